Context: an optimization exercise on an open-source flow, tuned for small area. The choices shown serve that exercise and are no tape-out recipe. Only simulation tests tie the RTL to the original design; equivalence was not proved. The runs stand in the order in which they began. Some may have run side by side, so a run need not build on the results above it, and the first need not be the original design. Some runs may be left out. An edit can pass the tests and still lose a function that they never use. Power is estimated from default activity; no workload was simulated.

==> flow/config.mk <==
export PLATFORM = sky130hd
export DESIGN_NAME = ef934x_video
export DESIGN_NICKNAME = ef934x_video
export VERILOG_FILES = /design/flow/design.v
export SDC_FILE = /design/flow/constraint.sdc
export NUM_CORES = 4
export LEC_CHECK = 0
export CAP_MARGIN = 20
export CORE_MARGIN = 2
export CORE_UTILIZATION = 40
export SLEW_MARGIN = 20
export SYNTH_MEMORY_MAX_BITS = 32768
==> flow/constraint.sdc <==
create_clock -name core_clock -period 10.0 [get_ports {clk}]
set_input_delay 2.0000 -clock core_clock [delete_from_list [all_inputs] [get_ports {clk}]]
set_output_delay 2.0000 -clock core_clock [all_outputs]
set_load 0.01 [all_outputs]
==> flow/design.v <==
`timescale 1ns / 1ps
`default_nettype none
module VIN_9340(
    input wire  [7:0]busA,
    input wire  [7:0]busB,   
    output reg  [9:0]adr,
    output reg  r_w,
    output reg  sm_n,       
    output reg  sg_n,       
    output reg  st_n,       
    output wire r,g,b,       
    output wire tt,          
    output wire tl,          
    output reg  i,         
    input wire  syt,         
    input wire  clk,         
    input wire  ve_n,         
    input wire  c_t,         
    input wire  res_n,        
    input wire  rst           
    );
assign tl=(TL_Disabled)||                    
          (R[5])?(TF<12 || TF>51)?1:0: 
          (TF<4)?0:1;                        
assign tt=(LineCounter>1);
wire BusEnable=(R[0])?
    (R[6] && LineCounter>38 && LineCounter<290)?1:
    (~R[6] && LineCounter>30 && LineCounter<242)?1:0:0;
wire VisibleLine=(TF>11) && (TF<52) && BusEnable;
wire [9:0]Transcode=(Y[4] & Y[3])?
        {2'b11,X[5:3],2'b11,X[2:0]}:
        (X[5])?{2'b11,Y[2:0],Y[4:3],X[2:0]}:
        {Y[4:0],X[4:0]};        
wire [9:0]Transcode_C=(YC[4] & YC[3])?
        {2'b11,XC[5:3],2'b11,XC[2:0]}:
        (XC[5])?{2'b11,YC[2:0],YC[4:3],XC[2:0]}:
        {YC[4:0],XC[4:0]};
reg [7:0] R;       
reg [7:0] M;           
reg [5:0] XC;          
reg [4:0] YC;          
reg [5:0] Y0;          
reg [5:0] X;           
reg [4:0] Y;           
reg [3:0] S;           
reg [5:0]BlinkCounter;  
reg [1:0]WindowDivider;        
reg [5:0]TF;                   
reg [8:0]LineCounter;          
reg [6:0] AttrL;       
reg [3:0] TypeL;
reg [7:0] SliceVal;    
reg [2:0] C0;          
reg [2:0] C1;          
reg BOXED;             
reg CONCEALED;         
reg UNDERLINE;         
reg ZOOM;              
reg CURSOR_POS_MATCH;
reg command_pending;   
reg ve_n_copy;          
reg mailbox_full;      
reg HParity;           
reg WParity;           
reg DHeight;           
reg DWidth;            
reg syt_copy;          
reg syt_valid;         
reg TL_Disabled;       
reg prescaler;    
reg doublescan;
reg [2:0]BGR_HIGH;
assign r=BGR_HIGH[0];
assign g=BGR_HIGH[1];
assign b=BGR_HIGH[2];
always @(posedge clk)begin
    if (rst) begin
        adr<=0;
        r_w<=1;
        sm_n<=1;
        sg_n<=1;
        st_n<=1;
        i<=0;
        R<=8'h41;
        M<=0;
        XC<=0;
        YC<=0;
        Y0<=0;
        X<=0;
        Y<=0;
        S<=0;
        BlinkCounter<=0;
        WindowDivider<=0;
        TF<=0;
        LineCounter<=0;
        AttrL<=0;
        TypeL<=0;
        SliceVal<=0;
        C0<=0;
        C1<=0;
        BOXED<=0;
        CONCEALED<=0;
        UNDERLINE<=0;
        ZOOM<=0;
        CURSOR_POS_MATCH<=0;
        command_pending<=0;
        ve_n_copy<=0;
        mailbox_full<=0;
        HParity<=0;
        WParity<=0;
        DHeight<=0;
        DWidth<=0;
        syt_copy<=0;
        syt_valid<=0;
        TL_Disabled<=0;
        prescaler<=0;
        doublescan<=0;
        BGR_HIGH<=0;
    end
    else begin
prescaler<=~prescaler;
if (~prescaler) begin         
    WindowDivider<=WindowDivider+1;
    if (~res_n)TL_Disabled<=1;  
    ve_n_copy<=ve_n;
    if (ve_n_copy & ~ve_n)command_pending<=c_t;  
    if (VisibleLine) begin            
        case (WindowDivider)         
            {2'b00}:begin            
                adr<=Transcode;
                r_w<=1;
                sm_n<=0;              
                if (Y==11)begin
                    syt_copy<=syt;
                    if (~syt & syt_copy) syt_valid<=1; 
                end
                CURSOR_POS_MATCH<=(X==XC & Y==YC & R[4]==1);
                INC_X;
                end
            {2'b01}:begin            
                sm_n<=1;              
                AttrL<=busA[6:0];
                TypeL<={busB[7:5],busA[7]};
                end             
            {2'b10}:begin            
                if ((~TypeL[0]) && AttrL[4]) begin   
                    if (HParity)adr[3:0]<=((S>>1)+4'h5) & 4'hF;
                    else adr[3:0]<=(S>>1)& 4'hF;
                end
                else adr[3:0]<=S;         
                adr[4]<=TypeL[3] & (TypeL[2] | TypeL[1]);  
                sg_n<=0;
                end
            {2'b11}:begin            
                sg_n<=1;             
                DECODE_WINDOW_CODE;
                end
        endcase
    end      
end  
if (~doublescan) begin      
    if (~BusEnable)begin                          
        case (WindowDivider)             
            {2'b00}:begin
                if (~ve_n) begin          
                    mailbox_full<=1;     
                    if (command_pending) begin   
                        st_n<=0;
                        r_w<=0;
                    end
                    else ACCESS_MODE;
                end
                end
            {2'b01}:begin                
                end             
            {2'b10}:begin
                if (mailbox_full) begin
                    if (command_pending) begin
                        DECODE_COMMAND;
                    end
                    else begin
                        if (M[7:5]==3'b000 ||
                            M[7:5]==3'b001)INC_C;
                    end
                end
                end
            {2'b11}:begin                
                    mailbox_full<=0;
                    if (ve_n)command_pending<=0;
                    st_n<=1;
                    sm_n<=1;
                    sg_n<=1;
                end
        endcase
    end      
end      
if (~prescaler) begin         
    if (&WindowDivider)begin 
        if (TF==55)begin
            TF<=0;
            DWidth<=0;
            X<=0;
            BOXED<=0;
            CONCEALED<=0;
            UNDERLINE<=0;
            C0<=0;          
            doublescan<=~doublescan;
            if (doublescan) begin  
            if ((~R[6] && LineCounter==261)   
                ||LineCounter==311
                ||syt_valid) begin
                LineCounter<=0;
                BlinkCounter<=BlinkCounter+1;
                syt_valid<=0;
                end
            else begin 
                LineCounter<=LineCounter+1;      
                if ((R[6] && LineCounter==38) || (~R[6] && LineCounter==30)) begin
                    Y<=31;             
                    S<=0;
                end
                else begin                     
                    if (~ZOOM || LineCounter[0] || Y==31) INC_S;    
                end
            end
            end  
        end
        else begin
            TF<=TF+1;
        end 
    end  
end         
    if ({WindowDivider,prescaler}!=3'b110) SliceVal<={SliceVal[6:0],1'b00};
    if (VisibleLine && (R[3] || Y!=31)&&
       ~(R[2] & CONCEALED) && ~(R[1] & ~BOXED))begin  
        BGR_HIGH<=SliceVal[7]?C1:C0;             
    end
    else begin
        BGR_HIGH<=0;
    end
    if (R[1] & ~BOXED) i<=0;             
    else i<=1;
    end  
end   
task INC_X;              
begin
    if (X==39) X<=0;
    else X<=X+1;
    if (DWidth) WParity<=~WParity;
    else WParity<=0;
    DWidth<=0;
end
endtask
task INC_S;              
begin
    if (S==9)begin       
        S<=0;
        INC_Y;
    end
    else S<=S+1;
end
endtask
task INC_Y;              
begin
    if (DHeight)HParity<=~HParity;
    else HParity<=0;
    DHeight<=0; 
    if (Y==31) begin
        Y<=Y0[4:0];
        ZOOM<=Y0[5];      
    end
    else if (Y==23) Y<=0;
    else Y<=Y+1;
end
endtask
task INC_C;              
begin
    if (XC==39 || XC==47 || XC==55 || XC==63) begin
        XC<=0;
        if (YC==23) YC<=0;
        else YC<=YC+1;
    end
    else XC<=XC+1;
end
endtask
task DECODE_COMMAND;       
begin
    case (busB[7:5])
    3'b000:  begin X<=0;Y<=busA[4:0];end
    3'b001:     begin Y<=busA[4:0];end
    3'b010:     begin X<=busA[5:0];end
    3'b011:      begin INC_C;end
    3'b100:     begin M<=busA;end
    3'b101:     begin R<=busA;TL_Disabled<=0;end  
    3'b110:    begin Y0<=busA[5:0];end
    endcase
end
endtask
task ACCESS_MODE;          
begin
    case (M[7:5])
    3'b000:     begin           
                            adr<=Transcode_C;r_w<=0;sm_n<=0;st_n<=0;end 
    3'b001:      begin           
                            adr<=Transcode_C;r_w<=1;sm_n<=0;st_n<=0;end 
    3'b010:  begin           
                            adr<=Transcode_C;r_w<=0;sm_n<=0;st_n<=0;end 
    3'b011:   begin           
                            adr<=Transcode_C;r_w<=1;sm_n<=0;st_n<=0;end 
    3'b100:  begin           
                            adr[3:0]<=M[3:0];r_w<=0;sg_n<=0;st_n<=0;INC_NT;end 
    3'b101:   begin           
                            adr[3:0]<=M[3:0];r_w<=1;sg_n<=0;st_n<=0;INC_NT;end 
    default:             begin           
                            r_w<=1;st_n<=0;end
    endcase
end
endtask
task INC_NT;
begin
    if (M[3:0]==9) M[3:0]<=0;
    else M[3:0]<=M[3:0]+1;
end
endtask
task DECODE_WINDOW_CODE;
begin
    if (TypeL==4'b1000) begin              
        C1<=AttrL[2:0];               
        C0<=AttrL[6:4];
        BOXED<=busA[1];
        CONCEALED<=busA[0];
        UNDERLINE<=busA[2];
        SliceVal<=8'hFF & ~(CURSOR_POS_MATCH & (R[7] & BlinkCounter[5]));  
        end     
    else if (~TypeL[0]) begin      
        C1<=AttrL[2:0];
        if (AttrL[5])DWidth<=1;
        if (AttrL[4])DHeight<=1;
        SliceVal<=(((((AttrL[5])?                 
            (~WParity)?{{2{busA[7]}},{2{busA[6]}},{2{busA[5]}},{2{busA[4]}}}:
            {{2{busA[3]}},{2{busA[2]}},{2{busA[1]}},{2{busA[0]}}}:
            busA[7:0]) |
            ({8{(S==9 & UNDERLINE)}})) &                    
            ~(CURSOR_POS_MATCH & (R[7] & (BlinkCounter[5] ^AttrL[6]))))   
            ^({8{AttrL[6]}}));                   
        end
    else if (TypeL==4'b1001) begin
        SliceVal<=8'hFF;
        end
    else begin           
        C1<=AttrL[2:0];C0<=AttrL[6:4];
        SliceVal<=busA[7:0] &
        ~(CURSOR_POS_MATCH & (R[7] & BlinkCounter[5]) & AttrL[3]);   
        end
end
endtask
endmodule
`timescale 1ns / 1ps
`default_nettype none
module GEN_9341(
    input wire      clk,
    input wire      rst,         
    input wire    [7:0]d,
    input wire         e,
    input wire      cs_n,
    input wire       r_w,
    input wire       b_a,
    input wire       c_t,
    output wire      ve_n,
    input wire  [7:0]busA_i,     
    output wire [7:0]busA_o,     
    output wire      busA_oe,    
    input wire  [7:0]busB_i,     
    output wire [7:0]busB_o,     
    output wire      busB_oe,    
    input wire       r_wi,
    input wire       sm_n,
    input wire       st_n,
    input wire       sg_n,
    input wire   [3:0]adr);
wire busA_gen=(r_wi & ~prev_sg & (Gen_Selected || Del_Selected));  
wire busA_mbx=(~r_wi & ~st_n);                                     
assign busA_oe=busA_gen | busA_mbx;
assign busA_o=busA_gen?OutA:
              busA_mbx?TA:
              8'h00;  
assign busB_oe=(~r_wi & ~st_n);                                     
assign busB_o=busB_oe?TB:8'h00;
assign ve_n=~Busy;
reg [7:0] TA;      
reg [7:0] TB;
reg     Busy;      
reg [7:0] OutA;
reg Gen_Selected;
reg Del_Selected;
reg s;
reg i;
reg m;
reg prev_e;        
reg prev_sm;       
reg prev_sg;      
reg pprev_sm;      
reg pprev_sg;      
reg prev_st;
reg pprev_st;
reg [11:0]CC;
reg [7:0]ROM[0:2559];   
initial $readmemh ("charset_ef9341.hex",ROM);
always @(posedge clk)begin
  if (rst) begin
    TA<=0;TB<=0;Busy<=0;OutA<=0;
    Gen_Selected<=0;Del_Selected<=0;s<=0;i<=0;m<=0;
    prev_e<=1;prev_sm<=0;prev_sg<=0;pprev_sm<=0;pprev_sg<=0;prev_st<=0;pprev_st<=0;
    CC<=0;
  end
  else begin
    prev_e<=e;
    prev_sm<=sm_n;pprev_sm<=prev_sm;
    prev_sg<=sg_n;pprev_sg<=prev_sg;
    prev_st<=st_n;pprev_st<=prev_st;
    if (pprev_st & ~prev_st & ~st_n) Busy<=0;
    if (~prev_e & e & ~cs_n) begin          
        case ({c_t,b_a,r_w})                
            3'b000:begin TA<=d;end          
            3'b010:begin TB<=d;Busy<=1;end
            3'b011:begin Busy<=1;end 
            3'b100:begin TA<=d;end
            3'b110:begin TB<=d;Busy<=1;end
            default:;
        endcase
    end
    if (pprev_sm & ~prev_sm & ~sm_n)begin    
        if (r_wi) begin
            if (st_n)begin                    
                Gen_Selected<=(~busB_i[7]);
                CC<={busA_i[7],busB_i[6:0]}*10;
                if ({busB_i[7:5],busA_i[7]}==4'b1000) begin  
                    s<=busB_i[2];
                    i<=busB_i[1];
                    m<=busB_i[0];
                    Del_Selected<=1;
                end
                else Del_Selected<=0;
            end
            else begin                       
                TA<=busA_i;
                TB<=busB_i;
            end
        end
    end
    else if (prev_sg & ~sg_n)begin    
        if (r_wi) begin
            if (st_n)begin                    
                if (Gen_Selected) OutA<=ROM[CC+adr];
                else if (Del_Selected) OutA<={5'h00,s,i,m};
            end
            else begin                       
                TA<=busA_i;
                TB<=busB_i;
            end
        end
    end
  end
end   
endmodule
`timescale 1ns / 1ps
`default_nettype none
module ef934x_video(
    input  wire       clk,       
    input  wire       rst,       
    input  wire  [7:0]d,
    input  wire       e,
    input  wire       cs_n,
    input  wire       cpu_r_w,
    input  wire       b_a,
    input  wire       c_t,
    output wire  [9:0]adr,
    output wire       r_w,
    output wire       sm_n,
    output wire       sg_n,
    output wire       st_n,
    input  wire  [7:0]busA_i,    
    input  wire  [7:0]busB_i,    
    output wire  [7:0]busA_o,    
    output wire       busA_oe,
    output wire  [7:0]busB_o,    
    output wire       busB_oe,
    output wire       r,
    output wire       g,
    output wire       b,
    output wire       tt,
    output wire       tl,
    output wire       i,
    input  wire       syt,
    input  wire       res_n);
wire ve_n;
wire [7:0]busA=busA_oe?busA_o:busA_i;
wire [7:0]busB=busB_oe?busB_o:busB_i;
VIN_9340 vin(
    .busA(busA),.busB(busB),
    .adr(adr),.r_w(r_w),.sm_n(sm_n),.sg_n(sg_n),.st_n(st_n),
    .r(r),.g(g),.b(b),.tt(tt),.tl(tl),.i(i),.syt(syt),
    .clk(clk),.ve_n(ve_n),.c_t(c_t),.res_n(res_n),.rst(rst));
GEN_9341 gen(
    .clk(clk),.rst(rst),
    .d(d),.e(e),.cs_n(cs_n),.r_w(cpu_r_w),.b_a(b_a),.c_t(c_t),
    .ve_n(ve_n),
    .busA_i(busA),.busA_o(busA_o),.busA_oe(busA_oe),
    .busB_i(busB),.busB_o(busB_o),.busB_oe(busB_oe),
    .r_wi(r_w),.sm_n(sm_n),.st_n(st_n),.sg_n(sg_n),.adr(adr[3:0]));
endmodule
==> flow/charset_ef9341.hex <==
00 38 44 40 20 10 00 10 00 00 00 10 28 00 38 44
7C 44 00 00 00 08 10 3C 20 30 20 3C 00 00 00 08
14 10 38 10 24 3C 00 00 00 10 38 50 38 14 54 38
10 00 00 38 44 40 40 40 44 38 10 20 00 28 28 7C
28 7C 28 28 00 00 00 20 18 00 38 44 7C 44 00 00
00 20 18 00 44 44 44 38 00 00 00 10 08 3C 20 30
20 3C 00 00 00 3C 50 50 58 50 50 3C 00 00 00 08
14 3C 20 30 20 3C 00 00 00 00 10 20 7F 20 10 00
00 00 00 10 38 54 10 10 10 10 10 10 00 00 08 04
FE 04 08 00 00 00 10 10 10 10 10 10 54 38 10 00
00 18 24 18 00 00 00 00 00 00 00 10 10 7C 10 10
00 7C 00 00 00 08 10 38 44 7C 40 38 00 00 00 28
00 38 44 7C 40 38 00 00 00 28 00 30 10 10 10 38
00 00 00 00 00 38 40 40 40 38 10 20 00 10 28 00
44 44 4C 34 00 00 00 20 10 34 4C 44 4C 34 00 00
00 00 10 00 7C 00 10 00 00 00 00 20 10 38 44 7C
40 38 00 00 00 00 00 3C 52 5E 50 3E 00 00 00 10
28 38 44 7C 40 38 00 00 00 40 C0 40 44 4C 14 3E
04 00 00 40 C0 40 4C 52 04 08 1E 00 00 E0 20 40
24 CC 14 3E 04 00 00 10 28 00 38 44 44 38 00 00
00 00 00 00 00 00 00 00 00 00 00 10 10 10 10 10
00 10 00 00 00 28 28 28 00 00 00 00 00 00 00 28
00 3C 20 30 20 3C 00 00 00 10 28 34 4C 44 4C 34
00 00 00 60 64 08 10 20 4C 0C 00 00 00 20 50 50
20 54 48 34 00 00 00 10 10 20 00 00 00 00 00 00
00 08 10 20 20 20 10 08 00 00 00 20 10 08 08 08
10 20 00 00 00 10 54 38 10 38 54 10 00 00 00 00
10 10 7C 10 10 00 00 00 00 00 00 00 00 00 20 20
40 00 00 00 00 00 00 3C 00 00 00 00 00 00 00 00
00 00 00 20 00 00 01 02 02 04 08 10 20 20 40 80
00 10 28 44 44 44 28 10 00 00 00 10 30 10 10 10
10 10 00 00 00 38 44 04 18 20 40 7C 00 00 00 7C
04 08 18 04 44 38 00 00 00 08 18 28 48 7C 08 08
00 00 00 7C 40 78 04 04 44 38 00 00 00 18 20 40
78 44 44 38 00 00 00 7C 04 08 10 20 20 20 00 00
00 38 44 44 38 44 44 38 00 00 00 38 44 44 3C 04
04 38 00 00 00 00 00 20 00 00 00 20 00 00 00 00
00 20 00 00 20 20 40 00 00 04 08 10 20 10 08 04
00 00 00 00 00 7C 00 7C 00 00 00 00 00 40 20 10
08 10 20 40 00 00 00 38 44 04 08 10 00 10 00 00
00 38 44 5C 54 5C 40 38 00 00 00 38 44 44 44 7C
44 44 00 00 00 78 44 44 78 44 44 78 00 00 00 38
44 40 40 40 44 38 00 00 00 78 44 44 44 44 44 78
00 00 00 7C 40 40 70 40 40 7C 00 00 00 7C 40 40
70 40 40 40 00 00 00 38 44 40 40 4C 44 3C 00 00
00 44 44 44 7C 44 44 44 00 00 00 38 10 10 10 10
10 38 00 00 00 1C 08 08 08 08 48 30 00 00 00 44
48 50 60 50 48 44 00 00 00 40 40 40 40 40 40 7C
00 00 00 44 6C 54 44 44 44 44 00 00 00 44 44 64
54 4C 44 44 00 00 00 38 44 44 44 44 44 38 00 00
00 78 44 44 78 40 40 40 00 00 00 38 44 44 44 54
48 34 00 00 00 78 44 44 78 50 48 44 00 00 00 38
44 40 38 04 44 38 00 00 00 7C 10 10 10 10 10 10
00 00 00 44 44 44 44 44 44 38 00 00 00 44 44 44
28 28 10 10 00 00 00 44 44 44 54 54 54 28 00 00
00 44 44 28 10 28 44 44 00 00 00 44 44 28 10 10
10 10 00 00 00 7C 04 08 10 20 40 7C 00 00 00 1C
10 10 10 10 10 1C 00 00 80 40 40 20 10 08 04 04
02 01 00 38 08 08 08 08 08 38 00 00 00 10 28 00
30 10 10 38 00 00 00 00 00 00 00 00 00 00 00 FF
00 00 00 00 FF 00 00 00 00 00 00 00 00 34 4C 44
4C 34 00 00 00 40 40 78 44 44 44 78 00 00 00 00
00 38 40 40 40 38 00 00 00 04 04 3C 44 44 44 3C
00 00 00 00 00 38 44 7C 40 38 00 00 00 18 24 20
70 20 20 20 00 00 00 00 00 3C 44 44 3C 04 24 18
00 40 40 58 64 44 44 44 00 00 00 10 00 30 10 10
10 38 00 00 00 08 00 18 08 08 08 08 48 30 00 20
20 24 28 30 28 24 00 00 00 30 10 10 10 10 10 38
00 00 00 00 00 68 54 54 54 54 00 00 00 00 00 58
64 44 44 44 00 00 00 00 00 38 44 44 44 38 00 00
00 00 00 78 44 44 44 78 40 40 00 00 00 3C 44 44
44 3C 04 04 00 00 00 58 64 40 40 40 00 00 00 00
00 38 40 38 04 78 00 00 00 20 20 38 20 20 20 18
00 00 00 00 00 44 44 44 4C 34 00 00 00 00 00 44
44 28 28 10 00 00 00 00 00 44 44 54 54 28 00 00
00 00 00 44 28 10 28 44 00 00 00 00 00 44 44 4C
34 04 44 38 00 00 00 7C 08 10 20 7C 00 00 80 80
80 80 80 80 80 80 80 80 10 10 10 10 10 10 10 10
10 10 01 01 01 01 01 01 01 01 01 01 FF 00 00 00
00 00 00 00 00 00 FF FF FF FF FF FF FF FF FF FF
00 00 00 00 00 00 00 00 00 00 70 70 00 00 00 00
00 00 00 00 07 07 00 00 00 00 00 00 00 00 77 77
00 00 00 00 00 00 00 00 00 00 00 70 70 70 00 00
00 00 70 70 00 70 70 70 00 00 00 00 07 07 00 70
70 70 00 00 00 00 77 77 00 70 70 70 00 00 00 00
00 00 00 07 07 07 00 00 00 00 70 70 00 07 07 07
00 00 00 00 07 07 00 07 07 07 00 00 00 00 77 77
00 07 07 07 00 00 00 00 00 00 00 77 77 77 00 00
00 00 70 70 00 77 77 77 00 00 00 00 07 07 00 77
77 77 00 00 00 00 77 77 00 77 77 77 00 00 00 00
00 00 00 00 00 00 00 70 70 00 70 70 00 00 00 00
00 70 70 00 07 07 00 00 00 00 00 70 70 00 77 77
00 00 00 00 00 70 70 00 00 00 00 70 70 70 00 70
70 00 70 70 00 70 70 70 00 70 70 00 07 07 00 70
70 70 00 70 70 00 77 77 00 70 70 70 00 70 70 00
00 00 00 07 07 07 00 70 70 00 70 70 00 07 07 07
00 70 70 00 07 07 00 07 07 07 00 70 70 00 77 77
00 07 07 07 00 70 70 00 00 00 00 77 77 77 00 70
70 00 70 70 00 77 77 77 00 70 70 00 07 07 00 77
77 77 00 70 70 00 77 77 00 77 77 77 00 70 70 00
00 00 00 00 00 00 00 07 07 00 70 70 00 00 00 00
00 07 07 00 07 07 00 00 00 00 00 07 07 00 77 77
00 00 00 00 00 07 07 00 00 00 00 70 70 70 00 07
07 00 70 70 00 70 70 70 00 07 07 00 07 07 00 70
70 70 00 07 07 00 77 77 00 70 70 70 00 07 07 00
00 00 00 07 07 07 00 07 07 00 70 70 00 07 07 07
00 07 07 00 07 07 00 07 07 07 00 07 07 00 77 77
00 07 07 07 00 07 07 00 00 00 00 77 77 77 00 07
07 00 70 70 00 77 77 77 00 07 07 00 07 07 00 77
77 77 00 07 07 00 77 77 00 77 77 77 00 07 07 00
00 00 00 00 00 00 00 77 77 00 70 70 00 00 00 00
00 77 77 00 07 07 00 00 00 00 00 77 77 00 77 77
00 00 00 00 00 77 77 00 00 00 00 70 70 70 00 77
77 00 70 70 00 70 70 70 00 77 77 00 07 07 00 70
70 70 00 77 77 00 77 77 00 70 70 70 00 77 77 00
00 00 00 07 07 07 00 77 77 00 70 70 00 07 07 07
00 77 77 00 07 07 00 07 07 07 00 77 77 00 77 77
00 07 07 07 00 77 77 00 00 00 00 77 77 77 00 77
77 00 70 70 00 77 77 77 00 77 77 00 07 07 00 77
77 77 00 77 77 00 77 77 00 77 77 77 00 77 77 00
00 00 00 00 00 00 00 00 00 00 F0 F0 F0 00 00 00
00 00 00 00 0F 0F 0F 00 00 00 00 00 00 00 FF FF
FF 00 00 00 00 00 00 00 00 00 00 F0 F0 F0 F0 00
00 00 F0 F0 F0 F0 F0 F0 F0 00 00 00 0F 0F 0F F0
F0 F0 F0 00 00 00 FF FF FF F0 F0 F0 F0 00 00 00
00 00 00 0F 0F 0F 0F 00 00 00 F0 F0 F0 0F 0F 0F
0F 00 00 00 0F 0F 0F 0F 0F 0F 0F 00 00 00 FF FF
FF 0F 0F 0F 0F 00 00 00 00 00 00 FF FF FF FF 00
00 00 F0 F0 F0 FF FF FF FF 00 00 00 0F 0F 0F FF
FF FF FF 00 00 00 FF FF FF FF FF FF FF 00 00 00
00 00 00 00 00 00 00 F0 F0 F0 F0 F0 F0 00 00 00
00 F0 F0 F0 0F 0F 0F 00 00 00 00 F0 F0 F0 FF FF
FF 00 00 00 00 F0 F0 F0 00 00 00 F0 F0 F0 F0 F0
F0 F0 F0 F0 F0 F0 F0 F0 F0 F0 F0 F0 0F 0F 0F F0
F0 F0 F0 F0 F0 F0 FF FF FF F0 F0 F0 F0 F0 F0 F0
00 00 00 0F 0F 0F 0F F0 F0 F0 F0 F0 F0 0F 0F 0F
0F F0 F0 F0 0F 0F 0F 0F 0F 0F 0F F0 F0 F0 FF FF
FF 0F 0F 0F 0F F0 F0 F0 00 00 00 FF FF FF FF F0
F0 F0 F0 F0 F0 FF FF FF FF F0 F0 F0 0F 0F 0F FF
FF FF FF F0 F0 F0 FF FF FF FF FF FF FF F0 F0 F0
00 00 00 00 00 00 00 0F 0F 0F F0 F0 F0 00 00 00
00 0F 0F 0F 0F 0F 0F 00 00 00 00 0F 0F 0F FF FF
FF 00 00 00 00 0F 0F 0F 00 00 00 F0 F0 F0 F0 0F
0F 0F F0 F0 F0 F0 F0 F0 F0 0F 0F 0F 0F 0F 0F F0
F0 F0 F0 0F 0F 0F FF FF FF F0 F0 F0 F0 0F 0F 0F
00 00 00 0F 0F 0F 0F 0F 0F 0F F0 F0 F0 0F 0F 0F
0F 0F 0F 0F 0F 0F 0F 0F 0F 0F 0F 0F 0F 0F FF FF
FF 0F 0F 0F 0F 0F 0F 0F 00 00 00 FF FF FF FF 0F
0F 0F F0 F0 F0 FF FF FF FF 0F 0F 0F 0F 0F 0F FF
FF FF FF 0F 0F 0F FF FF FF FF FF FF FF 0F 0F 0F
00 00 00 00 00 00 00 FF FF FF F0 F0 F0 00 00 00
00 FF FF FF 0F 0F 0F 00 00 00 00 FF FF FF FF FF
FF 00 00 00 00 FF FF FF 00 00 00 F0 F0 F0 F0 FF
FF FF F0 F0 F0 F0 F0 F0 F0 FF FF FF 0F 0F 0F F0
F0 F0 F0 FF FF FF FF FF FF F0 F0 F0 F0 FF FF FF
00 00 00 0F 0F 0F 0F FF FF FF F0 F0 F0 0F 0F 0F
0F FF FF FF 0F 0F 0F 0F 0F 0F 0F FF FF FF FF FF
FF 0F 0F 0F 0F FF FF FF 00 00 00 FF FF FF FF FF
FF FF F0 F0 F0 FF FF FF FF FF FF FF 0F 0F 0F FF
FF FF FF FF FF FF FF FF FF FF FF FF FF FF FF FF
==> flow/run.sh <==
#!/bin/bash
# synth_recipe.tcl (not shown) runs the flow's synth.tcl, then flattens the netlist and writes it again
# the make line also repeats each setting of config.mk as NAME=value (left out here)
make -C /OpenROAD-flow-scripts/flow DESIGN_CONFIG=/design/flow/config.mk WORK_HOME=/design/flow/orfs CLKGATE_MAP_FILE= SYNTH_SCRIPT=/design/flow/synth_recipe.tcl finish
==> results of run 1 <==
==> worst reg2reg max path: cells and delay by family, from the launching register on <==
kind	cells	cell delay [ns]
flops	1	0.34
fa+ha+maj	2	0.83
xor+xnor	1	0.78
buf+inv	1	0.62
simple gates	4	1.41
compound gates	4	1.56
==> power groups by stage <==
| stage | Sequential (mW) | Clock, mW | Combinational [mW] |
|---|---|---|---|
| 6_report | 0.742 | 0.729 | 0.582 |
| 5_1_grt | 0.744 | 0.760 | 0.591 |
| 4_1_cts | 0.741 | 0.739 | 0.540 |
| 3_5_place_dp | 0.757 | 0 | 0.538 |
| 3_3_place_gp | 0.757 | 0 | 0.544 |
| 2_1_floorplan | 0.748 | 0 | 0.326 |
==> layer usage <==
layer  wire (um)  track usage [%]  share of wire [%]  vias to the layer above
li1            -                -                  -                     9634
met1       42200             57.0                 39                    10800
met2       42400             61.2                 39                     1947
met3       15600             19.1                 14                      513
met4        8600             29.3                7.9                        0
met5           0                0                  0                        -
==> worst max-delay path by stage <==
stage                     from  depth (start not counted)  slack (ns)          end
CTS                 vin.adr[1]                         12        4.82  gen.OutA[4]
global route        vin.adr[1]                         12        4.56  gen.OutA[2]
floorplan            busB_i[1]                         11        5.80   gen.CC[10]
finish              vin.adr[1]                         12        4.40  gen.OutA[4]
detailed placement  vin.adr[1]                         12        4.86  gen.OutA[4]
global placement    vin.adr[1]                         12        4.74  gen.OutA[4]
==> area by class of cell <==
type	instances	area [sq um]	share of cell area, %
Multi-Input combinational cell	2119	13500	67.4
Sequential cell	177	3540	17.7
Timing Repair Buffer	159	1390	6.96
Tap cell	600	751	3.75
Clock buffer	17	425	2.13
Inverter	55	206	1.03
Clock inverter	15	203	1.01
Antenna cell	5	12.5	0.0625
==> synthesized netlist by cell type (8+ instances only) <==
cell type	instances
a2111oi_0	10
a211o_1	8
a211oi_1	78
a21o_1	38
a21oi_1	204
a221oi_1	38
a22oi_1	28
a311oi_1	22
a31oi_1	54
a32oi_1	12
a41oi_1	10
and2_1	33
and3_1	28
buf_1	10
buf_2	73
buf_4	23
buf_6	14
clkbuf_1	133
dfxtp_1	177
ha_1	51
inv_1	51
mux2_2	8
mux2i_1	69
nand2_1	258
nand2b_1	17
nand3_1	104
nand3b_1	13
nand4_1	32
nor2_1	302
nor2b_1	33
nor3_1	78
nor3b_1	11
nor4_1	22
o2111ai_1	14
o211ai_1	43
o21ai_0	173
o21ai_1	15
o221ai_1	12
o22ai_1	21
o311ai_0	17
o31ai_1	23
o32ai_1	14
or3_1	18
xnor2_1	33
xor2_1	23
==> state kept, by name, summed over array words and instances (netlist names), 7 cells and up <==
register and count:
vin.R 8, gen.OutA 8, gen.TA 8, vin.LineCounter 9, vin.AttrL 7, vin.adr 10
vin.M 7, vin.SliceVal 8, gen.TB 8, gen.CC 11
==> placed cells by master (no fill, tap or decap), types with 11 or more instances in the layout <==
| master | n |
|---|---|
| a311oi_1 | 22 |
| o21ai_0 | 169 |
| mux2i_1 | 69 |
| o32ai_1 | 14 |
| o311ai_0 | 16 |
| a21oi_1 | 203 |
| nand4_1 | 32 |
| dfxtp_1 | 177 |
| o2111ai_1 | 14 |
| a22oi_1 | 28 |
| nor2b_1 | 32 |
| nand3_1 | 104 |
| nand2_1 | 257 |
| nor3b_1 | 11 |
| a221oi_1 | 37 |
| buf_4 | 86 |
| nand3b_1 | 13 |
| o31ai_1 | 23 |
| o21ai_1 | 18 |
| nor4_1 | 20 |
| o211ai_1 | 43 |
| clkdlybuf4s50_1 | 69 |
| clkbuf_16 | 17 |
| inv_1 | 51 |
| nand2b_1 | 17 |
| and3_1 | 28 |
| ha_1 | 51 |
| a21o_1 | 38 |
| xor2_1 | 20 |
| and2_1 | 34 |
| o22ai_1 | 21 |
| xnor2_1 | 32 |
| a32oi_1 | 12 |
| a31oi_1 | 54 |
| o221ai_1 | 12 |
| a211oi_1 | 78 |
| or3_1 | 17 |
| nor3_1 | 78 |
| nor2_1 | 298 |
==> kinds of logic after synthesis <==
family          Yosys count  share of synthesized area [%]
flops                   177                           19.3
mux                      83                           5.00
fa+ha+maj                54                           3.76
simple gates            989                           25.7
buf+inv                 309                           7.93
xor+xnor                 59                           2.94
compound gates          934                           35.4
==> stage by stage <==
| step | hold slack (ns) | power (mW) | worst slack [ns] | instances |
|---|---|---|---|---|
| global placement | 0.442 | 1.30 | 4.74 | 3108 |
| global route | 0.482 | 2.10 | 4.56 | 3143 |
| CTS | 0.462 | 2.02 | 4.82 | 3140 |
| finish | 0.460 | 2.05 | 4.40 | 3147 |
| floorplan | 0.427 | 1.07 | 5.80 | 2605 |
| detailed placement | 0.452 | 1.30 | 4.86 | 3108 |
==> run notes, run 1 <==
status -> no timing/DRC/antenna violations
worst reg-to-reg setup slack -> 4.40 ns
CP max stage cell -> xor2_4
Sum Neg Setup Slack -> 0 ns
syn_area_per_cell -> 7.04 sq um
first drt pass iteration count -> 7
Port Buf Inserts -> 70
die height -> 218 um
antenna violations before repair -> 4
max cap viols -> 0
ys flop type -> dfxtp_1
Sw Share -> 38.8%
clk_skew -> 0.0245 ns
Worst Path Arrival -> 6.01 ns
Hold Startpoint -> vin.Y0[5]
Worst Hold End -> vin.ZOOM
crit-path leading delay family -> compound AO/OA/AOI/OAI gates
R2R Path Start -> vin.adr[1]
Area contributors post-synth -> dfxtp_1 19%, nor2_1 6.2%, a21oi_1 5.6%
Nets -> 2615
I/O Pins -> 71
Synth top area share -> 19.3%
Critical Path Start Type -> flop
unrepaired setup endpoints after global routing -> no
core area -> 45300 sq um
# resized after CTS -> 0
PD cells -> 103 nW/um^2
f_max -> 179 MHz
Max clock buf depth -> 2
drt total wl -> 109000 um
DRT iter0 DRCs -> 3923
die area -> 47500 sq um
CTS Buf Count -> 17
worst skew pair latency -> 0.50 ns
hold depth -> 2
Max stage delay on crit path -> 0.78 ns
CTS Hold Bufs -> 0
kind of end point of the critical path -> flop
initial core utilization -> 40.5%
crit-path most repeated cell -> nand2_1
vias in the first global route -> 21100
Final setup violation count -> 0
register share of total power -> 36.1%
Cells after Synth -> 2605
final core utilization -> 44.2%
Worst Setup Path Type -> reg2reg
RePlAce Congestion -> 1.11
worst-margin pin slew -> 1.27 ns
Leakage -> 6.77 nW
combinational group share of total power -> 28.3%
grt ovf -> 0
buffers and inverters on the worst path -> 1
Syn Std Cell Area -> 18300 sq um
Synth area leader -> dfxtp_1
post-place instance area -> 19300 sq um
R2R cell count -> 12
FP Rows -> 78
Slew headroom -> 15.2%
total track usage -> 44.9%
fin crit share -> 56.0%
ANT nets after route -> 0
dpl hpwl -> 75900 um
count of final hold-check violations -> 0
layout cells sized above 1 -> 8.34%
TritonCTS Sinks -> 177
CTS root buffer -> clkbuf_16
Reg2Reg Capture Point -> gen.OutA[4]
Clk pin slew, worst setup/hold paths -> 0.08 ns
Synth cell types -> 106
Internal -> 1.26 mW
Worst Path Required -> 10.41 ns
width of the die -> 218 um
Post-CTS Setup Inserts -> 0
H-tree depth -> 4
VDD IR max -> 0.000123 V
Async SR Flop Fraction -> 0%
EDFF count, synth -> 0
final instance area -> 20000 sq um
Ys Warns -> 2
largest net degree at the start of global routing -> 132
fill count -> 4763
Area Growth Syn to Fin -> 9.23%
fin crit period -> 5.60 ns
Clk pwr share -> 35.5%
Slew Viols, Final -> 0
DRC errors left -> 0
sequential fraction of the synthesis area -> 19.3%
CP cell instances -> ha_1 -> fa_2 -> xor2_4 -> buf_4 -> nand2_1 -> nand2_1 -> nor3_1 -> o21ai_0 -> nand4_1 -> a221oi_1 -> o22ai_1 -> a221oi_2
routed length per instance -> 34.6 um
Hold Path Class -> reg2reg
flops & latches, synth -> 177
CTS tree -> done
total number of vias -> 22900
vias per cell -> 7.29
critical path fanouts, max -> 37
P_sw -> 0.796 mW
first-pass GRT wire length -> 154000 um
==> inputs of run 2 (changes only) <==
--- a/flow/design.v
+++ b/flow/design.v
@@ -393,30 +393,37 @@
 reg [7:0] OutA;
 reg Gen_Selected;
 reg Del_Selected;
-reg s;
-reg i;
-reg m;
 reg prev_e;        
 reg prev_sm;       
 reg prev_sg;      
 reg pprev_sm;      
-reg pprev_sg;      
 reg prev_st;
 reg pprev_st;
-reg [11:0]CC;
-reg [7:0]ROM[0:2559];   
-initial $readmemh ("charset_ef9341.hex",ROM);
+reg [7:0]CC;
+wire [7:0]rom_al;
+GEN_alrom alrom(
+    .c6(CC[6]),.c5(CC[5]),.c4(CC[4]),.c3(CC[3]),.c2(CC[2]),.c1(CC[1]),.c0(CC[0]),
+    .s3(adr[3]),.s2(adr[2]),.s1(adr[1]),.s0(adr[0]),
+    .q7(rom_al[7]),.q6(rom_al[6]),.q5(rom_al[5]),.q4(rom_al[4]),
+    .q3(rom_al[3]),.q2(rom_al[2]),.q1(rom_al[1]),.q0(rom_al[0]));
+wire band0=CC[6]?(adr<=4'd2):(adr<=4'd1);
+wire band1=CC[6]?(adr>=4'd3 && adr<=4'd6):(adr>=4'd3 && adr<=4'd5);
+wire band2=CC[6]?(adr>=4'd7):(adr>=4'd7 && adr<=4'd8);
+wire blk_h=(band0&CC[0])|(band1&CC[2])|(band2&CC[4]);
+wire blk_l=(band0&CC[1])|(band1&CC[3])|(band2&CC[5]);
+wire [7:0]rom_sg={blk_h&CC[6],blk_h,blk_h,blk_h,blk_l&CC[6],blk_l,blk_l,blk_l};
+wire [7:0]rom_q=CC[7]?rom_sg:rom_al;
 always @(posedge clk)begin
   if (rst) begin
     TA<=0;TB<=0;Busy<=0;OutA<=0;
-    Gen_Selected<=0;Del_Selected<=0;s<=0;i<=0;m<=0;
-    prev_e<=1;prev_sm<=0;prev_sg<=0;pprev_sm<=0;pprev_sg<=0;prev_st<=0;pprev_st<=0;
+    Gen_Selected<=0;Del_Selected<=0;
+    prev_e<=1;prev_sm<=0;prev_sg<=0;pprev_sm<=0;prev_st<=0;pprev_st<=0;
     CC<=0;
   end
   else begin
     prev_e<=e;
     prev_sm<=sm_n;pprev_sm<=prev_sm;
-    prev_sg<=sg_n;pprev_sg<=prev_sg;
+    prev_sg<=sg_n;
     prev_st<=st_n;pprev_st<=prev_st;
     if (pprev_st & ~prev_st & ~st_n) Busy<=0;
     if (~prev_e & e & ~cs_n) begin          
@@ -433,14 +440,8 @@
         if (r_wi) begin
             if (st_n)begin                    
                 Gen_Selected<=(~busB_i[7]);
-                CC<={busA_i[7],busB_i[6:0]}*10;
-                if ({busB_i[7:5],busA_i[7]}==4'b1000) begin  
-                    s<=busB_i[2];
-                    i<=busB_i[1];
-                    m<=busB_i[0];
-                    Del_Selected<=1;
-                end
-                else Del_Selected<=0;
+                CC<={busA_i[7],busB_i[6:0]};
+                Del_Selected<=({busB_i[7:5],busA_i[7]}==4'b1000);  
             end
             else begin                       
                 TA<=busA_i;
@@ -451,8 +452,8 @@
     else if (prev_sg & ~sg_n)begin    
         if (r_wi) begin
             if (st_n)begin                    
-                if (Gen_Selected) OutA<=ROM[CC+adr];
-                else if (Del_Selected) OutA<={5'h00,s,i,m};
+                if (Gen_Selected) OutA<=rom_q;
+                else if (Del_Selected) OutA<={5'h00,CC[2:0]};
             end
             else begin                       
                 TA<=busA_i;
@@ -463,6 +464,1440 @@
   end
 end   
 endmodule
+module GEN_alrom ( 
+    c6, c5, c4, c3, c2, c1, c0, s3, s2, s1, s0,
+    q7, q6, q5, q4, q3, q2, q1, q0  );
+  input  c6, c5, c4, c3, c2, c1, c0, s3, s2, s1, s0;
+  output q7, q6, q5, q4, q3, q2, q1, q0;
+  wire new_n20, new_n21, new_n22, new_n23, new_n24, new_n25, new_n26,
+    new_n27, new_n28, new_n29, new_n30, new_n31, new_n32, new_n33, new_n34,
+    new_n35, new_n36, new_n37, new_n38, new_n39, new_n40, new_n41, new_n42,
+    new_n43, new_n44, new_n45, new_n46, new_n47, new_n48, new_n49, new_n50,
+    new_n51, new_n52, new_n53, new_n54, new_n55, new_n56, new_n57, new_n58,
+    new_n59, new_n60, new_n61, new_n62, new_n63, new_n64, new_n65, new_n66,
+    new_n67, new_n68, new_n69, new_n70, new_n71, new_n72, new_n73, new_n74,
+    new_n75, new_n76, new_n77, new_n78, new_n79, new_n80, new_n82, new_n83,
+    new_n84, new_n85, new_n86, new_n87, new_n88, new_n89, new_n90, new_n91,
+    new_n92, new_n93, new_n94, new_n95, new_n96, new_n97, new_n98, new_n99,
+    new_n100, new_n101, new_n102, new_n103, new_n104, new_n105, new_n106,
+    new_n107, new_n108, new_n109, new_n110, new_n111, new_n112, new_n113,
+    new_n114, new_n115, new_n116, new_n117, new_n118, new_n119, new_n120,
+    new_n121, new_n122, new_n123, new_n124, new_n125, new_n126, new_n127,
+    new_n128, new_n129, new_n130, new_n131, new_n132, new_n133, new_n134,
+    new_n135, new_n136, new_n137, new_n138, new_n139, new_n140, new_n141,
+    new_n142, new_n143, new_n144, new_n145, new_n146, new_n147, new_n148,
+    new_n149, new_n150, new_n151, new_n152, new_n153, new_n154, new_n155,
+    new_n156, new_n157, new_n158, new_n159, new_n160, new_n161, new_n162,
+    new_n163, new_n164, new_n165, new_n166, new_n167, new_n168, new_n169,
+    new_n170, new_n171, new_n172, new_n173, new_n174, new_n175, new_n176,
+    new_n177, new_n178, new_n179, new_n180, new_n181, new_n182, new_n183,
+    new_n184, new_n185, new_n186, new_n187, new_n188, new_n189, new_n190,
+    new_n191, new_n192, new_n193, new_n194, new_n195, new_n196, new_n197,
+    new_n198, new_n199, new_n200, new_n201, new_n202, new_n203, new_n204,
+    new_n205, new_n206, new_n207, new_n208, new_n209, new_n210, new_n211,
+    new_n212, new_n213, new_n214, new_n215, new_n216, new_n217, new_n218,
+    new_n219, new_n220, new_n221, new_n222, new_n223, new_n224, new_n225,
+    new_n226, new_n227, new_n228, new_n229, new_n230, new_n231, new_n232,
+    new_n233, new_n234, new_n235, new_n236, new_n237, new_n238, new_n239,
+    new_n240, new_n241, new_n242, new_n243, new_n244, new_n245, new_n246,
+    new_n247, new_n248, new_n249, new_n250, new_n251, new_n252, new_n253,
+    new_n254, new_n255, new_n256, new_n257, new_n258, new_n259, new_n260,
+    new_n261, new_n262, new_n263, new_n264, new_n265, new_n266, new_n267,
+    new_n268, new_n269, new_n270, new_n271, new_n272, new_n273, new_n274,
+    new_n275, new_n276, new_n277, new_n278, new_n279, new_n280, new_n281,
+    new_n282, new_n283, new_n284, new_n285, new_n286, new_n287, new_n288,
+    new_n289, new_n290, new_n291, new_n292, new_n293, new_n294, new_n295,
+    new_n296, new_n297, new_n298, new_n299, new_n300, new_n301, new_n302,
+    new_n303, new_n304, new_n305, new_n306, new_n307, new_n308, new_n309,
+    new_n310, new_n311, new_n312, new_n313, new_n314, new_n315, new_n316,
+    new_n317, new_n318, new_n319, new_n320, new_n321, new_n322, new_n323,
+    new_n324, new_n325, new_n326, new_n327, new_n328, new_n329, new_n330,
+    new_n331, new_n332, new_n333, new_n334, new_n335, new_n336, new_n337,
+    new_n338, new_n339, new_n340, new_n341, new_n342, new_n343, new_n344,
+    new_n345, new_n346, new_n347, new_n348, new_n349, new_n350, new_n351,
+    new_n352, new_n353, new_n354, new_n355, new_n356, new_n357, new_n358,
+    new_n359, new_n360, new_n361, new_n362, new_n363, new_n364, new_n365,
+    new_n366, new_n367, new_n368, new_n369, new_n370, new_n371, new_n372,
+    new_n373, new_n374, new_n375, new_n376, new_n377, new_n378, new_n379,
+    new_n380, new_n381, new_n382, new_n383, new_n384, new_n385, new_n386,
+    new_n387, new_n388, new_n389, new_n390, new_n391, new_n393, new_n394,
+    new_n395, new_n396, new_n397, new_n398, new_n399, new_n400, new_n401,
+    new_n402, new_n403, new_n404, new_n405, new_n406, new_n407, new_n408,
+    new_n409, new_n410, new_n411, new_n412, new_n413, new_n414, new_n415,
+    new_n416, new_n417, new_n418, new_n419, new_n420, new_n421, new_n422,
+    new_n423, new_n424, new_n425, new_n426, new_n427, new_n428, new_n429,
+    new_n430, new_n431, new_n432, new_n433, new_n434, new_n435, new_n436,
+    new_n437, new_n438, new_n439, new_n440, new_n441, new_n442, new_n443,
+    new_n444, new_n445, new_n446, new_n447, new_n448, new_n449, new_n450,
+    new_n451, new_n452, new_n453, new_n454, new_n455, new_n456, new_n457,
+    new_n458, new_n459, new_n460, new_n461, new_n462, new_n463, new_n464,
+    new_n465, new_n466, new_n467, new_n468, new_n469, new_n470, new_n471,
+    new_n472, new_n473, new_n474, new_n475, new_n476, new_n477, new_n478,
+    new_n479, new_n480, new_n481, new_n482, new_n483, new_n484, new_n485,
+    new_n486, new_n487, new_n488, new_n489, new_n490, new_n491, new_n492,
+    new_n493, new_n494, new_n495, new_n496, new_n497, new_n498, new_n499,
+    new_n500, new_n501, new_n502, new_n503, new_n504, new_n505, new_n506,
+    new_n507, new_n508, new_n509, new_n510, new_n511, new_n512, new_n513,
+    new_n514, new_n515, new_n516, new_n517, new_n518, new_n519, new_n520,
+    new_n521, new_n522, new_n523, new_n524, new_n525, new_n526, new_n527,
+    new_n528, new_n529, new_n530, new_n531, new_n532, new_n533, new_n534,
+    new_n535, new_n536, new_n537, new_n538, new_n539, new_n540, new_n541,
+    new_n542, new_n543, new_n544, new_n545, new_n546, new_n547, new_n548,
+    new_n549, new_n550, new_n551, new_n552, new_n553, new_n554, new_n555,
+    new_n556, new_n557, new_n558, new_n559, new_n560, new_n561, new_n562,
+    new_n563, new_n564, new_n565, new_n566, new_n567, new_n568, new_n569,
+    new_n570, new_n571, new_n572, new_n573, new_n574, new_n575, new_n576,
+    new_n577, new_n578, new_n579, new_n580, new_n581, new_n582, new_n583,
+    new_n584, new_n585, new_n586, new_n587, new_n588, new_n589, new_n590,
+    new_n591, new_n592, new_n593, new_n594, new_n595, new_n596, new_n597,
+    new_n598, new_n599, new_n600, new_n601, new_n602, new_n603, new_n604,
+    new_n605, new_n606, new_n607, new_n608, new_n609, new_n610, new_n611,
+    new_n612, new_n613, new_n614, new_n615, new_n616, new_n617, new_n618,
+    new_n619, new_n620, new_n621, new_n622, new_n623, new_n624, new_n625,
+    new_n626, new_n627, new_n628, new_n629, new_n630, new_n631, new_n632,
+    new_n633, new_n634, new_n635, new_n636, new_n637, new_n638, new_n639,
+    new_n640, new_n641, new_n642, new_n643, new_n644, new_n645, new_n646,
+    new_n647, new_n648, new_n649, new_n650, new_n651, new_n652, new_n653,
+    new_n654, new_n655, new_n657, new_n658, new_n659, new_n660, new_n661,
+    new_n662, new_n663, new_n664, new_n665, new_n666, new_n667, new_n668,
+    new_n669, new_n670, new_n671, new_n672, new_n673, new_n674, new_n675,
+    new_n676, new_n677, new_n678, new_n679, new_n680, new_n681, new_n682,
+    new_n683, new_n684, new_n685, new_n686, new_n687, new_n688, new_n689,
+    new_n690, new_n691, new_n692, new_n693, new_n694, new_n695, new_n696,
+    new_n697, new_n698, new_n699, new_n700, new_n701, new_n702, new_n703,
+    new_n704, new_n705, new_n706, new_n707, new_n708, new_n709, new_n710,
+    new_n711, new_n712, new_n713, new_n714, new_n715, new_n716, new_n717,
+    new_n718, new_n719, new_n720, new_n721, new_n722, new_n723, new_n724,
+    new_n725, new_n726, new_n727, new_n728, new_n729, new_n730, new_n731,
+    new_n732, new_n733, new_n734, new_n735, new_n736, new_n737, new_n738,
+    new_n739, new_n740, new_n741, new_n742, new_n743, new_n744, new_n745,
+    new_n746, new_n747, new_n748, new_n749, new_n750, new_n751, new_n752,
+    new_n753, new_n754, new_n755, new_n756, new_n757, new_n758, new_n759,
+    new_n760, new_n761, new_n762, new_n763, new_n764, new_n765, new_n766,
+    new_n767, new_n768, new_n769, new_n770, new_n771, new_n772, new_n773,
+    new_n774, new_n775, new_n776, new_n777, new_n778, new_n779, new_n780,
+    new_n781, new_n782, new_n783, new_n784, new_n785, new_n786, new_n787,
+    new_n788, new_n789, new_n790, new_n791, new_n792, new_n793, new_n794,
+    new_n795, new_n796, new_n797, new_n798, new_n799, new_n800, new_n801,
+    new_n802, new_n803, new_n804, new_n805, new_n806, new_n807, new_n808,
+    new_n809, new_n810, new_n811, new_n812, new_n813, new_n814, new_n815,
+    new_n816, new_n817, new_n818, new_n819, new_n820, new_n821, new_n822,
+    new_n823, new_n824, new_n825, new_n826, new_n827, new_n828, new_n829,
+    new_n830, new_n831, new_n832, new_n833, new_n834, new_n835, new_n836,
+    new_n837, new_n838, new_n839, new_n840, new_n841, new_n842, new_n843,
+    new_n844, new_n845, new_n846, new_n847, new_n848, new_n849, new_n850,
+    new_n851, new_n852, new_n853, new_n854, new_n855, new_n856, new_n857,
+    new_n858, new_n859, new_n860, new_n861, new_n862, new_n863, new_n864,
+    new_n865, new_n866, new_n867, new_n868, new_n869, new_n870, new_n871,
+    new_n872, new_n873, new_n874, new_n875, new_n876, new_n877, new_n878,
+    new_n879, new_n880, new_n881, new_n882, new_n883, new_n885, new_n886,
+    new_n887, new_n888, new_n889, new_n890, new_n891, new_n892, new_n893,
+    new_n894, new_n895, new_n896, new_n897, new_n898, new_n899, new_n900,
+    new_n901, new_n902, new_n903, new_n904, new_n905, new_n906, new_n907,
+    new_n908, new_n909, new_n910, new_n911, new_n912, new_n913, new_n914,
+    new_n915, new_n916, new_n917, new_n918, new_n919, new_n920, new_n921,
+    new_n922, new_n923, new_n924, new_n925, new_n926, new_n927, new_n928,
+    new_n929, new_n930, new_n931, new_n932, new_n933, new_n934, new_n935,
+    new_n936, new_n937, new_n938, new_n939, new_n940, new_n941, new_n942,
+    new_n943, new_n944, new_n945, new_n946, new_n947, new_n948, new_n949,
+    new_n950, new_n951, new_n952, new_n953, new_n954, new_n955, new_n956,
+    new_n957, new_n958, new_n959, new_n960, new_n961, new_n962, new_n963,
+    new_n964, new_n965, new_n966, new_n967, new_n968, new_n969, new_n970,
+    new_n971, new_n972, new_n973, new_n974, new_n975, new_n976, new_n977,
+    new_n978, new_n979, new_n980, new_n981, new_n982, new_n983, new_n984,
+    new_n985, new_n986, new_n987, new_n988, new_n989, new_n990, new_n991,
+    new_n992, new_n993, new_n994, new_n995, new_n996, new_n997, new_n998,
+    new_n999, new_n1000, new_n1001, new_n1002, new_n1003, new_n1004,
+    new_n1005, new_n1006, new_n1007, new_n1008, new_n1009, new_n1010,
+    new_n1011, new_n1012, new_n1013, new_n1014, new_n1015, new_n1016,
+    new_n1017, new_n1018, new_n1019, new_n1020, new_n1021, new_n1022,
+    new_n1023, new_n1024, new_n1025, new_n1026, new_n1027, new_n1028,
+    new_n1029, new_n1030, new_n1031, new_n1032, new_n1033, new_n1034,
+    new_n1035, new_n1036, new_n1037, new_n1038, new_n1039, new_n1040,
+    new_n1041, new_n1042, new_n1043, new_n1044, new_n1045, new_n1046,
+    new_n1047, new_n1048, new_n1049, new_n1050, new_n1051, new_n1052,
+    new_n1053, new_n1054, new_n1055, new_n1056, new_n1057, new_n1059,
+    new_n1060, new_n1061, new_n1062, new_n1063, new_n1064, new_n1065,
+    new_n1066, new_n1067, new_n1068, new_n1069, new_n1070, new_n1071,
+    new_n1072, new_n1073, new_n1074, new_n1075, new_n1076, new_n1077,
+    new_n1078, new_n1079, new_n1080, new_n1081, new_n1082, new_n1083,
+    new_n1084, new_n1085, new_n1086, new_n1087, new_n1088, new_n1089,
+    new_n1090, new_n1091, new_n1092, new_n1093, new_n1094, new_n1095,
+    new_n1096, new_n1097, new_n1098, new_n1099, new_n1100, new_n1101,
+    new_n1102, new_n1103, new_n1104, new_n1105, new_n1106, new_n1107,
+    new_n1108, new_n1109, new_n1110, new_n1111, new_n1112, new_n1113,
+    new_n1114, new_n1115, new_n1116, new_n1117, new_n1118, new_n1119,
+    new_n1120, new_n1121, new_n1122, new_n1123, new_n1124, new_n1125,
+    new_n1126, new_n1127, new_n1128, new_n1129, new_n1130, new_n1131,
+    new_n1132, new_n1133, new_n1134, new_n1135, new_n1136, new_n1137,
+    new_n1138, new_n1139, new_n1140, new_n1141, new_n1142, new_n1143,
+    new_n1144, new_n1145, new_n1146, new_n1147, new_n1148, new_n1149,
+    new_n1150, new_n1151, new_n1152, new_n1153, new_n1154, new_n1155,
+    new_n1156, new_n1157, new_n1158, new_n1159, new_n1160, new_n1161,
+    new_n1162, new_n1163, new_n1164, new_n1165, new_n1166, new_n1167,
+    new_n1168, new_n1169, new_n1170, new_n1171, new_n1172, new_n1173,
+    new_n1174, new_n1175, new_n1176, new_n1177, new_n1178, new_n1179,
+    new_n1180, new_n1181, new_n1182, new_n1183, new_n1184, new_n1185,
+    new_n1186, new_n1187, new_n1188, new_n1189, new_n1190, new_n1191,
+    new_n1192, new_n1193, new_n1194, new_n1195, new_n1196, new_n1197,
+    new_n1198, new_n1199, new_n1200, new_n1201, new_n1202, new_n1203,
+    new_n1204, new_n1205, new_n1206, new_n1207, new_n1208, new_n1209,
+    new_n1210, new_n1211, new_n1212, new_n1213, new_n1214, new_n1215,
+    new_n1216, new_n1217, new_n1218, new_n1219, new_n1220, new_n1221,
+    new_n1222, new_n1223, new_n1224, new_n1225, new_n1226, new_n1227,
+    new_n1228, new_n1229, new_n1230, new_n1231, new_n1232, new_n1233,
+    new_n1234, new_n1235, new_n1236, new_n1237, new_n1238, new_n1239,
+    new_n1240, new_n1241, new_n1243, new_n1244, new_n1245, new_n1246,
+    new_n1247, new_n1248, new_n1249, new_n1250, new_n1251, new_n1252,
+    new_n1253, new_n1254, new_n1255, new_n1257, new_n1258, new_n1259,
+    new_n1260, new_n1261, new_n1262, new_n1263, new_n1264;
+  assign new_n20 = ~c6 & c2;
+  assign new_n21 = c1 & ~c0;
+  assign new_n22 = new_n20 & new_n21;
+  assign new_n23 = ~c5 & ~c4;
+  assign new_n24 = c3 & new_n23;
+  assign new_n25 = ~s3 & s2;
+  assign new_n26 = ~s1 & new_n25;
+  assign new_n27 = ~s0 & new_n26;
+  assign new_n28 = new_n24 & new_n27;
+  assign new_n29 = new_n22 & new_n28;
+  assign new_n30 = c4 & c3;
+  assign new_n31 = ~s2 & ~s1;
+  assign new_n32 = s3 & new_n31;
+  assign new_n33 = s0 & new_n32;
+  assign new_n34 = new_n30 & new_n33;
+  assign new_n35 = c6 & c2;
+  assign new_n36 = c1 & c0;
+  assign new_n37 = new_n35 & new_n36;
+  assign new_n38 = new_n34 & new_n37;
+  assign new_n39 = c1 & new_n35;
+  assign new_n40 = c5 & new_n30;
+  assign new_n41 = ~s1 & ~s0;
+  assign new_n42 = ~s3 & ~s2;
+  assign new_n43 = new_n41 & new_n42;
+  assign new_n44 = new_n40 & new_n43;
+  assign new_n45 = new_n39 & new_n44;
+  assign new_n46 = c6 & ~c2;
+  assign new_n47 = ~c1 & ~c0;
+  assign new_n48 = new_n46 & new_n47;
+  assign new_n49 = new_n27 & new_n48;
+  assign new_n50 = c5 & ~c3;
+  assign new_n51 = ~c4 & new_n50;
+  assign new_n52 = new_n49 & new_n51;
+  assign new_n53 = ~new_n38 & ~new_n45;
+  assign new_n54 = ~new_n52 & new_n53;
+  assign new_n55 = ~c5 & new_n30;
+  assign new_n56 = new_n35 & new_n47;
+  assign new_n57 = new_n43 & new_n56;
+  assign new_n58 = ~s1 & s0;
+  assign new_n59 = ~s3 & new_n58;
+  assign new_n60 = new_n22 & new_n59;
+  assign new_n61 = ~new_n57 & ~new_n60;
+  assign new_n62 = new_n55 & ~new_n61;
+  assign new_n63 = c5 & c3;
+  assign new_n64 = ~c4 & new_n63;
+  assign new_n65 = new_n20 & new_n36;
+  assign new_n66 = new_n64 & new_n65;
+  assign new_n67 = new_n33 & new_n66;
+  assign new_n68 = c6 & new_n36;
+  assign new_n69 = s3 & ~new_n31;
+  assign new_n70 = new_n40 & ~new_n69;
+  assign new_n71 = new_n68 & new_n70;
+  assign new_n72 = ~c1 & new_n20;
+  assign new_n73 = s1 & ~s0;
+  assign new_n74 = new_n42 & new_n73;
+  assign new_n75 = new_n55 & new_n74;
+  assign new_n76 = new_n72 & new_n75;
+  assign new_n77 = ~new_n67 & ~new_n71;
+  assign new_n78 = ~new_n76 & new_n77;
+  assign new_n79 = ~new_n29 & ~new_n62;
+  assign new_n80 = new_n78 & new_n79;
+  assign q7 = ~new_n54 | ~new_n80;
+  assign new_n82 = c4 & ~c3;
+  assign new_n83 = s1 & s0;
+  assign new_n84 = new_n42 & new_n83;
+  assign new_n85 = new_n82 & new_n84;
+  assign new_n86 = c6 & new_n21;
+  assign new_n87 = new_n85 & new_n86;
+  assign new_n88 = ~c1 & c0;
+  assign new_n89 = ~c2 & new_n88;
+  assign new_n90 = ~c5 & ~c3;
+  assign new_n91 = c4 & new_n90;
+  assign new_n92 = new_n84 & new_n91;
+  assign new_n93 = new_n89 & new_n92;
+  assign new_n94 = c5 & c4;
+  assign new_n95 = new_n46 & new_n88;
+  assign new_n96 = new_n94 & new_n95;
+  assign new_n97 = c3 & new_n96;
+  assign new_n98 = new_n21 & new_n46;
+  assign new_n99 = new_n64 & new_n98;
+  assign new_n100 = ~new_n97 & ~new_n99;
+  assign new_n101 = ~c6 & c0;
+  assign new_n102 = ~c2 & c1;
+  assign new_n103 = new_n101 & new_n102;
+  assign new_n104 = new_n40 & new_n103;
+  assign new_n105 = c2 & ~c1;
+  assign new_n106 = ~c6 & ~c0;
+  assign new_n107 = new_n105 & new_n106;
+  assign new_n108 = ~new_n65 & ~new_n107;
+  assign new_n109 = new_n64 & ~new_n108;
+  assign new_n110 = ~new_n104 & ~new_n109;
+  assign new_n111 = new_n100 & new_n110;
+  assign new_n112 = ~s0 & new_n32;
+  assign new_n113 = ~new_n111 & new_n112;
+  assign new_n114 = new_n25 & new_n73;
+  assign new_n115 = c2 & new_n88;
+  assign new_n116 = ~c3 & new_n115;
+  assign new_n117 = ~c2 & new_n21;
+  assign new_n118 = ~c5 & c4;
+  assign new_n119 = new_n117 & new_n118;
+  assign new_n120 = ~c0 & new_n46;
+  assign new_n121 = ~new_n65 & ~new_n120;
+  assign new_n122 = ~c5 & ~new_n121;
+  assign new_n123 = c6 & new_n23;
+  assign new_n124 = ~new_n88 & new_n123;
+  assign new_n125 = ~new_n116 & ~new_n119;
+  assign new_n126 = ~new_n124 & new_n125;
+  assign new_n127 = ~new_n122 & new_n126;
+  assign new_n128 = new_n114 & ~new_n127;
+  assign new_n129 = ~c4 & ~c3;
+  assign new_n130 = new_n105 & new_n114;
+  assign new_n131 = ~s3 & ~new_n41;
+  assign new_n132 = ~c2 & new_n131;
+  assign new_n133 = new_n86 & new_n132;
+  assign new_n134 = ~new_n130 & ~new_n133;
+  assign new_n135 = new_n129 & ~new_n134;
+  assign new_n136 = new_n42 & new_n58;
+  assign new_n137 = c6 & new_n47;
+  assign new_n138 = new_n118 & new_n137;
+  assign new_n139 = new_n22 & new_n30;
+  assign new_n140 = new_n98 & new_n118;
+  assign new_n141 = ~new_n138 & ~new_n139;
+  assign new_n142 = ~new_n140 & new_n141;
+  assign new_n143 = new_n136 & ~new_n142;
+  assign new_n144 = new_n25 & ~new_n83;
+  assign new_n145 = ~c3 & new_n144;
+  assign new_n146 = ~s3 & new_n83;
+  assign new_n147 = c5 & new_n146;
+  assign new_n148 = new_n25 & new_n83;
+  assign new_n149 = ~new_n145 & ~new_n148;
+  assign new_n150 = ~new_n147 & new_n149;
+  assign new_n151 = c4 & new_n120;
+  assign new_n152 = ~new_n150 & new_n151;
+  assign new_n153 = ~c4 & c3;
+  assign new_n154 = new_n39 & new_n144;
+  assign new_n155 = ~new_n21 & ~new_n88;
+  assign new_n156 = new_n35 & ~new_n155;
+  assign new_n157 = ~new_n48 & ~new_n156;
+  assign new_n158 = ~new_n132 & ~new_n146;
+  assign new_n159 = ~new_n157 & ~new_n158;
+  assign new_n160 = ~new_n154 & ~new_n159;
+  assign new_n161 = new_n153 & ~new_n160;
+  assign new_n162 = c4 & new_n50;
+  assign new_n163 = new_n102 & new_n148;
+  assign new_n164 = c6 & new_n163;
+  assign new_n165 = s1 & new_n25;
+  assign new_n166 = new_n117 & new_n165;
+  assign new_n167 = new_n32 & new_n48;
+  assign new_n168 = ~new_n166 & ~new_n167;
+  assign new_n169 = ~new_n164 & new_n168;
+  assign new_n170 = new_n162 & ~new_n169;
+  assign new_n171 = ~s0 & new_n25;
+  assign new_n172 = ~c6 & ~c2;
+  assign new_n173 = c0 & new_n172;
+  assign new_n174 = new_n171 & new_n173;
+  assign new_n175 = s1 & new_n42;
+  assign new_n176 = new_n72 & new_n175;
+  assign new_n177 = ~c1 & new_n46;
+  assign new_n178 = new_n136 & new_n177;
+  assign new_n179 = ~new_n174 & ~new_n176;
+  assign new_n180 = ~new_n178 & new_n179;
+  assign new_n181 = new_n55 & ~new_n180;
+  assign new_n182 = ~c6 & ~c1;
+  assign new_n183 = ~c2 & ~c0;
+  assign new_n184 = new_n182 & new_n183;
+  assign new_n185 = new_n94 & new_n184;
+  assign new_n186 = ~c6 & new_n55;
+  assign new_n187 = c2 & new_n90;
+  assign new_n188 = ~new_n186 & ~new_n187;
+  assign new_n189 = c0 & ~new_n188;
+  assign new_n190 = ~new_n185 & ~new_n189;
+  assign new_n191 = s0 & new_n25;
+  assign new_n192 = ~s1 & new_n191;
+  assign new_n193 = ~new_n190 & new_n192;
+  assign new_n194 = new_n20 & new_n88;
+  assign new_n195 = new_n84 & new_n94;
+  assign new_n196 = new_n194 & new_n195;
+  assign new_n197 = ~new_n34 & ~new_n70;
+  assign new_n198 = new_n37 & ~new_n197;
+  assign new_n199 = ~new_n45 & ~new_n198;
+  assign new_n200 = ~new_n196 & new_n199;
+  assign new_n201 = ~c3 & new_n23;
+  assign new_n202 = ~c2 & new_n47;
+  assign new_n203 = ~new_n115 & ~new_n202;
+  assign new_n204 = new_n175 & ~new_n203;
+  assign new_n205 = ~new_n114 & ~new_n192;
+  assign new_n206 = new_n88 & ~new_n205;
+  assign new_n207 = new_n65 & new_n165;
+  assign new_n208 = c2 & ~c0;
+  assign new_n209 = new_n84 & new_n208;
+  assign new_n210 = ~new_n207 & ~new_n209;
+  assign new_n211 = ~new_n204 & new_n210;
+  assign new_n212 = ~new_n206 & new_n211;
+  assign new_n213 = new_n201 & ~new_n212;
+  assign new_n214 = c6 & new_n129;
+  assign new_n215 = c6 & c0;
+  assign new_n216 = new_n50 & new_n215;
+  assign new_n217 = ~new_n214 & ~new_n216;
+  assign new_n218 = new_n27 & ~new_n217;
+  assign new_n219 = new_n21 & new_n172;
+  assign new_n220 = ~s3 & s1;
+  assign new_n221 = new_n23 & new_n220;
+  assign new_n222 = ~s2 & new_n221;
+  assign new_n223 = c3 & new_n222;
+  assign new_n224 = ~c5 & c3;
+  assign new_n225 = new_n26 & new_n224;
+  assign new_n226 = c4 & ~new_n50;
+  assign new_n227 = ~s3 & new_n73;
+  assign new_n228 = ~new_n129 & ~new_n226;
+  assign new_n229 = new_n227 & new_n228;
+  assign new_n230 = ~new_n223 & ~new_n225;
+  assign new_n231 = ~new_n229 & new_n230;
+  assign new_n232 = new_n219 & ~new_n231;
+  assign new_n233 = new_n192 & new_n194;
+  assign new_n234 = c3 & new_n233;
+  assign new_n235 = c4 & new_n234;
+  assign new_n236 = ~new_n37 & ~new_n202;
+  assign new_n237 = new_n195 & ~new_n236;
+  assign new_n238 = new_n51 & new_n175;
+  assign new_n239 = new_n40 & new_n148;
+  assign new_n240 = ~new_n238 & ~new_n239;
+  assign new_n241 = new_n22 & ~new_n240;
+  assign new_n242 = new_n184 & new_n227;
+  assign new_n243 = ~c2 & ~c1;
+  assign new_n244 = new_n84 & new_n243;
+  assign new_n245 = ~new_n242 & ~new_n244;
+  assign new_n246 = new_n40 & ~new_n245;
+  assign new_n247 = new_n27 & new_n63;
+  assign new_n248 = ~c4 & new_n103;
+  assign new_n249 = new_n247 & new_n248;
+  assign new_n250 = ~c6 & new_n36;
+  assign new_n251 = new_n162 & new_n250;
+  assign new_n252 = new_n35 & new_n91;
+  assign new_n253 = ~new_n251 & ~new_n252;
+  assign new_n254 = new_n136 & ~new_n253;
+  assign new_n255 = ~c6 & new_n91;
+  assign new_n256 = c1 & new_n26;
+  assign new_n257 = new_n255 & new_n256;
+  assign new_n258 = ~new_n249 & ~new_n257;
+  assign new_n259 = ~new_n254 & new_n258;
+  assign new_n260 = new_n22 & new_n192;
+  assign new_n261 = ~c3 & new_n260;
+  assign new_n262 = c2 & c0;
+  assign new_n263 = ~c6 & c1;
+  assign new_n264 = new_n82 & new_n114;
+  assign new_n265 = ~new_n262 & new_n263;
+  assign new_n266 = new_n264 & new_n265;
+  assign new_n267 = new_n50 & new_n194;
+  assign new_n268 = ~new_n136 & ~new_n227;
+  assign new_n269 = new_n267 & ~new_n268;
+  assign new_n270 = new_n22 & new_n50;
+  assign new_n271 = ~new_n84 & ~new_n114;
+  assign new_n272 = new_n270 & ~new_n271;
+  assign new_n273 = new_n90 & new_n175;
+  assign new_n274 = c2 & new_n47;
+  assign new_n275 = c6 & ~new_n274;
+  assign new_n276 = new_n273 & new_n275;
+  assign new_n277 = new_n27 & new_n224;
+  assign new_n278 = new_n118 & new_n263;
+  assign new_n279 = new_n106 & ~new_n278;
+  assign new_n280 = new_n277 & new_n279;
+  assign new_n281 = ~c4 & new_n49;
+  assign new_n282 = ~c1 & new_n172;
+  assign new_n283 = new_n40 & new_n282;
+  assign new_n284 = new_n175 & new_n283;
+  assign new_n285 = new_n215 & new_n227;
+  assign new_n286 = new_n26 & new_n115;
+  assign new_n287 = ~new_n285 & ~new_n286;
+  assign new_n288 = new_n90 & ~new_n287;
+  assign new_n289 = s0 & new_n42;
+  assign new_n290 = ~new_n36 & new_n289;
+  assign new_n291 = ~new_n192 & ~new_n290;
+  assign new_n292 = new_n20 & new_n55;
+  assign new_n293 = ~new_n291 & new_n292;
+  assign new_n294 = new_n118 & new_n177;
+  assign new_n295 = c2 & new_n36;
+  assign new_n296 = new_n40 & new_n295;
+  assign new_n297 = ~new_n294 & ~new_n296;
+  assign new_n298 = new_n74 & ~new_n297;
+  assign new_n299 = c6 & new_n88;
+  assign new_n300 = new_n25 & new_n201;
+  assign new_n301 = ~new_n145 & ~new_n300;
+  assign new_n302 = new_n299 & ~new_n301;
+  assign new_n303 = new_n153 & ~new_n157;
+  assign new_n304 = ~new_n214 & ~new_n303;
+  assign new_n305 = ~c2 & c0;
+  assign new_n306 = ~new_n263 & ~new_n305;
+  assign new_n307 = ~new_n299 & new_n306;
+  assign new_n308 = ~new_n304 & ~new_n307;
+  assign new_n309 = new_n37 & new_n94;
+  assign new_n310 = ~new_n308 & ~new_n309;
+  assign new_n311 = new_n171 & ~new_n310;
+  assign new_n312 = ~new_n26 & ~new_n175;
+  assign new_n313 = new_n68 & ~new_n312;
+  assign new_n314 = ~s3 & s0;
+  assign new_n315 = ~new_n36 & new_n314;
+  assign new_n316 = ~new_n175 & ~new_n315;
+  assign new_n317 = new_n35 & ~new_n316;
+  assign new_n318 = new_n36 & new_n46;
+  assign new_n319 = new_n314 & new_n318;
+  assign new_n320 = new_n26 & new_n202;
+  assign new_n321 = new_n114 & new_n183;
+  assign new_n322 = ~new_n319 & ~new_n320;
+  assign new_n323 = ~new_n321 & new_n322;
+  assign new_n324 = c3 & ~new_n323;
+  assign new_n325 = ~new_n313 & ~new_n317;
+  assign new_n326 = ~new_n324 & new_n325;
+  assign new_n327 = new_n23 & ~new_n326;
+  assign new_n328 = new_n47 & new_n123;
+  assign new_n329 = new_n51 & new_n274;
+  assign new_n330 = ~new_n96 & ~new_n329;
+  assign new_n331 = c0 & new_n214;
+  assign new_n332 = ~c6 & new_n47;
+  assign new_n333 = new_n162 & new_n332;
+  assign new_n334 = c0 & new_n35;
+  assign new_n335 = ~new_n30 & new_n334;
+  assign new_n336 = new_n118 & new_n194;
+  assign new_n337 = ~new_n328 & ~new_n331;
+  assign new_n338 = ~new_n333 & ~new_n335;
+  assign new_n339 = ~new_n336 & new_n338;
+  assign new_n340 = new_n330 & new_n337;
+  assign new_n341 = new_n339 & new_n340;
+  assign new_n342 = new_n26 & ~new_n341;
+  assign new_n343 = new_n74 & new_n224;
+  assign new_n344 = new_n137 & new_n343;
+  assign new_n345 = new_n90 & new_n148;
+  assign new_n346 = new_n88 & new_n172;
+  assign new_n347 = new_n345 & new_n346;
+  assign new_n348 = new_n27 & new_n162;
+  assign new_n349 = new_n21 & new_n348;
+  assign new_n350 = new_n84 & new_n88;
+  assign new_n351 = c5 & ~c4;
+  assign new_n352 = ~new_n226 & ~new_n351;
+  assign new_n353 = new_n350 & new_n352;
+  assign new_n354 = ~new_n349 & ~new_n353;
+  assign new_n355 = c2 & ~new_n354;
+  assign new_n356 = ~new_n87 & ~new_n93;
+  assign new_n357 = ~new_n218 & ~new_n237;
+  assign new_n358 = ~new_n266 & ~new_n269;
+  assign new_n359 = ~new_n272 & ~new_n276;
+  assign new_n360 = ~new_n284 & ~new_n344;
+  assign new_n361 = ~new_n347 & new_n360;
+  assign new_n362 = new_n358 & new_n359;
+  assign new_n363 = new_n356 & new_n357;
+  assign new_n364 = ~new_n241 & ~new_n246;
+  assign new_n365 = ~new_n261 & ~new_n280;
+  assign new_n366 = ~new_n281 & ~new_n288;
+  assign new_n367 = ~new_n293 & ~new_n298;
+  assign new_n368 = ~new_n302 & new_n367;
+  assign new_n369 = new_n365 & new_n366;
+  assign new_n370 = new_n363 & new_n364;
+  assign new_n371 = new_n361 & new_n362;
+  assign new_n372 = ~new_n135 & ~new_n143;
+  assign new_n373 = ~new_n152 & ~new_n170;
+  assign new_n374 = ~new_n181 & ~new_n235;
+  assign new_n375 = new_n373 & new_n374;
+  assign new_n376 = new_n371 & new_n372;
+  assign new_n377 = new_n369 & new_n370;
+  assign new_n378 = ~new_n113 & new_n368;
+  assign new_n379 = ~new_n128 & ~new_n161;
+  assign new_n380 = ~new_n193 & ~new_n213;
+  assign new_n381 = ~new_n232 & new_n259;
+  assign new_n382 = ~new_n342 & ~new_n355;
+  assign new_n383 = new_n381 & new_n382;
+  assign new_n384 = new_n379 & new_n380;
+  assign new_n385 = new_n377 & new_n378;
+  assign new_n386 = new_n375 & new_n376;
+  assign new_n387 = new_n200 & ~new_n327;
+  assign new_n388 = new_n386 & new_n387;
+  assign new_n389 = new_n384 & new_n385;
+  assign new_n390 = ~new_n311 & new_n383;
+  assign new_n391 = new_n389 & new_n390;
+  assign q6 = ~new_n388 | ~new_n391;
+  assign new_n393 = ~new_n31 & new_n314;
+  assign new_n394 = new_n173 & new_n224;
+  assign new_n395 = new_n393 & new_n394;
+  assign new_n396 = new_n94 & new_n146;
+  assign new_n397 = ~c3 & new_n396;
+  assign new_n398 = new_n177 & new_n397;
+  assign new_n399 = new_n23 & new_n136;
+  assign new_n400 = new_n184 & new_n399;
+  assign new_n401 = ~c6 & new_n21;
+  assign new_n402 = new_n136 & new_n401;
+  assign new_n403 = c0 & new_n112;
+  assign new_n404 = ~c0 & new_n220;
+  assign new_n405 = ~new_n114 & ~new_n404;
+  assign new_n406 = ~new_n403 & new_n405;
+  assign new_n407 = new_n39 & ~new_n406;
+  assign new_n408 = ~new_n402 & ~new_n407;
+  assign new_n409 = new_n51 & ~new_n408;
+  assign new_n410 = new_n55 & new_n136;
+  assign new_n411 = new_n27 & new_n201;
+  assign new_n412 = ~new_n410 & ~new_n411;
+  assign new_n413 = new_n35 & new_n88;
+  assign new_n414 = ~new_n412 & new_n413;
+  assign new_n415 = new_n33 & ~new_n100;
+  assign new_n416 = new_n46 & new_n50;
+  assign new_n417 = ~new_n255 & ~new_n416;
+  assign new_n418 = c0 & ~new_n417;
+  assign new_n419 = new_n146 & new_n418;
+  assign new_n420 = ~new_n136 & ~new_n148;
+  assign new_n421 = new_n117 & new_n146;
+  assign new_n422 = ~new_n37 & ~new_n421;
+  assign new_n423 = new_n23 & ~new_n420;
+  assign new_n424 = ~new_n422 & new_n423;
+  assign new_n425 = ~new_n414 & ~new_n424;
+  assign new_n426 = ~new_n415 & ~new_n419;
+  assign new_n427 = new_n425 & new_n426;
+  assign new_n428 = ~new_n41 & new_n65;
+  assign new_n429 = new_n162 & new_n428;
+  assign new_n430 = s1 & ~new_n110;
+  assign new_n431 = s0 & new_n118;
+  assign new_n432 = ~new_n51 & ~new_n431;
+  assign new_n433 = new_n103 & ~new_n432;
+  assign new_n434 = ~new_n429 & ~new_n433;
+  assign new_n435 = ~new_n430 & new_n434;
+  assign new_n436 = new_n25 & ~new_n435;
+  assign new_n437 = c1 & new_n172;
+  assign new_n438 = new_n226 & new_n437;
+  assign new_n439 = new_n36 & new_n51;
+  assign new_n440 = new_n24 & new_n86;
+  assign new_n441 = c2 & new_n440;
+  assign new_n442 = ~new_n439 & ~new_n441;
+  assign new_n443 = ~s2 & ~new_n442;
+  assign new_n444 = new_n51 & new_n86;
+  assign new_n445 = ~new_n438 & ~new_n444;
+  assign new_n446 = ~new_n443 & new_n445;
+  assign new_n447 = new_n146 & ~new_n446;
+  assign new_n448 = new_n65 & new_n94;
+  assign new_n449 = new_n46 & new_n90;
+  assign new_n450 = ~new_n448 & ~new_n449;
+  assign new_n451 = new_n90 & new_n137;
+  assign new_n452 = ~c5 & new_n95;
+  assign new_n453 = ~c4 & new_n452;
+  assign new_n454 = new_n450 & ~new_n451;
+  assign new_n455 = ~new_n453 & new_n454;
+  assign new_n456 = new_n136 & ~new_n455;
+  assign new_n457 = new_n219 & new_n238;
+  assign new_n458 = ~new_n68 & ~new_n115;
+  assign new_n459 = new_n345 & ~new_n458;
+  assign new_n460 = new_n74 & new_n129;
+  assign new_n461 = new_n107 & new_n460;
+  assign new_n462 = new_n148 & new_n224;
+  assign new_n463 = ~new_n75 & ~new_n462;
+  assign new_n464 = new_n250 & ~new_n463;
+  assign new_n465 = ~c4 & new_n56;
+  assign new_n466 = new_n21 & new_n55;
+  assign new_n467 = ~c5 & new_n437;
+  assign new_n468 = ~new_n465 & ~new_n466;
+  assign new_n469 = ~new_n467 & new_n468;
+  assign new_n470 = new_n148 & ~new_n469;
+  assign new_n471 = new_n25 & new_n162;
+  assign new_n472 = new_n319 & new_n471;
+  assign new_n473 = new_n30 & new_n184;
+  assign new_n474 = new_n46 & ~new_n88;
+  assign new_n475 = new_n91 & new_n474;
+  assign new_n476 = ~c0 & new_n20;
+  assign new_n477 = new_n23 & new_n476;
+  assign new_n478 = ~new_n473 & ~new_n475;
+  assign new_n479 = ~new_n477 & new_n478;
+  assign new_n480 = new_n27 & ~new_n479;
+  assign new_n481 = new_n63 & new_n233;
+  assign new_n482 = ~new_n457 & ~new_n459;
+  assign new_n483 = ~new_n461 & ~new_n472;
+  assign new_n484 = new_n482 & new_n483;
+  assign new_n485 = ~new_n464 & ~new_n481;
+  assign new_n486 = new_n484 & new_n485;
+  assign new_n487 = ~new_n470 & ~new_n480;
+  assign new_n488 = new_n486 & new_n487;
+  assign new_n489 = ~new_n456 & new_n488;
+  assign new_n490 = new_n200 & new_n489;
+  assign new_n491 = new_n137 & new_n148;
+  assign new_n492 = new_n59 & new_n95;
+  assign new_n493 = ~new_n491 & ~new_n492;
+  assign new_n494 = new_n201 & ~new_n493;
+  assign new_n495 = new_n84 & new_n215;
+  assign new_n496 = new_n148 & new_n476;
+  assign new_n497 = ~new_n495 & ~new_n496;
+  assign new_n498 = new_n351 & ~new_n497;
+  assign new_n499 = new_n56 & ~new_n312;
+  assign new_n500 = ~new_n242 & ~new_n499;
+  assign new_n501 = new_n162 & ~new_n500;
+  assign new_n502 = new_n51 & new_n74;
+  assign new_n503 = ~new_n85 & ~new_n502;
+  assign new_n504 = new_n72 & ~new_n503;
+  assign new_n505 = new_n90 & new_n194;
+  assign new_n506 = new_n33 & new_n505;
+  assign new_n507 = new_n118 & new_n148;
+  assign new_n508 = ~new_n345 & ~new_n507;
+  assign new_n509 = new_n476 & ~new_n508;
+  assign new_n510 = new_n23 & new_n346;
+  assign new_n511 = ~new_n139 & ~new_n510;
+  assign new_n512 = ~new_n224 & new_n227;
+  assign new_n513 = ~new_n511 & new_n512;
+  assign new_n514 = ~new_n36 & new_n46;
+  assign new_n515 = new_n114 & new_n514;
+  assign new_n516 = ~new_n421 & ~new_n515;
+  assign new_n517 = new_n40 & ~new_n516;
+  assign new_n518 = c2 & ~new_n47;
+  assign new_n519 = new_n136 & new_n201;
+  assign new_n520 = new_n518 & new_n519;
+  assign new_n521 = ~new_n89 & ~new_n137;
+  assign new_n522 = new_n55 & new_n84;
+  assign new_n523 = ~new_n521 & new_n522;
+  assign new_n524 = new_n74 & new_n162;
+  assign new_n525 = new_n282 & new_n524;
+  assign new_n526 = ~new_n25 & ~new_n146;
+  assign new_n527 = new_n201 & new_n401;
+  assign new_n528 = ~new_n526 & new_n527;
+  assign new_n529 = ~c0 & new_n35;
+  assign new_n530 = new_n114 & new_n162;
+  assign new_n531 = new_n529 & new_n530;
+  assign new_n532 = ~new_n27 & ~new_n136;
+  assign new_n533 = new_n283 & ~new_n532;
+  assign new_n534 = c3 & ~new_n23;
+  assign new_n535 = new_n346 & new_n534;
+  assign new_n536 = ~new_n194 & ~new_n437;
+  assign new_n537 = new_n50 & ~new_n536;
+  assign new_n538 = new_n91 & new_n274;
+  assign new_n539 = ~new_n64 & ~new_n82;
+  assign new_n540 = new_n56 & ~new_n539;
+  assign new_n541 = ~new_n140 & ~new_n535;
+  assign new_n542 = ~new_n538 & new_n541;
+  assign new_n543 = ~new_n537 & ~new_n540;
+  assign new_n544 = new_n542 & new_n543;
+  assign new_n545 = new_n136 & ~new_n544;
+  assign new_n546 = new_n22 & new_n410;
+  assign new_n547 = ~c3 & new_n263;
+  assign new_n548 = ~new_n173 & ~new_n547;
+  assign new_n549 = new_n23 & new_n171;
+  assign new_n550 = ~new_n548 & new_n549;
+  assign new_n551 = new_n40 & new_n332;
+  assign new_n552 = ~c2 & new_n36;
+  assign new_n553 = new_n153 & new_n552;
+  assign new_n554 = new_n86 & new_n90;
+  assign new_n555 = new_n82 & new_n98;
+  assign new_n556 = c1 & new_n292;
+  assign new_n557 = new_n21 & new_n35;
+  assign new_n558 = ~new_n23 & ~new_n94;
+  assign new_n559 = new_n557 & new_n558;
+  assign new_n560 = ~new_n270 & ~new_n551;
+  assign new_n561 = ~new_n553 & ~new_n554;
+  assign new_n562 = ~new_n555 & ~new_n559;
+  assign new_n563 = new_n561 & new_n562;
+  assign new_n564 = ~new_n556 & new_n560;
+  assign new_n565 = new_n563 & new_n564;
+  assign new_n566 = new_n27 & ~new_n565;
+  assign new_n567 = ~c0 & new_n172;
+  assign new_n568 = new_n136 & new_n567;
+  assign new_n569 = new_n74 & new_n115;
+  assign new_n570 = ~new_n26 & ~new_n84;
+  assign new_n571 = new_n107 & ~new_n570;
+  assign new_n572 = ~new_n568 & ~new_n569;
+  assign new_n573 = ~new_n571 & new_n572;
+  assign new_n574 = new_n24 & ~new_n573;
+  assign new_n575 = new_n55 & new_n120;
+  assign new_n576 = new_n162 & new_n274;
+  assign new_n577 = new_n51 & new_n115;
+  assign new_n578 = ~c3 & ~new_n23;
+  assign new_n579 = new_n557 & new_n578;
+  assign new_n580 = ~new_n575 & ~new_n576;
+  assign new_n581 = ~new_n577 & ~new_n579;
+  assign new_n582 = new_n580 & new_n581;
+  assign new_n583 = new_n192 & ~new_n582;
+  assign new_n584 = new_n84 & new_n274;
+  assign new_n585 = new_n148 & new_n299;
+  assign new_n586 = ~new_n584 & ~new_n585;
+  assign new_n587 = new_n50 & ~new_n586;
+  assign new_n588 = new_n82 & new_n148;
+  assign new_n589 = ~new_n262 & ~new_n263;
+  assign new_n590 = new_n588 & ~new_n589;
+  assign new_n591 = s0 & ~new_n312;
+  assign new_n592 = new_n567 & new_n591;
+  assign new_n593 = new_n68 & ~new_n158;
+  assign new_n594 = ~new_n592 & ~new_n593;
+  assign new_n595 = new_n64 & ~new_n594;
+  assign new_n596 = new_n82 & new_n184;
+  assign new_n597 = ~c4 & ~new_n90;
+  assign new_n598 = new_n22 & ~new_n597;
+  assign new_n599 = ~new_n596 & ~new_n598;
+  assign new_n600 = new_n74 & ~new_n599;
+  assign new_n601 = new_n413 & new_n507;
+  assign new_n602 = new_n48 & new_n597;
+  assign new_n603 = new_n106 & new_n201;
+  assign new_n604 = new_n63 & new_n202;
+  assign new_n605 = ~new_n602 & ~new_n603;
+  assign new_n606 = ~new_n604 & new_n605;
+  assign new_n607 = new_n27 & ~new_n606;
+  assign new_n608 = c0 & new_n91;
+  assign new_n609 = new_n89 & new_n153;
+  assign new_n610 = ~new_n24 & ~new_n40;
+  assign new_n611 = new_n172 & ~new_n610;
+  assign new_n612 = ~new_n608 & ~new_n609;
+  assign new_n613 = ~new_n611 & new_n612;
+  assign new_n614 = new_n148 & ~new_n613;
+  assign new_n615 = c2 & new_n21;
+  assign new_n616 = new_n75 & new_n615;
+  assign new_n617 = new_n136 & new_n250;
+  assign new_n618 = new_n191 & new_n219;
+  assign new_n619 = ~new_n617 & ~new_n618;
+  assign new_n620 = new_n82 & ~new_n619;
+  assign new_n621 = ~new_n395 & ~new_n400;
+  assign new_n622 = ~new_n506 & ~new_n520;
+  assign new_n623 = ~new_n523 & ~new_n525;
+  assign new_n624 = ~new_n528 & ~new_n531;
+  assign new_n625 = ~new_n546 & ~new_n550;
+  assign new_n626 = ~new_n590 & ~new_n601;
+  assign new_n627 = ~new_n616 & new_n626;
+  assign new_n628 = new_n624 & new_n625;
+  assign new_n629 = new_n622 & new_n623;
+  assign new_n630 = ~new_n398 & new_n621;
+  assign new_n631 = ~new_n494 & ~new_n498;
+  assign new_n632 = ~new_n504 & ~new_n509;
+  assign new_n633 = ~new_n513 & ~new_n517;
+  assign new_n634 = ~new_n533 & ~new_n587;
+  assign new_n635 = ~new_n600 & ~new_n620;
+  assign new_n636 = new_n634 & new_n635;
+  assign new_n637 = new_n632 & new_n633;
+  assign new_n638 = new_n630 & new_n631;
+  assign new_n639 = new_n628 & new_n629;
+  assign new_n640 = ~new_n501 & new_n627;
+  assign new_n641 = ~new_n574 & ~new_n583;
+  assign new_n642 = ~new_n607 & ~new_n614;
+  assign new_n643 = new_n641 & new_n642;
+  assign new_n644 = new_n639 & new_n640;
+  assign new_n645 = new_n637 & new_n638;
+  assign new_n646 = ~new_n545 & new_n636;
+  assign new_n647 = ~new_n566 & ~new_n595;
+  assign new_n648 = new_n646 & new_n647;
+  assign new_n649 = new_n644 & new_n645;
+  assign new_n650 = ~new_n409 & new_n643;
+  assign new_n651 = new_n427 & ~new_n436;
+  assign new_n652 = ~new_n447 & new_n651;
+  assign new_n653 = new_n649 & new_n650;
+  assign new_n654 = new_n648 & new_n653;
+  assign new_n655 = new_n490 & new_n652;
+  assign q5 = ~new_n654 | ~new_n655;
+  assign new_n657 = ~c6 & new_n88;
+  assign new_n658 = new_n399 & new_n657;
+  assign new_n659 = new_n92 & new_n182;
+  assign new_n660 = new_n82 & new_n192;
+  assign new_n661 = new_n197 & ~new_n660;
+  assign new_n662 = new_n37 & ~new_n661;
+  assign new_n663 = ~new_n22 & ~new_n305;
+  assign new_n664 = new_n50 & ~new_n663;
+  assign new_n665 = c1 & new_n46;
+  assign new_n666 = ~new_n274 & ~new_n665;
+  assign new_n667 = new_n129 & ~new_n666;
+  assign new_n668 = ~new_n465 & ~new_n664;
+  assign new_n669 = ~new_n667 & new_n668;
+  assign new_n670 = new_n148 & ~new_n669;
+  assign new_n671 = new_n165 & new_n557;
+  assign new_n672 = new_n307 & ~new_n476;
+  assign new_n673 = new_n148 & ~new_n672;
+  assign new_n674 = new_n175 & new_n346;
+  assign new_n675 = ~new_n671 & ~new_n674;
+  assign new_n676 = ~new_n673 & new_n675;
+  assign new_n677 = new_n118 & ~new_n676;
+  assign new_n678 = s0 & ~new_n153;
+  assign new_n679 = ~c5 & new_n32;
+  assign new_n680 = ~new_n678 & new_n679;
+  assign new_n681 = ~new_n195 & ~new_n680;
+  assign new_n682 = new_n194 & ~new_n681;
+  assign new_n683 = ~new_n137 & ~new_n243;
+  assign new_n684 = new_n90 & ~new_n683;
+  assign new_n685 = new_n22 & new_n82;
+  assign new_n686 = ~c5 & new_n98;
+  assign new_n687 = ~new_n685 & ~new_n686;
+  assign new_n688 = ~new_n684 & new_n687;
+  assign new_n689 = new_n136 & ~new_n688;
+  assign new_n690 = c5 & new_n84;
+  assign new_n691 = new_n98 & new_n690;
+  assign new_n692 = new_n33 & new_n51;
+  assign new_n693 = new_n63 & new_n146;
+  assign new_n694 = ~new_n692 & ~new_n693;
+  assign new_n695 = new_n37 & ~new_n694;
+  assign new_n696 = new_n48 & new_n314;
+  assign new_n697 = new_n171 & new_n346;
+  assign new_n698 = ~new_n696 & ~new_n697;
+  assign new_n699 = new_n201 & ~new_n698;
+  assign new_n700 = ~new_n691 & ~new_n699;
+  assign new_n701 = ~new_n695 & new_n700;
+  assign new_n702 = new_n31 & new_n56;
+  assign new_n703 = new_n191 & new_n295;
+  assign new_n704 = ~new_n702 & ~new_n703;
+  assign new_n705 = new_n40 & ~new_n704;
+  assign new_n706 = ~new_n49 & ~new_n260;
+  assign new_n707 = new_n129 & ~new_n706;
+  assign new_n708 = ~new_n86 & ~new_n250;
+  assign new_n709 = ~new_n412 & ~new_n708;
+  assign new_n710 = new_n84 & new_n552;
+  assign new_n711 = new_n25 & new_n219;
+  assign new_n712 = ~new_n710 & ~new_n711;
+  assign new_n713 = new_n224 & ~new_n712;
+  assign new_n714 = ~new_n108 & new_n171;
+  assign new_n715 = ~c3 & new_n72;
+  assign new_n716 = new_n112 & new_n715;
+  assign new_n717 = ~new_n714 & ~new_n716;
+  assign new_n718 = new_n23 & ~new_n717;
+  assign new_n719 = new_n20 & new_n28;
+  assign new_n720 = ~new_n155 & ~new_n665;
+  assign new_n721 = new_n588 & new_n720;
+  assign new_n722 = new_n105 & new_n345;
+  assign new_n723 = ~c0 & new_n64;
+  assign new_n724 = new_n84 & new_n723;
+  assign new_n725 = ~new_n519 & ~new_n724;
+  assign new_n726 = c6 & ~new_n725;
+  assign new_n727 = ~new_n50 & ~new_n94;
+  assign new_n728 = new_n136 & ~new_n727;
+  assign new_n729 = new_n74 & new_n90;
+  assign new_n730 = ~new_n728 & ~new_n729;
+  assign new_n731 = new_n65 & ~new_n730;
+  assign new_n732 = c1 & new_n20;
+  assign new_n733 = new_n74 & new_n732;
+  assign new_n734 = ~new_n495 & ~new_n733;
+  assign new_n735 = new_n51 & ~new_n734;
+  assign new_n736 = new_n220 & new_n318;
+  assign new_n737 = new_n25 & new_n557;
+  assign new_n738 = ~new_n736 & ~new_n737;
+  assign new_n739 = new_n55 & ~new_n738;
+  assign new_n740 = new_n37 & new_n578;
+  assign new_n741 = new_n55 & new_n106;
+  assign new_n742 = ~new_n740 & ~new_n741;
+  assign new_n743 = new_n114 & ~new_n742;
+  assign new_n744 = new_n50 & ~new_n312;
+  assign new_n745 = ~new_n471 & ~new_n744;
+  assign new_n746 = new_n346 & ~new_n745;
+  assign new_n747 = new_n118 & new_n665;
+  assign new_n748 = new_n129 & new_n557;
+  assign new_n749 = ~new_n747 & ~new_n748;
+  assign new_n750 = ~c3 & new_n346;
+  assign new_n751 = new_n749 & ~new_n750;
+  assign new_n752 = ~new_n532 & ~new_n751;
+  assign new_n753 = ~s0 & new_n221;
+  assign new_n754 = new_n129 & new_n289;
+  assign new_n755 = ~new_n524 & ~new_n753;
+  assign new_n756 = ~new_n754 & new_n755;
+  assign new_n757 = new_n107 & ~new_n756;
+  assign new_n758 = new_n91 & new_n220;
+  assign new_n759 = ~new_n25 & ~new_n131;
+  assign new_n760 = new_n63 & ~new_n759;
+  assign new_n761 = ~new_n147 & ~new_n758;
+  assign new_n762 = ~new_n760 & new_n761;
+  assign new_n763 = new_n56 & ~new_n762;
+  assign new_n764 = new_n91 & new_n117;
+  assign new_n765 = ~new_n20 & ~new_n120;
+  assign new_n766 = new_n40 & ~new_n765;
+  assign new_n767 = ~new_n35 & new_n153;
+  assign new_n768 = c6 & new_n162;
+  assign new_n769 = ~new_n767 & ~new_n768;
+  assign new_n770 = new_n36 & ~new_n769;
+  assign new_n771 = new_n94 & new_n107;
+  assign new_n772 = new_n224 & new_n305;
+  assign new_n773 = ~new_n452 & ~new_n772;
+  assign new_n774 = ~new_n603 & ~new_n764;
+  assign new_n775 = ~new_n771 & new_n774;
+  assign new_n776 = ~new_n766 & new_n773;
+  assign new_n777 = new_n775 & new_n776;
+  assign new_n778 = ~new_n770 & new_n777;
+  assign new_n779 = new_n192 & ~new_n778;
+  assign new_n780 = new_n219 & new_n273;
+  assign new_n781 = new_n184 & new_n343;
+  assign new_n782 = new_n23 & new_n148;
+  assign new_n783 = new_n567 & new_n782;
+  assign new_n784 = new_n94 & new_n282;
+  assign new_n785 = ~new_n420 & new_n784;
+  assign new_n786 = ~new_n114 & ~new_n221;
+  assign new_n787 = c3 & new_n95;
+  assign new_n788 = ~new_n786 & new_n787;
+  assign new_n789 = ~new_n40 & ~new_n129;
+  assign new_n790 = new_n84 & new_n476;
+  assign new_n791 = ~new_n789 & new_n790;
+  assign new_n792 = ~new_n65 & ~new_n177;
+  assign new_n793 = new_n277 & ~new_n792;
+  assign new_n794 = new_n137 & new_n397;
+  assign new_n795 = new_n89 & new_n118;
+  assign new_n796 = new_n351 & new_n413;
+  assign new_n797 = ~new_n795 & ~new_n796;
+  assign new_n798 = new_n191 & ~new_n797;
+  assign new_n799 = new_n26 & new_n64;
+  assign new_n800 = ~new_n222 & ~new_n799;
+  assign new_n801 = new_n437 & ~new_n800;
+  assign new_n802 = new_n136 & new_n162;
+  assign new_n803 = ~c6 & ~new_n47;
+  assign new_n804 = new_n802 & new_n803;
+  assign new_n805 = new_n25 & new_n538;
+  assign new_n806 = new_n44 & new_n529;
+  assign new_n807 = new_n25 & new_n299;
+  assign new_n808 = new_n172 & new_n227;
+  assign new_n809 = ~new_n807 & ~new_n808;
+  assign new_n810 = new_n64 & ~new_n809;
+  assign new_n811 = new_n248 & new_n591;
+  assign new_n812 = new_n263 & new_n348;
+  assign new_n813 = new_n393 & new_n467;
+  assign new_n814 = ~new_n95 & ~new_n219;
+  assign new_n815 = new_n153 & new_n314;
+  assign new_n816 = ~new_n814 & new_n815;
+  assign new_n817 = new_n30 & new_n148;
+  assign new_n818 = new_n98 & new_n817;
+  assign new_n819 = new_n68 & new_n91;
+  assign new_n820 = new_n129 & new_n194;
+  assign new_n821 = ~new_n346 & ~new_n820;
+  assign new_n822 = ~new_n727 & ~new_n821;
+  assign new_n823 = new_n23 & new_n557;
+  assign new_n824 = ~new_n138 & ~new_n473;
+  assign new_n825 = ~new_n819 & ~new_n823;
+  assign new_n826 = new_n824 & new_n825;
+  assign new_n827 = ~new_n822 & new_n826;
+  assign new_n828 = new_n27 & ~new_n827;
+  assign new_n829 = ~new_n112 & ~new_n220;
+  assign new_n830 = c2 & ~new_n829;
+  assign new_n831 = ~new_n191 & ~new_n830;
+  assign new_n832 = new_n101 & ~new_n831;
+  assign new_n833 = ~s3 & new_n65;
+  assign new_n834 = ~new_n350 & ~new_n833;
+  assign new_n835 = ~new_n832 & new_n834;
+  assign new_n836 = new_n24 & ~new_n835;
+  assign new_n837 = ~new_n658 & ~new_n659;
+  assign new_n838 = ~new_n721 & ~new_n722;
+  assign new_n839 = ~new_n780 & ~new_n781;
+  assign new_n840 = ~new_n783 & ~new_n785;
+  assign new_n841 = ~new_n788 & ~new_n791;
+  assign new_n842 = ~new_n804 & ~new_n805;
+  assign new_n843 = ~new_n806 & ~new_n813;
+  assign new_n844 = ~new_n816 & ~new_n818;
+  assign new_n845 = new_n843 & new_n844;
+  assign new_n846 = new_n841 & new_n842;
+  assign new_n847 = new_n839 & new_n840;
+  assign new_n848 = new_n837 & new_n838;
+  assign new_n849 = ~new_n234 & ~new_n705;
+  assign new_n850 = ~new_n713 & ~new_n719;
+  assign new_n851 = ~new_n731 & ~new_n735;
+  assign new_n852 = ~new_n739 & ~new_n743;
+  assign new_n853 = ~new_n793 & ~new_n794;
+  assign new_n854 = ~new_n798 & ~new_n801;
+  assign new_n855 = ~new_n810 & ~new_n811;
+  assign new_n856 = ~new_n812 & new_n855;
+  assign new_n857 = new_n853 & new_n854;
+  assign new_n858 = new_n851 & new_n852;
+  assign new_n859 = new_n849 & new_n850;
+  assign new_n860 = new_n847 & new_n848;
+  assign new_n861 = new_n845 & new_n846;
+  assign new_n862 = ~new_n682 & ~new_n689;
+  assign new_n863 = ~new_n707 & ~new_n709;
+  assign new_n864 = ~new_n718 & ~new_n726;
+  assign new_n865 = ~new_n746 & ~new_n752;
+  assign new_n866 = ~new_n757 & ~new_n763;
+  assign new_n867 = new_n865 & new_n866;
+  assign new_n868 = new_n863 & new_n864;
+  assign new_n869 = new_n861 & new_n862;
+  assign new_n870 = new_n859 & new_n860;
+  assign new_n871 = new_n857 & new_n858;
+  assign new_n872 = ~new_n662 & new_n856;
+  assign new_n873 = ~new_n670 & ~new_n677;
+  assign new_n874 = new_n701 & ~new_n828;
+  assign new_n875 = new_n873 & new_n874;
+  assign new_n876 = new_n871 & new_n872;
+  assign new_n877 = new_n869 & new_n870;
+  assign new_n878 = new_n867 & new_n868;
+  assign new_n879 = new_n427 & ~new_n779;
+  assign new_n880 = new_n878 & new_n879;
+  assign new_n881 = new_n876 & new_n877;
+  assign new_n882 = ~new_n836 & new_n875;
+  assign new_n883 = new_n881 & new_n882;
+  assign q4 = ~new_n880 | ~new_n883;
+  assign new_n885 = new_n115 & new_n519;
+  assign new_n886 = ~c4 & new_n95;
+  assign new_n887 = ~new_n107 & ~new_n886;
+  assign new_n888 = new_n50 & ~new_n887;
+  assign new_n889 = new_n40 & new_n48;
+  assign new_n890 = new_n82 & new_n686;
+  assign new_n891 = ~new_n889 & ~new_n890;
+  assign new_n892 = ~new_n888 & new_n891;
+  assign new_n893 = new_n171 & ~new_n892;
+  assign new_n894 = ~new_n56 & ~new_n194;
+  assign new_n895 = ~new_n552 & new_n894;
+  assign new_n896 = new_n50 & ~new_n895;
+  assign new_n897 = new_n91 & new_n657;
+  assign new_n898 = ~new_n394 & ~new_n897;
+  assign new_n899 = ~new_n896 & new_n898;
+  assign new_n900 = new_n146 & ~new_n899;
+  assign new_n901 = new_n314 & new_n413;
+  assign new_n902 = new_n191 & ~new_n262;
+  assign new_n903 = new_n803 & new_n902;
+  assign new_n904 = ~new_n901 & ~new_n903;
+  assign new_n905 = new_n55 & ~new_n904;
+  assign new_n906 = new_n59 & new_n177;
+  assign new_n907 = ~new_n163 & ~new_n906;
+  assign new_n908 = new_n201 & ~new_n907;
+  assign new_n909 = ~new_n117 & ~new_n657;
+  assign new_n910 = new_n64 & ~new_n909;
+  assign new_n911 = ~new_n440 & ~new_n910;
+  assign new_n912 = new_n192 & ~new_n911;
+  assign new_n913 = new_n182 & ~new_n208;
+  assign new_n914 = new_n24 & new_n913;
+  assign new_n915 = ~new_n510 & ~new_n914;
+  assign new_n916 = new_n74 & ~new_n915;
+  assign new_n917 = new_n153 & new_n289;
+  assign new_n918 = ~new_n82 & new_n147;
+  assign new_n919 = ~new_n917 & ~new_n918;
+  assign new_n920 = new_n98 & ~new_n919;
+  assign new_n921 = new_n118 & new_n393;
+  assign new_n922 = ~new_n399 & ~new_n921;
+  assign new_n923 = ~new_n348 & new_n922;
+  assign new_n924 = c1 & ~new_n923;
+  assign new_n925 = ~new_n92 & ~new_n924;
+  assign new_n926 = new_n172 & ~new_n925;
+  assign new_n927 = new_n397 & new_n418;
+  assign new_n928 = new_n20 & new_n802;
+  assign new_n929 = new_n51 & new_n114;
+  assign new_n930 = ~new_n300 & ~new_n929;
+  assign new_n931 = new_n22 & ~new_n930;
+  assign new_n932 = ~new_n120 & ~new_n401;
+  assign new_n933 = new_n28 & ~new_n932;
+  assign new_n934 = new_n55 & new_n192;
+  assign new_n935 = ~new_n397 & ~new_n934;
+  assign new_n936 = new_n47 & ~new_n172;
+  assign new_n937 = ~new_n935 & new_n936;
+  assign new_n938 = ~new_n201 & ~new_n396;
+  assign new_n939 = new_n37 & new_n191;
+  assign new_n940 = ~new_n938 & new_n939;
+  assign new_n941 = ~c4 & new_n686;
+  assign new_n942 = ~new_n65 & ~new_n554;
+  assign new_n943 = new_n118 & ~new_n942;
+  assign new_n944 = new_n55 & new_n115;
+  assign new_n945 = new_n22 & new_n94;
+  assign new_n946 = new_n51 & new_n177;
+  assign new_n947 = ~new_n944 & ~new_n945;
+  assign new_n948 = ~new_n946 & new_n947;
+  assign new_n949 = ~new_n941 & new_n948;
+  assign new_n950 = ~new_n943 & new_n949;
+  assign new_n951 = new_n27 & ~new_n950;
+  assign new_n952 = ~new_n75 & ~new_n660;
+  assign new_n953 = new_n557 & ~new_n952;
+  assign new_n954 = new_n114 & new_n665;
+  assign new_n955 = ~new_n95 & ~new_n184;
+  assign new_n956 = new_n148 & ~new_n955;
+  assign new_n957 = new_n84 & new_n346;
+  assign new_n958 = ~new_n954 & ~new_n957;
+  assign new_n959 = ~new_n956 & new_n958;
+  assign new_n960 = new_n153 & ~new_n959;
+  assign new_n961 = c3 & new_n665;
+  assign new_n962 = ~new_n22 & ~new_n961;
+  assign new_n963 = ~c5 & ~new_n30;
+  assign new_n964 = ~new_n962 & new_n963;
+  assign new_n965 = ~new_n333 & ~new_n771;
+  assign new_n966 = ~new_n964 & new_n965;
+  assign new_n967 = new_n227 & ~new_n966;
+  assign new_n968 = ~c5 & new_n183;
+  assign new_n969 = ~new_n437 & ~new_n968;
+  assign new_n970 = ~c3 & ~new_n969;
+  assign new_n971 = ~new_n283 & new_n749;
+  assign new_n972 = ~new_n970 & new_n971;
+  assign new_n973 = new_n136 & ~new_n972;
+  assign new_n974 = new_n346 & new_n817;
+  assign new_n975 = ~new_n33 & ~new_n192;
+  assign new_n976 = new_n97 & ~new_n975;
+  assign new_n977 = ~s0 & new_n799;
+  assign new_n978 = ~new_n507 & ~new_n977;
+  assign new_n979 = new_n552 & ~new_n978;
+  assign new_n980 = ~new_n120 & ~new_n299;
+  assign new_n981 = new_n522 & ~new_n980;
+  assign new_n982 = new_n250 & new_n289;
+  assign new_n983 = new_n148 & new_n401;
+  assign new_n984 = ~new_n982 & ~new_n983;
+  assign new_n985 = new_n162 & ~new_n984;
+  assign new_n986 = new_n95 & new_n114;
+  assign new_n987 = new_n47 & new_n136;
+  assign new_n988 = ~new_n986 & ~new_n987;
+  assign new_n989 = new_n91 & ~new_n988;
+  assign new_n990 = new_n72 & ~new_n508;
+  assign new_n991 = new_n88 & new_n292;
+  assign new_n992 = ~new_n99 & ~new_n991;
+  assign new_n993 = new_n112 & ~new_n992;
+  assign new_n994 = new_n250 & new_n411;
+  assign new_n995 = ~new_n37 & ~new_n72;
+  assign new_n996 = new_n929 & ~new_n995;
+  assign new_n997 = ~new_n117 & ~new_n334;
+  assign new_n998 = new_n84 & new_n351;
+  assign new_n999 = ~new_n997 & new_n998;
+  assign new_n1000 = new_n156 & new_n530;
+  assign new_n1001 = new_n289 & new_n527;
+  assign new_n1002 = new_n51 & new_n314;
+  assign new_n1003 = ~new_n55 & ~new_n1002;
+  assign new_n1004 = new_n25 & ~new_n1003;
+  assign new_n1005 = ~new_n343 & ~new_n1004;
+  assign new_n1006 = new_n413 & ~new_n1005;
+  assign new_n1007 = new_n63 & new_n184;
+  assign new_n1008 = new_n23 & new_n37;
+  assign new_n1009 = ~new_n1007 & ~new_n1008;
+  assign new_n1010 = ~new_n420 & ~new_n1009;
+  assign new_n1011 = ~new_n114 & ~new_n753;
+  assign new_n1012 = new_n90 & new_n732;
+  assign new_n1013 = ~new_n1011 & new_n1012;
+  assign new_n1014 = ~new_n65 & ~new_n98;
+  assign new_n1015 = ~new_n346 & new_n1014;
+  assign new_n1016 = new_n247 & ~new_n1015;
+  assign new_n1017 = new_n275 & new_n724;
+  assign new_n1018 = new_n107 & new_n471;
+  assign new_n1019 = ~new_n885 & ~new_n928;
+  assign new_n1020 = ~new_n974 & ~new_n981;
+  assign new_n1021 = ~new_n996 & ~new_n999;
+  assign new_n1022 = ~new_n1000 & ~new_n1001;
+  assign new_n1023 = ~new_n1018 & new_n1022;
+  assign new_n1024 = new_n1020 & new_n1021;
+  assign new_n1025 = ~new_n908 & new_n1019;
+  assign new_n1026 = ~new_n916 & ~new_n931;
+  assign new_n1027 = ~new_n933 & ~new_n940;
+  assign new_n1028 = ~new_n976 & ~new_n985;
+  assign new_n1029 = ~new_n989 & ~new_n990;
+  assign new_n1030 = ~new_n994 & ~new_n1010;
+  assign new_n1031 = ~new_n1013 & ~new_n1016;
+  assign new_n1032 = ~new_n1017 & new_n1031;
+  assign new_n1033 = new_n1029 & new_n1030;
+  assign new_n1034 = new_n1027 & new_n1028;
+  assign new_n1035 = new_n1025 & new_n1026;
+  assign new_n1036 = new_n1023 & new_n1024;
+  assign new_n1037 = ~new_n905 & ~new_n912;
+  assign new_n1038 = ~new_n920 & ~new_n927;
+  assign new_n1039 = ~new_n937 & ~new_n953;
+  assign new_n1040 = ~new_n960 & ~new_n979;
+  assign new_n1041 = ~new_n993 & new_n1040;
+  assign new_n1042 = new_n1038 & new_n1039;
+  assign new_n1043 = new_n1036 & new_n1037;
+  assign new_n1044 = new_n1034 & new_n1035;
+  assign new_n1045 = new_n1032 & new_n1033;
+  assign new_n1046 = new_n701 & ~new_n893;
+  assign new_n1047 = ~new_n900 & ~new_n967;
+  assign new_n1048 = ~new_n973 & ~new_n1006;
+  assign new_n1049 = new_n1047 & new_n1048;
+  assign new_n1050 = new_n1045 & new_n1046;
+  assign new_n1051 = new_n1043 & new_n1044;
+  assign new_n1052 = new_n1041 & new_n1042;
+  assign new_n1053 = ~new_n926 & ~new_n951;
+  assign new_n1054 = new_n1052 & new_n1053;
+  assign new_n1055 = new_n1050 & new_n1051;
+  assign new_n1056 = new_n1049 & new_n1055;
+  assign new_n1057 = new_n490 & new_n1054;
+  assign q3 = ~new_n1056 | ~new_n1057;
+  assign new_n1059 = ~new_n63 & new_n260;
+  assign new_n1060 = new_n185 & new_n591;
+  assign new_n1061 = ~new_n137 & ~new_n318;
+  assign new_n1062 = new_n224 & ~new_n1061;
+  assign new_n1063 = ~new_n140 & ~new_n1062;
+  assign new_n1064 = new_n148 & ~new_n1063;
+  assign new_n1065 = ~new_n277 & ~new_n1004;
+  assign new_n1066 = new_n476 & ~new_n1065;
+  assign new_n1067 = new_n201 & new_n305;
+  assign new_n1068 = ~new_n267 & ~new_n1067;
+  assign new_n1069 = new_n114 & ~new_n1068;
+  assign new_n1070 = c5 & new_n37;
+  assign new_n1071 = ~c3 & new_n1070;
+  assign new_n1072 = ~new_n610 & new_n657;
+  assign new_n1073 = new_n63 & new_n65;
+  assign new_n1074 = ~new_n527 & ~new_n1073;
+  assign new_n1075 = ~new_n1071 & new_n1074;
+  assign new_n1076 = ~new_n1072 & new_n1075;
+  assign new_n1077 = new_n84 & ~new_n1076;
+  assign new_n1078 = new_n129 & new_n1070;
+  assign new_n1079 = ~new_n96 & ~new_n1078;
+  assign new_n1080 = new_n112 & ~new_n1079;
+  assign new_n1081 = new_n23 & new_n84;
+  assign new_n1082 = ~new_n264 & ~new_n1081;
+  assign new_n1083 = new_n22 & ~new_n1082;
+  assign new_n1084 = ~new_n36 & new_n112;
+  assign new_n1085 = ~new_n114 & ~new_n1084;
+  assign new_n1086 = new_n292 & ~new_n1085;
+  assign new_n1087 = new_n27 & new_n86;
+  assign new_n1088 = new_n32 & new_n95;
+  assign new_n1089 = new_n171 & new_n177;
+  assign new_n1090 = ~new_n1088 & ~new_n1089;
+  assign new_n1091 = ~new_n1087 & new_n1090;
+  assign new_n1092 = new_n162 & ~new_n1091;
+  assign new_n1093 = new_n68 & new_n90;
+  assign new_n1094 = ~new_n283 & ~new_n820;
+  assign new_n1095 = ~new_n1093 & new_n1094;
+  assign new_n1096 = new_n227 & ~new_n1095;
+  assign new_n1097 = new_n118 & new_n514;
+  assign new_n1098 = c6 & ~new_n47;
+  assign new_n1099 = new_n91 & new_n1098;
+  assign new_n1100 = ~new_n1097 & ~new_n1099;
+  assign new_n1101 = new_n450 & new_n1100;
+  assign new_n1102 = new_n74 & ~new_n1101;
+  assign new_n1103 = new_n50 & new_n95;
+  assign new_n1104 = new_n351 & new_n715;
+  assign new_n1105 = ~new_n214 & ~new_n1012;
+  assign new_n1106 = new_n295 & ~new_n1105;
+  assign new_n1107 = new_n55 & new_n137;
+  assign new_n1108 = ~new_n1104 & ~new_n1107;
+  assign new_n1109 = ~new_n1106 & new_n1108;
+  assign new_n1110 = s1 & ~new_n1109;
+  assign new_n1111 = new_n22 & new_n118;
+  assign new_n1112 = ~new_n1103 & ~new_n1111;
+  assign new_n1113 = ~new_n303 & new_n1112;
+  assign new_n1114 = ~new_n1110 & new_n1113;
+  assign new_n1115 = new_n25 & ~new_n1114;
+  assign new_n1116 = new_n89 & new_n191;
+  assign new_n1117 = new_n137 & new_n175;
+  assign new_n1118 = ~new_n1116 & ~new_n1117;
+  assign new_n1119 = new_n201 & ~new_n1118;
+  assign new_n1120 = new_n51 & new_n103;
+  assign new_n1121 = new_n64 & new_n318;
+  assign new_n1122 = new_n89 & new_n91;
+  assign new_n1123 = ~new_n1120 & ~new_n1121;
+  assign new_n1124 = ~new_n1122 & new_n1123;
+  assign new_n1125 = new_n146 & ~new_n1124;
+  assign new_n1126 = new_n82 & new_n171;
+  assign new_n1127 = new_n26 & new_n597;
+  assign new_n1128 = ~new_n1126 & ~new_n1127;
+  assign new_n1129 = new_n35 & ~new_n1128;
+  assign new_n1130 = ~new_n928 & ~new_n1129;
+  assign new_n1131 = c0 & ~new_n1130;
+  assign new_n1132 = ~c2 & new_n410;
+  assign new_n1133 = new_n82 & ~new_n570;
+  assign new_n1134 = ~new_n471 & ~new_n1133;
+  assign new_n1135 = new_n88 & ~new_n1134;
+  assign new_n1136 = new_n223 & new_n518;
+  assign new_n1137 = ~new_n1132 & ~new_n1136;
+  assign new_n1138 = ~new_n1135 & new_n1137;
+  assign new_n1139 = c6 & ~new_n1138;
+  assign new_n1140 = new_n56 & new_n1002;
+  assign new_n1141 = new_n146 & new_n173;
+  assign new_n1142 = new_n117 & new_n136;
+  assign new_n1143 = ~new_n1141 & ~new_n1142;
+  assign new_n1144 = new_n24 & ~new_n1143;
+  assign new_n1145 = new_n144 & new_n1070;
+  assign new_n1146 = new_n120 & new_n146;
+  assign new_n1147 = new_n107 & new_n136;
+  assign new_n1148 = ~new_n1146 & ~new_n1147;
+  assign new_n1149 = new_n40 & ~new_n1148;
+  assign new_n1150 = new_n162 & ~new_n203;
+  assign new_n1151 = new_n30 & new_n182;
+  assign new_n1152 = ~new_n278 & ~new_n1151;
+  assign new_n1153 = new_n305 & ~new_n1152;
+  assign new_n1154 = ~new_n1150 & ~new_n1153;
+  assign new_n1155 = new_n26 & ~new_n1154;
+  assign new_n1156 = ~new_n26 & ~new_n146;
+  assign new_n1157 = ~c3 & new_n95;
+  assign new_n1158 = ~new_n1156 & new_n1157;
+  assign new_n1159 = new_n530 & new_n552;
+  assign new_n1160 = new_n136 & new_n224;
+  assign new_n1161 = new_n474 & new_n1160;
+  assign new_n1162 = ~c0 & new_n399;
+  assign new_n1163 = ~new_n85 & ~new_n1162;
+  assign new_n1164 = new_n39 & ~new_n1163;
+  assign new_n1165 = ~new_n91 & ~new_n187;
+  assign new_n1166 = new_n36 & ~new_n1165;
+  assign new_n1167 = ~new_n278 & ~new_n333;
+  assign new_n1168 = ~new_n1166 & new_n1167;
+  assign new_n1169 = new_n192 & ~new_n1168;
+  assign new_n1170 = ~new_n330 & ~new_n526;
+  assign new_n1171 = new_n107 & new_n817;
+  assign new_n1172 = new_n103 & new_n660;
+  assign new_n1173 = ~new_n205 & new_n307;
+  assign new_n1174 = new_n667 & new_n1173;
+  assign new_n1175 = new_n48 & ~new_n312;
+  assign new_n1176 = new_n114 & new_n295;
+  assign new_n1177 = new_n74 & new_n103;
+  assign new_n1178 = new_n413 & ~new_n420;
+  assign new_n1179 = ~new_n1176 & ~new_n1177;
+  assign new_n1180 = ~new_n1175 & new_n1179;
+  assign new_n1181 = ~new_n1178 & new_n1180;
+  assign new_n1182 = new_n23 & ~new_n1181;
+  assign new_n1183 = new_n24 & new_n144;
+  assign new_n1184 = ~new_n729 & ~new_n1183;
+  assign new_n1185 = new_n202 & ~new_n1184;
+  assign new_n1186 = ~new_n524 & ~new_n782;
+  assign new_n1187 = new_n437 & ~new_n1186;
+  assign new_n1188 = new_n92 & new_n295;
+  assign new_n1189 = new_n47 & new_n214;
+  assign new_n1190 = new_n50 & new_n120;
+  assign new_n1191 = ~c1 & new_n186;
+  assign new_n1192 = ~new_n1189 & ~new_n1190;
+  assign new_n1193 = ~new_n1191 & new_n1192;
+  assign new_n1194 = new_n27 & ~new_n1193;
+  assign new_n1195 = new_n502 & new_n529;
+  assign new_n1196 = new_n64 & new_n227;
+  assign new_n1197 = new_n55 & new_n146;
+  assign new_n1198 = ~new_n1196 & ~new_n1197;
+  assign new_n1199 = ~new_n397 & new_n1198;
+  assign new_n1200 = new_n219 & ~new_n1199;
+  assign new_n1201 = new_n120 & new_n273;
+  assign new_n1202 = ~new_n1140 & ~new_n1145;
+  assign new_n1203 = ~new_n1158 & ~new_n1159;
+  assign new_n1204 = ~new_n1161 & ~new_n1171;
+  assign new_n1205 = ~new_n1188 & ~new_n1195;
+  assign new_n1206 = ~new_n1201 & new_n1205;
+  assign new_n1207 = new_n1203 & new_n1204;
+  assign new_n1208 = ~new_n481 & new_n1202;
+  assign new_n1209 = ~new_n1059 & ~new_n1060;
+  assign new_n1210 = ~new_n1069 & ~new_n1083;
+  assign new_n1211 = ~new_n1119 & ~new_n1144;
+  assign new_n1212 = ~new_n1149 & ~new_n1170;
+  assign new_n1213 = ~new_n1172 & ~new_n1185;
+  assign new_n1214 = ~new_n1187 & new_n1213;
+  assign new_n1215 = new_n1211 & new_n1212;
+  assign new_n1216 = new_n1209 & new_n1210;
+  assign new_n1217 = new_n1207 & new_n1208;
+  assign new_n1218 = ~new_n1064 & new_n1206;
+  assign new_n1219 = ~new_n1080 & ~new_n1086;
+  assign new_n1220 = ~new_n1092 & ~new_n1096;
+  assign new_n1221 = ~new_n1102 & ~new_n1125;
+  assign new_n1222 = ~new_n1155 & ~new_n1164;
+  assign new_n1223 = ~new_n1169 & ~new_n1174;
+  assign new_n1224 = ~new_n1194 & ~new_n1200;
+  assign new_n1225 = new_n1223 & new_n1224;
+  assign new_n1226 = new_n1221 & new_n1222;
+  assign new_n1227 = new_n1219 & new_n1220;
+  assign new_n1228 = new_n1217 & new_n1218;
+  assign new_n1229 = new_n1215 & new_n1216;
+  assign new_n1230 = new_n199 & new_n1214;
+  assign new_n1231 = new_n259 & ~new_n1066;
+  assign new_n1232 = ~new_n1077 & ~new_n1131;
+  assign new_n1233 = ~new_n1182 & new_n1232;
+  assign new_n1234 = new_n1230 & new_n1231;
+  assign new_n1235 = new_n1228 & new_n1229;
+  assign new_n1236 = new_n1226 & new_n1227;
+  assign new_n1237 = ~new_n1139 & new_n1225;
+  assign new_n1238 = new_n1236 & new_n1237;
+  assign new_n1239 = new_n1234 & new_n1235;
+  assign new_n1240 = ~new_n1115 & new_n1233;
+  assign new_n1241 = new_n1239 & new_n1240;
+  assign q2 = ~new_n1238 | ~new_n1241;
+  assign new_n1243 = new_n28 & new_n476;
+  assign new_n1244 = new_n112 & ~new_n894;
+  assign new_n1245 = ~s1 & new_n711;
+  assign new_n1246 = ~new_n496 & ~new_n983;
+  assign new_n1247 = ~new_n233 & new_n1246;
+  assign new_n1248 = ~new_n1244 & ~new_n1245;
+  assign new_n1249 = new_n1247 & new_n1248;
+  assign new_n1250 = new_n55 & ~new_n1249;
+  assign new_n1251 = ~new_n74 & ~new_n136;
+  assign new_n1252 = new_n66 & ~new_n1251;
+  assign new_n1253 = ~new_n52 & ~new_n1252;
+  assign new_n1254 = ~new_n1243 & new_n1253;
+  assign new_n1255 = new_n199 & new_n1254;
+  assign q1 = new_n1250 | ~new_n1255;
+  assign new_n1257 = new_n70 & new_n334;
+  assign new_n1258 = new_n28 & new_n107;
+  assign new_n1259 = new_n43 & new_n66;
+  assign new_n1260 = ~c5 & new_n56;
+  assign new_n1261 = new_n34 & new_n1260;
+  assign new_n1262 = ~new_n1257 & ~new_n1259;
+  assign new_n1263 = ~new_n1258 & new_n1262;
+  assign new_n1264 = ~new_n1261 & new_n1263;
+  assign q0 = ~new_n54 | ~new_n1264;
+endmodule
 `timescale 1ns / 1ps
 `default_nettype none
 module ef934x_video(
==> flow/flow/run.sh (new file) <==
#!/bin/bash
# Layout flow: the standard flow, with the synthesis's final ABC mapping
# replaced by an area-oriented one (flow/abc_area.script). Everything else
# (registers, flattening, renaming, floorplan, place, CTS, route) as standard.
set -euo pipefail
W=$PWD
sed 's#source $::env(SCRIPTS_DIR)/synth.tcl#source '"$W"'/my_synth_core.tcl#' synth_recipe.tcl > my_synth.tcl
sed 's#log_cmd abc {\*}$abc_args#log_cmd abc -script '"$W"'/flow/abc_area.script {*}[lrange $abc_args 2 end]#' \
    "$FLOW_HOME/scripts/synth.tcl" > my_synth_core.tcl
grep -q my_synth_core my_synth.tcl
grep -q "flow/abc_area.script" my_synth_core.tcl
sed "s#SYNTH_SCRIPT=[^ ]*#SYNTH_SCRIPT=$W/my_synth.tcl#" standard.sh > my_standard.sh
grep -q "SYNTH_SCRIPT=$W/my_synth.tcl" my_standard.sh
bash my_standard.sh finish > flow.log 2>&1
==> flow/flow/abc_area.script (new file) <==
strash
dch
map -a
topo
stime -c
==> flow/standard.sh (new file) <==
#!/bin/bash
# synth_recipe.tcl (not shown) runs the flow's synth.tcl, then flattens the netlist and writes it again
# the make line also repeats each setting of config.mk as NAME=value (left out here)
make -C /OpenROAD-flow-scripts/flow DESIGN_CONFIG=/design/flow/config.mk WORK_HOME=/design/flow/orfs CLKGATE_MAP_FILE= SYNTH_SCRIPT=/design/flow/synth_recipe.tcl "${@:-finish}"
removed: flow/charset_ef9341.hex
removed: flow/run.sh
==> run 2 against run 1 <==
Effect of this change:
- clock-buffer cell count increased by 1
- synthesized cell count fell by 24%
- maximum frequency is 6.8% lower
- cell count down 19%
- via count shrank 20%
- first-iteration DRC count is 27% lower
- die area fell by 31%
- global-route usage rose by 7.5 points
- clock skew fell by 0.014 ns
- clock power grew 1%
- utilization rose by 4.0 points
- combinational power fell by 62%
- critical endpoint unchanged
- largest cell class unchanged
==> run notes, run 2 <==
# resized after CTS -> 0
unrepaired setup endpoints after global routing -> no
grt ovf -> 0
R2R cell count -> 14
Slew headroom -> 2.39%
largest net degree at the start of global routing -> 72
initial core utilization -> 40.7%
f_max -> 166 MHz
total number of vias -> 18400
first-pass GRT wire length -> 123000 um
sequential fraction of the synthesis area -> 27.4%
core area -> 30700 sq um
CTS root buffer -> clkbuf_16
max cap viols -> 0
count of final hold-check violations -> 0
Regs by FF count -> vin.adr: 10 flops, vin.LineCounter: 9 flops
RePlAce Congestion -> 1.24
syn_area_per_cell -> 6.29 sq um
most common cell in the netlist -> nor2_1
kind of end point of the critical path -> flop
Post-CTS Setup Inserts -> 0
Nets -> 2184
die area -> 32700 sq um
DRT iter0 DRCs -> 2879
CTS tree -> done
Reg2Reg Capture Point -> gen.OutA[4]
vias in the first global route -> 17300
dpl hpwl -> 61700 um
FP Rows -> 64
crit-path most repeated cell -> clkinv_1
worst-margin pin slew -> 1.45 ns
Final setup violation count -> 0
PD cells -> 113 nW/um^2
Max stage delay on crit path -> 0.92 ns
first drt pass iteration count -> 12
flops & latches, synth -> 171
critical path fanouts, max -> 9
fin crit period -> 6.01 ns
Ys Warns -> 2
Synth cell types -> 43
Area contributors post-synth -> dfxtp_1 27%, nor2_1 10%, a21oi_1 10%
VDD IR max -> 0.000217 V
total track usage -> 52.4%
Cells after Synth -> 1985
ys flop type -> dfxtp_1
drt total wl -> 87200 um
fin crit share -> 60.1%
CP cell instances -> clkinv_1 -> nor2_1 -> clkinv_1 -> nor2_1 -> buf_4 -> clkinv_1 -> nor2_1 -> buf_4 -> clkinv_1 -> o22ai_1 -> a22oi_1 -> a311oi_1 -> o41ai_1 -> a21oi_1
status -> no timing/DRC/antenna violations
CP max stage cell -> a311oi_1
CTS Buf Count -> 17
Slew Viols, Final -> 0
die height -> 181 um
most frequent cells in the layout -> 341 x nor2_1, 285 x clkinv_1, 255 x a21oi_1
Port Buf Inserts -> 70
Synth top area share -> 27.4%
Synth area leader -> dfxtp_1
R2R Path Start -> vin.adr[1]
I/O Pins -> 71
Hold Path Class -> reg2reg
ANT nets after route -> 0
Syn Std Cell Area -> 12500 sq um
Worst Setup Path Type -> reg2reg
antenna violations before repair -> 15
Worst Hold End -> gen.pprev_st
Largest Register -> vin.adr
Clk pin slew, worst setup/hold paths -> 0.07 ns
width of the die -> 181 um
clk_skew -> 0.0108 ns
Sum Neg Setup Slack -> 0 ns
TritonCTS Sinks -> 171
worst skew pair latency -> 0.45 ns
hold depth -> 2
EDFF count, synth -> 0
max reg flops -> 10
Worst Path Arrival -> 6.38 ns
worst reg-to-reg setup slack -> 3.99 ns
Worst Path Required -> 10.37 ns
Hold Startpoint -> gen.prev_st
H-tree depth -> 4
Critical Path Start Type -> flop
Async SR Flop Fraction -> 0%
Max clock buf depth -> 2
most common cell after layout, fill and taps aside -> nor2_1
Leakage -> 4.99 nW
routed length per instance -> 34.2 um
Design Power -> 1.68 mW
DRC errors left -> 0
CTS Hold Bufs -> 0
vias per cell -> 7.24
layout cells sized above 1 -> 5.00%
top cells by count, synth -> 346 x nor2_1, 286 x clkinv_1, 255 x a21oi_1
Area Growth Syn to Fin -> 18.3%
[run 2: report_power, final]
group | internal [mW] | switching [mW] | total [mW]
Clock | 0.426 | 0.310 | 0.736
Combinational | 0.0595 | 0.162 | 0.222
Sequential | 0.699 | 0.0183 | 0.717
Total | 1.18 | 0.491 | 1.68
[run 2: cell families (layout without fill, tap and decap cells)]
family          after synthesis  count (layout)  synth area share (%)
xor+xnor                     15              15                  1.05
flops                       171             171                  27.4
buf+inv                     290             445                  8.84
simple gates                731             731                  24.3
fa+ha+maj                    24              24                  2.40
mux                          10              10                 0.801
other cells                   0              11                     0
compound gates              744             744                  35.2
[run 2: worst max path at each step]
stage / startpoint / to / slack (ns) / depth (start not counted)
CTS: vin.LineCounter[1] / vin.adr[8] / 4.80 / 18
global placement: vin.adr[1] / gen.OutA[4] / 4.61 / 14
finish: vin.adr[1] / gen.OutA[4] / 3.99 / 14
floorplan: busB_i[7] / vin.YC[4] / 5.89 / 10
global route: vin.LineCounter[1] / vin.X[2] / 4.11 / 19
detailed placement: busB_i[7] / vin.YC[0] / 4.63 / 12
[run 2: area by class of cell]
class                      count  area [sq um]
fill                        3076         15900
sequential                   171          3420
antenna                       11          27.5
clock inverter                14           209
clock buffer                  18           429
inverter                     286          1070
tap                          396           495
timing repair buffer         127          1120
multi-input combinational   1524          7990
[run 2: metal layers]
metal | up-vias | global-route usage, % | part of all wire (%)
met5 | - | 3.26 | 0.26
met4 | 16 | 46.4 | 12
met3 | 713 | 28.1 | 15
met2 | 1874 | 77.0 | 41
met1 | 8386 | 53.6 | 32
li1 | 7453 | - | -
[run 2: worst max-delay path, delay by kind of cell, from the launching register on]
kind,cells,cell delay [ns]
flip-flops,1,0.67
AO/OA/AOI/OAI,5,2.23
AND/OR/NAND/NOR,3,0.73
buffers and inverters,6,2.27
[run 2: metrics by stage]
step	setup slack (ns)	util [%]	area (sq um)	hold WS, ns	instances
5_1_grt	4.11	48.1	14800	0.450	2538
3_5_place_dp	4.63	46.0	14100	0.415	2504
6_report	3.99	48.2	14800	0.421	2547
4_1_cts	4.80	48.0	14700	0.424	2536
2_1_floorplan	5.89	-	12500	0.398	1985
3_3_place_gp	4.61	45.9	14100	0.403	2504
==> inputs of run 3 (changes only) <==
==> flow/design.v (replaced) <==
`timescale 1ns / 1ps
`default_nettype none
module VIN_9340(
    input wire  [7:0]busA,
    input wire  [7:0]busB,   
    output reg  [9:0]adr,
    output reg  r_w,
    output reg  sm_n,       
    output reg  sg_n,       
    output reg  st_n,       
    output wire r,g,b,       
    output wire tt,          
    output wire tl,          
    output reg  i,         
    input wire  syt,         
    input wire  clk,         
    input wire  ve_n,         
    input wire  c_t,         
    input wire  res_n,        
    input wire  rst           
    );
assign tl=(TL_Disabled)||                    
          (R[5])?(TF<12 || TF>51)?1:0: 
          (TF<4)?0:1;                        
assign tt=(LineCounter>1);
wire BusEnable=(R[0])?
    (R[6] && LineCounter>38 && LineCounter<290)?1:
    (~R[6] && LineCounter>30 && LineCounter<242)?1:0:0;
wire VisibleLine=(TF>11) && (TF<52) && BusEnable;
wire [9:0]Transcode=(Y[4] & Y[3])?
        {2'b11,X[5:3],2'b11,X[2:0]}:
        (X[5])?{2'b11,Y[2:0],Y[4:3],X[2:0]}:
        {Y[4:0],X[4:0]};        
wire [9:0]Transcode_C=(YC[4] & YC[3])?
        {2'b11,XC[5:3],2'b11,XC[2:0]}:
        (XC[5])?{2'b11,YC[2:0],YC[4:3],XC[2:0]}:
        {YC[4:0],XC[4:0]};
reg [7:0] R;       
reg [7:0] M;           
reg [5:0] XC;          
reg [4:0] YC;          
reg [5:0] Y0;          
reg [5:0] X;           
reg [4:0] Y;           
reg [3:0] S;           
reg [5:0]BlinkCounter;  
reg [1:0]WindowDivider;        
reg [5:0]TF;                   
reg [8:0]LineCounter;          
reg [6:0] AttrL;       
reg [3:0] TypeL;
reg [7:0] SliceVal;    
reg [2:0] C0;          
reg [2:0] C1;          
reg BOXED;             
reg CONCEALED;         
reg UNDERLINE;         
reg ZOOM;              
reg CURSOR_POS_MATCH;
reg command_pending;   
reg ve_n_copy;          
reg mailbox_full;      
reg HParity;           
reg WParity;           
reg DHeight;           
reg DWidth;            
reg syt_copy;          
reg syt_valid;         
reg TL_Disabled;       
reg prescaler;    
reg doublescan;
reg [2:0]BGR_HIGH;
assign r=BGR_HIGH[0];
assign g=BGR_HIGH[1];
assign b=BGR_HIGH[2];
always @(posedge clk)begin
    if (rst) begin
        adr<=0;
        r_w<=1;
        sm_n<=1;
        sg_n<=1;
        st_n<=1;
        i<=0;
        R<=8'h41;
        M<=0;
        XC<=0;
        YC<=0;
        Y0<=0;
        X<=0;
        Y<=0;
        S<=0;
        BlinkCounter<=0;
        WindowDivider<=0;
        TF<=0;
        LineCounter<=0;
        AttrL<=0;
        TypeL<=0;
        SliceVal<=0;
        C0<=0;
        C1<=0;
        BOXED<=0;
        CONCEALED<=0;
        UNDERLINE<=0;
        ZOOM<=0;
        CURSOR_POS_MATCH<=0;
        command_pending<=0;
        ve_n_copy<=0;
        mailbox_full<=0;
        HParity<=0;
        WParity<=0;
        DHeight<=0;
        DWidth<=0;
        syt_copy<=0;
        syt_valid<=0;
        TL_Disabled<=0;
        prescaler<=0;
        doublescan<=0;
        BGR_HIGH<=0;
    end
    else begin
prescaler<=~prescaler;
if (~prescaler) begin         
    WindowDivider<=WindowDivider+1;
    if (~res_n)TL_Disabled<=1;  
    ve_n_copy<=ve_n;
    if (ve_n_copy & ~ve_n)command_pending<=c_t;  
    if (VisibleLine) begin            
        case (WindowDivider)         
            {2'b00}:begin            
                adr<=Transcode;
                r_w<=1;
                sm_n<=0;              
                if (Y==11)begin
                    syt_copy<=syt;
                    if (~syt & syt_copy) syt_valid<=1; 
                end
                CURSOR_POS_MATCH<=(X==XC & Y==YC & R[4]==1);
                INC_X;
                end
            {2'b01}:begin            
                sm_n<=1;              
                AttrL<=busA[6:0];
                TypeL<={busB[7:5],busA[7]};
                end             
            {2'b10}:begin            
                if ((~TypeL[0]) && AttrL[4]) begin   
                    if (HParity)adr[3:0]<=((S>>1)+4'h5) & 4'hF;
                    else adr[3:0]<=(S>>1)& 4'hF;
                end
                else adr[3:0]<=S;         
                adr[4]<=TypeL[3] & (TypeL[2] | TypeL[1]);  
                sg_n<=0;
                end
            {2'b11}:begin            
                sg_n<=1;             
                DECODE_WINDOW_CODE;
                end
        endcase
    end      
end  
if (~doublescan) begin      
    if (~BusEnable)begin                          
        case (WindowDivider)             
            {2'b00}:begin
                if (~ve_n) begin          
                    mailbox_full<=1;     
                    if (command_pending) begin   
                        st_n<=0;
                        r_w<=0;
                    end
                    else ACCESS_MODE;
                end
                end
            {2'b01}:begin                
                end             
            {2'b10}:begin
                if (mailbox_full) begin
                    if (command_pending) begin
                        DECODE_COMMAND;
                    end
                    else begin
                        if (M[7:5]==3'b000 ||
                            M[7:5]==3'b001)INC_C;
                    end
                end
                end
            {2'b11}:begin                
                    mailbox_full<=0;
                    if (ve_n)command_pending<=0;
                    st_n<=1;
                    sm_n<=1;
                    sg_n<=1;
                end
        endcase
    end      
end      
if (~prescaler) begin         
    if (&WindowDivider)begin 
        if (TF==55)begin
            TF<=0;
            DWidth<=0;
            X<=0;
            BOXED<=0;
            CONCEALED<=0;
            UNDERLINE<=0;
            C0<=0;          
            doublescan<=~doublescan;
            if (doublescan) begin  
            if ((~R[6] && LineCounter==261)   
                ||LineCounter==311
                ||syt_valid) begin
                LineCounter<=0;
                BlinkCounter<=BlinkCounter+1;
                syt_valid<=0;
                end
            else begin 
                LineCounter<=LineCounter+1;      
                if ((R[6] && LineCounter==38) || (~R[6] && LineCounter==30)) begin
                    Y<=31;             
                    S<=0;
                end
                else begin                     
                    if (~ZOOM || LineCounter[0] || Y==31) INC_S;    
                end
            end
            end  
        end
        else begin
            TF<=TF+1;
        end 
    end  
end         
    if ({WindowDivider,prescaler}!=3'b110) SliceVal<={SliceVal[6:0],1'b00};
    if (VisibleLine && (R[3] || Y!=31)&&
       ~(R[2] & CONCEALED) && ~(R[1] & ~BOXED))begin  
        BGR_HIGH<=SliceVal[7]?C1:C0;             
    end
    else begin
        BGR_HIGH<=0;
    end
    if (R[1] & ~BOXED) i<=0;             
    else i<=1;
    end  
end   
task INC_X;              
begin
    if (X==39) X<=0;
    else X<=X+1;
    if (DWidth) WParity<=~WParity;
    else WParity<=0;
    DWidth<=0;
end
endtask
task INC_S;              
begin
    if (S==9)begin       
        S<=0;
        INC_Y;
    end
    else S<=S+1;
end
endtask
task INC_Y;              
begin
    if (DHeight)HParity<=~HParity;
    else HParity<=0;
    DHeight<=0; 
    if (Y==31) begin
        Y<=Y0[4:0];
        ZOOM<=Y0[5];      
    end
    else if (Y==23) Y<=0;
    else Y<=Y+1;
end
endtask
task INC_C;              
begin
    if (XC==39 || XC==47 || XC==55 || XC==63) begin
        XC<=0;
        if (YC==23) YC<=0;
        else YC<=YC+1;
    end
    else XC<=XC+1;
end
endtask
task DECODE_COMMAND;       
begin
    case (busB[7:5])
    3'b000:  begin X<=0;Y<=busA[4:0];end
    3'b001:     begin Y<=busA[4:0];end
    3'b010:     begin X<=busA[5:0];end
    3'b011:      begin INC_C;end
    3'b100:     begin M<=busA;end
    3'b101:     begin R<=busA;TL_Disabled<=0;end  
    3'b110:    begin Y0<=busA[5:0];end
    endcase
end
endtask
task ACCESS_MODE;          
begin
    case (M[7:5])
    3'b000:     begin           
                            adr<=Transcode_C;r_w<=0;sm_n<=0;st_n<=0;end 
    3'b001:      begin           
                            adr<=Transcode_C;r_w<=1;sm_n<=0;st_n<=0;end 
    3'b010:  begin           
                            adr<=Transcode_C;r_w<=0;sm_n<=0;st_n<=0;end 
    3'b011:   begin           
                            adr<=Transcode_C;r_w<=1;sm_n<=0;st_n<=0;end 
    3'b100:  begin           
                            adr[3:0]<=M[3:0];r_w<=0;sg_n<=0;st_n<=0;INC_NT;end 
    3'b101:   begin           
                            adr[3:0]<=M[3:0];r_w<=1;sg_n<=0;st_n<=0;INC_NT;end 
    default:             begin           
                            r_w<=1;st_n<=0;end
    endcase
end
endtask
task INC_NT;
begin
    if (M[3:0]==9) M[3:0]<=0;
    else M[3:0]<=M[3:0]+1;
end
endtask
task DECODE_WINDOW_CODE;
begin
    if (TypeL==4'b1000) begin              
        C1<=AttrL[2:0];               
        C0<=AttrL[6:4];
        BOXED<=busA[1];
        CONCEALED<=busA[0];
        UNDERLINE<=busA[2];
        SliceVal<=8'hFF & ~(CURSOR_POS_MATCH & (R[7] & BlinkCounter[5]));  
        end     
    else if (~TypeL[0]) begin      
        C1<=AttrL[2:0];
        if (AttrL[5])DWidth<=1;
        if (AttrL[4])DHeight<=1;
        SliceVal<=(((((AttrL[5])?                 
            (~WParity)?{{2{busA[7]}},{2{busA[6]}},{2{busA[5]}},{2{busA[4]}}}:
            {{2{busA[3]}},{2{busA[2]}},{2{busA[1]}},{2{busA[0]}}}:
            busA[7:0]) |
            ({8{(S==9 & UNDERLINE)}})) &                    
            ~(CURSOR_POS_MATCH & (R[7] & (BlinkCounter[5] ^AttrL[6]))))   
            ^({8{AttrL[6]}}));                   
        end
    else if (TypeL==4'b1001) begin
        SliceVal<=8'hFF;
        end
    else begin           
        C1<=AttrL[2:0];C0<=AttrL[6:4];
        SliceVal<=busA[7:0] &
        ~(CURSOR_POS_MATCH & (R[7] & BlinkCounter[5]) & AttrL[3]);   
        end
end
endtask
endmodule
`timescale 1ns / 1ps
`default_nettype none
module GEN_9341(
    input wire      clk,
    input wire      rst,         
    input wire    [7:0]d,
    input wire         e,
    input wire      cs_n,
    input wire       r_w,
    input wire       b_a,
    input wire       c_t,
    output wire      ve_n,
    input wire  [7:0]busA_i,     
    output wire [7:0]busA_o,     
    output wire      busA_oe,    
    input wire  [7:0]busB_i,     
    output wire [7:0]busB_o,     
    output wire      busB_oe,    
    input wire       r_wi,
    input wire       sm_n,
    input wire       st_n,
    input wire       sg_n,
    input wire   [3:0]adr);
wire busA_gen=(r_wi & ~prev_sg & (Gen_Selected || Del_Selected));  
wire busA_mbx=(~r_wi & ~st_n);                                     
assign busA_oe=busA_gen | busA_mbx;
assign busA_o=busA_gen?OutA:
              busA_mbx?TA:
              8'h00;  
assign busB_oe=(~r_wi & ~st_n);                                     
assign busB_o=busB_oe?TB:8'h00;
assign ve_n=~Busy;
reg [7:0] TA;      
reg [7:0] TB;
reg     Busy;      
reg [7:0] OutA;
reg Gen_Selected;
reg Del_Selected;
reg prev_e;        
reg prev_sm;       
reg prev_sg;      
reg pprev_sm;      
reg prev_st;
reg pprev_st;
reg [7:0]CC;
wire [7:0]rom_al;
GEN_alrom alrom(
    .c6(CC[6]),.c5(CC[5]),.c4(CC[4]),.c3(CC[3]),.c2(CC[2]),.c1(CC[1]),.c0(CC[0]),
    .s3(adr[3]),.s2(adr[2]),.s1(adr[1]),.s0(adr[0]),
    .q7(rom_al[7]),.q6(rom_al[6]),.q5(rom_al[5]),.q4(rom_al[4]),
    .q3(rom_al[3]),.q2(rom_al[2]),.q1(rom_al[1]),.q0(rom_al[0]));
wire band0=CC[6]?(adr<=4'd2):(adr<=4'd1);
wire band1=CC[6]?(adr>=4'd3 && adr<=4'd6):(adr>=4'd3 && adr<=4'd5);
wire band2=CC[6]?(adr>=4'd7):(adr>=4'd7 && adr<=4'd8);
wire blk_h=(band0&CC[0])|(band1&CC[2])|(band2&CC[4]);
wire blk_l=(band0&CC[1])|(band1&CC[3])|(band2&CC[5]);
wire [7:0]rom_sg={blk_h&CC[6],blk_h,blk_h,blk_h,blk_l&CC[6],blk_l,blk_l,blk_l};
wire [7:0]rom_q=CC[7]?rom_sg:rom_al;
always @(posedge clk)begin
  if (rst) begin
    TA<=0;TB<=0;Busy<=0;OutA<=0;
    Gen_Selected<=0;Del_Selected<=0;
    prev_e<=1;prev_sm<=0;prev_sg<=0;pprev_sm<=0;prev_st<=0;pprev_st<=0;
    CC<=0;
  end
  else begin
    prev_e<=e;
    prev_sm<=sm_n;pprev_sm<=prev_sm;
    prev_sg<=sg_n;
    prev_st<=st_n;pprev_st<=prev_st;
    if (pprev_st & ~prev_st & ~st_n) Busy<=0;
    if (~prev_e & e & ~cs_n) begin          
        case ({c_t,b_a,r_w})                
            3'b000:begin TA<=d;end          
            3'b010:begin TB<=d;Busy<=1;end
            3'b011:begin Busy<=1;end 
            3'b100:begin TA<=d;end
            3'b110:begin TB<=d;Busy<=1;end
            default:;
        endcase
    end
    if (pprev_sm & ~prev_sm & ~sm_n)begin    
        if (r_wi) begin
            if (st_n)begin                    
                Gen_Selected<=(~busB_i[7]);
                CC<={busA_i[7],busB_i[6:0]};
                Del_Selected<=({busB_i[7:5],busA_i[7]}==4'b1000);  
            end
            else begin                       
                TA<=busA_i;
                TB<=busB_i;
            end
        end
    end
    else if (prev_sg & ~sg_n)begin    
        if (r_wi) begin
            if (st_n)begin                    
                if (Gen_Selected) OutA<=rom_q;
                else if (Del_Selected) OutA<={5'h00,CC[2:0]};
            end
            else begin                       
                TA<=busA_i;
                TB<=busB_i;
            end
        end
    end
  end
end   
endmodule
module GEN_alrom ( 
    s1, s2, c2, c3, c1, c4, c0, s3, c5, c6, s0,
    q7, q6, q5, q4, q3, q2, q1, q0  );
  input  s1, s2, c2, c3, c1, c4, c0, s3, c5, c6, s0;
  output q7, q6, q5, q4, q3, q2, q1, q0;
  wire new_n20, new_n21, new_n22, new_n23, new_n24, new_n25, new_n26,
    new_n27, new_n28, new_n29, new_n30, new_n31, new_n32, new_n33, new_n34,
    new_n35, new_n36, new_n37, new_n38, new_n39, new_n40, new_n41, new_n42,
    new_n43, new_n44, new_n45, new_n46, new_n47, new_n48, new_n49, new_n50,
    new_n51, new_n52, new_n53, new_n54, new_n55, new_n56, new_n57, new_n58,
    new_n59, new_n60, new_n61, new_n62, new_n63, new_n64, new_n65, new_n66,
    new_n67, new_n68, new_n69, new_n70, new_n71, new_n72, new_n73, new_n74,
    new_n75, new_n76, new_n77, new_n78, new_n79, new_n80, new_n81, new_n82,
    new_n83, new_n84, new_n86, new_n87, new_n88, new_n89, new_n90, new_n91,
    new_n92, new_n93, new_n94, new_n95, new_n96, new_n97, new_n98, new_n99,
    new_n100, new_n101, new_n102, new_n103, new_n104, new_n105, new_n106,
    new_n107, new_n108, new_n109, new_n110, new_n111, new_n112, new_n113,
    new_n114, new_n115, new_n116, new_n117, new_n118, new_n119, new_n120,
    new_n121, new_n122, new_n123, new_n124, new_n125, new_n126, new_n127,
    new_n128, new_n129, new_n130, new_n131, new_n132, new_n133, new_n134,
    new_n135, new_n136, new_n137, new_n138, new_n139, new_n140, new_n141,
    new_n142, new_n143, new_n144, new_n145, new_n146, new_n147, new_n148,
    new_n149, new_n150, new_n151, new_n152, new_n153, new_n154, new_n155,
    new_n156, new_n157, new_n158, new_n159, new_n160, new_n161, new_n162,
    new_n163, new_n164, new_n165, new_n166, new_n167, new_n168, new_n169,
    new_n170, new_n171, new_n172, new_n173, new_n174, new_n175, new_n176,
    new_n177, new_n178, new_n179, new_n180, new_n181, new_n182, new_n183,
    new_n184, new_n185, new_n186, new_n187, new_n188, new_n189, new_n190,
    new_n191, new_n192, new_n193, new_n194, new_n195, new_n196, new_n197,
    new_n198, new_n199, new_n200, new_n201, new_n202, new_n203, new_n204,
    new_n205, new_n206, new_n207, new_n208, new_n209, new_n210, new_n211,
    new_n212, new_n213, new_n214, new_n215, new_n216, new_n217, new_n218,
    new_n219, new_n220, new_n221, new_n222, new_n223, new_n224, new_n225,
    new_n226, new_n227, new_n228, new_n229, new_n230, new_n231, new_n232,
    new_n233, new_n234, new_n235, new_n236, new_n237, new_n238, new_n239,
    new_n240, new_n241, new_n242, new_n243, new_n244, new_n245, new_n246,
    new_n247, new_n248, new_n249, new_n250, new_n251, new_n252, new_n253,
    new_n254, new_n255, new_n256, new_n257, new_n258, new_n259, new_n260,
    new_n261, new_n262, new_n263, new_n264, new_n265, new_n266, new_n267,
    new_n268, new_n269, new_n270, new_n271, new_n272, new_n273, new_n274,
    new_n275, new_n276, new_n277, new_n278, new_n279, new_n280, new_n281,
    new_n282, new_n283, new_n284, new_n285, new_n286, new_n287, new_n288,
    new_n289, new_n290, new_n291, new_n292, new_n293, new_n294, new_n295,
    new_n296, new_n297, new_n298, new_n299, new_n300, new_n301, new_n302,
    new_n303, new_n304, new_n305, new_n306, new_n307, new_n308, new_n309,
    new_n310, new_n311, new_n312, new_n313, new_n314, new_n315, new_n316,
    new_n317, new_n318, new_n319, new_n320, new_n321, new_n322, new_n323,
    new_n324, new_n325, new_n326, new_n327, new_n328, new_n329, new_n330,
    new_n331, new_n332, new_n333, new_n334, new_n335, new_n336, new_n337,
    new_n338, new_n339, new_n340, new_n341, new_n342, new_n343, new_n344,
    new_n345, new_n346, new_n347, new_n348, new_n349, new_n350, new_n351,
    new_n352, new_n353, new_n354, new_n356, new_n357, new_n358, new_n359,
    new_n360, new_n361, new_n362, new_n363, new_n364, new_n365, new_n366,
    new_n367, new_n368, new_n369, new_n370, new_n371, new_n372, new_n373,
    new_n374, new_n375, new_n376, new_n377, new_n378, new_n379, new_n380,
    new_n381, new_n382, new_n383, new_n384, new_n385, new_n386, new_n387,
    new_n388, new_n389, new_n390, new_n391, new_n392, new_n393, new_n394,
    new_n395, new_n396, new_n397, new_n398, new_n399, new_n400, new_n401,
    new_n402, new_n403, new_n404, new_n405, new_n406, new_n407, new_n408,
    new_n409, new_n410, new_n411, new_n412, new_n413, new_n414, new_n415,
    new_n416, new_n417, new_n418, new_n419, new_n420, new_n421, new_n422,
    new_n423, new_n424, new_n425, new_n426, new_n427, new_n428, new_n429,
    new_n430, new_n431, new_n432, new_n433, new_n434, new_n435, new_n436,
    new_n437, new_n438, new_n439, new_n440, new_n441, new_n442, new_n443,
    new_n444, new_n445, new_n446, new_n447, new_n448, new_n449, new_n450,
    new_n451, new_n452, new_n453, new_n454, new_n455, new_n456, new_n457,
    new_n458, new_n459, new_n460, new_n461, new_n462, new_n463, new_n464,
    new_n465, new_n466, new_n467, new_n468, new_n469, new_n470, new_n471,
    new_n472, new_n473, new_n474, new_n475, new_n476, new_n477, new_n478,
    new_n479, new_n480, new_n481, new_n482, new_n483, new_n484, new_n485,
    new_n486, new_n487, new_n488, new_n489, new_n490, new_n491, new_n492,
    new_n493, new_n494, new_n495, new_n496, new_n497, new_n498, new_n499,
    new_n500, new_n501, new_n502, new_n503, new_n504, new_n505, new_n506,
    new_n507, new_n508, new_n509, new_n510, new_n511, new_n512, new_n513,
    new_n514, new_n515, new_n516, new_n517, new_n518, new_n519, new_n520,
    new_n521, new_n522, new_n523, new_n524, new_n525, new_n526, new_n527,
    new_n528, new_n529, new_n530, new_n531, new_n532, new_n533, new_n534,
    new_n535, new_n536, new_n537, new_n538, new_n539, new_n540, new_n541,
    new_n542, new_n543, new_n544, new_n545, new_n546, new_n547, new_n548,
    new_n549, new_n550, new_n551, new_n552, new_n553, new_n554, new_n555,
    new_n556, new_n557, new_n558, new_n559, new_n560, new_n561, new_n562,
    new_n563, new_n564, new_n565, new_n566, new_n567, new_n568, new_n569,
    new_n570, new_n571, new_n572, new_n573, new_n574, new_n575, new_n576,
    new_n577, new_n578, new_n579, new_n580, new_n581, new_n582, new_n583,
    new_n584, new_n585, new_n586, new_n587, new_n588, new_n589, new_n590,
    new_n591, new_n592, new_n593, new_n594, new_n595, new_n596, new_n597,
    new_n598, new_n599, new_n600, new_n601, new_n602, new_n603, new_n604,
    new_n605, new_n607, new_n608, new_n609, new_n610, new_n611, new_n612,
    new_n613, new_n614, new_n615, new_n616, new_n617, new_n618, new_n619,
    new_n620, new_n621, new_n622, new_n623, new_n624, new_n625, new_n626,
    new_n627, new_n628, new_n629, new_n630, new_n631, new_n632, new_n633,
    new_n634, new_n635, new_n636, new_n637, new_n638, new_n639, new_n640,
    new_n641, new_n642, new_n643, new_n644, new_n645, new_n646, new_n647,
    new_n648, new_n649, new_n650, new_n651, new_n652, new_n653, new_n654,
    new_n655, new_n656, new_n657, new_n658, new_n659, new_n660, new_n661,
    new_n662, new_n663, new_n664, new_n665, new_n666, new_n667, new_n668,
    new_n669, new_n670, new_n671, new_n672, new_n673, new_n674, new_n675,
    new_n676, new_n677, new_n678, new_n679, new_n680, new_n681, new_n682,
    new_n683, new_n684, new_n685, new_n686, new_n687, new_n688, new_n689,
    new_n690, new_n691, new_n692, new_n693, new_n694, new_n695, new_n696,
    new_n697, new_n698, new_n699, new_n700, new_n701, new_n702, new_n703,
    new_n704, new_n705, new_n706, new_n707, new_n708, new_n709, new_n710,
    new_n711, new_n712, new_n713, new_n714, new_n715, new_n716, new_n717,
    new_n718, new_n719, new_n720, new_n721, new_n722, new_n723, new_n724,
    new_n725, new_n726, new_n727, new_n728, new_n729, new_n730, new_n731,
    new_n732, new_n733, new_n734, new_n735, new_n736, new_n737, new_n738,
    new_n739, new_n740, new_n741, new_n742, new_n743, new_n744, new_n745,
    new_n746, new_n747, new_n748, new_n749, new_n750, new_n751, new_n752,
    new_n753, new_n754, new_n755, new_n756, new_n757, new_n758, new_n759,
    new_n760, new_n761, new_n762, new_n763, new_n764, new_n765, new_n766,
    new_n767, new_n768, new_n769, new_n770, new_n771, new_n772, new_n773,
    new_n774, new_n775, new_n776, new_n777, new_n778, new_n779, new_n780,
    new_n781, new_n782, new_n783, new_n784, new_n785, new_n786, new_n787,
    new_n788, new_n789, new_n790, new_n791, new_n792, new_n793, new_n794,
    new_n795, new_n796, new_n797, new_n798, new_n799, new_n800, new_n801,
    new_n803, new_n804, new_n805, new_n806, new_n807, new_n808, new_n809,
    new_n810, new_n811, new_n812, new_n813, new_n814, new_n815, new_n816,
    new_n817, new_n818, new_n819, new_n820, new_n821, new_n822, new_n823,
    new_n824, new_n825, new_n826, new_n827, new_n828, new_n829, new_n830,
    new_n831, new_n832, new_n833, new_n834, new_n835, new_n836, new_n837,
    new_n838, new_n839, new_n840, new_n841, new_n842, new_n843, new_n844,
    new_n845, new_n846, new_n847, new_n848, new_n849, new_n850, new_n851,
    new_n852, new_n853, new_n854, new_n855, new_n856, new_n857, new_n858,
    new_n859, new_n860, new_n861, new_n862, new_n863, new_n864, new_n865,
    new_n866, new_n867, new_n868, new_n869, new_n870, new_n871, new_n872,
    new_n873, new_n874, new_n875, new_n876, new_n877, new_n878, new_n879,
    new_n880, new_n881, new_n882, new_n883, new_n884, new_n885, new_n886,
    new_n887, new_n888, new_n889, new_n890, new_n891, new_n892, new_n893,
    new_n894, new_n895, new_n896, new_n897, new_n898, new_n899, new_n900,
    new_n901, new_n902, new_n903, new_n904, new_n905, new_n906, new_n907,
    new_n908, new_n909, new_n910, new_n911, new_n912, new_n913, new_n914,
    new_n915, new_n916, new_n917, new_n918, new_n919, new_n920, new_n921,
    new_n922, new_n923, new_n924, new_n925, new_n926, new_n927, new_n928,
    new_n929, new_n930, new_n931, new_n932, new_n933, new_n934, new_n935,
    new_n936, new_n937, new_n938, new_n939, new_n940, new_n941, new_n942,
    new_n943, new_n944, new_n945, new_n946, new_n947, new_n948, new_n949,
    new_n950, new_n951, new_n952, new_n953, new_n954, new_n955, new_n956,
    new_n957, new_n958, new_n959, new_n960, new_n961, new_n962, new_n963,
    new_n964, new_n965, new_n966, new_n967, new_n968, new_n970, new_n971,
    new_n972, new_n973, new_n974, new_n975, new_n976, new_n977, new_n978,
    new_n979, new_n980, new_n981, new_n982, new_n983, new_n984, new_n985,
    new_n986, new_n987, new_n988, new_n989, new_n990, new_n991, new_n992,
    new_n993, new_n994, new_n995, new_n996, new_n997, new_n998, new_n999,
    new_n1000, new_n1001, new_n1002, new_n1003, new_n1004, new_n1005,
    new_n1006, new_n1007, new_n1008, new_n1009, new_n1010, new_n1011,
    new_n1012, new_n1013, new_n1014, new_n1015, new_n1016, new_n1017,
    new_n1018, new_n1019, new_n1020, new_n1021, new_n1022, new_n1023,
    new_n1024, new_n1025, new_n1026, new_n1027, new_n1028, new_n1029,
    new_n1030, new_n1031, new_n1032, new_n1033, new_n1034, new_n1035,
    new_n1036, new_n1037, new_n1038, new_n1039, new_n1040, new_n1041,
    new_n1042, new_n1043, new_n1044, new_n1045, new_n1046, new_n1047,
    new_n1048, new_n1049, new_n1050, new_n1051, new_n1052, new_n1053,
    new_n1054, new_n1055, new_n1056, new_n1057, new_n1058, new_n1059,
    new_n1060, new_n1061, new_n1062, new_n1063, new_n1064, new_n1065,
    new_n1066, new_n1067, new_n1068, new_n1069, new_n1070, new_n1071,
    new_n1072, new_n1073, new_n1074, new_n1075, new_n1076, new_n1077,
    new_n1078, new_n1079, new_n1080, new_n1081, new_n1082, new_n1083,
    new_n1084, new_n1085, new_n1086, new_n1087, new_n1088, new_n1089,
    new_n1090, new_n1091, new_n1092, new_n1093, new_n1094, new_n1095,
    new_n1096, new_n1097, new_n1098, new_n1099, new_n1100, new_n1101,
    new_n1102, new_n1103, new_n1104, new_n1105, new_n1106, new_n1107,
    new_n1108, new_n1109, new_n1110, new_n1111, new_n1112, new_n1113,
    new_n1114, new_n1115, new_n1116, new_n1117, new_n1118, new_n1119,
    new_n1120, new_n1121, new_n1122, new_n1124, new_n1125, new_n1126,
    new_n1127, new_n1128, new_n1129, new_n1130, new_n1131, new_n1132,
    new_n1133, new_n1134, new_n1135, new_n1136, new_n1137, new_n1138,
    new_n1139, new_n1140, new_n1141, new_n1142, new_n1143, new_n1144,
    new_n1146, new_n1147, new_n1148, new_n1149, new_n1150, new_n1151,
    new_n1152, new_n1153, new_n1154, new_n1155, new_n1156, new_n1157;
  assign new_n20 = ~s1 & ~s2;
  assign new_n21 = s3 & ~new_n20;
  assign new_n22 = c5 & ~new_n21;
  assign new_n23 = c1 & new_n22;
  assign new_n24 = c4 & c0;
  assign new_n25 = c6 & new_n24;
  assign new_n26 = new_n23 & new_n25;
  assign new_n27 = ~c2 & ~new_n26;
  assign new_n28 = s1 & ~s3;
  assign new_n29 = s0 & new_n28;
  assign new_n30 = ~c0 & ~new_n29;
  assign new_n31 = ~s3 & s0;
  assign new_n32 = ~c5 & new_n31;
  assign new_n33 = new_n30 & new_n32;
  assign new_n34 = c1 & new_n33;
  assign new_n35 = ~s2 & new_n28;
  assign new_n36 = ~c5 & new_n35;
  assign new_n37 = ~s0 & new_n36;
  assign new_n38 = ~c1 & new_n37;
  assign new_n39 = ~new_n34 & ~new_n38;
  assign new_n40 = c4 & ~new_n39;
  assign new_n41 = s2 & ~s3;
  assign new_n42 = ~s0 & new_n41;
  assign new_n43 = ~s1 & new_n42;
  assign new_n44 = ~c0 & ~new_n43;
  assign new_n45 = ~c5 & ~new_n43;
  assign new_n46 = s0 & new_n41;
  assign new_n47 = ~s1 & new_n46;
  assign new_n48 = c5 & ~new_n47;
  assign new_n49 = ~new_n45 & ~new_n48;
  assign new_n50 = ~c0 & ~new_n49;
  assign new_n51 = ~new_n44 & ~new_n50;
  assign new_n52 = s3 & new_n20;
  assign new_n53 = s0 & new_n52;
  assign new_n54 = c5 & new_n53;
  assign new_n55 = c0 & ~new_n54;
  assign new_n56 = c1 & ~c4;
  assign new_n57 = ~new_n55 & new_n56;
  assign new_n58 = new_n51 & new_n57;
  assign new_n59 = ~new_n40 & ~new_n58;
  assign new_n60 = ~c6 & ~new_n59;
  assign new_n61 = ~new_n28 & ~new_n41;
  assign new_n62 = ~s0 & new_n61;
  assign new_n63 = ~s3 & new_n62;
  assign new_n64 = c5 & new_n63;
  assign new_n65 = ~c0 & ~new_n64;
  assign new_n66 = new_n63 & new_n65;
  assign new_n67 = ~c1 & ~new_n66;
  assign new_n68 = c0 & ~new_n22;
  assign new_n69 = ~new_n53 & new_n68;
  assign new_n70 = ~new_n65 & ~new_n69;
  assign new_n71 = c1 & ~new_n70;
  assign new_n72 = c4 & ~new_n71;
  assign new_n73 = c6 & new_n72;
  assign new_n74 = ~new_n67 & new_n73;
  assign new_n75 = c2 & ~new_n60;
  assign new_n76 = ~new_n74 & new_n75;
  assign new_n77 = ~new_n27 & ~new_n76;
  assign new_n78 = c3 & ~new_n77;
  assign new_n79 = ~c4 & c6;
  assign new_n80 = ~c2 & ~c1;
  assign new_n81 = new_n79 & new_n80;
  assign new_n82 = new_n43 & new_n81;
  assign new_n83 = ~new_n51 & new_n82;
  assign new_n84 = ~c3 & ~new_n83;
  assign q7 = ~new_n78 & ~new_n84;
  assign new_n86 = ~s0 & new_n52;
  assign new_n87 = c5 & ~new_n86;
  assign new_n88 = ~s0 & new_n28;
  assign new_n89 = s2 & new_n88;
  assign new_n90 = ~c5 & ~new_n89;
  assign new_n91 = ~new_n87 & ~new_n90;
  assign new_n92 = c0 & ~new_n91;
  assign new_n93 = c1 & ~new_n92;
  assign new_n94 = new_n51 & new_n93;
  assign new_n95 = ~new_n45 & ~new_n87;
  assign new_n96 = ~c0 & ~new_n95;
  assign new_n97 = s1 & new_n32;
  assign new_n98 = ~s2 & new_n97;
  assign new_n99 = c0 & ~new_n98;
  assign new_n100 = ~c1 & ~new_n99;
  assign new_n101 = ~new_n96 & new_n100;
  assign new_n102 = ~c4 & ~new_n101;
  assign new_n103 = ~new_n94 & new_n102;
  assign new_n104 = ~c5 & ~new_n31;
  assign new_n105 = ~s1 & ~s3;
  assign new_n106 = s2 & new_n105;
  assign new_n107 = ~new_n35 & ~new_n106;
  assign new_n108 = new_n104 & new_n107;
  assign new_n109 = s2 & new_n28;
  assign new_n110 = c5 & ~new_n109;
  assign new_n111 = ~new_n88 & new_n110;
  assign new_n112 = ~c0 & new_n111;
  assign new_n113 = s0 & ~new_n107;
  assign new_n114 = c5 & ~new_n113;
  assign new_n115 = ~c1 & ~new_n114;
  assign new_n116 = s2 & new_n29;
  assign new_n117 = ~new_n108 & ~new_n116;
  assign new_n118 = ~new_n112 & new_n117;
  assign new_n119 = new_n115 & new_n118;
  assign new_n120 = new_n31 & ~new_n35;
  assign new_n121 = ~new_n106 & new_n120;
  assign new_n122 = c5 & ~new_n121;
  assign new_n123 = ~c5 & new_n109;
  assign new_n124 = ~c5 & new_n106;
  assign new_n125 = s0 & new_n124;
  assign new_n126 = ~new_n123 & ~new_n125;
  assign new_n127 = ~new_n104 & ~new_n122;
  assign new_n128 = new_n126 & new_n127;
  assign new_n129 = ~c0 & ~new_n125;
  assign new_n130 = ~new_n128 & new_n129;
  assign new_n131 = ~s2 & new_n88;
  assign new_n132 = c5 & ~new_n131;
  assign new_n133 = ~new_n47 & new_n90;
  assign new_n134 = ~new_n132 & ~new_n133;
  assign new_n135 = c0 & ~new_n134;
  assign new_n136 = c1 & ~new_n135;
  assign new_n137 = ~new_n130 & new_n136;
  assign new_n138 = c4 & ~new_n119;
  assign new_n139 = ~new_n137 & new_n138;
  assign new_n140 = ~c6 & ~new_n103;
  assign new_n141 = ~new_n139 & new_n140;
  assign new_n142 = ~c1 & c0;
  assign new_n143 = s0 & new_n105;
  assign new_n144 = ~s2 & new_n143;
  assign new_n145 = ~c5 & new_n144;
  assign new_n146 = ~c1 & ~new_n37;
  assign new_n147 = ~new_n145 & new_n146;
  assign new_n148 = ~new_n142 & ~new_n147;
  assign new_n149 = ~new_n71 & new_n148;
  assign new_n150 = c4 & ~new_n149;
  assign new_n151 = s3 & s0;
  assign new_n152 = ~new_n62 & ~new_n151;
  assign new_n153 = ~c5 & ~new_n152;
  assign new_n154 = c5 & ~new_n29;
  assign new_n155 = ~new_n41 & new_n154;
  assign new_n156 = ~new_n153 & ~new_n155;
  assign new_n157 = ~c5 & new_n152;
  assign new_n158 = ~c0 & ~new_n157;
  assign new_n159 = ~c1 & new_n156;
  assign new_n160 = ~new_n158 & new_n159;
  assign new_n161 = ~c0 & ~new_n156;
  assign new_n162 = ~new_n42 & ~new_n47;
  assign new_n163 = ~new_n36 & new_n162;
  assign new_n164 = c0 & new_n163;
  assign new_n165 = c1 & ~new_n164;
  assign new_n166 = ~new_n161 & new_n165;
  assign new_n167 = ~c4 & ~new_n160;
  assign new_n168 = ~new_n166 & new_n167;
  assign new_n169 = c6 & ~new_n150;
  assign new_n170 = ~new_n168 & new_n169;
  assign new_n171 = c3 & ~new_n141;
  assign new_n172 = ~new_n170 & new_n171;
  assign new_n173 = c5 & ~new_n42;
  assign new_n174 = ~new_n113 & new_n173;
  assign new_n175 = ~c0 & new_n174;
  assign new_n176 = c5 & ~new_n144;
  assign new_n177 = c0 & new_n176;
  assign new_n178 = ~c5 & ~new_n42;
  assign new_n179 = ~new_n47 & new_n178;
  assign new_n180 = ~new_n177 & ~new_n179;
  assign new_n181 = c1 & ~new_n175;
  assign new_n182 = new_n180 & new_n181;
  assign new_n183 = new_n31 & ~new_n41;
  assign new_n184 = c5 & ~new_n183;
  assign new_n185 = ~new_n88 & new_n184;
  assign new_n186 = ~new_n179 & ~new_n185;
  assign new_n187 = c0 & ~new_n186;
  assign new_n188 = c5 & new_n106;
  assign new_n189 = ~c0 & ~new_n188;
  assign new_n190 = ~c1 & ~new_n189;
  assign new_n191 = ~new_n187 & new_n190;
  assign new_n192 = c4 & ~new_n191;
  assign new_n193 = ~new_n182 & new_n192;
  assign new_n194 = c0 & new_n126;
  assign new_n195 = c5 & new_n88;
  assign new_n196 = ~c0 & ~new_n195;
  assign new_n197 = ~new_n113 & new_n196;
  assign new_n198 = c1 & ~new_n197;
  assign new_n199 = ~new_n194 & new_n198;
  assign new_n200 = ~c0 & ~new_n98;
  assign new_n201 = ~new_n47 & new_n173;
  assign new_n202 = ~new_n90 & ~new_n201;
  assign new_n203 = new_n200 & ~new_n202;
  assign new_n204 = ~new_n35 & new_n179;
  assign new_n205 = c5 & ~new_n88;
  assign new_n206 = ~new_n144 & new_n205;
  assign new_n207 = ~new_n204 & ~new_n206;
  assign new_n208 = c0 & ~new_n207;
  assign new_n209 = ~c1 & ~new_n203;
  assign new_n210 = ~new_n208 & new_n209;
  assign new_n211 = ~c4 & ~new_n199;
  assign new_n212 = ~new_n210 & new_n211;
  assign new_n213 = ~c6 & ~new_n193;
  assign new_n214 = ~new_n212 & new_n213;
  assign new_n215 = ~c0 & ~new_n145;
  assign new_n216 = ~c1 & new_n215;
  assign new_n217 = s0 & new_n123;
  assign new_n218 = ~new_n153 & ~new_n217;
  assign new_n219 = ~s0 & new_n188;
  assign new_n220 = ~c0 & ~new_n219;
  assign new_n221 = ~new_n121 & new_n220;
  assign new_n222 = ~new_n35 & new_n221;
  assign new_n223 = ~new_n174 & new_n218;
  assign new_n224 = ~new_n222 & new_n223;
  assign new_n225 = ~new_n216 & new_n224;
  assign new_n226 = c4 & ~new_n225;
  assign new_n227 = c5 & ~new_n106;
  assign new_n228 = ~new_n204 & ~new_n227;
  assign new_n229 = c0 & ~new_n228;
  assign new_n230 = ~new_n157 & new_n220;
  assign new_n231 = c1 & ~new_n230;
  assign new_n232 = ~new_n229 & new_n231;
  assign new_n233 = c5 & ~new_n41;
  assign new_n234 = ~new_n153 & ~new_n233;
  assign new_n235 = ~c1 & new_n234;
  assign new_n236 = c5 & new_n121;
  assign new_n237 = new_n235 & ~new_n236;
  assign new_n238 = ~c4 & ~new_n232;
  assign new_n239 = ~new_n237 & new_n238;
  assign new_n240 = c6 & ~new_n226;
  assign new_n241 = ~new_n239 & new_n240;
  assign new_n242 = ~c3 & ~new_n214;
  assign new_n243 = ~new_n241 & new_n242;
  assign new_n244 = ~new_n172 & ~new_n243;
  assign new_n245 = c2 & ~new_n244;
  assign new_n246 = ~c0 & ~new_n36;
  assign new_n247 = ~c1 & ~new_n194;
  assign new_n248 = ~new_n246 & new_n247;
  assign new_n249 = ~c4 & ~new_n248;
  assign new_n250 = c5 & new_n113;
  assign new_n251 = new_n189 & ~new_n250;
  assign new_n252 = c0 & ~new_n97;
  assign new_n253 = ~c1 & ~new_n252;
  assign new_n254 = ~new_n251 & new_n253;
  assign new_n255 = c4 & ~new_n254;
  assign new_n256 = ~new_n89 & ~new_n180;
  assign new_n257 = c1 & ~new_n112;
  assign new_n258 = ~new_n256 & new_n257;
  assign new_n259 = new_n255 & ~new_n258;
  assign new_n260 = ~new_n249 & ~new_n259;
  assign new_n261 = ~c6 & ~new_n260;
  assign new_n262 = c5 & ~new_n89;
  assign new_n263 = ~c5 & ~new_n116;
  assign new_n264 = ~new_n262 & ~new_n263;
  assign new_n265 = c5 & ~new_n43;
  assign new_n266 = ~new_n35 & new_n263;
  assign new_n267 = ~new_n265 & ~new_n266;
  assign new_n268 = ~new_n109 & ~new_n267;
  assign new_n269 = ~new_n264 & ~new_n268;
  assign new_n270 = c0 & ~new_n269;
  assign new_n271 = c1 & ~new_n161;
  assign new_n272 = ~new_n270 & new_n271;
  assign new_n273 = ~s2 & new_n29;
  assign new_n274 = ~new_n106 & ~new_n273;
  assign new_n275 = new_n87 & new_n274;
  assign new_n276 = ~new_n41 & new_n275;
  assign new_n277 = ~new_n53 & new_n276;
  assign new_n278 = ~new_n153 & ~new_n277;
  assign new_n279 = ~c0 & ~new_n278;
  assign new_n280 = ~c1 & ~new_n164;
  assign new_n281 = ~new_n279 & new_n280;
  assign new_n282 = ~new_n272 & ~new_n281;
  assign new_n283 = c4 & ~new_n282;
  assign new_n284 = ~c0 & new_n152;
  assign new_n285 = c1 & new_n163;
  assign new_n286 = ~new_n284 & new_n285;
  assign new_n287 = ~c0 & ~new_n265;
  assign new_n288 = ~new_n107 & new_n287;
  assign new_n289 = ~c5 & ~new_n162;
  assign new_n290 = ~c0 & new_n289;
  assign new_n291 = ~c1 & ~new_n290;
  assign new_n292 = ~c5 & new_n61;
  assign new_n293 = c0 & ~new_n292;
  assign new_n294 = ~new_n201 & new_n293;
  assign new_n295 = ~new_n288 & ~new_n294;
  assign new_n296 = new_n291 & new_n295;
  assign new_n297 = ~c4 & ~new_n286;
  assign new_n298 = ~new_n296 & new_n297;
  assign new_n299 = c6 & ~new_n298;
  assign new_n300 = ~new_n283 & new_n299;
  assign new_n301 = ~new_n261 & ~new_n300;
  assign new_n302 = ~c3 & ~new_n301;
  assign new_n303 = ~c0 & ~new_n205;
  assign new_n304 = ~new_n204 & new_n303;
  assign new_n305 = c0 & new_n219;
  assign new_n306 = c1 & ~new_n305;
  assign new_n307 = ~new_n304 & new_n306;
  assign new_n308 = ~new_n291 & ~new_n307;
  assign new_n309 = ~c4 & ~new_n308;
  assign new_n310 = c0 & new_n95;
  assign new_n311 = ~new_n289 & ~new_n310;
  assign new_n312 = c1 & ~new_n311;
  assign new_n313 = c5 & ~new_n273;
  assign new_n314 = ~new_n45 & ~new_n313;
  assign new_n315 = new_n135 & ~new_n314;
  assign new_n316 = ~new_n113 & new_n205;
  assign new_n317 = ~new_n45 & ~new_n316;
  assign new_n318 = ~c0 & ~new_n317;
  assign new_n319 = ~c1 & ~new_n318;
  assign new_n320 = ~new_n315 & new_n319;
  assign new_n321 = c4 & ~new_n312;
  assign new_n322 = ~new_n320 & new_n321;
  assign new_n323 = ~c6 & ~new_n309;
  assign new_n324 = ~new_n322 & new_n323;
  assign new_n325 = ~c0 & ~new_n91;
  assign new_n326 = c0 & ~new_n157;
  assign new_n327 = c1 & ~new_n326;
  assign new_n328 = ~new_n325 & new_n327;
  assign new_n329 = ~c1 & new_n284;
  assign new_n330 = ~c4 & ~new_n329;
  assign new_n331 = ~new_n328 & new_n330;
  assign new_n332 = c1 & c0;
  assign new_n333 = ~new_n131 & ~new_n144;
  assign new_n334 = ~c5 & new_n333;
  assign new_n335 = ~new_n275 & ~new_n334;
  assign new_n336 = c0 & ~new_n335;
  assign new_n337 = ~c5 & ~new_n121;
  assign new_n338 = ~new_n154 & ~new_n337;
  assign new_n339 = ~c0 & ~new_n338;
  assign new_n340 = ~c5 & new_n88;
  assign new_n341 = new_n339 & ~new_n340;
  assign new_n342 = ~new_n336 & ~new_n341;
  assign new_n343 = ~c1 & ~new_n342;
  assign new_n344 = c1 & ~new_n338;
  assign new_n345 = ~new_n123 & new_n344;
  assign new_n346 = ~new_n332 & ~new_n345;
  assign new_n347 = ~new_n343 & new_n346;
  assign new_n348 = c4 & ~new_n347;
  assign new_n349 = c6 & ~new_n331;
  assign new_n350 = ~new_n348 & new_n349;
  assign new_n351 = c3 & ~new_n324;
  assign new_n352 = ~new_n350 & new_n351;
  assign new_n353 = ~new_n302 & ~new_n352;
  assign new_n354 = ~c2 & ~new_n353;
  assign q6 = ~new_n245 & ~new_n354;
  assign new_n356 = ~new_n263 & ~new_n265;
  assign new_n357 = ~c0 & ~new_n356;
  assign new_n358 = c0 & ~new_n250;
  assign new_n359 = ~c1 & ~new_n357;
  assign new_n360 = ~new_n358 & new_n359;
  assign new_n361 = ~s0 & ~new_n107;
  assign new_n362 = new_n263 & ~new_n361;
  assign new_n363 = ~new_n176 & ~new_n362;
  assign new_n364 = c0 & ~new_n363;
  assign new_n365 = ~new_n116 & ~new_n361;
  assign new_n366 = ~c5 & ~new_n365;
  assign new_n367 = ~new_n205 & ~new_n337;
  assign new_n368 = ~c0 & ~new_n367;
  assign new_n369 = ~new_n366 & new_n368;
  assign new_n370 = c1 & ~new_n364;
  assign new_n371 = ~new_n369 & new_n370;
  assign new_n372 = c4 & ~new_n360;
  assign new_n373 = ~new_n371 & new_n372;
  assign new_n374 = ~c5 & ~new_n106;
  assign new_n375 = ~new_n110 & ~new_n374;
  assign new_n376 = new_n200 & ~new_n375;
  assign new_n377 = ~c5 & ~new_n131;
  assign new_n378 = ~new_n48 & ~new_n377;
  assign new_n379 = c0 & ~new_n378;
  assign new_n380 = ~c1 & ~new_n379;
  assign new_n381 = ~new_n376 & new_n380;
  assign new_n382 = c0 & ~new_n116;
  assign new_n383 = ~new_n264 & new_n382;
  assign new_n384 = c5 & ~new_n116;
  assign new_n385 = ~new_n45 & ~new_n384;
  assign new_n386 = ~c0 & ~new_n385;
  assign new_n387 = c1 & ~new_n383;
  assign new_n388 = ~new_n386 & new_n387;
  assign new_n389 = ~c4 & ~new_n381;
  assign new_n390 = ~new_n388 & new_n389;
  assign new_n391 = ~c6 & ~new_n373;
  assign new_n392 = ~new_n390 & new_n391;
  assign new_n393 = c0 & ~new_n338;
  assign new_n394 = c0 & ~new_n32;
  assign new_n395 = ~new_n393 & ~new_n394;
  assign new_n396 = ~new_n200 & new_n395;
  assign new_n397 = ~c1 & ~new_n396;
  assign new_n398 = ~c0 & new_n366;
  assign new_n399 = new_n71 & ~new_n398;
  assign new_n400 = ~new_n397 & ~new_n399;
  assign new_n401 = c4 & ~new_n400;
  assign new_n402 = c1 & ~new_n393;
  assign new_n403 = new_n200 & ~new_n219;
  assign new_n404 = new_n402 & ~new_n403;
  assign new_n405 = ~new_n313 & ~new_n377;
  assign new_n406 = c0 & ~new_n405;
  assign new_n407 = ~c1 & ~new_n406;
  assign new_n408 = ~c0 & ~new_n116;
  assign new_n409 = ~new_n236 & new_n408;
  assign new_n410 = new_n407 & ~new_n409;
  assign new_n411 = ~c4 & ~new_n410;
  assign new_n412 = ~new_n404 & new_n411;
  assign new_n413 = c6 & ~new_n412;
  assign new_n414 = ~new_n401 & new_n413;
  assign new_n415 = c2 & ~new_n392;
  assign new_n416 = ~new_n414 & new_n415;
  assign new_n417 = ~new_n29 & new_n110;
  assign new_n418 = c1 & ~new_n417;
  assign new_n419 = ~new_n20 & new_n31;
  assign new_n420 = ~c5 & ~new_n419;
  assign new_n421 = ~new_n35 & new_n420;
  assign new_n422 = ~new_n30 & ~new_n421;
  assign new_n423 = new_n418 & new_n422;
  assign new_n424 = ~new_n121 & new_n265;
  assign new_n425 = ~new_n104 & ~new_n424;
  assign new_n426 = c0 & ~new_n425;
  assign new_n427 = new_n44 & ~new_n236;
  assign new_n428 = ~c1 & ~new_n427;
  assign new_n429 = ~new_n426 & new_n428;
  assign new_n430 = c4 & ~new_n423;
  assign new_n431 = ~new_n429 & new_n430;
  assign new_n432 = ~c5 & ~new_n29;
  assign new_n433 = ~new_n41 & new_n432;
  assign new_n434 = ~new_n265 & new_n332;
  assign new_n435 = ~new_n433 & new_n434;
  assign new_n436 = ~c0 & ~new_n337;
  assign new_n437 = ~new_n114 & new_n436;
  assign new_n438 = ~new_n122 & ~new_n433;
  assign new_n439 = c0 & ~new_n438;
  assign new_n440 = new_n190 & ~new_n439;
  assign new_n441 = ~c4 & ~new_n435;
  assign new_n442 = ~new_n437 & new_n441;
  assign new_n443 = ~new_n440 & new_n442;
  assign new_n444 = ~c6 & ~new_n431;
  assign new_n445 = ~new_n443 & new_n444;
  assign new_n446 = ~c1 & ~new_n393;
  assign new_n447 = ~new_n44 & new_n446;
  assign new_n448 = ~c0 & ~new_n217;
  assign new_n449 = ~new_n54 & new_n448;
  assign new_n450 = c5 & ~new_n152;
  assign new_n451 = ~new_n45 & ~new_n450;
  assign new_n452 = c0 & ~new_n451;
  assign new_n453 = c1 & ~new_n449;
  assign new_n454 = ~new_n452 & new_n453;
  assign new_n455 = ~c4 & ~new_n454;
  assign new_n456 = ~new_n447 & new_n455;
  assign new_n457 = ~c5 & ~new_n120;
  assign new_n458 = ~c0 & ~new_n457;
  assign new_n459 = new_n418 & new_n458;
  assign new_n460 = ~c5 & ~new_n273;
  assign new_n461 = ~new_n53 & new_n262;
  assign new_n462 = ~new_n460 & ~new_n461;
  assign new_n463 = c0 & ~new_n462;
  assign new_n464 = ~c5 & ~new_n113;
  assign new_n465 = ~new_n173 & ~new_n464;
  assign new_n466 = ~c0 & ~new_n465;
  assign new_n467 = ~c1 & ~new_n466;
  assign new_n468 = ~new_n463 & new_n467;
  assign new_n469 = c4 & ~new_n459;
  assign new_n470 = ~new_n468 & new_n469;
  assign new_n471 = c6 & ~new_n456;
  assign new_n472 = ~new_n470 & new_n471;
  assign new_n473 = ~c2 & ~new_n445;
  assign new_n474 = ~new_n472 & new_n473;
  assign new_n475 = ~new_n416 & ~new_n474;
  assign new_n476 = c3 & ~new_n475;
  assign new_n477 = c5 & ~new_n120;
  assign new_n478 = ~new_n420 & ~new_n477;
  assign new_n479 = ~c0 & ~new_n478;
  assign new_n480 = c0 & ~new_n236;
  assign new_n481 = ~new_n32 & new_n480;
  assign new_n482 = ~new_n479 & ~new_n481;
  assign new_n483 = c1 & ~new_n482;
  assign new_n484 = c5 & new_n131;
  assign new_n485 = new_n252 & ~new_n484;
  assign new_n486 = ~c0 & ~new_n37;
  assign new_n487 = ~new_n195 & new_n486;
  assign new_n488 = ~new_n485 & ~new_n487;
  assign new_n489 = ~c1 & ~new_n488;
  assign new_n490 = c4 & ~new_n489;
  assign new_n491 = ~new_n483 & new_n490;
  assign new_n492 = ~c0 & new_n51;
  assign new_n493 = ~new_n61 & new_n104;
  assign new_n494 = c0 & ~new_n493;
  assign new_n495 = ~new_n215 & ~new_n494;
  assign new_n496 = ~c1 & ~new_n495;
  assign new_n497 = ~new_n492 & new_n496;
  assign new_n498 = ~new_n131 & new_n184;
  assign new_n499 = ~c0 & ~new_n498;
  assign new_n500 = ~new_n433 & new_n499;
  assign new_n501 = ~new_n109 & new_n178;
  assign new_n502 = ~new_n31 & new_n233;
  assign new_n503 = ~new_n501 & ~new_n502;
  assign new_n504 = c0 & new_n503;
  assign new_n505 = c1 & ~new_n500;
  assign new_n506 = ~new_n504 & new_n505;
  assign new_n507 = ~c4 & ~new_n506;
  assign new_n508 = ~new_n497 & new_n507;
  assign new_n509 = ~c6 & ~new_n491;
  assign new_n510 = ~new_n508 & new_n509;
  assign new_n511 = ~c5 & ~new_n143;
  assign new_n512 = ~new_n154 & ~new_n511;
  assign new_n513 = c0 & ~new_n512;
  assign new_n514 = ~new_n32 & new_n44;
  assign new_n515 = ~new_n513 & ~new_n514;
  assign new_n516 = ~c1 & ~new_n515;
  assign new_n517 = new_n344 & ~new_n492;
  assign new_n518 = ~new_n516 & ~new_n517;
  assign new_n519 = ~c1 & new_n221;
  assign new_n520 = ~c4 & ~new_n519;
  assign new_n521 = new_n518 & new_n520;
  assign new_n522 = c5 & ~new_n419;
  assign new_n523 = new_n45 & ~new_n121;
  assign new_n524 = ~new_n522 & ~new_n523;
  assign new_n525 = c0 & ~new_n524;
  assign new_n526 = c1 & ~new_n525;
  assign new_n527 = ~new_n43 & new_n215;
  assign new_n528 = new_n526 & ~new_n527;
  assign new_n529 = ~new_n124 & new_n512;
  assign new_n530 = ~new_n51 & ~new_n529;
  assign new_n531 = new_n446 & ~new_n530;
  assign new_n532 = ~new_n528 & ~new_n531;
  assign new_n533 = c4 & ~new_n532;
  assign new_n534 = c6 & ~new_n521;
  assign new_n535 = ~new_n533 & new_n534;
  assign new_n536 = ~c2 & ~new_n510;
  assign new_n537 = ~new_n535 & new_n536;
  assign new_n538 = ~c0 & new_n362;
  assign new_n539 = new_n48 & new_n333;
  assign new_n540 = ~new_n53 & new_n337;
  assign new_n541 = ~new_n539 & ~new_n540;
  assign new_n542 = c0 & ~new_n541;
  assign new_n543 = new_n215 & ~new_n484;
  assign new_n544 = new_n154 & new_n543;
  assign new_n545 = ~c1 & ~new_n538;
  assign new_n546 = ~new_n544 & new_n545;
  assign new_n547 = ~new_n542 & new_n546;
  assign new_n548 = ~new_n121 & new_n230;
  assign new_n549 = ~new_n144 & new_n178;
  assign new_n550 = ~new_n313 & ~new_n549;
  assign new_n551 = c0 & ~new_n550;
  assign new_n552 = c1 & ~new_n551;
  assign new_n553 = ~new_n548 & new_n552;
  assign new_n554 = ~new_n547 & ~new_n553;
  assign new_n555 = ~c4 & ~new_n554;
  assign new_n556 = new_n361 & ~new_n377;
  assign new_n557 = new_n408 & ~new_n556;
  assign new_n558 = ~new_n183 & new_n432;
  assign new_n559 = ~new_n109 & new_n477;
  assign new_n560 = ~new_n558 & ~new_n559;
  assign new_n561 = c0 & ~new_n560;
  assign new_n562 = c1 & ~new_n557;
  assign new_n563 = ~new_n561 & new_n562;
  assign new_n564 = ~c5 & new_n53;
  assign new_n565 = ~new_n29 & new_n480;
  assign new_n566 = ~new_n564 & new_n565;
  assign new_n567 = ~new_n114 & ~new_n558;
  assign new_n568 = ~c0 & ~new_n567;
  assign new_n569 = ~c1 & ~new_n568;
  assign new_n570 = ~new_n566 & new_n569;
  assign new_n571 = ~new_n563 & ~new_n570;
  assign new_n572 = c4 & ~new_n571;
  assign new_n573 = ~c6 & ~new_n555;
  assign new_n574 = ~new_n572 & new_n573;
  assign new_n575 = ~new_n339 & ~new_n525;
  assign new_n576 = ~c1 & ~new_n575;
  assign new_n577 = ~c0 & c5;
  assign new_n578 = ~new_n43 & ~new_n144;
  assign new_n579 = ~c0 & ~new_n578;
  assign new_n580 = ~new_n577 & ~new_n579;
  assign new_n581 = ~new_n28 & new_n233;
  assign new_n582 = ~new_n580 & ~new_n581;
  assign new_n583 = ~new_n233 & ~new_n367;
  assign new_n584 = c0 & ~new_n276;
  assign new_n585 = ~new_n583 & new_n584;
  assign new_n586 = c1 & ~new_n582;
  assign new_n587 = ~new_n585 & new_n586;
  assign new_n588 = ~c4 & ~new_n576;
  assign new_n589 = ~new_n587 & new_n588;
  assign new_n590 = new_n152 & new_n384;
  assign new_n591 = new_n215 & ~new_n590;
  assign new_n592 = ~new_n382 & ~new_n591;
  assign new_n593 = ~c1 & ~new_n592;
  assign new_n594 = ~new_n162 & ~new_n269;
  assign new_n595 = ~c0 & ~new_n594;
  assign new_n596 = ~new_n382 & ~new_n595;
  assign new_n597 = c1 & ~new_n596;
  assign new_n598 = c4 & ~new_n597;
  assign new_n599 = ~new_n593 & new_n598;
  assign new_n600 = c6 & ~new_n589;
  assign new_n601 = ~new_n599 & new_n600;
  assign new_n602 = c2 & ~new_n574;
  assign new_n603 = ~new_n601 & new_n602;
  assign new_n604 = ~c3 & ~new_n537;
  assign new_n605 = ~new_n603 & new_n604;
  assign q5 = ~new_n476 & ~new_n605;
  assign new_n607 = ~new_n97 & ~new_n289;
  assign new_n608 = ~c0 & new_n607;
  assign new_n609 = c1 & ~new_n394;
  assign new_n610 = ~new_n608 & new_n609;
  assign new_n611 = ~new_n421 & ~new_n424;
  assign new_n612 = c0 & ~new_n611;
  assign new_n613 = ~c5 & ~new_n88;
  assign new_n614 = ~new_n424 & ~new_n613;
  assign new_n615 = new_n44 & ~new_n614;
  assign new_n616 = ~c1 & ~new_n612;
  assign new_n617 = ~new_n615 & new_n616;
  assign new_n618 = c4 & ~new_n610;
  assign new_n619 = ~new_n617 & new_n618;
  assign new_n620 = ~new_n37 & new_n448;
  assign new_n621 = ~new_n394 & ~new_n620;
  assign new_n622 = ~new_n195 & ~new_n621;
  assign new_n623 = ~c1 & ~new_n622;
  assign new_n624 = c5 & ~new_n162;
  assign new_n625 = ~c5 & new_n419;
  assign new_n626 = ~new_n35 & ~new_n625;
  assign new_n627 = ~new_n624 & new_n626;
  assign new_n628 = c0 & ~new_n627;
  assign new_n629 = ~new_n284 & ~new_n628;
  assign new_n630 = c1 & ~new_n629;
  assign new_n631 = ~c4 & ~new_n623;
  assign new_n632 = ~new_n630 & new_n631;
  assign new_n633 = ~new_n619 & ~new_n632;
  assign new_n634 = ~c6 & ~new_n633;
  assign new_n635 = ~c5 & ~new_n41;
  assign new_n636 = ~new_n461 & ~new_n635;
  assign new_n637 = c0 & ~new_n636;
  assign new_n638 = ~c1 & ~new_n50;
  assign new_n639 = ~new_n637 & new_n638;
  assign new_n640 = ~c0 & ~new_n524;
  assign new_n641 = new_n327 & ~new_n640;
  assign new_n642 = c4 & ~new_n639;
  assign new_n643 = ~new_n641 & new_n642;
  assign new_n644 = new_n326 & ~new_n503;
  assign new_n645 = ~c0 & ~new_n314;
  assign new_n646 = ~c1 & ~new_n645;
  assign new_n647 = ~new_n644 & new_n646;
  assign new_n648 = ~new_n48 & ~new_n464;
  assign new_n649 = c0 & new_n648;
  assign new_n650 = ~new_n53 & new_n313;
  assign new_n651 = new_n436 & ~new_n650;
  assign new_n652 = ~new_n649 & ~new_n651;
  assign new_n653 = c1 & ~new_n652;
  assign new_n654 = ~c4 & ~new_n647;
  assign new_n655 = ~new_n653 & new_n654;
  assign new_n656 = ~new_n643 & ~new_n655;
  assign new_n657 = c6 & ~new_n656;
  assign new_n658 = c3 & ~new_n657;
  assign new_n659 = ~new_n634 & new_n658;
  assign new_n660 = ~c0 & ~new_n128;
  assign new_n661 = ~new_n108 & ~new_n450;
  assign new_n662 = c0 & ~new_n661;
  assign new_n663 = c4 & ~new_n662;
  assign new_n664 = ~new_n660 & new_n663;
  assign new_n665 = c5 & ~new_n31;
  assign new_n666 = new_n107 & new_n665;
  assign new_n667 = ~new_n549 & ~new_n666;
  assign new_n668 = c0 & ~new_n667;
  assign new_n669 = ~new_n33 & new_n448;
  assign new_n670 = ~c4 & ~new_n668;
  assign new_n671 = ~new_n669 & new_n670;
  assign new_n672 = ~c1 & ~new_n671;
  assign new_n673 = ~new_n664 & new_n672;
  assign new_n674 = new_n107 & new_n432;
  assign new_n675 = ~new_n522 & ~new_n674;
  assign new_n676 = c0 & ~new_n675;
  assign new_n677 = ~new_n35 & ~new_n419;
  assign new_n678 = ~c5 & ~new_n677;
  assign new_n679 = ~c0 & ~new_n678;
  assign new_n680 = ~c4 & ~new_n679;
  assign new_n681 = ~new_n676 & new_n680;
  assign new_n682 = ~new_n420 & ~new_n424;
  assign new_n683 = c0 & ~new_n682;
  assign new_n684 = c4 & new_n611;
  assign new_n685 = ~new_n683 & new_n684;
  assign new_n686 = c1 & ~new_n681;
  assign new_n687 = ~new_n685 & new_n686;
  assign new_n688 = ~new_n673 & ~new_n687;
  assign new_n689 = ~c6 & ~new_n688;
  assign new_n690 = ~c4 & new_n518;
  assign new_n691 = ~new_n33 & new_n645;
  assign new_n692 = new_n526 & ~new_n691;
  assign new_n693 = ~new_n116 & new_n513;
  assign new_n694 = ~c1 & ~new_n693;
  assign new_n695 = ~new_n530 & new_n694;
  assign new_n696 = ~new_n692 & ~new_n695;
  assign new_n697 = c4 & ~new_n696;
  assign new_n698 = c6 & ~new_n690;
  assign new_n699 = ~new_n697 & new_n698;
  assign new_n700 = ~c3 & ~new_n689;
  assign new_n701 = ~new_n699 & new_n700;
  assign new_n702 = ~new_n659 & ~new_n701;
  assign new_n703 = ~c2 & ~new_n702;
  assign new_n704 = ~c5 & new_n86;
  assign new_n705 = new_n565 & ~new_n704;
  assign new_n706 = ~new_n433 & ~new_n581;
  assign new_n707 = ~new_n539 & new_n706;
  assign new_n708 = ~c0 & ~new_n707;
  assign new_n709 = ~c1 & ~new_n708;
  assign new_n710 = ~new_n705 & new_n709;
  assign new_n711 = ~new_n144 & new_n265;
  assign new_n712 = ~new_n266 & ~new_n711;
  assign new_n713 = c0 & ~new_n712;
  assign new_n714 = c1 & ~new_n221;
  assign new_n715 = ~new_n713 & new_n714;
  assign new_n716 = c4 & ~new_n715;
  assign new_n717 = ~new_n710 & new_n716;
  assign new_n718 = new_n158 & ~new_n512;
  assign new_n719 = ~new_n41 & ~new_n86;
  assign new_n720 = ~c5 & new_n719;
  assign new_n721 = ~new_n122 & ~new_n720;
  assign new_n722 = new_n718 & ~new_n721;
  assign new_n723 = ~new_n219 & ~new_n704;
  assign new_n724 = ~new_n395 & new_n723;
  assign new_n725 = ~c1 & ~new_n722;
  assign new_n726 = ~new_n724 & new_n725;
  assign new_n727 = ~new_n464 & ~new_n677;
  assign new_n728 = ~c0 & ~new_n727;
  assign new_n729 = c5 & ~new_n333;
  assign new_n730 = c0 & ~new_n729;
  assign new_n731 = ~new_n493 & new_n730;
  assign new_n732 = c1 & ~new_n728;
  assign new_n733 = ~new_n731 & new_n732;
  assign new_n734 = ~c4 & ~new_n733;
  assign new_n735 = ~new_n726 & new_n734;
  assign new_n736 = ~c6 & ~new_n717;
  assign new_n737 = ~new_n735 & new_n736;
  assign new_n738 = c0 & ~new_n337;
  assign new_n739 = new_n262 & new_n650;
  assign new_n740 = new_n738 & ~new_n739;
  assign new_n741 = c1 & ~new_n579;
  assign new_n742 = ~new_n740 & new_n741;
  assign new_n743 = ~new_n576 & ~new_n742;
  assign new_n744 = ~c4 & ~new_n743;
  assign new_n745 = ~c1 & ~new_n382;
  assign new_n746 = ~new_n718 & new_n745;
  assign new_n747 = new_n41 & ~new_n219;
  assign new_n748 = new_n597 & new_n747;
  assign new_n749 = c4 & ~new_n746;
  assign new_n750 = ~new_n748 & new_n749;
  assign new_n751 = c6 & ~new_n744;
  assign new_n752 = ~new_n750 & new_n751;
  assign new_n753 = ~c3 & ~new_n737;
  assign new_n754 = ~new_n752 & new_n753;
  assign new_n755 = new_n402 & ~new_n645;
  assign new_n756 = new_n408 & ~new_n590;
  assign new_n757 = ~new_n233 & ~new_n460;
  assign new_n758 = c0 & ~new_n757;
  assign new_n759 = ~c1 & ~new_n756;
  assign new_n760 = ~new_n758 & new_n759;
  assign new_n761 = ~c4 & ~new_n760;
  assign new_n762 = ~new_n755 & new_n761;
  assign new_n763 = ~new_n22 & ~new_n51;
  assign new_n764 = ~new_n394 & new_n446;
  assign new_n765 = ~new_n763 & new_n764;
  assign new_n766 = c5 & ~new_n63;
  assign new_n767 = ~new_n635 & ~new_n766;
  assign new_n768 = new_n669 & ~new_n767;
  assign new_n769 = c1 & ~new_n69;
  assign new_n770 = ~new_n768 & new_n769;
  assign new_n771 = c4 & ~new_n770;
  assign new_n772 = ~new_n765 & new_n771;
  assign new_n773 = c6 & ~new_n762;
  assign new_n774 = ~new_n772 & new_n773;
  assign new_n775 = ~new_n477 & ~new_n523;
  assign new_n776 = new_n332 & ~new_n775;
  assign new_n777 = ~c0 & ~new_n123;
  assign new_n778 = ~new_n125 & new_n142;
  assign new_n779 = ~new_n704 & new_n778;
  assign new_n780 = ~new_n777 & ~new_n779;
  assign new_n781 = ~new_n250 & ~new_n780;
  assign new_n782 = ~new_n776 & ~new_n781;
  assign new_n783 = c4 & ~new_n782;
  assign new_n784 = c1 & ~new_n151;
  assign new_n785 = ~new_n48 & new_n784;
  assign new_n786 = ~new_n21 & new_n785;
  assign new_n787 = new_n51 & new_n786;
  assign new_n788 = ~c0 & ~new_n493;
  assign new_n789 = ~new_n52 & new_n153;
  assign new_n790 = ~new_n48 & ~new_n789;
  assign new_n791 = c0 & ~new_n790;
  assign new_n792 = ~c1 & ~new_n788;
  assign new_n793 = ~new_n791 & new_n792;
  assign new_n794 = ~c4 & ~new_n787;
  assign new_n795 = ~new_n793 & new_n794;
  assign new_n796 = ~c6 & ~new_n783;
  assign new_n797 = ~new_n795 & new_n796;
  assign new_n798 = c3 & ~new_n774;
  assign new_n799 = ~new_n797 & new_n798;
  assign new_n800 = c2 & ~new_n799;
  assign new_n801 = ~new_n754 & new_n800;
  assign q4 = new_n703 | new_n801;
  assign new_n803 = ~c1 & ~new_n129;
  assign new_n804 = ~new_n326 & new_n803;
  assign new_n805 = ~new_n64 & new_n620;
  assign new_n806 = new_n769 & ~new_n805;
  assign new_n807 = c6 & ~new_n804;
  assign new_n808 = ~new_n806 & new_n807;
  assign new_n809 = ~c5 & ~new_n46;
  assign new_n810 = new_n287 & ~new_n809;
  assign new_n811 = c0 & ~new_n362;
  assign new_n812 = ~new_n711 & new_n811;
  assign new_n813 = ~new_n810 & ~new_n812;
  assign new_n814 = c1 & ~new_n813;
  assign new_n815 = ~new_n47 & new_n613;
  assign new_n816 = ~new_n719 & new_n815;
  assign new_n817 = ~new_n250 & ~new_n816;
  assign new_n818 = c0 & ~new_n817;
  assign new_n819 = new_n303 & ~new_n809;
  assign new_n820 = ~new_n818 & ~new_n819;
  assign new_n821 = ~c1 & ~new_n820;
  assign new_n822 = ~c6 & ~new_n814;
  assign new_n823 = ~new_n821 & new_n822;
  assign new_n824 = ~new_n808 & ~new_n823;
  assign new_n825 = c4 & ~new_n824;
  assign new_n826 = c5 & new_n273;
  assign new_n827 = new_n129 & ~new_n826;
  assign new_n828 = new_n402 & ~new_n827;
  assign new_n829 = new_n407 & ~new_n408;
  assign new_n830 = new_n79 & ~new_n829;
  assign new_n831 = ~new_n828 & new_n830;
  assign new_n832 = c0 & ~new_n356;
  assign new_n833 = c1 & ~new_n788;
  assign new_n834 = ~new_n832 & new_n833;
  assign new_n835 = new_n51 & new_n380;
  assign new_n836 = ~c4 & ~c6;
  assign new_n837 = ~new_n834 & new_n836;
  assign new_n838 = ~new_n835 & new_n837;
  assign new_n839 = c2 & ~new_n838;
  assign new_n840 = ~new_n831 & new_n839;
  assign new_n841 = ~new_n825 & new_n840;
  assign new_n842 = ~new_n37 & new_n409;
  assign new_n843 = ~new_n97 & ~new_n188;
  assign new_n844 = new_n406 & new_n843;
  assign new_n845 = ~new_n842 & ~new_n844;
  assign new_n846 = ~c1 & ~new_n845;
  assign new_n847 = ~c0 & ~new_n114;
  assign new_n848 = ~new_n523 & new_n847;
  assign new_n849 = ~new_n265 & ~new_n558;
  assign new_n850 = c0 & new_n849;
  assign new_n851 = c1 & ~new_n850;
  assign new_n852 = ~new_n848 & new_n851;
  assign new_n853 = ~new_n846 & ~new_n852;
  assign new_n854 = ~c4 & ~new_n853;
  assign new_n855 = ~c0 & ~new_n625;
  assign new_n856 = c1 & ~new_n855;
  assign new_n857 = new_n678 & new_n856;
  assign new_n858 = new_n428 & ~new_n683;
  assign new_n859 = c4 & ~new_n857;
  assign new_n860 = ~new_n858 & new_n859;
  assign new_n861 = ~new_n854 & ~new_n860;
  assign new_n862 = ~c6 & ~new_n861;
  assign new_n863 = ~new_n48 & ~new_n460;
  assign new_n864 = c0 & ~new_n863;
  assign new_n865 = ~new_n54 & new_n864;
  assign new_n866 = new_n467 & ~new_n865;
  assign new_n867 = ~new_n29 & ~new_n849;
  assign new_n868 = ~new_n394 & new_n402;
  assign new_n869 = ~new_n867 & new_n868;
  assign new_n870 = c4 & ~new_n866;
  assign new_n871 = ~new_n869 & new_n870;
  assign new_n872 = ~new_n173 & ~new_n613;
  assign new_n873 = c0 & new_n872;
  assign new_n874 = ~new_n86 & new_n502;
  assign new_n875 = ~c0 & ~new_n874;
  assign new_n876 = new_n218 & new_n875;
  assign new_n877 = ~new_n873 & ~new_n876;
  assign new_n878 = c1 & ~new_n877;
  assign new_n879 = new_n382 & ~new_n395;
  assign new_n880 = new_n646 & ~new_n879;
  assign new_n881 = ~c4 & ~new_n878;
  assign new_n882 = ~new_n880 & new_n881;
  assign new_n883 = ~new_n871 & ~new_n882;
  assign new_n884 = c6 & ~new_n883;
  assign new_n885 = ~c2 & ~new_n862;
  assign new_n886 = ~new_n884 & new_n885;
  assign new_n887 = ~new_n841 & ~new_n886;
  assign new_n888 = c3 & ~new_n887;
  assign new_n889 = c0 & new_n29;
  assign new_n890 = ~new_n425 & ~new_n889;
  assign new_n891 = c1 & ~new_n890;
  assign new_n892 = new_n32 & ~new_n41;
  assign new_n893 = new_n196 & ~new_n892;
  assign new_n894 = new_n253 & ~new_n893;
  assign new_n895 = ~new_n891 & ~new_n894;
  assign new_n896 = c4 & ~new_n895;
  assign new_n897 = c0 & ~new_n184;
  assign new_n898 = ~new_n889 & ~new_n897;
  assign new_n899 = ~new_n523 & ~new_n898;
  assign new_n900 = new_n499 & ~new_n558;
  assign new_n901 = c1 & ~new_n899;
  assign new_n902 = ~new_n900 & new_n901;
  assign new_n903 = ~c4 & ~new_n496;
  assign new_n904 = ~new_n902 & new_n903;
  assign new_n905 = ~new_n896 & ~new_n904;
  assign new_n906 = ~c2 & ~new_n905;
  assign new_n907 = ~new_n337 & ~new_n450;
  assign new_n908 = ~c0 & ~new_n907;
  assign new_n909 = ~new_n565 & ~new_n908;
  assign new_n910 = ~c1 & ~new_n909;
  assign new_n911 = ~new_n178 & new_n897;
  assign new_n912 = ~c0 & new_n614;
  assign new_n913 = c1 & ~new_n911;
  assign new_n914 = ~new_n912 & new_n913;
  assign new_n915 = ~new_n910 & ~new_n914;
  assign new_n916 = c4 & ~new_n915;
  assign new_n917 = c1 & ~new_n262;
  assign new_n918 = ~new_n494 & new_n917;
  assign new_n919 = ~new_n153 & new_n918;
  assign new_n920 = ~c0 & ~new_n361;
  assign new_n921 = ~new_n393 & ~new_n920;
  assign new_n922 = ~new_n264 & ~new_n921;
  assign new_n923 = ~c1 & ~new_n922;
  assign new_n924 = ~c4 & ~new_n919;
  assign new_n925 = ~new_n923 & new_n924;
  assign new_n926 = c2 & ~new_n916;
  assign new_n927 = ~new_n925 & new_n926;
  assign new_n928 = ~new_n906 & ~new_n927;
  assign new_n929 = ~c6 & ~new_n928;
  assign new_n930 = ~c0 & ~new_n550;
  assign new_n931 = new_n526 & ~new_n930;
  assign new_n932 = ~new_n90 & ~new_n313;
  assign new_n933 = c0 & ~new_n932;
  assign new_n934 = ~new_n529 & new_n933;
  assign new_n935 = ~c1 & ~new_n934;
  assign new_n936 = ~new_n530 & new_n935;
  assign new_n937 = ~new_n931 & ~new_n936;
  assign new_n938 = c4 & ~new_n937;
  assign new_n939 = ~new_n32 & new_n220;
  assign new_n940 = ~new_n173 & ~new_n511;
  assign new_n941 = c0 & ~new_n940;
  assign new_n942 = ~new_n939 & ~new_n941;
  assign new_n943 = ~c1 & ~new_n942;
  assign new_n944 = ~c4 & ~new_n943;
  assign new_n945 = ~new_n517 & new_n944;
  assign new_n946 = ~c2 & ~new_n945;
  assign new_n947 = ~new_n938 & new_n946;
  assign new_n948 = ~c0 & new_n529;
  assign new_n949 = c0 & new_n264;
  assign new_n950 = ~c1 & ~new_n948;
  assign new_n951 = ~new_n949 & new_n950;
  assign new_n952 = new_n598 & ~new_n951;
  assign new_n953 = ~c0 & new_n144;
  assign new_n954 = c0 & ~new_n457;
  assign new_n955 = ~new_n739 & new_n954;
  assign new_n956 = c1 & ~new_n953;
  assign new_n957 = ~new_n955 & new_n956;
  assign new_n958 = ~new_n337 & ~new_n522;
  assign new_n959 = ~new_n339 & new_n958;
  assign new_n960 = ~c1 & ~new_n959;
  assign new_n961 = ~c4 & ~new_n957;
  assign new_n962 = ~new_n960 & new_n961;
  assign new_n963 = c2 & ~new_n962;
  assign new_n964 = ~new_n952 & new_n963;
  assign new_n965 = c6 & ~new_n947;
  assign new_n966 = ~new_n964 & new_n965;
  assign new_n967 = ~new_n929 & ~new_n966;
  assign new_n968 = ~c3 & ~new_n967;
  assign q3 = new_n888 | new_n968;
  assign new_n970 = ~new_n155 & ~new_n215;
  assign new_n971 = new_n218 & new_n970;
  assign new_n972 = ~c1 & ~new_n971;
  assign new_n973 = c1 & ~new_n224;
  assign new_n974 = c4 & ~new_n972;
  assign new_n975 = ~new_n973 & new_n974;
  assign new_n976 = ~new_n88 & new_n809;
  assign new_n977 = ~new_n276 & ~new_n976;
  assign new_n978 = c0 & ~new_n977;
  assign new_n979 = ~new_n543 & ~new_n978;
  assign new_n980 = c1 & ~new_n979;
  assign new_n981 = ~new_n227 & new_n738;
  assign new_n982 = ~new_n204 & new_n284;
  assign new_n983 = ~c1 & ~new_n982;
  assign new_n984 = ~new_n981 & new_n983;
  assign new_n985 = ~c4 & ~new_n984;
  assign new_n986 = ~new_n980 & new_n985;
  assign new_n987 = c6 & ~new_n975;
  assign new_n988 = ~new_n986 & new_n987;
  assign new_n989 = new_n126 & new_n595;
  assign new_n990 = new_n607 & new_n730;
  assign new_n991 = c1 & ~new_n990;
  assign new_n992 = ~new_n989 & new_n991;
  assign new_n993 = new_n154 & ~new_n502;
  assign new_n994 = new_n638 & new_n993;
  assign new_n995 = ~new_n992 & ~new_n994;
  assign new_n996 = c4 & ~new_n995;
  assign new_n997 = ~new_n133 & ~new_n155;
  assign new_n998 = ~c0 & ~new_n997;
  assign new_n999 = ~new_n111 & ~new_n613;
  assign new_n1000 = c0 & ~new_n999;
  assign new_n1001 = ~c1 & ~new_n1000;
  assign new_n1002 = ~new_n998 & new_n1001;
  assign new_n1003 = c5 & ~new_n46;
  assign new_n1004 = ~new_n464 & ~new_n1003;
  assign new_n1005 = ~c0 & ~new_n1004;
  assign new_n1006 = c1 & ~new_n194;
  assign new_n1007 = ~new_n1005 & new_n1006;
  assign new_n1008 = ~new_n1002 & ~new_n1007;
  assign new_n1009 = ~c4 & ~new_n1008;
  assign new_n1010 = ~c6 & ~new_n1009;
  assign new_n1011 = ~new_n996 & new_n1010;
  assign new_n1012 = ~new_n988 & ~new_n1011;
  assign new_n1013 = c2 & ~new_n1012;
  assign new_n1014 = ~c0 & ~new_n97;
  assign new_n1015 = ~new_n340 & new_n382;
  assign new_n1016 = ~new_n932 & new_n1015;
  assign new_n1017 = c1 & ~new_n1014;
  assign new_n1018 = ~new_n1016 & new_n1017;
  assign new_n1019 = new_n247 & ~new_n486;
  assign new_n1020 = ~c4 & ~new_n1018;
  assign new_n1021 = ~new_n1019 & new_n1020;
  assign new_n1022 = ~new_n577 & ~new_n729;
  assign new_n1023 = ~new_n594 & new_n1022;
  assign new_n1024 = c1 & ~new_n544;
  assign new_n1025 = ~new_n1023 & new_n1024;
  assign new_n1026 = ~c0 & new_n38;
  assign new_n1027 = new_n255 & ~new_n1026;
  assign new_n1028 = ~new_n1025 & new_n1027;
  assign new_n1029 = ~c6 & ~new_n1021;
  assign new_n1030 = ~new_n1028 & new_n1029;
  assign new_n1031 = ~new_n262 & ~new_n815;
  assign new_n1032 = c0 & ~new_n1031;
  assign new_n1033 = ~c0 & ~new_n267;
  assign new_n1034 = c1 & ~new_n1032;
  assign new_n1035 = ~new_n1033 & new_n1034;
  assign new_n1036 = new_n246 & ~new_n624;
  assign new_n1037 = ~new_n277 & ~new_n674;
  assign new_n1038 = c0 & ~new_n1037;
  assign new_n1039 = ~c1 & ~new_n1036;
  assign new_n1040 = ~new_n1038 & new_n1039;
  assign new_n1041 = c4 & ~new_n1035;
  assign new_n1042 = ~new_n1040 & new_n1041;
  assign new_n1043 = ~new_n155 & new_n293;
  assign new_n1044 = ~new_n288 & ~new_n1043;
  assign new_n1045 = ~c1 & ~new_n1044;
  assign new_n1046 = ~new_n648 & ~new_n872;
  assign new_n1047 = c0 & ~new_n340;
  assign new_n1048 = c1 & ~new_n1047;
  assign new_n1049 = ~new_n1046 & new_n1048;
  assign new_n1050 = ~c4 & ~new_n1045;
  assign new_n1051 = ~new_n1049 & new_n1050;
  assign new_n1052 = c6 & ~new_n1051;
  assign new_n1053 = ~new_n1042 & new_n1052;
  assign new_n1054 = ~c2 & ~new_n1053;
  assign new_n1055 = ~new_n1030 & new_n1054;
  assign new_n1056 = ~new_n1013 & ~new_n1055;
  assign new_n1057 = ~c3 & ~new_n1056;
  assign new_n1058 = c0 & ~new_n267;
  assign new_n1059 = ~new_n368 & ~new_n1058;
  assign new_n1060 = c1 & ~new_n1059;
  assign new_n1061 = c0 & new_n97;
  assign new_n1062 = new_n291 & ~new_n1061;
  assign new_n1063 = ~new_n1060 & ~new_n1062;
  assign new_n1064 = ~c4 & ~new_n1063;
  assign new_n1065 = c0 & ~new_n124;
  assign new_n1066 = new_n856 & ~new_n1065;
  assign new_n1067 = ~new_n35 & new_n162;
  assign new_n1068 = ~new_n374 & ~new_n1067;
  assign new_n1069 = new_n319 & new_n1068;
  assign new_n1070 = c4 & ~new_n1066;
  assign new_n1071 = ~new_n1069 & new_n1070;
  assign new_n1072 = ~new_n1064 & ~new_n1071;
  assign new_n1073 = ~c6 & ~new_n1072;
  assign new_n1074 = ~new_n37 & new_n339;
  assign new_n1075 = new_n868 & ~new_n1074;
  assign new_n1076 = ~new_n276 & ~new_n334;
  assign new_n1077 = c0 & ~new_n1076;
  assign new_n1078 = ~c1 & ~new_n341;
  assign new_n1079 = ~new_n1077 & new_n1078;
  assign new_n1080 = ~new_n1075 & ~new_n1079;
  assign new_n1081 = c4 & ~new_n1080;
  assign new_n1082 = ~new_n215 & new_n402;
  assign new_n1083 = ~c0 & new_n235;
  assign new_n1084 = ~new_n1082 & ~new_n1083;
  assign new_n1085 = ~c4 & ~new_n1084;
  assign new_n1086 = c6 & ~new_n1085;
  assign new_n1087 = ~new_n1081 & new_n1086;
  assign new_n1088 = ~new_n1073 & ~new_n1087;
  assign new_n1089 = ~c2 & ~new_n1088;
  assign new_n1090 = ~c0 & ~new_n23;
  assign new_n1091 = new_n721 & new_n1090;
  assign new_n1092 = ~new_n134 & ~new_n932;
  assign new_n1093 = c1 & ~new_n1092;
  assign new_n1094 = ~new_n86 & new_n178;
  assign new_n1095 = new_n115 & ~new_n1094;
  assign new_n1096 = ~new_n1093 & ~new_n1095;
  assign new_n1097 = c0 & ~new_n1096;
  assign new_n1098 = c4 & ~new_n1091;
  assign new_n1099 = ~new_n1097 & new_n1098;
  assign new_n1100 = ~c1 & ~new_n864;
  assign new_n1101 = new_n51 & new_n1100;
  assign new_n1102 = c1 & ~new_n313;
  assign new_n1103 = ~new_n376 & new_n1102;
  assign new_n1104 = ~new_n933 & new_n1103;
  assign new_n1105 = ~c4 & ~new_n1101;
  assign new_n1106 = ~new_n1104 & new_n1105;
  assign new_n1107 = ~c6 & ~new_n1106;
  assign new_n1108 = ~new_n1099 & new_n1107;
  assign new_n1109 = ~c1 & ~new_n123;
  assign new_n1110 = ~new_n142 & ~new_n1109;
  assign new_n1111 = ~new_n71 & new_n1110;
  assign new_n1112 = c4 & ~new_n1111;
  assign new_n1113 = ~c1 & ~new_n448;
  assign new_n1114 = ~new_n165 & ~new_n1113;
  assign new_n1115 = new_n234 & ~new_n1114;
  assign new_n1116 = ~c4 & ~new_n1115;
  assign new_n1117 = c6 & ~new_n1112;
  assign new_n1118 = ~new_n1116 & new_n1117;
  assign new_n1119 = c2 & ~new_n1108;
  assign new_n1120 = ~new_n1118 & new_n1119;
  assign new_n1121 = ~new_n1089 & ~new_n1120;
  assign new_n1122 = c3 & ~new_n1121;
  assign q2 = ~new_n1057 & ~new_n1122;
  assign new_n1124 = c4 & ~new_n332;
  assign new_n1125 = ~new_n448 & new_n1124;
  assign new_n1126 = ~new_n779 & new_n1125;
  assign new_n1127 = new_n51 & ~new_n142;
  assign new_n1128 = ~c4 & ~new_n730;
  assign new_n1129 = new_n1127 & new_n1128;
  assign new_n1130 = ~new_n1126 & ~new_n1129;
  assign new_n1131 = ~c6 & ~new_n1130;
  assign new_n1132 = ~c0 & new_n704;
  assign new_n1133 = ~c1 & ~new_n1132;
  assign new_n1134 = new_n73 & ~new_n1133;
  assign new_n1135 = ~new_n1131 & ~new_n1134;
  assign new_n1136 = c2 & ~new_n1135;
  assign new_n1137 = ~c2 & c1;
  assign new_n1138 = c4 & ~c0;
  assign new_n1139 = ~c6 & new_n1138;
  assign new_n1140 = new_n41 & new_n1137;
  assign new_n1141 = new_n1139 & new_n1140;
  assign new_n1142 = new_n613 & new_n1141;
  assign new_n1143 = c3 & ~new_n1142;
  assign new_n1144 = ~new_n1136 & new_n1143;
  assign q1 = ~new_n84 & ~new_n1144;
  assign new_n1146 = ~c0 & ~new_n564;
  assign new_n1147 = ~new_n68 & ~new_n1146;
  assign new_n1148 = ~c1 & ~new_n1147;
  assign new_n1149 = new_n72 & ~new_n1148;
  assign new_n1150 = c6 & ~new_n1149;
  assign new_n1151 = ~c4 & ~new_n785;
  assign new_n1152 = new_n767 & new_n1151;
  assign new_n1153 = new_n1127 & new_n1152;
  assign new_n1154 = ~c6 & ~new_n1153;
  assign new_n1155 = c2 & ~new_n1154;
  assign new_n1156 = ~new_n1150 & new_n1155;
  assign new_n1157 = c3 & ~new_n1156;
  assign q0 = ~new_n84 & ~new_n1157;
endmodule
`timescale 1ns / 1ps
`default_nettype none
module ef934x_video(
    input  wire       clk,       
    input  wire       rst,       
    input  wire  [7:0]d,
    input  wire       e,
    input  wire       cs_n,
    input  wire       cpu_r_w,
    input  wire       b_a,
    input  wire       c_t,
    output wire  [9:0]adr,
    output wire       r_w,
    output wire       sm_n,
    output wire       sg_n,
    output wire       st_n,
    input  wire  [7:0]busA_i,    
    input  wire  [7:0]busB_i,    
    output wire  [7:0]busA_o,    
    output wire       busA_oe,
    output wire  [7:0]busB_o,    
    output wire       busB_oe,
    output wire       r,
    output wire       g,
    output wire       b,
    output wire       tt,
    output wire       tl,
    output wire       i,
    input  wire       syt,
    input  wire       res_n);
wire ve_n;
wire [7:0]busA=busA_oe?busA_o:busA_i;
wire [7:0]busB=busB_oe?busB_o:busB_i;
VIN_9340 vin(
    .busA(busA),.busB(busB),
    .adr(adr),.r_w(r_w),.sm_n(sm_n),.sg_n(sg_n),.st_n(st_n),
    .r(r),.g(g),.b(b),.tt(tt),.tl(tl),.i(i),.syt(syt),
    .clk(clk),.ve_n(ve_n),.c_t(c_t),.res_n(res_n),.rst(rst));
GEN_9341 gen(
    .clk(clk),.rst(rst),
    .d(d),.e(e),.cs_n(cs_n),.r_w(cpu_r_w),.b_a(b_a),.c_t(c_t),
    .ve_n(ve_n),
    .busA_i(busA),.busA_o(busA_o),.busA_oe(busA_oe),
    .busB_i(busB),.busB_o(busB_o),.busB_oe(busB_oe),
    .r_wi(r_w),.sm_n(sm_n),.st_n(st_n),.sg_n(sg_n),.adr(adr[3:0]));
endmodule
==> flow/flow/run.sh (replaced) <==
#!/bin/bash
# Layout flow: the standard flow (standard.sh's make command), with
#  - the synthesis's final ABC mapping replaced by an area-oriented one
#    (flow/abc_area.script); registers, flattening and renaming as standard;
#  - port buffers of the smallest buffer cell (every port still buffered);
#  - CTS with the buffers of CTS_BUF_LIST and without dummy loads.
# Each tool's output is in orfs/logs/...; make's output in flow.log.
set -euo pipefail
W=$PWD
sed 's#source $::env(SCRIPTS_DIR)/synth.tcl#source '"$W"'/my_synth_core.tcl#' synth_recipe.tcl > my_synth.tcl
sed 's#log_cmd abc {\*}$abc_args#log_cmd abc -script '"$W"'/flow/abc_area.script {*}[lrange $abc_args 2 end]#' \
    "$FLOW_HOME/scripts/synth.tcl" > my_synth_core.tcl
grep -q my_synth_core my_synth.tcl
grep -q "flow/abc_area.script" my_synth_core.tcl
BUFS=$(sed -n 's/^export CTS_BUF_LIST *= *//p' config.mk)
BUFS=${BUFS:-sky130_fd_sc_hd__clkbuf_4}
ROOT=$(cat flow/cts_root_buf.txt 2>/dev/null || true)
CTS="-sink_clustering_enable -repair_clock_nets -dont_use_dummy_load -buf_list {$BUFS}"
[ -n "$ROOT" ] && CTS="$CTS -root_buf $ROOT"
CSIZE=$(sed -n 's/^export CTS_CLUSTER_SIZE *= *//p' config.mk)
CDIAM=$(sed -n 's/^export CTS_CLUSTER_DIAMETER *= *//p' config.mk)
[ -n "$CSIZE" ] && CTS="$CTS -sink_clustering_size $CSIZE"
[ -n "$CDIAM" ] && CTS="$CTS -sink_clustering_max_diameter $CDIAM"
EXTRA="BUFFER_PORTS_ARGS=\"-buffer_cell sky130_fd_sc_hd__buf_1\" CTS_ARGS=\"$CTS\""
sed "s#SYNTH_SCRIPT=[^ ]*#SYNTH_SCRIPT=$W/my_synth.tcl $EXTRA#" standard.sh > my_standard.sh
grep -q "SYNTH_SCRIPT=$W/my_synth.tcl" my_standard.sh
bash my_standard.sh "${FLOW_TARGET:-finish}" > flow.log 2>&1
==> flow/flow/abc_area.script (replaced) <==
strash
dc2
dch
map -a
strash
dc2
dch
map -a
strash
dch
map -a
topo
stime -c
--- a/flow/config.mk
+++ b/flow/config.mk
@@ -5,8 +5,10 @@
 export SDC_FILE = /design/flow/constraint.sdc
 export NUM_CORES = 4
 export LEC_CHECK = 0
-export CAP_MARGIN = 20
+export CAP_MARGIN = 10
 export CORE_MARGIN = 2
 export CORE_UTILIZATION = 40
-export SLEW_MARGIN = 20
+export CTS_BUF_LIST = sky130_fd_sc_hd__clkbuf_8
+export GPL_TIMING_DRIVEN = 0
+export SLEW_MARGIN = 10
 export SYNTH_MEMORY_MAX_BITS = 32768
==> run 3 against run 2 <==
Effect of this change:
- now fails the layout checks on capacitance limit, slew limit
- utilization decreased by 3.3 points
- maximum frequency decreased by 16%
- first-iteration DRC count decreased by 25%
- critical endpoint is now gen.OutA[2]
==> run notes, run 3 <==
dpl hpwl -> 46400 um
Syn Std Cell Area -> 11800 sq um
EDFF count, synth -> 0
antenna violations before repair -> 0
first drt pass iteration count -> 6
dpl cells -> 2346
largest net degree at the start of global routing -> 66
Post-CTS Setup Inserts -> 0
Worst Slack Setup Final -> 2.85 ns
top cells by count, synth -> 342 x nor2_1, 284 x clkinv_1, 229 x a21oi_1
total track usage -> 39.2%
max cap viols -> 1
sequential fraction of the synthesis area -> 28.9%
worst skew pair latency -> 0.49 ns
I/O Pins -> 71
n_diodes -> 0
critical path fanouts, max -> 10
grt ovf -> 0
Post-Synth XOR/XNOR Area -> 0.814%
drt total wl -> 61500 um
CTS Buf Count -> 17
Critical Path Start Type -> flop
FP Rows -> 62
unrepaired setup endpoints after global routing -> no
fin crit share -> 71.5%
VDD IR max -> 0.0000829 V
vias per cell -> 6.49
pre-CTS setup slack -> 3.30 ns
Sum Neg Setup Slack -> 0 ns
Max clock buf depth -> 2
most common cell in the netlist -> nor2_1
CTS Hold Bufs -> 0
Slew Viols, Final -> 1
Compound-Gate Fraction of Synth Area -> 33.4%
main combinational cell family by area after synthesis -> compound AO/OA/AOI/OAI gates
total number of vias -> 15300
width of the die -> 176 um
H-tree depth -> 4
die height -> 176 um
most frequent cells in the layout -> 342 x nor2_1, 280 x clkinv_1, 229 x a21oi_1
fin crit period -> 7.15 ns
Nets -> 2030
Regs by FF count -> vin.adr: 10 flops, vin.LineCounter: 9 flops
syn_area_per_cell -> 6.28 sq um
mux share of post-synthesis cell area -> 0.169%
TritonCTS Sinks -> 171
SO Faults -> capacitance limit, slew limit
max reg flops -> 10
Clk pin slew, worst setup/hold paths -> 0.10 ns
Worst Setup Path Type -> reg2reg
DRT iter0 DRCs -> 2163
Slew headroom -> -0.0675%
Hold WS -> 0.427 ns
Worst Path Required -> 10.39 ns
Leakage -> 4.23 nW
worst reg-to-reg setup slack -> 2.85 ns
Largest Register -> vin.adr
die area -> 31000 sq um
# resized after CTS -> 0
worst-margin pin slew -> 1.49 ns
Hold Path Class -> reg2reg
CTS root buffer -> clkbuf_8
initial core utilization -> 40.9%
layout cells sized above 1 -> 2.27%
core area -> 28900 sq um
Cells after Synth -> 1885
Worst Path Arrival -> 7.54 ns
first-pass GRT wire length -> 90400 um
status -> complete, but fails checks
RePlAce Congestion -> 1.10
Final setup violation count -> 0
fill count -> 3119
ys flop type -> dfxtp_1
Final Instance Count excl. Fillers -> 2363
Area Growth Syn to Fin -> 9.70%
PD cells -> 102 nW/um^2
Synth cell types -> 40
vias in the first global route -> 14400
ANT nets after route -> 0
Design Power -> 1.33 mW
clk_skew -> 0.0491 ns
CTS tree -> done
Synth top area share -> 28.9%
Port Buf Inserts -> 70
DRC errors left -> 0
Post-Synth Adder-Cell Area -> 1.69%
count of final hold-check violations -> 0
routed length per instance -> 26.0 um
Area contributors post-synth -> dfxtp_1 29%, nor2_1 11%, a21oi_1 9.7%
Ys Warns -> 2
Synth area leader -> dfxtp_1
kind of end point of the critical path -> flop
Async SR Flop Fraction -> 0%
flops & latches, synth -> 171
f_max -> 140 MHz
simple-gate share of the synthesized area -> 25.8%
most common cell after layout, fill and taps aside -> nor2_1
==> run 3: cell types whose count changed in the layout (fill, tap and decap cells not counted), sizes merged, moves of 10 or more <==
cell	previous run	this run
clkdlybuf4s50	69	0
o22ai	66	19
nor3	60	99
a21oi	255	229
o21ai	227	203
buf	58	81
nand4	25	4
a211oi	17	36
nand2	211	193
o221ai	7	19
a31oi	23	34
diode	11	0
a22oi	40	30
==> run 3: cell families after synthesis <==
| family | after synthesis |
|---|---|
| XOR/XNOR | 11 |
| buffers and inverters | 288 |
| adder cells (fa/ha/maj) | 16 |
| flip-flops | 171 |
| multiplexers | 2 |
| AND/OR/NAND/NOR | 733 |
| AO/OA/AOI/OAI | 664 |
==> run 3: area by class of cell <==
cell class / instances / area, sq um / area share [%]
buffer: 4 / 30.0 / 0.231
clock buffer: 17 / 234 / 1.80
inverter: 284 / 1070 / 8.25
multi-input combinational: 1426 / 7330 / 56.4
sequential: 171 / 3430 / 26.4
tap: 384 / 480 / 3.70
timing repair buffer: 77 / 414 / 3.19
==> run 3: stage by stage <==
stage / cell area, sq um / util (%)
5_1_grt: 13000 / 44.9
3_5_place_dp: 12800 / 44.1
4_1_cts: 13000 / 44.9
6_report: 13000 / 44.9
2_1_floorplan: 11800 / -
3_3_place_gp: 12600 / 43.5
==> run 3: worst paths after layout <==
kind / start / cells past startpoint / end
worst max-delay path: vin.adr[2] / 24 / gen.OutA[2]
worst max register to register: vin.adr[2] / 24 / gen.OutA[2]
worst min-delay path: gen.prev_st / 2 / gen.pprev_st
worst min register to register: gen.prev_st / 2 / gen.pprev_st
==> run 3: critical path: stages (launching register included) <==
cell	delay [ns]
dfxtp_1	0.61
clkinv_1	0.35
nor2_1	0.69
clkinv_1	0.68
nor2_1	0.31
clkinv_1	0.19
nand2_1	0.23
clkinv_1	0.09
nor2_1	0.37
clkinv_1	0.32
nand2_1	0.18
clkinv_1	0.29
nor2_1	0.38
nor2_1	0.22
nor2_1	0.25
clkinv_1	0.26
nor2_1	0.33
o21ai_0	0.15
o21ai_0	0.12
nand2_1	0.07
o2111ai_1	0.11
nand3_1	0.26
a21oi_1	0.26
o221ai_1	0.16
a21oi_1	0.17
==> run 3: where the power goes <==
part,switching [mW],internal (mW)
logic,0.166,0.0582
registers,0.0234,0.697
clock network,0.231,0.150
total,0.421,0.906
==> run 3: metal layers <==
layer  global-route usage (%)  vias up  part of all wire [%]
li1                         -     6864                     -
met1                     48.8     7189                    39
met2                     63.0     1023                    45
met3                     5.84      266                   8.8
met4                     26.4        0                   7.7
met5                        0        -                     0
==> inputs of run 4 (changes only) <==
--- a/flow/design.v
+++ b/flow/design.v
@@ -20,19 +20,21 @@
     input wire  rst           
     );
 assign tl=(TL_Disabled)||                    
-          (R[5])?(TF<12 || TF>51)?1:0: 
+          (R[5])?(TF<12 || TF_ge52)?1:0: 
           (TF<4)?0:1;                        
 assign tt=(LineCounter>1);
 wire BusEnable=(R[0])?
     (R[6] && LineCounter>38 && LineCounter<290)?1:
     (~R[6] && LineCounter>30 && LineCounter<242)?1:0:0;
-wire VisibleLine=(TF>11) && (TF<52) && BusEnable;
+wire TF_ge52=TF[5] & TF[4] & TF[2];
+wire TF_55=TF[5] & TF[4] & TF[2] & TF[1] & TF[0];
+wire S_9=S[3] & S[0];
+wire VisibleLine=(TF>11) && ~TF_ge52 && BusEnable;
 wire [9:0]Transcode=(Y[4] & Y[3])?
         {2'b11,X[5:3],2'b11,X[2:0]}:
         (X[5])?{2'b11,Y[2:0],Y[4:3],X[2:0]}:
         {Y[4:0],X[4:0]};        
-wire [9:0]Transcode_C=(YC[4] & YC[3])?
-        {2'b11,XC[5:3],2'b11,XC[2:0]}:
+wire [9:0]Transcode_C=
         (XC[5])?{2'b11,YC[2:0],YC[4:3],XC[2:0]}:
         {YC[4:0],XC[4:0]};
 reg [7:0] R;       
@@ -48,7 +50,9 @@
 reg [5:0]TF;                   
 reg [8:0]LineCounter;          
 reg [6:0] AttrL;       
-reg [3:0] TypeL;
+reg TypeL0;             
+reg TypeL3;             
+reg TypeL21;            
 reg [7:0] SliceVal;    
 reg [2:0] C0;          
 reg [2:0] C1;          
@@ -73,6 +77,19 @@
 assign r=BGR_HIGH[0];
 assign g=BGR_HIGH[1];
 assign b=BGR_HIGH[2];
+wire CursorBlink=CURSOR_POS_MATCH & R[7];
+wire [7:0]SliceWide=(AttrL[5])?                 
+            (~WParity)?{{2{busA[7]}},{2{busA[6]}},{2{busA[5]}},{2{busA[4]}}}:
+            {{2{busA[3]}},{2{busA[2]}},{2{busA[1]}},{2{busA[0]}}}:
+            busA[7:0];
+wire [7:0]SliceUnder=SliceWide | {8{S_9 & UNDERLINE}};             
+wire [7:0]SliceAlpha={SliceUnder[7:1],
+            SliceUnder[0] & ~(CursorBlink & (BlinkCounter[5] ^ AttrL[6]))}  
+            ^ {8{AttrL[6]}};                                    
+wire [7:0]SliceSemi={busA[7:1], busA[0] & ~(CursorBlink & BlinkCounter[5] & AttrL[3])};
+wire [7:0]SliceDelIll={7'h7F, ~(CursorBlink & BlinkCounter[5]) | TypeL0};  
+wire [7:0]NewSlice=(TypeL3 & ~TypeL21)? SliceDelIll:
+            (~TypeL0) ? SliceAlpha : SliceSemi;
 always @(posedge clk)begin
     if (rst) begin
         adr<=0;
@@ -94,7 +111,9 @@
         TF<=0;
         LineCounter<=0;
         AttrL<=0;
-        TypeL<=0;
+        TypeL0<=0;
+        TypeL3<=0;
+        TypeL21<=0;
         SliceVal<=0;
         C0<=0;
         C1<=0;
@@ -140,15 +159,17 @@
             {2'b01}:begin            
                 sm_n<=1;              
                 AttrL<=busA[6:0];
-                TypeL<={busB[7:5],busA[7]};
+                TypeL0<=busA[7];
+                TypeL3<=busB[7];
+                TypeL21<=busB[6] | busB[5];
                 end             
             {2'b10}:begin            
-                if ((~TypeL[0]) && AttrL[4]) begin   
+                if ((~TypeL0) && AttrL[4]) begin   
                     if (HParity)adr[3:0]<=((S>>1)+4'h5) & 4'hF;
                     else adr[3:0]<=(S>>1)& 4'hF;
                 end
                 else adr[3:0]<=S;         
-                adr[4]<=TypeL[3] & (TypeL[2] | TypeL[1]);  
+                adr[4]<=TypeL3 & TypeL21;  
                 sg_n<=0;
                 end
             {2'b11}:begin            
@@ -196,7 +217,7 @@
 end      
 if (~prescaler) begin         
     if (&WindowDivider)begin 
-        if (TF==55)begin
+        if (TF_55)begin
             TF<=0;
             DWidth<=0;
             X<=0;
@@ -206,8 +227,8 @@
             C0<=0;          
             doublescan<=~doublescan;
             if (doublescan) begin  
-            if ((~R[6] && LineCounter==261)   
-                ||LineCounter==311
+            if ((~R[6] && LineCounter[8] && LineCounter[5:0]==6'd5)   
+                ||(LineCounter[8] && LineCounter[5:0]==6'd55)         
                 ||syt_valid) begin
                 LineCounter<=0;
                 BlinkCounter<=BlinkCounter+1;
@@ -230,7 +251,7 @@
         end 
     end  
 end         
-    if ({WindowDivider,prescaler}!=3'b110) SliceVal<={SliceVal[6:0],1'b00};
+    if (~({WindowDivider,prescaler}==3'b110 && VisibleLine)) SliceVal<={SliceVal[6:0],1'b0};
     if (VisibleLine && (R[3] || Y!=31)&&
        ~(R[2] & CONCEALED) && ~(R[1] & ~BOXED))begin  
         BGR_HIGH<=SliceVal[7]?C1:C0;             
@@ -253,7 +274,7 @@
 endtask
 task INC_S;              
 begin
-    if (S==9)begin       
+    if (S_9)begin       
         S<=0;
         INC_Y;
     end
@@ -275,9 +296,9 @@
 endtask
 task INC_C;              
 begin
-    if (XC==39 || XC==47 || XC==55 || XC==63) begin
+    if (XC[5] & (&XC[2:0])) begin      
         XC<=0;
-        if (YC==23) YC<=0;
+        if (YC[4] & (&YC[2:0])) YC<=0;    
         else YC<=YC+1;
     end
     else XC<=XC+1;
@@ -324,33 +345,23 @@
 endtask
 task DECODE_WINDOW_CODE;
 begin
-    if (TypeL==4'b1000) begin              
+    SliceVal<=NewSlice;
+    if (TypeL3 & ~TypeL21 & ~TypeL0) begin              
         C1<=AttrL[2:0];               
         C0<=AttrL[6:4];
         BOXED<=busA[1];
         CONCEALED<=busA[0];
         UNDERLINE<=busA[2];
-        SliceVal<=8'hFF & ~(CURSOR_POS_MATCH & (R[7] & BlinkCounter[5]));  
         end     
-    else if (~TypeL[0]) begin      
+    else if (~TypeL0) begin      
         C1<=AttrL[2:0];
         if (AttrL[5])DWidth<=1;
         if (AttrL[4])DHeight<=1;
-        SliceVal<=(((((AttrL[5])?                 
-            (~WParity)?{{2{busA[7]}},{2{busA[6]}},{2{busA[5]}},{2{busA[4]}}}:
-            {{2{busA[3]}},{2{busA[2]}},{2{busA[1]}},{2{busA[0]}}}:
-            busA[7:0]) |
-            ({8{(S==9 & UNDERLINE)}})) &                    
-            ~(CURSOR_POS_MATCH & (R[7] & (BlinkCounter[5] ^AttrL[6]))))   
-            ^({8{AttrL[6]}}));                   
         end
-    else if (TypeL==4'b1001) begin
-        SliceVal<=8'hFF;
+    else if (TypeL3 & ~TypeL21 & TypeL0) begin
         end
     else begin           
         C1<=AttrL[2:0];C0<=AttrL[6:4];
-        SliceVal<=busA[7:0] &
-        ~(CURSOR_POS_MATCH & (R[7] & BlinkCounter[5]) & AttrL[3]);   
         end
 end
 endtask
--- a/flow/config.mk
+++ b/flow/config.mk
@@ -5,10 +5,10 @@
 export SDC_FILE = /design/flow/constraint.sdc
 export NUM_CORES = 4
 export LEC_CHECK = 0
-export CAP_MARGIN = 10
+export CAP_MARGIN = 20
 export CORE_MARGIN = 2
 export CORE_UTILIZATION = 40
 export CTS_BUF_LIST = sky130_fd_sc_hd__clkbuf_8
 export GPL_TIMING_DRIVEN = 0
-export SLEW_MARGIN = 10
+export SLEW_MARGIN = 20
 export SYNTH_MEMORY_MAX_BITS = 32768
==> run 4 against run 3 <==
Effect of this change:
- sequential share of layout area is 0.20 points lower
- critical endpoint is now gen.OutA[5]
- worst hold slack worse by 0.017 ns
- clock-buffer cell count stayed put
- critical path type unchanged
- wire length is 2.9% lower
- the run now finishes clean
- combinational power hardly changed
- global-route usage is 0.76 points lower
- first-iteration DRC count is 13% lower
- non-clock buffer count is 8 higher
- clock skew is 0.013 ns lower
- sequential power is 0.8% lower
- power is 0.95% lower
- maximum frequency is 13% higher
==> run notes, run 4 <==
status -> no timing/DRC/antenna violations
grt ovf -> 0
CTS root buffer -> clkbuf_8
TritonCTS Sinks -> 170
largest net degree at the start of global routing -> 60
Worst Path Required -> 10.41 ns
CTS Hold Bufs -> 0
dpl cells -> 2341
vias in the first global route -> 13600
total number of vias -> 14900
total track usage -> 38.5%
Sum Neg Setup Slack -> 0 ns
most frequent cells in the layout -> 343 x nor2_1, 271 x clkinv_1, 249 x a21oi_1
last element of the critical path -> gen.OutA[5]
top cells by count, synth -> 346 x nor2_1, 275 x clkinv_1, 253 x a21oi_1
Leakage -> 4.36 nW
post-place instance area -> 12800 sq um
I/O Pins -> 71
register area -> 3410 sq um
flops & latches, synth -> 170
H-tree depth -> 4
FP Rows -> 62
Hold Path Class -> reg2reg
Synth area leader -> dfxtp_1
count of final hold-check violations -> 0
dpl hpwl -> 45800 um
vias per cell -> 6.33
ys flop type -> dfxtp_1
worst skew pair latency -> 0.51 ns
Nets -> 2027
area of the multi-input gates -> 7300 sq um
n_diodes -> 0
Syn Std Cell Area -> 11700 sq um
Regs by FF count -> vin.adr: 10 flops, vin.LineCounter: 9 flops
layout cells sized above 1 -> 3.34%
syn_area_per_cell -> 6.26 sq um
Port Buf Inserts -> 70
PD cells -> 101 nW/um^2
die area -> 30700 sq um
Clk pin slew, worst setup/hold paths -> 0.08 ns
first-pass GRT wire length -> 88100 um
Area contributors post-synth -> dfxtp_1 29%, nor2_1 11%, a21oi_1 11%
CP Launch Point -> vin.adr[0]
Slew headroom -> 21.4%
VDD IR max -> 0.000137 V
final instance area -> 13000 sq um
CTS Buf Count -> 17
initial core utilization -> 40.7%
CTS tree -> done
die height -> 175 um
Worst Path Arrival -> 6.74 ns
Max clock buf depth -> 2
EDFF count, synth -> 0
R2R cell count -> 16
Worst Setup Path Type -> reg2reg
routed length per instance -> 25.3 um
Area Growth Syn to Fin -> 11.0%
ANT nets after route -> 0
Critical Path Start Type -> flop
fill count -> 3115
Design Power -> 1.31 mW
Synth top area share -> 29.0%
drt total wl -> 59700 um
clk_skew -> 0.0366 ns
width of the die -> 175 um
DRT iter0 DRCs -> 1892
DRC errors left -> 0
Cells after Synth -> 1873
critical path fanouts, max -> 13
Reg2Reg Capture Point -> gen.OutA[5]
Synth cell types -> 40
# resized after CTS -> 0
Slew Viols, Final -> 0
most common cell after layout, fill and taps aside -> nor2_1
kind of end point of the critical path -> flop
antenna violations before repair -> 1
Final setup violation count -> 0
worst-margin pin slew -> 1.17 ns
Hold WS -> 0.410 ns
fin crit period -> 6.33 ns
Async SR Flop Fraction -> 0%
Ys Warns -> 2
most common cell in the netlist -> nor2_1
worst reg-to-reg setup slack -> 3.67 ns
sequential fraction of the synthesis area -> 29.0%
R2R Path Start -> vin.adr[0]
f_max -> 158 MHz
unrepaired setup endpoints after global routing -> no
max cap viols -> 0
core area -> 28800 sq um
fin crit share -> 63.3%
Largest Register -> vin.adr
first drt pass iteration count -> 6
RePlAce Congestion -> 1.07
max reg flops -> 10
Post-CTS Setup Inserts -> 0
Final Instance Count excl. Fillers -> 2359
[run 4: report_power, final]
| group | total [mW] | switching [mW] | internal [mW] |
|---|---|---|---|
| logic | 0.221 | 0.161 | 0.0598 |
| clock network | 0.379 | 0.229 | 0.150 |
| registers | 0.715 | 0.0217 | 0.693 |
| total | 1.31 | 0.412 | 0.902 |
[run 4: worst max-delay path, cell delays in order (launching register included)]
cell and delay (ns):
dfxtp_1 0.89, clkinv_1 0.59, nor2_1 0.49, clkinv_1 0.24
nor2_1 0.71, nor2_1 0.23, nor2_1 0.29, nor2_1 0.19
nor2_1 0.36, nor2_1 0.20, nor2_1 0.43, o21ai_0 0.22
a32oi_1 0.21, nor2_1 0.06, a2111oi_0 0.78, o31ai_1 0.19
a21oi_1 0.15
[run 4: per-stage QoR]
stage / setup slack, ns / utilization [%]
2_1_floorplan: 5.80 / -
3_3_place_gp: 1.34 / 43.3
3_5_place_dp: 4.25 / 44.3
4_1_cts: 4.12 / 45.2
5_1_grt: 3.55 / 45.2
6_report: 3.67 / 45.2
[run 4: cell type report]
| class | instances | share of cell area, % |
|---|---|---|
| multi-input cells | 1424 | 56.1 |
| well taps | 384 | 3.69 |
| clock buffers | 17 | 1.80 |
| repair buffers | 85 | 4.04 |
| flip-flops and latches | 170 | 26.2 |
| plain buffers | 4 | 0.231 |
| inverters | 275 | 7.97 |
[run 4: logic make-up after synthesis]
| group | after synthesis | share of synthesized area (%) |
|---|---|---|
| buffers and inverters | 279 | 9.07 |
| xor gates and xnor gates | 9 | 0.673 |
| DFF | 170 | 29.0 |
| adders and majority gates | 17 | 1.82 |
| and+or+nand+nor | 697 | 24.3 |
| AOI/OAI and AO/OA | 701 | 35.1 |
[run 4: worst min-delay path by stage]
stage	cells past startpoint	end	from	slack (ns)
global route	2	gen.pprev_sm	gen.prev_sm	0.44
global placement	2	gen.pprev_sm	gen.prev_sm	0.40
floorplan	2	gen.pprev_sm	gen.prev_sm	0.40
finish	2	gen.pprev_sm	gen.prev_sm	0.41
CTS	2	gen.pprev_sm	gen.prev_sm	0.41
detailed placement	2	gen.pprev_sm	gen.prev_sm	0.41
[run 4: per-layer routing]
layer | track usage [%] | wire length [um] | vias to the layer above
met5 | 0 | 13 | -
met4 | 17.0 | 2840 | 2
met3 | 10.3 | 6640 | 164
met2 | 54.1 | 23900 | 916
met1 | 54.6 | 26300 | 7021
li1 | - | - | 6834
==> inputs of run 5 (changes only) <==
==> flow/design.v (replaced) <==
`timescale 1ns / 1ps
`default_nettype none
module VIN_9340(
    input wire  [7:0]busA,
    input wire  [7:0]busB,   
    output reg  [9:0]adr,
    output reg  r_w,
    output reg  sm_n,       
    output reg  sg_n,       
    output reg  st_n,       
    output wire r,g,b,       
    output wire tt,          
    output wire tl,          
    output reg  i,         
    input wire  syt,         
    input wire  clk,         
    input wire  ve_n,         
    input wire  c_t,         
    input wire  res_n,        
    input wire  rst           
    );
assign tl=(TL_Disabled)||                    
          (R[5])?(TF<12 || TF_ge52)?1:0: 
          (TF<4)?0:1;                        
assign tt=(LineCounter>1);
wire BusEnable=(R[0])?
    (R[6] && LineCounter>38 && LineCounter<290)?1:
    (~R[6] && LineCounter>30 && LineCounter<242)?1:0:0;
wire TF_ge52=TF[5] & TF[4] & TF[2];
wire TF_55=TF[5] & TF[4] & TF[2] & TF[1] & TF[0];
wire S_9=S[3] & S[0];
wire VisibleLine=(TF>11) && ~TF_ge52 && BusEnable;
wire [9:0]Transcode=(Y[4] & Y[3])?
        {2'b11,X[5:3],2'b11,X[2:0]}:
        (X[5])?{2'b11,Y[2:0],Y[4:3],X[2:0]}:
        {Y[4:0],X[4:0]};        
wire [9:0]Transcode_C=
        (XC[5])?{2'b11,YC[2:0],YC[4:3],XC[2:0]}:
        {YC[4:0],XC[4:0]};
reg [7:0] R;       
reg [7:0] M;           
reg [5:0] XC;          
reg [4:0] YC;          
reg [5:0] Y0;          
reg [5:0] X;           
reg [4:0] Y;           
reg [3:0] S;           
reg [5:0]BlinkCounter;  
reg [1:0]WindowDivider;        
reg [5:0]TF;                   
reg [8:0]LineCounter;          
reg [6:0] AttrL;       
reg TypeL0;             
reg TypeL3;             
reg TypeL21;            
reg [7:0] SliceVal;    
reg [2:0] C0;          
reg [2:0] C1;          
reg BOXED;             
reg CONCEALED;         
reg UNDERLINE;         
reg ZOOM;              
reg CURSOR_POS_MATCH;
reg command_pending;   
reg ve_n_copy;          
reg mailbox_full;      
reg HParity;           
reg WParity;           
reg DHeight;           
reg DWidth;            
reg syt_copy;          
reg syt_valid;         
reg TL_Disabled;       
reg prescaler;    
reg doublescan;
reg [2:0]BGR_HIGH;
assign r=BGR_HIGH[0];
assign g=BGR_HIGH[1];
assign b=BGR_HIGH[2];
wire CursorBlink=CURSOR_POS_MATCH & R[7];
wire [7:0]SliceWide=(AttrL[5])?                 
            (~WParity)?{{2{busA[7]}},{2{busA[6]}},{2{busA[5]}},{2{busA[4]}}}:
            {{2{busA[3]}},{2{busA[2]}},{2{busA[1]}},{2{busA[0]}}}:
            busA[7:0];
wire [7:0]SliceUnder=SliceWide | {8{S_9 & UNDERLINE}};             
wire [7:0]SliceAlpha={SliceUnder[7:1],
            SliceUnder[0] & ~(CursorBlink & (BlinkCounter[5] ^ AttrL[6]))}  
            ^ {8{AttrL[6]}};                                    
wire [7:0]SliceSemi={busA[7:1], busA[0] & ~(CursorBlink & BlinkCounter[5] & AttrL[3])};
wire [7:0]SliceDelIll={7'h7F, ~(CursorBlink & BlinkCounter[5]) | TypeL0};  
wire [7:0]NewSlice=(TypeL3 & ~TypeL21)? SliceDelIll:
            (~TypeL0) ? SliceAlpha : SliceSemi;
always @(posedge clk)begin
    if (rst) begin
        adr<=0;
        r_w<=1;
        sm_n<=1;
        sg_n<=1;
        st_n<=1;
        i<=0;
        R<=8'h41;
        M<=0;
        XC<=0;
        YC<=0;
        Y0<=0;
        X<=0;
        Y<=0;
        S<=0;
        BlinkCounter<=0;
        WindowDivider<=0;
        TF<=0;
        LineCounter<=0;
        AttrL<=0;
        TypeL0<=0;
        TypeL3<=0;
        TypeL21<=0;
        SliceVal<=0;
        C0<=0;
        C1<=0;
        BOXED<=0;
        CONCEALED<=0;
        UNDERLINE<=0;
        ZOOM<=0;
        CURSOR_POS_MATCH<=0;
        command_pending<=0;
        ve_n_copy<=0;
        mailbox_full<=0;
        HParity<=0;
        WParity<=0;
        DHeight<=0;
        DWidth<=0;
        syt_copy<=0;
        syt_valid<=0;
        TL_Disabled<=0;
        prescaler<=0;
        doublescan<=0;
        BGR_HIGH<=0;
    end
    else begin
prescaler<=~prescaler;
if (~prescaler) begin         
    WindowDivider<=WindowDivider+1;
    if (~res_n)TL_Disabled<=1;  
    ve_n_copy<=ve_n;
    if (ve_n_copy & ~ve_n)command_pending<=c_t;  
    if (VisibleLine) begin            
        case (WindowDivider)         
            {2'b00}:begin            
                adr<=Transcode;
                r_w<=1;
                sm_n<=0;              
                if (Y==11)begin
                    syt_copy<=syt;
                    if (~syt & syt_copy) syt_valid<=1; 
                end
                CURSOR_POS_MATCH<=(X==XC & Y==YC & R[4]==1);
                INC_X;
                end
            {2'b01}:begin            
                sm_n<=1;              
                AttrL<=busA[6:0];
                TypeL0<=busA[7];
                TypeL3<=busB[7];
                TypeL21<=busB[6] | busB[5];
                end             
            {2'b10}:begin            
                if ((~TypeL0) && AttrL[4]) begin   
                    if (HParity)adr[3:0]<=((S>>1)+4'h5) & 4'hF;
                    else adr[3:0]<=(S>>1)& 4'hF;
                end
                else adr[3:0]<=S;         
                adr[4]<=TypeL3 & TypeL21;  
                sg_n<=0;
                end
            {2'b11}:begin            
                sg_n<=1;             
                DECODE_WINDOW_CODE;
                end
        endcase
    end      
end  
if (~doublescan) begin      
    if (~BusEnable)begin                          
        case (WindowDivider)             
            {2'b00}:begin
                if (~ve_n) begin          
                    mailbox_full<=1;     
                    if (command_pending) begin   
                        st_n<=0;
                        r_w<=0;
                    end
                    else ACCESS_MODE;
                end
                end
            {2'b01}:begin                
                end             
            {2'b10}:begin
                if (mailbox_full) begin
                    if (command_pending) begin
                        DECODE_COMMAND;
                    end
                    else begin
                        if (M[7:5]==3'b000 ||
                            M[7:5]==3'b001)INC_C;
                    end
                end
                end
            {2'b11}:begin                
                    mailbox_full<=0;
                    if (ve_n)command_pending<=0;
                    st_n<=1;
                    sm_n<=1;
                    sg_n<=1;
                end
        endcase
    end      
end      
if (~prescaler) begin         
    if (&WindowDivider)begin 
        if (TF_55)begin
            TF<=0;
            DWidth<=0;
            X<=0;
            BOXED<=0;
            CONCEALED<=0;
            UNDERLINE<=0;
            C0<=0;          
            doublescan<=~doublescan;
            if (doublescan) begin  
            if ((~R[6] && LineCounter[8] && LineCounter[5:0]==6'd5)   
                ||(LineCounter[8] && LineCounter[5:0]==6'd55)         
                ||syt_valid) begin
                LineCounter<=0;
                BlinkCounter<=BlinkCounter+1;
                syt_valid<=0;
                end
            else begin 
                LineCounter<=LineCounter+1;      
                if ((R[6] && LineCounter==38) || (~R[6] && LineCounter==30)) begin
                    Y<=31;             
                    S<=0;
                end
                else begin                     
                    if (~ZOOM || LineCounter[0] || Y==31) INC_S;    
                end
            end
            end  
        end
        else begin
            TF<=TF+1;
        end 
    end  
end         
    if (~({WindowDivider,prescaler}==3'b110 && VisibleLine)) SliceVal<={SliceVal[6:0],1'b0};
    if (VisibleLine && (R[3] || Y!=31)&&
       ~(R[2] & CONCEALED) && ~(R[1] & ~BOXED))begin  
        BGR_HIGH<=SliceVal[7]?C1:C0;             
    end
    else begin
        BGR_HIGH<=0;
    end
    if (R[1] & ~BOXED) i<=0;             
    else i<=1;
    end  
end   
task INC_X;              
begin
    if (X==39) X<=0;
    else X<=X+1;
    if (DWidth) WParity<=~WParity;
    else WParity<=0;
    DWidth<=0;
end
endtask
task INC_S;              
begin
    if (S_9)begin       
        S<=0;
        INC_Y;
    end
    else S<=S+1;
end
endtask
task INC_Y;              
begin
    if (DHeight)HParity<=~HParity;
    else HParity<=0;
    DHeight<=0; 
    if (Y==31) begin
        Y<=Y0[4:0];
        ZOOM<=Y0[5];      
    end
    else if (Y==23) Y<=0;
    else Y<=Y+1;
end
endtask
task INC_C;              
begin
    if (XC[5] & (&XC[2:0])) begin      
        XC<=0;
        if (YC[4] & (&YC[2:0])) YC<=0;    
        else YC<=YC+1;
    end
    else XC<=XC+1;
end
endtask
task DECODE_COMMAND;       
begin
    case (busB[7:5])
    3'b000:  begin X<=0;Y<=busA[4:0];end
    3'b001:     begin Y<=busA[4:0];end
    3'b010:     begin X<=busA[5:0];end
    3'b011:      begin INC_C;end
    3'b100:     begin M<=busA;end
    3'b101:     begin R<=busA;TL_Disabled<=0;end  
    3'b110:    begin Y0<=busA[5:0];end
    endcase
end
endtask
task ACCESS_MODE;          
begin
    case (M[7:5])
    3'b000:     begin           
                            adr<=Transcode_C;r_w<=0;sm_n<=0;st_n<=0;end 
    3'b001:      begin           
                            adr<=Transcode_C;r_w<=1;sm_n<=0;st_n<=0;end 
    3'b010:  begin           
                            adr<=Transcode_C;r_w<=0;sm_n<=0;st_n<=0;end 
    3'b011:   begin           
                            adr<=Transcode_C;r_w<=1;sm_n<=0;st_n<=0;end 
    3'b100:  begin           
                            adr[3:0]<=M[3:0];r_w<=0;sg_n<=0;st_n<=0;INC_NT;end 
    3'b101:   begin           
                            adr[3:0]<=M[3:0];r_w<=1;sg_n<=0;st_n<=0;INC_NT;end 
    default:             begin           
                            r_w<=1;st_n<=0;end
    endcase
end
endtask
task INC_NT;
begin
    if (M[3:0]==9) M[3:0]<=0;
    else M[3:0]<=M[3:0]+1;
end
endtask
task DECODE_WINDOW_CODE;
begin
    SliceVal<=NewSlice;
    if (TypeL3 & ~TypeL21 & ~TypeL0) begin              
        C1<=AttrL[2:0];               
        C0<=AttrL[6:4];
        BOXED<=busA[1];
        CONCEALED<=busA[0];
        UNDERLINE<=busA[2];
        end     
    else if (~TypeL0) begin      
        C1<=AttrL[2:0];
        if (AttrL[5])DWidth<=1;
        if (AttrL[4])DHeight<=1;
        end
    else if (TypeL3 & ~TypeL21 & TypeL0) begin
        end
    else begin           
        C1<=AttrL[2:0];C0<=AttrL[6:4];
        end
end
endtask
endmodule
`timescale 1ns / 1ps
`default_nettype none
module GEN_9341(
    input wire      clk,
    input wire      rst,         
    input wire    [7:0]d,
    input wire         e,
    input wire      cs_n,
    input wire       r_w,
    input wire       b_a,
    input wire       c_t,
    output wire      ve_n,
    input wire  [7:0]busA_i,     
    output wire [7:0]busA_o,     
    output wire      busA_oe,    
    input wire  [7:0]busB_i,     
    output wire [7:0]busB_o,     
    output wire      busB_oe,    
    input wire       r_wi,
    input wire       sm_n,
    input wire       st_n,
    input wire       sg_n,
    input wire   [3:0]adr);
wire busA_gen=(r_wi & ~prev_sg & (Gen_Selected || Del_Selected));  
wire busA_mbx=(~r_wi & ~st_n);                                     
assign busA_oe=busA_gen | busA_mbx;
assign busA_o=busA_gen?OutA:
              busA_mbx?TA:
              8'h00;  
assign busB_oe=(~r_wi & ~st_n);                                     
assign busB_o=busB_oe?TB:8'h00;
assign ve_n=~Busy;
reg [7:0] TA;      
reg [7:0] TB;
reg     Busy;      
reg [7:0] OutA;
reg SelB7;
wire Gen_Selected=~SelB7;
wire Del_Selected=SelB7 & (CC[7:5]==3'b000);
reg prev_e;        
reg prev_sm;       
reg prev_sg;      
reg pprev_sm;      
reg prev_st;
reg pprev_st;
reg [7:0]CC;
wire [7:0]rom_al;
GEN_alrom alrom(
    .c6(CC[6]),.c5(CC[5]),.c4(CC[4]),.c3(CC[3]),.c2(CC[2]),.c1(CC[1]),.c0(CC[0]),
    .s3(adr[3]),.s2(adr[2]),.s1(adr[1]),.s0(adr[0]),
    .q7(rom_al[7]),.q6(rom_al[6]),.q5(rom_al[5]),.q4(rom_al[4]),
    .q3(rom_al[3]),.q2(rom_al[2]),.q1(rom_al[1]),.q0(rom_al[0]));
wire band0=CC[6]?(adr<=4'd2):(adr<=4'd1);
wire band1=CC[6]?(adr>=4'd3 && adr<=4'd6):(adr>=4'd3 && adr<=4'd5);
wire band2=CC[6]?(adr>=4'd7):(adr>=4'd7 && adr<=4'd8);
wire blk_h=(band0&CC[0])|(band1&CC[2])|(band2&CC[4]);
wire blk_l=(band0&CC[1])|(band1&CC[3])|(band2&CC[5]);
wire [7:0]rom_sg={blk_h&CC[6],blk_h,blk_h,blk_h,blk_l&CC[6],blk_l,blk_l,blk_l};
wire [7:0]rom_q=CC[7]?rom_sg:rom_al;
always @(posedge clk)begin
  if (rst) begin
    TA<=0;TB<=0;Busy<=0;OutA<=0;
    SelB7<=1;
    prev_e<=1;prev_sm<=0;prev_sg<=0;pprev_sm<=0;prev_st<=0;pprev_st<=0;
    CC<=8'h80;    
  end
  else begin
    prev_e<=e;
    prev_sm<=sm_n;pprev_sm<=prev_sm;
    prev_sg<=sg_n;
    prev_st<=st_n;pprev_st<=prev_st;
    if (pprev_st & ~prev_st & ~st_n) Busy<=0;
    if (~prev_e & e & ~cs_n) begin          
        case ({c_t,b_a,r_w})                
            3'b000:begin TA<=d;end          
            3'b010:begin TB<=d;Busy<=1;end
            3'b011:begin Busy<=1;end 
            3'b100:begin TA<=d;end
            3'b110:begin TB<=d;Busy<=1;end
            default:;
        endcase
    end
    if (pprev_sm & ~prev_sm & ~sm_n)begin    
        if (r_wi) begin
            if (st_n)begin                    
                SelB7<=busB_i[7];
                CC<={busA_i[7],busB_i[6:0]};
            end
            else begin                       
                TA<=busA_i;
                TB<=busB_i;
            end
        end
    end
    else if (prev_sg & ~sg_n)begin    
        if (r_wi) begin
            if (st_n)begin                    
                if (Gen_Selected) OutA<=rom_q;
                else if (Del_Selected) OutA<={5'h00,CC[2:0]};
            end
            else begin                       
                TA<=busA_i;
                TB<=busB_i;
            end
        end
    end
  end
end   
endmodule
module GEN_alrom ( 
    s1, s2, c2, c3, c1, c4, c0, s3, c5, c6, s0,
    q7, q6, q5, q4, q3, q2, q1, q0  );
  input  s1, s2, c2, c3, c1, c4, c0, s3, c5, c6, s0;
  output q7, q6, q5, q4, q3, q2, q1, q0;
  wire new_n20, new_n21, new_n22, new_n23, new_n24, new_n25, new_n26,
    new_n27, new_n28, new_n29, new_n30, new_n31, new_n32, new_n33, new_n34,
    new_n35, new_n36, new_n37, new_n38, new_n39, new_n40, new_n41, new_n42,
    new_n43, new_n44, new_n45, new_n46, new_n47, new_n48, new_n49, new_n50,
    new_n51, new_n52, new_n53, new_n54, new_n55, new_n56, new_n57, new_n58,
    new_n59, new_n60, new_n61, new_n62, new_n63, new_n64, new_n65, new_n66,
    new_n67, new_n68, new_n69, new_n70, new_n71, new_n72, new_n73, new_n74,
    new_n75, new_n76, new_n77, new_n78, new_n79, new_n80, new_n81, new_n82,
    new_n83, new_n84, new_n85, new_n86, new_n87, new_n88, new_n89, new_n90,
    new_n91, new_n92, new_n93, new_n94, new_n95, new_n96, new_n97, new_n98,
    new_n99, new_n100, new_n101, new_n102, new_n103, new_n104, new_n105,
    new_n106, new_n107, new_n108, new_n109, new_n110, new_n111, new_n112,
    new_n113, new_n114, new_n115, new_n116, new_n117, new_n118, new_n119,
    new_n120, new_n121, new_n122, new_n123, new_n124, new_n125, new_n126,
    new_n127, new_n128, new_n129, new_n130, new_n131, new_n132, new_n133,
    new_n134, new_n135, new_n136, new_n137, new_n138, new_n139, new_n140,
    new_n141, new_n142, new_n143, new_n144, new_n145, new_n146, new_n147,
    new_n148, new_n149, new_n150, new_n151, new_n153, new_n154, new_n155,
    new_n156, new_n157, new_n158, new_n159, new_n160, new_n161, new_n162,
    new_n163, new_n164, new_n165, new_n166, new_n167, new_n168, new_n169,
    new_n170, new_n171, new_n172, new_n173, new_n174, new_n175, new_n176,
    new_n177, new_n178, new_n179, new_n180, new_n181, new_n182, new_n183,
    new_n184, new_n185, new_n186, new_n187, new_n188, new_n189, new_n190,
    new_n191, new_n192, new_n193, new_n194, new_n195, new_n196, new_n197,
    new_n198, new_n199, new_n200, new_n201, new_n202, new_n203, new_n204,
    new_n205, new_n206, new_n207, new_n208, new_n209, new_n210, new_n211,
    new_n212, new_n213, new_n214, new_n215, new_n216, new_n217, new_n218,
    new_n219, new_n220, new_n221, new_n222, new_n223, new_n224, new_n225,
    new_n226, new_n227, new_n228, new_n229, new_n230, new_n231, new_n232,
    new_n233, new_n234, new_n235, new_n236, new_n237, new_n238, new_n239,
    new_n240, new_n241, new_n242, new_n243, new_n244, new_n245, new_n246,
    new_n247, new_n248, new_n249, new_n250, new_n251, new_n252, new_n253,
    new_n254, new_n255, new_n256, new_n257, new_n258, new_n259, new_n260,
    new_n261, new_n262, new_n263, new_n264, new_n265, new_n266, new_n267,
    new_n268, new_n269, new_n270, new_n271, new_n272, new_n273, new_n274,
    new_n275, new_n276, new_n277, new_n278, new_n279, new_n280, new_n281,
    new_n282, new_n283, new_n284, new_n285, new_n286, new_n287, new_n288,
    new_n289, new_n290, new_n291, new_n292, new_n293, new_n294, new_n295,
    new_n296, new_n297, new_n298, new_n299, new_n300, new_n301, new_n302,
    new_n303, new_n304, new_n305, new_n306, new_n307, new_n308, new_n309,
    new_n310, new_n311, new_n312, new_n313, new_n314, new_n315, new_n316,
    new_n317, new_n318, new_n319, new_n320, new_n321, new_n322, new_n323,
    new_n324, new_n325, new_n326, new_n327, new_n328, new_n329, new_n330,
    new_n331, new_n332, new_n333, new_n334, new_n335, new_n337, new_n338,
    new_n339, new_n340, new_n341, new_n342, new_n343, new_n344, new_n345,
    new_n346, new_n347, new_n348, new_n349, new_n350, new_n351, new_n352,
    new_n353, new_n354, new_n355, new_n356, new_n357, new_n358, new_n359,
    new_n360, new_n361, new_n362, new_n363, new_n364, new_n365, new_n366,
    new_n367, new_n368, new_n369, new_n370, new_n371, new_n372, new_n373,
    new_n374, new_n375, new_n376, new_n377, new_n378, new_n379, new_n380,
    new_n381, new_n382, new_n383, new_n384, new_n385, new_n386, new_n387,
    new_n388, new_n389, new_n390, new_n391, new_n392, new_n393, new_n394,
    new_n395, new_n396, new_n397, new_n398, new_n399, new_n400, new_n401,
    new_n402, new_n403, new_n404, new_n405, new_n406, new_n407, new_n408,
    new_n409, new_n410, new_n411, new_n412, new_n413, new_n414, new_n415,
    new_n416, new_n417, new_n418, new_n419, new_n420, new_n421, new_n422,
    new_n423, new_n424, new_n425, new_n426, new_n427, new_n428, new_n429,
    new_n430, new_n431, new_n432, new_n433, new_n434, new_n435, new_n436,
    new_n437, new_n438, new_n439, new_n440, new_n441, new_n442, new_n443,
    new_n444, new_n445, new_n446, new_n447, new_n448, new_n449, new_n450,
    new_n451, new_n452, new_n453, new_n454, new_n455, new_n456, new_n457,
    new_n458, new_n459, new_n460, new_n461, new_n462, new_n463, new_n464,
    new_n465, new_n466, new_n467, new_n468, new_n469, new_n470, new_n471,
    new_n472, new_n473, new_n474, new_n475, new_n476, new_n477, new_n478,
    new_n479, new_n480, new_n481, new_n482, new_n483, new_n484, new_n485,
    new_n486, new_n487, new_n488, new_n489, new_n490, new_n491, new_n492,
    new_n493, new_n494, new_n495, new_n496, new_n497, new_n498, new_n499,
    new_n500, new_n501, new_n502, new_n503, new_n504, new_n505, new_n506,
    new_n507, new_n508, new_n509, new_n510, new_n511, new_n512, new_n513,
    new_n514, new_n515, new_n516, new_n517, new_n518, new_n519, new_n520,
    new_n521, new_n522, new_n523, new_n524, new_n525, new_n526, new_n527,
    new_n528, new_n529, new_n530, new_n531, new_n532, new_n533, new_n534,
    new_n535, new_n536, new_n537, new_n538, new_n539, new_n540, new_n541,
    new_n542, new_n543, new_n544, new_n545, new_n546, new_n547, new_n548,
    new_n549, new_n550, new_n551, new_n552, new_n553, new_n554, new_n555,
    new_n556, new_n557, new_n558, new_n559, new_n560, new_n561, new_n562,
    new_n563, new_n564, new_n565, new_n566, new_n567, new_n568, new_n569,
    new_n570, new_n571, new_n572, new_n573, new_n574, new_n575, new_n576,
    new_n577, new_n578, new_n579, new_n580, new_n582, new_n583, new_n584,
    new_n585, new_n586, new_n587, new_n588, new_n589, new_n590, new_n591,
    new_n592, new_n593, new_n594, new_n595, new_n596, new_n597, new_n598,
    new_n599, new_n600, new_n601, new_n602, new_n603, new_n604, new_n605,
    new_n606, new_n607, new_n608, new_n609, new_n610, new_n611, new_n612,
    new_n613, new_n614, new_n615, new_n616, new_n617, new_n618, new_n619,
    new_n620, new_n621, new_n622, new_n623, new_n624, new_n625, new_n626,
    new_n627, new_n628, new_n629, new_n630, new_n631, new_n632, new_n633,
    new_n634, new_n635, new_n636, new_n637, new_n638, new_n639, new_n640,
    new_n641, new_n642, new_n643, new_n644, new_n645, new_n646, new_n647,
    new_n648, new_n649, new_n650, new_n651, new_n652, new_n653, new_n654,
    new_n655, new_n656, new_n657, new_n658, new_n659, new_n660, new_n661,
    new_n662, new_n663, new_n664, new_n665, new_n666, new_n667, new_n668,
    new_n669, new_n670, new_n671, new_n672, new_n673, new_n674, new_n675,
    new_n676, new_n677, new_n678, new_n679, new_n680, new_n681, new_n682,
    new_n683, new_n684, new_n685, new_n686, new_n687, new_n688, new_n689,
    new_n690, new_n691, new_n692, new_n693, new_n694, new_n695, new_n696,
    new_n697, new_n698, new_n699, new_n700, new_n701, new_n702, new_n703,
    new_n704, new_n705, new_n706, new_n707, new_n708, new_n709, new_n710,
    new_n711, new_n712, new_n713, new_n714, new_n715, new_n716, new_n717,
    new_n718, new_n719, new_n720, new_n721, new_n722, new_n723, new_n724,
    new_n725, new_n726, new_n727, new_n728, new_n730, new_n731, new_n732,
    new_n733, new_n734, new_n735, new_n736, new_n737, new_n738, new_n739,
    new_n740, new_n741, new_n742, new_n743, new_n744, new_n745, new_n746,
    new_n747, new_n748, new_n749, new_n750, new_n751, new_n752, new_n753,
    new_n754, new_n755, new_n756, new_n757, new_n758, new_n759, new_n760,
    new_n761, new_n762, new_n763, new_n764, new_n765, new_n766, new_n767,
    new_n768, new_n769, new_n770, new_n771, new_n772, new_n773, new_n774,
    new_n775, new_n776, new_n777, new_n778, new_n779, new_n780, new_n781,
    new_n782, new_n783, new_n784, new_n785, new_n786, new_n787, new_n788,
    new_n789, new_n790, new_n791, new_n792, new_n793, new_n794, new_n795,
    new_n796, new_n797, new_n798, new_n799, new_n800, new_n801, new_n802,
    new_n803, new_n804, new_n805, new_n806, new_n807, new_n808, new_n809,
    new_n810, new_n811, new_n812, new_n813, new_n814, new_n815, new_n816,
    new_n817, new_n818, new_n819, new_n820, new_n821, new_n822, new_n823,
    new_n824, new_n825, new_n826, new_n827, new_n828, new_n829, new_n831,
    new_n832, new_n833, new_n834, new_n835, new_n836, new_n837, new_n838,
    new_n839, new_n840, new_n841, new_n842, new_n843, new_n844, new_n845,
    new_n846, new_n847, new_n848, new_n849, new_n850, new_n851, new_n852,
    new_n853, new_n854, new_n855, new_n856, new_n857, new_n858, new_n859,
    new_n860, new_n861, new_n862, new_n863, new_n864, new_n865, new_n866,
    new_n867, new_n868, new_n869, new_n870, new_n871, new_n872, new_n873,
    new_n874, new_n875, new_n876, new_n877, new_n878, new_n879, new_n880,
    new_n881, new_n882, new_n883, new_n884, new_n885, new_n886, new_n887,
    new_n888, new_n889, new_n890, new_n891, new_n892, new_n893, new_n894,
    new_n895, new_n896, new_n897, new_n898, new_n899, new_n900, new_n901,
    new_n902, new_n903, new_n904, new_n905, new_n906, new_n907, new_n908,
    new_n909, new_n910, new_n911, new_n912, new_n913, new_n914, new_n915,
    new_n916, new_n917, new_n918, new_n919, new_n920, new_n921, new_n922,
    new_n923, new_n924, new_n925, new_n926, new_n927, new_n928, new_n929,
    new_n930, new_n931, new_n932, new_n933, new_n934, new_n935, new_n936,
    new_n937, new_n938, new_n939, new_n940, new_n942, new_n943, new_n944,
    new_n945, new_n946, new_n947, new_n948, new_n949, new_n950, new_n951,
    new_n952, new_n953, new_n954, new_n955, new_n956, new_n957, new_n958,
    new_n960, new_n961, new_n962, new_n963, new_n964, new_n965, new_n966,
    new_n967;
  assign new_n20 = ~s3 & ~c5;
  assign new_n21 = s1 & ~s2;
  assign new_n22 = new_n20 & new_n21;
  assign new_n23 = s1 & s0;
  assign new_n24 = s2 & ~s3;
  assign new_n25 = ~new_n23 & new_n24;
  assign new_n26 = ~new_n22 & ~new_n25;
  assign new_n27 = ~s3 & s0;
  assign new_n28 = ~s1 & c5;
  assign new_n29 = new_n27 & ~new_n28;
  assign new_n30 = new_n26 & new_n29;
  assign new_n31 = c1 & new_n30;
  assign new_n32 = ~s1 & ~s0;
  assign new_n33 = new_n24 & new_n32;
  assign new_n34 = c1 & ~c0;
  assign new_n35 = ~c5 & new_n34;
  assign new_n36 = new_n33 & new_n35;
  assign new_n37 = ~new_n31 & ~new_n36;
  assign new_n38 = c0 & s0;
  assign new_n39 = s1 & ~s3;
  assign new_n40 = new_n38 & new_n39;
  assign new_n41 = ~c1 & ~c5;
  assign new_n42 = new_n27 & new_n41;
  assign new_n43 = ~new_n40 & new_n42;
  assign new_n44 = new_n37 & ~new_n43;
  assign new_n45 = ~c1 & ~c0;
  assign new_n46 = new_n33 & new_n45;
  assign new_n47 = ~c4 & c6;
  assign new_n48 = c0 & c5;
  assign new_n49 = s1 & new_n27;
  assign new_n50 = new_n48 & new_n49;
  assign new_n51 = new_n47 & ~new_n50;
  assign new_n52 = ~new_n46 & new_n51;
  assign new_n53 = new_n44 & new_n52;
  assign new_n54 = ~c3 & ~new_n53;
  assign new_n55 = ~s2 & c5;
  assign new_n56 = ~s1 & new_n55;
  assign new_n57 = s3 & new_n56;
  assign new_n58 = s1 & ~c0;
  assign new_n59 = s2 & ~c5;
  assign new_n60 = ~s3 & new_n59;
  assign new_n61 = new_n58 & new_n60;
  assign new_n62 = ~new_n57 & ~new_n61;
  assign new_n63 = new_n34 & ~new_n62;
  assign new_n64 = s0 & new_n63;
  assign new_n65 = new_n47 & ~new_n64;
  assign new_n66 = ~c1 & c0;
  assign new_n67 = ~new_n34 & ~new_n66;
  assign new_n68 = ~s3 & ~new_n32;
  assign new_n69 = ~new_n24 & ~new_n68;
  assign new_n70 = ~new_n48 & ~new_n69;
  assign new_n71 = new_n67 & new_n70;
  assign new_n72 = ~new_n63 & ~new_n71;
  assign new_n73 = new_n65 & ~new_n72;
  assign new_n74 = ~s1 & s2;
  assign new_n75 = ~new_n21 & ~new_n74;
  assign new_n76 = ~c5 & ~new_n75;
  assign new_n77 = new_n73 & new_n76;
  assign new_n78 = ~c2 & ~new_n77;
  assign new_n79 = new_n54 & new_n78;
  assign new_n80 = ~s3 & new_n74;
  assign new_n81 = new_n73 & new_n80;
  assign new_n82 = new_n79 & new_n81;
  assign new_n83 = c4 & c6;
  assign new_n84 = c1 & ~s0;
  assign new_n85 = ~s3 & c5;
  assign new_n86 = new_n84 & new_n85;
  assign new_n87 = ~s1 & ~s2;
  assign new_n88 = new_n86 & new_n87;
  assign new_n89 = s3 & ~new_n87;
  assign new_n90 = ~new_n38 & ~new_n48;
  assign new_n91 = ~new_n20 & ~new_n41;
  assign new_n92 = ~new_n90 & new_n91;
  assign new_n93 = ~new_n89 & new_n92;
  assign new_n94 = ~new_n88 & ~new_n93;
  assign new_n95 = c1 & ~new_n94;
  assign new_n96 = new_n83 & new_n95;
  assign new_n97 = ~c2 & ~new_n48;
  assign new_n98 = c3 & ~new_n97;
  assign new_n99 = new_n96 & new_n98;
  assign new_n100 = c2 & c3;
  assign new_n101 = s1 & ~s0;
  assign new_n102 = ~s3 & new_n101;
  assign new_n103 = ~s2 & ~c0;
  assign new_n104 = ~c1 & ~new_n103;
  assign new_n105 = new_n102 & new_n104;
  assign new_n106 = c1 & c0;
  assign new_n107 = ~new_n32 & new_n106;
  assign new_n108 = new_n60 & new_n107;
  assign new_n109 = ~c4 & ~c6;
  assign new_n110 = ~new_n108 & new_n109;
  assign new_n111 = ~new_n105 & new_n110;
  assign new_n112 = ~c0 & ~s3;
  assign new_n113 = c1 & s0;
  assign new_n114 = new_n112 & new_n113;
  assign new_n115 = ~new_n75 & new_n114;
  assign new_n116 = new_n21 & new_n41;
  assign new_n117 = new_n27 & new_n116;
  assign new_n118 = new_n58 & new_n86;
  assign new_n119 = ~new_n117 & ~new_n118;
  assign new_n120 = ~new_n115 & new_n119;
  assign new_n121 = new_n111 & new_n120;
  assign new_n122 = new_n38 & new_n57;
  assign new_n123 = ~c5 & new_n33;
  assign new_n124 = ~c0 & new_n123;
  assign new_n125 = ~new_n122 & ~new_n124;
  assign new_n126 = c1 & ~new_n125;
  assign new_n127 = new_n121 & new_n126;
  assign new_n128 = ~c1 & ~s3;
  assign new_n129 = ~c0 & ~c5;
  assign new_n130 = new_n128 & new_n129;
  assign new_n131 = new_n83 & new_n130;
  assign new_n132 = ~c1 & new_n21;
  assign new_n133 = s2 & ~c0;
  assign new_n134 = ~s0 & ~new_n133;
  assign new_n135 = ~new_n132 & new_n134;
  assign new_n136 = new_n131 & new_n135;
  assign new_n137 = c4 & ~c6;
  assign new_n138 = ~s2 & new_n101;
  assign new_n139 = new_n20 & new_n138;
  assign new_n140 = ~c1 & new_n139;
  assign new_n141 = c1 & ~s3;
  assign new_n142 = ~new_n23 & new_n141;
  assign new_n143 = ~c5 & s0;
  assign new_n144 = ~c0 & new_n143;
  assign new_n145 = new_n142 & new_n144;
  assign new_n146 = ~new_n140 & ~new_n145;
  assign new_n147 = new_n137 & ~new_n146;
  assign new_n148 = ~new_n136 & ~new_n147;
  assign new_n149 = ~new_n127 & new_n148;
  assign new_n150 = new_n100 & ~new_n149;
  assign new_n151 = ~new_n99 & ~new_n150;
  assign q7 = new_n82 | ~new_n151;
  assign new_n153 = ~new_n96 & new_n100;
  assign new_n154 = ~new_n23 & ~new_n34;
  assign new_n155 = c5 & new_n21;
  assign new_n156 = new_n142 & new_n155;
  assign new_n157 = ~new_n108 & ~new_n156;
  assign new_n158 = new_n154 & ~new_n157;
  assign new_n159 = c5 & new_n27;
  assign new_n160 = ~new_n75 & new_n159;
  assign new_n161 = new_n66 & new_n160;
  assign new_n162 = ~new_n158 & ~new_n161;
  assign new_n163 = c4 & new_n162;
  assign new_n164 = new_n41 & ~new_n69;
  assign new_n165 = ~new_n114 & ~new_n164;
  assign new_n166 = c5 & ~new_n75;
  assign new_n167 = s1 & new_n59;
  assign new_n168 = ~new_n166 & ~new_n167;
  assign new_n169 = ~new_n165 & new_n168;
  assign new_n170 = new_n163 & ~new_n169;
  assign new_n171 = new_n27 & ~new_n106;
  assign new_n172 = new_n26 & ~new_n171;
  assign new_n173 = ~c0 & c5;
  assign new_n174 = ~c1 & new_n173;
  assign new_n175 = new_n47 & ~new_n56;
  assign new_n176 = ~new_n174 & new_n175;
  assign new_n177 = ~new_n172 & new_n176;
  assign new_n178 = c6 & ~new_n177;
  assign new_n179 = ~s2 & ~new_n23;
  assign new_n180 = new_n45 & new_n179;
  assign new_n181 = c4 & new_n180;
  assign new_n182 = new_n178 & ~new_n181;
  assign new_n183 = c0 & new_n84;
  assign new_n184 = ~new_n32 & new_n60;
  assign new_n185 = ~new_n57 & ~new_n184;
  assign new_n186 = new_n183 & ~new_n185;
  assign new_n187 = c0 & new_n42;
  assign new_n188 = new_n21 & new_n187;
  assign new_n189 = ~new_n124 & ~new_n188;
  assign new_n190 = s3 & new_n87;
  assign new_n191 = ~s0 & new_n190;
  assign new_n192 = new_n174 & new_n191;
  assign new_n193 = new_n109 & ~new_n192;
  assign new_n194 = new_n189 & new_n193;
  assign new_n195 = ~new_n186 & new_n194;
  assign new_n196 = ~new_n182 & ~new_n195;
  assign new_n197 = ~new_n170 & new_n196;
  assign new_n198 = new_n153 & ~new_n197;
  assign new_n199 = ~c2 & c3;
  assign new_n200 = ~new_n73 & new_n199;
  assign new_n201 = s2 & new_n32;
  assign new_n202 = new_n48 & new_n201;
  assign new_n203 = ~new_n76 & ~new_n101;
  assign new_n204 = ~c0 & ~new_n203;
  assign new_n205 = ~new_n202 & ~new_n204;
  assign new_n206 = ~new_n60 & ~new_n141;
  assign new_n207 = ~new_n205 & ~new_n206;
  assign new_n208 = new_n109 & new_n207;
  assign new_n209 = ~new_n26 & ~new_n45;
  assign new_n210 = new_n59 & new_n209;
  assign new_n211 = ~new_n186 & ~new_n210;
  assign new_n212 = ~s0 & new_n28;
  assign new_n213 = ~new_n143 & ~new_n212;
  assign new_n214 = ~c0 & ~new_n213;
  assign new_n215 = s2 & new_n23;
  assign new_n216 = ~s3 & ~new_n87;
  assign new_n217 = ~s1 & ~c1;
  assign new_n218 = ~c1 & c5;
  assign new_n219 = ~new_n217 & ~new_n218;
  assign new_n220 = new_n216 & ~new_n219;
  assign new_n221 = ~new_n215 & new_n220;
  assign new_n222 = ~new_n214 & new_n221;
  assign new_n223 = ~new_n209 & new_n222;
  assign new_n224 = new_n211 & ~new_n223;
  assign new_n225 = new_n137 & ~new_n224;
  assign new_n226 = new_n20 & new_n101;
  assign new_n227 = ~new_n30 & ~new_n226;
  assign new_n228 = ~c0 & ~new_n227;
  assign new_n229 = new_n164 & new_n179;
  assign new_n230 = new_n128 & ~new_n179;
  assign new_n231 = ~new_n191 & ~new_n230;
  assign new_n232 = new_n48 & ~new_n231;
  assign new_n233 = ~new_n229 & ~new_n232;
  assign new_n234 = ~new_n228 & new_n233;
  assign new_n235 = s1 & s2;
  assign new_n236 = ~new_n84 & ~new_n235;
  assign new_n237 = s2 & new_n58;
  assign new_n238 = ~new_n236 & ~new_n237;
  assign new_n239 = new_n83 & ~new_n238;
  assign new_n240 = ~new_n234 & new_n239;
  assign new_n241 = ~new_n225 & ~new_n240;
  assign new_n242 = ~new_n208 & new_n241;
  assign new_n243 = new_n200 & new_n242;
  assign new_n244 = new_n26 & ~new_n228;
  assign new_n245 = ~new_n106 & ~new_n244;
  assign new_n246 = ~c0 & new_n57;
  assign new_n247 = ~c1 & new_n246;
  assign new_n248 = ~new_n23 & ~new_n32;
  assign new_n249 = s2 & c1;
  assign new_n250 = ~new_n248 & new_n249;
  assign new_n251 = new_n85 & new_n250;
  assign new_n252 = new_n83 & ~new_n226;
  assign new_n253 = ~new_n251 & new_n252;
  assign new_n254 = ~new_n247 & new_n253;
  assign new_n255 = ~new_n245 & new_n254;
  assign new_n256 = s2 & ~new_n173;
  assign new_n257 = ~new_n23 & new_n256;
  assign new_n258 = new_n59 & new_n66;
  assign new_n259 = ~new_n34 & ~new_n258;
  assign new_n260 = ~new_n257 & new_n259;
  assign new_n261 = new_n68 & ~new_n260;
  assign new_n262 = ~c4 & ~new_n33;
  assign new_n263 = ~new_n261 & new_n262;
  assign new_n264 = ~new_n255 & ~new_n263;
  assign new_n265 = ~new_n22 & ~new_n264;
  assign new_n266 = c1 & ~c5;
  assign new_n267 = ~s3 & new_n266;
  assign new_n268 = new_n74 & new_n267;
  assign new_n269 = ~new_n156 & ~new_n268;
  assign new_n270 = ~new_n260 & ~new_n269;
  assign new_n271 = new_n114 & ~new_n167;
  assign new_n272 = c0 & ~c5;
  assign new_n273 = new_n80 & new_n272;
  assign new_n274 = ~new_n155 & new_n216;
  assign new_n275 = ~new_n273 & new_n274;
  assign new_n276 = ~new_n246 & ~new_n275;
  assign new_n277 = new_n84 & ~new_n276;
  assign new_n278 = ~new_n271 & ~new_n277;
  assign new_n279 = new_n235 & ~new_n278;
  assign new_n280 = s1 & new_n187;
  assign new_n281 = new_n27 & ~new_n75;
  assign new_n282 = ~new_n80 & ~new_n281;
  assign new_n283 = new_n174 & ~new_n282;
  assign new_n284 = ~new_n280 & ~new_n283;
  assign new_n285 = new_n38 & new_n87;
  assign new_n286 = new_n85 & new_n285;
  assign new_n287 = c1 & new_n286;
  assign new_n288 = new_n137 & ~new_n287;
  assign new_n289 = new_n284 & new_n288;
  assign new_n290 = ~new_n279 & new_n289;
  assign new_n291 = ~new_n270 & new_n290;
  assign new_n292 = new_n68 & new_n258;
  assign new_n293 = new_n109 & ~new_n292;
  assign new_n294 = new_n21 & new_n130;
  assign new_n295 = new_n293 & ~new_n294;
  assign new_n296 = ~c2 & ~new_n295;
  assign new_n297 = ~new_n291 & new_n296;
  assign new_n298 = ~new_n265 & new_n297;
  assign new_n299 = ~c3 & ~new_n298;
  assign new_n300 = ~new_n243 & ~new_n299;
  assign new_n301 = ~new_n121 & ~new_n137;
  assign new_n302 = ~c0 & new_n75;
  assign new_n303 = ~s2 & s0;
  assign new_n304 = ~new_n302 & new_n303;
  assign new_n305 = ~new_n67 & new_n304;
  assign new_n306 = ~c0 & ~new_n75;
  assign new_n307 = ~new_n67 & new_n101;
  assign new_n308 = ~new_n306 & ~new_n307;
  assign new_n309 = ~new_n103 & ~new_n308;
  assign new_n310 = c5 & ~new_n285;
  assign new_n311 = ~new_n309 & new_n310;
  assign new_n312 = ~new_n305 & new_n311;
  assign new_n313 = ~new_n85 & ~new_n210;
  assign new_n314 = new_n121 & ~new_n217;
  assign new_n315 = ~new_n313 & ~new_n314;
  assign new_n316 = ~new_n312 & new_n315;
  assign new_n317 = ~new_n301 & ~new_n316;
  assign new_n318 = new_n25 & new_n278;
  assign new_n319 = ~c5 & ~new_n172;
  assign new_n320 = ~new_n33 & new_n47;
  assign new_n321 = ~new_n319 & new_n320;
  assign new_n322 = ~new_n318 & new_n321;
  assign new_n323 = new_n26 & ~new_n29;
  assign new_n324 = ~new_n215 & ~new_n323;
  assign new_n325 = new_n28 & new_n84;
  assign new_n326 = ~s2 & c1;
  assign new_n327 = ~c0 & ~new_n87;
  assign new_n328 = ~new_n326 & new_n327;
  assign new_n329 = ~new_n325 & new_n328;
  assign new_n330 = new_n324 & ~new_n329;
  assign new_n331 = new_n83 & ~new_n330;
  assign new_n332 = c2 & ~new_n331;
  assign new_n333 = ~new_n322 & new_n332;
  assign new_n334 = ~new_n317 & new_n333;
  assign new_n335 = ~new_n300 & ~new_n334;
  assign q6 = ~new_n198 & ~new_n335;
  assign new_n337 = new_n90 & new_n330;
  assign new_n338 = ~c1 & ~new_n337;
  assign new_n339 = new_n256 & new_n275;
  assign new_n340 = ~c5 & ~s0;
  assign new_n341 = new_n207 & ~new_n340;
  assign new_n342 = ~new_n159 & ~new_n341;
  assign new_n343 = ~s2 & ~new_n342;
  assign new_n344 = c1 & ~new_n343;
  assign new_n345 = ~new_n339 & new_n344;
  assign new_n346 = ~new_n338 & ~new_n345;
  assign new_n347 = ~new_n123 & ~new_n346;
  assign new_n348 = ~c4 & ~new_n347;
  assign new_n349 = new_n38 & new_n60;
  assign new_n350 = new_n30 & ~new_n59;
  assign new_n351 = ~new_n250 & new_n350;
  assign new_n352 = ~new_n124 & ~new_n351;
  assign new_n353 = ~new_n349 & new_n352;
  assign new_n354 = ~c1 & ~new_n353;
  assign new_n355 = new_n27 & new_n74;
  assign new_n356 = new_n354 & ~new_n355;
  assign new_n357 = new_n216 & ~new_n248;
  assign new_n358 = new_n34 & ~new_n123;
  assign new_n359 = new_n357 & new_n358;
  assign new_n360 = new_n31 & ~new_n359;
  assign new_n361 = ~new_n123 & ~new_n160;
  assign new_n362 = new_n106 & ~new_n361;
  assign new_n363 = c4 & ~new_n362;
  assign new_n364 = ~new_n360 & new_n363;
  assign new_n365 = new_n133 & new_n141;
  assign new_n366 = new_n32 & new_n365;
  assign new_n367 = new_n364 & ~new_n366;
  assign new_n368 = ~new_n356 & new_n367;
  assign new_n369 = c6 & ~new_n368;
  assign new_n370 = ~c5 & new_n23;
  assign new_n371 = ~new_n45 & new_n370;
  assign new_n372 = ~c1 & ~new_n272;
  assign new_n373 = new_n138 & new_n372;
  assign new_n374 = ~new_n371 & ~new_n373;
  assign new_n375 = new_n101 & new_n174;
  assign new_n376 = ~new_n28 & new_n103;
  assign new_n377 = new_n113 & ~new_n376;
  assign new_n378 = ~new_n375 & ~new_n377;
  assign new_n379 = new_n374 & new_n378;
  assign new_n380 = ~s3 & new_n137;
  assign new_n381 = ~new_n362 & new_n380;
  assign new_n382 = ~new_n379 & new_n381;
  assign new_n383 = ~new_n369 & ~new_n382;
  assign new_n384 = ~new_n348 & new_n383;
  assign new_n385 = new_n79 & ~new_n384;
  assign new_n386 = new_n20 & ~new_n179;
  assign new_n387 = ~new_n209 & new_n386;
  assign new_n388 = new_n191 & new_n272;
  assign new_n389 = ~new_n355 & ~new_n388;
  assign new_n390 = ~new_n38 & ~new_n389;
  assign new_n391 = ~new_n40 & ~new_n390;
  assign new_n392 = new_n251 & new_n391;
  assign new_n393 = ~c1 & ~new_n391;
  assign new_n394 = new_n22 & new_n106;
  assign new_n395 = ~new_n393 & ~new_n394;
  assign new_n396 = ~new_n392 & new_n395;
  assign new_n397 = ~new_n387 & new_n396;
  assign new_n398 = ~new_n154 & ~new_n397;
  assign new_n399 = ~c5 & new_n179;
  assign new_n400 = ~c1 & ~new_n399;
  assign new_n401 = new_n304 & new_n400;
  assign new_n402 = c5 & ~new_n74;
  assign new_n403 = s0 & new_n45;
  assign new_n404 = ~new_n59 & new_n403;
  assign new_n405 = ~new_n402 & new_n404;
  assign new_n406 = ~new_n59 & new_n106;
  assign new_n407 = ~new_n21 & ~new_n32;
  assign new_n408 = new_n406 & new_n407;
  assign new_n409 = new_n34 & new_n138;
  assign new_n410 = ~new_n408 & ~new_n409;
  assign new_n411 = ~new_n405 & new_n410;
  assign new_n412 = ~new_n401 & new_n411;
  assign new_n413 = ~s3 & ~new_n412;
  assign new_n414 = new_n38 & new_n190;
  assign new_n415 = new_n412 & new_n414;
  assign new_n416 = ~c6 & ~new_n415;
  assign new_n417 = ~new_n413 & new_n416;
  assign new_n418 = ~new_n398 & new_n417;
  assign new_n419 = c4 & ~new_n418;
  assign new_n420 = ~new_n28 & ~new_n139;
  assign new_n421 = ~new_n386 & new_n420;
  assign new_n422 = new_n324 & new_n421;
  assign new_n423 = ~new_n38 & ~new_n340;
  assign new_n424 = ~new_n26 & ~new_n423;
  assign new_n425 = ~new_n173 & ~new_n272;
  assign new_n426 = new_n216 & ~new_n425;
  assign new_n427 = ~new_n424 & new_n426;
  assign new_n428 = c1 & ~new_n427;
  assign new_n429 = ~new_n422 & new_n428;
  assign new_n430 = ~new_n232 & new_n429;
  assign new_n431 = ~c1 & ~new_n30;
  assign new_n432 = new_n162 & new_n431;
  assign new_n433 = new_n47 & ~new_n432;
  assign new_n434 = new_n47 & new_n272;
  assign new_n435 = new_n33 & new_n434;
  assign new_n436 = ~new_n433 & ~new_n435;
  assign new_n437 = ~new_n430 & ~new_n436;
  assign new_n438 = ~new_n249 & ~new_n306;
  assign new_n439 = new_n20 & ~new_n438;
  assign new_n440 = new_n85 & new_n132;
  assign new_n441 = ~new_n439 & ~new_n440;
  assign new_n442 = ~c5 & new_n403;
  assign new_n443 = ~new_n38 & ~new_n442;
  assign new_n444 = ~new_n441 & new_n443;
  assign new_n445 = new_n50 & new_n326;
  assign new_n446 = ~new_n248 & new_n365;
  assign new_n447 = ~new_n445 & ~new_n446;
  assign new_n448 = ~c5 & new_n87;
  assign new_n449 = ~new_n85 & ~new_n448;
  assign new_n450 = new_n38 & new_n217;
  assign new_n451 = ~new_n449 & new_n450;
  assign new_n452 = new_n27 & new_n75;
  assign new_n453 = ~new_n48 & ~new_n217;
  assign new_n454 = ~new_n249 & new_n453;
  assign new_n455 = new_n452 & new_n454;
  assign new_n456 = ~new_n451 & ~new_n455;
  assign new_n457 = new_n447 & new_n456;
  assign new_n458 = ~new_n444 & new_n457;
  assign new_n459 = new_n109 & ~new_n458;
  assign new_n460 = new_n112 & new_n201;
  assign new_n461 = new_n433 & new_n460;
  assign new_n462 = ~new_n459 & ~new_n461;
  assign new_n463 = ~new_n437 & new_n462;
  assign new_n464 = ~new_n419 & new_n463;
  assign new_n465 = c2 & ~c3;
  assign new_n466 = new_n24 & ~new_n154;
  assign new_n467 = ~new_n212 & new_n466;
  assign new_n468 = ~new_n228 & new_n467;
  assign new_n469 = ~s3 & new_n375;
  assign new_n470 = new_n27 & new_n180;
  assign new_n471 = new_n83 & ~new_n470;
  assign new_n472 = ~new_n469 & new_n471;
  assign new_n473 = ~new_n283 & new_n472;
  assign new_n474 = ~new_n468 & new_n473;
  assign new_n475 = new_n465 & ~new_n474;
  assign new_n476 = ~new_n464 & new_n475;
  assign new_n477 = new_n22 & new_n403;
  assign new_n478 = new_n90 & ~new_n123;
  assign new_n479 = new_n209 & new_n478;
  assign new_n480 = new_n80 & new_n129;
  assign new_n481 = s2 & ~new_n41;
  assign new_n482 = new_n39 & ~new_n129;
  assign new_n483 = new_n481 & new_n482;
  assign new_n484 = ~new_n480 & ~new_n483;
  assign new_n485 = ~new_n479 & ~new_n484;
  assign new_n486 = new_n66 & ~new_n420;
  assign new_n487 = new_n109 & ~new_n124;
  assign new_n488 = ~new_n486 & new_n487;
  assign new_n489 = ~new_n485 & new_n488;
  assign new_n490 = new_n83 & ~new_n95;
  assign new_n491 = s2 & ~new_n248;
  assign new_n492 = ~new_n138 & ~new_n491;
  assign new_n493 = new_n267 & ~new_n492;
  assign new_n494 = new_n58 & new_n493;
  assign new_n495 = new_n490 & ~new_n494;
  assign new_n496 = new_n75 & new_n187;
  assign new_n497 = ~new_n36 & ~new_n496;
  assign new_n498 = new_n495 & new_n497;
  assign new_n499 = ~new_n489 & ~new_n498;
  assign new_n500 = ~new_n477 & ~new_n499;
  assign new_n501 = new_n218 & new_n452;
  assign new_n502 = ~new_n359 & ~new_n501;
  assign new_n503 = ~new_n30 & ~new_n502;
  assign new_n504 = new_n30 & new_n106;
  assign new_n505 = c0 & new_n75;
  assign new_n506 = ~new_n306 & ~new_n505;
  assign new_n507 = new_n49 & new_n372;
  assign new_n508 = new_n506 & new_n507;
  assign new_n509 = new_n66 & new_n139;
  assign new_n510 = new_n47 & ~new_n509;
  assign new_n511 = ~new_n508 & new_n510;
  assign new_n512 = ~new_n504 & new_n511;
  assign new_n513 = ~new_n503 & new_n512;
  assign new_n514 = ~c1 & new_n48;
  assign new_n515 = ~new_n288 & ~new_n514;
  assign new_n516 = ~new_n161 & ~new_n515;
  assign new_n517 = ~new_n69 & new_n174;
  assign new_n518 = new_n23 & new_n24;
  assign new_n519 = new_n45 & new_n518;
  assign new_n520 = ~new_n517 & ~new_n519;
  assign new_n521 = ~new_n212 & ~new_n370;
  assign new_n522 = ~new_n520 & ~new_n521;
  assign new_n523 = new_n141 & new_n143;
  assign new_n524 = new_n302 & new_n523;
  assign new_n525 = ~new_n118 & ~new_n524;
  assign new_n526 = ~new_n493 & new_n525;
  assign new_n527 = ~new_n522 & new_n526;
  assign new_n528 = new_n516 & new_n527;
  assign new_n529 = new_n100 & ~new_n528;
  assign new_n530 = ~new_n513 & new_n529;
  assign new_n531 = ~new_n500 & new_n530;
  assign new_n532 = ~c5 & ~new_n103;
  assign new_n533 = new_n102 & ~new_n532;
  assign new_n534 = new_n24 & new_n370;
  assign new_n535 = ~new_n533 & ~new_n534;
  assign new_n536 = ~new_n266 & new_n535;
  assign new_n537 = new_n245 & ~new_n536;
  assign new_n538 = c5 & new_n537;
  assign new_n539 = c0 & ~s0;
  assign new_n540 = ~s0 & new_n128;
  assign new_n541 = new_n481 & new_n540;
  assign new_n542 = new_n57 & new_n66;
  assign new_n543 = ~new_n541 & ~new_n542;
  assign new_n544 = ~new_n539 & ~new_n543;
  assign new_n545 = ~new_n117 & ~new_n544;
  assign new_n546 = ~new_n31 & ~new_n480;
  assign new_n547 = new_n423 & ~new_n546;
  assign new_n548 = new_n83 & ~new_n547;
  assign new_n549 = new_n545 & new_n548;
  assign new_n550 = ~new_n538 & new_n549;
  assign new_n551 = new_n33 & new_n106;
  assign new_n552 = ~new_n60 & ~new_n281;
  assign new_n553 = ~new_n425 & ~new_n552;
  assign new_n554 = ~new_n106 & new_n425;
  assign new_n555 = new_n452 & new_n554;
  assign new_n556 = new_n109 & ~new_n555;
  assign new_n557 = ~new_n283 & new_n556;
  assign new_n558 = ~new_n553 & new_n557;
  assign new_n559 = new_n30 & new_n66;
  assign new_n560 = ~new_n46 & ~new_n559;
  assign new_n561 = new_n85 & new_n107;
  assign new_n562 = new_n560 & ~new_n561;
  assign new_n563 = new_n65 & new_n562;
  assign new_n564 = ~new_n558 & ~new_n563;
  assign new_n565 = ~new_n551 & ~new_n564;
  assign new_n566 = ~new_n46 & new_n137;
  assign new_n567 = new_n33 & new_n514;
  assign new_n568 = ~new_n187 & ~new_n567;
  assign new_n569 = new_n566 & new_n568;
  assign new_n570 = ~new_n501 & new_n569;
  assign new_n571 = ~new_n55 & new_n406;
  assign new_n572 = ~new_n113 & ~new_n571;
  assign new_n573 = new_n39 & ~new_n572;
  assign new_n574 = ~new_n349 & ~new_n573;
  assign new_n575 = new_n570 & new_n574;
  assign new_n576 = new_n199 & ~new_n575;
  assign new_n577 = ~new_n565 & new_n576;
  assign new_n578 = ~new_n550 & new_n577;
  assign new_n579 = ~new_n531 & ~new_n578;
  assign new_n580 = ~new_n476 & new_n579;
  assign q5 = new_n385 | ~new_n580;
  assign new_n582 = ~new_n523 & new_n570;
  assign new_n583 = new_n290 & new_n448;
  assign new_n584 = ~new_n582 & ~new_n583;
  assign new_n585 = new_n20 & ~new_n171;
  assign new_n586 = ~new_n135 & new_n585;
  assign new_n587 = ~new_n584 & ~new_n586;
  assign new_n588 = new_n85 & ~new_n179;
  assign new_n589 = s0 & new_n24;
  assign new_n590 = ~new_n226 & ~new_n589;
  assign new_n591 = ~new_n588 & new_n590;
  assign new_n592 = new_n106 & ~new_n591;
  assign new_n593 = ~new_n235 & new_n592;
  assign new_n594 = new_n109 & ~new_n114;
  assign new_n595 = ~new_n365 & new_n594;
  assign new_n596 = ~new_n187 & new_n595;
  assign new_n597 = new_n535 & new_n596;
  assign new_n598 = ~new_n593 & new_n597;
  assign new_n599 = ~c0 & new_n361;
  assign new_n600 = new_n24 & ~new_n599;
  assign new_n601 = ~new_n312 & new_n600;
  assign new_n602 = ~c1 & new_n122;
  assign new_n603 = new_n31 & ~new_n48;
  assign new_n604 = new_n83 & ~new_n603;
  assign new_n605 = ~new_n602 & new_n604;
  assign new_n606 = ~new_n601 & new_n605;
  assign new_n607 = ~new_n598 & ~new_n606;
  assign new_n608 = ~new_n394 & ~new_n607;
  assign new_n609 = c0 & ~new_n84;
  assign new_n610 = ~new_n155 & ~new_n609;
  assign new_n611 = ~new_n172 & ~new_n610;
  assign new_n612 = new_n123 & ~new_n209;
  assign new_n613 = ~new_n524 & ~new_n612;
  assign new_n614 = ~new_n611 & new_n613;
  assign new_n615 = new_n65 & new_n614;
  assign new_n616 = c3 & ~new_n615;
  assign new_n617 = ~new_n608 & new_n616;
  assign new_n618 = ~new_n587 & new_n617;
  assign new_n619 = new_n113 & ~new_n166;
  assign new_n620 = c5 & new_n23;
  assign new_n621 = ~new_n619 & ~new_n620;
  assign new_n622 = s2 & ~new_n621;
  assign new_n623 = ~c1 & ~new_n167;
  assign new_n624 = ~new_n370 & ~new_n623;
  assign new_n625 = c0 & ~new_n624;
  assign new_n626 = new_n21 & new_n35;
  assign new_n627 = new_n41 & new_n303;
  assign new_n628 = ~new_n56 & ~new_n325;
  assign new_n629 = ~new_n627 & new_n628;
  assign new_n630 = ~new_n626 & new_n629;
  assign new_n631 = ~new_n625 & new_n630;
  assign new_n632 = ~new_n622 & new_n631;
  assign new_n633 = new_n137 & ~new_n632;
  assign new_n634 = ~s0 & new_n41;
  assign new_n635 = ~new_n258 & ~new_n634;
  assign new_n636 = ~new_n539 & ~new_n635;
  assign new_n637 = ~c4 & ~new_n116;
  assign new_n638 = new_n84 & new_n133;
  assign new_n639 = ~s1 & new_n326;
  assign new_n640 = ~new_n638 & ~new_n639;
  assign new_n641 = new_n637 & new_n640;
  assign new_n642 = c5 & ~new_n609;
  assign new_n643 = new_n101 & new_n481;
  assign new_n644 = ~new_n642 & ~new_n643;
  assign new_n645 = new_n641 & new_n644;
  assign new_n646 = ~new_n636 & new_n645;
  assign new_n647 = ~new_n633 & ~new_n646;
  assign new_n648 = ~new_n69 & ~new_n647;
  assign new_n649 = ~new_n37 & ~new_n302;
  assign new_n650 = ~new_n145 & new_n363;
  assign new_n651 = ~new_n649 & new_n650;
  assign new_n652 = ~new_n354 & new_n651;
  assign new_n653 = c6 & ~new_n652;
  assign new_n654 = ~new_n648 & ~new_n653;
  assign new_n655 = new_n54 & ~new_n654;
  assign new_n656 = ~c2 & ~new_n655;
  assign new_n657 = ~new_n618 & new_n656;
  assign new_n658 = ~new_n114 & ~new_n469;
  assign new_n659 = new_n179 & ~new_n658;
  assign new_n660 = ~new_n286 & ~new_n659;
  assign new_n661 = new_n397 & new_n660;
  assign new_n662 = new_n137 & ~new_n661;
  assign new_n663 = new_n41 & new_n191;
  assign new_n664 = ~new_n287 & ~new_n496;
  assign new_n665 = ~new_n663 & new_n664;
  assign new_n666 = ~new_n130 & ~new_n271;
  assign new_n667 = ~new_n87 & ~new_n666;
  assign new_n668 = new_n70 & new_n183;
  assign new_n669 = new_n27 & ~new_n74;
  assign new_n670 = new_n45 & new_n669;
  assign new_n671 = ~new_n156 & ~new_n567;
  assign new_n672 = ~new_n670 & new_n671;
  assign new_n673 = ~new_n668 & new_n672;
  assign new_n674 = ~new_n667 & new_n673;
  assign new_n675 = new_n665 & new_n674;
  assign new_n676 = new_n109 & ~new_n675;
  assign new_n677 = ~new_n461 & new_n465;
  assign new_n678 = ~new_n676 & new_n677;
  assign new_n679 = ~new_n228 & ~new_n518;
  assign new_n680 = ~new_n106 & ~new_n679;
  assign new_n681 = new_n25 & new_n106;
  assign new_n682 = new_n130 & ~new_n179;
  assign new_n683 = ~new_n681 & ~new_n682;
  assign new_n684 = ~new_n680 & new_n683;
  assign new_n685 = new_n83 & ~new_n326;
  assign new_n686 = ~new_n325 & new_n685;
  assign new_n687 = ~new_n684 & new_n686;
  assign new_n688 = ~new_n34 & ~new_n429;
  assign new_n689 = ~new_n122 & ~new_n659;
  assign new_n690 = ~new_n688 & new_n689;
  assign new_n691 = ~new_n436 & ~new_n690;
  assign new_n692 = ~new_n687 & ~new_n691;
  assign new_n693 = new_n678 & new_n692;
  assign new_n694 = ~new_n662 & new_n693;
  assign new_n695 = ~new_n89 & new_n174;
  assign new_n696 = new_n34 & new_n60;
  assign new_n697 = ~new_n46 & ~new_n696;
  assign new_n698 = ~new_n695 & new_n697;
  assign new_n699 = ~new_n496 & ~new_n524;
  assign new_n700 = new_n698 & new_n699;
  assign new_n701 = new_n490 & new_n700;
  assign new_n702 = ~new_n109 & ~new_n701;
  assign new_n703 = new_n66 & ~new_n389;
  assign new_n704 = ~new_n61 & ~new_n703;
  assign new_n705 = new_n160 & ~new_n172;
  assign new_n706 = ~new_n123 & ~new_n452;
  assign new_n707 = new_n106 & ~new_n706;
  assign new_n708 = ~c6 & ~new_n707;
  assign new_n709 = ~new_n705 & new_n708;
  assign new_n710 = new_n704 & new_n709;
  assign new_n711 = new_n24 & new_n218;
  assign new_n712 = ~c4 & ~new_n711;
  assign new_n713 = ~new_n188 & new_n712;
  assign new_n714 = new_n520 & new_n713;
  assign new_n715 = ~new_n649 & new_n714;
  assign new_n716 = ~new_n710 & ~new_n715;
  assign new_n717 = new_n702 & new_n716;
  assign new_n718 = new_n272 & ~new_n540;
  assign new_n719 = ~new_n424 & ~new_n718;
  assign new_n720 = s3 & ~new_n32;
  assign new_n721 = ~new_n58 & ~new_n720;
  assign new_n722 = c1 & ~new_n721;
  assign new_n723 = ~new_n89 & new_n109;
  assign new_n724 = ~new_n722 & new_n723;
  assign new_n725 = ~new_n719 & new_n724;
  assign new_n726 = new_n100 & ~new_n725;
  assign new_n727 = ~new_n717 & new_n726;
  assign new_n728 = ~new_n694 & ~new_n727;
  assign q4 = ~new_n657 & new_n728;
  assign new_n730 = new_n514 & ~new_n537;
  assign new_n731 = ~c0 & ~new_n350;
  assign new_n732 = new_n372 & ~new_n731;
  assign new_n733 = ~new_n468 & ~new_n732;
  assign new_n734 = new_n83 & ~new_n733;
  assign new_n735 = ~new_n730 & new_n734;
  assign new_n736 = s0 & ~new_n58;
  assign new_n737 = new_n55 & new_n736;
  assign new_n738 = new_n23 & new_n104;
  assign new_n739 = new_n59 & new_n183;
  assign new_n740 = ~new_n738 & ~new_n739;
  assign new_n741 = ~new_n737 & new_n740;
  assign new_n742 = new_n173 & new_n491;
  assign new_n743 = new_n87 & new_n403;
  assign new_n744 = new_n35 & new_n101;
  assign new_n745 = ~new_n743 & ~new_n744;
  assign new_n746 = ~new_n742 & new_n745;
  assign new_n747 = new_n741 & new_n746;
  assign new_n748 = new_n520 & new_n747;
  assign new_n749 = new_n380 & ~new_n748;
  assign new_n750 = new_n465 & ~new_n749;
  assign new_n751 = ~new_n735 & new_n750;
  assign new_n752 = ~new_n469 & ~new_n668;
  assign new_n753 = new_n560 & new_n752;
  assign new_n754 = ~new_n537 & new_n753;
  assign new_n755 = new_n109 & ~new_n754;
  assign new_n756 = ~new_n349 & new_n690;
  assign new_n757 = new_n433 & ~new_n756;
  assign new_n758 = ~new_n755 & ~new_n757;
  assign new_n759 = new_n751 & new_n758;
  assign new_n760 = ~new_n524 & ~new_n707;
  assign new_n761 = new_n344 & new_n760;
  assign new_n762 = new_n109 & ~new_n338;
  assign new_n763 = ~new_n761 & new_n762;
  assign new_n764 = new_n60 & new_n307;
  assign new_n765 = new_n364 & ~new_n764;
  assign new_n766 = new_n352 & new_n765;
  assign new_n767 = ~new_n58 & new_n541;
  assign new_n768 = ~c4 & ~new_n767;
  assign new_n769 = new_n44 & new_n768;
  assign new_n770 = c6 & ~new_n769;
  assign new_n771 = ~new_n766 & new_n770;
  assign new_n772 = new_n212 & new_n249;
  assign new_n773 = ~new_n40 & ~new_n772;
  assign new_n774 = ~new_n405 & new_n773;
  assign new_n775 = ~new_n619 & new_n774;
  assign new_n776 = ~new_n218 & ~new_n775;
  assign new_n777 = ~new_n375 & ~new_n776;
  assign new_n778 = new_n380 & ~new_n777;
  assign new_n779 = ~c2 & ~new_n778;
  assign new_n780 = ~new_n771 & new_n779;
  assign new_n781 = ~new_n763 & new_n780;
  assign new_n782 = ~c3 & ~new_n781;
  assign new_n783 = ~new_n273 & new_n396;
  assign new_n784 = ~s0 & ~new_n783;
  assign new_n785 = new_n60 & ~new_n424;
  assign new_n786 = ~new_n469 & ~new_n785;
  assign new_n787 = new_n516 & new_n786;
  assign new_n788 = ~new_n784 & new_n787;
  assign new_n789 = ~c0 & ~new_n355;
  assign new_n790 = new_n164 & ~new_n789;
  assign new_n791 = new_n495 & ~new_n790;
  assign new_n792 = ~new_n521 & new_n592;
  assign new_n793 = ~s3 & new_n744;
  assign new_n794 = new_n488 & ~new_n793;
  assign new_n795 = ~new_n792 & new_n794;
  assign new_n796 = ~new_n31 & ~new_n145;
  assign new_n797 = ~new_n302 & ~new_n796;
  assign new_n798 = new_n511 & ~new_n797;
  assign new_n799 = c2 & ~new_n798;
  assign new_n800 = ~new_n795 & new_n799;
  assign new_n801 = ~new_n791 & new_n800;
  assign new_n802 = ~new_n788 & new_n801;
  assign new_n803 = ~new_n394 & ~new_n584;
  assign new_n804 = new_n354 & ~new_n506;
  assign new_n805 = new_n47 & new_n278;
  assign new_n806 = ~new_n804 & new_n805;
  assign new_n807 = ~c1 & new_n425;
  assign new_n808 = new_n355 & new_n807;
  assign new_n809 = ~new_n359 & ~new_n808;
  assign new_n810 = new_n545 & new_n809;
  assign new_n811 = new_n604 & new_n810;
  assign new_n812 = ~c5 & new_n40;
  assign new_n813 = new_n109 & ~new_n812;
  assign new_n814 = ~new_n792 & new_n813;
  assign new_n815 = ~new_n174 & ~new_n266;
  assign new_n816 = new_n452 & ~new_n815;
  assign new_n817 = new_n80 & new_n514;
  assign new_n818 = ~new_n140 & ~new_n817;
  assign new_n819 = ~new_n816 & new_n818;
  assign new_n820 = new_n34 & ~new_n361;
  assign new_n821 = ~new_n508 & ~new_n820;
  assign new_n822 = new_n819 & new_n821;
  assign new_n823 = new_n814 & new_n822;
  assign new_n824 = new_n199 & ~new_n823;
  assign new_n825 = ~new_n811 & new_n824;
  assign new_n826 = ~new_n806 & new_n825;
  assign new_n827 = ~new_n803 & new_n826;
  assign new_n828 = ~new_n802 & ~new_n827;
  assign new_n829 = ~new_n782 & new_n828;
  assign q3 = ~new_n759 & ~new_n829;
  assign new_n831 = new_n45 & new_n139;
  assign new_n832 = ~new_n83 & ~new_n831;
  assign new_n833 = ~new_n171 & new_n683;
  assign new_n834 = s1 & ~new_n833;
  assign new_n835 = ~new_n228 & new_n834;
  assign new_n836 = ~new_n273 & ~new_n711;
  assign new_n837 = new_n236 & ~new_n836;
  assign new_n838 = new_n365 & ~new_n521;
  assign new_n839 = ~new_n139 & ~new_n838;
  assign new_n840 = new_n543 & new_n839;
  assign new_n841 = ~new_n837 & new_n840;
  assign new_n842 = ~new_n835 & new_n841;
  assign new_n843 = ~new_n832 & ~new_n842;
  assign new_n844 = new_n23 & ~new_n173;
  assign new_n845 = new_n346 & new_n844;
  assign new_n846 = new_n106 & new_n226;
  assign new_n847 = new_n293 & ~new_n846;
  assign new_n848 = ~new_n845 & new_n847;
  assign new_n849 = new_n23 & new_n141;
  assign new_n850 = ~new_n561 & ~new_n849;
  assign new_n851 = ~new_n844 & ~new_n850;
  assign new_n852 = new_n269 & ~new_n851;
  assign new_n853 = new_n284 & new_n852;
  assign new_n854 = ~c6 & ~new_n853;
  assign new_n855 = c4 & ~new_n854;
  assign new_n856 = ~new_n256 & ~new_n357;
  assign new_n857 = new_n128 & ~new_n856;
  assign new_n858 = ~new_n228 & new_n857;
  assign new_n859 = c6 & ~new_n479;
  assign new_n860 = ~new_n858 & new_n859;
  assign new_n861 = ~new_n855 & ~new_n860;
  assign new_n862 = ~new_n848 & new_n861;
  assign new_n863 = ~new_n843 & ~new_n862;
  assign new_n864 = ~c2 & ~new_n863;
  assign new_n865 = ~new_n479 & new_n484;
  assign new_n866 = new_n171 & ~new_n865;
  assign new_n867 = c0 & new_n866;
  assign new_n868 = ~new_n332 & ~new_n867;
  assign new_n869 = new_n111 & ~new_n283;
  assign new_n870 = ~new_n866 & new_n869;
  assign new_n871 = ~c1 & ~new_n28;
  assign new_n872 = ~new_n212 & ~new_n871;
  assign new_n873 = ~new_n232 & ~new_n872;
  assign new_n874 = new_n48 & new_n249;
  assign new_n875 = ~s3 & ~new_n103;
  assign new_n876 = ~new_n620 & new_n875;
  assign new_n877 = ~new_n874 & new_n876;
  assign new_n878 = ~new_n399 & new_n877;
  assign new_n879 = ~new_n873 & new_n878;
  assign new_n880 = new_n137 & ~new_n879;
  assign new_n881 = ~s2 & ~new_n525;
  assign new_n882 = new_n47 & ~new_n817;
  assign new_n883 = ~new_n496 & new_n882;
  assign new_n884 = new_n45 & ~new_n518;
  assign new_n885 = new_n216 & new_n884;
  assign new_n886 = ~new_n517 & ~new_n885;
  assign new_n887 = new_n883 & new_n886;
  assign new_n888 = ~new_n186 & ~new_n592;
  assign new_n889 = new_n887 & new_n888;
  assign new_n890 = ~new_n881 & new_n889;
  assign new_n891 = ~new_n880 & ~new_n890;
  assign new_n892 = ~new_n870 & new_n891;
  assign new_n893 = ~new_n868 & new_n892;
  assign new_n894 = ~c3 & ~new_n893;
  assign new_n895 = ~new_n864 & new_n894;
  assign new_n896 = ~new_n129 & ~new_n403;
  assign new_n897 = ~new_n634 & new_n896;
  assign new_n898 = new_n75 & new_n85;
  assign new_n899 = ~new_n60 & ~new_n191;
  assign new_n900 = ~new_n898 & new_n899;
  assign new_n901 = ~new_n897 & ~new_n900;
  assign new_n902 = new_n163 & ~new_n901;
  assign new_n903 = ~c5 & new_n115;
  assign new_n904 = ~c4 & ~new_n903;
  assign new_n905 = new_n189 & new_n904;
  assign new_n906 = ~c6 & ~new_n905;
  assign new_n907 = ~new_n902 & new_n906;
  assign new_n908 = ~new_n142 & new_n160;
  assign new_n909 = ~new_n177 & ~new_n908;
  assign new_n910 = ~new_n186 & new_n909;
  assign new_n911 = ~new_n106 & new_n155;
  assign new_n912 = new_n87 & new_n106;
  assign new_n913 = ~new_n884 & ~new_n912;
  assign new_n914 = ~new_n911 & new_n913;
  assign new_n915 = ~new_n178 & new_n914;
  assign new_n916 = ~new_n910 & new_n915;
  assign new_n917 = new_n131 & new_n235;
  assign new_n918 = new_n153 & ~new_n917;
  assign new_n919 = ~new_n916 & new_n918;
  assign new_n920 = ~new_n907 & new_n919;
  assign new_n921 = new_n211 & ~new_n234;
  assign new_n922 = new_n604 & ~new_n921;
  assign new_n923 = ~c1 & new_n207;
  assign new_n924 = ~new_n394 & new_n525;
  assign new_n925 = new_n814 & new_n924;
  assign new_n926 = ~new_n923 & new_n925;
  assign new_n927 = new_n45 & ~new_n155;
  assign new_n928 = ~new_n323 & new_n927;
  assign new_n929 = new_n47 & ~new_n928;
  assign new_n930 = ~new_n360 & new_n929;
  assign new_n931 = new_n114 & new_n386;
  assign new_n932 = new_n137 & ~new_n273;
  assign new_n933 = ~new_n931 & new_n932;
  assign new_n934 = ~new_n222 & new_n933;
  assign new_n935 = ~new_n930 & ~new_n934;
  assign new_n936 = ~new_n926 & new_n935;
  assign new_n937 = ~new_n922 & new_n936;
  assign new_n938 = ~c2 & ~new_n937;
  assign new_n939 = ~new_n894 & new_n938;
  assign new_n940 = ~new_n920 & ~new_n939;
  assign q2 = ~new_n895 & new_n940;
  assign new_n942 = ~new_n143 & ~new_n191;
  assign new_n943 = new_n137 & ~new_n942;
  assign new_n944 = ~new_n704 & new_n943;
  assign new_n945 = new_n179 & new_n561;
  assign new_n946 = ~new_n124 & ~new_n945;
  assign new_n947 = new_n109 & ~new_n946;
  assign new_n948 = ~s1 & ~c2;
  assign new_n949 = ~c0 & new_n83;
  assign new_n950 = new_n663 & new_n949;
  assign new_n951 = ~new_n948 & ~new_n950;
  assign new_n952 = ~new_n947 & new_n951;
  assign new_n953 = ~new_n96 & new_n952;
  assign new_n954 = ~new_n944 & new_n953;
  assign new_n955 = new_n137 & new_n696;
  assign new_n956 = ~c2 & ~new_n955;
  assign new_n957 = c3 & ~new_n956;
  assign new_n958 = ~new_n954 & new_n957;
  assign q1 = new_n82 | new_n958;
  assign new_n960 = new_n190 & new_n442;
  assign new_n961 = new_n94 & ~new_n960;
  assign new_n962 = new_n83 & ~new_n961;
  assign new_n963 = ~new_n46 & ~new_n88;
  assign new_n964 = new_n109 & ~new_n173;
  assign new_n965 = ~new_n963 & new_n964;
  assign new_n966 = ~new_n962 & ~new_n965;
  assign new_n967 = new_n100 & ~new_n966;
  assign q0 = new_n82 | new_n967;
endmodule
`timescale 1ns / 1ps
`default_nettype none
module ef934x_video(
    input  wire       clk,       
    input  wire       rst,       
    input  wire  [7:0]d,
    input  wire       e,
    input  wire       cs_n,
    input  wire       cpu_r_w,
    input  wire       b_a,
    input  wire       c_t,
    output wire  [9:0]adr,
    output wire       r_w,
    output wire       sm_n,
    output wire       sg_n,
    output wire       st_n,
    input  wire  [7:0]busA_i,    
    input  wire  [7:0]busB_i,    
    output wire  [7:0]busA_o,    
    output wire       busA_oe,
    output wire  [7:0]busB_o,    
    output wire       busB_oe,
    output wire       r,
    output wire       g,
    output wire       b,
    output wire       tt,
    output wire       tl,
    output wire       i,
    input  wire       syt,
    input  wire       res_n);
wire ve_n;
wire [7:0]busA=busA_oe?busA_o:busA_i;
wire [7:0]busB=busB_oe?busB_o:busB_i;
VIN_9340 vin(
    .busA(busA),.busB(busB),
    .adr(adr),.r_w(r_w),.sm_n(sm_n),.sg_n(sg_n),.st_n(st_n),
    .r(r),.g(g),.b(b),.tt(tt),.tl(tl),.i(i),.syt(syt),
    .clk(clk),.ve_n(ve_n),.c_t(c_t),.res_n(res_n),.rst(rst));
GEN_9341 gen(
    .clk(clk),.rst(rst),
    .d(d),.e(e),.cs_n(cs_n),.r_w(cpu_r_w),.b_a(b_a),.c_t(c_t),
    .ve_n(ve_n),
    .busA_i(busA),.busA_o(busA_o),.busA_oe(busA_oe),
    .busB_i(busB),.busB_o(busB_o),.busB_oe(busB_oe),
    .r_wi(r_w),.sm_n(sm_n),.st_n(st_n),.sg_n(sg_n),.adr(adr[3:0]));
endmodule
--- a/flow/flow/run.sh
+++ b/flow/flow/run.sh
@@ -1,7 +1,8 @@
 #!/bin/bash
 # Layout flow: the standard flow (standard.sh's make command), with
 #  - the synthesis's final ABC mapping replaced by an area-oriented one
-#    (flow/abc_area.script); registers, flattening and renaming as standard;
+#    (flow/abc_area.script: &deepsyn with a time limit, then area mapping);
+#    registers, flattening and renaming as standard;
 #  - port buffers of the smallest buffer cell (every port still buffered);
 #  - CTS with the buffers of CTS_BUF_LIST and without dummy loads.
 # Each tool's output is in orfs/logs/...; make's output in flow.log.
==> flow/flow/abc_area.script (replaced) <==
strash
dc2
&get -n
&deepsyn -T 300 -S 2
&put
dch
map -a
strash
dch
map -a
topo
stime -c
==> run 5 against run 4 <==
Effect of this change:
- combinational power fell by 45%
- critical endpoint is now gen.OutA[2]
- highest routed layer is now met4
- utilization is 1.2 points lower
- largest power group unchanged
- critical path depth is 3 lower
- cell count decreased by 7.5%
- sequential share of layout area rose by 1.6 points
- wire length decreased by 1.1%
- clock power decreased by 3%
- register-to-register slack lost 0.88 ns
==> run notes, run 5 <==
Synth cell types -> 46
largest net degree at the start of global routing -> 45
Slew headroom -> 18.0%
Worst Path Required -> 10.41 ns
# resized after CTS -> 0
routed length per instance -> 27.1 um
Synth area leader -> dfxtp_1
top cells by count, synth -> 311 x nor2_1, 293 x clkinv_1, 189 x nand2_1
max cap viols -> 0
Area contributors post-synth -> dfxtp_1 30%, nor2_1 10%, clkinv_1 9.9%
Async SR Flop Fraction -> 0%
total number of vias -> 14000
Leakage -> 3.99 nW
unrepaired setup endpoints after global routing -> no
Area Growth Syn to Fin -> 9.22%
Regs by FF count -> vin.adr: 10 flops, vin.LineCounter: 9 flops
count of final hold-check violations -> 0
status -> no timing/DRC/antenna violations
die area -> 29200 sq um
drt total wl -> 59100 um
core area -> 27600 sq um
crit-path most repeated cell -> clkinv_1
syn_area_per_cell -> 6.50 sq um
layout cells sized above 1 -> 2.55%
Worst Path Arrival -> 7.62 ns
Nets -> 1873
fin crit share -> 72.1%
critical path fanouts, max -> 18
Worst Setup Path Type -> reg2reg
ANT nets after route -> 0
Clk pin slew, worst setup/hold paths -> 0.08 ns
worst-margin pin slew -> 1.22 ns
max reg flops -> 10
RePlAce Congestion -> 1.18
area of the multi-input gates -> 6650 sq um
die height -> 171 um
CTS tree -> done
f_max -> 139 MHz
CTS Buf Count -> 17
most common cell in the netlist -> nor2_1
fin crit period -> 7.21 ns
Post-CTS Setup Inserts -> 0
Ys Warns -> 2
most common cell after layout, fill and taps aside -> nor2_1
grt ovf -> 0
initial core utilization -> 40.3%
ys flop type -> dfxtp_1
post-place instance area -> 11900 sq um
Hold Path Class -> reg2reg
last element of the critical path -> gen.OutA[2]
Max stage delay on crit path -> 1.01 ns
worst skew pair latency -> 0.48 ns
kind of end point of the critical path -> flop
vias per cell -> 6.40
Critical Path Start Type -> flop
fill count -> 2979
DRC errors left -> 0
R2R Path Start -> vin.adr[2]
H-tree depth -> 4
most frequent cells in the layout -> 310 x nor2_1, 292 x clkinv_1, 189 x nand2_1
Syn Std Cell Area -> 11100 sq um
worst reg-to-reg setup slack -> 2.79 ns
dpl hpwl -> 44700 um
CP Launch Point -> vin.adr[2]
CTS root buffer -> clkbuf_8
Cells after Synth -> 1713
flops & latches, synth -> 169
total track usage -> 40.8%
EDFF count, synth -> 0
Sum Neg Setup Slack -> 0 ns
first-pass GRT wire length -> 85800 um
antenna violations before repair -> 1
CP cell instances -> clkinv_1 -> nor2_1 -> clkinv_1 -> nor2_1 -> clkinv_1 -> nor2_1 -> clkinv_1 -> a21oi_1 -> o311ai_0 -> o31ai_1 -> a2111oi_0 -> o311ai_0 -> a22o_2
width of the die -> 171 um
final instance area -> 12200 sq um
clk_skew -> 0.0362 ns
Reg2Reg Capture Point -> gen.OutA[2]
first drt pass iteration count -> 6
Slew Viols, Final -> 0
vias in the first global route -> 12800
TritonCTS Sinks -> 169
PD cells -> 97.5 nW/um^2
Port Buf Inserts -> 70
Synth top area share -> 30.4%
CP max stage cell -> clkinv_1
R2R cell count -> 13
VDD IR max -> 0.0000770 V
Max clock buf depth -> 2
DRT iter0 DRCs -> 1988
final core utilization -> 44.0%
Hold Startpoint -> gen.prev_st
Final setup violation count -> 0
sequential fraction of the synthesis area -> 30.4%
register area -> 3390 sq um
Largest Register -> vin.adr
CTS Hold Bufs -> 0
FP Rows -> 61
I/O Pins -> 71
-- run 5: cell types whose count changed after synthesis, sizes merged, moves of 15 or more --
cell    delta
a211oi    -23
a21oi    -120
a22oi     +16
clkinv    +18
ha        +19
nor2      -35
nor3      -15
o21ai     -74
o22ai     +36
-- run 5: cell type report --
cell class	count	share of cell area (%)
Sequential cell	169	27.8
Clock buffer	17	1.92
Antenna cell	1	0.0206
Multi-Input combinational cell	1247	54.7
Buffer	4	0.247
Tap cell	378	3.89
Timing Repair Buffer	72	2.38
Inverter	293	9.05
-- run 5: logic make-up (layout without fill, tap and decap cells) --
logic type	count (synthesis)	in the layout	share of synthesized area, %
adder cells (fa/ha/maj)	36	36	4.04
AO/OA/AOI/OAI	547	547	30.7
other	0	1	0
buffers and inverters	297	386	10.1
multiplexers	1	1	0.101
XOR/XNOR	2	2	0.157
flip-flops	169	169	30.4
AND/OR/NAND/NOR	661	661	24.5
-- run 5: how the worst min path moves through the flow --
stage	to	slack, ns	cells after the start
after floorplan	gen.pprev_sm	0.40	2
after global placement	gen.pprev_st	0.40	2
after detailed placement	gen.pprev_st	0.41	2
after CTS	gen.pprev_st	0.42	2
after global routing	gen.pprev_st	0.43	2
final	gen.pprev_st	0.41	2
-- run 5: through the flow --
step / hold WS [ns] / worst slack (ns) / std cells / power, mW
global placement: 0.402 / 3.22 / 2161 / 0.827
detailed placement: 0.405 / 3.67 / 2163 / 0.828
CTS: 0.417 / 3.61 / 2180 / 1.19
global route: 0.425 / 2.93 / 2180 / 1.23
finish: 0.414 / 2.79 / 2181 / 1.19
floorplan: 0.398 / 5.96 / 1713 / 0.774
-- run 5: routing by layer --
layer | vias up | GRT usage, % | share of wire [%] | routed length [um]
met5 | - | 0 | 0 | 0
met4 | 0 | 31.8 | 9.5 | 5630
met3 | 306 | 10.0 | 10 | 5900
met2 | 923 | 65.9 | 45 | 26400
met1 | 6474 | 46.2 | 36 | 21200
li1 | 6251 | - | - | -
-- run 5: where the power goes --
group | leakage, nW | switching (mW) | internal, mW
registers | 1.37 | 0.0125 | 0.684
clock network | 0.122 | 0.217 | 0.150
logic | 2.50 | 0.0911 | 0.0305
total | 3.99 | 0.321 | 0.865
-- run 5: worst max-delay path, delay by kind of cell (launching register included) --
kind                   cells  cell delay, ns
AND/OR/NAND/NOR            3            1.90
flip-flops                 1            0.97
AO/OA/AOI/OAI              6            2.06
buffers and inverters      4            2.19
==> inputs of run 6 (changes only) <==
--- a/flow/flow/run.sh
+++ b/flow/flow/run.sh
@@ -4,7 +4,9 @@
 #    (flow/abc_area.script: &deepsyn with a time limit, then area mapping);
 #    registers, flattening and renaming as standard;
 #  - port buffers of the smallest buffer cell (every port still buffered);
-#  - CTS with the buffers of CTS_BUF_LIST and without dummy loads.
+#  - CTS with the buffers of CTS_BUF_LIST and without dummy loads;
+#  - synthesis's buffers removed at floorplan (REMOVE_ABC_BUFFERS);
+#  - gates with timing slack downsized after global routing (RECOVER_POWER).
 # Each tool's output is in orfs/logs/...; make's output in flow.log.
 set -euo pipefail
 W=$PWD
@@ -22,7 +24,7 @@
 CDIAM=$(sed -n 's/^export CTS_CLUSTER_DIAMETER *= *//p' config.mk)
 [ -n "$CSIZE" ] && CTS="$CTS -sink_clustering_size $CSIZE"
 [ -n "$CDIAM" ] && CTS="$CTS -sink_clustering_max_diameter $CDIAM"
-EXTRA="BUFFER_PORTS_ARGS=\"-buffer_cell sky130_fd_sc_hd__buf_1\" CTS_ARGS=\"$CTS\""
+EXTRA="REMOVE_ABC_BUFFERS=1 RECOVER_POWER=100 BUFFER_PORTS_ARGS=\"-buffer_cell sky130_fd_sc_hd__buf_1\" CTS_ARGS=\"$CTS\""
 sed "s#SYNTH_SCRIPT=[^ ]*#SYNTH_SCRIPT=$W/my_synth.tcl $EXTRA#" standard.sh > my_standard.sh
 grep -q "SYNTH_SCRIPT=$W/my_synth.tcl" my_standard.sh
 bash my_standard.sh "${FLOW_TARGET:-finish}" > flow.log 2>&1
--- a/flow/config.mk
+++ b/flow/config.mk
@@ -7,7 +7,7 @@
 export LEC_CHECK = 0
 export CAP_MARGIN = 20
 export CORE_MARGIN = 2
-export CORE_UTILIZATION = 40
+export CORE_UTILIZATION = 55
 export CTS_BUF_LIST = sky130_fd_sc_hd__clkbuf_8
 export GPL_TIMING_DRIVEN = 0
 export SLEW_MARGIN = 20
==> run 6 against run 5 <==
Effect of this change:
- synthesized cell count unchanged
- worst setup slack improved by 0.50 ns
- global-route usage is 7.4 points higher
- maximum frequency up 7.4%
- combinational power about the same
- clock-buffer cell count unchanged
- utilization grew 16 points
- now fails the layout checks on capacitance limit, slew limit
- critical path depth is 8 lower
- critical endpoint is now vin.LineCounter[4]
- cell count down 5.0%
- cell area is 1.7% lower
- register-to-register slack improved by 0.80 ns
- clock power is 1% higher
==> run notes, run 6 <==
status -> complete, but fails checks
SO Faults -> capacitance limit, slew limit
Worst Hold End -> gen.pprev_st
fin crit period -> 6.71 ns
EDFF count, synth -> 0
vias per cell -> 7.03
syn_area_per_cell -> 6.50 sq um
CP Launch Point -> rst
Area contributors post-synth -> dfxtp_1 30%, nor2_1 10%, clkinv_1 9.9%
Largest Register -> vin.adr
kind of end point of the critical path -> flop
VDD IR max -> 0.0000934 V
Worst Setup Path Type -> in2reg
top cells by count, synth -> 311 x nor2_1, 293 x clkinv_1, 189 x nand2_1
Syn Std Cell Area -> 11100 sq um
H-tree depth -> 4
Regs by FF count -> vin.adr: 10 flops, vin.LineCounter: 9 flops
Final Instance Count excl. Fillers -> 2071
crit-path most repeated cell -> clkbuf_1
I/O Pins -> 71
CP cell instances -> clkbuf_1 -> clkbuf_1 -> clkinvlp_2 -> o21ai_0 -> nor3_1
Synth cell types -> 46
Synth area leader -> dfxtp_1
Slew Viols, Final -> 103
die area -> 21400 sq um
Max clock buf depth -> 2
final core utilization -> 59.7%
CTS Buf Count -> 17
worst-margin pin slew -> 1.93 ns
largest net degree at the start of global routing -> 45
grt ovf -> 0
width of the die -> 146 um
Clk pin slew, worst setup/hold paths -> 0.09 ns
dpl cells -> 2050
Post-CTS Setup Inserts -> 0
Reg2Reg Capture Point -> gen.OutA[5]
worst skew pair latency -> 0.47 ns
first drt pass iteration count -> 12
unrepaired setup endpoints after global routing -> no
Worst Path Arrival -> 6.99 ns
layout cells sized above 1 -> 1.95%
RePlAce Congestion -> 1.26
f_max -> 149 MHz
sequential fraction of the synthesis area -> 30.4%
most common cell after layout, fill and taps aside -> nor2_1
Critical Path Start Type -> input port
Leakage -> 3.94 nW
ANT nets after route -> 0
max cap viols -> 4
DRT iter0 DRCs -> 2347
Final setup violation count -> 0
first-pass GRT wire length -> 78200 um
Hold Path Class -> reg2reg
Synth top area share -> 30.4%
most frequent cells in the layout -> 311 x nor2_1, 292 x clkinv_1, 189 x nand2_1
fill count -> 1881
worst reg-to-reg setup slack -> 3.59 ns
Ys Warns -> 2
ys flop type -> dfxtp_1
core area -> 20000 sq um
CTS tree -> done
# resized after CTS -> 0
R2R Path Start -> gen.CC[5]
FP Rows -> 52
Async SR Flop Fraction -> 0%
die height -> 146 um
total track usage -> 48.2%
Area Growth Syn to Fin -> 7.41%
initial core utilization -> 55.6%
count of final hold-check violations -> 0
CTS Hold Bufs -> 0
Sum Neg Setup Slack -> 0 ns
fin crit share -> 67.1%
vias in the first global route -> 13100
CTS root buffer -> clkbuf_8
routed length per instance -> 25.8 um
most common cell in the netlist -> nor2_1
max reg flops -> 10
PD cells -> 99.6 nW/um^2
Max stage delay on crit path -> 2.10 ns
total number of vias -> 14600
Nets -> 1868
dpl hpwl -> 39700 um
clk_skew -> 0.0486 ns
CP max stage cell -> clkinvlp_2
Worst Path Required -> 10.28 ns
R2R cell count -> 13
Slew headroom -> -28.6%
drt total wl -> 53500 um
Hold Startpoint -> gen.prev_st
flops & latches, synth -> 169
Cells after Synth -> 1713
critical path fanouts, max -> 44
TritonCTS Sinks -> 169
DRC errors left -> 0
Port Buf Inserts -> 70
hold depth -> 2
antenna violations before repair -> 3
## run 6: layout make-up
type / instances / area (sq um) / share of cell area, %
Clock buffer: 17 / 234 / 1.96
Inverter: 293 / 1100 / 9.20
Tap cell: 270 / 338 / 2.82
Timing Repair Buffer: 71 / 267 / 2.23
Sequential cell: 169 / 3390 / 28.3
Antenna cell: 4 / 10.0 / 0.0837
Multi-Input combinational cell: 1247 / 6630 / 55.4
## run 6: critical path, delay by kind of cell
family	cells	cell delay, ns
simple gates	1	0.14
buf+inv	3	3.68
compound gates	1	1.14
## run 6: power by group
part	total, mW	internal [mW]	switching [mW]
clock	0.372	0.150	0.221
sequential	0.697	0.684	0.0123
combinational	0.123	0.0299	0.0935
## run 6: metrics by stage
step                      hold WS, ns  setup WS (ns)  total power [mW]  area (sq um)
after floorplan                 0.398           5.96             0.774         11100
after global placement          0.400           3.67             0.823         11700
after CTS                       0.426           3.93              1.18         12000
after global routing            0.446           2.95              1.21         12000
final                           0.429           3.29              1.19         12000
after detailed placement        0.414           4.36             0.827         11700
## run 6: how the worst max path moves through the flow
| stage | to | cells past startpoint |
|---|---|---|
| final | vin.LineCounter[4] | 5 |
| after global placement | vin.LineCounter[8] | 4 |
| after global routing | vin.LineCounter[4] | 5 |
| after CTS | busA_oe | 6 |
| after detailed placement | gen.OutA[2] | 14 |
| after floorplan | busA_oe | 5 |
## run 6: cell families (layout without fill, tap and decap cells)
logic type / count (synthesis) / in the layout / synth area share [%]
flops: 169 / 169 / 30.4
mux: 1 / 1 / 0.101
compound gates: 547 / 547 / 30.7
fa+ha+maj: 36 / 36 / 4.04
other cells: 0 / 4 / 0
simple gates: 661 / 661 / 24.5
xor+xnor: 2 / 2 / 0.157
buf+inv: 297 / 381 / 10.1
## run 6: routing by layer
layer	GRT usage, %	up-vias	part of all wire, %
met2	70.1	1446	40
met1	58.8	6488	35
met4	31.6	2	8.8
met5	0	-	0.022
met3	19.5	410	16
li1	-	6211	-
==> inputs of run 7 (changes only) <==
--- a/flow/flow/run.sh
+++ b/flow/flow/run.sh
@@ -5,8 +5,7 @@
 #    registers, flattening and renaming as standard;
 #  - port buffers of the smallest buffer cell (every port still buffered);
 #  - CTS with the buffers of CTS_BUF_LIST and without dummy loads;
-#  - synthesis's buffers removed at floorplan (REMOVE_ABC_BUFFERS);
-#  - gates with timing slack downsized after global routing (RECOVER_POWER).
+#  - synthesis's buffers removed at floorplan (REMOVE_ABC_BUFFERS).
 # Each tool's output is in orfs/logs/...; make's output in flow.log.
 set -euo pipefail
 W=$PWD
@@ -24,7 +23,7 @@
 CDIAM=$(sed -n 's/^export CTS_CLUSTER_DIAMETER *= *//p' config.mk)
 [ -n "$CSIZE" ] && CTS="$CTS -sink_clustering_size $CSIZE"
 [ -n "$CDIAM" ] && CTS="$CTS -sink_clustering_max_diameter $CDIAM"
-EXTRA="REMOVE_ABC_BUFFERS=1 RECOVER_POWER=100 BUFFER_PORTS_ARGS=\"-buffer_cell sky130_fd_sc_hd__buf_1\" CTS_ARGS=\"$CTS\""
+EXTRA="REMOVE_ABC_BUFFERS=1 BUFFER_PORTS_ARGS=\"-buffer_cell sky130_fd_sc_hd__buf_1\" CTS_ARGS=\"$CTS\""
 sed "s#SYNTH_SCRIPT=[^ ]*#SYNTH_SCRIPT=$W/my_synth.tcl $EXTRA#" standard.sh > my_standard.sh
 grep -q "SYNTH_SCRIPT=$W/my_synth.tcl" my_standard.sh
 bash my_standard.sh "${FLOW_TARGET:-finish}" > flow.log 2>&1
==> run 7 against run 6 <==
Effect of this change:
- cell count down 0.14%
- global-route usage stayed put
- critical path type is now reg2reg
- the run now finishes clean
- synthesized area did not move
- via count down 0.80%
- first-iteration DRC count fell by 2.4%
- synthesized cell count is the same
- die area unchanged
==> run notes, run 7 <==
status -> no timing/DRC/antenna violations
Async SR Flop Fraction -> 0%
Max clock buf depth -> 2
pre-CTS setup slack -> 4.36 ns
H-tree depth -> 4
VDD IR max -> 0.0000933 V
PD cells -> 99.5 nW/um^2
die area -> 21400 sq um
vias per cell -> 6.98
R2R cell count -> 13
most common cell after layout, fill and taps aside -> nor2_1
routed length per instance -> 25.8 um
most common cell in the netlist -> nor2_1
first-pass GRT wire length -> 78200 um
Nets -> 1868
Area contributors post-synth -> dfxtp_1 30%, nor2_1 10%, clkinv_1 9.9%
most frequent cells in the layout -> 311 x nor2_1, 292 x clkinv_1, 189 x nand2_1
Synth area leader -> dfxtp_1
ANT nets after route -> 0
final core utilization -> 59.8%
ys flop type -> dfxtp_1
fill count -> 1874
CTS tree -> done
Syn Std Cell Area -> 11100 sq um
RePlAce Congestion -> 1.26
register share of total power -> 58.4%
largest net degree at the start of global routing -> 45
FP Rows -> 52
Internal -> 0.865 mW
fin crit share -> 64.0%
Port Buf Inserts -> 70
Final setup violation count -> 0
DRT iter0 DRCs -> 2291
Ys Warns -> 2
DRC errors left -> 0
Sw Share -> 27.4%
kind of end point of the critical path -> flop
flops & latches, synth -> 169
Clk pin slew, worst setup/hold paths -> 0.09 ns
critical path fanouts, max -> 20
die height -> 146 um
syn_area_per_cell -> 6.50 sq um
Max stage delay on crit path -> 1.08 ns
Worst Path Required -> 10.39 ns
# resized after CTS -> 0
Worst Setup Path Type -> reg2reg
count of final hold-check violations -> 0
Area Growth Syn to Fin -> 7.63%
CTS Buf Count -> 17
CP cell instances -> clkinv_1 -> nor2_1 -> clkinv_1 -> nor2_1 -> clkinv_1 -> o21ai_0 -> a22oi_1 -> nand3_1 -> nand3_1 -> o21ai_0 -> a31oi_1 -> a31oi_1 -> a21o_2
Cells after Synth -> 1713
final instance area -> 12000 sq um
layout cells sized above 1 -> 2.23%
Slew Viols, Final -> 0
hold depth -> 2
crit-path most repeated cell -> clkinv_1
Reg2Reg Capture Point -> gen.OutA[5]
unrepaired setup endpoints after global routing -> no
CP Launch Point -> gen.CC[5]
grt ovf -> 0
Regs by FF count -> vin.adr: 10 flops, vin.LineCounter: 9 flops
drt total wl -> 53300 um
Worst Path Arrival -> 6.79 ns
Post-CTS Setup Inserts -> 0
Design Power -> 1.19 mW
Worst Slack Setup Final -> 3.60 ns
Worst Hold End -> gen.pprev_sm
first drt pass iteration count -> 10
EDFF count, synth -> 0
Critical Path Start Type -> flop
clk_skew -> 0.0483 ns
Sum Neg Setup Slack -> 0 ns
sequential fraction of the synthesis area -> 30.4%
max cap viols -> 0
P_sw -> 0.327 mW
worst skew pair latency -> 0.47 ns
combinational group share of total power -> 10.4%
worst-margin pin slew -> 1.24 ns
Synth cell types -> 46
total number of vias -> 14400
initial core utilization -> 55.6%
vias in the first global route -> 13100
Leakage -> 3.96 nW
Largest Register -> vin.adr
dpl hpwl -> 39700 um
top cells by count, synth -> 311 x nor2_1, 293 x clkinv_1, 189 x nand2_1
core area -> 20000 sq um
CTS root buffer -> clkbuf_8
R2R Path Start -> gen.CC[5]
TritonCTS Sinks -> 169
Clk pwr share -> 31.2%
Slew headroom -> 17.4%
Synth top area share -> 30.4%
width of the die -> 146 um
total track usage -> 48.2%
worst reg-to-reg setup slack -> 3.60 ns
antenna violations before repair -> 3
Hold Startpoint -> gen.prev_sm
Hold Path Class -> reg2reg
I/O Pins -> 71
f_max -> 156 MHz
post-place instance area -> 11700 sq um
max reg flops -> 10
CP max stage cell -> clkinv_1
fin crit period -> 6.40 ns
CTS Hold Bufs -> 0
run 7: cell type report:
class                      count  area (sq um)  area share [%]
timing repair buffer          71           284            2.37
sequential                   169          3390            28.2
antenna                        1          2.50          0.0209
tap                          270           338            2.82
inverter                     293          1100            9.18
multi-input combinational   1247          6640            55.4
clock buffer                  17           234            1.95
run 7: kinds of logic after synthesis:
group | synth area share (%)
simple gates | 24.5
mux | 0.101
fa+ha+maj | 4.04
xor+xnor | 0.157
flops | 30.4
buf+inv | 10.1
compound gates | 30.7
run 7: worst max-delay path: cells and delay by family (launching register included):
family | cells | cell delay (ns)
flops | 1 | 1.06
compound gates | 6 | 2.15
buf+inv | 3 | 1.86
simple gates | 4 | 1.23
run 7: worst max-delay path by stage:
stage                               to  slack (ns)  cells after the start
global placement    vin.LineCounter[8]        3.67                      4
global route                   busA_oe        3.73                      6
finish                     gen.OutA[5]        3.60                     13
detailed placement         gen.OutA[2]        4.36                     14
CTS                            busA_oe        3.93                      6
floorplan                      busA_oe        5.96                      5
run 7: power groups by stage:
stage	registers, mW	logic [mW]	clock network [mW]
floorplan	0.708	0.0658	0
global placement	0.710	0.113	0
detailed placement	0.711	0.116	0
CTS	0.696	0.117	0.367
global route	0.697	0.129	0.389
finish	0.696	0.124	0.372
run 7: metal layers:
| metal | track usage (%) | part of all wire, % | vias to the layer above |
|---|---|---|---|
| met1 | 58.8 | 35 | 6486 |
| met2 | 70.1 | 40 | 1385 |
| met3 | 19.5 | 16 | 358 |
| li1 | - | - | 6209 |
| met5 | 0 | 0.023 | - |
| met4 | 31.6 | 8.5 | 2 |
run 7: per-stage QoR:
stage	cells	hold slack (ns)
2_1_floorplan	1709	0.398
3_3_place_gp	2049	0.400
3_5_place_dp	2050	0.414
4_1_cts	2067	0.426
5_1_grt	2067	0.446
6_report	2068	0.426
==> inputs of run 8 (changes only) <==
--- a/flow/flow/run.sh
+++ b/flow/flow/run.sh
@@ -1,7 +1,8 @@
 #!/bin/bash
 # Layout flow: the standard flow (standard.sh's make command), with
 #  - the synthesis's final ABC mapping replaced by an area-oriented one
-#    (flow/abc_area.script: &deepsyn with a time limit, then area mapping);
+#    (flow/abc_area.script: &deepsyn with a time limit, then &nf mapping
+#    with a relaxed delay target, i.e. for area);
 #    registers, flattening and renaming as standard;
 #  - port buffers of the smallest buffer cell (every port still buffered);
 #  - CTS with the buffers of CTS_BUF_LIST and without dummy loads;
==> flow/flow/abc_area.script (replaced) <==
strash
dc2
&get -n
&deepsyn -T 300 -S 2
&put
strash
&get -n
&dch
&nf -R 1000
&put
strash
&get -n
&dch
&nf -R 1000
&put
topo
stime -c
==> run 8 against run 7 <==
Effect of this change:
- still clean
- synthesized area fell by 2.2%
- clock-buffer cell count did not move
- synthesized cell count fell by 13%
- clock power barely moved
==> run notes, run 8 <==
first drt pass iteration count -> 16
Synth top area share -> 31.1%
max cap viols -> 0
fin crit share -> 59.2%
post-place instance area -> 11500 sq um
FP Rows -> 51
Final Instance Count excl. Fillers -> 1838
Synth cell types -> 65
worst skew pair latency -> 0.47 ns
vias in the first global route -> 12400
flops & latches, synth -> 169
total track usage -> 46.0%
Slew headroom -> 17.6%
TritonCTS Sinks -> 169
Critical Path Start Type -> flop
met1 usage -> 56.4%
Worst Slack Setup Final -> 4.08 ns
n_diodes -> 0
Area Growth Syn to Fin -> 8.18%
total number of vias -> 13700
final core utilization -> 60.6%
Synth area leader -> dfxtp_1
final instance area -> 11800 sq um
Clk pin slew, worst setup/hold paths -> 0.08 ns
largest net degree at the start of global routing -> 40
grt ovf -> 0
Hold Path Class -> reg2reg
M2 GR Usage -> 63.9%
DRT iter0 DRCs -> 2444
layout cells sized above 1 -> 1.97%
CTS Buf Count -> 17
Post-CTS Setup Inserts -> 0
first-pass GRT wire length -> 72100 um
RePlAce Congestion -> 1.23
Cells after Synth -> 1486
CTS root buffer -> clkbuf_8
Largest Register -> vin.adr
kind of end point of the critical path -> flop
ys flop type -> dfxtp_1
met3 Resource Use GR -> 19.9%
fin crit period -> 5.92 ns
die height -> 145 um
Regs by FF count -> vin.adr: 10 flops, vin.LineCounter: 9 flops
dpl cells -> 1820
Area contributors post-synth -> dfxtp_1 31%, nor2_1 7.1%, nand2_1 6.4%
Nets -> 1644
critical path fanouts, max -> 29
Leakage -> 4.25 nW
most frequent cells in the layout -> 205 x nor2_1, 187 x nand2_1, 162 x dfxtp_1
ANT nets after route -> 0
Worst Setup Path Type -> reg2reg
max reg flops -> 10
EDFF count, synth -> 0
die area -> 20900 sq um
most common cell in the netlist -> nor2_1
initial core utilization -> 56.0%
Syn Std Cell Area -> 10900 sq um
width of the die -> 145 um
# resized after CTS -> 0
unrepaired setup endpoints after global routing -> no
Design Power -> 1.19 mW
count of final hold-check violations -> 0
Async SR Flop Fraction -> 0%
H-tree depth -> 4
CTS tree -> done
Ys Warns -> 2
top cells by count, synth -> 205 x nor2_1, 187 x nand2_1, 169 x dfxtp_1
routed length per instance -> 26.9 um
Sum Neg Setup Slack -> 0 ns
I/O Pins -> 71
Port Buf Inserts -> 70
Final setup violation count -> 0
syn_area_per_cell -> 7.33 sq um
worst-margin pin slew -> 1.23 ns
Max clock buf depth -> 2
DRC errors left -> 0
Worst Path Arrival -> 6.31 ns
antenna violations before repair -> 1
PD cells -> 101 nW/um^2
CTS Hold Bufs -> 0
dpl hpwl -> 35500 um
core area -> 19500 sq um
Hold WS -> 0.442 ns
Worst Path Required -> 10.39 ns
most common cell after layout, fill and taps aside -> nor2_1
clk_skew -> 0.0444 ns
sequential fraction of the synthesis area -> 31.1%
Slew Viols, Final -> 0
VDD IR max -> 0.0000771 V
vias per cell -> 7.44
drt total wl -> 49400 um
f_max -> 169 MHz
GR peak layer -> met2
pre-CTS setup slack -> 4.70 ns
status -> no timing/DRC/antenna violations
## run 8: worst paths after layout
check             cells past startpoint       start     endpoint  slack, ns
setup / recovery                     15  vin.adr[2]  gen.OutA[6]       4.08
setup reg to reg                     15  vin.adr[2]  gen.OutA[6]       4.08
hold reg to reg                       2   gen.TB[5]    gen.TB[5]       0.44
hold / removal                        2   gen.TB[5]    gen.TB[5]       0.44
## run 8: cells by family (layout without fill, tap and decap cells)
| logic type | Yosys count | after routing | synth area share (%) |
|---|---|---|---|
| AND/OR/NAND/NOR | 668 | 668 | 28.1 |
| AO/OA/AOI/OAI | 531 | 531 | 32.4 |
| flip-flops | 169 | 169 | 31.1 |
| buffers and inverters | 54 | 141 | 2.00 |
| adder cells (fa/ha/maj) | 36 | 36 | 4.13 |
| XOR/XNOR | 19 | 19 | 1.53 |
| multiplexers | 9 | 9 | 0.850 |
## run 8: cell type report
class,count,area [sq um]
fillers,1792,7680
multi-input cells,1263,7300
flip-flops and latches,169,3390
repair buffers,74,337
well taps,265,332
clock buffers,17,234
inverters,50,188
## run 8: per-layer routing
layer | part of all wire, % | up-vias
li1 | - | 5797
met1 | 36 | 6249
met2 | 39 | 1246
met3 | 16 | 380
met4 | 9.0 | 4
met5 | 0.13 | -
## run 8: worst max-delay path: stages (launching register included)
cell	delay, ns
dfxtp_2	0.81
clkinv_1	0.72
ha_1	0.60
nand2_1	0.20
o21ai_0	0.22
nor3_2	0.76
o21ai_0	0.55
a21oi_1	0.59
o22ai_1	0.16
a22oi_1	0.25
a21oi_1	0.13
a211oi_1	0.35
a31oi_1	0.13
a21oi_1	0.19
o21ai_0	0.10
nand2_1	0.08
## run 8: report_power, final
| part | leakage (nW) | internal, mW | switching [mW] |
|---|---|---|---|
| Sequential | 1.37 | 0.684 | 0.0151 |
| Clock | 0.122 | 0.151 | 0.223 |
| Combinational | 2.76 | 0.0337 | 0.0849 |
==> inputs of run 9 (changes only) <==
--- a/flow/config.mk
+++ b/flow/config.mk
@@ -7,7 +7,7 @@
 export LEC_CHECK = 0
 export CAP_MARGIN = 20
 export CORE_MARGIN = 2
-export CORE_UTILIZATION = 55
+export CORE_UTILIZATION = 40
 export CTS_BUF_LIST = sky130_fd_sc_hd__clkbuf_8
 export GPL_TIMING_DRIVEN = 0
 export SLEW_MARGIN = 20
==> run 9 against run 8 <==
Effect of this change:
- highest routed layer unchanged
- still clean on timing, DRC and antenna
- non-clock buffer count unchanged
- utilization down 16 points
- via count down 2.3%
- largest cell class unchanged
==> run notes, run 9 <==
Regs by FF count -> vin.adr: 10 flops, vin.LineCounter: 9 flops
syn_area_per_cell -> 7.33 sq um
Synth top area share -> 31.1%
worst skew pair latency -> 0.48 ns
clk_skew -> 0.0308 ns
Met1 Wirelength -> 22800 um
simple-gate share of the synthesized area -> 28.1%
largest net degree at the start of global routing -> 40
critical path fanouts, max -> 26
Ys Warns -> 2
die height -> 169 um
CP max stage cell -> nor4_1
dpl hpwl -> 41700 um
# resized after CTS -> 0
Largest Register -> vin.adr
Hold Path Class -> reg2reg
top cells by count, synth -> 205 x nor2_1, 187 x nand2_1, 169 x dfxtp_1
worst-margin pin slew -> 1.17 ns
Post-Synth XOR/XNOR Area -> 1.53%
vias per cell -> 6.98
Worst Setup Path Type -> reg2reg
met3 routed wirelength -> 6370 um
Compound-Gate Fraction of Synth Area -> 32.4%
Slew headroom -> 21.6%
Reg2Reg Capture Point -> gen.OutA[3]
Worst Slack Setup Final -> 4.27 ns
Max clock buf depth -> 2
worst reg-to-reg setup slack -> 4.27 ns
Hold Startpoint -> gen.TB[5]
hold depth -> 2
H-tree depth -> 4
ANT nets after route -> 0
Design Power -> 1.19 mW
Max stage delay on crit path -> 0.96 ns
mux share of post-synthesis cell area -> 0.850%
count of final hold-check violations -> 0
total number of vias -> 13400
first-pass GRT wire length -> 80200 um
main combinational cell family by area after synthesis -> compound AO/OA/AOI/OAI gates
Slew Viols, Final -> 0
CTS tree -> done
Worst Path Required -> 10.37 ns
pre-CTS setup slack -> 4.61 ns
core area -> 26900 sq um
Cells after Synth -> 1486
DRT iter0 DRCs -> 1846
post-place instance area -> 11700 sq um
Clk pin slew, worst setup/hold paths -> 0.09 ns
unrepaired setup endpoints after global routing -> no
antenna violations before repair -> 2
buffers and inverters on the worst path -> 1
Area contributors post-synth -> dfxtp_1 31%, nor2_1 7.1%, nand2_1 6.4%
routed length per instance -> 28.7 um
layout cells sized above 1 -> 2.23%
ys flop type -> dfxtp_1
Leakage -> 4.25 nW
Synth area leader -> dfxtp_1
max cap viols -> 0
fin crit period -> 5.73 ns
Async SR Flop Fraction -> 0%
Area Growth Syn to Fin -> 9.20%
Hold WS -> 0.447 ns
CTS Hold Bufs -> 0
FP Rows -> 60
max reg flops -> 10
die area -> 28600 sq um
kind of end point of the critical path -> flop
crit-path most repeated cell -> o21ai_0
R2R Path Start -> vin.adr[0]
Worst Path Arrival -> 6.09 ns
DRC errors left -> 0
first drt pass iteration count -> 6
Worst Hold End -> gen.TB[5]
VDD IR max -> 0.0000791 V
initial core utilization -> 40.5%
sequential fraction of the synthesis area -> 31.1%
f_max -> 175 MHz
crit-path leading delay family -> compound AO/OA/AOI/OAI gates
CTS root buffer -> clkbuf_8
fill count -> 2872
fin crit share -> 57.3%
TritonCTS Sinks -> 169
total track usage -> 37.8%
Post-CTS Setup Inserts -> 0
Synth cell types -> 65
RePlAce Congestion -> 1.11
routed wl met2 -> 22200 um
Final setup violation count -> 0
Syn Std Cell Area -> 10900 sq um
status -> no timing/DRC/antenna violations
I/O Pins -> 71
Port Buf Inserts -> 70
grt ovf -> 0
Top Layer Used -> met5
Post-Synth Adder-Cell Area -> 4.13%
Critical Path Start Type -> flop
width of the die -> 169 um
Sum Neg Setup Slack -> 0 ns
EDFF count, synth -> 0
most common cell in the netlist -> nor2_1
most common cell after layout, fill and taps aside -> nor2_1
R2R cell count -> 12
flops & latches, synth -> 169
Nets -> 1644
drt total wl -> 55000 um
CTS Buf Count -> 17
vias in the first global route -> 12400
CP cell instances -> clkinv_1 -> ha_1 -> nand2b_1 -> nor2_1 -> o21ai_0 -> a21oi_1 -> o21ai_0 -> a31oi_1 -> nor4_1 -> nor3_1 -> a21oi_1 -> o21ai_0
final instance area -> 11900 sq um
PD cells -> 100 nW/um^2
most frequent cells in the layout -> 202 x nor2_1, 187 x nand2_1, 162 x dfxtp_1
-- run 9: cell counts after synthesis --
Identical to the previous run, type by type.
-- run 9: area by class of cell --
type	instances	area [sq um]	share of cell area (%)
repair buffers	74	339	2.85
diodes	1	2.50	0.0210
clock buffers	17	234	1.97
inverters	50	188	1.58
flip-flops and latches	169	3390	28.5
multi-input cells	1263	7310	61.5
well taps	341	427	3.59
-- run 9: how the worst max path moves through the flow --
stage	start	end	slack, ns	depth (start not counted)
6_report	vin.adr[0]	gen.OutA[3]	4.27	12
5_1_grt	gen.CC[0]	gen.OutA[3]	4.38	13
4_1_cts	vin.adr[0]	gen.OutA[3]	4.79	12
3_5_place_dp	rst	gen.TA[2]	4.61	9
3_3_place_gp	rst	gen.TA[2]	2.43	9
2_1_floorplan	rst	gen.TA[2]	5.72	8
-- run 9: logic make-up (layout without fill, tap and decap cells) --
kind of cell               count (synthesis)  after routing
other                                      0              1
muxes                                      9              9
and+or+nand+nor                          668            668
DFF                                      169            169
AOI/OAI and AO/OA                        531            531
adders and majority gates                 36             36
buffers and inverters                     54            141
xor gates and xnor gates                  19             19
-- run 9: worst register-to-register path: stages, from the launching register on --
cell	delay (ns)
dfxtp_2	0.81
clkinv_1	0.81
ha_1	0.62
nand2b_1	0.20
nor2_1	0.12
o21ai_0	0.89
a21oi_1	0.33
o21ai_0	0.31
a31oi_1	0.16
nor4_1	0.96
nor3_1	0.18
a21oi_1	0.16
o21ai_0	0.09
-- run 9: per-layer routing --
metal / track usage [%] / up-vias
li1: - / 5810
met1: 50.2 / 6358
met2: 53.8 / 965
met3: 11.7 / 232
met4: 22.2 / 2
met5: 0 / -
-- run 9: metrics by stage --
stage,util [%],cells
4_1_cts,44.2,1914
3_3_place_gp,43.0,1893
6_report,44.3,1915
5_1_grt,44.3,1914
3_5_place_dp,43.4,1897
2_1_floorplan,-,1482
-- run 9: where the power goes --
group | switching [mW] | leakage [nW] | internal (mW)
Sequential | 0.0157 | 1.37 | 0.684
Combinational | 0.0875 | 2.76 | 0.0337
Clock | 0.220 | 0.122 | 0.150
Total | 0.324 | 4.25 | 0.868

[port drivers added, routing unchanged]
In the flow no input, the clock included, has a driving cell. The finished layouts below were timed again as built, in two steps. Step 1: set_driving_cell puts a clkbuf_16 on clk and a buf_2 on each other input, an assumption about the parent block. Step 2 times the ports against the registers' clock, not the clock port: input delays grow and output delays shrink by t, the midpoint of the rising clock arrivals with the driver on. Three values: ideal, step 1, step 2; two values: the first two.
run	t, ns	setup WS [ns]	worst setup path at the end
run 1	0.544	4.401 / 4.401 / 4.401	register to register
run 2	0.492	3.989 / 3.989 / 3.989	register to register
run 3	0.515	2.853 / 2.853 / 2.853	register to register
run 4	0.542	3.672 / 3.672 / 3.672	register to register
run 5	0.508	2.791 / 2.791 / 2.791	register to register
run 6	0.496	3.289 / 3.315 / 2.819	input to register
run 7	0.498	3.601 / 3.586 / 3.601	register to register
run 8	0.489	4.085 / 4.085 / 4.085	register to register
run 9	0.510	4.275 / 4.275 / 4.275	register to register
The setup slack of run 6, which loses most, moves by +0.026 ns with the drivers and by -0.470 ns with both steps.
